Background: an optimization exercise with open tools, aiming at small area, a short achievable clock period and few clock cycles per item. Do not read the settings as production practice.
Where RTL was checked, it was by simulation tests only, not by an equivalence proof against the original.
Runs are listed by start time; runs that overlapped did not see each other's results, and the first one shown may already differ from the original design.
Not every run is shown, and edits may drop behaviour that the tests do not exercise.
For runs 1 to 6, 11, 13 to 16, 21, 24, 25, 27, 29, 32, 41, 42 and 44 to 46, only the layout was checked, not whether the RTL still works.

==> design/flow/run.sh <==
#!/bin/bash
# synth_recipe.tcl (not shown) runs the flow's synth.tcl, then flattens the netlist and writes it again
# the make line also repeats each setting of config.mk as NAME=value (left out here)
make -C /OpenROAD-flow-scripts/flow DESIGN_CONFIG=/design/flow/config.mk WORK_HOME=/design/flow/orfs CLKGATE_MAP_FILE= SYNTH_SCRIPT=/design/flow/synth_recipe.tcl finish
==> design/flow/config.mk <==
export PLATFORM = sky130hd
export DESIGN_NAME = non_restoring_divider
export DESIGN_NICKNAME = non_restoring_divider
export VERILOG_FILES = /design/flow/design.v
export SDC_FILE = /design/flow/constraint.sdc
export NUM_CORES = 4
export LEC_CHECK = 0
export CAP_MARGIN = 20
export CORE_MARGIN = 2
export CORE_UTILIZATION = 40
export SLEW_MARGIN = 20
==> design/flow/constraint.sdc <==
create_clock -name core_clock -period 6.0 [get_ports {clk_i}]
set_input_delay 1.2000 -clock core_clock [delete_from_list [all_inputs] [get_ports {clk_i}]]
set_output_delay 1.2000 -clock core_clock [all_outputs]
set_load 0.01 [all_outputs]
==> design/flow/design.v <==
module non_restoring_divider #(
    parameter DATA_WIDTH = 32
) (
    input  logic                    clk_i,
    input  logic                    clk_en_i,
    input  logic                    rst_n_i,
    input  logic [DATA_WIDTH - 1:0] dividend_i,
    input  logic [DATA_WIDTH - 1:0] divisor_i,
    input  logic                    data_valid_i,
    output logic [DATA_WIDTH - 1:0] quotient_o,
    output logic [DATA_WIDTH - 1:0] remainder_o,
    output logic                    divide_by_zero_o,
    output logic                    data_valid_o,
    output logic                    idle_o
);
    localparam COUNTER_WIDTH = $clog2(DATA_WIDTH);
    typedef enum logic [1:0] {IDLE, DIVIDE, RESTORE} fsm_state_t;
    typedef struct packed {
        logic                    rem_sign;
        logic [DATA_WIDTH - 1:0] remainder;
        logic [DATA_WIDTH - 1:0] quotient;
    } result_t;
    fsm_state_t state_CRT, state_NXT;
        always_ff @(posedge clk_i) begin : state_register
            if (!rst_n_i) begin
                state_CRT <= IDLE;
            end else if (clk_en_i) begin
                state_CRT <= state_NXT;
            end
        end : state_register
    result_t partial_CRT, partial_NXT;
    logic [DATA_WIDTH - 1:0] divisor_CRT, divisor_NXT;
        always_ff @(posedge clk_i) begin : datapath_register
            if (clk_en_i) begin
                partial_CRT <= partial_NXT;
                divisor_CRT <= divisor_NXT;
            end
        end : datapath_register
    logic [COUNTER_WIDTH - 1:0] iter_count_CRT, iter_count_NXT;
        always_ff @(posedge clk_i) begin : counter 
            if (clk_en_i) begin
                iter_count_CRT <= iter_count_NXT;
            end
        end : counter 
    logic divide_by_zero_CRT, divide_by_zero_NXT;
        always_ff @(posedge clk_i) begin : status_register
            if (!rst_n_i) begin
                divide_by_zero_CRT <= 1'b0;
            end else if (clk_en_i) begin
                divide_by_zero_CRT <= divide_by_zero_NXT;
            end
        end : status_register
    result_t pair_shifted;
        always_comb begin : fsm_logic 
            divide_by_zero_NXT = divide_by_zero_CRT;
            iter_count_NXT = iter_count_CRT;
            partial_NXT = partial_CRT;
            divisor_NXT = divisor_CRT;
            state_NXT = state_CRT;
            pair_shifted = 'b0;
            remainder_o = partial_CRT.remainder;
            data_valid_o = 1'b0;
            idle_o = 1'b0;
            case (state_CRT) 
                IDLE: begin 
                    if (data_valid_i) begin
                        state_NXT = DIVIDE;
                    end
                    divide_by_zero_NXT = (divisor_i == '0);
                    partial_NXT.rem_sign = 1'b0;
                    partial_NXT.quotient = dividend_i;
                    partial_NXT.remainder = '0;
                    divisor_NXT = divisor_i;
                    iter_count_NXT = '0;
                    idle_o = 1'b1;
                end
                DIVIDE: begin
                    state_NXT = (iter_count_CRT == (DATA_WIDTH - 1)) ? RESTORE : state_CRT;
                    iter_count_NXT = iter_count_CRT + 1;
                    pair_shifted = partial_CRT << 1; 
                    if (partial_CRT.rem_sign) begin
                        {partial_NXT.rem_sign, partial_NXT.remainder} = {pair_shifted.rem_sign, pair_shifted.remainder} + divisor_CRT;
                    end else begin
                        {partial_NXT.rem_sign, partial_NXT.remainder} = {pair_shifted.rem_sign, pair_shifted.remainder} - divisor_CRT;
                    end
                    partial_NXT.quotient = {pair_shifted.quotient[DATA_WIDTH - 1:1], !partial_NXT.rem_sign};
                end
                RESTORE: begin
                    state_NXT = IDLE;
                    data_valid_o = 1'b1;
                    idle_o = 1'b0;
                    if (partial_CRT.rem_sign) begin
                        {partial_NXT.rem_sign, partial_NXT.remainder} = {partial_CRT.rem_sign, partial_CRT.remainder} + divisor_CRT;
                    end
                    remainder_o = partial_NXT.remainder;
                end
            endcase
        end : fsm_logic
    assign quotient_o = partial_CRT.quotient;
    assign divide_by_zero_o = divide_by_zero_CRT;
endmodule
==> flow_summary_export.csv, run 1 <==
group,metric,value,unit
synth,synthesis.area,9160,um^2
layout,fin_util,0.480,
setup_path,start_kind,"flop",
layout,nets,1233,
layout,final_cell_mix,"134 x clkdlybuf4s50_1, 116 x nand2_1, 102 x edfxtp_1",
layout,area_growth,18.2,%
floorplan,die_area,24100,um^2
clocking,clock_latency,0.37,ns
layout,diodes,0,
sta,setup_viol,0,
grt,use_met2,0.339,
detailed_routing,via_count,7884,
clocking,path_clk_slew,0.08,ns
setup_path,worstPathArrival,3.93,ns
detailed_routing,drt_iter0_markers,572,
sta,maxSlewHeadroom,0.377,
sta,finClkSkew,0.0163,ns
setup_path,worstSetupEndpointType,"output pin",
setup_path,worstReg2RegEnd,"partial_CRT[64]$_DFFE_PP_",
setup_path,reg2reg_setup_slack,1.32,ns
synth,ys_warn_count,1,
synth,synthCells,1008,
sta,holdWs,0.524,ns
clocking,clk_path_buf_depth,2,
sta,period_share,0.855,
sta,slew_viol_final,0,
setup_path,path_cells,"ha_1 -> fa_1 -> a211oi_1 -> o21bai_1 -> a21oi_1 -> a2111oi_2 -> and3_1 -> o211ai_1 -> nand2_1 -> xnor2_1 -> o21ai_1 -> clkdlybuf4s50_1",
synth,synth_area_per_cell,9.09,um^2
setup_path,cp_max_fo,4,
sta,rsz0062_at_grt,"false",
synth,synthFlopType,"edfxtp_1",
placement,portBuffers,134,
floorplan,boundaryPins,135,
worst_hold_path,hold_end,"divide_by_zero_CRT$_SDFFE_PN0P_",
synth,synth-seq-cells,105,
worst_hold_path,hold_path_depth,2,
floorplan,core_area,22600,um^2
grt,grt_start_max_net_pins,54,
clocking,htreeDepth,3,
floorplan,initial_core_util,0.406,
grt,grt_pass1_wl,41.7,mm
synth,synth-edff-count,102,
layout,drive_gt1_frac,0.0693,
grt,grtUsageMet3,0.0543,
detailed_routing,wirelength,26.7,mm
status,status,"timing/DRC/antenna clean",
synth,synth.distinct_cells,74,
placement,gp_congestion,0.923,
sta,worst_pin_slew,0.934,ns
setup_path,worstPathRequired,4.80,ns
floorplan,row_count,55,
detailed_routing,via_per_inst,5.71,
setup_path,path_class,"reg2out",
sta,max_freq,195,MHz
job,maxCapViolations,0,
synth,synth_nets,1150,
setup_path,r2r_start,"divisor_CRT[6]$_DFFE_PP_",
worst_hold_path,worstHoldStart,"divide_by_zero_CRT$_SDFFE_PN0P_",
synth,ys_seq_area_frac,0.341,
clocking,cts-root-buf,"clkbuf_16",
grt,grt-ovfl-total,0,
clocking,cts_num_sinks,105,
floorplan,die_w,155,um
detailed_routing,dr.pass1.iters,5,
placement,dp_hpwl,20.5,mm
clocking,ctsHoldBuffers,0,
setup_path,max_stage_delay,0.57,ns
grt,top_usage_layer,"met2",
layout,layoutNonFillerInstCount,1381,
detailed_routing,wire_per_inst,19.4,um
grt,grt_use_total,0.222,
detailed_routing,drc,0,
layout,fillers,2176,
worst_hold_path,hold_class,"reg2reg",
placement,dpl.cell_count,1365,
grt,antenna_found_initial,0,
clocking,cts_buffers,9,
clocking,cts_setup_buffers,0,
setup_path,rr_worst_depth,18,
clocking,cts_resized,0,
sta,fin_crit,5.13,ns
sta,finalSetupTns,0,ns
detailed_routing,ant_nets,0,
clocking,tritoncts,"done",
grt,grt_pass1_vias,7649,
grt,use_met1,0.321,
floorplan,die_y,155,um
sta,report.final.hold_viol_count,0,
setup_path,critPathSlowestCell,"clkdlybuf4s50_1",
synth,async_flop_share,0,
layout,mostFrequentLayoutCell,"clkdlybuf4s50_1",
flip-flops by register name, indices dropped and copies added, names as in the netlist:
signal              flops
state_CRT               2
divide_by_zero_CRT      1
iter_count_CRT          5
divisor_CRT            32
partial_CRT            65
logic make-up (layout without fill, tap and decap cells):
family          count (synthesis)  in the layout  synth area share
xor+xnor                       86             86            0.0822
compound gates                273            273             0.195
flops                         105            105             0.341
simple gates                  312            312             0.162
fa+ha+maj                      74             74             0.103
buf+inv                       108            196            0.0574
mux                            50             50            0.0595
worst max-delay path by stage:
stage / startpoint / endpoint / slack [ns] / cells past startpoint
2_1_floorplan: divisor_CRT[7]$_DFFE_PP_ / partial_CRT[64]$_DFFE_PP_ / 1.95 / 18
3_3_place_gp: divisor_CRT[0]$_DFFE_PP_ / remainder_o[18] / 1.31 / 12
3_5_place_dp: divisor_CRT[0]$_DFFE_PP_ / remainder_o[18] / 1.27 / 12
4_1_cts: divisor_CRT[0]$_DFFE_PP_ / remainder_o[18] / 0.88 / 12
5_1_grt: divisor_CRT[0]$_DFFE_PP_ / remainder_o[24] / 0.63 / 12
6_report: divisor_CRT[0]$_DFFE_PP_ / remainder_o[24] / 0.87 / 12
routing by layer:
layer	vias up	wire [um]
li1	3871	-
met1	3679	12800
met2	318	11300
met3	16	2390
met4	0	208
met5	-	0
stage by stage:
step | area, um^2 | setup slack [ns]
6_report | 10800 | 0.871
5_1_grt | 10800 | 0.634
3_5_place_dp | 10500 | 1.27
4_1_cts | 10800 | 0.876
3_3_place_gp | 10500 | 1.31
2_1_floorplan | 9160 | 1.95
critical path, delay by kind of cell, from the launching register on:
family	cells	cell delay, ns
AO/OA/AOI/OAI	6	1.31
adder cells (fa/ha/maj)	2	0.71
buffers and inverters	1	0.57
flip-flops	1	0.44
AND/OR/NAND/NOR	2	0.37
XOR/XNOR	1	0.15
cell usage after synthesis, drive strengths merged, types with 3 or more instances:
cell type	n	area, um^2
edfxtp	102	3060
nand3	15	75.1
and3	9	56.3
a2111oi	5	57.6
a22oi	5	37.5
clkbuf	35	131
ha	72	901
and4	3	26.3
nand4	12	75.1
xnor2	37	324
nand2	116	435
o21bai	7	52.6
xor2	49	429
a211oi	10	75.1
a21boi	3	22.5
nor3b	5	42.5
o211ai	13	103
nor2b	9	56.3
buf	35	251
or3	5	31.3
a2bb2oi	3	26.3
a211o	3	26.3
o21ai	60	300
nor2	79	299
a21o	23	173
nand4b	3	26.3
nor3	19	105
nand2b	8	50.1
nor4	15	109
and2	9	56.3
a221o	3	30.0
a221oi	4	41.3
a21oi	81	405
mux2i	14	140
inv	38	143
mux2	36	405
dfxtp	3	60.1
o21a	10	75.1
a31oi	12	75.1
o22ai	11	68.8
final cells by class:
| type | count | area (um^2) | area share |
|---|---|---|---|
| clock buffer | 9 | 225 | 0.0208 |
| clock inverter | 7 | 53.8 | 0.00497 |
| inverter | 38 | 143 | 0.0132 |
| multi-input combinational | 795 | 5520 | 0.510 |
| sequential | 105 | 3120 | 0.288 |
| tap | 285 | 357 | 0.0329 |
| timing repair buffer | 142 | 1400 | 0.129 |
Power of run 1 is not shown: the default activity estimate is doubtful for this run.
==> inputs of run 2 (changes only) <==
==> design/flow/design.v (replaced) <==
module non_restoring_divider #(
    parameter DATA_WIDTH = 32
) (
    input  logic                    clk_i,
    input  logic                    clk_en_i,
    input  logic                    rst_n_i,
    input  logic [DATA_WIDTH - 1:0] dividend_i,
    input  logic [DATA_WIDTH - 1:0] divisor_i,
    input  logic                    data_valid_i,
    output logic [DATA_WIDTH - 1:0] quotient_o,
    output logic [DATA_WIDTH - 1:0] remainder_o,
    output logic                    divide_by_zero_o,
    output logic                    data_valid_o,
    output logic                    idle_o
);
    logic [31:0] divisor_q, rem_q, quo_q;
    logic [4:0]  cnt_q;
    logic        busy_q, valid_q, dbz_q;
    logic [1:0] skip;
    always_comb begin
        if      (|divisor_i[31:24]) skip = 2'd3;
        else if (|divisor_i[23:16]) skip = 2'd2;
        else if (|divisor_i[15:8])  skip = 2'd1;
        else                        skip = 2'd0;
    end
    logic [63:0] init;
    assign init = {32'b0, dividend_i} << {skip, 3'b000};
    logic [32:0] trial;
    logic [32:0] diff;
    logic        borrow;
    assign trial = {rem_q, quo_q[31]};
    assign {borrow, diff} = {1'b0, trial} - {2'b00, divisor_q};
    logic start;
    assign start = !busy_q && data_valid_i;
    always_ff @(posedge clk_i) begin
        if (!rst_n_i) begin
            busy_q  <= 1'b0;
            valid_q <= 1'b0;
        end else if (clk_en_i) begin
            valid_q <= busy_q && (cnt_q == 5'd0);
            if (busy_q)
                busy_q <= (cnt_q != 5'd0);
            else
                busy_q <= data_valid_i;
        end
    end
    always_ff @(posedge clk_i) begin
        if (clk_en_i) begin
            if (start) begin
                divisor_q      <= divisor_i;
                {rem_q, quo_q} <= init;
                cnt_q          <= {~skip, 3'b111};
                dbz_q          <= (divisor_i == 32'b0);
            end else if (busy_q) begin
                rem_q <= borrow ? trial[31:0] : diff[31:0];
                quo_q <= {quo_q[30:0], !borrow};
                cnt_q <= cnt_q - 5'd1;
            end
        end
    end
    assign quotient_o       = quo_q;
    assign remainder_o      = rem_q;
    assign divide_by_zero_o = dbz_q;
    assign data_valid_o     = valid_q;
    assign idle_o           = !busy_q;
endmodule
==> flow_summary_export.csv, run 2 <==
group,metric,value,unit
status,status,"timing/DRC/antenna clean",
sta,setup_viol,0,
placement,dp_hpwl,14.7,mm
worst_hold_path,hold_end,"quo_q[5]$_DFFE_PP_",
detailed_routing,drc,0,
synth,synthesis.area,6510,um^2
grt,grt-ovfl-total,0,
sta,period_share,0.681,
sta,rsz0062_at_grt,"false",
sta,finClkSkew,0.00837,ns
grt,grtUsageMet3,0.0316,
synth,synth_nets,766,
sta,slew_viol_final,0,
layout,nets,895,
sta,maxSlewHeadroom,0.374,
setup_path,reg2reg_setup_slack,2.24,ns
worst_hold_path,worstHoldStart,"quo_q[4]$_DFFE_PP_",
layout,mostFrequentLayoutCell,"clkdlybuf4s50_1",
detailed_routing,wirelength,19.5,mm
layout,multi_input_area,3150,um^2
setup_path,path_class,"in2reg",
layout,drive_gt1_frac,0.0514,
grt,grt_use_total,0.223,
grt,grt_pass1_wl,30.2,mm
synth,synthTopCellsByArea,"edfxtp_1 47%, ha_1 6.5%, nand2_1 5.5%",
layout,area_growth,28.8,%
floorplan,initial_core_util,0.410,
setup_path,critPathBufInv,3,
clocking,cts_resized,0,
layout,seq_area,3100,um^2
clocking,cts-root-buf,"clkbuf_16",
setup_path,rr_worst_depth,11,
setup_path,r2r_start,"rem_q[21]$_DFFE_PP_",
setup_path,critPathSlowestCell,"nor4_1",
synth,synth_area_per_cell,9.82,um^2
detailed_routing,dr.pass1.iters,7,
sta,report.final.hold_viol_count,0,
clocking,clk_path_buf_depth,2,
synth,synth_top_area_frac,0.471,
floorplan,die_w,132,um
layout,fillers,1506,
clocking,cts_num_sinks,104,
synth,synthCells,663,
detailed_routing,wire_per_inst,19.2,um
clocking,clock_latency,0.36,ns
detailed_routing,ant_nets,0,
floorplan,boundaryPins,135,
floorplan,die_area,17300,um^2
setup_path,start_kind,"input pin",
placement,gp_congestion,0.906,
grt,use_met2,0.353,
layout,diodes,0,
floorplan,row_count,46,
clocking,ctsHoldBuffers,0,
grt,top_usage_layer,"met2",
detailed_routing,via_per_inst,5.58,
clocking,htreeDepth,3,
grt,grt_start_max_net_pins,45,
synth,synthTopCellsByCount,"102 x edfxtp_1, 96 x nand2_1, 70 x a21oi_1",
worst_hold_path,hold_class,"reg2reg",
worst_hold_path,hold_path_depth,1,
sta,finalSetupTns,0,ns
detailed_routing,via_count,5651,
setup_path,worstReg2RegEnd,"rem_q[8]$_DFFE_PP_",
clocking,path_clk_slew,0.08,ns
synth,yosysMostFrequentCell,"edfxtp_1",
setup_path,cp_top_family,"simple AND/OR/NAND/NOR gates",
clocking,cts_buffers,9,
synth,ys_warn_count,1,
synth,synth.distinct_cells,56,
grt,grt_pass1_vias,5422,
sta,fin_crit,4.08,ns
job,maxCapViolations,0,
clocking,cts_setup_buffers,0,
placement,portBuffers,134,
setup_path,cp_max_fo,25,
sta,worst_pin_slew,0.930,ns
setup_path,path_cells,"clkdlybuf4s50_1 -> nor4_1 -> nand2_1 -> buf_4 -> nor2_2 -> buf_4 -> mux2i_1 -> nand2_1 -> a31o_2",
synth,synth-edff-count,102,
layout,final_cell_mix,"134 x clkdlybuf4s50_1, 102 x edfxtp_1, 95 x nand2_1",
floorplan,die_y,132,um
setup_path,worstPathArrival,4.20,ns
setup_path,worstPathRequired,6.12,ns
sta,max_freq,245,MHz
detailed_routing,drt_iter0_markers,543,
clocking,tritoncts,"done",
layout,largestRegisters,"divisor_q (32), quo_q (32), rem_q (32)",
grt,use_met1,0.319,
synth,synthFlopType,"edfxtp_1",
synth,synth-seq-cells,104,
floorplan,core_area,15900,um^2
synth,ys_seq_area_frac,0.477,
setup_path,worstSetupEndpointType,"flop",
grt,antenna_found_initial,0,
synth,synth_top_cell_by_area,"edfxtp_1",
setup_path,max_stage_delay,0.82,ns
synth,async_flop_share,0,
[run 2: worst max-delay path by stage]
stage | from | endpoint | slack (ns) | depth (start not counted)
after floorplan | divisor_i[25] | quo_q[27]$_DFFE_PP_ | 2.77 | 7
final | divisor_i[29] | quo_q[24]$_DFFE_PP_ | 1.92 | 9
after CTS | divisor_i[29] | quo_q[24]$_DFFE_PP_ | 1.96 | 9
after detailed placement | divisor_i[29] | quo_q[24]$_DFFE_PP_ | 1.61 | 9
after global routing | divisor_i[28] | quo_q[7]$_DFFE_PP_ | 1.78 | 9
after global placement | divisor_i[28] | quo_q[7]$_DFFE_PP_ | 1.59 | 9
[run 2: through the flow]
stage	setup WS, ns	hold WS (ns)	cell area, um^2	util	cells
after floorplan	2.77	0.526	6510	-	663
after global placement	1.59	0.551	8090	0.509	997
after detailed placement	1.61	0.558	8090	0.509	997
after CTS	1.96	0.584	8380	0.527	1013
after global routing	1.78	0.608	8380	0.528	1013
final	1.92	0.584	8380	0.528	1013
[run 2: cell type report]
type / count / area share
multi-input cells: 492 / 0.376
clock buffers: 9 / 0.0269
inverters: 42 / 0.0188
clock inverters: 7 / 0.00761
flip-flops and latches: 104 / 0.370
repair buffers: 143 / 0.168
well taps: 216 / 0.0322
[run 2: worst register-to-register path, stage by stage (launching register included)]
cell and delay [ns]:
edfxtp_1 0.44, ha_1 0.42, a21o_1 0.21, a21o_1 0.17, a21oi_1 0.18, o21ai_1 0.10, or4_1 0.45, o21ai_4 0.60
buf_4 0.43, nor2_1 0.10, a21oi_1 0.20, o22ai_1 0.16
[run 2: metal layers]
metal  wire length, um  vias up
li1                  -     2706
met1              8870     2698
met2              9030      228
met3              1290       19
met4               284        0
met5                 0        -
[run 2: cells by family after synthesis]
group	count (synthesis)	synth area share
multiplexers	21	0.0323
flip-flops	104	0.477
XOR/XNOR	28	0.0377
AO/OA/AOI/OAI	212	0.209
adder cells (fa/ha/maj)	35	0.0684
buffers and inverters	67	0.0419
AND/OR/NAND/NOR	196	0.134
Power of run 2 is not shown: the default activity estimate is doubtful for this run.
==> inputs of run 3 (changes only) <==
--- a/design/flow/config.mk
+++ b/design/flow/config.mk
@@ -8,4 +8,5 @@
 export CAP_MARGIN = 20
 export CORE_MARGIN = 2
 export CORE_UTILIZATION = 40
+export SETUP_SLACK_MARGIN = 2.5
 export SLEW_MARGIN = 20
==> flow_summary_export.csv, run 3 <==
group,metric,value,unit
setup_path,worstPathRequired,6.11,ns
setup_path,start_kind,"input pin",
synth,synthesis.area,6510,um^2
layout,diodes,0,
grt,grt_use_total,0.226,
synth,synth-seq-cells,104,
floorplan,die_area,17300,um^2
sta,worst_slack,2.65,ns
synth,async_flop_share,0,
layout,multi_input_area,3260,um^2
sta,report.final.hold_viol_count,0,
setup_path,cp-startpoint,"divisor_i[30]",
synth,ys_seq_area_frac,0.477,
clocking,cts_num_sinks,104,
grt,grt_start_max_net_pins,45,
setup_path,rr_worst_depth,10,
layout,area_growth,31.5,%
layout,nets,904,
floorplan,die_w,132,um
synth,synth_top_cell_by_area,"edfxtp_1",
synth,yosys.area_share.adder,0.0684,
placement,portBuffers,134,
layout,fillers,1489,
sta,max_freq,298,MHz
sta,worst_pin_slew,0.709,ns
synth,synth-xor-area-share,0.0377,
grt,antenna_found_initial,0,
grt,grt_pass1_wl,30.6,mm
sta,rsz0062_at_grt,"false",
clocking,clk_path_buf_depth,2,
setup_path,reg2reg_setup_slack,2.67,ns
synth,synth.distinct_cells,56,
status,status,"timing/DRC/antenna clean",
sta,finalSetupTns,0,ns
layout,seq_area,3100,um^2
setup_path,worstSetupEndpointType,"flop",
placement,dpl_worst_slack,1.61,ns
clocking,htreeDepth,3,
detailed_routing,wirelength,19.7,mm
layout,largestRegisters,"divisor_q (32), quo_q (32), rem_q (32)",
floorplan,row_count,46,
detailed_routing,ant_nets,0,
detailed_routing,wire_per_inst,19.3,um
sta,period_share,0.559,
job,maxCapViolations,0,
synth,yosysMostFrequentCell,"edfxtp_1",
clocking,clock_latency,0.36,ns
setup_path,path_cells,"clkdlybuf4s50_1 -> nor4_4 -> nand2_1 -> buf_4 -> nor2_4 -> buf_6 -> mux2i_1 -> nand2_1 -> a31o_2",
placement,dp_hpwl,14.7,mm
synth,synth.mux.area_fraction,0.0323,
synth,synth_simple_gate_area_share,0.134,
clocking,cts-root-buf,"clkbuf_16",
placement,gp_congestion,0.906,
clocking,path_clk_slew,0.08,ns
layout,final_cell_mix,"134 x clkdlybuf4s50_1, 102 x edfxtp_1, 93 x nand2_1",
layout,layoutNonFillerInstCount,1022,
synth,synth_area_per_cell,9.82,um^2
floorplan,initial_core_util,0.410,
sta,slew_viol_final,0,
synth,synthTopCellsByArea,"edfxtp_1 47%, ha_1 6.5%, nand2_1 5.5%",
setup_path,r2r_start,"rem_q[3]$_DFFE_PP_",
floorplan,die_y,132,um
floorplan,core_area,15900,um^2
synth,ys_warn_count,1,
detailed_routing,dr.pass1.iters,6,
detailed_routing,via_count,5651,
synth,synthCells,663,
synth,synth_top_area_frac,0.471,
setup_path,crit_end,"quo_q[24]$_DFFE_PP_",
synth,synth_top_family_by_area,"compound AO/OA/AOI/OAI gates",
synth,synthFlopType,"edfxtp_1",
layout,drive_gt1_frac,0.0732,
detailed_routing,via_per_inst,5.53,
setup_path,critPathSlowestCell,"clkdlybuf4s50_1",
detailed_routing,drc,0,
setup_path,max_stage_delay,0.46,ns
floorplan,boundaryPins,135,
setup_path,worstReg2RegEnd,"rem_q[11]$_DFFE_PP_",
sta,setup_viol,0,
clocking,cts_buffers,9,
worst_hold_path,hold_class,"reg2reg",
setup_path,cp_max_fo,25,
clocking,ctsHoldBuffers,0,
setup_path,cpMostUsedCell,"nand2_1",
synth,synth_compound_area_frac,0.209,
clocking,tritoncts,"done",
grt,grt_pass1_vias,5455,
synth,synthTopCellsByCount,"102 x edfxtp_1, 96 x nand2_1, 70 x a21oi_1",
setup_path,path_class,"in2reg",
sta,finClkSkew,0.00814,ns
synth,synth_nets,766,
layout,mostFrequentLayoutCell,"clkdlybuf4s50_1",
synth,synth-edff-count,102,
grt,grt-ovfl-total,0,
sta,fin_crit,3.35,ns
sta,maxSlewHeadroom,0.526,
setup_path,worstPathArrival,3.47,ns
placement,dpl.cell_count,997,
detailed_routing,drt_iter0_markers,643,
[run 3: cell counts after synthesis]
No cell type changed its count.
[run 3: area by class of cell]
cell class,instances,share of cell area
Clock buffer,9,0.0263
Multi-Input combinational cell,493,0.381
Timing Repair Buffer,151,0.173
Inverter,42,0.0184
Sequential cell,104,0.363
Clock inverter,7,0.00746
Tap cell,216,0.0316
[run 3: how the worst min path moves through the flow]
stage | start | to | slack, ns | depth (start not counted)
6_report | quo_q[5]$_DFFE_PP_ | quo_q[6]$_DFFE_PP_ | 0.58 | 1
2_1_floorplan | busy_q$_SDFFE_PN0P_ | busy_q$_SDFFE_PN0P_ | 0.53 | 2
3_3_place_gp | quo_q[9]$_DFFE_PP_ | quo_q[10]$_DFFE_PP_ | 0.55 | 2
5_1_grt | quo_q[9]$_DFFE_PP_ | quo_q[10]$_DFFE_PP_ | 0.61 | 2
3_5_place_dp | quo_q[25]$_DFFE_PP_ | quo_q[26]$_DFFE_PP_ | 0.56 | 2
4_1_cts | quo_q[5]$_DFFE_PP_ | quo_q[6]$_DFFE_PP_ | 0.58 | 1
[run 3: kinds of logic after synthesis]
kind of cell	after synthesis
AO/OA/AOI/OAI	212
AND/OR/NAND/NOR	196
flip-flops	104
buffers and inverters	67
adder cells (fa/ha/maj)	35
XOR/XNOR	28
multiplexers	21
[run 3: repair_timing]
action | 4_1_cts | 5_1_grt
setup endpoints to repair | 48 | 18
hold endpoints to repair | 0 | 0
setup buffers | 1 | 7
pin swaps | 1 | 3
gates cloned | 1 | 0
resized for setup | 12 | 6
[run 3: metrics by stage]
step	util	hold WS (ns)	cell area [um^2]
2_1_floorplan	-	0.526	6510
3_3_place_gp	0.509	0.551	8090
3_5_place_dp	0.509	0.558	8090
4_1_cts	0.533	0.584	8470
5_1_grt	0.539	0.608	8560
6_report	0.539	0.582	8560
[run 3: metal layers]
| metal | routed length (um) | up-vias | global-route usage |
|---|---|---|---|
| met2 | 9110 | 225 | 0.358 |
| met1 | 8860 | 2679 | 0.323 |
| met4 | 340 | 0 | 0.0616 |
| met3 | 1390 | 26 | 0.0316 |
| met5 | 0 | - | 0 |
| li1 | - | 2721 | - |
[run 3: critical path: cells and delay by family]
kind / cells / cell delay, ns
AND/OR/NAND/NOR: 4 / 0.83
AO/OA/AOI/OAI: 1 / 0.24
multiplexers: 1 / 0.27
buffers and inverters: 3 / 0.91
Power of run 3 is not shown: the default activity estimate is doubtful for this run.
==> inputs of run 4 (changes only) <==
--- a/design/flow/config.mk
+++ b/design/flow/config.mk
@@ -5,6 +5,7 @@
 export SDC_FILE = /design/flow/constraint.sdc
 export NUM_CORES = 4
 export LEC_CHECK = 0
+export ABC_CLOCK_PERIOD_IN_PS = 3000
 export CAP_MARGIN = 20
 export CORE_MARGIN = 2
 export CORE_UTILIZATION = 40
==> flow_summary_export.csv, run 4 <==
group,metric,value,unit
status,status,"timing/DRC/antenna clean",
synth,synth_top_cell_by_area,"edfxtp_1",
synth,synthCells,663,
floorplan,die_w,132,um
clocking,path_clk_slew,0.08,ns
floorplan,row_count,46,
sta,finalSetupTns,0,ns
sta,period_share,0.559,
setup_path,start_kind,"input pin",
setup_path,path_class,"in2reg",
setup_path,critPathBufInv,3,
setup_path,worstPathRequired,6.11,ns
setup_path,rr_worst_depth,10,
clocking,cts-root-buf,"clkbuf_16",
layout,drive_gt1_frac,0.0732,
setup_path,r2r_start,"rem_q[3]$_DFFE_PP_",
synth,synth.distinct_cells,56,
setup_path,path_cells,"clkdlybuf4s50_1 -> nor4_4 -> nand2_1 -> buf_4 -> nor2_4 -> buf_6 -> mux2i_1 -> nand2_1 -> a31o_2",
layout,diodes,0,
clocking,clk_path_buf_depth,2,
worst_hold_path,hold_path_depth,1,
layout,mostFrequentLayoutCell,"clkdlybuf4s50_1",
setup_path,worstReg2RegEnd,"rem_q[11]$_DFFE_PP_",
synth,synthFlopType,"edfxtp_1",
sta,slew_viol_final,0,
synth,synth-edff-count,102,
detailed_routing,via_per_inst,5.53,
synth,synthTopCellsByCount,"102 x edfxtp_1, 96 x nand2_1, 70 x a21oi_1",
sta,maxSlewHeadroom,0.526,
sta,setup_viol,0,
sta,rsz0062_at_grt,"false",
layout,nets,904,
clocking,htreeDepth,3,
floorplan,die_area,17300,um^2
setup_path,max_stage_delay,0.46,ns
setup_path,cp_top_family,"buffers and inverters",
grt,grt-ovfl-total,0,
sta,fin_crit,3.35,ns
sta,report.final.hold_viol_count,0,
synth,yosysMostFrequentCell,"edfxtp_1",
detailed_routing,wire_per_inst,19.3,um
clocking,cts_buffers,9,
sta,holdWs,0.582,ns
setup_path,reg2reg_setup_slack,2.67,ns
sta,finClkSkew,0.00814,ns
synth,synth_nets,766,
layout,largestRegisters,"divisor_q (32), quo_q (32), rem_q (32)",
clocking,tritoncts,"done",
grt,antenna_found_initial,0,
placement,gp_congestion,0.906,
grt,grt_start_max_net_pins,45,
synth,synth_top_area_frac,0.471,
placement,portBuffers,134,
detailed_routing,ant_nets,0,
worst_hold_path,hold_end,"quo_q[6]$_DFFE_PP_",
job,maxCapViolations,0,
floorplan,die_y,132,um
synth,async_flop_share,0,
layout,fillers,1489,
worst_hold_path,hold_class,"reg2reg",
sta,max_freq,298,MHz
setup_path,cpMostUsedCell,"nand2_1",
detailed_routing,dr.pass1.iters,6,
sta,worst_pin_slew,0.709,ns
floorplan,initial_core_util,0.410,
floorplan,core_area,15900,um^2
grt,grt_use_total,0.226,
grt,grt_pass1_wl,30.6,mm
layout,area_growth,31.5,%
clocking,cts_num_sinks,104,
detailed_routing,drt_iter0_markers,643,
synth,ys_warn_count,1,
worst_hold_path,worstHoldStart,"quo_q[5]$_DFFE_PP_",
synth,synthTopCellsByArea,"edfxtp_1 47%, ha_1 6.5%, nand2_1 5.5%",
layout,final_cell_mix,"134 x clkdlybuf4s50_1, 102 x edfxtp_1, 93 x nand2_1",
floorplan,boundaryPins,135,
grt,grt_pass1_vias,5455,
synth,synth-seq-cells,104,
detailed_routing,wirelength,19.7,mm
synth,ys_seq_area_frac,0.477,
setup_path,cp_max_fo,25,
detailed_routing,drc,0,
detailed_routing,via_count,5651,
synth,synthesis.area,6510,um^2
synth,synth_area_per_cell,9.82,um^2
placement,dp_hpwl,14.7,mm
setup_path,worstSetupEndpointType,"flop",
setup_path,critPathSlowestCell,"clkdlybuf4s50_1",
setup_path,worstPathArrival,3.47,ns
clocking,clock_latency,0.36,ns
[run 4: cell counts after synthesis]
Identical to the previous run, type by type.
[run 4: layer usage]
layer / vias up / global-route usage / part of all wire
met3: 26 / 0.0316 / 0.070
li1: 2721 / - / -
met2: 225 / 0.358 / 0.46
met5: - / 0 / 0
met1: 2679 / 0.323 / 0.45
met4: 0 / 0.0616 / 0.017
[run 4: worst max path at each step]
stage / startpoint / to / slack, ns / cells past startpoint
6_report: divisor_i[30] / quo_q[24]$_DFFE_PP_ / 2.65 / 9
5_1_grt: rem_q[21]$_DFFE_PP_ / rem_q[11]$_DFFE_PP_ / 2.50 / 11
4_1_cts: divisor_i[29] / quo_q[24]$_DFFE_PP_ / 2.49 / 9
3_5_place_dp: divisor_i[29] / quo_q[24]$_DFFE_PP_ / 1.61 / 9
3_3_place_gp: divisor_i[28] / quo_q[7]$_DFFE_PP_ / 1.59 / 9
2_1_floorplan: divisor_i[25] / quo_q[27]$_DFFE_PP_ / 2.77 / 7
[run 4: repair_timing]
item / 4_1_cts / 5_1_grt
endpoints found under the setup margin: 48 / 18
pin swaps: 1 / 3
cloned: 1 / 0
buffers inserted: 1 / 7
gates resized for setup: 12 / 6
endpoints found under the hold margin: 0 / 0
hold buffers: 0 / 0
[run 4: final cells by class]
cell class / count / area [um^2] / share of cell area
multi-input combinational: 493 / 3260 / 0.381
sequential: 104 / 3100 / 0.363
timing repair buffer: 151 / 1480 / 0.173
tap: 216 / 270 / 0.0316
clock buffer: 9 / 225 / 0.0263
inverter: 42 / 158 / 0.0184
clock inverter: 7 / 63.8 / 0.00746
[run 4: logic make-up (layout without fill, tap and decap cells)]
family	after synthesis	count (layout)	synth area share
AO/OA/AOI/OAI	212	213	0.209
AND/OR/NAND/NOR	196	196	0.134
adder cells (fa/ha/maj)	35	35	0.0684
XOR/XNOR	28	28	0.0377
buffers and inverters	67	209	0.0419
multiplexers	21	21	0.0323
flip-flops	104	104	0.477
[run 4: per-stage QoR]
| step | utilization | setup slack (ns) | cells | area [um^2] |
|---|---|---|---|---|
| after detailed placement | 0.509 | 1.61 | 997 | 8090 |
| after CTS | 0.533 | 2.49 | 1015 | 8470 |
| final | 0.539 | 2.65 | 1022 | 8560 |
| after floorplan | - | 2.77 | 663 | 6510 |
| after global routing | 0.539 | 2.50 | 1022 | 8560 |
| after global placement | 0.509 | 1.59 | 997 | 8090 |
Power of run 4 is not shown: the default activity estimate is doubtful for this run.
==> inputs of run 5 (changes only) <==
--- a/design/flow/config.mk
+++ b/design/flow/config.mk
@@ -5,9 +5,8 @@
 export SDC_FILE = /design/flow/constraint.sdc
 export NUM_CORES = 4
 export LEC_CHECK = 0
-export ABC_CLOCK_PERIOD_IN_PS = 3000
 export CAP_MARGIN = 20
 export CORE_MARGIN = 2
 export CORE_UTILIZATION = 40
-export SETUP_SLACK_MARGIN = 2.5
+export SETUP_SLACK_MARGIN = 3.5
 export SLEW_MARGIN = 20
==> flow_summary_export.csv, run 5 <==
group,metric,value,unit
status,status,"timing/DRC/antenna clean",
synth,synthTopCellsByCount,"102 x edfxtp_1, 96 x nand2_1, 70 x a21oi_1",
sta,finalSetupTns,0,ns
synth,ys_warn_count,1,
synth,synth-seq-cells,104,
setup_path,path_class,"reg2reg",
setup_path,worstPathRequired,6.11,ns
detailed_routing,via_per_inst,5.77,
clocking,clk_path_buf_depth,2,
detailed_routing,wire_per_inst,21.8,um
clocking,cts_buffers,9,
sta,slew_viol_final,0,
sta,finClkSkew,0.00985,ns
placement,portBuffers,134,
grt,grt_use_total,0.270,
synth,synth_top_cell_by_area,"edfxtp_1",
setup_path,critPathSlowestCell,"edfxtp_1",
sta,fin_crit,3.02,ns
setup_path,r2r_start,"rem_q[4]$_DFFE_PP_",
detailed_routing,top_layer,"met4",
grt,antenna_found_initial,0,
floorplan,die_area,17300,um^2
synth,synthFlopType,"edfxtp_1",
clocking,clock_latency,0.37,ns
synth,synthesis.area,6510,um^2
layout,multi_input_area,3920,um^2
synth,synth_nets,766,
detailed_routing,via_count,6335,
job,maxCapViolations,0,
layout,mostFrequentLayoutCell,"edfxtp_1",
sta,setup_viol,0,
setup_path,cp_max_fo,3,
synth,ys_seq_area_frac,0.477,
clocking,cts-root-buf,"clkbuf_16",
floorplan,core_area,15900,um^2
floorplan,die_y,132,um
floorplan,die_w,132,um
floorplan,row_count,46,
setup_path,start_kind,"flop",
sta,max_freq,331,MHz
synth,synth-edff-count,102,
detailed_routing,m1WireLength,10.4,mm
setup_path,reg2reg_setup_slack,2.98,ns
worst_hold_path,hold_class,"reg2reg",
setup_path,max_stage_delay,0.46,ns
sta,rsz0062_at_grt,"true",
detailed_routing,wirelength,23.9,mm
setup_path,worstSetupEndpointType,"flop",
synth,synth_top_area_frac,0.471,
sta,report.final.hold_viol_count,0,
detailed_routing,dr.pass1.iters,6,
grt,grt_start_max_net_pins,48,
grt,grt_pass1_vias,6128,
setup_path,worstPathArrival,3.13,ns
sta,period_share,0.503,
layout,nets,979,
detailed_routing,ant_nets,0,
layout,diodes,0,
detailed_routing,drc,0,
worst_hold_path,hold_path_depth,2,
grt,grt-ovfl-total,0,
setup_path,rr_worst_depth,10,
layout,fin_util,0.623,
placement,gp_congestion,0.880,
layout,drive_gt1_frac,0.278,
detailed_routing,drt_iter0_markers,612,
clocking,ctsHoldBuffers,0,
layout,seq_area,3110,um^2
layout,final_cell_mix,"102 x edfxtp_1, 86 x nand2_1, 54 x buf_4",
clocking,cts_num_sinks,104,
placement,dp_hpwl,15.1,mm
sta,maxSlewHeadroom,0.593,
clocking,tritoncts,"done",
clocking,path_clk_slew,0.07,ns
synth,synthCells,663,
synth,synth_area_per_cell,9.82,um^2
floorplan,boundaryPins,135,
detailed_routing,met2_length,11.0,mm
worst_hold_path,hold_end,"quo_q[31]$_DFFE_PP_",
floorplan,initial_core_util,0.410,
setup_path,path_cells,"ha_4 -> and3_4 -> a21bo_4 -> a2111oi_4 -> nor2_1 -> a21oi_2 -> o21ai_1 -> xor2_1 -> o21ai_4 -> a22o_1",
synth,synthTopCellsByArea,"edfxtp_1 47%, ha_1 6.5%, nand2_1 5.5%",
setup_path,worstReg2RegEnd,"rem_q[23]$_DFFE_PP_",
layout,fillers,1390,
worst_hold_path,worstHoldStart,"quo_q[30]$_DFFE_PP_",
sta,worst_pin_slew,0.611,ns
synth,async_flop_share,0,
synth,yosysMostFrequentCell,"edfxtp_1",
grt,grt_pass1_wl,35.8,mm
detailed_routing,met3_length,2.09,mm
clocking,htreeDepth,3,
layout,largestRegisters,"divisor_q (32), quo_q (32), rem_q (32)",
layout,area_growth,52.0,%
synth,synth.distinct_cells,56,
## run 5: cell count changes in the layout (fill, tap and decap cells not counted), moves of 15 or more
cell	delta
a21oi_2	+16
clkdlybuf4s50_1	-88
buf_6	+22
a21oi_1	-18
dlymetal6s2s_1	+15
dlygate4sd2_1	+50
buf_4	+39
## run 5: per-layer routing
metal	vias to the layer above	track usage
met3	38	0.0598
li1	2881	-
met5	-	0
met1	3098	0.378
met4	0	0.0791
met2	318	0.419
## run 5: worst max-delay path: cells and delay by family, from the launching register on
| family | cells | cell delay (ns) |
|---|---|---|
| xor+xnor | 1 | 0.34 |
| compound gates | 6 | 1.32 |
| fa+ha+maj | 1 | 0.30 |
| simple gates | 2 | 0.34 |
| flops | 1 | 0.46 |
## run 5: worst max path at each step
| stage | end | slack, ns | startpoint |
|---|---|---|---|
| after detailed placement | quo_q[19]$_DFFE_PP_ | 1.75 | divisor_i[29] |
| after floorplan | rem_q[9]$_DFFE_PP_ | 3.14 | divisor_i[21] |
| after CTS | rem_q[20]$_DFFE_PP_ | 3.01 | rem_q[4]$_DFFE_PP_ |
| after global routing | rem_q[23]$_DFFE_PP_ | 2.92 | rem_q[4]$_DFFE_PP_ |
| after global placement | quo_q[16]$_DFFE_PP_ | 1.74 | divisor_i[29] |
| final | rem_q[23]$_DFFE_PP_ | 2.98 | rem_q[4]$_DFFE_PP_ |
## run 5: metrics by stage
stage	instances	hold WS, ns	setup WS (ns)	instance area [um^2]
after global placement	993	0.552	1.74	8270
after floorplan	663	0.538	3.14	6780
final	1097	0.569	2.98	9890
after CTS	1086	0.580	3.01	9530
after global routing	1097	0.622	2.92	9890
after detailed placement	993	0.556	1.75	8270
## run 5: cell families after synthesis
family / synth area share
buffers and inverters: 0.0419
flip-flops: 0.477
adder cells (fa/ha/maj): 0.0684
XOR/XNOR: 0.0377
AO/OA/AOI/OAI: 0.209
AND/OR/NAND/NOR: 0.134
multiplexers: 0.0323
## run 5: area by class of cell
type | instances | area share
clock buffers | 9 | 0.0228
clock inverters | 7 | 0.00582
inverters | 42 | 0.0159
multi-input cells | 500 | 0.396
flip-flops and latches | 104 | 0.314
well taps | 216 | 0.0273
repair buffers | 219 | 0.218
## run 5: timing repair
action	CTS	global route
setup buffers	67	10
pin swaps	40	33
resized for setup	239	66
cloned	10	1
hold endpoints to repair	0	0
setup endpoints to repair	221	116
Power of run 5 is not shown: the default activity estimate is doubtful for this run.
==> inputs of run 6 (changes only) <==
--- a/design/flow/design.v
+++ b/design/flow/design.v
@@ -14,7 +14,7 @@
     output logic                    idle_o
 );
     logic [31:0] divisor_q, rem_q, quo_q;
-    logic [4:0]  cnt_q;
+    logic [3:0]  cnt_q;
     logic        busy_q, valid_q, dbz_q;
     logic [1:0] skip;
     always_comb begin
@@ -25,11 +25,14 @@
     end
     logic [63:0] init;
     assign init = {32'b0, dividend_i} << {skip, 3'b000};
-    logic [32:0] trial;
-    logic [32:0] diff;
-    logic        borrow;
-    assign trial = {rem_q, quo_q[31]};
-    assign {borrow, diff} = {1'b0, trial} - {2'b00, divisor_q};
+    logic [32:0] trial1, diff1, trial2, diff2;
+    logic        borrow1, borrow2;
+    logic [31:0] rem1;
+    assign trial1 = {rem_q, quo_q[31]};
+    assign {borrow1, diff1} = {1'b0, trial1} - {2'b00, divisor_q};
+    assign rem1 = borrow1 ? trial1[31:0] : diff1[31:0];
+    assign trial2 = {rem1, quo_q[30]};
+    assign {borrow2, diff2} = {1'b0, trial2} - {2'b00, divisor_q};
     logic start;
     assign start = !busy_q && data_valid_i;
     always_ff @(posedge clk_i) begin
@@ -37,9 +40,9 @@
             busy_q  <= 1'b0;
             valid_q <= 1'b0;
         end else if (clk_en_i) begin
-            valid_q <= busy_q && (cnt_q == 5'd0);
+            valid_q <= busy_q && (cnt_q == 4'd0);
             if (busy_q)
-                busy_q <= (cnt_q != 5'd0);
+                busy_q <= (cnt_q != 4'd0);
             else
                 busy_q <= data_valid_i;
         end
@@ -49,12 +52,12 @@
             if (start) begin
                 divisor_q      <= divisor_i;
                 {rem_q, quo_q} <= init;
-                cnt_q          <= {~skip, 3'b111};
+                cnt_q          <= {~skip, 2'b11};
                 dbz_q          <= (divisor_i == 32'b0);
             end else if (busy_q) begin
-                rem_q <= borrow ? trial[31:0] : diff[31:0];
-                quo_q <= {quo_q[30:0], !borrow};
-                cnt_q <= cnt_q - 5'd1;
+                rem_q <= borrow2 ? trial2[31:0] : diff2[31:0];
+                quo_q <= {quo_q[29:0], !borrow1, !borrow2};
+                cnt_q <= cnt_q - 4'd1;
             end
         end
     end
--- a/design/flow/config.mk
+++ b/design/flow/config.mk
@@ -8,5 +8,5 @@
 export CAP_MARGIN = 20
 export CORE_MARGIN = 2
 export CORE_UTILIZATION = 40
-export SETUP_SLACK_MARGIN = 3.5
+export SETUP_SLACK_MARGIN = 2.5
 export SLEW_MARGIN = 20
==> flow_summary_export.csv, run 6 <==
group,metric,value,unit
worst_hold_path,hold_class,"reg2reg",
setup_path,cp_max_fo,6,
sta,fin_crit,5.06,ns
floorplan,boundaryPins,135,
synth,synth-seq-cells,103,
sta,worst_slack,0.940,ns
status,status,"timing/DRC/antenna clean",
synth,ys_warn_count,1,
layout,fillers,1649,
synth,synth_simple_gate_area_share,0.133,
clocking,tritoncts,"done",
grt,grt-ovfl-total,0,
synth,synth.mux.area_fraction,0.0742,
detailed_routing,wirelength,30.5,mm
synth,synth_top_area_frac,0.362,
synth,synth.distinct_cells,74,
clocking,cts_num_sinks,103,
setup_path,worstReg2RegEnd,"rem_q[0]$_DFFE_PP_",
setup_path,r2r_start,"rem_q[13]$_DFFE_PP_",
synth,synth-xor-area-share,0.0554,
layout,nets,1268,
synth,synth_compound_area_frac,0.227,
detailed_routing,drt_iter0_markers,602,
synth,yosysMostFrequentCell,"nand2_1",
detailed_routing,via_count,8181,
setup_path,reg2reg_setup_slack,0.94,ns
placement,dpl_worst_slack,0.571,ns
clocking,ctsHoldBuffers,0,
worst_hold_path,hold_path_depth,2,
setup_path,start_kind,"flop",
setup_path,critPathSlowestCell,"or4_4",
sta,finalSetupTns,0,ns
clocking,clk_path_buf_depth,2,
layout,diodes,0,
grt,grt_use_total,0.274,
detailed_routing,drc,0,
synth,ys_seq_area_frac,0.367,
setup_path,rr_worst_depth,24,
synth,synthFlopType,"edfxtp_1",
sta,report.final.hold_viol_count,0,
setup_path,max_stage_delay,0.52,ns
setup_path,path_class,"reg2reg",
placement,dp_hpwl,20.4,mm
floorplan,die_w,149,um
job,maxCapViolations,0,
clocking,cts_buffers,9,
grt,grt_pass1_wl,46.2,mm
synth,synth_top_family_by_area,"compound AO/OA/AOI/OAI gates",
synth,synthTopCellsByArea,"edfxtp_1 36%, ha_1 9.9%, mux2i_1 6.2%",
setup_path,critPathBufInv,5,
floorplan,core_area,20400,um^2
floorplan,die_area,22100,um^2
worst_hold_path,worstHoldStart,"valid_q$_SDFFE_PN0P_",
sta,slew_viol_final,0,
layout,fin_util,0.622,
layout,area_growth,51.2,%
sta,max_freq,198,MHz
setup_path,worstPathRequired,6.13,ns
placement,portBuffers,134,
detailed_routing,ant_nets,0,
synth,synth-edff-count,101,
placement,dpl.cell_count,1282,
synth,yosys.area_share.adder,0.103,
worst_hold_path,hold_end,"valid_q$_SDFFE_PN0P_",
sta,rsz0062_at_grt,"true",
clocking,path_clk_slew,0.08,ns
synth,synthTopCellsByCount,"106 x nand2_1, 101 x edfxtp_1, 66 x ha_1",
clocking,htreeDepth,3,
layout,final_cell_mix,"133 x clkdlybuf4s50_1, 104 x nand2_1, 101 x edfxtp_1",
synth,synth_top_cell_by_area,"edfxtp_1",
clocking,cts-root-buf,"clkbuf_16",
detailed_routing,via_per_inst,5.81,
grt,grt_pass1_vias,8322,
sta,maxSlewHeadroom,0.415,
floorplan,initial_core_util,0.411,
sta,period_share,0.843,
grt,grt_start_max_net_pins,60,
sta,worst_pin_slew,0.878,ns
synth,synth_area_per_cell,9.40,um^2
setup_path,path_cells,"ha_4 -> a21oi_2 -> buf_4 -> o21ba_4 -> o41a_1 -> o211ai_2 -> a31oi_4 -> buf_12 -> buf_6 -> a211oi_2 -> a21o_1 -> ha_4 -> or4_4 -> o21ai_4 -> a211oi_2 -> a21oi_2 -> o21a_2 -> o21ai_4 -> a21oi_2 -> o211ai_1 -> buf_4 -> clkbuf_16 -> mux2i_1 -> a221o_1",
grt,antenna_found_initial,0,
detailed_routing,wire_per_inst,21.7,um
floorplan,row_count,52,
placement,gp_congestion,0.953,
synth,synthCells,891,
layout,drive_gt1_frac,0.288,
layout,layoutNonFillerInstCount,1407,
synth,async_flop_share,0,
detailed_routing,dr.pass1.iters,5,
setup_path,cpMostUsedCell,"a21oi_2",
layout,mostFrequentLayoutCell,"clkdlybuf4s50_1",
setup_path,worstSetupEndpointType,"flop",
clocking,clock_latency,0.37,ns
floorplan,die_y,149,um
setup_path,cp.depth,24,
sta,finClkSkew,0.0169,ns
synth,synthesis.area,8380,um^2
sta,setup_viol,0,
layout,largestRegisters,"divisor_q (32), quo_q (32), rem_q (32)",
synth,synth_nets,1027,
setup_path,worstPathArrival,5.19,ns
setup_path,cp_top_family,"compound AO/OA/AOI/OAI gates",
run 6: cell types whose count changed after synthesis, moves of 9 or more:
cell | before | now
inv_1 | 42 | 52
mux2_2 | 0 | 9
mux2i_1 | 21 | 52
ha_1 | 34 | 66
xor2_1 | 11 | 23
nand2_1 | 96 | 106
xnor2_1 | 17 | 30
a22oi_1 | 12 | 0
a21oi_1 | 70 | 57
o21ai_0 | 25 | 58
run 6: area by class of cell:
type / count / area [um^2] / share of cell area
multi-input cells: 709 / 6180 / 0.488
flip-flops and latches: 103 / 3070 / 0.243
repair buffers: 257 / 2570 / 0.203
well taps: 270 / 338 / 0.0267
clock buffers: 9 / 225 / 0.0178
inverters: 52 / 195 / 0.0154
clock inverters: 7 / 87.6 / 0.00691
run 6: how the worst max path moves through the flow:
stage	start	end	slack (ns)
after detailed placement	rem_q[3]$_DFFE_PP_	rem_q[0]$_DFFE_PP_	0.57
after global routing	rem_q[13]$_DFFE_PP_	rem_q[7]$_DFFE_PP_	0.79
after global placement	quo_q[31]$_DFFE_PP_	rem_q[30]$_SDFFCE_PP0P_	0.68
after floorplan	rem_q[23]$_DFFE_PP_	rem_q[6]$_DFFE_PP_	1.41
after CTS	rem_q[13]$_DFFE_PP_	rem_q[0]$_DFFE_PP_	1.11
final	rem_q[13]$_DFFE_PP_	rem_q[0]$_DFFE_PP_	0.94
run 6: kinds of logic (layout without fill, tap and decap cells):
group / Yosys count / after routing
mux: 61 / 61
buf+inv: 80 / 325
xor+xnor: 53 / 53
flops: 103 / 103
fa+ha+maj: 68 / 68
compound gates: 288 / 289
simple gates: 238 / 238
run 6: through the flow:
step / hold WS [ns] / area, um^2
6_report: 0.500 / 12700
5_1_grt: 0.546 / 12700
4_1_cts: 0.503 / 12200
3_5_place_dp: 0.485 / 10200
3_3_place_gp: 0.480 / 10200
2_1_floorplan: 0.500 / 8580
run 6: per-layer routing:
metal / track usage / wire (um)
met5: 0 / 0
met4: 0.106 / 1070
met3: 0.0586 / 2140
met2: 0.445 / 14300
met1: 0.358 / 13100
run 6: what timing repair did:
action                                  4_1_cts  5_1_grt
pin swaps                                    49       32
endpoints found under the setup margin       64       57
gates cloned                                  8        2
resized for setup                           156       62
buffers inserted                             83       16
run 6: worst register-to-register path: stages (launching register included):
cell and delay (ns):
edfxtp_1 0.44, ha_4 0.31, a21oi_2 0.05, buf_4 0.14
o21ba_4 0.19, o41a_1 0.43, o211ai_2 0.12, a31oi_4 0.06
buf_12 0.18, buf_6 0.12, a211oi_2 0.15, a21o_1 0.17
ha_4 0.22, or4_4 0.53, o21ai_4 0.08, a211oi_2 0.07
a21oi_2 0.19, o21a_2 0.18, o21ai_4 0.07, a21oi_2 0.18
o211ai_1 0.17, buf_4 0.19, clkbuf_16 0.16, mux2i_1 0.13
a221o_1 0.29
Power of run 6 is not shown: the default activity estimate is doubtful for this run.
==> inputs of run 7 (changes only) <==
--- a/design/flow/design.v
+++ b/design/flow/design.v
@@ -14,7 +14,7 @@
     output logic                    idle_o
 );
     logic [31:0] divisor_q, rem_q, quo_q;
-    logic [3:0]  cnt_q;
+    logic [4:0]  cnt_q;
     logic        busy_q, valid_q, dbz_q;
     logic [1:0] skip;
     always_comb begin
@@ -25,14 +25,11 @@
     end
     logic [63:0] init;
     assign init = {32'b0, dividend_i} << {skip, 3'b000};
-    logic [32:0] trial1, diff1, trial2, diff2;
-    logic        borrow1, borrow2;
-    logic [31:0] rem1;
-    assign trial1 = {rem_q, quo_q[31]};
-    assign {borrow1, diff1} = {1'b0, trial1} - {2'b00, divisor_q};
-    assign rem1 = borrow1 ? trial1[31:0] : diff1[31:0];
-    assign trial2 = {rem1, quo_q[30]};
-    assign {borrow2, diff2} = {1'b0, trial2} - {2'b00, divisor_q};
+    logic [32:0] trial;
+    logic [32:0] diff;
+    logic        borrow;
+    assign trial = {rem_q, quo_q[31]};
+    assign {borrow, diff} = {1'b0, trial} - {2'b00, divisor_q};
     logic start;
     assign start = !busy_q && data_valid_i;
     always_ff @(posedge clk_i) begin
@@ -40,24 +37,24 @@
             busy_q  <= 1'b0;
             valid_q <= 1'b0;
         end else if (clk_en_i) begin
-            valid_q <= busy_q && (cnt_q == 4'd0);
+            valid_q <= busy_q && (cnt_q == 5'd0);
             if (busy_q)
-                busy_q <= (cnt_q != 4'd0);
+                busy_q <= (cnt_q != 5'd0);
             else
                 busy_q <= data_valid_i;
         end
     end
     always_ff @(posedge clk_i) begin
         if (clk_en_i) begin
-            if (start) begin
+            if (!busy_q) begin
                 divisor_q      <= divisor_i;
                 {rem_q, quo_q} <= init;
-                cnt_q          <= {~skip, 2'b11};
+                cnt_q          <= {~skip, 3'b111};
                 dbz_q          <= (divisor_i == 32'b0);
             end else if (busy_q) begin
-                rem_q <= borrow2 ? trial2[31:0] : diff2[31:0];
-                quo_q <= {quo_q[29:0], !borrow1, !borrow2};
-                cnt_q <= cnt_q - 4'd1;
+                rem_q <= borrow ? trial[31:0] : diff[31:0];
+                quo_q <= {quo_q[30:0], !borrow};
+                cnt_q <= cnt_q - 5'd1;
             end
         end
     end
--- a/design/flow/config.mk
+++ b/design/flow/config.mk
@@ -7,6 +7,6 @@
 export LEC_CHECK = 0
 export CAP_MARGIN = 20
 export CORE_MARGIN = 2
-export CORE_UTILIZATION = 40
+export CORE_UTILIZATION = 65
 export SETUP_SLACK_MARGIN = 2.5
 export SLEW_MARGIN = 20
==> flow_summary_export.csv, run 7 <==
group,metric,value,unit
setup_path,start_kind,"input pin",
synth,yosysMostFrequentCell,"edfxtp_1",
setup_path,path_class,"in2reg",
setup_path,worstReg2RegEnd,"rem_q[3]$_DFFE_PP_",
layout,final_cell_mix,"133 x clkdlybuf4s50_1, 102 x edfxtp_1, 87 x nand2_1",
layout,mostFrequentLayoutCell,"clkdlybuf4s50_1",
synth,synthTopCellsByArea,"edfxtp_1 48%, ha_1 6.6%, nand2_1 5.3%",
synth,synth_nets,742,
clocking,clock_latency,0.37,ns
floorplan,boundaryPins,135,
sta,rsz0062_at_grt,"true",
floorplan,initial_core_util,0.662,
detailed_routing,dr.pass1.iters,7,
floorplan,die_area,10700,um^2
floorplan,core_area,9680,um^2
grt,top_usage_layer,"met2",
synth,synth_top_area_frac,0.478,
sta,slew_viol_final,0,
sta,maxSlewHeadroom,0.391,
placement,portBuffers,134,
clocking,ctsHoldBuffers,0,
synth,synthesis.area,6410,um^2
grt,grt_pass1_vias,5448,
setup_path,rr_worst_depth,11,
layout,diodes,0,
worst_hold_path,hold_path_depth,2,
status,status,"timing/DRC/antenna clean",
setup_path,worstSetupEndpointType,"flop",
layout,layoutNonFillerInstCount,913,
grt,grtUsageMet3,0.0571,
layout,largestRegisters,"divisor_q (32), quo_q (32), rem_q (32)",
clocking,htreeDepth,3,
detailed_routing,drt_iter0_markers,542,
grt,antenna_found_initial,0,
grt,grt-ovfl-total,0,
synth,synthFlopType,"edfxtp_1",
detailed_routing,via_per_inst,6.46,
placement,dpl.cell_count,888,
clocking,tritoncts,"done",
grt,grt_start_max_net_pins,92,
worst_hold_path,hold_end,"quo_q[18]$_DFFE_PP_",
worst_hold_path,hold_class,"reg2reg",
sta,finalSetupTns,0,ns
synth,synthCells,639,
clocking,cts_num_sinks,104,
detailed_routing,wire_per_inst,20.9,um
floorplan,die_w,103,um
setup_path,reg2reg_setup_slack,2.63,ns
floorplan,die_y,103,um
detailed_routing,wirelength,19.1,mm
synth,synth.distinct_cells,58,
job,maxCapViolations,0,
layout,nets,878,
sta,report.final.hold_viol_count,0,
layout,drive_gt1_frac,0.0897,
grt,grt_use_total,0.343,
synth,ys_seq_area_frac,0.484,
clocking,path_clk_slew,0.10,ns
synth,synth_top_cell_by_area,"edfxtp_1",
setup_path,worstPathRequired,6.14,ns
placement,dp_hpwl,13.5,mm
clocking,clk_path_buf_depth,2,
detailed_routing,via_count,5902,
sta,setup_viol,0,
sta,max_freq,279,MHz
sta,worst_pin_slew,0.901,ns
grt,use_met2,0.592,
clocking,cts_buffers,9,
detailed_routing,drc,0,
synth,synth_area_per_cell,10.0,um^2
floorplan,row_count,36,
setup_path,cp_max_fo,12,
sta,fin_crit,3.58,ns
grt,grt_pass1_wl,27.6,mm
placement,gp_congestion,0.968,
synth,synth-edff-count,102,
layout,area_growth,29.0,%
synth,ys_warn_count,1,
sta,finClkSkew,0.0112,ns
synth,async_flop_share,0,
detailed_routing,ant_nets,0,
clocking,cts-root-buf,"clkbuf_8",
setup_path,worstPathArrival,3.72,ns
sta,period_share,0.597,
synth,synthTopCellsByCount,"102 x edfxtp_1, 90 x nand2_1, 60 x o21ai_0",
grt,use_met1,0.443,
worst_hold_path,worstHoldStart,"quo_q[17]$_DFFE_PP_",
setup_path,r2r_start,"rem_q[14]$_DFFE_PP_",
synth,synth-seq-cells,104,
[run 7: changes by cell type after synthesis, sizes merged, moves of 9 or more]
| cell | change |
|---|---|
| xnor2 | -15 |
| ha | -32 |
| a21oi | -15 |
| o21ai | -26 |
| mux2i | -33 |
| o21a | -10 |
| nand2 | -16 |
| xor2 | -10 |
| a21o | -12 |
| inv | -9 |
[run 7: cell type report]
| type | instances | area, um^2 |
|---|---|---|
| inverter | 43 | 161 |
| fill | 552 | 1410 |
| clock inverter | 6 | 83.8 |
| clock buffer | 10 | 128 |
| multi-input combinational | 467 | 3130 |
| tap | 133 | 166 |
| timing repair buffer | 150 | 1500 |
| sequential | 104 | 3100 |
[run 7: what timing repair did]
action / 4_1_cts / 5_1_grt
gates resized for setup: 13 / 12
gates cloned: 0 / 2
setup buffers: 1 / 6
endpoints found under the setup margin: 60 / 43
pin swaps: 2 / 6
endpoints found under the hold margin: 0 / 0
[run 7: worst max path at each step]
stage	start	endpoint	slack [ns]	depth (start not counted)
final	divisor_i[14]	quo_q[23]$_DFFE_PP_	2.42	9
after global routing	divisor_i[14]	quo_q[29]$_DFFE_PP_	2.39	10
after CTS	divisor_i[12]	rem_q[6]$_DFFE_PP_	2.50	9
after detailed placement	divisor_i[28]	quo_q[4]$_DFFE_PP_	1.65	8
after global placement	divisor_i[29]	quo_q[1]$_DFFE_PP_	1.80	8
after floorplan	divisor_i[13]	quo_q[16]$_DFFE_PP_	2.68	8
[run 7: worst max-delay path: stages]
cell and delay (ns):
clkdlybuf4s50_1 0.43, or4_4 0.57, nor2_4 0.18, nor2_2 0.08
nor2_4 0.23, clkbuf_16 0.23, mux2i_1 0.34, o21ai_0 0.15
mux2_2 0.28
[run 7: cells by family after synthesis]
family	count (synthesis)	share of synthesized area
AND/OR/NAND/NOR	192	0.135
flip-flops	104	0.484
adder cells (fa/ha/maj)	35	0.0695
AO/OA/AOI/OAI	182	0.180
XOR/XNOR	28	0.0382
multiplexers	30	0.0490
buffers and inverters	68	0.0451
[run 7: through the flow]
stage | hold slack, ns | util | area (um^2) | setup slack (ns)
2_1_floorplan | 0.556 | - | 6410 | 2.68
3_3_place_gp | 0.539 | 0.810 | 7850 | 1.80
3_5_place_dp | 0.558 | 0.810 | 7850 | 1.65
4_1_cts | 0.577 | 0.838 | 8120 | 2.50
5_1_grt | 0.602 | 0.854 | 8270 | 2.39
6_report | 0.577 | 0.854 | 8270 | 2.42
[run 7: per-layer routing]
layer / vias up / wire length, um
met4: 0 / 561
met2: 376 / 9440
li1: 2633 / -
met1: 2826 / 7130
met5: - / 0
met3: 67 / 1920
Testbench counts for the RTL of run 7, summed over its fixed seeds: cycles 167,768, divisions 8,000.
Power of run 7 is not shown: the default activity estimate is doubtful for this run.
==> inputs of run 8 (changes only) <==
--- a/design/flow/config.mk
+++ b/design/flow/config.mk
@@ -7,6 +7,6 @@
 export LEC_CHECK = 0
 export CAP_MARGIN = 20
 export CORE_MARGIN = 2
-export CORE_UTILIZATION = 65
+export CORE_UTILIZATION = 40
 export SETUP_SLACK_MARGIN = 2.5
 export SLEW_MARGIN = 20
==> flow_summary_export.csv, run 8 <==
group,metric,value,unit
layout,mostFrequentLayoutCell,"clkdlybuf4s50_1",
setup_path,max_stage_delay,0.57,ns
setup_path,path_cells,"clkdlybuf4s50_1 -> or4_4 -> nor2_4 -> nor2_4 -> nor2_4 -> bufbuf_16 -> mux2_2 -> o21ai_0 -> o21ai_0",
setup_path,cpMostUsedCell,"nor2_4",
synth,synthTopCellsByCount,"102 x edfxtp_1, 90 x nand2_1, 60 x o21ai_0",
clocking,clock_latency,0.36,ns
synth,ys_seq_area_frac,0.484,
detailed_routing,drc,0,
floorplan,die_area,17100,um^2
clocking,clk_path_buf_depth,2,
detailed_routing,via_per_inst,5.48,
sta,fin_crit,3.46,ns
sta,maxSlewHeadroom,0.421,
detailed_routing,via_count,5444,
synth,synth-edff-count,102,
detailed_routing,wirelength,18.9,mm
sta,setup_viol,0,
synth,synth-seq-cells,104,
clocking,path_clk_slew,0.08,ns
grt,antenna_found_initial,0,
job,maxCapViolations,0,
layout,nets,875,
clocking,cts_num_sinks,104,
setup_path,cp_max_fo,6,
floorplan,die_y,131,um
floorplan,core_area,15800,um^2
sta,worst_pin_slew,0.869,ns
grt,grt_use_total,0.222,
setup_path,worstPathRequired,6.08,ns
sta,max_freq,289,MHz
synth,synth_top_area_frac,0.478,
layout,final_cell_mix,"133 x clkdlybuf4s50_1, 102 x edfxtp_1, 87 x nand2_1",
detailed_routing,ant_nets,0,
synth,synthTopCellsByArea,"edfxtp_1 48%, ha_1 6.6%, nand2_1 5.3%",
sta,finClkSkew,0.00978,ns
status,status,"timing/DRC/antenna clean",
synth,async_flop_share,0,
placement,dp_hpwl,13.9,mm
clocking,cts_buffers,9,
setup_path,critPathSlowestCell,"or4_4",
floorplan,row_count,46,
layout,diodes,0,
detailed_routing,m1WireLength,8.62,mm
synth,yosysMostFrequentCell,"edfxtp_1",
synth,synth_top_cell_by_area,"edfxtp_1",
layout,final_area,8540,um^2
worst_hold_path,hold_class,"reg2reg",
setup_path,worstPathArrival,3.54,ns
sta,rsz0062_at_grt,"true",
grt,grt_pass1_wl,28.7,mm
synth,ys_warn_count,1,
placement,dpl_cell_area,7940,um^2
detailed_routing,top_layer,"met4",
clocking,tritoncts,"done",
sta,finalSetupTns,0,ns
setup_path,start_kind,"input pin",
layout,area_growth,33.2,%
synth,synthFlopType,"edfxtp_1",
layout,drive_gt1_frac,0.102,
synth,synthesis.area,6410,um^2
synth,synthCells,639,
detailed_routing,wire_per_inst,19.0,um
setup_path,path_class,"in2reg",
sta,worst_slack,2.54,ns
placement,portBuffers,134,
sta,slew_viol_final,0,
synth,synth.distinct_cells,58,
grt,grt_start_max_net_pins,92,
sta,report.final.hold_viol_count,0,
layout,fin_util,0.542,
detailed_routing,drt_iter0_markers,315,
floorplan,die_w,131,um
detailed_routing,met3_length,833,um
detailed_routing,dr.pass1.iters,4,
floorplan,initial_core_util,0.407,
synth,synth_nets,742,
grt,grt_pass1_vias,5313,
sta,period_share,0.577,
detailed_routing,met2_length,8.91,mm
setup_path,worstSetupEndpointType,"flop",
clocking,htreeDepth,3,
clocking,cts-root-buf,"clkbuf_16",
placement,gp_congestion,0.871,
floorplan,boundaryPins,135,
layout,largestRegisters,"divisor_q (32), quo_q (32), rem_q (32)",
placement,dpl_worst_slack,1.53,ns
grt,grt-ovfl-total,0,
synth,synth_area_per_cell,10.0,um^2
run 8: worst paths after layout:
kind / start / to / slack, ns / depth (start not counted)
min: quo_q[11]$_DFFE_PP_ / quo_q[12]$_DFFE_PP_ / 0.56 / 2
max: divisor_i[14] / quo_q[29]$_DFFE_PP_ / 2.54 / 9
max reg2reg: rem_q[9]$_DFFE_PP_ / rem_q[27]$_SDFFCE_PN0P_ / 2.73 / 11
min reg2reg: quo_q[11]$_DFFE_PP_ / quo_q[12]$_DFFE_PP_ / 0.56 / 2
run 8: what timing repair did:
| action | CTS | global route |
|---|---|---|
| endpoints found under the setup margin | 60 | 50 |
| setup buffers | 4 | 1 |
| gates resized for setup | 20 | 28 |
| pin swaps | 4 | 5 |
| cloned | 2 | 0 |
| hold buffers | 0 | 0 |
run 8: cells by family (layout without fill, tap and decap cells):
kind of cell    Yosys count  in the layout  share of synthesized area
mux                      30             30                     0.0490
compound gates          182            182                      0.180
buf+inv                  68            206                     0.0451
simple gates            192            192                      0.135
flops                   104            104                      0.484
fa+ha+maj                35             35                     0.0695
xor+xnor                 28             28                     0.0382
run 8: final cells by class:
class                      instances  area, um^2
fill                            1443        7230
timing repair buffer             147        1500
inverter                          43         161
multi-input combinational        467        3230
sequential                       104        3100
tap                              216         270
clock buffer                       9         225
clock inverter                     7        53.8
run 8: layer usage:
layer  vias up  global-route usage
met3        37              0.0314
met1      2622               0.305
met5         -                   0
met2       161               0.367
li1       2624                   -
met4         0              0.0695
run 8: per-stage QoR:
| step | instances | hold WS (ns) |
|---|---|---|
| after floorplan | 639 | 0.556 |
| after global placement | 970 | 0.535 |
| after detailed placement | 970 | 0.539 |
| after CTS | 992 | 0.558 |
| after global routing | 993 | 0.588 |
| final | 993 | 0.562 |
run 8: worst max-delay path, delay by kind of cell:
family	cells	cell delay (ns)
compound gates	2	0.28
mux	1	0.35
buf+inv	2	0.72
simple gates	4	0.98
Power of run 8 is not shown: the default activity estimate is doubtful for this run.
==> inputs of run 9 (changes only) <==
==> design/flow/flow/run.sh (new file) <==
#!/bin/bash
# Standard ORFS layout, but with small buffers on the ports instead of the
# default delay-cell buffers (repair may still upsize them).
set -euo pipefail
export BUFFER_PORTS_ARGS="-buffer_cell sky130_fd_sc_hd__buf_2"
bash standard.sh > standard.log 2>&1
==> design/flow/standard.sh (new file) <==
#!/bin/bash
# synth_recipe.tcl (not shown) runs the flow's synth.tcl, then flattens the netlist and writes it again
# the make line also repeats each setting of config.mk as NAME=value (left out here)
make -C /OpenROAD-flow-scripts/flow DESIGN_CONFIG=/design/flow/config.mk WORK_HOME=/design/flow/orfs CLKGATE_MAP_FILE= SYNTH_SCRIPT=/design/flow/synth_recipe.tcl "${@:-finish}"
removed: design/flow/run.sh
==> flow_summary_export.csv, run 9 <==
group,metric,value,unit
grt,antenna_found_initial,0,
synth,synth.distinct_cells,58,
floorplan,die_area,17100,um^2
layout,final_cell_mix,"134 x buf_2, 102 x edfxtp_1, 87 x nand2_1",
floorplan,die_w,131,um
sta,fin_crit,3.36,ns
synth,synthTopCellsByArea,"edfxtp_1 48%, ha_1 6.6%, nand2_1 5.3%",
setup_path,worstReg2RegEnd,"rem_q[16]$_DFFE_PP_",
layout,diodes,0,
setup_path,reg2reg_setup_slack,2.70,ns
sta,finClkSkew,0.0108,ns
grt,grt-ovfl-total,0,
placement,dpl_worst_slack,1.53,ns
worst_hold_path,hold_end,"quo_q[12]$_DFFE_PP_",
detailed_routing,drt_iter0_markers,338,
layout,largestRegisters,"divisor_q (32), quo_q (32), rem_q (32)",
synth,async_flop_share,0,
detailed_routing,met3_length,1.01,mm
floorplan,core_area,15800,um^2
synth,synthCells,639,
setup_path,worstSetupEndpointType,"flop",
layout,multi_input_area,3090,um^2
detailed_routing,wire_per_inst,18.4,um
floorplan,row_count,46,
sta,worst_pin_slew,0.748,ns
sta,report.final.hold_viol_count,0,
synth,ys_seq_area_frac,0.484,
synth,synthTopCellsByCount,"102 x edfxtp_1, 90 x nand2_1, 60 x o21ai_0",
synth,yosysMostFrequentCell,"edfxtp_1",
detailed_routing,via_per_inst,5.48,
clocking,cts-root-buf,"clkbuf_16",
sta,rsz0062_at_grt,"false",
placement,dp_hpwl,13.7,mm
detailed_routing,dr.pass1.iters,7,
synth,synth_area_per_cell,10.0,um^2
synth,synth_top_cell_by_area,"edfxtp_1",
layout,area_growth,19.8,%
detailed_routing,met2_length,8.81,mm
detailed_routing,wirelength,18.2,mm
synth,synth_top_area_frac,0.478,
sta,max_freq,298,MHz
job,maxCapViolations,0,
sta,finalSetupTns,0,ns
worst_hold_path,hold_class,"reg2reg",
floorplan,initial_core_util,0.407,
placement,portBuffers,134,
sta,holdWs,0.564,ns
synth,ys_warn_count,1,
setup_path,worstPathRequired,6.03,ns
grt,grt_pass1_wl,28.1,mm
grt,grt_use_total,0.217,
synth,synthesis.area,6410,um^2
layout,mostFrequentLayoutCell,"buf_2",
floorplan,die_y,131,um
clocking,cts_num_sinks,104,
synth,synthFlopType,"edfxtp_1",
layout,nets,876,
floorplan,boundaryPins,135,
worst_hold_path,worstHoldStart,"quo_q[11]$_DFFE_PP_",
clocking,clock_latency,0.36,ns
setup_path,path_class,"in2reg",
detailed_routing,drc,0,
grt,grt_pass1_vias,5216,
synth,synth-seq-cells,104,
sta,setup_viol,0,
layout,drive_gt1_frac,0.252,
setup_path,rr_worst_depth,9,
detailed_routing,via_count,5445,
sta,slew_viol_final,0,
setup_path,worstPathArrival,3.39,ns
synth,synth_nets,742,
sta,maxSlewHeadroom,0.497,
clocking,htreeDepth,3,
setup_path,cp_max_fo,6,
clocking,ctsHoldBuffers,0,
layout,seq_area,3100,um^2
clocking,cts_buffers,9,
clocking,tritoncts,"done",
placement,gp_congestion,0.914,
clocking,path_clk_slew,0.08,ns
clocking,clk_path_buf_depth,2,
status,status,"timing/DRC/antenna clean",
sta,period_share,0.560,
layout,fillers,1572,
synth,synth-edff-count,102,
detailed_routing,m1WireLength,8.18,mm
detailed_routing,ant_nets,0,
detailed_routing,top_layer,"met4",
sta,worst_slack,2.64,ns
setup_path,r2r_start,"rem_q[13]$_DFFE_PP_",
grt,grt_start_max_net_pins,93,
setup_path,start_kind,"input pin",
worst_hold_path,hold_path_depth,2,
-- run 9: cell counts after synthesis --
No cell type changed its count.
-- run 9: cells by family (layout without fill, tap and decap cells) --
kind of cell	Yosys count	count (layout)	share of synthesized area
buf+inv	68	206	0.0451
flops	104	104	0.484
xor+xnor	28	28	0.0382
mux	30	30	0.0490
compound gates	182	182	0.180
fa+ha+maj	35	35	0.0695
simple gates	192	192	0.135
-- run 9: how the worst max path moves through the flow --
stage	to	cells past startpoint	startpoint
finish	quo_q[31]$_DFFE_PP_	10	divisor_i[13]
global route	rem_q[3]$_DFFE_PP_	11	rem_q[14]$_DFFE_PP_
CTS	rem_q[6]$_DFFE_PP_	6	divisor_i[17]
detailed placement	quo_q[26]$_DFFE_PP_	8	divisor_i[29]
global placement	quo_q[24]$_DFFE_PP_	8	divisor_i[29]
floorplan	quo_q[16]$_DFFE_PP_	8	divisor_i[13]
-- run 9: repair_timing --
item | in CTS | in global routing
setup buffers | 3 | 3
gates cloned | 0 | 1
setup endpoints to repair | 60 | 40
resized for setup | 6 | 10
pin swaps | 1 | 2
-- run 9: routing by layer --
layer / GRT usage / vias up
met1: 0.285 / 2644
met4: 0.0626 / 0
met5: 0 / -
met3: 0.0383 / 16
li1: - / 2630
met2: 0.371 / 155
-- run 9: layout make-up --
cell class,instances,area share
tap,216,0.0352
clock inverter,5,0.00456
multi-input combinational,467,0.402
clock buffer,10,0.0298
inverter,43,0.0215
timing repair buffer,147,0.102
sequential,104,0.404
timing repair inverter,1,0.000651
-- run 9: worst max-delay path, cell delays in order --
cell,delay [ns]
buf_2,0.10
or4_1,0.56
nor2_2,0.29
nor2_1,0.17
nor2_4,0.23
buf_4,0.20
mux2i_1,0.31
nand2_1,0.09
nand2_1,0.06
o21ai_0,0.16
-- run 9: metrics by stage --
step / util / instance area (um^2) / instances
5_1_grt: 0.487 / 7680 / 993
3_3_place_gp: 0.462 / 7290 / 971
2_1_floorplan: - / 6410 / 639
3_5_place_dp: 0.462 / 7290 / 971
4_1_cts: 0.483 / 7610 / 989
6_report: 0.487 / 7680 / 993
Power of run 9 is not shown: the default activity estimate is doubtful for this run.
==> inputs of run 10 (changes only) <==
--- a/design/flow/config.mk
+++ b/design/flow/config.mk
@@ -8,5 +8,5 @@
 export CAP_MARGIN = 20
 export CORE_MARGIN = 2
 export CORE_UTILIZATION = 40
-export SETUP_SLACK_MARGIN = 2.5
+export SETUP_SLACK_MARGIN = 3.0
 export SLEW_MARGIN = 20
==> flow_summary_export.csv, run 10 <==
group,metric,value,unit
sta,report.final.hold_viol_count,0,
sta,finClkSkew,0.0106,ns
placement,dpl.cell_count,969,
sta,worst_pin_slew,0.997,ns
clocking,cts-root-buf,"clkbuf_16",
sta,maxSlewHeadroom,0.332,
sta,setup_viol,0,
placement,gp_congestion,0.895,
setup_path,reg2reg_setup_slack,3.04,ns
worst_hold_path,hold_class,"reg2reg",
grt,grt-ovfl-total,0,
floorplan,die_area,17100,um^2
floorplan,row_count,46,
setup_path,worstPathRequired,6.12,ns
synth,synth_area_per_cell,10.0,um^2
sta,fin_crit,3.06,ns
synth,synthCells,639,
floorplan,die_w,131,um
floorplan,die_y,131,um
layout,diodes,0,
detailed_routing,wirelength,20.1,mm
layout,area_growth,32.7,%
synth,ys_warn_count,1,
clocking,clk_path_buf_depth,2,
clocking,path_clk_slew,0.08,ns
synth,async_flop_share,0,
floorplan,core_area,15800,um^2
sta,worst_slack,2.94,ns
detailed_routing,ant_nets,0,
detailed_routing,dr.pass1.iters,5,
clocking,cts_num_sinks,104,
sta,slew_viol_final,0,
setup_path,cp_max_fo,7,
setup_path,crit_end,"rem_q[6]$_DFFE_PP_",
layout,drive_gt1_frac,0.341,
floorplan,initial_core_util,0.407,
synth,synthesis.area,6410,um^2
detailed_routing,via_count,5788,
setup_path,cp-startpoint,"divisor_i[10]",
synth,synth.distinct_cells,58,
setup_path,start_kind,"input pin",
synth,synth-seq-cells,104,
placement,dp_hpwl,13.9,mm
setup_path,rr_worst_depth,10,
detailed_routing,via_per_inst,5.66,
synth,synth_top_area_frac,0.478,
grt,grt_use_total,0.231,
layout,largestRegisters,"divisor_q (32), quo_q (32), rem_q (32)",
clocking,ctsHoldBuffers,0,
sta,finalSetupTns,0,ns
detailed_routing,wire_per_inst,19.7,um
setup_path,worstReg2RegEnd,"rem_q[27]$_SDFFCE_PN0P_",
grt,grt_pass1_vias,5599,
placement,dpl_worst_slack,1.80,ns
synth,synth-edff-count,102,
layout,layoutNonFillerInstCount,1022,
setup_path,worstPathArrival,3.18,ns
detailed_routing,drc,0,
clocking,tritoncts,"done",
worst_hold_path,worstHoldStart,"quo_q[20]$_DFFE_PP_",
grt,antenna_found_initial,0,
layout,fin_util,0.540,
sta,max_freq,327,MHz
synth,synthFlopType,"edfxtp_1",
status,status,"timing/DRC/antenna clean",
clocking,clock_latency,0.36,ns
layout,mostFrequentLayoutCell,"buf_2",
layout,nets,904,
grt,grt_start_max_net_pins,94,
clocking,cts_buffers,9,
synth,yosysMostFrequentCell,"edfxtp_1",
synth,ys_seq_area_frac,0.484,
layout,fillers,1459,
synth,synthTopCellsByCount,"102 x edfxtp_1, 90 x nand2_1, 60 x o21ai_0",
clocking,htreeDepth,3,
setup_path,worstSetupEndpointType,"flop",
layout,final_cell_mix,"131 x buf_2, 102 x edfxtp_1, 86 x nand2_1",
job,maxCapViolations,0,
grt,grt_pass1_wl,29.6,mm
floorplan,boundaryPins,135,
placement,portBuffers,134,
setup_path,path_class,"in2reg",
sta,period_share,0.510,
synth,synth_nets,742,
synth,synth_top_cell_by_area,"edfxtp_1",
setup_path,r2r_start,"rem_q[0]$_DFFE_PP_",
detailed_routing,drt_iter0_markers,442,
synth,synthTopCellsByArea,"edfxtp_1 48%, ha_1 6.6%, nand2_1 5.3%",
sta,rsz0062_at_grt,"true",
-- run 10: how the worst min path moves through the flow --
| stage | to | slack, ns | cells past startpoint |
|---|---|---|---|
| 5_1_grt | quo_q[12]$_DFFE_PP_ | 0.59 | 2 |
| 4_1_cts | quo_q[21]$_DFFE_PP_ | 0.56 | 2 |
| 6_report | quo_q[21]$_DFFE_PP_ | 0.55 | 2 |
| 3_5_place_dp | quo_q[21]$_DFFE_PP_ | 0.54 | 2 |
| 3_3_place_gp | quo_q[14]$_DFFE_PP_ | 0.54 | 2 |
| 2_1_floorplan | cnt_q[0]$_SDFFCE_PN1P_ | 0.56 | 1 |
-- run 10: kinds of logic (layout without fill, tap and decap cells) --
logic type | count (synthesis) | after routing | share of synthesized area
compound gates | 182 | 182 | 0.180
xor+xnor | 28 | 28 | 0.0382
fa+ha+maj | 35 | 35 | 0.0695
buf+inv | 68 | 234 | 0.0451
flops | 104 | 104 | 0.484
mux | 30 | 30 | 0.0490
simple gates | 192 | 193 | 0.135
-- run 10: layer usage --
metal	part of all wire	up-vias	track usage
met4	0.031	0	0.104
met3	0.064	40	0.0428
li1	-	2689	-
met5	0	-	0
met1	0.41	2844	0.297
met2	0.49	215	0.383
-- run 10: stage by stage --
step / instance area, um^2 / hold WS (ns)
3_3_place_gp: 7300 / 0.536
6_report: 8510 / 0.555
5_1_grt: 8510 / 0.588
2_1_floorplan: 6450 / 0.556
3_5_place_dp: 7300 / 0.539
4_1_cts: 7970 / 0.557
-- run 10: what timing repair did --
item | in CTS | in global routing
pin swaps | 11 | 32
setup endpoints to repair | 66 | 53
buffers inserted | 14 | 18
resized for setup | 37 | 80
gates cloned | 3 | 2
-- run 10: worst max-delay path, cell delays in order --
cell and delay (ns):
buf_6 0.09, or4_4 0.53, nor2_4 0.21, nor2_4 0.08
nor2_4 0.18, buf_12 0.17, mux2_4 0.32, nor2b_4 0.13
a221o_1 0.26
-- run 10: final cells by class --
cell class                 instances  area [um^2]  share of cell area
multi-input combinational        468         3580               0.421
tap                              216          270              0.0317
clock buffer                      10          229              0.0269
timing repair inverter             1         5.00            0.000588
timing repair buffer             174         1080               0.127
inverter                          43          165              0.0194
clock inverter                     6         73.8             0.00867
sequential                       104         3100               0.365
Power of run 10 is not shown: the default activity estimate is doubtful for this run.
==> inputs of run 11 (changes only) <==
--- a/design/flow/design.v
+++ b/design/flow/design.v
@@ -29,7 +29,28 @@
     logic [32:0] diff;
     logic        borrow;
     assign trial = {rem_q, quo_q[31]};
-    assign {borrow, diff} = {1'b0, trial} - {2'b00, divisor_q};
+    logic [33:0] g, p, gp, pp;
+    always_comb begin
+        g[0] = 1'b1;
+        p[0] = 1'b0;
+        for (int i = 0; i < 33; i++) begin
+            g[i+1] = trial[i] & ~((i < 32) ? divisor_q[i % 32] : 1'b0);
+            p[i+1] = ~(trial[i] ^ ((i < 32) ? divisor_q[i % 32] : 1'b0));
+        end
+        gp = g;
+        pp = p;
+        for (int l = 0; l < 6; l++) begin
+            for (int i = 0; i < 34; i++) begin
+                if ((i >> l) & 1) begin
+                    gp[i] = gp[i] | (pp[i] & gp[((i >> l) << l) - 1]);
+                    pp[i] = pp[i] & pp[((i >> l) << l) - 1];
+                end
+            end
+        end
+        for (int i = 0; i < 33; i++)
+            diff[i] = p[i+1] ^ gp[i];
+        borrow = ~gp[33];
+    end
     logic start;
     assign start = !busy_q && data_valid_i;
     always_ff @(posedge clk_i) begin
==> design/flow/flow/run.sh (replaced) <==
#!/bin/bash
# Standard ORFS layout, but with small buffers on the ports instead of the
# default delay-cell buffers (repair may still upsize them).
set -euo pipefail
export BUFFER_PORTS_ARGS="-buffer_cell sky130_fd_sc_hd__buf_1"
bash standard.sh > standard.log 2>&1
--- a/design/flow/config.mk
+++ b/design/flow/config.mk
@@ -8,5 +8,5 @@
 export CAP_MARGIN = 20
 export CORE_MARGIN = 2
 export CORE_UTILIZATION = 40
-export SETUP_SLACK_MARGIN = 3.0
+export SETUP_SLACK_MARGIN = 2.5
 export SLEW_MARGIN = 20
==> flow_summary_export.csv, run 11 <==
group,metric,value,unit
status,status,"timing/DRC/antenna clean",
sta,setup_viol,0,
setup_path,cp-startpoint,"rem_q[23]$_DFFE_PP_",
synth,synth_top_area_frac,0.478,
synth,synthCells,633,
detailed_routing,via_per_inst,5.49,
setup_path,worstPathArrival,3.48,ns
grt,use_met1,0.283,
clocking,clk_path_buf_depth,2,
setup_path,worstSetupEndpointType,"flop",
synth,synth_compound_area_frac,0.175,
synth,yosysMostFrequentCell,"edfxtp_1",
floorplan,initial_core_util,0.406,
detailed_routing,ant_nets,0,
synth,synth_simple_gate_area_share,0.139,
grt,antenna_found_initial,2,
grt,grtUsageMet3,0.0472,
sta,slew_viol_final,0,
layout,area_growth,17.9,%
sta,report.final.hold_viol_count,0,
detailed_routing,wirelength,18.1,mm
floorplan,die_area,17000,um^2
placement,portBuffers,134,
layout,nets,873,
floorplan,row_count,46,
synth,synthesis.area,6410,um^2
setup_path,cp_max_fo,6,
floorplan,boundaryPins,135,
layout,largestRegisters,"divisor_q (32), quo_q (32), rem_q (32)",
worst_hold_path,hold_class,"reg2reg",
job,maxCapViolations,0,
floorplan,die_y,131,um
grt,use_met2,0.343,
grt,grt_pass1_vias,5181,
synth,synth_top_family_by_area,"compound AO/OA/AOI/OAI gates",
sta,max_freq,294,MHz
sta,fin_crit,3.41,ns
clocking,tritoncts,"done",
sta,finalSetupTns,0,ns
synth,synth-edff-count,102,
layout,mostFrequentLayoutCell,"buf_1",
placement,gp_congestion,0.894,
detailed_routing,drc,0,
clocking,htreeDepth,3,
synth,synthFlopType,"edfxtp_1",
synth,synth_area_per_cell,10.1,um^2
layout,drive_gt1_frac,0.0751,
sta,maxSlewHeadroom,0.376,
clocking,ctsHoldBuffers,0,
setup_path,path_class,"reg2reg",
synth,synth.mux.area_fraction,0.0453,
setup_path,start_kind,"flop",
sta,finClkSkew,0.0134,ns
synth,synthTopCellsByArea,"edfxtp_1 48%, ha_1 6.6%, mux2i_1 4.5%",
detailed_routing,dr.pass1.iters,5,
synth,ys_seq_area_frac,0.484,
clocking,cts-root-buf,"clkbuf_16",
setup_path,worstPathRequired,6.08,ns
synth,async_flop_share,0,
grt,grt_start_max_net_pins,95,
clocking,path_clk_slew,0.07,ns
sta,holdWs,0.558,ns
floorplan,core_area,15800,um^2
detailed_routing,wire_per_inst,18.3,um
setup_path,r2r_start,"rem_q[23]$_DFFE_PP_",
synth,synth-seq-cells,104,
sta,period_share,0.568,
worst_hold_path,worstHoldStart,"quo_q[27]$_DFFE_PP_",
detailed_routing,via_count,5432,
layout,final_cell_mix,"133 x buf_1, 102 x edfxtp_1, 71 x nand2_1",
clocking,cts_buffers,9,
synth,synth_top_cell_by_area,"edfxtp_1",
grt,grt-ovfl-total,0,
synth,ys_warn_count,1,
synth,synth-xor-area-share,0.0287,
synth,yosys.area_share.adder,0.0789,
sta,rsz0062_at_grt,"false",
synth,synthTopCellsByCount,"102 x edfxtp_1, 73 x nand2_1, 52 x nor2_1",
clocking,clock_latency,0.36,ns
floorplan,die_w,131,um
clocking,cts_num_sinks,104,
synth,synth.distinct_cells,57,
sta,worst_pin_slew,0.936,ns
synth,synth_nets,739,
grt,grt_use_total,0.212,
placement,dp_hpwl,13.4,mm
detailed_routing,drt_iter0_markers,507,
grt,top_usage_layer,"met2",
grt,grt_pass1_wl,27.6,mm
run 11: changes by cell type after synthesis, sizes merged, moves of 6 or more:
cell / change
a221o: -7
inv: +6
a21o: -6
a221oi: +8
a22oi: +8
mux2: -11
nor3: +8
o22ai: -6
nor2: +12
nand2: -17
mux2i: +10
o21ai: -16
run 11: final cells by class:
class                      count  area (um^2)
clock buffer                  10          229
sequential                   104         3100
timing repair buffer         150          626
clock inverter                 6         67.6
fill                        1556         8220
antenna                        1         2.50
multi-input combinational    453         3070
inverter                      49          184
tap                          216          270
run 11: path summary, 6_finish.rpt:
check,to,slack [ns],depth (start not counted)
min reg2reg,quo_q[28]$_DFFE_PP_,0.56,2
max,rem_q[27]$_SDFFCE_PN0P_,2.60,11
max reg2reg,rem_q[27]$_SDFFCE_PN0P_,2.60,11
min,quo_q[28]$_DFFE_PP_,0.56,2
run 11: cell families after synthesis:
| kind of cell | after synthesis |
|---|---|
| buffers and inverters | 76 |
| AO/OA/AOI/OAI | 168 |
| flip-flops | 104 |
| multiplexers | 29 |
| XOR/XNOR | 21 |
| adder cells (fa/ha/maj) | 38 |
| AND/OR/NAND/NOR | 197 |
run 11: timing repair:
| action | 4_1_cts | 5_1_grt |
|---|---|---|
| gates resized for setup | 11 | 6 |
| cloned | 0 | 1 |
| endpoints found under the setup margin | 54 | 34 |
| setup buffers | 6 | 2 |
| pin swaps | 2 | 3 |
run 11: metal layers:
| layer | wire [um] | share of wire | vias up |
|---|---|---|---|
| li1 | - | - | 2608 |
| met1 | 7770 | 0.43 | 2609 |
| met2 | 8660 | 0.48 | 184 |
| met3 | 1230 | 0.068 | 31 |
| met4 | 478 | 0.026 | 0 |
| met5 | 0 | 0 | - |
run 11: critical path, cell delays in order, from the launching register on:
cell,delay (ns)
edfxtp_1,0.46
ha_1,0.39
a21oi_1,0.19
o21bai_1,0.11
a2111oi_1,0.58
o32a_1,0.25
o21ai_2,0.10
o41ai_4,0.22
buf_4,0.20
buf_4,0.14
nand2b_1,0.32
o21ai_0,0.17
run 11: metrics by stage:
| stage | instances | utilization | setup slack [ns] | area [um^2] |
|---|---|---|---|---|
| after floorplan | 633 | - | 2.79 | 6410 |
| after global placement | 963 | 0.451 | 1.52 | 7110 |
| after detailed placement | 963 | 0.451 | 1.35 | 7110 |
| after CTS | 985 | 0.476 | 2.54 | 7500 |
| after global routing | 988 | 0.479 | 2.50 | 7550 |
| final | 989 | 0.479 | 2.60 | 7550 |
Power of run 11 is not shown: the default activity estimate is doubtful for this run.
==> inputs of run 12 (changes only) <==
--- a/design/flow/design.v
+++ b/design/flow/design.v
@@ -29,28 +29,7 @@
     logic [32:0] diff;
     logic        borrow;
     assign trial = {rem_q, quo_q[31]};
-    logic [33:0] g, p, gp, pp;
-    always_comb begin
-        g[0] = 1'b1;
-        p[0] = 1'b0;
-        for (int i = 0; i < 33; i++) begin
-            g[i+1] = trial[i] & ~((i < 32) ? divisor_q[i % 32] : 1'b0);
-            p[i+1] = ~(trial[i] ^ ((i < 32) ? divisor_q[i % 32] : 1'b0));
-        end
-        gp = g;
-        pp = p;
-        for (int l = 0; l < 6; l++) begin
-            for (int i = 0; i < 34; i++) begin
-                if ((i >> l) & 1) begin
-                    gp[i] = gp[i] | (pp[i] & gp[((i >> l) << l) - 1]);
-                    pp[i] = pp[i] & pp[((i >> l) << l) - 1];
-                end
-            end
-        end
-        for (int i = 0; i < 33; i++)
-            diff[i] = p[i+1] ^ gp[i];
-        borrow = ~gp[33];
-    end
+    assign {borrow, diff} = {1'b0, trial} - {2'b00, divisor_q};
     logic start;
     assign start = !busy_q && data_valid_i;
     always_ff @(posedge clk_i) begin
--- a/design/flow/config.mk
+++ b/design/flow/config.mk
@@ -8,5 +8,5 @@
 export CAP_MARGIN = 20
 export CORE_MARGIN = 2
 export CORE_UTILIZATION = 40
-export SETUP_SLACK_MARGIN = 2.5
+export SETUP_SLACK_MARGIN = 2.0
 export SLEW_MARGIN = 20
==> flow_summary_export.csv, run 12 <==
group,metric,value,unit
sta,worst_slack,2.23,ns
detailed_routing,drt_iter0_markers,341,
floorplan,boundaryPins,135,
setup_path,critPathBufInv,2,
detailed_routing,via_count,5370,
sta,finalSetupTns,0,ns
setup_path,path_cells,"buf_1 -> nor4_1 -> nand2_1 -> nor2_4 -> buf_4 -> mux2_2 -> nor2b_1 -> a221o_1",
synth,synthCells,639,
layout,diodes,0,
layout,largestRegisters,"divisor_q (32), quo_q (32), rem_q (32)",
sta,period_share,0.629,
synth,ys_warn_count,1,
setup_path,worstSetupEndpointType,"flop",
sta,fin_crit,3.77,ns
synth,ys_seq_area_frac,0.484,
detailed_routing,ant_nets,0,
setup_path,rr_worst_depth,9,
synth,synthFlopType,"edfxtp_1",
detailed_routing,drc,0,
synth,synth-seq-cells,104,
placement,portBuffers,134,
status,status,"timing/DRC/antenna clean",
floorplan,row_count,46,
floorplan,die_area,17100,um^2
clocking,clock_latency,0.36,ns
floorplan,core_area,15800,um^2
setup_path,reg2reg_setup_slack,2.44,ns
setup_path,start_kind,"input pin",
setup_path,worstPathRequired,6.12,ns
floorplan,die_w,131,um
setup_path,critPathSlowestCell,"nor4_1",
layout,fillers,1601,
placement,gp_congestion,0.936,
synth,synth_top_cell_by_area,"edfxtp_1",
clocking,tritoncts,"done",
worst_hold_path,hold_class,"reg2reg",
grt,grt_pass1_vias,5283,
clocking,path_clk_slew,0.08,ns
grt,grt_use_total,0.216,
clocking,cts_num_sinks,104,
synth,synth_area_per_cell,10.0,um^2
sta,rsz0062_at_grt,"false",
grt,grt-ovfl-total,0,
clocking,clk_path_buf_depth,2,
setup_path,cp_top_family,"simple AND/OR/NAND/NOR gates",
layout,drive_gt1_frac,0.0636,
placement,dp_hpwl,13.8,mm
synth,synthTopCellsByArea,"edfxtp_1 48%, ha_1 6.6%, nand2_1 5.3%",
floorplan,die_y,131,um
setup_path,worstPathArrival,3.90,ns
sta,slew_viol_final,0,
clocking,cts_setup_buffers,0,
synth,synth.distinct_cells,58,
synth,synth-edff-count,102,
layout,mostFrequentLayoutCell,"buf_1",
job,maxCapViolations,0,
layout,fin_util,0.472,
sta,report.final.hold_viol_count,0,
layout,final_cell_mix,"133 x buf_1, 102 x edfxtp_1, 90 x nand2_1",
sta,maxSlewHeadroom,0.419,
layout,nets,868,
detailed_routing,via_per_inst,5.45,
placement,dpl_worst_slack,1.56,ns
synth,yosysMostFrequentCell,"edfxtp_1",
clocking,htreeDepth,3,
sta,max_freq,265,MHz
setup_path,cp_max_fo,13,
synth,synthesis.area,6410,um^2
detailed_routing,wire_per_inst,18.2,um
clocking,cts-root-buf,"clkbuf_16",
grt,grt_start_max_net_pins,93,
sta,finClkSkew,0.0126,ns
detailed_routing,wirelength,17.9,mm
grt,antenna_found_initial,0,
synth,synth_top_area_frac,0.478,
synth,async_flop_share,0,
worst_hold_path,hold_path_depth,2,
layout,area_growth,16.0,%
synth,synth_nets,742,
setup_path,path_class,"in2reg",
sta,worst_pin_slew,0.869,ns
grt,grt_pass1_wl,27.8,mm
synth,synthTopCellsByCount,"102 x edfxtp_1, 90 x nand2_1, 60 x o21ai_0",
setup_path,cp.depth,8,
sta,setup_viol,0,
clocking,cts_buffers,9,
setup_path,max_stage_delay,0.59,ns
detailed_routing,dr.pass1.iters,4,
floorplan,initial_core_util,0.407,
-- run 12: cells by family (layout without fill, tap and decap cells) --
logic type / count (synthesis) / in the layout / share of synthesized area
AND/OR/NAND/NOR: 192 / 192 / 0.135
AO/OA/AOI/OAI: 182 / 182 / 0.180
flip-flops: 104 / 104 / 0.484
buffers and inverters: 68 / 199 / 0.0451
adder cells (fa/ha/maj): 35 / 35 / 0.0695
multiplexers: 30 / 30 / 0.0490
XOR/XNOR: 28 / 28 / 0.0382
-- run 12: what timing repair did --
action / CTS / global route
endpoints found under the setup margin: 1 / 9
hold buffers: 0 / 0
pin swaps: 0 / 0
gates resized for setup: 1 / 3
-- run 12: final cells by class --
type / instances / area (um^2) / area share
clock inverters: 7 / 83.8 / 0.0113
clock buffers: 9 / 225 / 0.0303
repair buffers: 140 / 549 / 0.0739
multi-input cells: 467 / 3040 / 0.409
inverters: 43 / 161 / 0.0217
flip-flops and latches: 104 / 3100 / 0.417
well taps: 216 / 270 / 0.0363
-- run 12: worst paths after layout --
kind | startpoint | end
setup / recovery | divisor_i[29] | rem_q[6]$_DFFE_PP_
hold / removal | quo_q[11]$_DFFE_PP_ | quo_q[12]$_DFFE_PP_
setup reg to reg | rem_q[13]$_DFFE_PP_ | rem_q[15]$_DFFE_PP_
hold reg to reg | quo_q[11]$_DFFE_PP_ | quo_q[12]$_DFFE_PP_
-- run 12: routing by layer --
layer  share of wire  up-vias  global-route usage
met5               0        -                   0
met4           0.027        0              0.0876
met3           0.047       33              0.0326
met2            0.48      150               0.364
met1            0.44     2575               0.280
li1                -     2612                   -
-- run 12: worst min-delay path: stages, from the launching register on --
cell and delay [ns]:
edfxtp_1 0.36, nand2_1 0.06, nand2_1 0.05
-- run 12: through the flow --
| step | instance area (um^2) | std cells | hold WS [ns] |
|---|---|---|---|
| finish | 7440 | 986 | 0.561 |
| global route | 7440 | 986 | 0.593 |
| CTS | 7430 | 986 | 0.555 |
| detailed placement | 7110 | 970 | 0.535 |
| global placement | 7110 | 970 | 0.531 |
| floorplan | 6410 | 639 | 0.556 |
Testbench counts for the RTL of run 12, summed over its fixed seeds: cycles 167,768, divisions 8,000.
Power of run 12 is not shown: the default activity estimate is doubtful for this run.
==> inputs of run 13 (changes only) <==
--- a/design/flow/design.v
+++ b/design/flow/design.v
@@ -15,7 +15,7 @@
 );
     logic [31:0] divisor_q, rem_q, quo_q;
     logic [4:0]  cnt_q;
-    logic        busy_q, valid_q, dbz_q;
+    logic        busy_q, idle_q, valid_q, dbz_q;
     logic [1:0] skip;
     always_comb begin
         if      (|divisor_i[31:24]) skip = 2'd3;
@@ -30,18 +30,20 @@
     logic        borrow;
     assign trial = {rem_q, quo_q[31]};
     assign {borrow, diff} = {1'b0, trial} - {2'b00, divisor_q};
-    logic start;
-    assign start = !busy_q && data_valid_i;
     always_ff @(posedge clk_i) begin
         if (!rst_n_i) begin
             busy_q  <= 1'b0;
+            idle_q  <= 1'b1;
             valid_q <= 1'b0;
         end else if (clk_en_i) begin
             valid_q <= busy_q && (cnt_q == 5'd0);
-            if (busy_q)
+            if (busy_q) begin
                 busy_q <= (cnt_q != 5'd0);
-            else
+                idle_q <= (cnt_q == 5'd0);
+            end else begin
                 busy_q <= data_valid_i;
+                idle_q <= !data_valid_i;
+            end
         end
     end
     always_ff @(posedge clk_i) begin
@@ -62,5 +64,5 @@
     assign remainder_o      = rem_q;
     assign divide_by_zero_o = dbz_q;
     assign data_valid_o     = valid_q;
-    assign idle_o           = !busy_q;
+    assign idle_o           = idle_q;   
 endmodule
--- a/design/flow/config.mk
+++ b/design/flow/config.mk
@@ -8,5 +8,5 @@
 export CAP_MARGIN = 20
 export CORE_MARGIN = 2
 export CORE_UTILIZATION = 40
-export SETUP_SLACK_MARGIN = 2.0
+export SETUP_SLACK_MARGIN = 2.5
 export SLEW_MARGIN = 20
==> flow_summary_export.csv, run 13 <==
group,metric,value,unit
synth,synthFlopType,"edfxtp_1",
placement,dp_hpwl,13.9,mm
synth,ys_warn_count,1,
setup_path,path_class,"reg2reg",
grt,grt_start_max_net_pins,70,
detailed_routing,wirelength,18.8,mm
sta,worst_pin_slew,1.02,ns
job,maxCapViolations,0,
clocking,path_clk_slew,0.08,ns
setup_path,max_stage_delay,0.57,ns
synth,synth-edff-count,102,
floorplan,core_area,15900,um^2
detailed_routing,drt_iter0_markers,414,
synth,ys_seq_area_frac,0.480,
detailed_routing,dr.pass1.iters,4,
placement,gp_congestion,0.964,
clocking,cts_num_sinks,105,
sta,max_freq,295,MHz
grt,antenna_found_initial,0,
placement,dpl_worst_slack,1.70,ns
grt,grt_pass1_wl,29.6,mm
detailed_routing,top_layer,"met4",
grt,grt_use_total,0.218,
layout,fin_util,0.480,
setup_path,cp-startpoint,"rem_q[10]$_DFFE_PP_",
sta,worst_slack,2.61,ns
detailed_routing,via_count,5509,
clocking,clock_latency,0.37,ns
clocking,htreeDepth,3,
floorplan,row_count,46,
floorplan,boundaryPins,135,
layout,mostFrequentLayoutCell,"buf_1",
floorplan,die_w,132,um
grt,grt-ovfl-total,0,
setup_path,critPathSlowestCell,"or4_1",
placement,dpl.cell_count,963,
synth,async_flop_share,0,
synth,synth_top_area_frac,0.471,
sta,maxSlewHeadroom,0.321,
setup_path,r2r_start,"rem_q[10]$_DFFE_PP_",
layout,layoutNonFillerInstCount,987,
setup_path,worstPathRequired,6.08,ns
sta,finalSetupTns,0,ns
layout,area_growth,17.3,%
grt,grt_pass1_vias,5495,
detailed_routing,met2_length,8.93,mm
worst_hold_path,hold_class,"reg2reg",
status,status,"timing/DRC/antenna clean",
sta,rsz0062_at_grt,"true",
sta,report.final.hold_viol_count,0,
synth,synth.distinct_cells,66,
synth,synthesis.area,6510,um^2
synth,synth_nets,735,
detailed_routing,m1WireLength,8.26,mm
setup_path,path_cells,"ha_1 -> nand2_1 -> or4_1 -> a21oi_2 -> o21ai_4 -> o211ai_4 -> a31oi_4 -> buf_12 -> mux2i_1 -> o22ai_1",
layout,largestRegisters,"divisor_q (32), quo_q (32), rem_q (32)",
clocking,cts_buffers,9,
placement,portBuffers,134,
synth,synth_area_per_cell,10.3,um^2
floorplan,die_area,17300,um^2
detailed_routing,ant_nets,0,
synth,synthTopCellsByCount,"102 x edfxtp_1, 75 x nand2_1, 44 x o21ai_1",
sta,period_share,0.564,
setup_path,worstSetupEndpointType,"flop",
worst_hold_path,worstHoldStart,"quo_q[22]$_DFFE_PP_",
sta,setup_viol,0,
detailed_routing,met3_length,1.08,mm
synth,synth_top_cell_by_area,"edfxtp_1",
floorplan,initial_core_util,0.410,
clocking,cts-root-buf,"clkbuf_16",
layout,final_cell_mix,"133 x buf_1, 102 x edfxtp_1, 75 x nand2_1",
synth,synth-seq-cells,105,
detailed_routing,via_per_inst,5.58,
setup_path,start_kind,"flop",
sta,slew_viol_final,0,
synth,synthCells,632,
clocking,tritoncts,"done",
sta,finClkSkew,0.0164,ns
setup_path,cp_max_fo,14,
layout,diodes,0,
layout,drive_gt1_frac,0.0700,
detailed_routing,wire_per_inst,19.0,um
floorplan,die_y,132,um
layout,nets,869,
synth,synthTopCellsByArea,"edfxtp_1 47%, ha_1 6.5%, mux2i_1 5.7%",
clocking,clk_path_buf_depth,2,
synth,yosysMostFrequentCell,"edfxtp_1",
sta,fin_crit,3.39,ns
detailed_routing,drc,0,
setup_path,worstPathArrival,3.46,ns
run 13: worst paths after layout:
kind | to | slack [ns] | depth (start not counted)
hold reg to reg | quo_q[23]$_DFFE_PP_ | 0.58 | 2
setup / recovery | rem_q[13]$_DFFE_PP_ | 2.61 | 10
hold / removal | quo_q[23]$_DFFE_PP_ | 0.58 | 2
setup reg to reg | rem_q[13]$_DFFE_PP_ | 2.61 | 10
run 13: final cells by class:
cell class,instances,area [um^2]
multi-input combinational,464,3200
timing repair buffer,145,599
clock buffer,9,225
inverter,41,154
sequential,105,3120
fill,1524,8260
clock inverter,7,51.3
tap,216,270
run 13: logic make-up after synthesis:
logic type | Yosys count | synth area share
fa+ha+maj | 35 | 0.0685
buf+inv | 65 | 0.0410
compound gates | 164 | 0.162
mux | 48 | 0.0760
simple gates | 185 | 0.132
flops | 105 | 0.480
xor+xnor | 30 | 0.0404
run 13: what timing repair did:
action | CTS | global route
setup endpoints to repair | 63 | 29
hold buffers | 0 | 0
pin swaps | 2 | 0
buffers inserted | 6 | 0
gates resized for setup | 4 | 6
cloned | 2 | 0
run 13: worst max-delay path: cells and delay by family, from the launching register on:
family / cells / cell delay, ns
AO/OA/AOI/OAI: 5 / 0.99
adder cells (fa/ha/maj): 1 / 0.39
buffers and inverters: 1 / 0.18
flip-flops: 1 / 0.48
multiplexers: 1 / 0.30
AND/OR/NAND/NOR: 2 / 0.73
run 13: per-stage QoR:
stage          cell area (um^2)  hold slack [ns]
2_1_floorplan              6510            0.556
3_3_place_gp               7220            0.539
3_5_place_dp               7220            0.554
4_1_cts                    7600            0.573
5_1_grt                    7630            0.602
6_report                   7630            0.576
run 13: per-layer routing:
metal	vias to the layer above	track usage
li1	2626	-
met1	2638	0.284
met2	206	0.357
met3	39	0.0467
met4	0	0.0821
met5	-	0
Power of run 13 is not shown: the default activity estimate is doubtful for this run.
==> inputs of run 14 (changes only) <==
--- a/design/flow/config.mk
+++ b/design/flow/config.mk
@@ -8,5 +8,5 @@
 export CAP_MARGIN = 20
 export CORE_MARGIN = 2
 export CORE_UTILIZATION = 40
-export SETUP_SLACK_MARGIN = 2.5
+export SETUP_SLACK_MARGIN = 2.8
 export SLEW_MARGIN = 20
==> flow_summary_export.csv, run 14 <==
group,metric,value,unit
placement,dpl_worst_slack,1.70,ns
placement,portBuffers,134,
clocking,ctsHoldBuffers,0,
synth,async_flop_share,0,
layout,final_cell_mix,"133 x buf_1, 102 x edfxtp_1, 73 x nand2_1",
grt,grt_pass1_vias,5496,
grt,use_met2,0.364,
sta,max_freq,314,MHz
detailed_routing,dr.pass1.iters,5,
synth,yosysMostFrequentCell,"edfxtp_1",
detailed_routing,ant_nets,0,
synth,synth.distinct_cells,66,
layout,mostFrequentLayoutCell,"buf_1",
synth,synth_nets,735,
sta,period_share,0.530,
placement,dpl_cell_area,7220,um^2
clocking,path_clk_slew,0.08,ns
layout,drive_gt1_frac,0.117,
sta,fin_crit,3.18,ns
sta,report.final.hold_viol_count,0,
setup_path,start_kind,"input pin",
sta,worst_pin_slew,1.01,ns
grt,grtUsageMet3,0.0359,
setup_path,critPathBufInv,2,
clocking,cts_buffers,9,
layout,area_growth,23.6,%
floorplan,core_area,15900,um^2
layout,largestRegisters,"divisor_q (32), quo_q (32), rem_q (32)",
clocking,htreeDepth,3,
synth,synth_top_area_frac,0.471,
detailed_routing,wirelength,19.7,mm
synth,synth-seq-cells,105,
status,status,"timing/DRC/antenna clean",
sta,finalSetupTns,0,ns
grt,grt_use_total,0.221,
synth,synthTopCellsByCount,"102 x edfxtp_1, 75 x nand2_1, 44 x o21ai_1",
floorplan,boundaryPins,135,
placement,gp_congestion,0.918,
floorplan,die_y,132,um
synth,ys_seq_area_frac,0.480,
clocking,tritoncts,"done",
grt,top_usage_layer,"met2",
detailed_routing,drt_iter0_markers,494,
sta,finClkSkew,0.0128,ns
synth,synth_top_cell_by_area,"edfxtp_1",
setup_path,max_stage_delay,0.57,ns
detailed_routing,via_per_inst,5.63,
detailed_routing,wire_per_inst,19.6,um
setup_path,cp_top_family,"simple AND/OR/NAND/NOR gates",
job,maxCapViolations,0,
floorplan,die_area,17300,um^2
placement,dp_hpwl,14.1,mm
sta,rsz0062_at_grt,"true",
setup_path,critPathSlowestCell,"or4_1",
grt,grt_start_max_net_pins,70,
clocking,clk_path_buf_depth,2,
grt,use_met1,0.294,
layout,final_area,8040,um^2
setup_path,worstPathRequired,6.08,ns
setup_path,path_cells,"buf_1 -> or4_1 -> nor2_4 -> nor2_2 -> nor2_4 -> buf_4 -> mux2i_1 -> nor2_1 -> a31oi_1 -> o21ai_1",
worst_hold_path,hold_class,"reg2reg",
sta,slew_viol_final,0,
grt,antenna_found_initial,0,
setup_path,cpMostUsedCell,"nor2_4",
synth,synthTopCellsByArea,"edfxtp_1 47%, ha_1 6.5%, mux2i_1 5.7%",
clocking,cts-root-buf,"clkbuf_16",
synth,synth-edff-count,102,
clocking,clock_latency,0.36,ns
grt,grt-ovfl-total,0,
sta,setup_viol,0,
synth,ys_warn_count,1,
sta,maxSlewHeadroom,0.326,
worst_hold_path,hold_path_depth,2,
synth,synthesis.area,6510,um^2
layout,diodes,0,
setup_path,cp_max_fo,3,
synth,synthFlopType,"edfxtp_1",
detailed_routing,drc,0,
grt,grt_pass1_wl,30.0,mm
setup_path,path_class,"in2reg",
synth,synth_area_per_cell,10.3,um^2
setup_path,cp.depth,10,
setup_path,worstSetupEndpointType,"flop",
floorplan,initial_core_util,0.410,
sta,worst_slack,2.82,ns
synth,synthCells,632,
setup_path,rr_worst_depth,10,
layout,fillers,1497,
setup_path,worstPathArrival,3.26,ns
clocking,cts_num_sinks,105,
sta,holdWs,0.560,ns
floorplan,row_count,46,
layout,nets,887,
floorplan,die_w,132,um
detailed_routing,via_count,5654,
[run 14: timing repair]
action                                  CTS  global route
setup buffers                            10            13
pin swaps                                 3            12
resized for setup                        15            28
gates cloned                              2             1
endpoints found under the setup margin   64            47
[run 14: layout make-up]
cell class,count,area [um^2],area share
sequential,105,3120,0.389
clock buffer,10,229,0.0285
clock inverter,6,67.6,0.00840
timing repair buffer,163,785,0.0976
tap,216,270,0.0336
multi-input combinational,464,3410,0.424
inverter,41,154,0.0191
[run 14: worst paths after layout]
kind / startpoint / endpoint / slack, ns
worst min register to register: quo_q[9]$_DFFE_PP_ / quo_q[10]$_DFFE_PP_ / 0.56
worst max-delay path: divisor_i[9] / quo_q[20]$_DFFE_PP_ / 2.82
worst max register to register: rem_q[11]$_DFFE_PP_ / rem_q[1]$_DFFE_PP_ / 2.84
worst min-delay path: quo_q[9]$_DFFE_PP_ / quo_q[10]$_DFFE_PP_ / 0.56
[run 14: cells by family (layout without fill, tap and decap cells)]
kind of cell / Yosys count / in the layout / share of synthesized area
simple gates: 185 / 186 / 0.132
compound gates: 164 / 165 / 0.162
flops: 105 / 105 / 0.480
xor+xnor: 30 / 30 / 0.0404
fa+ha+maj: 35 / 35 / 0.0685
buf+inv: 65 / 220 / 0.0410
mux: 48 / 48 / 0.0760
[run 14: tightest hold or removal path, cell delays in order, from the launching register on]
cell      delay (ns)
edfxtp_1        0.36
nand2_1         0.06
nand2_1         0.05
[run 14: metrics by stage]
step,utilization,cells
2_1_floorplan,-,632
3_3_place_gp,0.455,963
3_5_place_dp,0.455,963
4_1_cts,0.486,991
5_1_grt,0.506,1005
6_report,0.506,1005
[run 14: per-layer routing]
| metal | routed length [um] | vias up | part of all wire |
|---|---|---|---|
| met5 | 0 | - | 0 |
| met4 | 397 | 0 | 0.020 |
| met3 | 1230 | 25 | 0.063 |
| met2 | 9650 | 228 | 0.49 |
| met1 | 8370 | 2737 | 0.43 |
| li1 | - | 2664 | - |
Power of run 14 is not shown: the default activity estimate is doubtful for this run.
==> inputs of run 15 (changes only) <==
--- a/design/flow/design.v
+++ b/design/flow/design.v
@@ -46,17 +46,23 @@
             end
         end
     end
+    logic [31:0] rem_keep, rem_sub, rem_nxt;
+    logic        qbit_keep, qbit_sub;
+    assign rem_keep  = busy_q ? trial[31:0] : init[63:32];
+    assign rem_sub   = busy_q ? diff[31:0]  : init[63:32];
+    assign rem_nxt   = borrow ? rem_keep : rem_sub;
+    assign qbit_keep = busy_q ? 1'b0 : init[0];
+    assign qbit_sub  = busy_q ? 1'b1 : init[0];
     always_ff @(posedge clk_i) begin
         if (clk_en_i) begin
+            rem_q <= rem_nxt;
+            quo_q <= busy_q ? {quo_q[30:0], borrow ? qbit_keep : qbit_sub} : init[31:0];
             if (!busy_q) begin
-                divisor_q      <= divisor_i;
-                {rem_q, quo_q} <= init;
-                cnt_q          <= {~skip, 3'b111};
-                dbz_q          <= (divisor_i == 32'b0);
-            end else if (busy_q) begin
-                rem_q <= borrow ? trial[31:0] : diff[31:0];
-                quo_q <= {quo_q[30:0], !borrow};
-                cnt_q <= cnt_q - 5'd1;
+                divisor_q <= divisor_i;
+                cnt_q     <= {~skip, 3'b111};
+                dbz_q     <= (divisor_i == 32'b0);
+            end else begin
+                cnt_q     <= cnt_q - 5'd1;
             end
         end
     end
--- a/design/flow/config.mk
+++ b/design/flow/config.mk
@@ -8,5 +8,5 @@
 export CAP_MARGIN = 20
 export CORE_MARGIN = 2
 export CORE_UTILIZATION = 40
-export SETUP_SLACK_MARGIN = 2.8
+export SETUP_SLACK_MARGIN = 2.5
 export SLEW_MARGIN = 20
==> flow_summary_export.csv, run 15 <==
group,metric,value,unit
status,status,"timing/DRC/antenna clean",
setup_path,worstSetupEndpointType,"flop",
synth,synth_top_area_frac,0.466,
setup_path,start_kind,"flop",
sta,period_share,0.572,
clocking,ctsHoldBuffers,0,
floorplan,initial_core_util,0.412,
synth,synthTopCellsByArea,"edfxtp_1 47%, ha_1 6.5%, mux2i_1 6.2%",
synth,synth_nets,749,
grt,grt_use_total,0.210,
setup_path,worstPathRequired,6.09,ns
sta,worst_slack,2.57,ns
synth,synthesis.area,6570,um^2
layout,drive_gt1_frac,0.0691,
grt,grt_pass1_wl,28.8,mm
placement,dpl.cell_count,975,
synth,yosysMostFrequentCell,"edfxtp_1",
detailed_routing,via_per_inst,5.68,
detailed_routing,met2_length,9.30,mm
synth,synth_area_per_cell,10.2,um^2
placement,gp_congestion,0.852,
detailed_routing,m1WireLength,8.28,mm
placement,dp_hpwl,13.8,mm
floorplan,row_count,46,
floorplan,die_w,132,um
layout,area_growth,17.3,%
synth,synthCells,646,
sta,setup_viol,0,
layout,nets,879,
detailed_routing,drc,0,
detailed_routing,dr.pass1.iters,5,
detailed_routing,wire_per_inst,19.1,um
clocking,cts_buffers,9,
synth,ys_warn_count,1,
grt,grt_start_max_net_pins,77,
setup_path,path_class,"reg2reg",
synth,synth.distinct_cells,55,
sta,rsz0062_at_grt,"true",
setup_path,worstPathArrival,3.52,ns
detailed_routing,met3_length,1.12,mm
clocking,path_clk_slew,0.07,ns
grt,grt_pass1_vias,5427,
detailed_routing,drt_iter0_markers,435,
floorplan,boundaryPins,135,
clocking,cts_num_sinks,105,
clocking,clk_path_buf_depth,2,
layout,diodes,0,
floorplan,core_area,15900,um^2
synth,synth-edff-count,102,
synth,ys_seq_area_frac,0.475,
layout,fillers,1557,
layout,mostFrequentLayoutCell,"buf_1",
floorplan,die_area,17500,um^2
detailed_routing,wirelength,19.0,mm
sta,worst_pin_slew,0.977,ns
setup_path,cp_max_fo,4,
synth,synth-seq-cells,105,
synth,synthFlopType,"edfxtp_1",
sta,holdWs,0.571,ns
detailed_routing,top_layer,"met4",
synth,async_flop_share,0,
sta,finClkSkew,0.00915,ns
grt,grt-ovfl-total,0,
floorplan,die_y,132,um
sta,finalSetupTns,0,ns
setup_path,reg2reg_setup_slack,2.57,ns
sta,max_freq,291,MHz
layout,largestRegisters,"divisor_q (32), quo_q (32), rem_q (32)",
sta,fin_crit,3.43,ns
worst_hold_path,hold_class,"reg2reg",
clocking,clock_latency,0.36,ns
detailed_routing,via_count,5663,
synth,synthTopCellsByCount,"102 x edfxtp_1, 77 x nand2_1, 57 x o21ai_0",
detailed_routing,ant_nets,0,
sta,report.final.hold_viol_count,0,
sta,maxSlewHeadroom,0.347,
placement,dpl_worst_slack,1.78,ns
synth,synth_top_cell_by_area,"edfxtp_1",
placement,portBuffers,134,
clocking,tritoncts,"done",
layout,layoutNonFillerInstCount,997,
clocking,htreeDepth,3,
grt,antenna_found_initial,0,
sta,slew_viol_final,0,
clocking,cts-root-buf,"clkbuf_16",
layout,final_cell_mix,"133 x buf_1, 102 x edfxtp_1, 74 x nand2_1",
job,maxCapViolations,0,
## run 15: worst max-delay path: stages (launching register included)
cell,delay [ns]
edfxtp_1,0.50
ha_1,0.33
nor2b_1,0.13
o21a_1,0.18
a311o_1,0.44
a211oi_4,0.34
nor3b_4,0.38
buf_4,0.17
o311ai_0,0.18
a21oi_1,0.23
xor2_1,0.17
o21ai_0,0.12
## run 15: timing repair
item | in CTS | in global routing
resized for setup | 9 | 12
pin swaps | 0 | 6
setup endpoints to repair | 45 | 36
gates cloned | 0 | 2
buffers inserted | 0 | 4
## run 15: per-layer routing
layer	vias to the layer above	track usage
met5	-	0
met4	0	0.0574
met3	23	0.0496
met2	217	0.349
met1	2755	0.274
li1	2668	-
## run 15: layout make-up
cell class / count / area, um^2 / area share
well taps: 216 / 270 / 0.0351
clock buffers: 9 / 225 / 0.0292
multi-input cells: 474 / 3280 / 0.426
inverters: 44 / 165 / 0.0214
repair buffers: 142 / 577 / 0.0748
flip-flops and latches: 105 / 3120 / 0.405
clock inverters: 7 / 61.3 / 0.00795
## run 15: per-stage QoR
| step | area, um^2 | utilization |
|---|---|---|
| 2_1_floorplan | 6570 | - |
| 3_3_place_gp | 7280 | 0.457 |
| 3_5_place_dp | 7280 | 0.457 |
| 4_1_cts | 7600 | 0.477 |
| 5_1_grt | 7710 | 0.483 |
| 6_report | 7710 | 0.483 |
## run 15: final timing paths
check                                    startpoint  depth (start not counted)             endpoint
worst max-delay path             rem_q[0]$_DFFE_PP_                         11  rem_q[31]$_DFFE_PP_
worst min-delay path            quo_q[17]$_DFFE_PP_                          2  quo_q[18]$_DFFE_PP_
worst max register to register   rem_q[0]$_DFFE_PP_                         11  rem_q[31]$_DFFE_PP_
worst min register to register  quo_q[17]$_DFFE_PP_                          2  quo_q[18]$_DFFE_PP_
## run 15: logic make-up after synthesis
kind of cell | count (synthesis) | share of synthesized area
buf+inv | 69 | 0.0427
fa+ha+maj | 35 | 0.0678
mux | 49 | 0.0762
compound gates | 179 | 0.173
simple gates | 178 | 0.124
flops | 105 | 0.475
xor+xnor | 31 | 0.0413
Power of run 15 is not shown: the default activity estimate is doubtful for this run.
==> inputs of run 16 (changes only) <==
--- a/design/flow/config.mk
+++ b/design/flow/config.mk
@@ -8,5 +8,5 @@
 export CAP_MARGIN = 20
 export CORE_MARGIN = 2
 export CORE_UTILIZATION = 40
-export SETUP_SLACK_MARGIN = 2.5
+export SETUP_SLACK_MARGIN = 2.8
 export SLEW_MARGIN = 20
==> flow_summary_export.csv, run 16 <==
group,metric,value,unit
setup_path,path_cells,"buf_1 -> or4_1 -> nor2_2 -> nand2_4 -> nand2_2 -> a21oi_1 -> a21oi_1 -> o311ai_1",
clocking,tritoncts,"done",
detailed_routing,drc,0,
layout,nets,897,
placement,gp_congestion,0.856,
sta,max_freq,315,MHz
detailed_routing,ant_nets,0,
sta,worst_pin_slew,0.967,ns
setup_path,max_stage_delay,0.60,ns
synth,ys_seq_area_frac,0.475,
sta,worst_slack,2.83,ns
detailed_routing,wire_per_inst,18.9,um
setup_path,cp_max_fo,19,
detailed_routing,via_count,5723,
placement,dpl_worst_slack,1.60,ns
layout,fillers,1518,
synth,synth_top_area_frac,0.466,
synth,synthesis.area,6570,um^2
sta,holdWs,0.568,ns
grt,antenna_found_initial,0,
synth,synth_nets,749,
placement,dp_hpwl,13.6,mm
sta,finalSetupTns,0,ns
layout,multi_input_area,3460,um^2
setup_path,worstPathRequired,6.09,ns
clocking,cts_buffers,9,
clocking,clk_path_buf_depth,2,
detailed_routing,via_per_inst,5.64,
layout,area_growth,22.2,%
floorplan,die_w,132,um
clocking,path_clk_slew,0.07,ns
sta,slew_viol_final,0,
synth,ys_warn_count,1,
layout,largestRegisters,"divisor_q (32), quo_q (32), rem_q (32)",
synth,synthTopCellsByCount,"102 x edfxtp_1, 77 x nand2_1, 57 x o21ai_0",
synth,synthFlopType,"edfxtp_1",
sta,period_share,0.529,
clocking,cts-root-buf,"clkbuf_16",
layout,final_cell_mix,"133 x buf_1, 102 x edfxtp_1, 74 x nand2_1",
clocking,ctsHoldBuffers,0,
worst_hold_path,hold_class,"reg2reg",
worst_hold_path,worstHoldStart,"quo_q[21]$_DFFE_PP_",
floorplan,die_y,132,um
clocking,cts_num_sinks,105,
grt,grt-ovfl-total,0,
clocking,htreeDepth,3,
setup_path,cpMostUsedCell,"a21oi_1",
layout,seq_area,3120,um^2
setup_path,start_kind,"input pin",
synth,synthTopCellsByArea,"edfxtp_1 47%, ha_1 6.5%, mux2i_1 6.2%",
floorplan,boundaryPins,135,
floorplan,core_area,15900,um^2
sta,report.final.hold_viol_count,0,
detailed_routing,wirelength,19.2,mm
setup_path,r2r_start,"rem_q[19]$_DFFE_PP_",
layout,drive_gt1_frac,0.118,
floorplan,die_area,17500,um^2
setup_path,cp-startpoint,"divisor_i[25]",
setup_path,path_class,"in2reg",
floorplan,initial_core_util,0.412,
synth,synth-edff-count,102,
synth,synth-seq-cells,105,
synth,async_flop_share,0,
sta,maxSlewHeadroom,0.356,
floorplan,row_count,46,
placement,portBuffers,134,
layout,final_area,8030,um^2
setup_path,critPathSlowestCell,"or4_1",
setup_path,worstSetupEndpointType,"flop",
layout,mostFrequentLayoutCell,"buf_1",
layout,diodes,0,
status,status,"timing/DRC/antenna clean",
synth,yosysMostFrequentCell,"edfxtp_1",
sta,setup_viol,0,
detailed_routing,dr.pass1.iters,4,
detailed_routing,drt_iter0_markers,418,
grt,grt_pass1_wl,29.3,mm
setup_path,worstPathArrival,3.26,ns
placement,dpl_cell_area,7280,um^2
grt,grt_use_total,0.214,
job,maxCapViolations,0,
synth,synthCells,646,
synth,synth_top_cell_by_area,"edfxtp_1",
sta,rsz0062_at_grt,"true",
synth,synth_area_per_cell,10.2,um^2
grt,grt_start_max_net_pins,77,
sta,finClkSkew,0.00937,ns
clocking,clock_latency,0.36,ns
setup_path,cp_top_family,"simple AND/OR/NAND/NOR gates",
setup_path,critPathBufInv,1,
grt,grt_pass1_vias,5452,
sta,fin_crit,3.17,ns
synth,synth.distinct_cells,55,
## run 16: cell types whose count changed in the layout (fill, tap and decap cells not counted), sizes merged
cell / before / now
inv: 43 / 45
clkinv: 6 / 3
buf: 142 / 160
clkinvlp: 1 / 2
## run 16: repair_timing
item,in CTS,in global routing
pin swaps,6,10
cloned,3,0
setup endpoints to repair,57,44
setup buffers,5,16
gates resized for setup,18,36
## run 16: metrics by stage
| step | std cells | utilization |
|---|---|---|
| global route | 1015 | 0.504 |
| floorplan | 646 | - |
| detailed placement | 975 | 0.457 |
| finish | 1015 | 0.504 |
| global placement | 975 | 0.457 |
| CTS | 999 | 0.484 |
## run 16: tightest hold or removal path: stages, from the launching register on
cell,delay (ns)
edfxtp_1,0.35
nand2_1,0.05
o21ai_0,0.06
## run 16: cell families (layout without fill, tap and decap cells)
| kind of cell | after synthesis | count (layout) | synth area share |
|---|---|---|---|
| AND/OR/NAND/NOR | 178 | 178 | 0.124 |
| AO/OA/AOI/OAI | 179 | 181 | 0.173 |
| buffers and inverters | 69 | 220 | 0.0427 |
| XOR/XNOR | 31 | 31 | 0.0413 |
| adder cells (fa/ha/maj) | 35 | 35 | 0.0678 |
| multiplexers | 49 | 49 | 0.0762 |
| flip-flops | 105 | 105 | 0.475 |
## run 16: layer usage
metal	vias up	routed length, um	GRT usage
met5	-	0	0
met4	0	396	0.0682
met3	30	1320	0.0481
met2	223	9370	0.354
met1	2762	8140	0.280
li1	2708	-	-
## run 16: area by class of cell
| cell class | count | area share |
|---|---|---|
| Multi-Input combinational cell | 474 | 0.431 |
| Sequential cell | 105 | 0.389 |
| Timing Repair Buffer | 160 | 0.0885 |
| Tap cell | 216 | 0.0337 |
| Clock buffer | 9 | 0.0280 |
| Inverter | 44 | 0.0210 |
| Clock inverter | 7 | 0.00857 |
## run 16: path summary, 6_finish.rpt
kind / to / slack, ns / cells after the start
setup reg to reg: rem_q[29]$_DFFE_PP_ / 2.84 / 9
hold / removal: quo_q[22]$_DFFE_PP_ / 0.57 / 2
setup / recovery: rem_q[0]$_DFFE_PP_ / 2.83 / 8
hold reg to reg: quo_q[22]$_DFFE_PP_ / 0.57 / 2
Power of run 16 is not shown: the default activity estimate is doubtful for this run.
==> inputs of run 17 (changes only) <==
==> design/flow/design.v (replaced) <==
module non_restoring_divider #(
    parameter DATA_WIDTH = 32
) (
    input  logic                    clk_i,
    input  logic                    clk_en_i,
    input  logic                    rst_n_i,
    input  logic [DATA_WIDTH - 1:0] dividend_i,
    input  logic [DATA_WIDTH - 1:0] divisor_i,
    input  logic                    data_valid_i,
    output logic [DATA_WIDTH - 1:0] quotient_o,
    output logic [DATA_WIDTH - 1:0] remainder_o,
    output logic                    divide_by_zero_o,
    output logic                    data_valid_o,
    output logic                    idle_o
);
    logic [31:0] divisor_q, rem_q, quo_q;
    logic [4:0]  cnt_q;
    logic        busy_q, valid_q, dbz_q;
    logic [1:0] skip;
    always_comb begin
        if      (|divisor_i[31:24]) skip = 2'd3;
        else if (|divisor_i[23:16]) skip = 2'd2;
        else if (|divisor_i[15:8])  skip = 2'd1;
        else                        skip = 2'd0;
    end
    logic [63:0] init;
    assign init = {32'b0, dividend_i} << {skip, 3'b000};
    logic [32:0] trial;
    logic [32:0] diff;
    logic        borrow;
    assign trial = {rem_q, quo_q[31]};
    assign {borrow, diff} = {1'b0, trial} - {2'b00, divisor_q};
    logic start;
    assign start = !busy_q && data_valid_i;
    always_ff @(posedge clk_i) begin
        if (!rst_n_i) begin
            busy_q  <= 1'b0;
            valid_q <= 1'b0;
        end else if (clk_en_i) begin
            valid_q <= busy_q && (cnt_q == 5'd0);
            if (busy_q)
                busy_q <= (cnt_q != 5'd0);
            else
                busy_q <= data_valid_i;
        end
    end
    always_ff @(posedge clk_i) begin
        if (clk_en_i) begin
            if (!busy_q) begin
                divisor_q      <= divisor_i;
                {rem_q, quo_q} <= init;
                cnt_q          <= {~skip, 3'b111};
                dbz_q          <= (divisor_i == 32'b0);
            end else if (busy_q) begin
                rem_q <= borrow ? trial[31:0] : diff[31:0];
                quo_q <= {quo_q[30:0], !borrow};
                cnt_q <= cnt_q - 5'd1;
            end
        end
    end
    assign quotient_o       = quo_q;
    assign remainder_o      = rem_q;
    assign divide_by_zero_o = dbz_q;
    assign data_valid_o     = valid_q;
    assign idle_o           = !busy_q;
endmodule
--- a/design/flow/config.mk
+++ b/design/flow/config.mk
@@ -8,5 +8,5 @@
 export CAP_MARGIN = 20
 export CORE_MARGIN = 2
 export CORE_UTILIZATION = 40
-export SETUP_SLACK_MARGIN = 2.8
+export SETUP_SLACK_MARGIN = 2.5
 export SLEW_MARGIN = 20
==> flow_summary_export.csv, run 17 <==
group,metric,value,unit
status,status,"timing/DRC/antenna clean",
sta,report.final.hold_viol_count,0,
worst_hold_path,hold_path_depth,2,
setup_path,critPathBufInv,2,
floorplan,core_area,15800,um^2
clocking,cts-root-buf,"clkbuf_16",
floorplan,initial_core_util,0.407,
synth,synth_top_area_frac,0.478,
synth,synth.distinct_cells,58,
setup_path,path_class,"in2reg",
sta,fin_crit,3.29,ns
floorplan,boundaryPins,135,
sta,finalSetupTns,0,ns
job,maxCapViolations,0,
sta,setup_viol,0,
clocking,tritoncts,"done",
setup_path,max_stage_delay,0.50,ns
synth,synthFlopType,"edfxtp_1",
synth,ys_warn_count,1,
setup_path,cp.depth,8,
layout,area_growth,16.9,%
setup_path,cp_max_fo,24,
detailed_routing,via_count,5370,
synth,synthCells,639,
clocking,path_clk_slew,0.08,ns
synth,synth_top_cell_by_area,"edfxtp_1",
clocking,cts_num_sinks,104,
setup_path,worstPathArrival,3.52,ns
layout,nets,870,
synth,synth-edff-count,102,
setup_path,cp_top_family,"simple AND/OR/NAND/NOR gates",
grt,antenna_found_initial,0,
worst_hold_path,hold_class,"reg2reg",
placement,dpl_cell_area,7110,um^2
sta,worst_pin_slew,0.808,ns
placement,dp_hpwl,13.8,mm
layout,mostFrequentLayoutCell,"buf_1",
setup_path,worstPathRequired,6.23,ns
clocking,clk_path_buf_depth,2,
sta,finClkSkew,0.0143,ns
layout,final_cell_mix,"133 x buf_1, 102 x edfxtp_1, 88 x nand2_1",
detailed_routing,dr.pass1.iters,4,
placement,portBuffers,134,
setup_path,start_kind,"input pin",
sta,holdWs,0.556,ns
sta,period_share,0.548,
synth,yosysMostFrequentCell,"edfxtp_1",
grt,grt_pass1_vias,5301,
layout,largestRegisters,"divisor_q (32), quo_q (32), rem_q (32)",
floorplan,die_w,131,um
layout,final_area,7500,um^2
detailed_routing,wirelength,18.1,mm
synth,ys_seq_area_frac,0.484,
synth,synth-seq-cells,104,
clocking,clock_latency,0.36,ns
grt,grt_use_total,0.216,
grt,grt-ovfl-total,0,
detailed_routing,drt_iter0_markers,348,
synth,synth_area_per_cell,10.0,um^2
synth,synth_nets,742,
sta,max_freq,304,MHz
grt,grt_start_max_net_pins,93,
synth,synthTopCellsByArea,"edfxtp_1 48%, ha_1 6.6%, nand2_1 5.3%",
detailed_routing,ant_nets,0,
setup_path,critPathSlowestCell,"nor4_1",
synth,synthTopCellsByCount,"102 x edfxtp_1, 90 x nand2_1, 60 x o21ai_0",
sta,maxSlewHeadroom,0.461,
floorplan,die_area,17100,um^2
clocking,cts_buffers,9,
synth,async_flop_share,0,
detailed_routing,drc,0,
layout,fin_util,0.475,
grt,grt_pass1_wl,27.8,mm
clocking,htreeDepth,3,
detailed_routing,wire_per_inst,18.3,um
layout,diodes,0,
placement,gp_congestion,0.936,
setup_path,rr_worst_depth,11,
synth,synthesis.area,6410,um^2
sta,rsz0062_at_grt,"true",
floorplan,row_count,46,
setup_path,worstSetupEndpointType,"flop",
setup_path,reg2reg_setup_slack,2.71,ns
detailed_routing,via_per_inst,5.44,
floorplan,die_y,131,um
layout,drive_gt1_frac,0.0751,
setup_path,path_cells,"buf_1 -> nor4_1 -> nand2_1 -> nor2_1 -> buf_4 -> nand2_1 -> nor2_1 -> a221o_1",
sta,slew_viol_final,0,
==> run 17: cell families (layout without fill, tap and decap cells) <==
logic type	after synthesis	in the layout	synth area share
compound gates	182	182	0.180
xor+xnor	28	28	0.0382
fa+ha+maj	35	35	0.0695
buf+inv	68	201	0.0451
flops	104	104	0.484
mux	30	30	0.0490
simple gates	192	192	0.135
==> run 17: area by class of cell <==
class / count / area (um^2)
sequential: 104 / 3100
timing repair inverter: 1 / 5.00
inverter: 43 / 165
fill: 1603 / 8270
clock inverter: 7 / 83.8
multi-input combinational: 467 / 3080
clock buffer: 9 / 225
timing repair buffer: 141 / 561
tap: 216 / 270
==> run 17: per-stage QoR <==
step | worst slack, ns | std cells
floorplan | 2.68 | 639
global placement | 1.63 | 970
detailed placement | 1.56 | 970
CTS | 2.51 | 987
global route | 2.46 | 988
finish | 2.71 | 988
==> run 17: worst min-delay path, delay by kind of cell (launching register included) <==
family,cells,cell delay [ns]
flops,1,0.35
simple gates,2,0.11
==> run 17: worst paths after layout <==
kind                  startpoint                  end
min reg2reg  quo_q[11]$_DFFE_PP_  quo_q[12]$_DFFE_PP_
max reg2reg  rem_q[13]$_DFFE_PP_   rem_q[6]$_DFFE_PP_
max                divisor_i[25]   rem_q[0]$_DFFE_PP_
min          quo_q[11]$_DFFE_PP_  quo_q[12]$_DFFE_PP_
==> run 17: timing repair <==
item,4_1_cts,5_1_grt
resized for setup,8,6
cloned,0,1
setup endpoints to repair,56,14
hold buffers,0,0
pin swaps,1,1
buffers inserted,1,0
==> run 17: routing by layer <==
metal,vias to the layer above,GRT usage,wire length [um]
li1,2619,-,-
met1,2561,0.279,7940
met2,159,0.363,8770
met3,31,0.0334,905
met4,0,0.0895,467
met5,-,0,0
Testbench counts for the RTL of run 17, summed over its fixed seeds: cycles 167,768, divisions 8,000.
Power of run 17 is not shown: the default activity estimate is doubtful for this run.
==> inputs of run 18 (changes only) <==
--- a/design/flow/config.mk
+++ b/design/flow/config.mk
@@ -7,6 +7,6 @@
 export LEC_CHECK = 0
 export CAP_MARGIN = 20
 export CORE_MARGIN = 2
-export CORE_UTILIZATION = 40
+export CORE_UTILIZATION = 60
 export SETUP_SLACK_MARGIN = 2.5
 export SLEW_MARGIN = 20
==> flow_summary_export.csv, run 18 <==
group,metric,value,unit
detailed_routing,via_per_inst,6.15,
layout,nets,875,
layout,diodes,0,
setup_path,start_kind,"input pin",
clocking,htreeDepth,3,
floorplan,core_area,10400,um^2
clocking,tritoncts,"done",
placement,dp_hpwl,13.1,mm
clocking,ctsHoldBuffers,0,
synth,async_flop_share,0,
floorplan,die_w,107,um
sta,max_freq,299,MHz
job,maxCapViolations,0,
clocking,path_clk_slew,0.10,ns
setup_path,worstSetupEndpointType,"flop",
sta,period_share,0.558,
detailed_routing,via_count,5612,
floorplan,boundaryPins,135,
setup_path,cp_top_family,"simple AND/OR/NAND/NOR gates",
detailed_routing,wirelength,17.7,mm
sta,finClkSkew,0.0112,ns
synth,synth.distinct_cells,58,
synth,synth-edff-count,102,
grt,grt_start_max_net_pins,71,
placement,portBuffers,134,
floorplan,die_area,11500,um^2
synth,ys_seq_area_frac,0.484,
setup_path,worstPathRequired,6.16,ns
sta,rsz0062_at_grt,"true",
grt,grt_pass1_vias,5300,
setup_path,cpMostUsedCell,"buf_4",
synth,synthCells,639,
detailed_routing,drc,0,
synth,ys_warn_count,1,
sta,slew_viol_final,0,
worst_hold_path,hold_class,"reg2reg",
synth,synth_top_area_frac,0.478,
layout,mostFrequentLayoutCell,"buf_1",
layout,drive_gt1_frac,0.0798,
detailed_routing,dr.pass1.iters,5,
layout,final_cell_mix,"133 x buf_1, 102 x edfxtp_1, 88 x nand2_1",
clocking,cts_buffers,9,
status,status,"timing/DRC/antenna clean",
grt,grt_pass1_wl,27.7,mm
synth,synth_top_cell_by_area,"edfxtp_1",
placement,gp_congestion,0.983,
setup_path,critPathBufInv,3,
floorplan,row_count,37,
detailed_routing,wire_per_inst,19.4,um
synth,yosysMostFrequentCell,"edfxtp_1",
setup_path,path_class,"in2reg",
grt,antenna_found_initial,0,
detailed_routing,ant_nets,0,
layout,area_growth,14.5,%
setup_path,cp_max_fo,7,
floorplan,die_y,107,um
sta,maxSlewHeadroom,0.393,
setup_path,max_stage_delay,0.67,ns
synth,synthTopCellsByArea,"edfxtp_1 48%, ha_1 6.6%, nand2_1 5.3%",
setup_path,reg2reg_setup_slack,2.66,ns
synth,synthFlopType,"edfxtp_1",
setup_path,worstPathArrival,3.50,ns
detailed_routing,drt_iter0_markers,456,
setup_path,path_cells,"buf_1 -> nor4_1 -> nand2_1 -> nor2_1 -> nor2_4 -> buf_4 -> buf_4 -> mux2i_1 -> o21ai_0 -> mux2_2",
sta,finalSetupTns,0,ns
clocking,cts-root-buf,"clkbuf_8",
grt,grt_use_total,0.316,
synth,synth_area_per_cell,10.0,um^2
sta,setup_viol,0,
layout,largestRegisters,"divisor_q (32), quo_q (32), rem_q (32)",
setup_path,critPathSlowestCell,"nor4_1",
sta,worst_pin_slew,0.910,ns
sta,fin_crit,3.35,ns
clocking,clock_latency,0.40,ns
grt,grt-ovfl-total,0,
sta,report.final.hold_viol_count,0,
synth,synthesis.area,6410,um^2
synth,synth_nets,742,
clocking,cts_num_sinks,104,
synth,synthTopCellsByCount,"102 x edfxtp_1, 90 x nand2_1, 60 x o21ai_0",
synth,synth-seq-cells,104,
clocking,clk_path_buf_depth,2,
floorplan,initial_core_util,0.618,
==> run 18: cell count changes in the layout (fill, tap and decap cells not counted), moves of 3 or more <==
cell       previous run  this run
clkbuf_8              0        10
clkbuf_16             9         0
buf_4                 6        12
clkbuf_1              0         3
inv_6                 3         0
==> run 18: worst paths after layout <==
check                 startpoint                 endpoint  depth (start not counted)
max                divisor_i[17]      quo_q[19]$_DFFE_PP_                         10
min          quo_q[11]$_DFFE_PP_      quo_q[12]$_DFFE_PP_                          2
max reg2reg  quo_q[31]$_DFFE_PP_  rem_q[30]$_SDFFCE_PN0P_                         12
min reg2reg  quo_q[11]$_DFFE_PP_      quo_q[12]$_DFFE_PP_                          2
==> run 18: area by class of cell <==
| cell class | count | area [um^2] |
|---|---|---|
| clock buffer | 13 | 149 |
| sequential | 104 | 3100 |
| clock inverter | 3 | 42.5 |
| multi-input combinational | 467 | 3110 |
| tap | 136 | 170 |
| inverter | 43 | 161 |
| fill | 833 | 3030 |
| timing repair buffer | 147 | 606 |
==> run 18: repair_timing <==
action	4_1_cts	5_1_grt
resized for setup	4	14
setup endpoints to repair	58	39
pin swaps	1	2
setup buffers	5	1
==> run 18: kinds of logic (layout without fill, tap and decap cells) <==
group | count (synthesis) | in the layout | share of synthesized area
multiplexers | 30 | 30 | 0.0490
XOR/XNOR | 28 | 28 | 0.0382
AND/OR/NAND/NOR | 192 | 192 | 0.135
flip-flops | 104 | 104 | 0.484
adder cells (fa/ha/maj) | 35 | 35 | 0.0695
AO/OA/AOI/OAI | 182 | 182 | 0.180
buffers and inverters | 68 | 206 | 0.0451
==> run 18: per-stage QoR <==
step | worst slack (ns) | utilization | std cells | hold slack [ns] | cell area, um^2
3_3_place_gp | 1.73 | 0.677 | 891 | 0.522 | 7020
2_1_floorplan | 2.68 | - | 639 | 0.556 | 6410
4_1_cts | 2.51 | 0.700 | 912 | 0.566 | 7260
3_5_place_dp | 1.64 | 0.677 | 891 | 0.543 | 7020
5_1_grt | 2.44 | 0.708 | 913 | 0.598 | 7340
6_report | 2.65 | 0.708 | 913 | 0.561 | 7340
==> run 18: per-layer routing <==
metal  GRT usage  share of wire  vias up  wire length [um]
li1            -              -     2620                 -
met1       0.433           0.42     2669              7440
met2       0.514           0.47      287              8370
met3      0.0623          0.080       36              1410
met4      0.0934          0.025        0               444
met5           0              0        -                 0
==> run 18: tightest hold or removal path: stages (launching register included) <==
cell and delay [ns]:
edfxtp_1 0.36, nand2_1 0.06, nand2_1 0.05
Power of run 18 is not shown: the default activity estimate is doubtful for this run.
==> inputs of run 19 (changes only) <==
--- a/design/flow/config.mk
+++ b/design/flow/config.mk
@@ -7,6 +7,7 @@
 export LEC_CHECK = 0
 export CAP_MARGIN = 20
 export CORE_MARGIN = 2
-export CORE_UTILIZATION = 60
+export CORE_UTILIZATION = 40
+export CTS_BUF_LIST = sky130_fd_sc_hd__clkbuf_8
 export SETUP_SLACK_MARGIN = 2.5
 export SLEW_MARGIN = 20
==> flow_summary_export.csv, run 19 <==
group,metric,value,unit
floorplan,die_area,17100,um^2
grt,grt_use_total,0.216,
grt,grt_pass1_wl,27.9,mm
grt,grt-ovfl-total,0,
setup_path,start_kind,"flop",
clocking,ctsHoldBuffers,0,
synth,synthesis.area,6410,um^2
setup_path,critPathBufInv,1,
setup_path,max_stage_delay,0.50,ns
synth,yosysMostFrequentCell,"edfxtp_1",
synth,synthFlopType,"edfxtp_1",
sta,slew_viol_final,0,
synth,synth_nets,742,
setup_path,worstSetupEndpointType,"flop",
detailed_routing,drc,0,
setup_path,cp_top_family,"compound AO/OA/AOI/OAI gates",
layout,nets,870,
detailed_routing,via_per_inst,5.40,
detailed_routing,ant_nets,0,
grt,grt_start_max_net_pins,94,
layout,area_growth,15.4,%
clocking,cts_buffers,9,
setup_path,cp_max_fo,36,
floorplan,core_area,15800,um^2
sta,finalSetupTns,0,ns
sta,rsz0062_at_grt,"false",
synth,synth_top_area_frac,0.478,
floorplan,die_w,131,um
floorplan,row_count,46,
sta,max_freq,302,MHz
sta,worst_pin_slew,0.827,ns
synth,synth_top_cell_by_area,"edfxtp_1",
job,maxCapViolations,0,
detailed_routing,wirelength,18.1,mm
synth,synth-edff-count,102,
placement,gp_congestion,0.936,
floorplan,boundaryPins,135,
clocking,htreeDepth,3,
placement,dp_hpwl,13.8,mm
grt,grt_pass1_vias,5315,
layout,final_cell_mix,"133 x buf_1, 102 x edfxtp_1, 88 x nand2_1",
synth,synthTopCellsByArea,"edfxtp_1 48%, ha_1 6.6%, nand2_1 5.3%",
placement,dpl_worst_slack,1.56,ns
sta,worst_slack,2.69,ns
sta,fin_crit,3.31,ns
layout,mostFrequentLayoutCell,"buf_1",
synth,synth.distinct_cells,58,
clocking,cts-root-buf,"clkbuf_8",
synth,ys_seq_area_frac,0.484,
clocking,path_clk_slew,0.12,ns
layout,drive_gt1_frac,0.0764,
setup_path,path_cells,"ha_1 -> nand4_1 -> nor3_2 -> o2111ai_1 -> a31oi_2 -> o211ai_2 -> and2_1 -> buf_4 -> nand2_1 -> o21ai_1 -> a221o_1",
sta,maxSlewHeadroom,0.448,
synth,synth-seq-cells,104,
setup_path,path_class,"reg2reg",
placement,dpl.cell_count,970,
layout,diodes,0,
floorplan,die_y,131,um
worst_hold_path,worstHoldStart,"quo_q[11]$_DFFE_PP_",
layout,fillers,1606,
clocking,clk_path_buf_depth,2,
setup_path,worstPathRequired,6.16,ns
synth,synth_area_per_cell,10.0,um^2
floorplan,initial_core_util,0.407,
grt,antenna_found_initial,0,
synth,synthTopCellsByCount,"102 x edfxtp_1, 90 x nand2_1, 60 x o21ai_0",
setup_path,r2r_start,"rem_q[13]$_DFFE_PP_",
detailed_routing,wire_per_inst,18.3,um
clocking,clock_latency,0.39,ns
setup_path,cp-startpoint,"rem_q[13]$_DFFE_PP_",
synth,async_flop_share,0,
placement,portBuffers,134,
detailed_routing,via_count,5339,
setup_path,worstPathArrival,3.47,ns
layout,layoutNonFillerInstCount,988,
detailed_routing,drt_iter0_markers,345,
sta,period_share,0.552,
status,status,"timing/DRC/antenna clean",
sta,report.final.hold_viol_count,0,
synth,synthCells,639,
clocking,cts_num_sinks,104,
layout,largestRegisters,"divisor_q (32), quo_q (32), rem_q (32)",
sta,setup_viol,0,
setup_path,critPathSlowestCell,"edfxtp_1",
sta,finClkSkew,0.0178,ns
synth,ys_warn_count,1,
clocking,tritoncts,"done",
worst_hold_path,hold_class,"reg2reg",
detailed_routing,dr.pass1.iters,4,
[run 19: cell types whose count changed in the layout (fill, tap and decap cells not counted), moves of 2 or more]
| cell | delta |
|---|---|
| clkbuf_1 | -3 |
| nor3_4 | -2 |
| ha_2 | -2 |
| buf_4 | -6 |
| inv_6 | +3 |
| nor3_2 | +2 |
| ha_1 | +2 |
| inv_8 | +2 |
[run 19: repair_timing]
item                       in CTS  in global routing
resized for setup               7                  8
pin swaps                       0                  2
buffers inserted                0                  1
cloned                          1                  0
setup endpoints to repair      50                 39
[run 19: cells by family after synthesis]
family	share of synthesized area
DFF	0.484
buffers and inverters	0.0451
muxes	0.0490
AOI/OAI and AO/OA	0.180
adders and majority gates	0.0695
and+or+nand+nor	0.135
xor gates and xnor gates	0.0382
[run 19: final cells by class]
| cell class | count | area (um^2) | area share |
|---|---|---|---|
| multi-input combinational | 467 | 3090 | 0.417 |
| tap | 216 | 270 | 0.0365 |
| sequential | 104 | 3100 | 0.420 |
| timing repair buffer | 141 | 561 | 0.0758 |
| inverter | 43 | 165 | 0.0223 |
| clock inverter | 7 | 83.8 | 0.0113 |
| timing repair inverter | 1 | 5.00 | 0.000676 |
| clock buffer | 9 | 124 | 0.0167 |
[run 19: per-layer routing]
layer / share of wire / track usage / wire (um)
met5: 0 / 0 / 0
met3: 0.046 / 0.0395 / 827
met4: 0.022 / 0.0726 / 393
met2: 0.48 / 0.363 / 8760
met1: 0.45 / 0.282 / 8130
[run 19: worst register-to-register path, cell delays in order, from the launching register on]
cell and delay [ns]:
edfxtp_1 0.50, ha_1 0.45, nand4_1 0.18, nor3_2 0.28
o2111ai_1 0.22, a31oi_2 0.37, o211ai_2 0.15, and2_1 0.17
buf_4 0.24, nand2_1 0.12, o21ai_1 0.09, a221o_1 0.31
[run 19: worst paths after layout]
check	end	slack, ns	cells past startpoint
max	rem_q[6]$_DFFE_PP_	2.69	11
min	quo_q[12]$_DFFE_PP_	0.57	2
max reg2reg	rem_q[6]$_DFFE_PP_	2.69	11
min reg2reg	quo_q[12]$_DFFE_PP_	0.57	2
[run 19: per-stage QoR]
stage               instance area (um^2)  hold WS (ns)   util
floorplan                           6410         0.556      -
global placement                    7110         0.531  0.451
detailed placement                  7110         0.535  0.451
CTS                                 7350         0.564  0.466
global route                        7400         0.602  0.469
finish                              7400         0.565  0.469
Power of run 19 is not shown: the default activity estimate is doubtful for this run.
==> inputs of run 20 (changes only) <==
--- a/design/flow/config.mk
+++ b/design/flow/config.mk
@@ -9,5 +9,6 @@
 export CORE_MARGIN = 2
 export CORE_UTILIZATION = 40
 export CTS_BUF_LIST = sky130_fd_sc_hd__clkbuf_8
+export CTS_CLUSTER_SIZE = 30
 export SETUP_SLACK_MARGIN = 2.5
 export SLEW_MARGIN = 20
==> flow_summary_export.csv, run 20 <==
group,metric,value,unit
detailed_routing,drc,0,
setup_path,worstPathArrival,3.47,ns
sta,finalSetupTns,0,ns
synth,async_flop_share,0,
sta,setup_viol,0,
clocking,clock_latency,0.39,ns
sta,report.final.hold_viol_count,0,
synth,synth-edff-count,102,
layout,largestRegisters,"divisor_q (32), quo_q (32), rem_q (32)",
layout,mostFrequentLayoutCell,"buf_1",
synth,ys_seq_area_frac,0.484,
synth,synthTopCellsByArea,"edfxtp_1 48%, ha_1 6.6%, nand2_1 5.3%",
synth,yosysMostFrequentCell,"edfxtp_1",
clocking,path_clk_slew,0.12,ns
detailed_routing,drt_iter0_markers,345,
clocking,clk_path_buf_depth,2,
synth,synthesis.area,6410,um^2
layout,area_growth,15.4,%
placement,dp_hpwl,13.8,mm
sta,period_share,0.552,
sta,worst_slack,2.69,ns
synth,synthFlopType,"edfxtp_1",
layout,final_area,7400,um^2
detailed_routing,ant_nets,0,
detailed_routing,dr.pass1.iters,4,
sta,fin_crit,3.31,ns
status,status,"timing/DRC/antenna clean",
floorplan,die_w,131,um
detailed_routing,via_count,5339,
synth,synthCells,639,
placement,gp_congestion,0.936,
synth,synth_area_per_cell,10.0,um^2
clocking,cts_buffers,9,
sta,slew_viol_final,0,
grt,grt_start_max_net_pins,94,
floorplan,initial_core_util,0.407,
synth,synthTopCellsByCount,"102 x edfxtp_1, 90 x nand2_1, 60 x o21ai_0",
synth,synth_top_area_frac,0.478,
job,maxCapViolations,0,
clocking,cts_num_sinks,104,
sta,max_freq,302,MHz
placement,dpl_cell_area,7110,um^2
placement,dpl_worst_slack,1.56,ns
grt,grt_use_total,0.216,
grt,grt-ovfl-total,0,
floorplan,boundaryPins,135,
setup_path,worstSetupEndpointType,"flop",
detailed_routing,via_per_inst,5.40,
synth,synth_nets,742,
floorplan,die_y,131,um
placement,portBuffers,134,
grt,grt_pass1_wl,27.9,mm
setup_path,worstPathRequired,6.16,ns
synth,ys_warn_count,1,
detailed_routing,wirelength,18.1,mm
sta,rsz0062_at_grt,"false",
clocking,cts-root-buf,"clkbuf_8",
detailed_routing,wire_per_inst,18.3,um
layout,final_cell_mix,"133 x buf_1, 102 x edfxtp_1, 88 x nand2_1",
layout,diodes,0,
grt,antenna_found_initial,0,
grt,grt_pass1_vias,5315,
floorplan,die_area,17100,um^2
setup_path,cp_max_fo,36,
floorplan,core_area,15800,um^2
synth,synth-seq-cells,104,
clocking,tritoncts,"done",
clocking,htreeDepth,3,
setup_path,path_class,"reg2reg",
sta,finClkSkew,0.0178,ns
synth,synth_top_cell_by_area,"edfxtp_1",
sta,worst_pin_slew,0.827,ns
synth,synth.distinct_cells,58,
worst_hold_path,hold_class,"reg2reg",
layout,nets,870,
clocking,ctsHoldBuffers,0,
setup_path,start_kind,"flop",
floorplan,row_count,46,
layout,drive_gt1_frac,0.0764,
sta,maxSlewHeadroom,0.448,
[run 20: logic make-up after synthesis]
kind of cell | count (synthesis) | share of synthesized area
flip-flops | 104 | 0.484
AND/OR/NAND/NOR | 192 | 0.135
buffers and inverters | 68 | 0.0451
AO/OA/AOI/OAI | 182 | 0.180
adder cells (fa/ha/maj) | 35 | 0.0695
XOR/XNOR | 28 | 0.0382
multiplexers | 30 | 0.0490
[run 20: path summary, 6_finish.rpt]
path,start,endpoint,slack (ns),cells after the start
worst max-delay path,rem_q[13]$_DFFE_PP_,rem_q[6]$_DFFE_PP_,2.69,11
worst min-delay path,quo_q[11]$_DFFE_PP_,quo_q[12]$_DFFE_PP_,0.57,2
worst max register to register,rem_q[13]$_DFFE_PP_,rem_q[6]$_DFFE_PP_,2.69,11
worst min register to register,quo_q[11]$_DFFE_PP_,quo_q[12]$_DFFE_PP_,0.57,2
[run 20: through the flow]
step / utilization / instances / hold WS [ns]
finish: 0.469 / 988 / 0.565
global route: 0.469 / 988 / 0.602
CTS: 0.466 / 987 / 0.564
detailed placement: 0.451 / 970 / 0.535
global placement: 0.451 / 970 / 0.531
floorplan: - / 639 / 0.556
[run 20: final cells by class]
| cell class | instances | area (um^2) |
|---|---|---|
| well taps | 216 | 270 |
| repair inverters | 1 | 5.00 |
| clock buffers | 9 | 124 |
| repair buffers | 141 | 561 |
| fillers | 1606 | 8370 |
| flip-flops and latches | 104 | 3100 |
| inverters | 43 | 165 |
| clock inverters | 7 | 83.8 |
| multi-input cells | 467 | 3090 |
[run 20: critical path: stages (launching register included)]
cell	delay (ns)
edfxtp_1	0.50
ha_1	0.45
nand4_1	0.18
nor3_2	0.28
o2111ai_1	0.22
a31oi_2	0.37
o211ai_2	0.15
and2_1	0.17
buf_4	0.24
nand2_1	0.11
o21ai_1	0.09
a221o_1	0.31
[run 20: what timing repair did]
action,in CTS,in global routing
buffers inserted,0,1
gates cloned,1,0
setup endpoints to repair,50,39
pin swaps,0,2
gates resized for setup,7,8
[run 20: metal layers]
layer | wire [um] | track usage
met4 | 393 | 0.0726
met2 | 8760 | 0.363
met1 | 8130 | 0.282
met3 | 827 | 0.0395
met5 | 0 | 0
Power of run 20 is not shown: the default activity estimate is doubtful for this run.
==> inputs of run 21 (changes only) <==
--- a/design/flow/design.v
+++ b/design/flow/design.v
@@ -15,7 +15,7 @@
 );
     logic [31:0] divisor_q, rem_q, quo_q;
     logic [4:0]  cnt_q;
-    logic        busy_q, valid_q, dbz_q;
+    logic        busy_q, idle_q, valid_q, dbz_q;
     logic [1:0] skip;
     always_comb begin
         if      (|divisor_i[31:24]) skip = 2'd3;
@@ -30,18 +30,20 @@
     logic        borrow;
     assign trial = {rem_q, quo_q[31]};
     assign {borrow, diff} = {1'b0, trial} - {2'b00, divisor_q};
-    logic start;
-    assign start = !busy_q && data_valid_i;
     always_ff @(posedge clk_i) begin
         if (!rst_n_i) begin
             busy_q  <= 1'b0;
+            idle_q  <= 1'b1;
             valid_q <= 1'b0;
         end else if (clk_en_i) begin
             valid_q <= busy_q && (cnt_q == 5'd0);
-            if (busy_q)
+            if (busy_q) begin
                 busy_q <= (cnt_q != 5'd0);
-            else
+                idle_q <= (cnt_q == 5'd0);
+            end else begin
                 busy_q <= data_valid_i;
+                idle_q <= !data_valid_i;
+            end
         end
     end
     always_ff @(posedge clk_i) begin
@@ -62,5 +64,5 @@
     assign remainder_o      = rem_q;
     assign divide_by_zero_o = dbz_q;
     assign data_valid_o     = valid_q;
-    assign idle_o           = !busy_q;
+    assign idle_o           = idle_q;   
 endmodule
--- a/design/flow/config.mk
+++ b/design/flow/config.mk
@@ -9,6 +9,5 @@
 export CORE_MARGIN = 2
 export CORE_UTILIZATION = 40
 export CTS_BUF_LIST = sky130_fd_sc_hd__clkbuf_8
-export CTS_CLUSTER_SIZE = 30
-export SETUP_SLACK_MARGIN = 2.5
+export SETUP_SLACK_MARGIN = 2.6
 export SLEW_MARGIN = 20
==> flow_summary_export.csv, run 21 <==
group,metric,value,unit
worst_hold_path,hold_class,"reg2reg",
sta,slew_viol_final,0,
detailed_routing,wirelength,18.7,mm
sta,report.final.hold_viol_count,0,
synth,synth_compound_area_frac,0.162,
sta,setup_viol,0,
setup_path,crit_end,"rem_q[13]$_DFFE_PP_",
clocking,path_clk_slew,0.11,ns
grt,grt_pass1_wl,29.5,mm
synth,synth-edff-count,102,
sta,maxSlewHeadroom,0.332,
synth,synth-seq-cells,105,
clocking,tritoncts,"done",
synth,synth-xor-area-share,0.0404,
grt,grt-ovfl-total,0,
floorplan,row_count,46,
setup_path,cp_max_fo,14,
layout,drive_gt1_frac,0.0724,
detailed_routing,ant_nets,0,
synth,synthCells,632,
setup_path,critPathSlowestCell,"or4_1",
placement,dp_hpwl,13.9,mm
grt,grt_pass1_vias,5506,
synth,synthTopCellsByArea,"edfxtp_1 47%, ha_1 6.5%, mux2i_1 5.7%",
synth,synthTopCellsByCount,"102 x edfxtp_1, 75 x nand2_1, 44 x o21ai_1",
synth,async_flop_share,0,
layout,mostFrequentLayoutCell,"buf_1",
clocking,cts_buffers,9,
synth,synthesis.area,6510,um^2
detailed_routing,via_per_inst,5.61,
setup_path,max_stage_delay,0.54,ns
setup_path,start_kind,"flop",
setup_path,worstSetupEndpointType,"flop",
layout,area_growth,15.9,%
synth,ys_warn_count,1,
grt,grt_start_max_net_pins,70,
synth,yosysMostFrequentCell,"edfxtp_1",
synth,synth_top_family_by_area,"compound AO/OA/AOI/OAI gates",
sta,fin_crit,3.30,ns
detailed_routing,drt_iter0_markers,377,
synth,synth_simple_gate_area_share,0.132,
layout,fillers,1540,
grt,antenna_found_initial,0,
setup_path,worstPathArrival,3.41,ns
sta,finalSetupTns,0,ns
layout,final_cell_mix,"133 x buf_1, 102 x edfxtp_1, 75 x nand2_1",
setup_path,path_class,"reg2reg",
floorplan,die_area,17300,um^2
synth,synth_top_cell_by_area,"edfxtp_1",
sta,finClkSkew,0.0208,ns
status,status,"timing/DRC/antenna clean",
grt,grt_use_total,0.218,
clocking,clock_latency,0.40,ns
synth,synthFlopType,"edfxtp_1",
placement,gp_congestion,0.964,
clocking,cts_num_sinks,105,
floorplan,die_w,132,um
layout,nets,871,
setup_path,worstPathRequired,6.11,ns
layout,multi_input_area,3200,um^2
synth,synth.mux.area_fraction,0.0760,
detailed_routing,via_count,5544,
synth,synth_top_area_frac,0.471,
detailed_routing,wire_per_inst,19.0,um
clocking,ctsHoldBuffers,0,
clocking,htreeDepth,3,
job,maxCapViolations,0,
sta,worst_pin_slew,1.00,ns
setup_path,worstReg2RegEnd,"rem_q[13]$_DFFE_PP_",
sta,period_share,0.550,
worst_hold_path,hold_path_depth,2,
layout,diodes,0,
floorplan,initial_core_util,0.410,
detailed_routing,drc,0,
placement,portBuffers,134,
synth,synth_area_per_cell,10.3,um^2
synth,synth_nets,735,
synth,ys_seq_area_frac,0.480,
synth,synth.distinct_cells,66,
floorplan,die_y,132,um
worst_hold_path,worstHoldStart,"quo_q[22]$_DFFE_PP_",
clocking,clk_path_buf_depth,2,
setup_path,rr_worst_depth,11,
layout,seq_area,3120,um^2
sta,max_freq,303,MHz
synth,yosys.area_share.adder,0.0685,
layout,largestRegisters,"divisor_q (32), quo_q (32), rem_q (32)",
detailed_routing,dr.pass1.iters,5,
setup_path,r2r_start,"rem_q[5]$_DFFE_PP_",
floorplan,core_area,15900,um^2
sta,rsz0062_at_grt,"true",
floorplan,boundaryPins,135,
setup_path,reg2reg_setup_slack,2.70,ns
clocking,cts-root-buf,"clkbuf_8",
setup_path,path_cells,"ha_1 -> a21o_1 -> a21oi_1 -> or4_1 -> a21oi_2 -> o21ai_4 -> o211ai_4 -> a31oi_4 -> buf_12 -> mux2i_1 -> o22ai_1",
setup_path,cp-startpoint,"rem_q[5]$_DFFE_PP_",
run 21: cell types whose count changed after synthesis, sizes merged, moves of 5 or more:
| cell | before | now |
|---|---|---|
| a32oi | 0 | 5 |
| o221ai | 0 | 5 |
| and3 | 6 | 1 |
| a21o | 9 | 3 |
| mux2i | 19 | 37 |
| a21oi | 45 | 38 |
| a221o | 8 | 3 |
| nand2 | 90 | 75 |
run 21: final cells by class:
cell class / count / area share
clock buffers: 9 / 0.0164
clock inverters: 7 / 0.00680
inverters: 41 / 0.0204
multi-input cells: 464 / 0.425
flip-flops and latches: 105 / 0.414
well taps: 216 / 0.0358
repair buffers: 147 / 0.0815
run 21: worst max-delay path: cells and delay by family (launching register included):
kind | cells | cell delay [ns]
and+or+nand+nor | 1 | 0.54
adders and majority gates | 1 | 0.39
AOI/OAI and AO/OA | 7 | 1.11
buffers and inverters | 1 | 0.18
DFF | 1 | 0.47
muxes | 1 | 0.29
run 21: layer usage:
metal	vias to the layer above	wire length, um	share of wire	global-route usage
li1	2631	-	-	-
met1	2621	7970	0.43	0.281
met2	253	8890	0.47	0.354
met3	39	1300	0.069	0.0498
met4	0	575	0.031	0.0870
met5	-	0	0	0
run 21: logic make-up (layout without fill, tap and decap cells):
family                   after synthesis  in the layout
AND/OR/NAND/NOR                      185            186
buffers and inverters                 65            204
XOR/XNOR                              30             30
adder cells (fa/ha/maj)               35             35
AO/OA/AOI/OAI                        164            165
flip-flops                           105            105
multiplexers                          48             48
run 21: worst min path at each step:
stage / endpoint / slack, ns
after floorplan: cnt_q[0]$_SDFFCE_PN1P_ / 0.56
after global placement: quo_q[23]$_DFFE_PP_ / 0.54
after detailed placement: quo_q[23]$_DFFE_PP_ / 0.55
after CTS: quo_q[23]$_DFFE_PP_ / 0.58
after global routing: quo_q[23]$_DFFE_PP_ / 0.61
final: quo_q[23]$_DFFE_PP_ / 0.58
run 21: repair_timing:
item / 4_1_cts / 5_1_grt
cloned: 2 / 0
endpoints found under the setup margin: 64 / 41
setup buffers: 6 / 2
gates resized for setup: 5 / 5
pin swaps: 2 / 2
run 21: stage by stage:
step           area (um^2)  setup slack, ns  hold WS, ns  std cells   util
4_1_cts               7500             2.64        0.581        987  0.472
2_1_floorplan         6510             2.66        0.556        632      -
3_3_place_gp          7220             1.78        0.539        963  0.455
5_1_grt               7540             2.52        0.611        989  0.475
6_report              7540             2.70        0.580        989  0.475
3_5_place_dp          7220             1.70        0.554        963  0.455
Power of run 21 is not shown: the default activity estimate is doubtful for this run.
==> inputs of run 22 (changes only) <==
--- a/design/flow/design.v
+++ b/design/flow/design.v
@@ -15,7 +15,7 @@
 );
     logic [31:0] divisor_q, rem_q, quo_q;
     logic [4:0]  cnt_q;
-    logic        busy_q, idle_q, valid_q, dbz_q;
+    logic        busy_q, valid_q, dbz_q;
     logic [1:0] skip;
     always_comb begin
         if      (|divisor_i[31:24]) skip = 2'd3;
@@ -30,20 +30,18 @@
     logic        borrow;
     assign trial = {rem_q, quo_q[31]};
     assign {borrow, diff} = {1'b0, trial} - {2'b00, divisor_q};
+    logic start;
+    assign start = !busy_q && data_valid_i;
     always_ff @(posedge clk_i) begin
         if (!rst_n_i) begin
             busy_q  <= 1'b0;
-            idle_q  <= 1'b1;
             valid_q <= 1'b0;
         end else if (clk_en_i) begin
             valid_q <= busy_q && (cnt_q == 5'd0);
-            if (busy_q) begin
+            if (busy_q)
                 busy_q <= (cnt_q != 5'd0);
-                idle_q <= (cnt_q == 5'd0);
-            end else begin
+            else
                 busy_q <= data_valid_i;
-                idle_q <= !data_valid_i;
-            end
         end
     end
     always_ff @(posedge clk_i) begin
@@ -64,5 +62,5 @@
     assign remainder_o      = rem_q;
     assign divide_by_zero_o = dbz_q;
     assign data_valid_o     = valid_q;
-    assign idle_o           = idle_q;   
+    assign idle_o           = !busy_q;
 endmodule
==> design/flow/flow/run.sh (replaced) <==
#!/bin/bash
# Standard ORFS layout (standard.sh), with small buffers on the
# ports instead of the default delay-cell buffers (repair may still upsize
# them). ORFS writes each step's log under orfs/logs; make's own output goes
# to standard.log here.
set -euo pipefail
export BUFFER_PORTS_ARGS="-buffer_cell sky130_fd_sc_hd__buf_1"
export RECOVER_POWER=100
bash standard.sh > standard.log 2>&1
--- a/design/flow/config.mk
+++ b/design/flow/config.mk
@@ -9,5 +9,5 @@
 export CORE_MARGIN = 2
 export CORE_UTILIZATION = 40
 export CTS_BUF_LIST = sky130_fd_sc_hd__clkbuf_8
-export SETUP_SLACK_MARGIN = 2.6
+export SETUP_SLACK_MARGIN = 2.9
 export SLEW_MARGIN = 20
==> flow_summary_export.csv, run 22 <==
group,metric,value,unit
status,status,"failed layout checks",
status,violations,"max-capacitance violations, max-slew violations",
sta,finalSetupTns,0,ns
sta,fin_crit,3.98,ns
layout,nets,894,
clocking,ctsHoldBuffers,0,
layout,mostFrequentLayoutCell,"buf_1",
floorplan,row_count,46,
worst_hold_path,hold_class,"reg2reg",
clocking,path_clk_slew,0.11,ns
detailed_routing,via_per_inst,5.56,
detailed_routing,drc,0,
synth,synth_top_cell_by_area,"edfxtp_1",
layout,area_growth,19.7,%
floorplan,initial_core_util,0.407,
synth,ys_seq_area_frac,0.484,
synth,synth_area_per_cell,10.0,um^2
synth,synth_top_area_frac,0.478,
grt,grt_pass1_wl,28.7,mm
clocking,cts-root-buf,"clkbuf_8",
grt,grt_use_total,0.223,
layout,final_cell_mix,"133 x buf_1, 102 x edfxtp_1, 89 x nand2_1",
synth,synthFlopType,"edfxtp_1",
synth,synthCells,639,
clocking,clk_path_buf_depth,2,
grt,grt_pass1_vias,5355,
synth,synth_nets,742,
synth,synthTopCellsByArea,"edfxtp_1 48%, ha_1 6.6%, nand2_1 5.3%",
clocking,cts_buffers,9,
detailed_routing,dr.pass1.iters,5,
synth,synthTopCellsByCount,"102 x edfxtp_1, 90 x nand2_1, 60 x o21ai_0",
detailed_routing,wire_per_inst,18.9,um
layout,drive_gt1_frac,0.0980,
setup_path,worstPathArrival,4.24,ns
setup_path,worstPathRequired,6.26,ns
sta,period_share,0.663,
synth,synth-edff-count,102,
clocking,cts_num_sinks,104,
job,maxCapViolations,1,
layout,fillers,1561,
placement,dp_hpwl,13.6,mm
layout,largestRegisters,"divisor_q (32), quo_q (32), rem_q (32)",
setup_path,path_class,"in2reg",
floorplan,boundaryPins,135,
grt,grt-ovfl-total,0,
synth,synthesis.area,6410,um^2
setup_path,cp_max_fo,24,
placement,gp_congestion,0.889,
floorplan,die_area,17100,um^2
grt,antenna_found_initial,0,
detailed_routing,ant_nets,0,
sta,report.final.hold_viol_count,0,
clocking,clock_latency,0.40,ns
floorplan,die_w,131,um
placement,portBuffers,134,
synth,synth-seq-cells,104,
detailed_routing,wirelength,19.1,mm
grt,grt_start_max_net_pins,94,
floorplan,die_y,131,um
layout,diodes,0,
sta,finClkSkew,0.0227,ns
synth,yosysMostFrequentCell,"edfxtp_1",
layout,fin_util,0.487,
detailed_routing,via_count,5624,
synth,ys_warn_count,1,
sta,worst_pin_slew,1.95,ns
clocking,tritoncts,"done",
sta,setup_viol,0,
setup_path,worstSetupEndpointType,"flop",
synth,synth.distinct_cells,58,
sta,rsz0062_at_grt,"true",
sta,slew_viol_final,32,
setup_path,start_kind,"input pin",
sta,max_freq,251,MHz
sta,maxSlewHeadroom,-0.299,
clocking,htreeDepth,3,
floorplan,core_area,15800,um^2
detailed_routing,drt_iter0_markers,438,
synth,async_flop_share,0,
[run 22: changes by cell type in the layout (fill, tap and decap cells not counted), sizes merged, moves of 6 or more]
cell,delta
nand2,+15
mux2i,-18
clkbuf,+14
a21o,+6
a21oi,+7
[run 22: per-layer routing]
| metal | part of all wire | GRT usage | vias to the layer above |
|---|---|---|---|
| li1 | - | - | 2660 |
| met1 | 0.44 | 0.304 | 2757 |
| met2 | 0.48 | 0.364 | 187 |
| met3 | 0.061 | 0.0411 | 20 |
| met4 | 0.015 | 0.0682 | 0 |
| met5 | 0 | 0 | - |
[run 22: area by class of cell]
cell class	count	area, um^2	share of cell area
inverters	43	163	0.0212
repair inverters	1	5.00	0.000652
clock buffers	9	124	0.0161
flip-flops and latches	104	3100	0.404
multi-input cells	469	3220	0.419
well taps	216	270	0.0352
clock inverters	7	78.8	0.0103
repair buffers	163	716	0.0932
[run 22: kinds of logic after synthesis]
family,Yosys count,share of synthesized area
AOI/OAI and AO/OA,182,0.180
xor gates and xnor gates,28,0.0382
adders and majority gates,35,0.0695
buffers and inverters,68,0.0451
DFF,104,0.484
muxes,30,0.0490
and+or+nand+nor,192,0.135
[run 22: path summary, 6_finish.rpt]
path                        from                  end  slack (ns)  cells past startpoint
max                divisor_i[25]   quo_q[4]$_DFFE_PP_        2.02                      8
min          quo_q[12]$_DFFE_PP_  quo_q[13]$_DFFE_PP_        0.58                      2
min reg2reg  quo_q[12]$_DFFE_PP_  quo_q[13]$_DFFE_PP_        0.58                      2
max reg2reg  rem_q[14]$_DFFE_PP_   rem_q[0]$_DFFE_PP_        2.16                     11
[run 22: per-stage QoR]
stage | instances | hold slack (ns) | instance area, um^2 | setup WS (ns)
2_1_floorplan | 639 | 0.556 | 6450 | 2.91
3_3_place_gp | 970 | 0.539 | 7140 | 1.85
3_5_place_dp | 970 | 0.549 | 7140 | 1.77
4_1_cts | 995 | 0.577 | 7540 | 2.90
5_1_grt | 1012 | 0.608 | 7680 | 1.74
6_report | 1012 | 0.576 | 7680 | 2.02
[run 22: what timing repair did]
item                                    4_1_cts  5_1_grt
pin swaps                                     6       24
buffers inserted                              7       15
gates resized for setup                      25       37
endpoints found under the setup margin       65       38
cloned                                        2        2
[run 22: worst max-delay path, stage by stage]
cell and delay, ns:
buf_1 0.09, nor4_1 0.76, nand2_4 0.22, nor2_1 0.15, clkbuf_1 0.67, nand2_1 0.21, nor3_1 0.70, a22o_1 0.24
Testbench counts for the RTL of run 22, summed over its fixed seeds: cycles 167,768, divisions 8,000.
Power of run 22 is not shown: the default activity estimate is doubtful for this run.
==> inputs of run 23 (changes only) <==
--- a/design/flow/flow/run.sh
+++ b/design/flow/flow/run.sh
@@ -5,5 +5,5 @@
 # to standard.log here.
 set -euo pipefail
 export BUFFER_PORTS_ARGS="-buffer_cell sky130_fd_sc_hd__buf_1"
-export RECOVER_POWER=100
+
 bash standard.sh > standard.log 2>&1
==> flow_summary_export.csv, run 23 <==
group,metric,value,unit
layout,largestRegisters,"divisor_q (32), quo_q (32), rem_q (32)",
detailed_routing,wirelength,19.1,mm
sta,fin_crit,3.04,ns
setup_path,path_class,"reg2reg",
grt,grt_use_total,0.223,
synth,synth_top_family_by_area,"compound AO/OA/AOI/OAI gates",
synth,synth_top_cell_by_area,"edfxtp_1",
clocking,tritoncts,"done",
detailed_routing,via_per_inst,5.56,
synth,ys_seq_area_frac,0.484,
floorplan,boundaryPins,135,
clocking,cts_num_sinks,104,
synth,yosysMostFrequentCell,"edfxtp_1",
worst_hold_path,hold_class,"reg2reg",
placement,dp_hpwl,13.6,mm
setup_path,path_cells,"ha_1 -> a21oi_1 -> nand2_1 -> o2111ai_4 -> a31oi_4 -> buf_6 -> o41ai_4 -> nor3_2 -> a211oi_2 -> mux2i_1 -> a311o_1",
grt,grt_pass1_vias,5355,
placement,dpl.cell_count,970,
sta,period_share,0.507,
sta,worst_pin_slew,0.702,ns
placement,gp_congestion,0.889,
job,maxCapViolations,0,
sta,setup_viol,0,
layout,nets,894,
detailed_routing,drc,0,
setup_path,cp_max_fo,5,
grt,grt-ovfl-total,0,
setup_path,max_stage_delay,0.46,ns
layout,final_cell_mix,"133 x buf_1, 102 x edfxtp_1, 87 x nand2_1",
floorplan,row_count,46,
detailed_routing,ant_nets,0,
sta,max_freq,329,MHz
layout,diodes,0,
sta,report.final.hold_viol_count,0,
synth,yosys.area_share.adder,0.0694,
floorplan,core_area,15800,um^2
floorplan,initial_core_util,0.407,
sta,slew_viol_final,0,
clocking,path_clk_slew,0.12,ns
detailed_routing,dr.pass1.iters,5,
synth,synthCells,639,
clocking,clock_latency,0.40,ns
sta,finalSetupTns,0,ns
synth,synth.mux.area_fraction,0.0490,
synth,synthesis.area,6410,um^2
grt,grt_start_max_net_pins,94,
grt,grt_pass1_wl,28.7,mm
floorplan,die_area,17100,um^2
floorplan,die_w,131,um
sta,finClkSkew,0.0213,ns
synth,async_flop_share,0,
clocking,cts_buffers,9,
detailed_routing,drt_iter0_markers,419,
setup_path,critPathSlowestCell,"edfxtp_1",
layout,area_growth,22.8,%
sta,holdWs,0.577,ns
floorplan,die_y,131,um
synth,synth.distinct_cells,58,
setup_path,worstPathArrival,3.21,ns
synth,synth_simple_gate_area_share,0.135,
synth,synthFlopType,"edfxtp_1",
synth,synth_area_per_cell,10.0,um^2
synth,synth-seq-cells,104,
layout,drive_gt1_frac,0.136,
setup_path,cp_top_family,"compound AO/OA/AOI/OAI gates",
layout,mostFrequentLayoutCell,"buf_1",
synth,synth_nets,742,
synth,ys_warn_count,1,
setup_path,critPathBufInv,1,
clocking,cts-root-buf,"clkbuf_8",
sta,maxSlewHeadroom,0.532,
detailed_routing,wire_per_inst,18.9,um
synth,synth_top_area_frac,0.478,
clocking,htreeDepth,3,
sta,rsz0062_at_grt,"true",
status,status,"timing/DRC/antenna clean",
synth,synth-edff-count,102,
synth,synthTopCellsByCount,"102 x edfxtp_1, 90 x nand2_1, 60 x o21ai_0",
setup_path,worstPathRequired,6.17,ns
setup_path,worstSetupEndpointType,"flop",
setup_path,start_kind,"flop",
placement,portBuffers,134,
synth,synth-xor-area-share,0.0382,
grt,antenna_found_initial,0,
detailed_routing,via_count,5624,
synth,synthTopCellsByArea,"edfxtp_1 48%, ha_1 6.6%, nand2_1 5.3%",
clocking,clk_path_buf_depth,2,
synth,synth_compound_area_frac,0.180,
layout,layoutNonFillerInstCount,1012,
[run 23: cell count changes in the layout (fill, tap and decap cells not counted), sizes merged]
cell    before  now
clkbuf      23   10
buf        149  162
[run 23: what timing repair did]
action,in CTS,in global routing
hold buffers,0,0
gates cloned,2,2
pin swaps,6,24
resized for setup,25,37
endpoints found under the hold margin,0,0
setup buffers,7,15
setup endpoints to repair,65,38
[run 23: worst reg2reg max path, cell delays in order, from the launching register on]
cell,delay (ns)
edfxtp_1,0.46
ha_1,0.40
a21oi_1,0.20
nand2_1,0.16
o2111ai_4,0.25
a31oi_4,0.16
buf_6,0.16
o41ai_4,0.36
nor3_2,0.07
a211oi_2,0.19
mux2i_1,0.10
a311o_1,0.31
[run 23: kinds of logic (layout without fill, tap and decap cells)]
kind of cell             count (synthesis)  count (layout)
adder cells (fa/ha/maj)                 35              35
AND/OR/NAND/NOR                        192             194
flip-flops                             104             104
multiplexers                            30              30
buffers and inverters                   68             223
AO/OA/AOI/OAI                          182             182
XOR/XNOR                                28              28
[run 23: area by class of cell]
cell class	instances	area, um^2
timing repair inverter	1	5.00
sequential	104	3100
timing repair buffer	163	776
tap	216	270
clock buffer	9	124
clock inverter	7	78.8
multi-input combinational	469	3360
fill	1526	7890
inverter	43	165
[run 23: final timing paths]
check	startpoint	endpoint	slack, ns	depth (start not counted)
hold / removal	quo_q[12]$_DFFE_PP_	quo_q[13]$_DFFE_PP_	0.58	2
setup reg to reg	rem_q[3]$_DFFE_PP_	rem_q[27]$_SDFFCE_PN0P_	2.96	11
hold reg to reg	quo_q[12]$_DFFE_PP_	quo_q[13]$_DFFE_PP_	0.58	2
setup / recovery	rem_q[3]$_DFFE_PP_	rem_q[27]$_SDFFCE_PN0P_	2.96	11
[run 23: per-stage QoR]
stage | area [um^2] | setup slack, ns | util
floorplan | 6450 | 2.91 | -
detailed placement | 7140 | 1.77 | 0.453
CTS | 7540 | 2.90 | 0.478
global placement | 7140 | 1.85 | 0.453
finish | 7880 | 2.96 | 0.500
global route | 7880 | 2.84 | 0.500
[run 23: routing by layer]
metal / up-vias / share of wire / track usage / routed length (um)
met1: 2753 / 0.44 / 0.304 / 8310
met4: 0 / 0.018 / 0.0682 / 346
met2: 190 / 0.48 / 0.364 / 9240
met5: - / 0 / 0 / 0
li1: 2655 / - / - / -
met3: 26 / 0.062 / 0.0411 / 1190
Power of run 23 is not shown: the default activity estimate is doubtful for this run.
==> inputs of run 24 (changes only) <==
--- a/design/flow/design.v
+++ b/design/flow/design.v
@@ -15,7 +15,7 @@
 );
     logic [31:0] divisor_q, rem_q, quo_q;
     logic [4:0]  cnt_q;
-    logic        busy_q, valid_q, dbz_q;
+    logic        busy_q, idle_q, valid_q, dbz_q;
     logic [1:0] skip;
     always_comb begin
         if      (|divisor_i[31:24]) skip = 2'd3;
@@ -30,18 +30,20 @@
     logic        borrow;
     assign trial = {rem_q, quo_q[31]};
     assign {borrow, diff} = {1'b0, trial} - {2'b00, divisor_q};
-    logic start;
-    assign start = !busy_q && data_valid_i;
     always_ff @(posedge clk_i) begin
         if (!rst_n_i) begin
             busy_q  <= 1'b0;
+            idle_q  <= 1'b1;
             valid_q <= 1'b0;
         end else if (clk_en_i) begin
             valid_q <= busy_q && (cnt_q == 5'd0);
-            if (busy_q)
+            if (busy_q) begin
                 busy_q <= (cnt_q != 5'd0);
-            else
+                idle_q <= (cnt_q == 5'd0);
+            end else begin
                 busy_q <= data_valid_i;
+                idle_q <= !data_valid_i;
+            end
         end
     end
     always_ff @(posedge clk_i) begin
@@ -62,5 +64,5 @@
     assign remainder_o      = rem_q;
     assign divide_by_zero_o = dbz_q;
     assign data_valid_o     = valid_q;
-    assign idle_o           = !busy_q;
+    assign idle_o           = idle_q;   
 endmodule
--- a/design/flow/config.mk
+++ b/design/flow/config.mk
@@ -9,5 +9,5 @@
 export CORE_MARGIN = 2
 export CORE_UTILIZATION = 40
 export CTS_BUF_LIST = sky130_fd_sc_hd__clkbuf_8
-export SETUP_SLACK_MARGIN = 2.9
+export SETUP_SLACK_MARGIN = 2.8
 export SLEW_MARGIN = 20
==> flow_summary_export.csv, run 24 <==
group,metric,value,unit
synth,synth-xor-area-share,0.0404,
synth,yosysMostFrequentCell,"edfxtp_1",
detailed_routing,drt_iter0_markers,451,
clocking,clock_latency,0.40,ns
sta,setup_viol,0,
synth,async_flop_share,0,
setup_path,cp_max_fo,7,
synth,synthTopCellsByCount,"102 x edfxtp_1, 75 x nand2_1, 44 x o21ai_1",
synth,synth_nets,735,
synth,synth_compound_area_frac,0.162,
worst_hold_path,hold_end,"quo_q[10]$_DFFE_PP_",
sta,period_share,0.527,
setup_path,rr_worst_depth,11,
floorplan,die_y,132,um
layout,diodes,0,
synth,synth_area_per_cell,10.3,um^2
setup_path,start_kind,"flop",
worst_hold_path,hold_class,"reg2reg",
setup_path,worstSetupEndpointType,"flop",
synth,synthesis.area,6510,um^2
synth,ys_seq_area_frac,0.480,
layout,seq_area,3120,um^2
synth,ys_warn_count,1,
worst_hold_path,hold_path_depth,2,
setup_path,r2r_start,"rem_q[11]$_DFFE_PP_",
layout,final_cell_mix,"133 x buf_1, 102 x edfxtp_1, 73 x nand2_1",
setup_path,worstReg2RegEnd,"rem_q[1]$_DFFE_PP_",
placement,dp_hpwl,14.1,mm
detailed_routing,via_per_inst,5.62,
layout,mostFrequentLayoutCell,"buf_1",
grt,grt_use_total,0.223,
synth,synth_top_area_frac,0.471,
clocking,htreeDepth,3,
grt,grt_pass1_wl,30.1,mm
sta,holdWs,0.563,ns
layout,multi_input_area,3420,um^2
synth,synthCells,632,
setup_path,worstPathArrival,3.32,ns
synth,synth_top_cell_by_area,"edfxtp_1",
grt,grt-ovfl-total,0,
synth,synth-seq-cells,105,
sta,max_freq,316,MHz
layout,nets,890,
sta,fin_crit,3.16,ns
synth,synth_top_family_by_area,"compound AO/OA/AOI/OAI gates",
detailed_routing,via_count,5668,
worst_hold_path,worstHoldStart,"quo_q[9]$_DFFE_PP_",
clocking,clk_path_buf_depth,2,
detailed_routing,ant_nets,0,
grt,antenna_found_initial,0,
job,maxCapViolations,0,
synth,yosys.area_share.adder,0.0685,
placement,portBuffers,134,
synth,synth.mux.area_fraction,0.0760,
floorplan,boundaryPins,135,
detailed_routing,dr.pass1.iters,7,
clocking,cts_buffers,9,
grt,grt_start_max_net_pins,70,
floorplan,die_area,17300,um^2
layout,area_growth,22.1,%
layout,drive_gt1_frac,0.120,
floorplan,initial_core_util,0.410,
clocking,cts_num_sinks,105,
floorplan,row_count,46,
sta,report.final.hold_viol_count,0,
setup_path,path_class,"reg2reg",
synth,synthFlopType,"edfxtp_1",
clocking,cts-root-buf,"clkbuf_8",
sta,finClkSkew,0.0141,ns
synth,synth_simple_gate_area_share,0.132,
status,status,"timing/DRC/antenna clean",
clocking,tritoncts,"done",
layout,largestRegisters,"divisor_q (32), quo_q (32), rem_q (32)",
grt,grt_pass1_vias,5546,
detailed_routing,drc,0,
sta,slew_viol_final,0,
floorplan,die_w,132,um
floorplan,core_area,15900,um^2
detailed_routing,wire_per_inst,19.7,um
synth,synth.distinct_cells,66,
sta,rsz0062_at_grt,"true",
detailed_routing,wirelength,19.8,mm
sta,finalSetupTns,0,ns
synth,synthTopCellsByArea,"edfxtp_1 47%, ha_1 6.5%, mux2i_1 5.7%",
sta,worst_pin_slew,1.03,ns
setup_path,worstPathRequired,6.16,ns
placement,gp_congestion,0.918,
layout,fillers,1509,
sta,maxSlewHeadroom,0.309,
setup_path,reg2reg_setup_slack,2.84,ns
synth,synth-edff-count,102,
clocking,path_clk_slew,0.11,ns
-- run 24: cell count changes after synthesis, moves of 6 or more --
cell	previous run	this run
o21ai_0	60	15
o21ai_1	4	44
mux2i_1	19	37
nand2_1	90	75
a21oi_1	45	37
a21o_1	9	3
mux2_1	0	6
mux2_2	11	5
-- run 24: cell type report --
| class | instances | area share |
|---|---|---|
| flip-flops and latches | 105 | 0.393 |
| well taps | 216 | 0.0340 |
| multi-input cells | 465 | 0.430 |
| clock buffers | 9 | 0.0156 |
| inverters | 41 | 0.0194 |
| clock inverters | 7 | 0.00897 |
| repair buffers | 165 | 0.0990 |
-- run 24: through the flow --
step | setup slack, ns | cells | instance area (um^2) | utilization
after floorplan | 2.81 | 632 | 6510 | -
after global placement | 1.76 | 963 | 7220 | 0.455
after detailed placement | 1.70 | 963 | 7220 | 0.455
after CTS | 2.81 | 992 | 7630 | 0.480
after global routing | 2.76 | 1008 | 7950 | 0.500
final | 2.84 | 1008 | 7950 | 0.500
-- run 24: metal layers --
metal  share of wire  track usage
met1            0.42        0.294
met3           0.071       0.0359
met2            0.49        0.367
met4           0.023       0.0882
met5               0            0
-- run 24: kinds of logic after synthesis --
kind of cell	count (synthesis)
multiplexers	48
adder cells (fa/ha/maj)	35
buffers and inverters	65
AND/OR/NAND/NOR	185
AO/OA/AOI/OAI	164
XOR/XNOR	30
flip-flops	105
-- run 24: worst max-delay path, cell delays in order, from the launching register on --
cell	delay [ns]
edfxtp_1	0.51
ha_4	0.37
nand2_1	0.07
or4_4	0.53
a21oi_4	0.18
o21ai_4	0.12
o211ai_4	0.30
a31oi_4	0.13
buf_12	0.17
buf_12	0.12
mux2i_1	0.12
a221o_1	0.30
-- run 24: timing repair --
action / 4_1_cts / 5_1_grt
setup endpoints to repair: 64 / 49
pin swaps: 4 / 9
resized for setup: 13 / 31
setup buffers: 10 / 16
hold buffers: 0 / 0
gates cloned: 3 / 0
-- run 24: worst max path at each step --
stage	start	to	slack (ns)	depth (start not counted)
4_1_cts	divisor_i[25]	quo_q[7]$_DFFE_PP_	2.81	8
2_1_floorplan	divisor_i[13]	quo_q[31]$_DFFE_PP_	2.81	8
6_report	rem_q[11]$_DFFE_PP_	rem_q[1]$_DFFE_PP_	2.84	11
5_1_grt	rem_q[11]$_DFFE_PP_	rem_q[1]$_DFFE_PP_	2.76	11
3_3_place_gp	divisor_i[25]	quo_q[22]$_DFFE_PP_	1.76	7
3_5_place_dp	divisor_i[25]	quo_q[22]$_DFFE_PP_	1.70	7
Power of run 24 is not shown: the default activity estimate is doubtful for this run.
==> inputs of run 25 (changes only) <==
--- a/design/flow/config.mk
+++ b/design/flow/config.mk
@@ -9,5 +9,5 @@
 export CORE_MARGIN = 2
 export CORE_UTILIZATION = 40
 export CTS_BUF_LIST = sky130_fd_sc_hd__clkbuf_8
-export SETUP_SLACK_MARGIN = 2.8
+export SETUP_SLACK_MARGIN = 3.0
 export SLEW_MARGIN = 20
==> flow_summary_export.csv, run 25 <==
group,metric,value,unit
status,status,"timing/DRC/antenna clean",
detailed_routing,met3_length,1.54,mm
setup_path,critPathBufInv,2,
clocking,path_clk_slew,0.11,ns
synth,synthCells,632,
layout,area_growth,28.5,%
job,maxCapViolations,0,
setup_path,start_kind,"flop",
grt,grt_pass1_wl,31.1,mm
layout,final_cell_mix,"133 x buf_1, 102 x edfxtp_1, 73 x nand2_1",
sta,finClkSkew,0.0172,ns
grt,grt_use_total,0.229,
synth,synth_simple_gate_area_share,0.132,
placement,portBuffers,134,
clocking,tritoncts,"done",
setup_path,path_cells,"ha_4 -> nand2_4 -> or4_4 -> a21oi_4 -> o21ai_4 -> o211ai_4 -> a31oi_4 -> buf_12 -> buf_12 -> mux2i_1 -> a221o_1",
setup_path,cpMostUsedCell,"buf_12",
floorplan,initial_core_util,0.410,
worst_hold_path,hold_class,"reg2reg",
sta,maxSlewHeadroom,0.316,
synth,synth_top_family_by_area,"compound AO/OA/AOI/OAI gates",
detailed_routing,via_per_inst,5.68,
sta,rsz0062_at_grt,"true",
grt,grt_start_max_net_pins,70,
detailed_routing,drt_iter0_markers,485,
sta,worst_pin_slew,1.02,ns
synth,ys_seq_area_frac,0.480,
sta,report.final.hold_viol_count,0,
clocking,cts_num_sinks,105,
sta,period_share,0.517,
grt,grt_pass1_vias,5705,
detailed_routing,top_layer,"met4",
synth,synth_top_area_frac,0.471,
setup_path,worstPathArrival,3.26,ns
clocking,clk_path_buf_depth,2,
synth,synth-seq-cells,105,
synth,synth_compound_area_frac,0.162,
placement,dp_hpwl,14.1,mm
grt,antenna_found_initial,0,
floorplan,die_y,132,um
synth,yosys.area_share.adder,0.0685,
setup_path,worstSetupEndpointType,"flop",
clocking,htreeDepth,3,
synth,synth_nets,735,
placement,dpl_worst_slack,1.74,ns
detailed_routing,drc,0,
setup_path,cp_top_family,"compound AO/OA/AOI/OAI gates",
sta,max_freq,323,MHz
detailed_routing,dr.pass1.iters,5,
placement,gp_congestion,0.964,
detailed_routing,ant_nets,0,
clocking,cts-root-buf,"clkbuf_8",
synth,synth_area_per_cell,10.3,um^2
setup_path,max_stage_delay,0.52,ns
synth,synthTopCellsByCount,"102 x edfxtp_1, 75 x nand2_1, 44 x o21ai_1",
sta,fin_crit,3.10,ns
synth,yosysMostFrequentCell,"edfxtp_1",
detailed_routing,wire_per_inst,19.8,um
synth,synth-edff-count,102,
sta,slew_viol_final,0,
floorplan,die_w,132,um
sta,finalSetupTns,0,ns
floorplan,row_count,46,
layout,largestRegisters,"divisor_q (32), quo_q (32), rem_q (32)",
layout,drive_gt1_frac,0.178,
sta,worst_slack,2.90,ns
layout,fin_util,0.526,
clocking,clock_latency,0.40,ns
detailed_routing,via_count,5892,
synth,async_flop_share,0,
clocking,ctsHoldBuffers,0,
sta,setup_viol,0,
synth,ys_warn_count,1,
floorplan,boundaryPins,135,
setup_path,path_class,"reg2reg",
synth,synthesis.area,6510,um^2
synth,synth.mux.area_fraction,0.0760,
detailed_routing,m1WireLength,8.56,mm
clocking,cts_buffers,9,
detailed_routing,wirelength,20.6,mm
synth,synth_top_cell_by_area,"edfxtp_1",
layout,mostFrequentLayoutCell,"buf_1",
synth,synth.distinct_cells,66,
synth,synthFlopType,"edfxtp_1",
floorplan,core_area,15900,um^2
setup_path,critPathSlowestCell,"or4_4",
synth,synth-xor-area-share,0.0404,
detailed_routing,met2_length,10.0,mm
floorplan,die_area,17300,um^2
layout,diodes,0,
synth,synthTopCellsByArea,"edfxtp_1 47%, ha_1 6.5%, mux2i_1 5.7%",
grt,grt-ovfl-total,0,
layout,nets,919,
setup_path,cp_max_fo,8,
setup_path,worstPathRequired,6.16,ns
==> run 25: path summary, 6_finish.rpt <==
| path | from | endpoint | slack (ns) | cells past startpoint |
|---|---|---|---|---|
| min | quo_q[10]$_DFFE_PP_ | quo_q[11]$_DFFE_PP_ | 0.58 | 2 |
| min reg2reg | quo_q[10]$_DFFE_PP_ | quo_q[11]$_DFFE_PP_ | 0.58 | 2 |
| max reg2reg | rem_q[10]$_DFFE_PP_ | rem_q[1]$_DFFE_PP_ | 2.90 | 11 |
| max | rem_q[10]$_DFFE_PP_ | rem_q[1]$_DFFE_PP_ | 2.90 | 11 |
==> run 25: cells by family after synthesis <==
family | count (synthesis)
buffers and inverters | 65
DFF | 105
muxes | 48
and+or+nand+nor | 185
AOI/OAI and AO/OA | 164
adders and majority gates | 35
xor gates and xnor gates | 30
==> run 25: repair_timing <==
action	in CTS	in global routing
pin swaps	13	32
buffers inserted	29	24
setup endpoints to repair	65	59
gates cloned	3	2
resized for setup	34	38
==> run 25: final cells by class <==
class                   instances  area, um^2
fillers                      1465        7520
multi-input cells             466        3590
flip-flops and latches        105        3120
repair buffers                193        1030
well taps                     216         270
inverters                      41         154
clock buffers                   9         124
clock inverters                 7        68.8
==> run 25: per-stage QoR <==
stage	instance area (um^2)	cells	hold slack [ns]
floorplan	6540	632	0.556
global placement	7240	963	0.545
detailed placement	7240	963	0.543
CTS	7950	1011	0.581
global route	8360	1037	0.618
finish	8360	1037	0.581
==> run 25: layer usage <==
metal / GRT usage / vias to the layer above
met2: 0.382 / 281
met4: 0.0767 / 0
met5: 0 / -
li1: - / 2737
met1: 0.296 / 2840
met3: 0.0475 / 34
==> run 25: worst register-to-register path, stage by stage (launching register included) <==
cell,delay [ns]
edfxtp_1,0.51
ha_4,0.34
nand2_4,0.05
or4_4,0.52
a21oi_4,0.19
o21ai_4,0.11
o211ai_4,0.28
a31oi_4,0.13
buf_12,0.17
buf_12,0.14
mux2i_1,0.12
a221o_1,0.30
Power of run 25 is not shown: the default activity estimate is doubtful for this run.
==> inputs of run 26 (changes only) <==
--- a/design/flow/design.v
+++ b/design/flow/design.v
@@ -15,7 +15,7 @@
 );
     logic [31:0] divisor_q, rem_q, quo_q;
     logic [4:0]  cnt_q;
-    logic        busy_q, idle_q, valid_q, dbz_q;
+    logic        busy_q, valid_q, dbz_q;
     logic [1:0] skip;
     always_comb begin
         if      (|divisor_i[31:24]) skip = 2'd3;
@@ -30,20 +30,18 @@
     logic        borrow;
     assign trial = {rem_q, quo_q[31]};
     assign {borrow, diff} = {1'b0, trial} - {2'b00, divisor_q};
+    logic start;
+    assign start = !busy_q && data_valid_i;
     always_ff @(posedge clk_i) begin
         if (!rst_n_i) begin
             busy_q  <= 1'b0;
-            idle_q  <= 1'b1;
             valid_q <= 1'b0;
         end else if (clk_en_i) begin
             valid_q <= busy_q && (cnt_q == 5'd0);
-            if (busy_q) begin
+            if (busy_q)
                 busy_q <= (cnt_q != 5'd0);
-                idle_q <= (cnt_q == 5'd0);
-            end else begin
+            else
                 busy_q <= data_valid_i;
-                idle_q <= !data_valid_i;
-            end
         end
     end
     always_ff @(posedge clk_i) begin
@@ -64,5 +62,5 @@
     assign remainder_o      = rem_q;
     assign divide_by_zero_o = dbz_q;
     assign data_valid_o     = valid_q;
-    assign idle_o           = idle_q;   
+    assign idle_o           = !busy_q;
 endmodule
==> design/flow/flow/run.sh (replaced) <==
#!/bin/bash
# Standard ORFS layout, but with small buffers on the ports instead of the
# default delay-cell buffers (repair may still upsize them).
set -euo pipefail
export BUFFER_PORTS_ARGS="-buffer_cell sky130_fd_sc_hd__buf_1"
bash standard.sh > standard.log 2>&1
--- a/design/flow/config.mk
+++ b/design/flow/config.mk
@@ -9,5 +9,5 @@
 export CORE_MARGIN = 2
 export CORE_UTILIZATION = 40
 export CTS_BUF_LIST = sky130_fd_sc_hd__clkbuf_8
-export SETUP_SLACK_MARGIN = 3.0
+export SETUP_SLACK_MARGIN = 2.7
 export SLEW_MARGIN = 20
==> flow_summary_export.csv, run 26 <==
group,metric,value,unit
detailed_routing,dr.pass1.iters,5,
layout,largestRegisters,"divisor_q (32), quo_q (32), rem_q (32)",
layout,drive_gt1_frac,0.0900,
synth,synthFlopType,"edfxtp_1",
sta,fin_crit,3.20,ns
floorplan,die_area,17100,um^2
detailed_routing,wirelength,18.0,mm
grt,grt_pass1_vias,5208,
layout,final_area,7490,um^2
sta,finClkSkew,0.0233,ns
setup_path,critPathSlowestCell,"or4_1",
setup_path,reg2reg_setup_slack,2.88,ns
detailed_routing,ant_nets,0,
layout,area_growth,16.7,%
floorplan,die_y,131,um
sta,max_freq,313,MHz
synth,synth_area_per_cell,10.0,um^2
setup_path,worstReg2RegEnd,"rem_q[27]$_SDFFCE_PN0P_",
grt,grt_pass1_wl,27.6,mm
sta,period_share,0.533,
layout,mostFrequentLayoutCell,"buf_1",
sta,finalSetupTns,0,ns
sta,worst_slack,2.80,ns
clocking,path_clk_slew,0.12,ns
clocking,cts-root-buf,"clkbuf_8",
placement,dpl_cell_area,7110,um^2
sta,slew_viol_final,0,
sta,maxSlewHeadroom,0.494,
floorplan,die_w,131,um
setup_path,max_stage_delay,0.61,ns
clocking,clk_path_buf_depth,2,
status,status,"timing/DRC/antenna clean",
sta,setup_viol,0,
sta,report.final.hold_viol_count,0,
detailed_routing,drt_iter0_markers,339,
floorplan,initial_core_util,0.407,
setup_path,cp_max_fo,25,
setup_path,path_cells,"buf_1 -> or4_1 -> nor2_4 -> nor2_1 -> nor2_2 -> buf_12 -> mux2_2 -> nor2b_1 -> a221o_1",
synth,synth_nets,742,
grt,antenna_found_initial,0,
floorplan,core_area,15800,um^2
sta,rsz0062_at_grt,"false",
synth,synth.distinct_cells,58,
setup_path,start_kind,"input pin",
clocking,htreeDepth,3,
placement,dpl_worst_slack,1.92,ns
detailed_routing,wire_per_inst,18.1,um
clocking,tritoncts,"done",
job,maxCapViolations,0,
clocking,ctsHoldBuffers,0,
clocking,clock_latency,0.40,ns
setup_path,worstPathArrival,3.35,ns
detailed_routing,via_count,5471,
synth,synthesis.area,6410,um^2
placement,gp_congestion,0.904,
grt,grt_start_max_net_pins,94,
synth,yosysMostFrequentCell,"edfxtp_1",
synth,synth_top_cell_by_area,"edfxtp_1",
setup_path,rr_worst_depth,11,
detailed_routing,drc,0,
layout,fillers,1578,
clocking,cts_num_sinks,104,
synth,async_flop_share,0,
worst_hold_path,worstHoldStart,"quo_q[28]$_DFFE_PP_",
sta,worst_pin_slew,0.759,ns
worst_hold_path,hold_end,"quo_q[29]$_DFFE_PP_",
synth,synth-edff-count,102,
clocking,cts_buffers,9,
setup_path,critPathBufInv,2,
synth,synthTopCellsByCount,"102 x edfxtp_1, 90 x nand2_1, 60 x o21ai_0",
detailed_routing,via_per_inst,5.50,
worst_hold_path,hold_path_depth,2,
floorplan,boundaryPins,135,
synth,synthTopCellsByArea,"edfxtp_1 48%, ha_1 6.6%, nand2_1 5.3%",
placement,portBuffers,134,
setup_path,cp_top_family,"simple AND/OR/NAND/NOR gates",
setup_path,path_class,"in2reg",
setup_path,r2r_start,"rem_q[7]$_DFFE_PP_",
synth,ys_warn_count,1,
synth,ys_seq_area_frac,0.484,
setup_path,worstPathRequired,6.15,ns
placement,dp_hpwl,13.4,mm
layout,nets,876,
layout,final_cell_mix,"133 x buf_1, 102 x edfxtp_1, 87 x nand2_1",
floorplan,row_count,46,
setup_path,worstSetupEndpointType,"flop",
synth,synthCells,639,
grt,grt-ovfl-total,0,
synth,synth_top_area_frac,0.478,
layout,diodes,0,
synth,synth-seq-cells,104,
grt,grt_use_total,0.213,
worst_hold_path,hold_class,"reg2reg",
[run 26: changes by cell type after synthesis, sizes merged, moves of 4 or more]
cell,before,now
a21o,3,9
a21oi,38,45
a221o,3,8
a32oi,5,0
and3,1,6
mux2i,37,19
nand2,75,90
o211ai,2,6
o21ai,60,64
o221ai,5,0
[run 26: tightest hold or removal path, stage by stage (launching register included)]
cell and delay [ns]:
edfxtp_1 0.36, nand2_1 0.05, o21ai_0 0.06
[run 26: cell families (layout without fill, tap and decap cells)]
family          count (synthesis)  count (layout)  synth area share
mux                            30              30            0.0490
xor+xnor                       28              28            0.0382
fa+ha+maj                      35              35            0.0695
simple gates                  192             192             0.135
buf+inv                        68             207            0.0451
compound gates                182             182             0.180
flops                         104             104             0.484
[run 26: layout make-up]
cell class | instances | area (um^2) | area share
multi-input cells | 467 | 3140 | 0.419
flip-flops and latches | 104 | 3100 | 0.415
repair buffers | 147 | 626 | 0.0836
well taps | 216 | 270 | 0.0361
inverters | 43 | 165 | 0.0221
clock buffers | 9 | 124 | 0.0165
clock inverters | 7 | 56.3 | 0.00752
repair inverters | 1 | 5.00 | 0.000669
[run 26: timing repair]
action / CTS / global route
gates resized for setup: 13 / 17
gates cloned: 1 / 0
pin swaps: 1 / 6
endpoints found under the setup margin: 63 / 39
hold endpoints to repair: 0 / 0
buffers inserted: 1 / 6
[run 26: routing by layer]
layer	GRT usage	share of wire
met4	0.0851	0.023
met2	0.350	0.47
met5	0	0
met1	0.283	0.45
met3	0.0362	0.053
[run 26: worst max path at each step]
stage | from | endpoint | slack, ns | cells after the start
6_report | divisor_i[13] | rem_q[6]$_DFFE_PP_ | 2.80 | 9
5_1_grt | rem_q[13]$_DFFE_PP_ | rem_q[27]$_SDFFCE_PN0P_ | 2.68 | 11
4_1_cts | divisor_i[13] | rem_q[6]$_DFFE_PP_ | 2.70 | 9
3_5_place_dp | divisor_i[29] | quo_q[7]$_DFFE_PP_ | 1.92 | 8
3_3_place_gp | divisor_i[29] | quo_q[4]$_DFFE_PP_ | 2.02 | 8
2_1_floorplan | divisor_i[13] | quo_q[16]$_DFFE_PP_ | 2.79 | 8
[run 26: through the flow]
stage               hold slack (ns)   util  cells
finish                        0.568  0.475    994
global route                  0.590  0.475    994
CTS                           0.572  0.466    988
detailed placement            0.543  0.451    970
global placement              0.536  0.451    970
floorplan                     0.556      -    639
Testbench counts for the RTL of run 26, summed over its fixed seeds: cycles 167,768, divisions 8,000.
Power of run 26 is not shown: the default activity estimate is doubtful for this run.
==> inputs of run 27 (changes only) <==
--- a/design/flow/design.v
+++ b/design/flow/design.v
@@ -15,33 +15,34 @@
 );
     logic [31:0] divisor_q, rem_q, quo_q;
     logic [4:0]  cnt_q;
-    logic        busy_q, valid_q, dbz_q;
-    logic [1:0] skip;
+    logic        busy_q, idle_q, valid_q, dbz_q;
+    logic [2:0] skip;
     always_comb begin
-        if      (|divisor_i[31:24]) skip = 2'd3;
-        else if (|divisor_i[23:16]) skip = 2'd2;
-        else if (|divisor_i[15:8])  skip = 2'd1;
-        else                        skip = 2'd0;
+        skip = 3'd0;
+        for (int k = 1; k < 8; k++)
+            if (|divisor_i[4*k +: 4]) skip = 3'(k);
     end
     logic [63:0] init;
-    assign init = {32'b0, dividend_i} << {skip, 3'b000};
+    assign init = {32'b0, dividend_i} << {skip, 2'b00};
     logic [32:0] trial;
     logic [32:0] diff;
     logic        borrow;
     assign trial = {rem_q, quo_q[31]};
     assign {borrow, diff} = {1'b0, trial} - {2'b00, divisor_q};
-    logic start;
-    assign start = !busy_q && data_valid_i;
     always_ff @(posedge clk_i) begin
         if (!rst_n_i) begin
             busy_q  <= 1'b0;
+            idle_q  <= 1'b1;
             valid_q <= 1'b0;
         end else if (clk_en_i) begin
             valid_q <= busy_q && (cnt_q == 5'd0);
-            if (busy_q)
+            if (busy_q) begin
                 busy_q <= (cnt_q != 5'd0);
-            else
+                idle_q <= (cnt_q == 5'd0);
+            end else begin
                 busy_q <= data_valid_i;
+                idle_q <= !data_valid_i;
+            end
         end
     end
     always_ff @(posedge clk_i) begin
@@ -49,7 +50,7 @@
             if (!busy_q) begin
                 divisor_q      <= divisor_i;
                 {rem_q, quo_q} <= init;
-                cnt_q          <= {~skip, 3'b111};
+                cnt_q          <= {~skip, 2'b11};
                 dbz_q          <= (divisor_i == 32'b0);
             end else if (busy_q) begin
                 rem_q <= borrow ? trial[31:0] : diff[31:0];
@@ -62,5 +63,5 @@
     assign remainder_o      = rem_q;
     assign divide_by_zero_o = dbz_q;
     assign data_valid_o     = valid_q;
-    assign idle_o           = !busy_q;
+    assign idle_o           = idle_q;   
 endmodule
==> design/flow/flow/run.sh (replaced) <==
#!/bin/bash
# Standard ORFS layout (standard.sh), with small buffers on the
# ports instead of the default delay-cell buffers (repair may still upsize
# them). ORFS writes each step's log under orfs/logs; make's own output goes
# to standard.log here.
set -euo pipefail
export BUFFER_PORTS_ARGS="-buffer_cell sky130_fd_sc_hd__buf_1"

bash standard.sh > standard.log 2>&1
==> flow_summary_export.csv, run 27 <==
group,metric,value,unit
clocking,tritoncts,"done",
clocking,cts_buffers,9,
layout,mostFrequentLayoutCell,"buf_1",
setup_path,reg2reg_setup_slack,2.80,ns
layout,area_growth,17.5,%
sta,rsz0062_at_grt,"false",
clocking,cts_num_sinks,105,
floorplan,core_area,17900,um^2
grt,grt-ovfl-total,0,
synth,synth_top_area_frac,0.420,
sta,maxSlewHeadroom,0.282,
clocking,path_clk_slew,0.12,ns
clocking,cts-root-buf,"clkbuf_8",
synth,synth_nets,831,
detailed_routing,dr.pass1.iters,5,
synth,synth-edff-count,102,
layout,fillers,1793,
setup_path,cp_max_fo,29,
sta,period_share,0.543,
detailed_routing,ant_nets,0,
grt,antenna_found_initial,0,
clocking,ctsHoldBuffers,0,
synth,synth.mux.area_fraction,0.103,
synth,ys_warn_count,1,
synth,synth_top_family_by_area,"compound AO/OA/AOI/OAI gates",
detailed_routing,drc,0,
placement,gp_congestion,0.920,
grt,grt_pass1_wl,34.3,mm
synth,synthTopCellsByArea,"edfxtp_1 42%, mux2i_1 10%, ha_1 5.8%",
floorplan,initial_core_util,0.407,
sta,report.final.hold_viol_count,0,
layout,multi_input_area,4060,um^2
job,maxCapViolations,0,
synth,synth-seq-cells,105,
clocking,clk_path_buf_depth,2,
setup_path,start_kind,"input pin",
floorplan,die_y,139,um
setup_path,path_class,"in2reg",
layout,seq_area,3120,um^2
sta,fin_crit,3.26,ns
layout,drive_gt1_frac,0.0998,
synth,synth_simple_gate_area_share,0.129,
grt,grt_use_total,0.227,
grt,grt_pass1_vias,6127,
synth,async_flop_share,0,
floorplan,boundaryPins,135,
detailed_routing,via_count,6490,
placement,portBuffers,134,
synth,synthTopCellsByCount,"102 x edfxtp_1, 74 x nand2_1, 73 x mux2i_1",
setup_path,worstPathRequired,6.28,ns
detailed_routing,wire_per_inst,20.2,um
synth,synth_top_cell_by_area,"edfxtp_1",
placement,dp_hpwl,16.5,mm
layout,diodes,0,
synth,synth.distinct_cells,69,
layout,final_cell_mix,"133 x buf_1, 102 x edfxtp_1, 72 x nand2_1",
clocking,htreeDepth,3,
synth,synthCells,728,
layout,largestRegisters,"divisor_q (32), quo_q (32), rem_q (32)",
synth,ys_seq_area_frac,0.429,
sta,worst_pin_slew,1.07,ns
detailed_routing,wirelength,22.2,mm
status,status,"timing/DRC/antenna clean",
clocking,clock_latency,0.41,ns
layout,nets,970,
detailed_routing,via_per_inst,5.89,
sta,finalSetupTns,0,ns
sta,slew_viol_final,0,
sta,finClkSkew,0.0218,ns
synth,synthesis.area,7290,um^2
sta,max_freq,307,MHz
synth,yosysMostFrequentCell,"edfxtp_1",
grt,grt_start_max_net_pins,53,
setup_path,worstPathArrival,3.54,ns
floorplan,row_count,49,
detailed_routing,drt_iter0_markers,580,
synth,synth-xor-area-share,0.0313,
floorplan,die_area,19300,um^2
floorplan,die_w,139,um
setup_path,worstSetupEndpointType,"flop",
worst_hold_path,hold_class,"reg2reg",
sta,setup_viol,0,
synth,synthFlopType,"edfxtp_1",
synth,synth_compound_area_frac,0.201,
synth,synth_area_per_cell,10.0,um^2
synth,yosys.area_share.adder,0.0611,
[run 27: metal layers]
metal  track usage  part of all wire
met1         0.310              0.44
met3        0.0508             0.067
met5             0                 0
met2         0.364              0.47
met4        0.0665             0.022
[run 27: per-stage QoR]
stage / setup slack, ns / instances / instance area [um^2] / hold slack (ns) / util
after global placement: 1.78 / 1063 / 7990 / 0.555 / 0.446
final: 2.74 / 1101 / 8560 / 0.577 / 0.478
after global routing: 2.68 / 1101 / 8560 / 0.595 / 0.478
after detailed placement: 1.79 / 1063 / 7990 / 0.543 / 0.446
after CTS: 2.70 / 1092 / 8400 / 0.576 / 0.469
after floorplan: 2.71 / 728 / 7310 / 0.555 / -
[run 27: logic make-up (layout without fill, tap and decap cells)]
group	after synthesis	count (layout)
buf+inv	79	221
simple gates	193	194
mux	75	75
compound gates	215	216
fa+ha+maj	35	35
xor+xnor	26	26
flops	105	105
[run 27: repair_timing]
| item | in CTS | in global routing |
|---|---|---|
| resized for setup | 26 | 17 |
| endpoints found under the hold margin | 0 | 0 |
| cloned | 2 | 0 |
| pin swaps | 5 | 2 |
| setup buffers | 11 | 9 |
| setup endpoints to repair | 65 | 45 |
[run 27: final timing paths]
path,to,from,cells past startpoint
worst max-delay path,quo_q[24]$_DFFE_PP_,divisor_i[9],10
worst min-delay path,quo_q[27]$_DFFE_PP_,quo_q[26]$_DFFE_PP_,1
worst max register to register,rem_q[20]$_DFFE_PP_,rem_q[9]$_DFFE_PP_,11
worst min register to register,quo_q[27]$_DFFE_PP_,quo_q[26]$_DFFE_PP_,1
[run 27: worst max-delay path: stages]
cell and delay, ns:
buf_1 0.09, or4_1 0.55, o21ai_2 0.22, a21oi_2 0.11, o21ai_2 0.19, buf_12 0.23
mux2i_1 0.47, nor2_1 0.08, a211oi_1 0.27, a21o_1 0.11
[run 27: cell type report]
type | instances | area share
inverter | 46 | 0.0202
sequential | 105 | 0.365
tap | 229 | 0.0335
multi-input combinational | 546 | 0.474
timing repair buffer | 159 | 0.0852
clock buffer | 9 | 0.0145
clock inverter | 7 | 0.00731
Power of run 27 is not shown: the default activity estimate is doubtful for this run.
==> inputs of run 28 (changes only) <==
--- a/design/flow/design.v
+++ b/design/flow/design.v
@@ -15,34 +15,33 @@
 );
     logic [31:0] divisor_q, rem_q, quo_q;
     logic [4:0]  cnt_q;
-    logic        busy_q, idle_q, valid_q, dbz_q;
-    logic [2:0] skip;
+    logic        busy_q, valid_q, dbz_q;
+    logic [1:0] skip;
     always_comb begin
-        skip = 3'd0;
-        for (int k = 1; k < 8; k++)
-            if (|divisor_i[4*k +: 4]) skip = 3'(k);
+        if      (|divisor_i[31:24]) skip = 2'd3;
+        else if (|divisor_i[23:16]) skip = 2'd2;
+        else if (|divisor_i[15:8])  skip = 2'd1;
+        else                        skip = 2'd0;
     end
     logic [63:0] init;
-    assign init = {32'b0, dividend_i} << {skip, 2'b00};
+    assign init = {32'b0, dividend_i} << {skip, 3'b000};
     logic [32:0] trial;
     logic [32:0] diff;
     logic        borrow;
     assign trial = {rem_q, quo_q[31]};
     assign {borrow, diff} = {1'b0, trial} - {2'b00, divisor_q};
+    logic start;
+    assign start = !busy_q && data_valid_i;
     always_ff @(posedge clk_i) begin
         if (!rst_n_i) begin
             busy_q  <= 1'b0;
-            idle_q  <= 1'b1;
             valid_q <= 1'b0;
         end else if (clk_en_i) begin
             valid_q <= busy_q && (cnt_q == 5'd0);
-            if (busy_q) begin
+            if (busy_q)
                 busy_q <= (cnt_q != 5'd0);
-                idle_q <= (cnt_q == 5'd0);
-            end else begin
+            else
                 busy_q <= data_valid_i;
-                idle_q <= !data_valid_i;
-            end
         end
     end
     always_ff @(posedge clk_i) begin
@@ -50,7 +49,7 @@
             if (!busy_q) begin
                 divisor_q      <= divisor_i;
                 {rem_q, quo_q} <= init;
-                cnt_q          <= {~skip, 2'b11};
+                cnt_q          <= {~skip, 3'b111};
                 dbz_q          <= (divisor_i == 32'b0);
             end else if (busy_q) begin
                 rem_q <= borrow ? trial[31:0] : diff[31:0];
@@ -63,5 +62,5 @@
     assign remainder_o      = rem_q;
     assign divide_by_zero_o = dbz_q;
     assign data_valid_o     = valid_q;
-    assign idle_o           = idle_q;   
+    assign idle_o           = !busy_q;
 endmodule
==> design/flow/flow/run.sh (replaced) <==
#!/bin/bash
# Standard ORFS layout (standard.sh) with two changes:
#  - small buffers on the ports instead of the default delay-cell buffers
#    (repair may still upsize them);
#  - synthesis maps the combinational logic with flow/abc.script in place of
#    ORFS's abc_speed.script (flip-flop mapping is unchanged, so the
#    registers keep the standard synthesis's names and cell types).
# ORFS writes each step's log under orfs/logs; make's output goes to
# standard.log here.
set -euo pipefail
rm -rf scripts_mod
cp -r "$FLOW_HOME/scripts" scripts_mod
cp flow/abc.script scripts_mod/abc_speed.script
export SCRIPTS_DIR="$PWD/scripts_mod"
export BUFFER_PORTS_ARGS="-buffer_cell sky130_fd_sc_hd__buf_1"
bash standard.sh > standard.log 2>&1
==> design/flow/flow/abc.script (new file) <==
&get -n
&st
&dch
&nf -R 1000
&put
==> flow_summary_export.csv, run 28 <==
group,metric,value,unit
layout,diodes,0,
detailed_routing,dr.pass1.iters,5,
clocking,path_clk_slew,0.11,ns
sta,report.final.hold_viol_count,0,
synth,synth_nets,732,
placement,dp_hpwl,14.7,mm
synth,synth_top_family_by_area,"compound AO/OA/AOI/OAI gates",
synth,synthCells,629,
setup_path,start_kind,"input pin",
detailed_routing,drc,0,
placement,dpl.cell_count,958,
detailed_routing,drt_iter0_markers,324,
synth,synth_simple_gate_area_share,0.117,
sta,max_freq,316,MHz
layout,layoutNonFillerInstCount,980,
worst_hold_path,hold_class,"reg2reg",
detailed_routing,ant_nets,0,
synth,synthesis.area,6230,um^2
grt,grt-ovfl-total,0,
sta,slew_viol_final,0,
floorplan,die_area,16600,um^2
grt,grt_start_max_net_pins,59,
synth,yosys.area_share.adder,0.0715,
clocking,clk_path_buf_depth,2,
clocking,cts_buffers,9,
sta,period_share,0.528,
floorplan,boundaryPins,135,
setup_path,worstSetupEndpointType,"flop",
detailed_routing,via_count,5659,
synth,synth.mux.area_fraction,0.0386,
sta,finalSetupTns,0,ns
clocking,clock_latency,0.39,ns
layout,drive_gt1_frac,0.0518,
synth,synthFlopType,"edfxtp_1",
status,status,"timing/DRC/antenna clean",
job,maxCapViolations,0,
synth,synth_compound_area_frac,0.205,
synth,synth_area_per_cell,9.90,um^2
setup_path,path_class,"in2reg",
sta,setup_viol,0,
floorplan,core_area,15200,um^2
floorplan,initial_core_util,0.410,
setup_path,worstPathRequired,6.15,ns
synth,synth_top_cell_by_area,"edfxtp_1",
detailed_routing,wirelength,19.5,mm
placement,portBuffers,134,
grt,antenna_found_initial,0,
synth,synth.distinct_cells,38,
sta,rsz0062_at_grt,"true",
detailed_routing,wire_per_inst,19.9,um
layout,area_growth,18.8,%
synth,synth_top_area_frac,0.492,
synth,synth-seq-cells,104,
synth,ys_seq_area_frac,0.498,
clocking,ctsHoldBuffers,0,
clocking,tritoncts,"done",
grt,grt_pass1_wl,30.0,mm
synth,synth-xor-area-share,0.0464,
sta,maxSlewHeadroom,0.468,
floorplan,die_y,129,um
synth,async_flop_share,0,
floorplan,row_count,45,
clocking,cts_num_sinks,104,
layout,largestRegisters,"divisor_q (32), quo_q (32), rem_q (32)",
layout,nets,890,
sta,worst_pin_slew,0.793,ns
clocking,htreeDepth,3,
synth,synthTopCellsByCount,"102 x edfxtp_1, 102 x o21ai_0, 81 x a21oi_1",
sta,finClkSkew,0.0143,ns
grt,grt_use_total,0.239,
setup_path,cp_max_fo,36,
placement,gp_congestion,0.901,
synth,synth-edff-count,102,
layout,final_cell_mix,"133 x buf_1, 102 x edfxtp_1, 89 x o21ai_0",
grt,grt_pass1_vias,5517,
synth,ys_warn_count,1,
sta,fin_crit,3.17,ns
synth,synthTopCellsByArea,"edfxtp_1 49%, o21ai_0 8.2%, ha_1 6.8%",
detailed_routing,via_per_inst,5.77,
clocking,cts-root-buf,"clkbuf_8",
layout,mostFrequentLayoutCell,"buf_1",
setup_path,worstPathArrival,3.32,ns
floorplan,die_w,129,um
-- run 28: kinds of logic (layout without fill, tap and decap cells) --
family                   Yosys count  after routing
AO/OA/AOI/OAI                    229            230
XOR/XNOR                          33             33
adder cells (fa/ha/maj)           35             35
buffers and inverters             38            200
flip-flops                       104            104
multiplexers                      24             24
AND/OR/NAND/NOR                  166            166
-- run 28: critical path: stages --
cell and delay [ns]:
buf_1 0.09, nor4_1 0.59, nand2_1 0.26, a21oi_4 0.20
buf_6 0.34, mux2i_1 0.35, nor2_1 0.07, a21oi_1 0.11
o21ai_1 0.07
-- run 28: what timing repair did --
action                                  in CTS  in global routing
setup buffers                                2                  3
pin swaps                                    1                  3
endpoints found under the setup margin      46                 32
resized for setup                            6                  6
gates cloned                                 1                  0
-- run 28: worst paths after layout --
path	start	endpoint	slack [ns]	cells past startpoint
setup reg to reg	quo_q[31]$_DFFE_PP_	rem_q[24]$_SDFFCE_PN0P_	2.84	11
hold reg to reg	quo_q[13]$_DFFE_PP_	quo_q[14]$_DFFE_PP_	0.57	2
setup / recovery	divisor_i[9]	quo_q[24]$_DFFE_PP_	2.83	9
hold / removal	quo_q[13]$_DFFE_PP_	quo_q[14]$_DFFE_PP_	0.57	2
-- run 28: per-layer routing --
metal | GRT usage | part of all wire
met1 | 0.307 | 0.41
met2 | 0.414 | 0.51
met3 | 0.0328 | 0.053
met4 | 0.0818 | 0.025
met5 | 0 | 0
-- run 28: final cells by class --
cell class	count	area, um^2
inverter	38	144
timing repair buffer	146	602
clock inverter	7	87.6
fill	1506	7800
sequential	104	3100
multi-input combinational	488	3100
clock buffer	9	124
tap	188	235
-- run 28: stage by stage --
stage / util / setup slack, ns / hold slack (ns) / cell area, um^2
after detailed placement: 0.467 / 2.14 / 0.550 / 7100
after global routing: 0.487 / 2.66 / 0.597 / 7400
after global placement: 0.467 / 2.24 / 0.537 / 7100
final: 0.487 / 2.83 / 0.574 / 7400
after CTS: 0.484 / 2.70 / 0.571 / 7360
after floorplan: - / 2.63 / 0.563 / 6300
Testbench counts for the RTL of run 28, summed over its fixed seeds: cycles 167,768, divisions 8,000.
Power of run 28 is not shown: the default activity estimate is doubtful for this run.
==> inputs of run 29 (changes only) <==
--- a/design/flow/design.v
+++ b/design/flow/design.v
@@ -14,7 +14,7 @@
     output logic                    idle_o
 );
     logic [31:0] divisor_q, rem_q, quo_q;
-    logic [4:0]  cnt_q;
+    logic [3:0]  cnt_q;
     logic        busy_q, valid_q, dbz_q;
     logic [1:0] skip;
     always_comb begin
@@ -25,11 +25,14 @@
     end
     logic [63:0] init;
     assign init = {32'b0, dividend_i} << {skip, 3'b000};
-    logic [32:0] trial;
-    logic [32:0] diff;
-    logic        borrow;
-    assign trial = {rem_q, quo_q[31]};
-    assign {borrow, diff} = {1'b0, trial} - {2'b00, divisor_q};
+    logic [32:0] trial1, diff1, trial2, diff2;
+    logic        borrow1, borrow2;
+    logic [31:0] rem1;
+    assign trial1 = {rem_q, quo_q[31]};
+    assign {borrow1, diff1} = {1'b0, trial1} - {2'b00, divisor_q};
+    assign rem1 = borrow1 ? trial1[31:0] : diff1[31:0];
+    assign trial2 = {rem1, quo_q[30]};
+    assign {borrow2, diff2} = {1'b0, trial2} - {2'b00, divisor_q};
     logic start;
     assign start = !busy_q && data_valid_i;
     always_ff @(posedge clk_i) begin
@@ -37,24 +40,24 @@
             busy_q  <= 1'b0;
             valid_q <= 1'b0;
         end else if (clk_en_i) begin
-            valid_q <= busy_q && (cnt_q == 5'd0);
+            valid_q <= busy_q && (cnt_q == 4'd0);
             if (busy_q)
-                busy_q <= (cnt_q != 5'd0);
+                busy_q <= (cnt_q != 4'd0);
             else
                 busy_q <= data_valid_i;
         end
     end
     always_ff @(posedge clk_i) begin
         if (clk_en_i) begin
-            if (!busy_q) begin
+            if (start) begin
                 divisor_q      <= divisor_i;
                 {rem_q, quo_q} <= init;
-                cnt_q          <= {~skip, 3'b111};
+                cnt_q          <= {~skip, 2'b11};
                 dbz_q          <= (divisor_i == 32'b0);
             end else if (busy_q) begin
-                rem_q <= borrow ? trial[31:0] : diff[31:0];
-                quo_q <= {quo_q[30:0], !borrow};
-                cnt_q <= cnt_q - 5'd1;
+                rem_q <= borrow2 ? trial2[31:0] : diff2[31:0];
+                quo_q <= {quo_q[29:0], !borrow1, !borrow2};
+                cnt_q <= cnt_q - 4'd1;
             end
         end
     end
==> design/flow/flow/run.sh (replaced) <==
#!/bin/bash
# Standard ORFS layout (standard.sh), with small buffers on the
# ports instead of the default delay-cell buffers (repair may still upsize
# them). ORFS writes each step's log under orfs/logs; make's own output goes
# to standard.log here.
set -euo pipefail
export BUFFER_PORTS_ARGS="-buffer_cell sky130_fd_sc_hd__buf_1"

bash standard.sh > standard.log 2>&1
--- a/design/flow/config.mk
+++ b/design/flow/config.mk
@@ -9,5 +9,5 @@
 export CORE_MARGIN = 2
 export CORE_UTILIZATION = 40
 export CTS_BUF_LIST = sky130_fd_sc_hd__clkbuf_8
-export SETUP_SLACK_MARGIN = 2.7
+export SETUP_SLACK_MARGIN = 1.0
 export SLEW_MARGIN = 20
removed: design/flow/flow/abc.script
==> flow_summary_export.csv, run 29 <==
group,metric,value,unit
detailed_routing,ant_nets,0,
clocking,cts_buffers,9,
synth,synthesis.area,8380,um^2
setup_path,cp_max_fo,8,
synth,yosysMostFrequentCell,"nand2_1",
sta,finalSetupTns,0,ns
floorplan,row_count,52,
layout,fin_util,0.533,
floorplan,die_area,22100,um^2
detailed_routing,met2_length,13.3,mm
worst_hold_path,hold_class,"reg2reg",
sta,worst_pin_slew,1.07,ns
clocking,cts-root-buf,"clkbuf_8",
floorplan,initial_core_util,0.411,
sta,fin_crit,5.12,ns
synth,synth_nets,1027,
sta,setup_viol,0,
grt,grt_use_total,0.241,
layout,mostFrequentLayoutCell,"buf_1",
detailed_routing,via_count,7913,
layout,largestRegisters,"divisor_q (32), quo_q (32), rem_q (32)",
placement,portBuffers,134,
detailed_routing,wire_per_inst,20.5,um
setup_path,path_class,"reg2reg",
grt,grt-ovfl-total,0,
sta,worst_slack,0.879,ns
synth,synthTopCellsByArea,"edfxtp_1 36%, ha_1 9.9%, mux2i_1 6.2%",
layout,final_cell_mix,"134 x buf_1, 105 x nand2_1, 101 x edfxtp_1",
clocking,tritoncts,"done",
clocking,htreeDepth,3,
placement,dpl_worst_slack,0.373,ns
setup_path,reg2reg_setup_slack,0.88,ns
detailed_routing,dr.pass1.iters,5,
floorplan,die_y,149,um
placement,dp_hpwl,19.7,mm
setup_path,worstSetupEndpointType,"flop",
detailed_routing,drt_iter0_markers,637,
sta,rsz0062_at_grt,"true",
synth,synthFlopType,"edfxtp_1",
clocking,cts_num_sinks,103,
sta,slew_viol_final,0,
job,maxCapViolations,0,
worst_hold_path,hold_path_depth,2,
status,status,"timing/DRC/antenna clean",
floorplan,boundaryPins,135,
layout,fillers,1862,
sta,finClkSkew,0.0138,ns
clocking,clock_latency,0.40,ns
detailed_routing,met3_length,1.80,mm
grt,grt_start_max_net_pins,60,
setup_path,start_kind,"flop",
layout,nets,1225,
grt,grt_pass1_wl,41.2,mm
layout,area_growth,29.5,%
grt,antenna_found_initial,0,
detailed_routing,via_per_inst,5.80,
sta,report.final.hold_viol_count,0,
detailed_routing,wirelength,28.0,mm
synth,synth-edff-count,101,
synth,ys_seq_area_frac,0.367,
synth,synth.distinct_cells,74,
detailed_routing,drc,0,
sta,maxSlewHeadroom,0.278,
clocking,ctsHoldBuffers,0,
synth,synthTopCellsByCount,"106 x nand2_1, 101 x edfxtp_1, 66 x ha_1",
synth,ys_warn_count,1,
synth,synthCells,891,
layout,diodes,0,
setup_path,rr_worst_depth,23,
grt,grt_pass1_vias,7631,
floorplan,core_area,20400,um^2
detailed_routing,top_layer,"met4",
setup_path,worstPathRequired,6.12,ns
placement,gp_congestion,0.963,
synth,synth_top_cell_by_area,"edfxtp_1",
synth,synth_top_area_frac,0.362,
clocking,clk_path_buf_depth,2,
layout,drive_gt1_frac,0.209,
sta,max_freq,195,MHz
synth,synth-seq-cells,103,
floorplan,die_w,149,um
synth,async_flop_share,0,
sta,period_share,0.854,
synth,synth_area_per_cell,9.40,um^2
clocking,path_clk_slew,0.12,ns
detailed_routing,m1WireLength,12.1,mm
setup_path,worstPathArrival,5.25,ns
[run 29: changes by cell type in the layout (fill, tap and decap cells not counted), sizes merged, moves of 9 or more]
cell	before	now
a211oi	3	14
ha	34	66
nand2	76	106
clkinv	38	2
inv	4	56
a21oi	81	60
mux2	0	9
mux2i	24	52
a21o	5	21
xnor2	15	30
o21ai	102	90
buf	146	211
o21a	1	14
[run 29: metal layers]
layer,up-vias,track usage
met2,294,0.401
li1,3744,-
met4,0,0.0724
met3,51,0.0414
met5,-,0
met1,3824,0.322
[run 29: area by class of cell]
type                            instances  area, um^2  share of cell area
Tap cell                              270         338              0.0311
Timing Repair Buffer                  215        1290               0.119
Clock buffer                            9         124              0.0114
Clock inverter                          7        95.1             0.00877
Multi-Input combinational cell        708        5740               0.529
Sequential cell                       103        3070               0.283
Inverter                               52         195              0.0180
[run 29: logic make-up after synthesis]
family,count (synthesis),share of synthesized area
AOI/OAI and AO/OA,288,0.227
xor gates and xnor gates,53,0.0554
adders and majority gates,68,0.103
buffers and inverters,80,0.0399
DFF,103,0.367
muxes,61,0.0742
and+or+nand+nor,238,0.133
[run 29: path summary, 6_finish.rpt]
path | startpoint | to
worst max register to register | rem_q[18]$_DFFE_PP_ | rem_q[3]$_DFFE_PP_
worst min register to register | valid_q$_SDFFE_PN0P_ | valid_q$_SDFFE_PN0P_
worst min-delay path | valid_q$_SDFFE_PN0P_ | valid_q$_SDFFE_PN0P_
worst max-delay path | rem_q[18]$_DFFE_PP_ | rem_q[3]$_DFFE_PP_
[run 29: timing repair]
item	CTS	global route
gates resized for setup	60	87
pin swaps	25	45
setup buffers	34	29
setup endpoints to repair	33	33
gates cloned	1	4
[run 29: worst max-delay path: stages (launching register included)]
cell and delay [ns]:
edfxtp_1 0.46, ha_4 0.32, and4_4 0.25, nand4bb_4 0.13, o41a_1 0.43, o211ai_2 0.11, a31oi_4 0.08, buf_12 0.16
clkbuf_16 0.15, nand2_1 0.08, o21ai_0 0.17, ha_1 0.37, o21a_1 0.17, o31ai_4 0.08, a211oi_2 0.27, a21oi_2 0.11
o21a_2 0.24, o21ai_4 0.21, a21oi_4 0.09, o211ai_1 0.22, buf_6 0.20, buf_12 0.16, mux2i_1 0.21, o221ai_1 0.16
[run 29: stage by stage]
step | instance area [um^2] | cells | hold slack (ns)
final | 10800 | 1364 | 0.500
after global routing | 10800 | 1364 | 0.541
after CTS | 10100 | 1331 | 0.498
after detailed placement | 9200 | 1280 | 0.478
after global placement | 9200 | 1280 | 0.472
after floorplan | 8380 | 891 | 0.500
Power of run 29 is not shown: the default activity estimate is doubtful for this run.
==> inputs of run 30 (changes only) <==
--- a/design/flow/design.v
+++ b/design/flow/design.v
@@ -14,7 +14,7 @@
     output logic                    idle_o
 );
     logic [31:0] divisor_q, rem_q, quo_q;
-    logic [3:0]  cnt_q;
+    logic [4:0]  cnt_q;
     logic        busy_q, valid_q, dbz_q;
     logic [1:0] skip;
     always_comb begin
@@ -25,14 +25,11 @@
     end
     logic [63:0] init;
     assign init = {32'b0, dividend_i} << {skip, 3'b000};
-    logic [32:0] trial1, diff1, trial2, diff2;
-    logic        borrow1, borrow2;
-    logic [31:0] rem1;
-    assign trial1 = {rem_q, quo_q[31]};
-    assign {borrow1, diff1} = {1'b0, trial1} - {2'b00, divisor_q};
-    assign rem1 = borrow1 ? trial1[31:0] : diff1[31:0];
-    assign trial2 = {rem1, quo_q[30]};
-    assign {borrow2, diff2} = {1'b0, trial2} - {2'b00, divisor_q};
+    logic [32:0] trial;
+    logic [32:0] diff;
+    logic        borrow;
+    assign trial = {rem_q, quo_q[31]};
+    assign {borrow, diff} = {1'b0, trial} - {2'b00, divisor_q};
     logic start;
     assign start = !busy_q && data_valid_i;
     always_ff @(posedge clk_i) begin
@@ -40,24 +37,24 @@
             busy_q  <= 1'b0;
             valid_q <= 1'b0;
         end else if (clk_en_i) begin
-            valid_q <= busy_q && (cnt_q == 4'd0);
+            valid_q <= busy_q && (cnt_q == 5'd0);
             if (busy_q)
-                busy_q <= (cnt_q != 4'd0);
+                busy_q <= (cnt_q != 5'd0);
             else
                 busy_q <= data_valid_i;
         end
     end
     always_ff @(posedge clk_i) begin
         if (clk_en_i) begin
-            if (start) begin
+            if (!busy_q) begin
                 divisor_q      <= divisor_i;
                 {rem_q, quo_q} <= init;
-                cnt_q          <= {~skip, 2'b11};
+                cnt_q          <= {~skip, 3'b111};
                 dbz_q          <= (divisor_i == 32'b0);
             end else if (busy_q) begin
-                rem_q <= borrow2 ? trial2[31:0] : diff2[31:0];
-                quo_q <= {quo_q[29:0], !borrow1, !borrow2};
-                cnt_q <= cnt_q - 4'd1;
+                rem_q <= borrow ? trial[31:0] : diff[31:0];
+                quo_q <= {quo_q[30:0], !borrow};
+                cnt_q <= cnt_q - 5'd1;
             end
         end
     end
--- a/design/flow/config.mk
+++ b/design/flow/config.mk
@@ -7,7 +7,7 @@
 export LEC_CHECK = 0
 export CAP_MARGIN = 20
 export CORE_MARGIN = 2
-export CORE_UTILIZATION = 40
+export CORE_UTILIZATION = 70
 export CTS_BUF_LIST = sky130_fd_sc_hd__clkbuf_8
-export SETUP_SLACK_MARGIN = 1.0
+export SETUP_SLACK_MARGIN = 2.7
 export SLEW_MARGIN = 20
==> flow_summary_export.csv, run 30 <==
group,metric,value,unit
status,status,"timing/DRC/antenna clean",
setup_path,worstPathArrival,3.44,ns
clocking,clk_path_buf_depth,2,
floorplan,row_count,34,
floorplan,boundaryPins,135,
worst_hold_path,worstHoldStart,"quo_q[11]$_DFFE_PP_",
synth,synthFlopType,"edfxtp_1",
detailed_routing,drt_iter0_markers,538,
clocking,cts_num_sinks,104,
grt,grt_start_max_net_pins,92,
detailed_routing,wire_per_inst,20.0,um
detailed_routing,via_per_inst,6.53,
placement,dp_hpwl,13.0,mm
synth,synthesis.area,6410,um^2
sta,report.final.hold_viol_count,0,
floorplan,die_area,9940,um^2
grt,grtUsageMet3,0.0422,
synth,synth_top_area_frac,0.478,
setup_path,rr_worst_depth,10,
detailed_routing,ant_nets,0,
synth,ys_seq_area_frac,0.484,
clocking,path_clk_slew,0.11,ns
layout,seq_area,3100,um^2
clocking,cts-root-buf,"clkbuf_8",
setup_path,worstReg2RegEnd,"rem_q[28]$_SDFFCE_PN0P_",
worst_hold_path,hold_end,"quo_q[12]$_DFFE_PP_",
grt,grt_use_total,0.354,
layout,largestRegisters,"divisor_q (32), quo_q (32), rem_q (32)",
floorplan,die_w,99.7,um
placement,portBuffers,134,
synth,synth-edff-count,102,
setup_path,worstPathRequired,6.19,ns
sta,maxSlewHeadroom,0.445,
detailed_routing,drc,0,
sta,finalSetupTns,0,ns
detailed_routing,dr.pass1.iters,5,
layout,area_growth,14.5,%
sta,fin_crit,3.25,ns
worst_hold_path,hold_class,"reg2reg",
setup_path,path_cells,"ha_1 -> nor2b_1 -> o2111ai_1 -> nand3b_1 -> a2111oi_4 -> o21ai_1 -> a31oi_2 -> o21ai_0 -> xnor2_1 -> a211oi_1",
layout,diodes,0,
layout,fillers,503,
synth,synthCells,639,
worst_hold_path,hold_path_depth,2,
setup_path,path_class,"reg2reg",
setup_path,worstSetupEndpointType,"flop",
synth,synthTopCellsByCount,"102 x edfxtp_1, 90 x nand2_1, 60 x o21ai_0",
sta,max_freq,307,MHz
layout,final_cell_mix,"133 x buf_1, 102 x edfxtp_1, 88 x nand2_1",
grt,use_met2,0.575,
clocking,htreeDepth,3,
synth,async_flop_share,0,
setup_path,cp_max_fo,4,
grt,grt-ovfl-total,0,
clocking,ctsHoldBuffers,0,
setup_path,reg2reg_setup_slack,2.75,ns
grt,grt_pass1_vias,5418,
layout,drive_gt1_frac,0.0840,
layout,multi_input_area,3150,um^2
setup_path,max_stage_delay,0.45,ns
synth,synth_nets,742,
floorplan,die_y,99.7,um
sta,worst_pin_slew,0.832,ns
clocking,cts_buffers,9,
grt,grt_pass1_wl,27.0,mm
placement,gp_congestion,0.953,
setup_path,r2r_start,"rem_q[1]$_DFFE_PP_",
layout,mostFrequentLayoutCell,"buf_1",
synth,yosysMostFrequentCell,"edfxtp_1",
synth,synth_area_per_cell,10.0,um^2
sta,period_share,0.542,
detailed_routing,via_count,5760,
sta,setup_viol,0,
sta,finClkSkew,0.0174,ns
synth,ys_warn_count,1,
synth,synth-seq-cells,104,
grt,use_met1,0.492,
synth,synth.distinct_cells,58,
clocking,tritoncts,"done",
synth,synth_top_cell_by_area,"edfxtp_1",
setup_path,critPathSlowestCell,"edfxtp_1",
grt,antenna_found_initial,0,
job,maxCapViolations,0,
layout,nets,872,
setup_path,start_kind,"flop",
sta,rsz0062_at_grt,"true",
floorplan,initial_core_util,0.728,
detailed_routing,wirelength,17.7,mm
grt,top_usage_layer,"met2",
sta,slew_viol_final,0,
synth,synthTopCellsByArea,"edfxtp_1 48%, ha_1 6.6%, nand2_1 5.3%",
clocking,clock_latency,0.38,ns
floorplan,core_area,8810,um^2
run 30: cell count changes after synthesis, sizes merged, moves of 10 or more:
cell and delta:
a21o -12, a21oi -15, ha -32, mux2i -33, nand2 -16, o21a -10
o21ai -26, xnor2 -15, xor2 -10
run 30: cell families after synthesis:
group	count (synthesis)	share of synthesized area
multiplexers	30	0.0490
buffers and inverters	68	0.0451
flip-flops	104	0.484
adder cells (fa/ha/maj)	35	0.0695
AO/OA/AOI/OAI	182	0.180
AND/OR/NAND/NOR	192	0.135
XOR/XNOR	28	0.0382
run 30: how the worst max path moves through the flow:
stage,to,startpoint
floorplan,quo_q[16]$_DFFE_PP_,divisor_i[13]
global placement,quo_q[22]$_DFFE_PP_,divisor_i[29]
detailed placement,quo_q[5]$_DFFE_PP_,divisor_i[29]
CTS,rem_q[28]$_SDFFCE_PN0P_,rem_q[1]$_DFFE_PP_
global route,rem_q[28]$_SDFFCE_PN0P_,quo_q[31]$_DFFE_PP_
finish,rem_q[28]$_SDFFCE_PN0P_,rem_q[1]$_DFFE_PP_
run 30: per-layer routing:
| metal | vias up | share of wire |
|---|---|---|
| met1 | 2724 | 0.40 |
| met4 | 0 | 0.031 |
| met5 | - | 0 |
| met3 | 45 | 0.096 |
| li1 | 2625 | - |
| met2 | 366 | 0.48 |
run 30: layout make-up:
| type | instances | share of cell area |
|---|---|---|
| timing repair buffer | 144 | 0.0804 |
| multi-input combinational | 467 | 0.429 |
| sequential | 104 | 0.423 |
| inverter | 43 | 0.0220 |
| clock buffer | 9 | 0.0169 |
| tap | 108 | 0.0184 |
| clock inverter | 7 | 0.0106 |
run 30: metrics by stage:
stage               utilization  instances  instance area, um^2  setup WS (ns)  hold WS [ns]
global route              0.834        882                 7340           2.64         0.588
detailed placement        0.793        863                 6980           2.00         0.525
finish                    0.834        882                 7340           2.75         0.548
CTS                       0.825        880                 7260           2.71         0.551
global placement          0.793        863                 6980           2.08         0.517
floorplan                     -        639                 6420           2.79         0.556
run 30: timing repair:
| item | 4_1_cts | 5_1_grt |
|---|---|---|
| gates resized for setup | 14 | 13 |
| endpoints found under the setup margin | 59 | 39 |
| buffers inserted | 1 | 2 |
| pin swaps | 1 | 3 |
run 30: worst max-delay path, delay by kind of cell, from the launching register on:
kind / cells / cell delay (ns)
xor+xnor: 1 / 0.17
flops: 1 / 0.45
fa+ha+maj: 1 / 0.38
compound gates: 6 / 1.61
simple gates: 2 / 0.45
Testbench counts for the RTL of run 30, summed over its fixed seeds: cycles 167,768, divisions 8,000.
Power of run 30 is not shown: the default activity estimate is doubtful for this run.
==> inputs of run 31 (changes only) <==
--- a/design/flow/config.mk
+++ b/design/flow/config.mk
@@ -7,7 +7,7 @@
 export LEC_CHECK = 0
 export CAP_MARGIN = 20
 export CORE_MARGIN = 2
-export CORE_UTILIZATION = 70
-export CTS_BUF_LIST = sky130_fd_sc_hd__clkbuf_8
+export CORE_UTILIZATION = 40
+export CTS_BUF_LIST = sky130_fd_sc_hd__clkbuf_8 sky130_fd_sc_hd__clkbuf_16
 export SETUP_SLACK_MARGIN = 2.7
 export SLEW_MARGIN = 20
==> flow_summary_export.csv, run 31 <==
group,metric,value,unit
setup_path,critPathBufInv,2,
detailed_routing,drc,0,
layout,fillers,1566,
detailed_routing,wirelength,18.1,mm
placement,gp_congestion,0.904,
layout,final_area,7590,um^2
sta,setup_viol,0,
setup_path,worstReg2RegEnd,"rem_q[27]$_SDFFCE_PN0P_",
synth,synth.distinct_cells,58,
floorplan,die_w,131,um
clocking,path_clk_slew,0.09,ns
layout,final_cell_mix,"133 x buf_1, 102 x edfxtp_1, 87 x nand2_1",
synth,synth-edff-count,102,
floorplan,initial_core_util,0.407,
grt,grt_use_total,0.213,
setup_path,start_kind,"input pin",
clocking,htreeDepth,3,
grt,grt-ovfl-total,0,
status,status,"timing/DRC/antenna clean",
floorplan,die_y,131,um
synth,synth_top_area_frac,0.478,
layout,mostFrequentLayoutCell,"buf_1",
setup_path,critPathSlowestCell,"or4_1",
detailed_routing,drt_iter0_markers,307,
clocking,cts_num_sinks,104,
clocking,cts_buffers,9,
clocking,clock_latency,0.37,ns
synth,synth_nets,742,
grt,antenna_found_initial,0,
sta,maxSlewHeadroom,0.496,
synth,ys_warn_count,1,
placement,portBuffers,134,
synth,synthTopCellsByCount,"102 x edfxtp_1, 90 x nand2_1, 60 x o21ai_0",
clocking,ctsHoldBuffers,0,
grt,grt_pass1_vias,5223,
placement,dpl_cell_area,7110,um^2
detailed_routing,wire_per_inst,18.3,um
floorplan,core_area,15800,um^2
setup_path,reg2reg_setup_slack,2.87,ns
synth,yosysMostFrequentCell,"edfxtp_1",
synth,synthesis.area,6410,um^2
clocking,cts-root-buf,"clkbuf_16",
job,maxCapViolations,0,
sta,fin_crit,3.20,ns
sta,rsz0062_at_grt,"false",
detailed_routing,dr.pass1.iters,5,
synth,synthCells,639,
setup_path,path_cells,"buf_1 -> or4_1 -> nor2_4 -> nor2_1 -> nor2_2 -> buf_12 -> mux2_2 -> nor2b_1 -> a221o_1",
worst_hold_path,hold_path_depth,2,
worst_hold_path,worstHoldStart,"quo_q[28]$_DFFE_PP_",
synth,async_flop_share,0,
setup_path,cp_max_fo,25,
grt,grt_start_max_net_pins,94,
placement,dp_hpwl,13.4,mm
clocking,clk_path_buf_depth,2,
clocking,tritoncts,"done",
setup_path,worstPathArrival,3.32,ns
synth,synthFlopType,"edfxtp_1",
worst_hold_path,hold_class,"reg2reg",
layout,largestRegisters,"divisor_q (32), quo_q (32), rem_q (32)",
sta,max_freq,312,MHz
setup_path,worstPathRequired,6.11,ns
setup_path,r2r_start,"rem_q[13]$_DFFE_PP_",
setup_path,max_stage_delay,0.57,ns
synth,synthTopCellsByArea,"edfxtp_1 48%, ha_1 6.6%, nand2_1 5.3%",
layout,area_growth,18.3,%
worst_hold_path,hold_end,"quo_q[29]$_DFFE_PP_",
layout,drive_gt1_frac,0.0901,
setup_path,cp_top_family,"simple AND/OR/NAND/NOR gates",
sta,slew_viol_final,0,
synth,synth-seq-cells,104,
floorplan,boundaryPins,135,
sta,period_share,0.534,
synth,synth_area_per_cell,10.0,um^2
layout,seq_area,3100,um^2
detailed_routing,via_count,5490,
setup_path,rr_worst_depth,11,
detailed_routing,via_per_inst,5.53,
sta,finalSetupTns,0,ns
grt,grt_pass1_wl,27.7,mm
floorplan,row_count,46,
layout,nets,875,
detailed_routing,ant_nets,0,
setup_path,worstSetupEndpointType,"flop",
layout,diodes,0,
synth,ys_seq_area_frac,0.484,
synth,synth_top_cell_by_area,"edfxtp_1",
layout,multi_input_area,3140,um^2
setup_path,path_class,"in2reg",
sta,worst_pin_slew,0.756,ns
sta,report.final.hold_viol_count,0,
floorplan,die_area,17100,um^2
sta,finClkSkew,0.0215,ns
[run 31: cell counts after synthesis]
Identical to the previous run, type by type.
[run 31: worst max-delay path by stage]
stage / from / to / slack [ns] / depth (start not counted)
3_5_place_dp: divisor_i[29] / quo_q[7]$_DFFE_PP_ / 1.92 / 8
4_1_cts: divisor_i[17] / rem_q[0]$_DFFE_PP_ / 2.71 / 6
5_1_grt: rem_q[13]$_DFFE_PP_ / rem_q[27]$_SDFFCE_PN0P_ / 2.68 / 11
2_1_floorplan: divisor_i[13] / quo_q[16]$_DFFE_PP_ / 2.79 / 8
6_report: divisor_i[9] / rem_q[6]$_DFFE_PP_ / 2.80 / 9
3_3_place_gp: divisor_i[29] / quo_q[4]$_DFFE_PP_ / 2.02 / 8
[run 31: area by class of cell]
type | count | area share
clock buffer | 9 | 0.0297
clock inverter | 7 | 0.00742
inverter | 43 | 0.0218
multi-input combinational | 467 | 0.414
sequential | 104 | 0.409
tap | 216 | 0.0356
timing repair buffer | 146 | 0.0815
timing repair inverter | 1 | 0.000660
[run 31: kinds of logic (layout without fill, tap and decap cells)]
family / count (synthesis) / count (layout) / share of synthesized area
mux: 30 / 30 / 0.0490
fa+ha+maj: 35 / 35 / 0.0695
compound gates: 182 / 182 / 0.180
buf+inv: 68 / 206 / 0.0451
xor+xnor: 28 / 28 / 0.0382
simple gates: 192 / 192 / 0.135
flops: 104 / 104 / 0.484
[run 31: metrics by stage]
step | cells | util | worst slack (ns) | hold slack, ns
3_3_place_gp | 970 | 0.451 | 2.02 | 0.536
2_1_floorplan | 639 | - | 2.79 | 0.556
4_1_cts | 988 | 0.474 | 2.71 | 0.564
5_1_grt | 993 | 0.481 | 2.68 | 0.581
6_report | 993 | 0.481 | 2.80 | 0.560
3_5_place_dp | 970 | 0.451 | 1.92 | 0.543
[run 31: what timing repair did]
action                                  in CTS  in global routing
resized for setup                           16                 15
endpoints found under the setup margin      63                 19
setup buffers                                1                  5
pin swaps                                    1                  7
gates cloned                                 1                  0
[run 31: worst register-to-register path, stage by stage, from the launching register on]
cell	delay, ns
edfxtp_1	0.45
ha_2	0.36
and3_1	0.18
o21a_1	0.19
a211oi_2	0.32
a31oi_4	0.15
buf_4	0.18
o41ai_4	0.28
nor3_1	0.10
a211oi_2	0.25
mux2i_1	0.10
a311o_1	0.32
[run 31: per-layer routing]
layer,GRT usage,vias up,wire [um]
li1,-,2630,-
met1,0.284,2643,8140
met5,0,-,0
met2,0.349,187,8540
met3,0.0366,30,1070
met4,0.0826,0,399
Power of run 31 is not shown: the default activity estimate is doubtful for this run.
==> inputs of run 32 (changes only) <==
--- a/design/flow/design.v
+++ b/design/flow/design.v
@@ -29,7 +29,34 @@
     logic [32:0] diff;
     logic        borrow;
     assign trial = {rem_q, quo_q[31]};
-    assign {borrow, diff} = {1'b0, trial} - {2'b00, divisor_q};
+    logic [33:0] g, p, gc, pc;
+    logic [32:0] dv;
+    assign dv = {1'b0, divisor_q};
+    always_comb begin
+        g[0] = 1'b1;
+        p[0] = 1'b0;
+        for (int i = 0; i < 33; i++) begin
+            g[i+1] = trial[i] & ~dv[i];
+            p[i+1] = ~(trial[i] ^ dv[i]);
+        end
+        gc = g;
+        pc = p;
+        for (int l = 0; l < 6; l++)
+            for (int i = 0; i < 34; i++)
+                if (((i + 1) % (2 << l)) == 0) begin
+                    gc[i] = gc[i] | (pc[i] & gc[i - (1 << l)]);
+                    pc[i] = pc[i] & pc[i - (1 << l)];
+                end
+        for (int l = 4; l >= 0; l--)
+            for (int i = 0; i < 34; i++)
+                if (((i + 1) % (2 << l)) == (1 << l) && i >= (2 << l)) begin
+                    gc[i] = gc[i] | (pc[i] & gc[i - (1 << l)]);
+                    pc[i] = pc[i] & pc[i - (1 << l)];
+                end
+        for (int i = 0; i < 33; i++)
+            diff[i] = p[i+1] ^ gc[i];
+        borrow = ~gc[33];
+    end
     logic start;
     assign start = !busy_q && data_valid_i;
     always_ff @(posedge clk_i) begin
--- a/design/flow/config.mk
+++ b/design/flow/config.mk
@@ -8,6 +8,6 @@
 export CAP_MARGIN = 20
 export CORE_MARGIN = 2
 export CORE_UTILIZATION = 40
-export CTS_BUF_LIST = sky130_fd_sc_hd__clkbuf_8 sky130_fd_sc_hd__clkbuf_16
+export CTS_BUF_LIST = sky130_fd_sc_hd__clkbuf_8
 export SETUP_SLACK_MARGIN = 2.7
 export SLEW_MARGIN = 20
==> flow_summary_export.csv, run 32 <==
group,metric,value,unit
status,status,"timing/DRC/antenna clean",
layout,drive_gt1_frac,0.100,
clocking,tritoncts,"done",
floorplan,boundaryPins,135,
synth,synth_nets,759,
clocking,path_clk_slew,0.11,ns
setup_path,critPathSlowestCell,"or4_1",
worst_hold_path,hold_class,"reg2reg",
detailed_routing,via_count,5649,
grt,grt_pass1_wl,29.6,mm
sta,slew_viol_final,0,
layout,diodes,0,
synth,synth.mux.area_fraction,0.0216,
floorplan,die_w,131,um
synth,synth-edff-count,102,
placement,portBuffers,134,
detailed_routing,dr.pass1.iters,6,
floorplan,die_area,17300,um^2
setup_path,worstSetupEndpointType,"flop",
synth,yosys.area_share.adder,0.112,
setup_path,start_kind,"input pin",
synth,synth_simple_gate_area_share,0.151,
setup_path,cp_max_fo,31,
setup_path,critPathBufInv,2,
synth,synth_top_family_by_area,"compound AO/OA/AOI/OAI gates",
clocking,cts_num_sinks,104,
sta,maxSlewHeadroom,0.364,
detailed_routing,wire_per_inst,19.3,um
floorplan,die_y,131,um
layout,largestRegisters,"divisor_q (32), quo_q (32), rem_q (32)",
sta,holdWs,0.568,ns
setup_path,path_class,"in2reg",
sta,finalSetupTns,0,ns
clocking,clock_latency,0.40,ns
layout,fillers,1538,
layout,area_growth,20.0,%
sta,worst_pin_slew,0.954,ns
synth,async_flop_share,0,
setup_path,cp_top_family,"simple AND/OR/NAND/NOR gates",
layout,final_cell_mix,"133 x buf_1, 106 x nand2_1, 102 x edfxtp_1",
floorplan,core_area,15900,um^2
clocking,clk_path_buf_depth,2,
grt,grt_pass1_vias,5429,
synth,yosysMostFrequentCell,"nand2_1",
sta,setup_viol,0,
placement,dpl_worst_slack,1.70,ns
job,maxCapViolations,0,
detailed_routing,drt_iter0_markers,477,
synth,ys_seq_area_frac,0.477,
sta,report.final.hold_viol_count,0,
layout,nets,901,
layout,mostFrequentLayoutCell,"buf_1",
grt,grt_use_total,0.220,
grt,grt-ovfl-total,0,
floorplan,row_count,46,
synth,synth_top_cell_by_area,"edfxtp_1",
synth,synth-seq-cells,104,
detailed_routing,ant_nets,0,
grt,antenna_found_initial,0,
synth,synth_top_area_frac,0.471,
synth,synthTopCellsByCount,"109 x nand2_1, 102 x edfxtp_1, 51 x o21ai_0",
sta,worst_slack,2.75,ns
detailed_routing,via_per_inst,5.62,
synth,synthCells,642,
clocking,htreeDepth,3,
sta,finClkSkew,0.0176,ns
sta,period_share,0.542,
synth,synthFlopType,"edfxtp_1",
placement,dp_hpwl,14.2,mm
synth,synthesis.area,6500,um^2
sta,rsz0062_at_grt,"true",
sta,max_freq,307,MHz
setup_path,worstPathArrival,3.39,ns
synth,synth_compound_area_frac,0.170,
synth,synth.distinct_cells,56,
layout,seq_area,3100,um^2
synth,synth_area_per_cell,10.1,um^2
floorplan,initial_core_util,0.409,
setup_path,path_cells,"buf_1 -> or4_1 -> nor2_4 -> o21a_1 -> buf_8 -> mux2i_1 -> nor2_1 -> a211oi_1 -> o311ai_0",
synth,synthTopCellsByArea,"edfxtp_1 47%, ha_1 6.5%, nand2_1 6.3%",
layout,multi_input_area,3300,um^2
detailed_routing,wirelength,19.4,mm
sta,fin_crit,3.25,ns
clocking,cts-root-buf,"clkbuf_8",
synth,ys_warn_count,1,
detailed_routing,drc,0,
clocking,cts_buffers,9,
setup_path,max_stage_delay,0.61,ns
setup_path,worstPathRequired,6.14,ns
placement,gp_congestion,0.940,
synth,synth-xor-area-share,0.0243,
grt,grt_start_max_net_pins,91,
-- run 32: tightest hold or removal path, cell delays in order, from the launching register on --
cell and delay, ns:
edfxtp_1 0.36, nand2_1 0.05, o21ai_0 0.05
-- run 32: cell families after synthesis --
family | after synthesis
AO/OA/AOI/OAI | 165
XOR/XNOR | 18
adder cells (fa/ha/maj) | 49
buffers and inverters | 72
flip-flops | 104
multiplexers | 14
AND/OR/NAND/NOR | 220
-- run 32: what timing repair did --
item | 4_1_cts | 5_1_grt
hold buffers | 0 | 0
gates resized for setup | 13 | 23
endpoints found under the setup margin | 47 | 42
pin swaps | 1 | 3
gates cloned | 0 | 1
setup buffers | 1 | 20
-- run 32: worst paths after layout --
path	start	to	slack (ns)	depth (start not counted)
setup / recovery	divisor_i[13]	rem_q[3]$_DFFE_PP_	2.75	9
hold / removal	quo_q[25]$_DFFE_PP_	quo_q[26]$_DFFE_PP_	0.57	2
setup reg to reg	rem_q[12]$_DFFE_PP_	rem_q[29]$_SDFFCE_PN0P_	2.77	11
hold reg to reg	quo_q[25]$_DFFE_PP_	quo_q[26]$_DFFE_PP_	0.57	2
-- run 32: layout make-up --
cell class	count	share of cell area
timing repair buffer	161	0.0916
multi-input combinational	467	0.424
clock inverter	7	0.0162
inverter	41	0.0197
sequential	104	0.398
clock buffer	9	0.0159
tap	216	0.0347
-- run 32: routing by layer --
metal	up-vias	wire length, um	global-route usage
met5	-	0	0
met4	0	432	0.0622
met3	26	1330	0.0498
met2	230	9510	0.369
met1	2747	8080	0.285
li1	2646	-	-
-- run 32: metrics by stage --
stage,util,area (um^2),cells
floorplan,-,6500,642
global placement,0.452,7180,967
detailed placement,0.452,7180,967
CTS,0.472,7490,984
global route,0.491,7800,1005
finish,0.491,7800,1005
Power of run 32 is not shown: the default activity estimate is doubtful for this run.
==> inputs of run 33 (changes only) <==
--- a/design/flow/design.v
+++ b/design/flow/design.v
@@ -29,34 +29,7 @@
     logic [32:0] diff;
     logic        borrow;
     assign trial = {rem_q, quo_q[31]};
-    logic [33:0] g, p, gc, pc;
-    logic [32:0] dv;
-    assign dv = {1'b0, divisor_q};
-    always_comb begin
-        g[0] = 1'b1;
-        p[0] = 1'b0;
-        for (int i = 0; i < 33; i++) begin
-            g[i+1] = trial[i] & ~dv[i];
-            p[i+1] = ~(trial[i] ^ dv[i]);
-        end
-        gc = g;
-        pc = p;
-        for (int l = 0; l < 6; l++)
-            for (int i = 0; i < 34; i++)
-                if (((i + 1) % (2 << l)) == 0) begin
-                    gc[i] = gc[i] | (pc[i] & gc[i - (1 << l)]);
-                    pc[i] = pc[i] & pc[i - (1 << l)];
-                end
-        for (int l = 4; l >= 0; l--)
-            for (int i = 0; i < 34; i++)
-                if (((i + 1) % (2 << l)) == (1 << l) && i >= (2 << l)) begin
-                    gc[i] = gc[i] | (pc[i] & gc[i - (1 << l)]);
-                    pc[i] = pc[i] & pc[i - (1 << l)];
-                end
-        for (int i = 0; i < 33; i++)
-            diff[i] = p[i+1] ^ gc[i];
-        borrow = ~gc[33];
-    end
+    assign {borrow, diff} = {1'b0, trial} - {2'b00, divisor_q};
     logic start;
     assign start = !busy_q && data_valid_i;
     always_ff @(posedge clk_i) begin
--- a/design/flow/config.mk
+++ b/design/flow/config.mk
@@ -9,5 +9,6 @@
 export CORE_MARGIN = 2
 export CORE_UTILIZATION = 40
 export CTS_BUF_LIST = sky130_fd_sc_hd__clkbuf_8
+export PLACE_DENSITY = 0.8
 export SETUP_SLACK_MARGIN = 2.7
 export SLEW_MARGIN = 20
==> flow_summary_export.csv, run 33 <==
group,metric,value,unit
status,status,"timing/DRC/antenna clean",
layout,final_cell_mix,"133 x buf_1, 102 x edfxtp_1, 87 x nand2_1",
placement,dp_hpwl,13.5,mm
layout,drive_gt1_frac,0.0899,
worst_hold_path,hold_path_depth,2,
setup_path,r2r_start,"rem_q[9]$_DFFE_PP_",
sta,rsz0062_at_grt,"true",
detailed_routing,dr.pass1.iters,5,
synth,synthTopCellsByArea,"edfxtp_1 48%, ha_1 6.6%, nand2_1 5.3%",
detailed_routing,ant_nets,0,
grt,grt-ovfl-total,0,
synth,synthTopCellsByCount,"102 x edfxtp_1, 90 x nand2_1, 60 x o21ai_0",
detailed_routing,drt_iter0_markers,558,
floorplan,die_area,17100,um^2
synth,synth_nets,742,
clocking,cts-root-buf,"clkbuf_8",
grt,grt_pass1_vias,5201,
setup_path,worstReg2RegEnd,"rem_q[27]$_SDFFCE_PN0P_",
detailed_routing,wire_per_inst,18.6,um
synth,synth_top_area_frac,0.478,
detailed_routing,via_count,5478,
grt,grt_use_total,0.217,
sta,slew_viol_final,0,
clocking,htreeDepth,3,
setup_path,path_cells,"buf_1 -> nor4_1 -> nand2_1 -> nor2_1 -> nor2_2 -> buf_8 -> mux2_2 -> a221oi_1 -> a21oi_1",
detailed_routing,drc,0,
setup_path,critPathSlowestCell,"nor4_1",
floorplan,initial_core_util,0.407,
floorplan,row_count,46,
layout,fillers,1514,
setup_path,reg2reg_setup_slack,2.84,ns
sta,maxSlewHeadroom,0.372,
detailed_routing,via_per_inst,5.50,
clocking,path_clk_slew,0.11,ns
setup_path,cp_max_fo,25,
grt,antenna_found_initial,1,
synth,ys_seq_area_frac,0.484,
setup_path,path_class,"in2reg",
sta,worst_pin_slew,0.943,ns
placement,portBuffers,134,
synth,synth.distinct_cells,58,
setup_path,cp-startpoint,"divisor_i[17]",
floorplan,boundaryPins,135,
clocking,tritoncts,"done",
sta,period_share,0.531,
setup_path,crit_end,"quo_q[22]$_DFFE_PP_",
setup_path,worstPathArrival,3.31,ns
synth,synth_area_per_cell,10.0,um^2
grt,grt_start_max_net_pins,92,
sta,fin_crit,3.18,ns
setup_path,rr_worst_depth,11,
layout,largestRegisters,"divisor_q (32), quo_q (32), rem_q (32)",
clocking,cts_buffers,9,
synth,async_flop_share,0,
floorplan,die_y,131,um
layout,area_growth,17.1,%
synth,synthFlopType,"edfxtp_1",
job,maxCapViolations,0,
sta,finalSetupTns,0,ns
grt,grt_pass1_wl,28.1,mm
clocking,ctsHoldBuffers,0,
floorplan,core_area,15800,um^2
detailed_routing,wirelength,18.5,mm
setup_path,worstSetupEndpointType,"flop",
sta,finClkSkew,0.0180,ns
synth,synth_top_cell_by_area,"edfxtp_1",
synth,yosysMostFrequentCell,"edfxtp_1",
sta,report.final.hold_viol_count,0,
synth,synthesis.area,6410,um^2
clocking,cts_num_sinks,104,
setup_path,worstPathRequired,6.13,ns
setup_path,start_kind,"input pin",
synth,ys_warn_count,1,
layout,nets,877,
sta,max_freq,314,MHz
placement,gp_congestion,0.931,
sta,setup_viol,0,
clocking,clk_path_buf_depth,2,
clocking,clock_latency,0.40,ns
setup_path,max_stage_delay,0.66,ns
synth,synthCells,639,
layout,mostFrequentLayoutCell,"buf_1",
worst_hold_path,hold_class,"reg2reg",
synth,synth-edff-count,102,
floorplan,die_w,131,um
synth,synth-seq-cells,104,
-- run 33: area by class of cell --
| cell class | instances | area (um^2) | share of cell area |
|---|---|---|---|
| clock buffer | 10 | 138 | 0.0183 |
| clock inverter | 6 | 67.6 | 0.00900 |
| inverter | 43 | 161 | 0.0215 |
| tap | 216 | 270 | 0.0360 |
| antenna | 1 | 2.50 | 0.000333 |
| timing repair buffer | 149 | 637 | 0.0848 |
| sequential | 104 | 3100 | 0.413 |
| multi-input combinational | 467 | 3130 | 0.417 |
-- run 33: worst max-delay path, delay by kind of cell --
kind	cells	cell delay, ns
multiplexers	1	0.30
buffers and inverters	2	0.28
AO/OA/AOI/OAI	2	0.37
AND/OR/NAND/NOR	4	1.16
-- run 33: per-stage QoR --
step	util	instance area (um^2)	hold WS (ns)	worst slack, ns	std cells
floorplan	-	6420	0.556	2.79	639
global placement	0.451	7120	0.535	2.05	971
detailed placement	0.451	7120	0.534	1.99	971
CTS	0.468	7370	0.579	2.70	988
global route	0.476	7510	0.609	2.63	996
finish	0.476	7510	0.578	2.82	996
-- run 33: worst min path at each step --
stage,from,slack (ns),to
after floorplan,cnt_q[0]$_SDFFCE_PN1P_,0.56,cnt_q[0]$_SDFFCE_PN1P_
after global placement,quo_q[17]$_DFFE_PP_,0.54,quo_q[18]$_DFFE_PP_
after detailed placement,quo_q[11]$_DFFE_PP_,0.53,quo_q[12]$_DFFE_PP_
after CTS,quo_q[29]$_DFFE_PP_,0.58,quo_q[30]$_DFFE_PP_
after global routing,quo_q[29]$_DFFE_PP_,0.61,quo_q[30]$_DFFE_PP_
final,quo_q[19]$_DFFE_PP_,0.58,quo_q[20]$_DFFE_PP_
-- run 33: metal layers --
metal | GRT usage | part of all wire | vias to the layer above | wire, um
met5 | 0 | 0 | - | 0
met4 | 0.0707 | 0.028 | 0 | 523
met3 | 0.0472 | 0.088 | 34 | 1630
met2 | 0.340 | 0.46 | 261 | 8590
met1 | 0.302 | 0.42 | 2565 | 7750
li1 | - | - | 2618 | -
-- run 33: kinds of logic after synthesis --
kind of cell	after synthesis	synth area share
fa+ha+maj	35	0.0695
mux	30	0.0490
compound gates	182	0.180
flops	104	0.484
buf+inv	68	0.0451
xor+xnor	28	0.0382
simple gates	192	0.135
-- run 33: timing repair --
item,CTS,global route
endpoints found under the setup margin,49,38
pin swaps,1,6
resized for setup,10,18
setup buffers,1,7
Testbench counts for the RTL of run 33, summed over its fixed seeds: cycles 167,768, divisions 8,000.
Power of run 33 is not shown: the default activity estimate is doubtful for this run.
==> inputs of run 34 (changes only) <==
--- a/design/flow/flow/run.sh
+++ b/design/flow/flow/run.sh
@@ -5,5 +5,5 @@
 # to standard.log here.
 set -euo pipefail
 export BUFFER_PORTS_ARGS="-buffer_cell sky130_fd_sc_hd__buf_1"
-
+export ADDER_MAP_FILE=
 bash standard.sh > standard.log 2>&1
--- a/design/flow/config.mk
+++ b/design/flow/config.mk
@@ -9,6 +9,5 @@
 export CORE_MARGIN = 2
 export CORE_UTILIZATION = 40
 export CTS_BUF_LIST = sky130_fd_sc_hd__clkbuf_8
-export PLACE_DENSITY = 0.8
 export SETUP_SLACK_MARGIN = 2.7
 export SLEW_MARGIN = 20
==> flow_summary_export.csv, run 34 <==
group,metric,value,unit
placement,dp_hpwl,14.2,mm
sta,period_share,0.592,
synth,async_flop_share,0,
sta,report.final.hold_viol_count,0,
clocking,htreeDepth,3,
synth,synthCells,651,
grt,grt_use_total,0.228,
setup_path,critPathBufInv,2,
detailed_routing,ant_nets,0,
synth,synth.distinct_cells,66,
clocking,cts-root-buf,"clkbuf_8",
synth,synthesis.area,6520,um^2
layout,final_cell_mix,"133 x buf_1, 102 x edfxtp_1, 81 x nand2_1",
layout,fin_util,0.528,
floorplan,row_count,46,
sta,finClkSkew,0.0122,ns
layout,final_area,8380,um^2
synth,ys_warn_count,1,
grt,grt_pass1_wl,30.9,mm
layout,area_growth,28.5,%
detailed_routing,via_count,6034,
synth,synth-seq-cells,104,
sta,fin_crit,3.55,ns
layout,drive_gt1_frac,0.179,
clocking,tritoncts,"done",
clocking,path_clk_slew,0.11,ns
synth,synth_top_cell_by_area,"edfxtp_1",
worst_hold_path,hold_class,"reg2reg",
floorplan,die_y,132,um
setup_path,cp_top_family,"compound AO/OA/AOI/OAI gates",
synth,synth-edff-count,102,
clocking,clk_path_buf_depth,2,
floorplan,boundaryPins,135,
sta,finalSetupTns,0,ns
sta,maxSlewHeadroom,0.525,
setup_path,start_kind,"flop",
detailed_routing,via_per_inst,5.76,
sta,slew_viol_final,0,
clocking,cts_buffers,9,
layout,nets,894,
grt,grt_pass1_vias,5691,
clocking,clock_latency,0.39,ns
synth,yosysMostFrequentCell,"edfxtp_1",
synth,ys_seq_area_frac,0.476,
synth,synthFlopType,"edfxtp_1",
setup_path,path_cells,"nor2b_4 -> maj3_2 -> maj3_2 -> maj3_2 -> o31ai_4 -> a211o_1 -> a21boi_2 -> o211ai_4 -> buf_6 -> buf_12 -> a21oi_4 -> xnor2_1 -> o221ai_1",
placement,dpl_cell_area,7260,um^2
setup_path,critPathSlowestCell,"edfxtp_1",
floorplan,core_area,15900,um^2
setup_path,worstSetupEndpointType,"flop",
synth,synth_area_per_cell,10.0,um^2
synth,synth_top_area_frac,0.470,
detailed_routing,wirelength,21.2,mm
setup_path,cpMostUsedCell,"maj3_2",
grt,grt_start_max_net_pins,66,
floorplan,die_area,17300,um^2
setup_path,max_stage_delay,0.49,ns
sta,worst_pin_slew,0.713,ns
job,maxCapViolations,0,
layout,largestRegisters,"divisor_q (32), quo_q (32), rem_q (32)",
sta,rsz0062_at_grt,"true",
grt,grt-ovfl-total,0,
setup_path,worstPathRequired,6.11,ns
status,status,"timing/DRC/antenna clean",
detailed_routing,drc,0,
sta,max_freq,281,MHz
floorplan,die_w,132,um
setup_path,path_class,"reg2reg",
placement,portBuffers,134,
setup_path,worstPathArrival,3.67,ns
grt,antenna_found_initial,0,
detailed_routing,drt_iter0_markers,521,
synth,synthTopCellsByArea,"edfxtp_1 47%, xnor2_1 6.0%, nand2_1 4.8%",
detailed_routing,wire_per_inst,20.3,um
setup_path,cp_max_fo,8,
synth,synth_nets,719,
clocking,cts_num_sinks,104,
detailed_routing,dr.pass1.iters,5,
synth,synthTopCellsByCount,"102 x edfxtp_1, 84 x nand2_1, 48 x o21ai_0",
layout,mostFrequentLayoutCell,"buf_1",
floorplan,initial_core_util,0.411,
placement,gp_congestion,0.841,
sta,setup_viol,0,
run 34: worst paths after layout:
| check | start | end | slack (ns) | cells past startpoint |
|---|---|---|---|---|
| hold / removal | quo_q[16]$_DFFE_PP_ | quo_q[17]$_DFFE_PP_ | 0.58 | 1 |
| hold reg to reg | quo_q[16]$_DFFE_PP_ | quo_q[17]$_DFFE_PP_ | 0.58 | 1 |
| setup reg to reg | rem_q[8]$_DFFE_PP_ | rem_q[2]$_DFFE_PP_ | 2.45 | 13 |
| setup / recovery | rem_q[8]$_DFFE_PP_ | rem_q[2]$_DFFE_PP_ | 2.45 | 13 |
run 34: metrics by stage:
stage	hold slack (ns)	instances	setup WS (ns)
floorplan	0.588	651	2.73
global placement	0.544	981	1.56
detailed placement	0.536	981	1.57
CTS	0.582	1027	2.43
global route	0.599	1047	2.33
finish	0.578	1048	2.45
run 34: kinds of logic (layout without fill, tap and decap cells):
group | after synthesis | in the layout | synth area share
adders and majority gates | 15 | 15 | 0.0238
muxes | 27 | 27 | 0.0416
xor gates and xnor gates | 56 | 56 | 0.0752
and+or+nand+nor | 217 | 217 | 0.169
DFF | 104 | 104 | 0.476
other | 0 | 1 | 0
buffers and inverters | 51 | 230 | 0.0311
AOI/OAI and AO/OA | 181 | 182 | 0.183
run 34: routing by layer:
metal,vias to the layer above,GRT usage,routed length [um]
met5,-,0,0
met4,0,0.0682,310
met3,27,0.0579,1590
met2,296,0.349,9910
met1,2931,0.319,9420
li1,2780,-,-
run 34: final cells by class:
cell class	count	area [um^2]
Antenna cell	1	2.50
Clock buffer	9	124
Clock inverter	7	56.3
Fill cell	1435	7500
Inverter	24	90.1
Multi-Input combinational cell	497	3710
Sequential cell	104	3100
Tap cell	216	270
Timing Repair Buffer	190	1020
run 34: what timing repair did:
item,in CTS,in global routing
hold buffers,0,0
cloned,1,2
endpoints found under the setup margin,58,52
resized for setup,35,67
buffers inserted,29,18
pin swaps,28,46
Power of run 34 is not shown: the default activity estimate is doubtful for this run.
==> inputs of run 35 (changes only) <==
--- a/design/flow/flow/run.sh
+++ b/design/flow/flow/run.sh
@@ -5,5 +5,5 @@
 # to standard.log here.
 set -euo pipefail
 export BUFFER_PORTS_ARGS="-buffer_cell sky130_fd_sc_hd__buf_1"
-export ADDER_MAP_FILE=
+
 bash standard.sh > standard.log 2>&1
--- a/design/flow/config.mk
+++ b/design/flow/config.mk
@@ -8,6 +8,6 @@
 export CAP_MARGIN = 20
 export CORE_MARGIN = 2
 export CORE_UTILIZATION = 40
-export CTS_BUF_LIST = sky130_fd_sc_hd__clkbuf_8
-export SETUP_SLACK_MARGIN = 2.7
+export CTS_BUF_LIST = sky130_fd_sc_hd__clkbuf_8 sky130_fd_sc_hd__clkbuf_16
+export SETUP_SLACK_MARGIN = 2.8
 export SLEW_MARGIN = 20
==> flow_summary_export.csv, run 35 <==
group,metric,value,unit
placement,gp_congestion,0.878,
detailed_routing,drt_iter0_markers,354,
detailed_routing,drc,0,
sta,fin_crit,3.13,ns
setup_path,rr_worst_depth,12,
clocking,tritoncts,"done",
clocking,cts_buffers,9,
synth,yosysMostFrequentCell,"edfxtp_1",
sta,maxSlewHeadroom,0.485,
synth,ys_seq_area_frac,0.484,
detailed_routing,via_per_inst,5.52,
grt,grt_pass1_vias,5368,
clocking,clock_latency,0.36,ns
synth,synth_area_per_cell,10.0,um^2
layout,final_cell_mix,"133 x buf_1, 102 x edfxtp_1, 87 x nand2_1",
sta,setup_viol,0,
sta,finClkSkew,0.0155,ns
synth,synthFlopType,"edfxtp_1",
setup_path,worstSetupEndpointType,"flop",
synth,synth-edff-count,102,
layout,nets,885,
synth,synth_top_cell_by_area,"edfxtp_1",
grt,antenna_found_initial,1,
grt,grt_pass1_wl,28.2,mm
floorplan,core_area,15800,um^2
job,maxCapViolations,0,
synth,ys_warn_count,1,
synth,synthCells,639,
grt,grt_use_total,0.217,
layout,diodes,0,
sta,max_freq,320,MHz
placement,dp_hpwl,13.8,mm
setup_path,start_kind,"input pin",
detailed_routing,dr.pass1.iters,4,
clocking,htreeDepth,3,
synth,synthTopCellsByCount,"102 x edfxtp_1, 90 x nand2_1, 60 x o21ai_0",
detailed_routing,wire_per_inst,18.1,um
synth,yosys.area_share.adder,0.0694,
synth,synth_top_family_by_area,"compound AO/OA/AOI/OAI gates",
detailed_routing,wirelength,18.2,mm
synth,synthTopCellsByArea,"edfxtp_1 48%, ha_1 6.6%, nand2_1 5.3%",
clocking,cts_num_sinks,104,
layout,area_growth,20.6,%
grt,grt_start_max_net_pins,94,
floorplan,row_count,46,
placement,dpl_worst_slack,1.70,ns
grt,grt-ovfl-total,0,
setup_path,worstReg2RegEnd,"rem_q[20]$_DFFE_PP_",
detailed_routing,via_count,5541,
setup_path,r2r_start,"quo_q[31]$_DFFE_PP_",
floorplan,die_y,131,um
status,status,"timing/DRC/antenna clean",
setup_path,cp_max_fo,5,
sta,period_share,0.521,
layout,mostFrequentLayoutCell,"buf_1",
setup_path,worstPathRequired,6.11,ns
synth,synth.distinct_cells,58,
detailed_routing,ant_nets,0,
sta,worst_slack,2.87,ns
sta,report.final.hold_viol_count,0,
clocking,cts-root-buf,"clkbuf_16",
synth,synth_compound_area_frac,0.180,
layout,fillers,1537,
layout,largestRegisters,"divisor_q (32), quo_q (32), rem_q (32)",
clocking,clk_path_buf_depth,2,
sta,slew_viol_final,0,
setup_path,worstPathArrival,3.24,ns
synth,synth-seq-cells,104,
setup_path,reg2reg_setup_slack,2.96,ns
floorplan,die_area,17100,um^2
layout,final_area,7740,um^2
synth,synthesis.area,6410,um^2
synth,synth-xor-area-share,0.0382,
sta,rsz0062_at_grt,"false",
clocking,path_clk_slew,0.08,ns
synth,synth_top_area_frac,0.478,
sta,worst_pin_slew,0.773,ns
layout,drive_gt1_frac,0.108,
floorplan,die_w,131,um
worst_hold_path,hold_path_depth,2,
placement,dpl_cell_area,7110,um^2
worst_hold_path,worstHoldStart,"quo_q[11]$_DFFE_PP_",
sta,finalSetupTns,0,ns
worst_hold_path,hold_end,"quo_q[12]$_DFFE_PP_",
sta,holdWs,0.565,ns
synth,synth_simple_gate_area_share,0.135,
worst_hold_path,hold_class,"reg2reg",
floorplan,boundaryPins,135,
setup_path,path_class,"in2reg",
synth,synth.mux.area_fraction,0.0490,
placement,portBuffers,134,
floorplan,initial_core_util,0.407,
synth,async_flop_share,0,
synth,synth_nets,742,
[run 35: cell types whose count changed in the layout (fill, tap and decap cells not counted), sizes merged, moves of 10 or more]
| cell | change |
|---|---|
| inv | +18 |
| nor2b | -21 |
| xnor2 | -30 |
| ha | +34 |
| nor2 | +21 |
| mux2 | +10 |
| o21ai | +13 |
| maj3 | -15 |
| nand2b | -16 |
| buf | -32 |
[run 35: metal layers]
layer	vias up	share of wire	GRT usage	routed length, um
met1	2700	0.44	0.282	7970
met5	-	0.00044	0	8
li1	2647	-	-	-
met4	2	0.022	0.0776	400
met3	29	0.056	0.0403	1010
met2	163	0.48	0.364	8810
[run 35: what timing repair did]
item                                    in CTS  in global routing
hold buffers                                 0                  0
endpoints found under the setup margin      64                 54
gates cloned                                 1                  0
pin swaps                                    6                  5
gates resized for setup                     21                 21
setup buffers                                7                  9
[run 35: metrics by stage]
step / utilization / cells
2_1_floorplan: - / 639
4_1_cts: 0.480 / 994
3_3_place_gp: 0.451 / 970
3_5_place_dp: 0.451 / 970
6_report: 0.491 / 1003
5_1_grt: 0.491 / 1003
[run 35: critical path: stages]
cell     delay [ns]
buf_1          0.08
or4_1          0.57
nor2_4         0.21
nor2_2         0.10
nor2_4         0.18
buf_4          0.18
mux2i_1        0.27
o21ai_0        0.13
mux2_2         0.31
[run 35: final cells by class]
class,count,area (um^2),area share
Timing Repair inverter,1,5.00,0.000647
Timing Repair Buffer,156,693,0.0896
Sequential cell,104,3100,0.401
Multi-Input combinational cell,467,3220,0.416
Clock inverter,6,45.0,0.00582
Clock buffer,10,239,0.0309
Inverter,43,165,0.0213
Tap cell,216,270,0.0349
[run 35: how the worst max path moves through the flow]
stage                   startpoint                       to  slack, ns  depth (start not counted)
6_report              divisor_i[9]      quo_q[23]$_DFFE_PP_       2.87                          9
3_5_place_dp         divisor_i[29]      quo_q[26]$_DFFE_PP_       1.70                          8
5_1_grt               divisor_i[9]      quo_q[23]$_DFFE_PP_       2.78                          9
3_3_place_gp         divisor_i[29]      quo_q[19]$_DFFE_PP_       1.78                          8
2_1_floorplan        divisor_i[13]       rem_q[6]$_DFFE_PP_       2.81                          7
4_1_cts        quo_q[31]$_DFFE_PP_  rem_q[30]$_SDFFCE_PN0P_       2.80                         12
[run 35: logic make-up (layout without fill, tap and decap cells)]
| group | count (synthesis) | after routing |
|---|---|---|
| AND/OR/NAND/NOR | 192 | 192 |
| AO/OA/AOI/OAI | 182 | 182 |
| flip-flops | 104 | 104 |
| buffers and inverters | 68 | 216 |
| adder cells (fa/ha/maj) | 35 | 35 |
| multiplexers | 30 | 30 |
| XOR/XNOR | 28 | 28 |
Power of run 35 is not shown: the default activity estimate is doubtful for this run.
==> inputs of run 36 (changes only) <==
==> design/flow/config.mk (replaced) <==
export PLATFORM = sky130hd
export DESIGN_NAME = non_restoring_divider
export DESIGN_NICKNAME = non_restoring_divider
export VERILOG_FILES = /design/flow/design.v
export SDC_FILE = /design/flow/constraint.sdc
export NUM_CORES = 4
export LEC_CHECK = 0
export CAP_MARGIN = 5
export CORE_MARGIN = 2
export CORE_UTILIZATION = 40
export CTS_BUF_LIST = sky130_fd_sc_hd__clkbuf_8
export SETUP_SLACK_MARGIN = 2.7
export SLEW_MARGIN = 5
==> flow_summary_export.csv, run 36 <==
group,metric,value,unit
clocking,tritoncts,"done",
worst_hold_path,worstHoldStart,"quo_q[28]$_DFFE_PP_",
grt,grt_pass1_wl,27.6,mm
placement,portBuffers,134,
clocking,cts_num_sinks,104,
placement,dpl.cell_count,970,
clocking,clock_latency,0.40,ns
clocking,cts_buffers,9,
detailed_routing,wire_per_inst,18.1,um
layout,final_area,7490,um^2
floorplan,core_area,15800,um^2
layout,drive_gt1_frac,0.0900,
sta,report.final.hold_viol_count,0,
detailed_routing,via_count,5471,
clocking,cts-root-buf,"clkbuf_8",
detailed_routing,via_per_inst,5.50,
synth,ys_seq_area_frac,0.484,
synth,synth_area_per_cell,10.0,um^2
layout,layoutNonFillerInstCount,994,
synth,synthTopCellsByCount,"102 x edfxtp_1, 90 x nand2_1, 60 x o21ai_0",
synth,synthFlopType,"edfxtp_1",
synth,synth-edff-count,102,
synth,async_flop_share,0,
setup_path,cp-startpoint,"divisor_i[13]",
worst_hold_path,hold_path_depth,2,
sta,finClkSkew,0.0233,ns
sta,fin_crit,3.20,ns
floorplan,initial_core_util,0.407,
synth,synthesis.area,6410,um^2
sta,maxSlewHeadroom,0.494,
setup_path,start_kind,"input pin",
synth,synthTopCellsByArea,"edfxtp_1 48%, ha_1 6.6%, nand2_1 5.3%",
sta,worst_slack,2.80,ns
placement,gp_congestion,0.904,
setup_path,worstSetupEndpointType,"flop",
grt,use_met1,0.283,
job,maxCapViolations,0,
detailed_routing,dr.pass1.iters,5,
floorplan,die_w,131,um
setup_path,worstPathArrival,3.35,ns
layout,final_cell_mix,"133 x buf_1, 102 x edfxtp_1, 87 x nand2_1",
sta,finalSetupTns,0,ns
synth,synth.distinct_cells,58,
synth,synthCells,639,
grt,grt_pass1_vias,5208,
setup_path,r2r_start,"rem_q[7]$_DFFE_PP_",
setup_path,path_class,"in2reg",
sta,rsz0062_at_grt,"false",
detailed_routing,drc,0,
synth,synth_top_cell_by_area,"edfxtp_1",
grt,grt-ovfl-total,0,
setup_path,rr_worst_depth,11,
layout,largestRegisters,"divisor_q (32), quo_q (32), rem_q (32)",
grt,grtUsageMet3,0.0362,
placement,dp_hpwl,13.4,mm
clocking,htreeDepth,3,
floorplan,die_area,17100,um^2
clocking,clk_path_buf_depth,2,
floorplan,boundaryPins,135,
synth,synth_top_area_frac,0.478,
setup_path,path_cells,"buf_1 -> or4_1 -> nor2_4 -> nor2_1 -> nor2_2 -> buf_12 -> mux2_2 -> nor2b_1 -> a221o_1",
grt,grt_use_total,0.213,
synth,synth-seq-cells,104,
sta,setup_viol,0,
sta,max_freq,313,MHz
sta,period_share,0.533,
floorplan,die_y,131,um
setup_path,cp_max_fo,25,
layout,diodes,0,
grt,top_usage_layer,"met2",
detailed_routing,ant_nets,0,
clocking,ctsHoldBuffers,0,
synth,ys_warn_count,1,
sta,slew_viol_final,0,
grt,grt_start_max_net_pins,94,
placement,dpl_cell_area,7110,um^2
layout,mostFrequentLayoutCell,"buf_1",
worst_hold_path,hold_class,"reg2reg",
floorplan,row_count,46,
setup_path,worstPathRequired,6.15,ns
sta,worst_pin_slew,0.759,ns
detailed_routing,wirelength,18.0,mm
synth,yosysMostFrequentCell,"edfxtp_1",
setup_path,max_stage_delay,0.61,ns
layout,nets,876,
grt,use_met2,0.350,
setup_path,critPathSlowestCell,"or4_1",
grt,antenna_found_initial,0,
status,status,"timing/DRC/antenna clean",
placement,dpl_worst_slack,1.92,ns
detailed_routing,drt_iter0_markers,339,
clocking,path_clk_slew,0.12,ns
synth,synth_nets,742,
layout,area_growth,16.7,%
[run 36: kinds of logic after synthesis]
logic type,synth area share
AO/OA/AOI/OAI,0.180
XOR/XNOR,0.0382
adder cells (fa/ha/maj),0.0695
buffers and inverters,0.0451
flip-flops,0.484
multiplexers,0.0490
AND/OR/NAND/NOR,0.135
[run 36: critical path: cells and delay by family]
family                 cells  cell delay, ns
AND/OR/NAND/NOR            5            1.21
multiplexers               1            0.37
buffers and inverters      2            0.29
AO/OA/AOI/OAI              1            0.26
[run 36: path summary, 6_finish.rpt]
kind	slack (ns)	end
worst max-delay path	2.80	rem_q[6]$_DFFE_PP_
worst min-delay path	0.57	quo_q[29]$_DFFE_PP_
worst max register to register	2.88	rem_q[27]$_SDFFCE_PN0P_
worst min register to register	0.57	quo_q[29]$_DFFE_PP_
[run 36: through the flow]
stage               utilization  hold WS, ns
floorplan                     -        0.556
finish                    0.475        0.568
global route              0.475        0.590
CTS                       0.466        0.572
detailed placement        0.451        0.543
global placement          0.451        0.536
[run 36: area by class of cell]
| class | count | area, um^2 |
|---|---|---|
| flip-flops and latches | 104 | 3100 |
| multi-input cells | 467 | 3140 |
| well taps | 216 | 270 |
| inverters | 43 | 165 |
| fillers | 1578 | 8280 |
| repair inverters | 1 | 5.00 |
| repair buffers | 147 | 626 |
| clock buffers | 9 | 124 |
| clock inverters | 7 | 56.3 |
[run 36: routing by layer]
metal	part of all wire	wire (um)
met1	0.45	8120
met2	0.47	8530
met3	0.053	964
met4	0.023	409
met5	0	0
[run 36: repair_timing]
item                                    4_1_cts  5_1_grt
cloned                                        1        0
setup buffers                                 1        6
resized for setup                            13       17
endpoints found under the setup margin       63       39
hold endpoints to repair                      0        0
pin swaps                                     1        6
Power of run 36 is not shown: the default activity estimate is doubtful for this run.
==> inputs of run 37 (changes only) <==
==> design/flow/flow/run.sh (replaced) <==
#!/bin/bash
# Standard ORFS layout (standard.sh) with two changes:
#  - small buffers on the ports instead of the default delay-cell buffers
#    (repair may still upsize them);
#  - synthesis maps the combinational logic with flow/abc.script in place of
#    ORFS's abc_speed.script (flip-flop mapping is unchanged, so the
#    registers keep the standard synthesis's names and cell types).
# ORFS writes each step's log under orfs/logs; make's output goes to
# standard.log here.
set -euo pipefail
rm -rf scripts_mod
cp -r "$FLOW_HOME/scripts" scripts_mod
cp flow/abc.script scripts_mod/abc_speed.script
export SCRIPTS_DIR="$PWD/scripts_mod"
export BUFFER_PORTS_ARGS="-buffer_cell sky130_fd_sc_hd__buf_1"
bash standard.sh > standard.log 2>&1
==> design/flow/flow/abc.script (new file) <==
&get -n
&st
&dch
&nf -p
&st
&syn2
&if -g -K 6
&synch2
&nf -p
&st
&syn2
&if -g -K 6
&synch2
&nf -p
&st
&syn2
&if -g -K 6
&synch2
&nf -p
&st
&syn2
&if -g -K 6
&synch2
&nf -p
&st
&syn2
&if -g -K 6
&synch2
&nf -p
&put
buffer -c
topo
stime -c
upsize -c
dnsize -c
--- a/design/flow/config.mk
+++ b/design/flow/config.mk
@@ -5,9 +5,9 @@
 export SDC_FILE = /design/flow/constraint.sdc
 export NUM_CORES = 4
 export LEC_CHECK = 0
-export CAP_MARGIN = 5
+export CAP_MARGIN = 20
 export CORE_MARGIN = 2
 export CORE_UTILIZATION = 40
 export CTS_BUF_LIST = sky130_fd_sc_hd__clkbuf_8
 export SETUP_SLACK_MARGIN = 2.7
-export SLEW_MARGIN = 5
+export SLEW_MARGIN = 20
==> flow_summary_export.csv, run 37 <==
group,metric,value,unit
status,status,"timing/DRC/antenna clean",
job,maxCapViolations,0,
grt,use_met1,0.316,
synth,synth_nets,730,
grt,use_met2,0.351,
setup_path,worstPathRequired,6.15,ns
sta,finClkSkew,0.0187,ns
synth,synthFlopType,"edfxtp_1",
grt,grt-ovfl-total,0,
detailed_routing,wire_per_inst,19.1,um
layout,final_area,7490,um^2
clocking,htreeDepth,3,
detailed_routing,via_per_inst,5.57,
sta,slew_viol_final,0,
clocking,ctsHoldBuffers,0,
setup_path,crit_end,"rem_q[27]$_SDFFCE_PN0P_",
synth,ys_seq_area_frac,0.484,
placement,dp_hpwl,14.1,mm
grt,top_usage_layer,"met2",
layout,nets,864,
sta,finalSetupTns,0,ns
synth,synth_area_per_cell,10.2,um^2
synth,synthTopCellsByArea,"edfxtp_1 48%, ha_1 6.6%, nand2_1 4.9%",
layout,fillers,1594,
synth,async_flop_share,0,
grt,grt_use_total,0.221,
floorplan,die_w,131,um
sta,worst_pin_slew,0.982,ns
synth,yosysMostFrequentCell,"edfxtp_1",
layout,diodes,0,
setup_path,cp-startpoint,"rem_q[25]$_SDFFCE_PN0P_",
grt,grtUsageMet3,0.0326,
floorplan,initial_core_util,0.407,
clocking,clock_latency,0.40,ns
detailed_routing,ant_nets,0,
sta,report.final.hold_viol_count,0,
floorplan,row_count,46,
synth,synth.distinct_cells,61,
sta,worst_slack,2.83,ns
setup_path,worstSetupEndpointType,"flop",
clocking,cts-root-buf,"clkbuf_8",
synth,synthCells,627,
detailed_routing,drt_iter0_markers,419,
synth,synthesis.area,6420,um^2
sta,max_freq,316,MHz
sta,fin_crit,3.17,ns
detailed_routing,dr.pass1.iters,5,
layout,drive_gt1_frac,0.0928,
layout,seq_area,3100,um^2
clocking,cts_buffers,9,
grt,antenna_found_initial,0,
placement,portBuffers,134,
placement,dpl_cell_area,7130,um^2
setup_path,rr_worst_depth,10,
setup_path,path_class,"reg2reg",
clocking,path_clk_slew,0.11,ns
floorplan,boundaryPins,135,
setup_path,cp_max_fo,37,
sta,rsz0062_at_grt,"true",
layout,multi_input_area,3160,um^2
sta,setup_viol,0,
floorplan,die_area,17100,um^2
setup_path,reg2reg_setup_slack,2.83,ns
clocking,tritoncts,"done",
detailed_routing,drc,0,
sta,period_share,0.528,
setup_path,r2r_start,"rem_q[25]$_SDFFCE_PN0P_",
floorplan,core_area,15800,um^2
setup_path,worstPathArrival,3.32,ns
worst_hold_path,hold_class,"reg2reg",
grt,grt_pass1_vias,5254,
clocking,cts_num_sinks,104,
detailed_routing,via_count,5464,
synth,synth_top_cell_by_area,"edfxtp_1",
setup_path,worstReg2RegEnd,"rem_q[27]$_SDFFCE_PN0P_",
synth,ys_warn_count,1,
detailed_routing,wirelength,18.7,mm
floorplan,die_y,131,um
layout,area_growth,16.7,%
layout,mostFrequentLayoutCell,"buf_1",
synth,synth-seq-cells,104,
grt,grt_start_max_net_pins,88,
synth,synth-edff-count,102,
clocking,clk_path_buf_depth,2,
sta,maxSlewHeadroom,0.345,
layout,final_cell_mix,"133 x buf_1, 102 x edfxtp_1, 80 x nand2_1",
synth,synth_top_area_frac,0.477,
synth,synthTopCellsByCount,"102 x edfxtp_1, 83 x nand2_1, 53 x o21ai_0",
placement,dpl_worst_slack,1.62,ns
layout,largestRegisters,"divisor_q (32), quo_q (32), rem_q (32)",
placement,gp_congestion,0.915,
setup_path,start_kind,"flop",
grt,grt_pass1_wl,28.5,mm
## run 37: changes by cell type after synthesis, sizes merged, moves of 4 or more
cell     before  now
nor2         40   32
nand2        90   83
o2bb2ai       0    4
o22ai         7    3
## run 37: worst min path at each step
stage,endpoint,slack [ns],start,cells after the start
after floorplan,cnt_q[0]$_SDFFCE_PN1P_,0.56,cnt_q[0]$_SDFFCE_PN1P_,1
after global routing,quo_q[3]$_DFFE_PP_,0.63,quo_q[2]$_DFFE_PP_,1
after CTS,quo_q[29]$_DFFE_PP_,0.59,quo_q[28]$_DFFE_PP_,2
after detailed placement,quo_q[12]$_DFFE_PP_,0.56,quo_q[11]$_DFFE_PP_,2
after global placement,quo_q[24]$_DFFE_PP_,0.56,quo_q[23]$_DFFE_PP_,2
final,quo_q[29]$_DFFE_PP_,0.58,quo_q[28]$_DFFE_PP_,2
## run 37: area by class of cell
class                           instances  area share
Clock buffer                            9      0.0165
Clock inverter                          6     0.00668
Inverter                               42      0.0210
Multi-Input combinational cell        456       0.422
Sequential cell                       104       0.414
Tap cell                              216      0.0361
Timing Repair Buffer                  148      0.0830
## run 37: through the flow
stage                     utilization  instances  hold slack (ns)
final                           0.475        981            0.580
after global routing            0.475        981            0.626
after CTS                       0.469        979            0.589
after detailed placement        0.452        959            0.559
after global placement          0.452        959            0.556
after floorplan                     -        627            0.556
## run 37: per-layer routing
layer | vias to the layer above | share of wire
met4 | 0 | 0.015
met2 | 207 | 0.46
met5 | - | 0
met3 | 19 | 0.071
met1 | 2649 | 0.46
li1 | 2589 | -
## run 37: kinds of logic (layout without fill, tap and decap cells)
group / after synthesis / after routing / share of synthesized area
AO/OA/AOI/OAI: 181 / 181 / 0.183
AND/OR/NAND/NOR: 178 / 178 / 0.128
XOR/XNOR: 28 / 28 / 0.0382
buffers and inverters: 67 / 205 / 0.0427
multiplexers: 34 / 34 / 0.0554
adder cells (fa/ha/maj): 35 / 35 / 0.0694
flip-flops: 104 / 104 / 0.484
## run 37: critical path, cell delays in order, from the launching register on
cell and delay (ns):
edfxtp_1 0.46, ha_1 0.43, a21oi_1 0.18, o21ai_1 0.12, or4b_1 0.60, o211ai_4 0.23
and2_1 0.20, buf_12 0.20, or3_1 0.14, mux2i_1 0.06, a311o_1 0.32
## run 37: timing repair
item                       4_1_cts  5_1_grt
resized for setup               10       17
pin swaps                        0        4
hold endpoints to repair         0        0
setup endpoints to repair       54       29
setup buffers                    5        2
Power of run 37 is not shown: the default activity estimate is doubtful for this run.
==> inputs of run 38 (changes only) <==
==> design/flow/flow/abc.script (replaced) <==
&get -n
&st
&dch -f
&nf -p
&put
buffer -c
topo
stime -c
upsize -c
dnsize -c
==> flow_summary_export.csv, run 38 <==
group,metric,value,unit
status,status,"timing/DRC/antenna clean",
synth,synthFlopType,"edfxtp_1",
detailed_routing,wire_per_inst,20.4,um
sta,setup_viol,0,
sta,holdWs,0.569,ns
setup_path,worstReg2RegEnd,"rem_q[0]$_DFFE_PP_",
setup_path,worstSetupEndpointType,"flop",
sta,slew_viol_final,0,
synth,synth_top_cell_by_area,"edfxtp_1",
layout,area_growth,15.1,%
synth,synthTopCellsByArea,"edfxtp_1 47%, o21ai_0 7.1%, ha_1 6.5%",
worst_hold_path,hold_path_depth,2,
detailed_routing,ant_nets,0,
synth,ys_seq_area_frac,0.475,
setup_path,cp_top_family,"simple AND/OR/NAND/NOR gates",
clocking,cts_num_sinks,104,
setup_path,path_cells,"ha_1 -> and4_1 -> nand2_1 -> or4_1 -> o211a_2 -> o31ai_4 -> buf_6 -> mux2i_1 -> a211o_1",
floorplan,row_count,46,
detailed_routing,dr.pass1.iters,5,
setup_path,r2r_start,"rem_q[12]$_DFFE_PP_",
clocking,ctsHoldBuffers,0,
floorplan,boundaryPins,135,
detailed_routing,drt_iter0_markers,573,
synth,synth.distinct_cells,44,
floorplan,die_y,132,um
grt,grt_pass1_wl,32.0,mm
setup_path,critPathSlowestCell,"edfxtp_1",
layout,drive_gt1_frac,0.0477,
setup_path,worstPathArrival,3.40,ns
synth,synthCells,686,
setup_path,reg2reg_setup_slack,2.75,ns
synth,synth_area_per_cell,9.51,um^2
setup_path,start_kind,"flop",
synth,synth_top_area_frac,0.469,
worst_hold_path,worstHoldStart,"quo_q[14]$_DFFE_PP_",
job,maxCapViolations,0,
floorplan,die_area,17400,um^2
sta,maxSlewHeadroom,0.409,
sta,worst_pin_slew,0.887,ns
layout,fin_util,0.471,
worst_hold_path,hold_class,"reg2reg",
synth,ys_warn_count,1,
sta,period_share,0.542,
placement,dpl_cell_area,7240,um^2
clocking,cts_buffers,9,
layout,final_area,7510,um^2
sta,finClkSkew,0.0144,ns
placement,gp_congestion,0.916,
clocking,tritoncts,"done",
clocking,htreeDepth,3,
floorplan,die_w,132,um
grt,grt_pass1_vias,5857,
synth,async_flop_share,0,
grt,antenna_found_initial,0,
worst_hold_path,hold_end,"quo_q[15]$_DFFE_PP_",
grt,grt-ovfl-total,0,
sta,report.final.hold_viol_count,0,
layout,mostFrequentLayoutCell,"buf_1",
detailed_routing,drc,0,
clocking,clk_path_buf_depth,2,
floorplan,core_area,15900,um^2
layout,largestRegisters,"divisor_q (32), quo_q (32), rem_q (32)",
setup_path,max_stage_delay,0.53,ns
layout,final_cell_mix,"133 x buf_1, 105 x nand2_1, 102 x edfxtp_1",
setup_path,path_class,"reg2reg",
sta,finalSetupTns,0,ns
layout,nets,916,
grt,grt_use_total,0.237,
layout,diodes,0,
synth,synth_nets,789,
sta,rsz0062_at_grt,"true",
clocking,path_clk_slew,0.11,ns
grt,grt_start_max_net_pins,80,
synth,yosysMostFrequentCell,"nand2_1",
synth,synthTopCellsByCount,"106 x nand2_1, 102 x edfxtp_1, 93 x o21ai_0",
detailed_routing,via_per_inst,5.77,
sta,fin_crit,3.25,ns
setup_path,critPathBufInv,1,
detailed_routing,wirelength,21.1,mm
clocking,clock_latency,0.39,ns
setup_path,cp_max_fo,23,
placement,portBuffers,134,
setup_path,worstPathRequired,6.15,ns
synth,synth-seq-cells,104,
floorplan,initial_core_util,0.409,
sta,max_freq,307,MHz
placement,dp_hpwl,16.1,mm
synth,synthesis.area,6530,um^2
clocking,cts-root-buf,"clkbuf_8",
synth,synth-edff-count,102,
detailed_routing,via_count,5968,
setup_path,rr_worst_depth,9,
[run 38: cell type report]
| class | instances | area, um^2 |
|---|---|---|
| Fill cell | 1562 | 8430 |
| Multi-Input combinational cell | 517 | 3230 |
| Sequential cell | 104 | 3100 |
| Timing Repair Buffer | 142 | 581 |
| Tap cell | 216 | 270 |
| Inverter | 39 | 148 |
| Clock buffer | 9 | 124 |
| Clock inverter | 7 | 55.1 |
[run 38: per-layer routing]
layer	vias to the layer above	track usage	wire length [um]
li1	2809	-	-
met1	2861	0.340	9780
met2	265	0.368	9560
met3	33	0.0258	1280
met4	0	0.0918	495
met5	-	0	0
[run 38: worst max path at each step]
| stage | startpoint | endpoint | slack, ns | depth (start not counted) |
|---|---|---|---|---|
| floorplan | clk_en_i | dbz_q$_DFFE_PP_ | 2.88 | 1 |
| global placement | divisor_i[21] | rem_q[0]$_DFFE_PP_ | 2.10 | 7 |
| detailed placement | divisor_i[17] | quo_q[17]$_DFFE_PP_ | 1.96 | 5 |
| CTS | rem_q[8]$_DFFE_PP_ | rem_q[23]$_DFFE_PP_ | 2.71 | 8 |
| global route | divisor_i[17] | quo_q[5]$_DFFE_PP_ | 2.67 | 5 |
| finish | rem_q[12]$_DFFE_PP_ | rem_q[0]$_DFFE_PP_ | 2.75 | 9 |
[run 38: worst reg2reg max path: stages (launching register included)]
cell and delay (ns):
edfxtp_1 0.53, ha_1 0.47, and4_1 0.27, nand2_1 0.08
or4_1 0.51, o211a_2 0.21, o31ai_4 0.28, buf_6 0.24
mux2i_1 0.13, a211o_1 0.29
[run 38: through the flow]
stage                     std cells  setup slack, ns
after CTS                      1031             2.71
after detailed placement       1013             1.96
after global placement         1013             2.10
final                          1034             2.75
after floorplan                 686             2.88
after global routing           1034             2.67
[run 38: cells by family after synthesis]
family | share of synthesized area
compound gates | 0.202
simple gates | 0.133
flops | 0.475
buf+inv | 0.0393
fa+ha+maj | 0.0683
xor+xnor | 0.0443
mux | 0.0383
[run 38: timing repair]
item | 4_1_cts | 5_1_grt
endpoints found under the setup margin | 56 | 32
pin swaps | 2 | 0
gates resized for setup | 4 | 10
cloned | 1 | 0
setup buffers | 1 | 3
Power of run 38 is not shown: the default activity estimate is doubtful for this run.
==> inputs of run 39 (changes only) <==
==> design/flow/flow/run.sh (replaced) <==
#!/bin/bash
# Standard ORFS layout (standard.sh), with small buffers on the
# ports instead of the default delay-cell buffers (repair may still upsize
# them). ORFS writes each step's log under orfs/logs; make's own output goes
# to standard.log here.
set -euo pipefail
export BUFFER_PORTS_ARGS="-buffer_cell sky130_fd_sc_hd__buf_1"

bash standard.sh > standard.log 2>&1
--- a/design/flow/config.mk
+++ b/design/flow/config.mk
@@ -8,6 +8,7 @@
 export CAP_MARGIN = 20
 export CORE_MARGIN = 2
 export CORE_UTILIZATION = 40
-export CTS_BUF_LIST = sky130_fd_sc_hd__clkbuf_8
+export CTS_BUF_LIST = sky130_fd_sc_hd__clkbuf_8 sky130_fd_sc_hd__clkbuf_16
+export PLACE_DENSITY = 0.8
 export SETUP_SLACK_MARGIN = 2.7
 export SLEW_MARGIN = 20
removed: design/flow/flow/abc.script
==> flow_summary_export.csv, run 39 <==
group,metric,value,unit
status,status,"timing/DRC/antenna clean",
setup_path,path_class,"reg2reg",
clocking,path_clk_slew,0.07,ns
layout,nets,875,
detailed_routing,drt_iter0_markers,558,
clocking,ctsHoldBuffers,0,
clocking,cts_num_sinks,104,
sta,fin_crit,3.20,ns
layout,largestRegisters,"divisor_q (32), quo_q (32), rem_q (32)",
setup_path,cp_max_fo,5,
sta,max_freq,313,MHz
synth,synth-seq-cells,104,
setup_path,worstSetupEndpointType,"flop",
synth,yosysMostFrequentCell,"edfxtp_1",
floorplan,core_area,15800,um^2
floorplan,die_y,131,um
setup_path,worstPathRequired,6.11,ns
detailed_routing,wire_per_inst,18.6,um
grt,grt_use_total,0.218,
detailed_routing,via_per_inst,5.52,
grt,grt_start_max_net_pins,92,
floorplan,die_area,17100,um^2
floorplan,initial_core_util,0.407,
floorplan,boundaryPins,135,
clocking,htreeDepth,3,
grt,grt-ovfl-total,0,
synth,synthTopCellsByCount,"102 x edfxtp_1, 90 x nand2_1, 60 x o21ai_0",
layout,area_growth,18.5,%
sta,setup_viol,0,
synth,async_flop_share,0,
clocking,cts_buffers,9,
sta,slew_viol_final,0,
clocking,clock_latency,0.36,ns
sta,finalSetupTns,0,ns
grt,grt_pass1_vias,5247,
synth,ys_warn_count,1,
detailed_routing,wirelength,18.5,mm
grt,grt_pass1_wl,28.2,mm
detailed_routing,via_count,5489,
clocking,tritoncts,"done",
synth,synth_top_cell_by_area,"edfxtp_1",
sta,rsz0062_at_grt,"true",
sta,report.final.hold_viol_count,0,
placement,dpl.cell_count,971,
synth,synthCells,639,
setup_path,start_kind,"flop",
job,maxCapViolations,0,
synth,ys_seq_area_frac,0.484,
placement,dp_hpwl,13.5,mm
detailed_routing,ant_nets,0,
sta,maxSlewHeadroom,0.369,
placement,gp_congestion,0.931,
clocking,clk_path_buf_depth,2,
synth,synth-edff-count,102,
detailed_routing,dr.pass1.iters,6,
worst_hold_path,hold_class,"reg2reg",
sta,finClkSkew,0.0140,ns
floorplan,die_w,131,um
layout,drive_gt1_frac,0.0862,
sta,holdWs,0.568,ns
floorplan,row_count,46,
clocking,cts-root-buf,"clkbuf_16",
grt,antenna_found_initial,1,
layout,layoutNonFillerInstCount,994,
synth,synthTopCellsByArea,"edfxtp_1 48%, ha_1 6.6%, nand2_1 5.3%",
synth,synthFlopType,"edfxtp_1",
sta,worst_pin_slew,0.946,ns
synth,synth_top_area_frac,0.478,
sta,period_share,0.533,
synth,synth_nets,742,
synth,synth.distinct_cells,58,
layout,mostFrequentLayoutCell,"buf_1",
setup_path,worstPathArrival,3.31,ns
synth,synthesis.area,6410,um^2
layout,final_cell_mix,"133 x buf_1, 102 x edfxtp_1, 87 x nand2_1",
placement,portBuffers,134,
synth,synth_area_per_cell,10.0,um^2
detailed_routing,drc,0,
-- run 39: changes by cell type in the layout (fill, tap and decap cells not counted), moves of 8 or more --
cell,change
nand3_1,+16
xor2_1,-10
o221ai_1,-16
mux2_2,+11
o21ai_0,-34
clkbuf_8,-8
a21oi_1,-16
nor2_1,-16
a221o_1,+8
clkbuf_16,+9
nand2_1,-18
-- run 39: path summary, 6_finish.rpt --
check                                          from  slack, ns  cells past startpoint                       to
worst max-delay path             rem_q[9]$_DFFE_PP_       2.80                     11  rem_q[27]$_SDFFCE_PN0P_
worst min-delay path            quo_q[29]$_DFFE_PP_       0.57                      2      quo_q[30]$_DFFE_PP_
worst max register to register   rem_q[9]$_DFFE_PP_       2.80                     11  rem_q[27]$_SDFFCE_PN0P_
worst min register to register  quo_q[29]$_DFFE_PP_       0.57                      2      quo_q[30]$_DFFE_PP_
-- run 39: routing by layer --
| metal | vias up | part of all wire | wire [um] | global-route usage |
|---|---|---|---|---|
| met1 | 2597 | 0.42 | 7800 | 0.297 |
| met2 | 241 | 0.47 | 8770 | 0.347 |
| met4 | 0 | 0.024 | 439 | 0.0682 |
| met5 | - | 0 | 0 | 0 |
| li1 | 2619 | - | - | - |
| met3 | 32 | 0.081 | 1500 | 0.0509 |
-- run 39: final cells by class --
| cell class | count | area, um^2 |
|---|---|---|
| inverter | 43 | 161 |
| tap | 216 | 270 |
| sequential | 104 | 3100 |
| clock inverter | 6 | 67.6 |
| antenna | 1 | 2.50 |
| fill | 1496 | 8170 |
| multi-input combinational | 467 | 3130 |
| timing repair buffer | 147 | 627 |
| clock buffer | 10 | 239 |
-- run 39: kinds of logic (layout without fill, tap and decap cells) --
kind of cell	after synthesis	after routing	synth area share
buf+inv	68	206	0.0451
xor+xnor	28	28	0.0382
simple gates	192	192	0.135
other cells	0	1	0
flops	104	104	0.484
compound gates	182	182	0.180
fa+ha+maj	35	35	0.0695
mux	30	30	0.0490
-- run 39: critical path, cell delays in order (launching register included) --
cell and delay (ns):
edfxtp_1 0.47, ha_1 0.40, a21oi_1 0.21, o21ai_0 0.17, a211oi_2 0.28, a31oi_2 0.18
buf_4 0.19, o41ai_4 0.27, nor3_1 0.10, a211oi_2 0.26, mux2i_1 0.10, a311o_1 0.31
-- run 39: repair_timing --
action | 4_1_cts | 5_1_grt
setup buffers | 1 | 5
gates resized for setup | 10 | 18
pin swaps | 1 | 6
endpoints found under the setup margin | 55 | 50
-- run 39: metrics by stage --
| stage | cell area (um^2) | util | setup WS [ns] |
|---|---|---|---|
| detailed placement | 7120 | 0.451 | 1.99 |
| global route | 7600 | 0.482 | 2.64 |
| finish | 7600 | 0.482 | 2.80 |
| floorplan | 6420 | - | 2.79 |
| global placement | 7120 | 0.451 | 2.05 |
| CTS | 7470 | 0.474 | 2.70 |
Power of run 39 is not shown: the default activity estimate is doubtful for this run.
==> inputs of run 40 (changes only) <==
--- a/design/flow/config.mk
+++ b/design/flow/config.mk
@@ -8,7 +8,6 @@
 export CAP_MARGIN = 20
 export CORE_MARGIN = 2
 export CORE_UTILIZATION = 40
-export CTS_BUF_LIST = sky130_fd_sc_hd__clkbuf_8 sky130_fd_sc_hd__clkbuf_16
-export PLACE_DENSITY = 0.8
-export SETUP_SLACK_MARGIN = 2.7
+export CTS_BUF_LIST = sky130_fd_sc_hd__clkbuf_8
+export SETUP_SLACK_MARGIN = 2.6
 export SLEW_MARGIN = 20
==> flow_summary_export.csv, run 40 <==
group,metric,value,unit
setup_path,path_class,"in2reg",
synth,ys_seq_area_frac,0.484,
sta,max_freq,302,MHz
layout,mostFrequentLayoutCell,"buf_1",
synth,synthTopCellsByArea,"edfxtp_1 48%, ha_1 6.6%, nand2_1 5.3%",
floorplan,initial_core_util,0.407,
sta,report.final.hold_viol_count,0,
detailed_routing,drt_iter0_markers,352,
synth,synth-seq-cells,104,
setup_path,max_stage_delay,0.57,ns
setup_path,r2r_start,"rem_q[13]$_DFFE_PP_",
setup_path,cp_max_fo,13,
detailed_routing,via_count,5377,
placement,portBuffers,134,
synth,ys_warn_count,1,
layout,layoutNonFillerInstCount,991,
synth,synth_top_area_frac,0.478,
grt,grtUsageMet3,0.0391,
sta,finalSetupTns,0,ns
floorplan,core_area,15800,um^2
sta,rsz0062_at_grt,"false",
grt,grt_pass1_vias,5320,
clocking,ctsHoldBuffers,0,
sta,worst_pin_slew,0.817,ns
layout,fillers,1606,
setup_path,critPathBufInv,2,
detailed_routing,ant_nets,0,
grt,antenna_found_initial,0,
detailed_routing,wire_per_inst,18.3,um
detailed_routing,via_per_inst,5.43,
setup_path,cp_top_family,"simple AND/OR/NAND/NOR gates",
placement,dpl.cell_count,970,
layout,seq_area,3100,um^2
worst_hold_path,hold_class,"reg2reg",
synth,synthTopCellsByCount,"102 x edfxtp_1, 90 x nand2_1, 60 x o21ai_0",
synth,synth_top_cell_by_area,"edfxtp_1",
sta,maxSlewHeadroom,0.455,
layout,largestRegisters,"divisor_q (32), quo_q (32), rem_q (32)",
setup_path,cp-startpoint,"divisor_i[13]",
synth,yosysMostFrequentCell,"edfxtp_1",
detailed_routing,drc,0,
layout,nets,873,
job,maxCapViolations,0,
layout,multi_input_area,3110,um^2
clocking,clk_path_buf_depth,2,
grt,top_usage_layer,"met2",
clocking,path_clk_slew,0.12,ns
grt,grt_start_max_net_pins,94,
worst_hold_path,worstHoldStart,"quo_q[11]$_DFFE_PP_",
sta,fin_crit,3.31,ns
grt,grt_use_total,0.216,
placement,dp_hpwl,13.8,mm
setup_path,critPathSlowestCell,"or4_1",
setup_path,start_kind,"input pin",
clocking,cts_num_sinks,104,
synth,async_flop_share,0,
sta,finClkSkew,0.0205,ns
floorplan,boundaryPins,135,
setup_path,path_cells,"buf_1 -> or4_1 -> nor2_2 -> nor2_1 -> nor2_4 -> buf_4 -> mux2_2 -> nor2b_1 -> a221o_1",
grt,grt-ovfl-total,0,
layout,diodes,0,
grt,use_met1,0.281,
sta,setup_viol,0,
floorplan,die_y,131,um
synth,synth.distinct_cells,58,
setup_path,worstPathArrival,3.47,ns
synth,synthFlopType,"edfxtp_1",
clocking,clock_latency,0.40,ns
grt,grt_pass1_wl,27.9,mm
detailed_routing,wirelength,18.2,mm
layout,final_cell_mix,"133 x buf_1, 102 x edfxtp_1, 88 x nand2_1",
synth,synthesis.area,6410,um^2
synth,synth_area_per_cell,10.0,um^2
grt,use_met2,0.366,
clocking,cts-root-buf,"clkbuf_8",
layout,area_growth,16.1,%
layout,fin_util,0.472,
status,status,"timing/DRC/antenna clean",
synth,synthCells,639,
clocking,tritoncts,"done",
synth,synth_nets,742,
floorplan,die_w,131,um
sta,slew_viol_final,0,
sta,period_share,0.551,
clocking,htreeDepth,3,
layout,drive_gt1_frac,0.0839,
setup_path,worstSetupEndpointType,"flop",
detailed_routing,dr.pass1.iters,5,
placement,gp_congestion,0.936,
floorplan,die_area,17100,um^2
setup_path,worstPathRequired,6.16,ns
synth,synth-edff-count,102,
clocking,cts_buffers,9,
floorplan,row_count,46,
-- run 40: worst reg2reg max path: stages, from the launching register on --
cell,delay [ns]
edfxtp_1,0.50
ha_2,0.44
nand4_1,0.16
nor3_2,0.28
o2111ai_1,0.21
a31oi_2,0.33
o211ai_2,0.14
and2_1,0.17
buf_4,0.23
nand2_1,0.13
o21ai_1,0.10
a221o_1,0.31
-- run 40: worst paths after layout --
kind | end | slack, ns | cells after the start
worst min-delay path | quo_q[12]$_DFFE_PP_ | 0.57 | 2
worst min register to register | quo_q[12]$_DFFE_PP_ | 0.57 | 2
worst max register to register | rem_q[6]$_DFFE_PP_ | 2.77 | 11
worst max-delay path | rem_q[6]$_DFFE_PP_ | 2.69 | 9
-- run 40: metrics by stage --
step	hold WS [ns]	setup WS, ns	cell area (um^2)
5_1_grt	0.602	2.60	7450
2_1_floorplan	0.556	2.68	6410
3_5_place_dp	0.535	1.56	7110
4_1_cts	0.564	2.66	7380
6_report	0.566	2.69	7450
3_3_place_gp	0.531	1.63	7110
-- run 40: cell type report --
cell class | count | area share
clock inverters | 7 | 0.0113
multi-input cells | 467 | 0.418
clock buffers | 9 | 0.0166
inverters | 43 | 0.0222
flip-flops and latches | 104 | 0.417
well taps | 216 | 0.0363
repair buffers | 144 | 0.0783
repair inverters | 1 | 0.000672
-- run 40: what timing repair did --
| action | in CTS | in global routing |
|---|---|---|
| setup buffers | 1 | 3 |
| setup endpoints to repair | 62 | 26 |
| pin swaps | 1 | 3 |
| gates resized for setup | 11 | 9 |
| cloned | 1 | 0 |
-- run 40: logic make-up after synthesis --
family                   synth area share
multiplexers                       0.0490
flip-flops                          0.484
AND/OR/NAND/NOR                     0.135
adder cells (fa/ha/maj)            0.0695
XOR/XNOR                           0.0382
buffers and inverters              0.0451
AO/OA/AOI/OAI                       0.180
-- run 40: metal layers --
| metal | wire length (um) | part of all wire |
|---|---|---|
| met1 | 8050 | 0.44 |
| met4 | 361 | 0.020 |
| met2 | 8850 | 0.49 |
| met5 | 0 | 0 |
| met3 | 906 | 0.050 |
Power of run 40 is not shown: the default activity estimate is doubtful for this run.
==> inputs of run 41 (changes only) <==
--- a/design/flow/design.v
+++ b/design/flow/design.v
@@ -16,15 +16,12 @@
     logic [31:0] divisor_q, rem_q, quo_q;
     logic [4:0]  cnt_q;
     logic        busy_q, valid_q, dbz_q;
-    logic [1:0] skip;
-    always_comb begin
-        if      (|divisor_i[31:24]) skip = 2'd3;
-        else if (|divisor_i[23:16]) skip = 2'd2;
-        else if (|divisor_i[15:8])  skip = 2'd1;
-        else                        skip = 2'd0;
-    end
-    logic [63:0] init;
-    assign init = {32'b0, dividend_i} << {skip, 3'b000};
+    logic        shift16, shift8;
+    logic [63:0] half, init;
+    assign shift16 = |divisor_i[31:16];
+    assign shift8  = shift16 ? |divisor_i[31:24] : |divisor_i[15:8];
+    assign half    = shift16 ? {16'b0, dividend_i, 16'b0} : {32'b0, dividend_i};
+    assign init    = shift8 ? {half[55:0], 8'b0} : half;
     logic [32:0] trial;
     logic [32:0] diff;
     logic        borrow;
@@ -49,7 +46,7 @@
             if (!busy_q) begin
                 divisor_q      <= divisor_i;
                 {rem_q, quo_q} <= init;
-                cnt_q          <= {~skip, 3'b111};
+                cnt_q          <= {~shift16, ~shift8, 3'b111};
                 dbz_q          <= (divisor_i == 32'b0);
             end else if (busy_q) begin
                 rem_q <= borrow ? trial[31:0] : diff[31:0];
--- a/design/flow/config.mk
+++ b/design/flow/config.mk
@@ -9,5 +9,5 @@
 export CORE_MARGIN = 2
 export CORE_UTILIZATION = 40
 export CTS_BUF_LIST = sky130_fd_sc_hd__clkbuf_8
-export SETUP_SLACK_MARGIN = 2.6
+export SETUP_SLACK_MARGIN = 2.9
 export SLEW_MARGIN = 20
==> flow_summary_export.csv, run 41 <==
group,metric,value,unit
status,status,"timing/DRC/antenna clean",
synth,ys_seq_area_frac,0.463,
synth,synthFlopType,"edfxtp_1",
sta,finClkSkew,0.0198,ns
floorplan,boundaryPins,135,
sta,worst_pin_slew,1.05,ns
layout,area_growth,17.5,%
sta,setup_viol,0,
clocking,tritoncts,"done",
layout,fin_util,0.479,
floorplan,row_count,47,
placement,dp_hpwl,14.2,mm
layout,drive_gt1_frac,0.0952,
setup_path,path_class,"reg2reg",
synth,synthesis.area,6710,um^2
clocking,clock_latency,0.40,ns
floorplan,core_area,16500,um^2
detailed_routing,via_count,5783,
clocking,cts_buffers,9,
clocking,clk_path_buf_depth,2,
floorplan,die_y,133,um
grt,grt_start_max_net_pins,83,
clocking,path_clk_slew,0.12,ns
sta,rsz0062_at_grt,"true",
sta,maxSlewHeadroom,0.298,
synth,synth-edff-count,102,
detailed_routing,via_per_inst,5.57,
synth,synth_nets,790,
synth,synth_area_per_cell,9.76,um^2
placement,portBuffers,134,
setup_path,worstPathArrival,3.22,ns
grt,grt_use_total,0.220,
floorplan,die_area,17800,um^2
synth,yosysMostFrequentCell,"nand2_1",
layout,final_cell_mix,"133 x buf_1, 115 x nand2_1, 102 x edfxtp_1",
sta,report.final.hold_viol_count,0,
clocking,cts_num_sinks,104,
clocking,cts-root-buf,"clkbuf_8",
layout,nets,917,
synth,synth-seq-cells,104,
synth,synth_top_cell_by_area,"edfxtp_1",
setup_path,cp_max_fo,3,
placement,gp_congestion,0.858,
setup_path,worstSetupEndpointType,"flop",
synth,synth_top_area_frac,0.457,
synth,synthCells,687,
detailed_routing,drc,0,
setup_path,worstPathRequired,6.14,ns
grt,grt-ovfl-total,0,
grt,grtUsageMet3,0.0590,
grt,top_usage_layer,"met2",
worst_hold_path,hold_class,"reg2reg",
sta,fin_crit,3.08,ns
layout,diodes,0,
synth,synth.distinct_cells,59,
synth,ys_warn_count,1,
detailed_routing,drt_iter0_markers,539,
grt,grt_pass1_wl,30.5,mm
clocking,htreeDepth,3,
grt,antenna_found_initial,0,
grt,use_met1,0.300,
detailed_routing,wire_per_inst,18.5,um
floorplan,die_w,133,um
grt,grt_pass1_vias,5536,
sta,max_freq,325,MHz
synth,async_flop_share,0,
grt,use_met2,0.352,
layout,largestRegisters,"divisor_q (32), quo_q (32), rem_q (32)",
sta,slew_viol_final,0,
synth,synthTopCellsByArea,"edfxtp_1 46%, nand2_1 6.6%, ha_1 6.3%",
sta,finalSetupTns,0,ns
sta,period_share,0.513,
job,maxCapViolations,0,
layout,mostFrequentLayoutCell,"buf_1",
detailed_routing,ant_nets,0,
detailed_routing,dr.pass1.iters,5,
setup_path,start_kind,"flop",
detailed_routing,wirelength,19.2,mm
floorplan,initial_core_util,0.407,
clocking,ctsHoldBuffers,0,
synth,synthTopCellsByCount,"118 x nand2_1, 102 x edfxtp_1, 59 x o21ai_0",
==> run 41: changes by cell type after synthesis, sizes merged, moves of 6 or more <==
| cell | before | now |
|---|---|---|
| a21oi | 45 | 51 |
| a221oi | 1 | 7 |
| a22o | 7 | 0 |
| buf | 10 | 17 |
| clkbuf | 15 | 21 |
| nand2 | 90 | 118 |
| nand3 | 17 | 10 |
| nand4 | 4 | 10 |
| nor2 | 40 | 30 |
| nor3 | 6 | 13 |
| o22ai | 7 | 1 |
==> run 41: per-stage QoR <==
stage	instances	hold slack, ns	setup slack, ns	instance area [um^2]
global route	1039	0.602	2.76	7880
CTS	1031	0.572	2.89	7770
floorplan	687	0.555	2.92	6710
detailed placement	1009	0.551	1.80	7360
global placement	1009	0.540	1.82	7360
finish	1039	0.573	2.92	7880
==> run 41: kinds of logic after synthesis <==
logic type / count (synthesis) / share of synthesized area
AO/OA/AOI/OAI: 199 / 0.198
XOR/XNOR: 30 / 0.0392
adder cells (fa/ha/maj): 35 / 0.0664
buffers and inverters: 79 / 0.0496
flip-flops: 104 / 0.463
multiplexers: 29 / 0.0448
AND/OR/NAND/NOR: 211 / 0.140
==> run 41: worst paths after layout <==
| kind | start | to | slack, ns | depth (start not counted) |
|---|---|---|---|---|
| hold reg to reg | quo_q[6]$_DFFE_PP_ | quo_q[7]$_DFFE_PP_ | 0.57 | 2 |
| setup / recovery | quo_q[31]$_DFFE_PP_ | rem_q[28]$_SDFFCE_PN0P_ | 2.92 | 12 |
| setup reg to reg | quo_q[31]$_DFFE_PP_ | rem_q[28]$_SDFFCE_PN0P_ | 2.92 | 12 |
| hold / removal | quo_q[6]$_DFFE_PP_ | quo_q[7]$_DFFE_PP_ | 0.57 | 2 |
==> run 41: critical path, stage by stage, from the launching register on <==
cell and delay (ns):
edfxtp_1 0.43, inv_1 0.06, ha_2 0.19, fa_2 0.40, nand2b_4 0.17, a21oi_4 0.18, o211ai_1 0.19, a2111oi_4 0.41
o2111a_2 0.28, o21ai_2 0.07, mux2i_1 0.13, a2111oi_2 0.22, a21oi_1 0.10
==> run 41: repair_timing <==
| action | in CTS | in global routing |
|---|---|---|
| setup endpoints to repair | 49 | 28 |
| setup buffers | 6 | 8 |
| gates resized for setup | 23 | 9 |
| pin swaps | 13 | 9 |
==> run 41: layer usage <==
metal	up-vias	part of all wire
li1	2783	-
met1	2763	0.44
met2	221	0.47
met3	16	0.078
met4	0	0.014
met5	-	0
==> run 41: area by class of cell <==
cell class                      instances  area [um^2]
Inverter                               41          154
Sequential cell                       104         3110
Timing Repair Buffer                  154          679
Clock inverter                          7          114
Tap cell                              220          275
Multi-Input combinational cell        504         3430
Fill cell                            1665         8590
Clock buffer                            9          124
Power of run 41 is not shown: the default activity estimate is doubtful for this run.
==> inputs of run 42 (changes only) <==
--- a/design/flow/config.mk
+++ b/design/flow/config.mk
@@ -9,5 +9,5 @@
 export CORE_MARGIN = 2
 export CORE_UTILIZATION = 40
 export CTS_BUF_LIST = sky130_fd_sc_hd__clkbuf_8
-export SETUP_SLACK_MARGIN = 2.9
+export SETUP_SLACK_MARGIN = 2.7
 export SLEW_MARGIN = 20
==> flow_summary_export.csv, run 42 <==
group,metric,value,unit
setup_path,path_cells,"inv_1 -> ha_2 -> fa_2 -> nand2b_4 -> a21oi_4 -> o211ai_1 -> a2111oi_4 -> o2111a_2 -> o21ai_2 -> mux2i_1 -> a2111oi_2 -> a21oi_1",
floorplan,row_count,47,
floorplan,boundaryPins,135,
synth,synth-seq-cells,104,
setup_path,cp_max_fo,3,
sta,finClkSkew,0.0161,ns
clocking,cts_buffers,9,
clocking,clk_path_buf_depth,2,
floorplan,die_w,133,um
synth,synth_top_cell_by_area,"edfxtp_1",
detailed_routing,wire_per_inst,18.9,um
synth,synthFlopType,"edfxtp_1",
grt,antenna_found_initial,0,
setup_path,worstPathArrival,3.38,ns
grt,grt-ovfl-total,0,
floorplan,die_area,17800,um^2
sta,slew_viol_final,0,
clocking,ctsHoldBuffers,0,
synth,async_flop_share,0,
synth,ys_seq_area_frac,0.463,
layout,nets,909,
placement,dp_hpwl,14.4,mm
clocking,cts_num_sinks,104,
worst_hold_path,hold_end,"quo_q[14]$_DFFE_PP_",
clocking,path_clk_slew,0.11,ns
detailed_routing,ant_nets,0,
sta,worst_slack,2.77,ns
setup_path,reg2reg_setup_slack,2.77,ns
worst_hold_path,hold_class,"reg2reg",
sta,max_freq,309,MHz
sta,fin_crit,3.23,ns
worst_hold_path,hold_path_depth,2,
sta,maxSlewHeadroom,0.315,
layout,final_cell_mix,"133 x buf_1, 116 x nand2_1, 102 x edfxtp_1",
sta,setup_viol,0,
synth,synthTopCellsByCount,"118 x nand2_1, 102 x edfxtp_1, 59 x o21ai_0",
detailed_routing,dr.pass1.iters,4,
status,status,"timing/DRC/antenna clean",
grt,grt_pass1_vias,5563,
grt,grt_pass1_wl,30.1,mm
layout,area_growth,15.4,%
synth,synth_nets,790,
placement,dpl_worst_slack,1.86,ns
grt,grt_start_max_net_pins,83,
sta,report.final.hold_viol_count,0,
floorplan,core_area,16500,um^2
setup_path,critPathBufInv,1,
detailed_routing,drc,0,
sta,worst_pin_slew,1.03,ns
setup_path,cp_top_family,"compound AO/OA/AOI/OAI gates",
setup_path,rr_worst_depth,12,
setup_path,critPathSlowestCell,"a2111oi_4",
setup_path,cp.depth,12,
layout,largestRegisters,"divisor_q (32), quo_q (32), rem_q (32)",
synth,synthCells,687,
detailed_routing,via_per_inst,5.53,
detailed_routing,wirelength,19.5,mm
floorplan,initial_core_util,0.407,
setup_path,start_kind,"flop",
sta,rsz0062_at_grt,"true",
worst_hold_path,worstHoldStart,"quo_q[13]$_DFFE_PP_",
synth,synth.distinct_cells,59,
setup_path,worstSetupEndpointType,"flop",
synth,synthTopCellsByArea,"edfxtp_1 46%, nand2_1 6.6%, ha_1 6.3%",
detailed_routing,via_count,5703,
setup_path,worstPathRequired,6.14,ns
job,maxCapViolations,0,
layout,drive_gt1_frac,0.0826,
clocking,clock_latency,0.40,ns
synth,ys_warn_count,1,
placement,gp_congestion,0.890,
layout,diodes,0,
synth,synth_top_area_frac,0.457,
setup_path,path_class,"reg2reg",
floorplan,die_y,133,um
clocking,htreeDepth,3,
clocking,cts-root-buf,"clkbuf_8",
layout,mostFrequentLayoutCell,"buf_1",
synth,synth_area_per_cell,9.76,um^2
clocking,tritoncts,"done",
setup_path,max_stage_delay,0.45,ns
synth,synth-edff-count,102,
detailed_routing,drt_iter0_markers,603,
synth,yosysMostFrequentCell,"nand2_1",
sta,period_share,0.539,
placement,portBuffers,134,
synth,synthesis.area,6710,um^2
setup_path,r2r_start,"quo_q[31]$_DFFE_PP_",
grt,grt_use_total,0.219,
sta,finalSetupTns,0,ns
setup_path,worstReg2RegEnd,"rem_q[28]$_SDFFCE_PN0P_",
==> run 42: final cells by class <==
cell class,count,area [um^2]
fillers,1637,8720
multi-input cells,504,3390
flip-flops and latches,104,3110
repair buffers,146,594
well taps,220,275
inverters,41,154
clock buffers,9,124
clock inverters,7,95.1
==> run 42: repair_timing <==
item                                    in CTS  in global routing
endpoints found under the setup margin      34                 22
resized for setup                           10                 13
pin swaps                                    6                  9
buffers inserted                             2                  3
hold endpoints to repair                     0                  0
==> run 42: metal layers <==
| layer | up-vias | wire length (um) | global-route usage |
|---|---|---|---|
| li1 | 2760 | - | - |
| met1 | 2681 | 8730 | 0.301 |
| met2 | 229 | 8950 | 0.345 |
| met3 | 33 | 1450 | 0.0514 |
| met4 | 0 | 368 | 0.0662 |
| met5 | - | 0 | 0 |
==> run 42: how the worst max path moves through the flow <==
stage,to,slack (ns),from
floorplan,dbz_q$_DFFE_PP_,2.88,clk_en_i
global placement,rem_q[2]$_DFFE_PP_,1.86,divisor_i[29]
detailed placement,rem_q[2]$_DFFE_PP_,1.86,divisor_i[29]
CTS,rem_q[30]$_SDFFCE_PN0P_,2.73,quo_q[31]$_DFFE_PP_
global route,rem_q[28]$_SDFFCE_PN0P_,2.64,quo_q[31]$_DFFE_PP_
finish,rem_q[28]$_SDFFCE_PN0P_,2.77,quo_q[31]$_DFFE_PP_
==> run 42: cells by family after synthesis <==
family / Yosys count / synth area share
xor+xnor: 30 / 0.0392
fa+ha+maj: 35 / 0.0664
simple gates: 211 / 0.140
buf+inv: 79 / 0.0496
compound gates: 199 / 0.198
flops: 104 / 0.463
mux: 29 / 0.0448
==> run 42: tightest hold or removal path: stages, from the launching register on <==
cell and delay (ns):
edfxtp_1 0.36, nand2_1 0.05, o21ai_0 0.06
==> run 42: metrics by stage <==
step	area [um^2]	std cells	hold slack, ns	util
2_1_floorplan	6710	687	0.555	-
4_1_cts	7650	1028	0.569	0.465
3_5_place_dp	7370	1010	0.543	0.448
5_1_grt	7740	1031	0.601	0.470
3_3_place_gp	7370	1010	0.537	0.448
6_report	7740	1031	0.564	0.470
Power of run 42 is not shown: the default activity estimate is doubtful for this run.
==> inputs of run 43 (changes only) <==
--- a/design/flow/design.v
+++ b/design/flow/design.v
@@ -16,12 +16,15 @@
     logic [31:0] divisor_q, rem_q, quo_q;
     logic [4:0]  cnt_q;
     logic        busy_q, valid_q, dbz_q;
-    logic        shift16, shift8;
-    logic [63:0] half, init;
-    assign shift16 = |divisor_i[31:16];
-    assign shift8  = shift16 ? |divisor_i[31:24] : |divisor_i[15:8];
-    assign half    = shift16 ? {16'b0, dividend_i, 16'b0} : {32'b0, dividend_i};
-    assign init    = shift8 ? {half[55:0], 8'b0} : half;
+    logic [1:0] skip;
+    always_comb begin
+        if      (|divisor_i[31:24]) skip = 2'd3;
+        else if (|divisor_i[23:16]) skip = 2'd2;
+        else if (|divisor_i[15:8])  skip = 2'd1;
+        else                        skip = 2'd0;
+    end
+    logic [63:0] init;
+    assign init = {32'b0, dividend_i} << {skip, 3'b000};
     logic [32:0] trial;
     logic [32:0] diff;
     logic        borrow;
@@ -46,7 +49,7 @@
             if (!busy_q) begin
                 divisor_q      <= divisor_i;
                 {rem_q, quo_q} <= init;
-                cnt_q          <= {~shift16, ~shift8, 3'b111};
+                cnt_q          <= {~skip, 3'b111};
                 dbz_q          <= (divisor_i == 32'b0);
             end else if (busy_q) begin
                 rem_q <= borrow ? trial[31:0] : diff[31:0];
--- a/design/flow/config.mk
+++ b/design/flow/config.mk
@@ -9,5 +9,5 @@
 export CORE_MARGIN = 2
 export CORE_UTILIZATION = 40
 export CTS_BUF_LIST = sky130_fd_sc_hd__clkbuf_8
-export SETUP_SLACK_MARGIN = 2.7
+export SETUP_SLACK_MARGIN = 2.8
 export SLEW_MARGIN = 20
==> flow_summary_export.csv, run 43 <==
group,metric,value,unit
synth,synthTopCellsByCount,"102 x edfxtp_1, 90 x nand2_1, 60 x o21ai_0",
layout,fillers,1548,
placement,dp_hpwl,13.8,mm
synth,synthFlopType,"edfxtp_1",
sta,fin_crit,3.14,ns
synth,synth-edff-count,102,
detailed_routing,met2_length,8.90,mm
job,maxCapViolations,0,
detailed_routing,drc,0,
detailed_routing,met3_length,1.06,mm
grt,grt-ovfl-total,0,
sta,maxSlewHeadroom,0.479,
clocking,tritoncts,"done",
sta,slew_viol_final,0,
setup_path,start_kind,"flop",
setup_path,worstPathArrival,3.29,ns
status,status,"timing/DRC/antenna clean",
worst_hold_path,hold_class,"reg2reg",
setup_path,critPathBufInv,1,
grt,grt_start_max_net_pins,94,
clocking,cts-root-buf,"clkbuf_8",
detailed_routing,dr.pass1.iters,5,
sta,finClkSkew,0.0251,ns
floorplan,die_area,17100,um^2
detailed_routing,m1WireLength,8.03,mm
detailed_routing,wire_per_inst,18.4,um
synth,synthCells,639,
floorplan,die_y,131,um
detailed_routing,drt_iter0_markers,385,
sta,finalSetupTns,0,ns
synth,synth-seq-cells,104,
setup_path,max_stage_delay,0.56,ns
floorplan,core_area,15800,um^2
sta,worst_pin_slew,0.781,ns
clocking,clock_latency,0.40,ns
layout,layoutNonFillerInstCount,1002,
placement,portBuffers,134,
detailed_routing,via_count,5545,
layout,drive_gt1_frac,0.111,
synth,synth_area_per_cell,10.0,um^2
placement,dpl_worst_slack,1.70,ns
synth,synth.distinct_cells,58,
clocking,cts_num_sinks,104,
placement,gp_congestion,0.878,
setup_path,worstSetupEndpointType,"flop",
synth,synth_top_area_frac,0.478,
synth,synth_top_cell_by_area,"edfxtp_1",
sta,setup_viol,0,
synth,ys_warn_count,1,
detailed_routing,ant_nets,0,
sta,period_share,0.523,
floorplan,die_w,131,um
clocking,clk_path_buf_depth,2,
synth,ys_seq_area_frac,0.484,
layout,area_growth,19.0,%
layout,final_cell_mix,"133 x buf_1, 102 x edfxtp_1, 87 x nand2_1",
floorplan,boundaryPins,135,
grt,antenna_found_initial,1,
grt,grt_pass1_wl,28.2,mm
setup_path,critPathSlowestCell,"a2111oi_4",
setup_path,cp_top_family,"compound AO/OA/AOI/OAI gates",
setup_path,path_class,"reg2reg",
layout,mostFrequentLayoutCell,"buf_1",
floorplan,initial_core_util,0.407,
setup_path,path_cells,"inv_2 -> ha_4 -> fa_2 -> nor2b_2 -> o2111ai_1 -> nand3b_1 -> a2111oi_4 -> o21ai_2 -> a31o_2 -> a211o_1 -> nand2_1 -> o21ai_1",
detailed_routing,via_per_inst,5.53,
clocking,path_clk_slew,0.11,ns
sta,report.final.hold_viol_count,0,
clocking,cts_buffers,9,
placement,dpl.cell_count,970,
synth,synth_nets,742,
detailed_routing,wirelength,18.4,mm
synth,async_flop_share,0,
layout,largestRegisters,"divisor_q (32), quo_q (32), rem_q (32)",
grt,grt_use_total,0.218,
sta,rsz0062_at_grt,"true",
sta,max_freq,319,MHz
synth,synthTopCellsByArea,"edfxtp_1 48%, ha_1 6.6%, nand2_1 5.3%",
detailed_routing,top_layer,"met5",
setup_path,worstPathRequired,6.15,ns
grt,grt_pass1_vias,5397,
clocking,htreeDepth,3,
sta,worst_slack,2.86,ns
layout,nets,884,
synth,yosysMostFrequentCell,"edfxtp_1",
layout,diodes,0,
floorplan,row_count,46,
setup_path,cp_max_fo,5,
synth,synthesis.area,6410,um^2
-- run 43: worst min-delay path, cell delays in order (launching register included) --
cell      delay [ns]
edfxtp_1        0.37
nand2_1         0.06
nand2_1         0.05
-- run 43: what timing repair did --
action | CTS | global route
gates resized for setup | 20 | 27
setup endpoints to repair | 64 | 60
gates cloned | 1 | 0
pin swaps | 4 | 16
setup buffers | 6 | 9
hold buffers | 0 | 0
-- run 43: cell families after synthesis --
| kind of cell | synth area share |
|---|---|
| muxes | 0.0490 |
| and+or+nand+nor | 0.135 |
| DFF | 0.484 |
| adders and majority gates | 0.0695 |
| AOI/OAI and AO/OA | 0.180 |
| xor gates and xnor gates | 0.0382 |
| buffers and inverters | 0.0451 |
-- run 43: final timing paths --
check                           start                       to  slack, ns  depth (start not counted)
setup / recovery  quo_q[31]$_DFFE_PP_  rem_q[24]$_SDFFCE_PN0P_       2.86                         12
hold / removal    quo_q[11]$_DFFE_PP_      quo_q[12]$_DFFE_PP_       0.58                          2
setup reg to reg  quo_q[31]$_DFFE_PP_  rem_q[24]$_SDFFCE_PN0P_       2.86                         12
hold reg to reg   quo_q[11]$_DFFE_PP_      quo_q[12]$_DFFE_PP_       0.58                          2
-- run 43: area by class of cell --
cell class	count	area (um^2)	share of cell area
clock buffer	10	138	0.0180
multi-input combinational	467	3230	0.422
inverter	43	165	0.0216
timing repair inverter	1	5.00	0.000656
sequential	104	3100	0.407
clock inverter	6	45.0	0.00590
timing repair buffer	155	682	0.0893
tap	216	270	0.0354
-- run 43: routing by layer --
| metal | global-route usage | up-vias |
|---|---|---|
| li1 | - | 2637 |
| met1 | 0.286 | 2711 |
| met2 | 0.358 | 167 |
| met3 | 0.0411 | 28 |
| met4 | 0.0832 | 2 |
| met5 | 0 | - |
-- run 43: through the flow --
stage	utilization	instance area (um^2)	hold slack (ns)
finish	0.484	7630	0.577
CTS	0.472	7440	0.574
detailed placement	0.451	7110	0.546
global placement	0.451	7110	0.542
global route	0.484	7630	0.596
floorplan	-	6420	0.556
Testbench counts for the RTL of run 43, summed over its fixed seeds: cycles 167,768, divisions 8,000.
Power of run 43 is not shown: the default activity estimate is doubtful for this run.
==> inputs of run 44 (changes only) <==
--- a/design/flow/design.v
+++ b/design/flow/design.v
@@ -26,12 +26,29 @@
     logic [63:0] init;
     assign init = {32'b0, dividend_i} << {skip, 3'b000};
     logic [32:0] trial;
-    logic [32:0] diff;
+    logic [33:0] g, p, gc, pc;
+    logic [31:0] rem_step;
     logic        borrow;
     assign trial = {rem_q, quo_q[31]};
-    assign {borrow, diff} = {1'b0, trial} - {2'b00, divisor_q};
-    logic start;
-    assign start = !busy_q && data_valid_i;
+    always_comb begin
+        g[0] = 1'b1;
+        p[0] = 1'b0;
+        for (int i = 0; i < 33; i++) begin
+            g[i+1] = trial[i] & ~((i < 32) ? divisor_q[i % 32] : 1'b0);
+            p[i+1] = ~(trial[i] ^ ((i < 32) ? divisor_q[i % 32] : 1'b0));
+        end
+        gc = g;
+        pc = p;
+        for (int l = 0; l < 6; l++)
+            for (int i = 0; i < 34; i++)
+                if ((i >> l) & 1) begin
+                    gc[i] = gc[i] | (pc[i] & gc[((i >> l) << l) - 1]);
+                    pc[i] = pc[i] & pc[((i >> l) << l) - 1];
+                end
+        borrow = ~gc[33];
+        for (int i = 0; i < 32; i++)
+            rem_step[i] = borrow ? trial[i] : (gc[i] ? ~p[i+1] : p[i+1]);
+    end
     always_ff @(posedge clk_i) begin
         if (!rst_n_i) begin
             busy_q  <= 1'b0;
@@ -52,7 +69,7 @@
                 cnt_q          <= {~skip, 3'b111};
                 dbz_q          <= (divisor_i == 32'b0);
             end else if (busy_q) begin
-                rem_q <= borrow ? trial[31:0] : diff[31:0];
+                rem_q <= rem_step;
                 quo_q <= {quo_q[30:0], !borrow};
                 cnt_q <= cnt_q - 5'd1;
             end
--- a/design/flow/config.mk
+++ b/design/flow/config.mk
@@ -9,5 +9,5 @@
 export CORE_MARGIN = 2
 export CORE_UTILIZATION = 40
 export CTS_BUF_LIST = sky130_fd_sc_hd__clkbuf_8
-export SETUP_SLACK_MARGIN = 2.8
+export SETUP_SLACK_MARGIN = 2.7
 export SLEW_MARGIN = 20
==> flow_summary_export.csv, run 44 <==
group,metric,value,unit
synth,async_flop_share,0,
sta,max_freq,314,MHz
synth,synthTopCellsByArea,"edfxtp_1 48%, ha_1 6.6%, mux2i_1 4.5%",
synth,synth-seq-cells,104,
detailed_routing,via_per_inst,5.46,
sta,setup_viol,0,
detailed_routing,wire_per_inst,18.4,um
grt,grt_pass1_wl,27.0,mm
sta,rsz0062_at_grt,"false",
layout,diodes,0,
floorplan,row_count,46,
synth,synth_nets,739,
placement,dpl.cell_count,963,
layout,drive_gt1_frac,0.0964,
job,maxCapViolations,0,
worst_hold_path,hold_path_depth,2,
clocking,clk_path_buf_depth,2,
grt,grt_pass1_vias,5144,
detailed_routing,drt_iter0_markers,425,
setup_path,path_cells,"buf_1 -> nor4_2 -> nand2_1 -> buf_4 -> nor2_2 -> nand2_1 -> nor2_4 -> a22o_1",
setup_path,critPathBufInv,2,
clocking,path_clk_slew,0.10,ns
setup_path,reg2reg_setup_slack,2.82,ns
sta,report.final.hold_viol_count,0,
worst_hold_path,hold_end,"quo_q[29]$_DFFE_PP_",
synth,synthFlopType,"edfxtp_1",
floorplan,die_y,131,um
sta,holdWs,0.563,ns
setup_path,worstSetupEndpointType,"flop",
worst_hold_path,worstHoldStart,"quo_q[28]$_DFFE_PP_",
detailed_routing,via_count,5426,
sta,maxSlewHeadroom,0.525,
detailed_routing,drc,0,
setup_path,worstReg2RegEnd,"rem_q[23]$_DFFE_PP_",
synth,synth_top_cell_by_area,"edfxtp_1",
synth,ys_seq_area_frac,0.484,
floorplan,die_w,131,um
clocking,htreeDepth,3,
synth,synth-edff-count,102,
setup_path,worstPathArrival,3.46,ns
detailed_routing,wirelength,18.2,mm
clocking,cts_buffers,9,
placement,dp_hpwl,13.4,mm
synth,synthTopCellsByCount,"102 x edfxtp_1, 73 x nand2_1, 52 x nor2_1",
grt,grt_start_max_net_pins,57,
sta,period_share,0.531,
placement,portBuffers,134,
detailed_routing,ant_nets,0,
synth,synthesis.area,6410,um^2
sta,slew_viol_final,0,
sta,worst_pin_slew,0.713,ns
setup_path,cp_max_fo,33,
setup_path,start_kind,"input pin",
synth,ys_warn_count,1,
setup_path,rr_worst_depth,11,
floorplan,core_area,15800,um^2
setup_path,cpMostUsedCell,"nand2_1",
grt,grt_use_total,0.209,
clocking,tritoncts,"done",
synth,yosysMostFrequentCell,"edfxtp_1",
setup_path,critPathSlowestCell,"nor4_2",
clocking,ctsHoldBuffers,0,
layout,final_cell_mix,"133 x buf_1, 102 x edfxtp_1, 72 x nand2_1",
synth,synth_top_area_frac,0.478,
placement,gp_congestion,0.866,
grt,antenna_found_initial,0,
sta,finClkSkew,0.0155,ns
status,status,"timing/DRC/antenna clean",
clocking,cts_num_sinks,104,
setup_path,r2r_start,"rem_q[9]$_DFFE_PP_",
worst_hold_path,hold_class,"reg2reg",
sta,worst_slack,2.81,ns
synth,synth.distinct_cells,57,
floorplan,die_area,17000,um^2
layout,layoutNonFillerInstCount,994,
clocking,clock_latency,0.40,ns
detailed_routing,dr.pass1.iters,6,
grt,grt-ovfl-total,0,
sta,finalSetupTns,0,ns
clocking,cts-root-buf,"clkbuf_8",
layout,largestRegisters,"divisor_q (32), quo_q (32), rem_q (32)",
synth,synth_area_per_cell,10.1,um^2
layout,area_growth,18.8,%
sta,fin_crit,3.19,ns
synth,synthCells,633,
placement,dpl_worst_slack,1.78,ns
setup_path,cp_top_family,"simple AND/OR/NAND/NOR gates",
setup_path,path_class,"in2reg",
floorplan,boundaryPins,135,
setup_path,worstPathRequired,6.27,ns
floorplan,initial_core_util,0.406,
setup_path,max_stage_delay,0.47,ns
layout,mostFrequentLayoutCell,"buf_1",
layout,nets,879,
## run 44: cell types whose count changed after synthesis, moves of 7 or more
| cell | delta |
|---|---|
| o21ai_0 | -18 |
| nand2_1 | -17 |
| nor2_1 | +12 |
| mux2_2 | -11 |
| mux2i_1 | +10 |
| nor3_1 | +9 |
| a22oi_1 | +8 |
| a221o_1 | -7 |
| a221oi_1 | +7 |
## run 44: layout make-up
class	count	area, um^2
clock buffers	9	124
clock inverters	7	72.6
fillers	1522	8160
inverters	49	184
multi-input cells	453	3160
flip-flops and latches	104	3100
well taps	216	270
repair buffers	156	694
## run 44: cell families after synthesis
| logic type | after synthesis | synth area share |
|---|---|---|
| AOI/OAI and AO/OA | 168 | 0.175 |
| xor gates and xnor gates | 21 | 0.0287 |
| adders and majority gates | 38 | 0.0789 |
| buffers and inverters | 76 | 0.0486 |
| DFF | 104 | 0.484 |
| muxes | 29 | 0.0453 |
| and+or+nand+nor | 197 | 0.139 |
## run 44: stage by stage
step / cell area (um^2) / util
floorplan: 6410 / -
global placement: 7110 / 0.451
detailed placement: 7110 / 0.451
CTS: 7410 / 0.470
global route: 7610 / 0.483
finish: 7610 / 0.483
## run 44: worst max-delay path by stage
stage | from | end | cells past startpoint
floorplan | divisor_i[21] | rem_q[13]$_DFFE_PP_ | 9
global placement | divisor_i[21] | quo_q[1]$_DFFE_PP_ | 7
detailed placement | divisor_i[21] | quo_q[1]$_DFFE_PP_ | 7
CTS | rem_q[3]$_DFFE_PP_ | rem_q[22]$_DFFE_PP_ | 10
global route | rem_q[7]$_DFFE_PP_ | rem_q[23]$_DFFE_PP_ | 11
finish | divisor_i[25] | quo_q[1]$_DFFE_PP_ | 8
## run 44: worst reg2reg max path, stage by stage, from the launching register on
cell	delay [ns]
edfxtp_1	0.49
ha_4	0.30
a21oi_2	0.19
nor2_1	0.06
o31a_1	0.39
o31ai_4	0.33
o21ai_4	0.12
o41ai_4	0.39
buf_4	0.21
buf_6	0.18
mux2i_1	0.23
o21ai_1	0.07
## run 44: routing by layer
metal	vias up	wire length, um	GRT usage
li1	2618	-	-
met1	2608	7850	0.268
met2	181	8960	0.349
met3	19	1170	0.0578
met4	0	273	0.0569
met5	-	0	0
## run 44: what timing repair did
item	in CTS	in global routing
pin swaps	1	8
gates resized for setup	16	18
buffers inserted	4	9
endpoints found under the setup margin	56	39
gates cloned	0	2
Power of run 44 is not shown: the default activity estimate is doubtful for this run.
==> inputs of run 45 (changes only) <==
==> design/flow/design.v (replaced) <==
module non_restoring_divider #(
    parameter DATA_WIDTH = 32
) (
    input  logic                    clk_i,
    input  logic                    clk_en_i,
    input  logic                    rst_n_i,
    input  logic [DATA_WIDTH - 1:0] dividend_i,
    input  logic [DATA_WIDTH - 1:0] divisor_i,
    input  logic                    data_valid_i,
    output logic [DATA_WIDTH - 1:0] quotient_o,
    output logic [DATA_WIDTH - 1:0] remainder_o,
    output logic                    divide_by_zero_o,
    output logic                    data_valid_o,
    output logic                    idle_o
);
    logic [31:0] divisor_q, rem_q, quo_q;
    logic [4:0]  cnt_q;
    logic        nxt_q;
    logic        busy_q, align_q, idle_q, valid_q, dbz_q;
    logic [7:0] nz, sel, keep;    
    logic [2:0] lead;
    always_comb begin
        for (int j = 0; j < 8; j++)
            nz[j] = |divisor_q[4*j +: 4];
        for (int j = 0; j < 8; j++)
            sel[j] = (j == 0 || nz[j]) && !(|(nz >> (j + 1)));
        lead = {|sel[7:4], |{sel[7:6], sel[3:2]}, |{sel[7], sel[5], sel[3], sel[1]}};
        for (int j = 0; j < 8; j++)
            keep[j] = !(|(sel >> (8 - j)));    
    end
    logic [31:0] rem_align, keep_mask;
    logic        nxt_bit;
    always_comb begin
        rem_align = '0;
        nxt_bit   = 1'b0;
        for (int j = 0; j < 8; j++) begin
            rem_align = rem_align | ({32{sel[j]}} & 32'({32'b0, quo_q} >> (32 - 4 * j)));
            nxt_bit   = nxt_bit   | (sel[j] & quo_q[31 - 4 * j]);
        end
        for (int j = 0; j < 8; j++)
            keep_mask[4*j +: 4] = {4{keep[j]}};
    end
    logic [32:0] trial;
    logic [32:0] diff;
    logic        borrow;
    assign trial = {rem_q, nxt_q};
    assign {borrow, diff} = {1'b0, trial} - {2'b00, divisor_q};
    logic step;
    assign step = busy_q && !align_q;
    always_ff @(posedge clk_i) begin
        if (!rst_n_i) begin
            busy_q  <= 1'b0;
            align_q <= 1'b0;
            idle_q  <= 1'b1;
            valid_q <= 1'b0;
        end else if (clk_en_i) begin
            valid_q <= step && (cnt_q == 5'd0);
            align_q <= !busy_q && data_valid_i;
            if (!busy_q) begin
                busy_q <= data_valid_i;
                idle_q <= !data_valid_i;
            end else if (step) begin
                busy_q <= (cnt_q != 5'd0);
                idle_q <= (cnt_q == 5'd0);
            end
        end
    end
    always_ff @(posedge clk_i) begin
        if (clk_en_i) begin
            rem_q <= step ? (borrow ? trial[31:0] : diff[31:0]) : rem_align;
            quo_q <= busy_q ? ({quo_q[30:0], !borrow} & keep_mask) : dividend_i;
            nxt_q <= nxt_bit;
            if (!busy_q) begin
                divisor_q <= divisor_i;
                dbz_q     <= (divisor_i == 32'b0);
            end else begin
                cnt_q     <= align_q ? {~lead, 2'b11} : cnt_q - 5'd1;
            end
        end
    end
    assign quotient_o       = quo_q;
    assign remainder_o      = rem_q;
    assign divide_by_zero_o = dbz_q;
    assign data_valid_o     = valid_q;
    assign idle_o           = idle_q;   
endmodule
--- a/design/flow/config.mk
+++ b/design/flow/config.mk
@@ -9,5 +9,5 @@
 export CORE_MARGIN = 2
 export CORE_UTILIZATION = 40
 export CTS_BUF_LIST = sky130_fd_sc_hd__clkbuf_8
-export SETUP_SLACK_MARGIN = 2.7
+export SETUP_SLACK_MARGIN = 2.9
 export SLEW_MARGIN = 20
==> flow_summary_export.csv, run 45 <==
group,metric,value,unit
setup_path,path_cells,"ha_2 -> nand2_1 -> nor3_2 -> o211ai_1 -> a21o_1 -> o41a_1 -> buf_4 -> buf_4 -> a21boi_4 -> buf_4 -> nand2b_1 -> a21oi_1",
synth,synth_top_area_frac,0.434,
layout,area_growth,19.2,%
detailed_routing,drc,0,
setup_path,worstPathRequired,6.15,ns
setup_path,start_kind,"flop",
sta,report.final.hold_viol_count,0,
grt,grt_start_max_net_pins,60,
setup_path,cpMostUsedCell,"buf_4",
layout,fillers,1695,
detailed_routing,via_per_inst,5.79,
sta,worst_pin_slew,1.10,ns
setup_path,path_class,"reg2reg",
sta,slew_viol_final,0,
status,status,"timing/DRC/antenna clean",
clocking,cts_buffers,9,
floorplan,boundaryPins,135,
layout,final_cell_mix,"133 x buf_1, 103 x edfxtp_1, 73 x inv_1",
sta,holdWs,0.603,ns
setup_path,r2r_start,"rem_q[11]$_DFFE_PP_",
worst_hold_path,hold_path_depth,1,
detailed_routing,via_count,6413,
clocking,path_clk_slew,0.11,ns
clocking,clock_latency,0.41,ns
grt,grt-ovfl-total,0,
detailed_routing,dr.pass1.iters,5,
synth,synth-edff-count,103,
clocking,ctsHoldBuffers,0,
setup_path,reg2reg_setup_slack,2.93,ns
clocking,htreeDepth,3,
sta,finalSetupTns,0,ns
setup_path,cp-startpoint,"rem_q[11]$_DFFE_PP_",
detailed_routing,wirelength,22.1,mm
synth,async_flop_share,0,
layout,drive_gt1_frac,0.103,
clocking,tritoncts,"done",
floorplan,die_w,137,um
placement,gp_congestion,0.899,
job,maxCapViolations,0,
floorplan,row_count,48,
detailed_routing,ant_nets,0,
placement,dp_hpwl,15.7,mm
synth,synth_nets,844,
setup_path,cp_top_family,"compound AO/OA/AOI/OAI gates",
sta,max_freq,326,MHz
synth,ys_warn_count,1,
synth,yosysMostFrequentCell,"edfxtp_1",
synth,synth_area_per_cell,9.61,um^2
layout,nets,981,
synth,synth-seq-cells,107,
grt,grt_pass1_vias,5979,
grt,antenna_found_initial,0,
floorplan,die_y,137,um
setup_path,worstSetupEndpointType,"flop",
sta,period_share,0.512,
synth,synthFlopType,"edfxtp_1",
synth,synthesis.area,7120,um^2
worst_hold_path,hold_class,"reg2reg",
placement,portBuffers,134,
clocking,cts_num_sinks,107,
worst_hold_path,worstHoldStart,"quo_q[2]$_DFFE_PP_",
synth,synthCells,741,
clocking,clk_path_buf_depth,2,
synth,synth_top_cell_by_area,"edfxtp_1",
setup_path,critPathSlowestCell,"edfxtp_1",
sta,finClkSkew,0.0151,ns
synth,ys_seq_area_frac,0.446,
sta,maxSlewHeadroom,0.258,
sta,setup_viol,0,
setup_path,cp_max_fo,7,
detailed_routing,wire_per_inst,19.9,um
grt,grt_use_total,0.235,
floorplan,initial_core_util,0.410,
synth,synthTopCellsByArea,"edfxtp_1 43%, ha_1 6.0%, a21oi_1 4.1%",
layout,largestRegisters,"divisor_q (32), quo_q (32), rem_q (32)",
floorplan,die_area,18900,um^2
setup_path,worstPathArrival,3.22,ns
sta,rsz0062_at_grt,"true",
layout,mostFrequentLayoutCell,"buf_1",
clocking,cts-root-buf,"clkbuf_8",
sta,fin_crit,3.07,ns
synth,synthTopCellsByCount,"103 x edfxtp_1, 72 x inv_1, 69 x nand2_1",
setup_path,critPathBufInv,3,
worst_hold_path,hold_end,"quo_q[3]$_DFFE_PP_",
floorplan,core_area,17400,um^2
layout,diodes,0,
setup_path,rr_worst_depth,12,
setup_path,max_stage_delay,0.45,ns
grt,grt_pass1_wl,33.5,mm
synth,synth.distinct_cells,66,
detailed_routing,drt_iter0_markers,584,
setup_path,worstReg2RegEnd,"rem_q[31]$_SDFFCE_PN0P_",
[run 45: worst reg2reg max path: stages (launching register included)]
cell      delay, ns
edfxtp_1       0.45
ha_2           0.41
nand2_1        0.11
nor3_2         0.19
o211ai_1       0.16
a21o_1         0.25
o41a_1         0.40
buf_4          0.16
buf_4          0.13
a21boi_4       0.19
buf_4          0.19
nand2b_1       0.11
a21oi_1        0.06
[run 45: cells by family after synthesis]
family | share of synthesized area
AO/OA/AOI/OAI | 0.225
multiplexers | 0.0358
buffers and inverters | 0.0627
flip-flops | 0.446
XOR/XNOR | 0.0320
adder cells (fa/ha/maj) | 0.0626
AND/OR/NAND/NOR | 0.136
[run 45: how the worst max path moves through the flow]
stage	endpoint	slack [ns]	cells after the start
floorplan	rem_q[2]$_DFFE_PP_	3.08	11
global placement	rem_q[13]$_DFFE_PP_	2.04	10
detailed placement	rem_q[2]$_DFFE_PP_	1.99	10
CTS	rem_q[1]$_DFFE_PP_	2.90	6
global route	rem_q[20]$_DFFE_PP_	2.81	11
finish	rem_q[31]$_SDFFCE_PN0P_	2.93	12
[run 45: timing repair]
item                                    CTS  global route
gates cloned                              1             0
pin swaps                                 3            13
buffers inserted                          4            19
hold endpoints to repair                  0             0
endpoints found under the setup margin   39            35
gates resized for setup                  22            21
[run 45: layer usage]
layer | global-route usage | vias to the layer above | wire length (um)
met3 | 0.0537 | 39 | 1320
met5 | 0 | - | 0
li1 | - | 3074 | -
met4 | 0.0756 | 0 | 572
met1 | 0.309 | 3084 | 9510
met2 | 0.386 | 216 | 10700
[run 45: final cells by class]
cell class | count | area, um^2 | area share
timing repair buffer | 165 | 790 | 0.0930
clock buffer | 9 | 124 | 0.0146
multi-input combinational | 523 | 3760 | 0.443
sequential | 107 | 3170 | 0.374
inverter | 72 | 270 | 0.0318
clock inverter | 7 | 85.1 | 0.0100
tap | 225 | 282 | 0.0332
[run 45: stage by stage]
stage	area [um^2]	instances	utilization	setup slack, ns
finish	8490	1108	0.489	2.93
global route	8490	1108	0.489	2.81
CTS	8180	1088	0.471	2.90
detailed placement	7810	1067	0.450	1.99
global placement	7810	1067	0.450	2.04
floorplan	7120	741	-	3.08
Power of run 45 is not shown: the default activity estimate is doubtful for this run.
==> inputs of run 46 (changes only) <==
--- a/design/flow/config.mk
+++ b/design/flow/config.mk
@@ -9,5 +9,5 @@
 export CORE_MARGIN = 2
 export CORE_UTILIZATION = 40
 export CTS_BUF_LIST = sky130_fd_sc_hd__clkbuf_8
-export SETUP_SLACK_MARGIN = 2.9
+export SETUP_SLACK_MARGIN = 3.1
 export SLEW_MARGIN = 20
==> flow_summary_export.csv, run 46 <==
group,metric,value,unit
setup_path,reg2reg_setup_slack,2.97,ns
layout,drive_gt1_frac,0.156,
synth,synthTopCellsByCount,"103 x edfxtp_1, 72 x inv_1, 69 x nand2_1",
setup_path,start_kind,"flop",
floorplan,die_area,18900,um^2
detailed_routing,wire_per_inst,19.9,um
synth,synth_top_cell_by_area,"edfxtp_1",
setup_path,cp_max_fo,7,
grt,grt-ovfl-total,0,
clocking,cts_num_sinks,107,
layout,diodes,0,
clocking,ctsHoldBuffers,0,
layout,mostFrequentLayoutCell,"buf_1",
synth,yosysMostFrequentCell,"edfxtp_1",
clocking,cts-root-buf,"clkbuf_8",
sta,setup_viol,0,
synth,synth.mux.area_fraction,0.0358,
synth,synthCells,741,
layout,nets,1014,
placement,dpl_worst_slack,2.03,ns
floorplan,row_count,48,
grt,use_met1,0.317,
synth,synth_simple_gate_area_share,0.136,
sta,report.final.hold_viol_count,0,
sta,period_share,0.504,
setup_path,crit_end,"rem_q[13]$_DFFE_PP_",
clocking,path_clk_slew,0.12,ns
grt,antenna_found_initial,0,
synth,synthFlopType,"edfxtp_1",
layout,final_cell_mix,"133 x buf_1, 103 x edfxtp_1, 71 x inv_1",
sta,maxSlewHeadroom,0.235,
setup_path,worstPathArrival,3.16,ns
sta,finClkSkew,0.0189,ns
clocking,tritoncts,"done",
sta,worst_slack,2.97,ns
setup_path,rr_worst_depth,11,
synth,synth_area_per_cell,9.61,um^2
clocking,htreeDepth,3,
synth,synthTopCellsByArea,"edfxtp_1 43%, ha_1 6.0%, a21oi_1 4.1%",
status,status,"timing/DRC/antenna clean",
grt,grt_pass1_vias,6121,
synth,synth_nets,844,
synth,synth_top_family_by_area,"compound AO/OA/AOI/OAI gates",
detailed_routing,drc,0,
synth,ys_seq_area_frac,0.446,
layout,area_growth,25.3,%
placement,gp_congestion,0.881,
detailed_routing,ant_nets,0,
sta,finalSetupTns,0,ns
sta,max_freq,330,MHz
grt,grt_start_max_net_pins,71,
setup_path,r2r_start,"rem_q[7]$_DFFE_PP_",
synth,synth_compound_area_frac,0.225,
sta,rsz0062_at_grt,"true",
sta,worst_pin_slew,1.14,ns
synth,async_flop_share,0,
detailed_routing,dr.pass1.iters,9,
layout,largestRegisters,"divisor_q (32), quo_q (32), rem_q (32)",
floorplan,die_y,137,um
detailed_routing,via_per_inst,5.84,
synth,ys_warn_count,1,
floorplan,die_w,137,um
synth,yosys.area_share.adder,0.0626,
worst_hold_path,hold_class,"reg2reg",
layout,fillers,1625,
setup_path,worstSetupEndpointType,"flop",
detailed_routing,drt_iter0_markers,533,
grt,grt_use_total,0.235,
detailed_routing,wirelength,22.7,mm
sta,fin_crit,3.03,ns
placement,portBuffers,134,
clocking,clk_path_buf_depth,2,
clocking,clock_latency,0.40,ns
job,maxCapViolations,0,
sta,slew_viol_final,0,
grt,grtUsageMet3,0.0401,
setup_path,path_class,"reg2reg",
floorplan,core_area,17400,um^2
synth,synth.distinct_cells,66,
floorplan,boundaryPins,135,
synth,synth-xor-area-share,0.0320,
synth,synthesis.area,7120,um^2
grt,grt_pass1_wl,33.7,mm
grt,use_met2,0.384,
synth,synth-seq-cells,107,
setup_path,worstReg2RegEnd,"rem_q[13]$_DFFE_PP_",
placement,dp_hpwl,15.5,mm
setup_path,worstPathRequired,6.14,ns
synth,synth-edff-count,103,
setup_path,cp-startpoint,"rem_q[7]$_DFFE_PP_",
grt,top_usage_layer,"met2",
synth,synth_top_area_frac,0.434,
layout,fin_util,0.514,
clocking,cts_buffers,9,
detailed_routing,via_count,6661,
floorplan,initial_core_util,0.410,
run 46: cell counts after synthesis:
Identical to the previous run, type by type.
run 46: repair_timing:
item,CTS,global route
gates resized for setup,54,24
setup buffers,36,17
pin swaps,17,29
setup endpoints to repair,39,38
gates cloned,1,2
run 46: area by class of cell:
type,instances,area [um^2],share of cell area
Inverter,72,270,0.0303
Sequential cell,107,3170,0.356
Clock inverter,7,53.8,0.00603
Clock buffer,9,124,0.0139
Tap cell,225,282,0.0316
Timing Repair Buffer,197,1080,0.121
Multi-Input combinational cell,524,3940,0.441
run 46: metrics by stage:
step	instances	hold slack (ns)	instance area [um^2]
floorplan	741	0.486	7160
global placement	1068	0.557	7860
detailed placement	1068	0.568	7860
CTS	1121	0.601	8640
global route	1141	0.628	8920
finish	1141	0.599	8920
run 46: logic make-up (layout without fill, tap and decap cells):
group / count (synthesis) / in the layout
AO/OA/AOI/OAI: 238 / 239
XOR/XNOR: 26 / 26
adder cells (fa/ha/maj): 35 / 35
buffers and inverters: 112 / 285
flip-flops: 107 / 107
multiplexers: 25 / 25
AND/OR/NAND/NOR: 198 / 199
run 46: worst min path at each step:
stage	startpoint	endpoint	slack, ns	cells after the start
detailed placement	quo_q[2]$_DFFE_PP_	quo_q[3]$_DFFE_PP_	0.57	1
global placement	quo_q[2]$_DFFE_PP_	quo_q[3]$_DFFE_PP_	0.56	1
global route	quo_q[2]$_DFFE_PP_	quo_q[3]$_DFFE_PP_	0.63	1
floorplan	align_q$_SDFFE_PN0P_	align_q$_SDFFE_PN0P_	0.49	2
finish	quo_q[2]$_DFFE_PP_	quo_q[3]$_DFFE_PP_	0.60	1
CTS	quo_q[2]$_DFFE_PP_	quo_q[3]$_DFFE_PP_	0.60	1
run 46: per-layer routing:
| metal | vias to the layer above | wire (um) |
|---|---|---|
| met5 | - | 0 |
| met4 | 0 | 617 |
| met3 | 46 | 1560 |
| met2 | 306 | 10800 |
| met1 | 3177 | 9660 |
| li1 | 3132 | - |
run 46: critical path, cell delays in order, from the launching register on:
cell	delay [ns]
edfxtp_1	0.45
ha_4	0.32
a211oi_2	0.08
o211ai_1	0.33
a211oi_2	0.13
a21o_1	0.24
o41a_1	0.44
a21boi_4	0.20
buf_12	0.16
buf_12	0.14
mux2i_1	0.21
a21oi_1	0.08
Power of run 46 is not shown: the default activity estimate is doubtful for this run.
==> inputs of run 47 (changes only) <==
==> design/flow/design.v (replaced) <==
module non_restoring_divider #(
    parameter DATA_WIDTH = 32
) (
    input  logic                    clk_i,
    input  logic                    clk_en_i,
    input  logic                    rst_n_i,
    input  logic [DATA_WIDTH - 1:0] dividend_i,
    input  logic [DATA_WIDTH - 1:0] divisor_i,
    input  logic                    data_valid_i,
    output logic [DATA_WIDTH - 1:0] quotient_o,
    output logic [DATA_WIDTH - 1:0] remainder_o,
    output logic                    divide_by_zero_o,
    output logic                    data_valid_o,
    output logic                    idle_o
);
    logic [31:0] divisor_q, rem_q, quo_q;
    logic [4:0]  cnt_q;
    logic        busy_q, valid_q, dbz_q;
    logic [1:0] skip;
    always_comb begin
        if      (|divisor_i[31:24]) skip = 2'd3;
        else if (|divisor_i[23:16]) skip = 2'd2;
        else if (|divisor_i[15:8])  skip = 2'd1;
        else                        skip = 2'd0;
    end
    logic [63:0] init;
    assign init = {32'b0, dividend_i} << {skip, 3'b000};
    logic [32:0] trial;
    logic [32:0] diff;
    logic        borrow;
    assign trial = {rem_q, quo_q[31]};
    assign {borrow, diff} = {1'b0, trial} - {2'b00, divisor_q};
    logic start;
    assign start = !busy_q && data_valid_i;
    always_ff @(posedge clk_i) begin
        if (!rst_n_i) begin
            busy_q  <= 1'b0;
            valid_q <= 1'b0;
        end else if (clk_en_i) begin
            valid_q <= busy_q && (cnt_q == 5'd0);
            if (busy_q)
                busy_q <= (cnt_q != 5'd0);
            else
                busy_q <= data_valid_i;
        end
    end
    always_ff @(posedge clk_i) begin
        if (clk_en_i) begin
            if (!busy_q) begin
                divisor_q      <= divisor_i;
                {rem_q, quo_q} <= init;
                cnt_q          <= {~skip, 3'b111};
                dbz_q          <= (divisor_i == 32'b0);
            end else if (busy_q) begin
                rem_q <= borrow ? trial[31:0] : diff[31:0];
                quo_q <= {quo_q[30:0], !borrow};
                cnt_q <= cnt_q - 5'd1;
            end
        end
    end
    assign quotient_o       = quo_q;
    assign remainder_o      = rem_q;
    assign divide_by_zero_o = dbz_q;
    assign data_valid_o     = valid_q;
    assign idle_o           = !busy_q;
endmodule
--- a/design/flow/config.mk
+++ b/design/flow/config.mk
@@ -9,5 +9,6 @@
 export CORE_MARGIN = 2
 export CORE_UTILIZATION = 40
 export CTS_BUF_LIST = sky130_fd_sc_hd__clkbuf_8
-export SETUP_SLACK_MARGIN = 3.1
+export GPL_ROUTABILITY_DRIVEN = 0
+export SETUP_SLACK_MARGIN = 2.7
 export SLEW_MARGIN = 20
==> flow_summary_export.csv, run 47 <==
group,metric,value,unit
layout,fillers,1578,
synth,synth_compound_area_frac,0.180,
placement,dp_hpwl,13.4,mm
sta,setup_viol,0,
layout,area_growth,16.7,%
worst_hold_path,worstHoldStart,"quo_q[28]$_DFFE_PP_",
synth,synthCells,639,
setup_path,worstReg2RegEnd,"rem_q[27]$_SDFFCE_PN0P_",
worst_hold_path,hold_end,"quo_q[29]$_DFFE_PP_",
layout,mostFrequentLayoutCell,"buf_1",
sta,maxSlewHeadroom,0.494,
grt,use_met1,0.283,
synth,synth_area_per_cell,10.0,um^2
sta,finClkSkew,0.0233,ns
floorplan,die_w,131,um
layout,final_cell_mix,"133 x buf_1, 102 x edfxtp_1, 87 x nand2_1",
status,status,"timing/DRC/antenna clean",
synth,synth_top_family_by_area,"compound AO/OA/AOI/OAI gates",
detailed_routing,wirelength,18.0,mm
setup_path,r2r_start,"rem_q[7]$_DFFE_PP_",
sta,max_freq,313,MHz
detailed_routing,via_count,5471,
detailed_routing,ant_nets,0,
setup_path,worstPathRequired,6.15,ns
clocking,cts_buffers,9,
sta,worst_pin_slew,0.759,ns
setup_path,start_kind,"input pin",
layout,nets,876,
sta,period_share,0.533,
job,maxCapViolations,0,
layout,seq_area,3100,um^2
grt,grt-ovfl-total,0,
floorplan,initial_core_util,0.407,
worst_hold_path,hold_class,"reg2reg",
setup_path,reg2reg_setup_slack,2.88,ns
clocking,clock_latency,0.40,ns
synth,synth_simple_gate_area_share,0.135,
detailed_routing,dr.pass1.iters,5,
synth,synth_nets,742,
detailed_routing,wire_per_inst,18.1,um
clocking,path_clk_slew,0.12,ns
synth,synth_top_cell_by_area,"edfxtp_1",
synth,synthTopCellsByCount,"102 x edfxtp_1, 90 x nand2_1, 60 x o21ai_0",
detailed_routing,drc,0,
placement,portBuffers,134,
grt,grt_use_total,0.213,
layout,largestRegisters,"divisor_q (32), quo_q (32), rem_q (32)",
grt,use_met2,0.350,
grt,antenna_found_initial,0,
floorplan,core_area,15800,um^2
synth,ys_seq_area_frac,0.484,
synth,yosysMostFrequentCell,"edfxtp_1",
synth,async_flop_share,0,
grt,grtUsageMet3,0.0362,
layout,multi_input_area,3140,um^2
detailed_routing,via_per_inst,5.50,
synth,synthTopCellsByArea,"edfxtp_1 48%, ha_1 6.6%, nand2_1 5.3%",
sta,report.final.hold_viol_count,0,
synth,synth_top_area_frac,0.478,
sta,fin_crit,3.20,ns
clocking,cts-root-buf,"clkbuf_8",
grt,grt_pass1_vias,5208,
synth,synth-xor-area-share,0.0382,
setup_path,path_cells,"buf_1 -> or4_1 -> nor2_4 -> nor2_1 -> nor2_2 -> buf_12 -> mux2_2 -> nor2b_1 -> a221o_1",
floorplan,die_y,131,um
sta,slew_viol_final,0,
worst_hold_path,hold_path_depth,2,
layout,drive_gt1_frac,0.0900,
synth,yosys.area_share.adder,0.0694,
clocking,tritoncts,"done",
grt,grt_pass1_wl,27.6,mm
setup_path,worstSetupEndpointType,"flop",
setup_path,worstPathArrival,3.35,ns
floorplan,row_count,46,
floorplan,die_area,17100,um^2
setup_path,max_stage_delay,0.61,ns
synth,synthesis.area,6410,um^2
sta,rsz0062_at_grt,"false",
floorplan,boundaryPins,135,
synth,synth.distinct_cells,58,
grt,grt_start_max_net_pins,94,
clocking,ctsHoldBuffers,0,
setup_path,rr_worst_depth,11,
synth,synthFlopType,"edfxtp_1",
grt,top_usage_layer,"met2",
sta,finalSetupTns,0,ns
synth,synth-edff-count,102,
clocking,clk_path_buf_depth,2,
clocking,cts_num_sinks,104,
layout,diodes,0,
setup_path,cp_max_fo,25,
detailed_routing,drt_iter0_markers,339,
setup_path,path_class,"in2reg",
synth,ys_warn_count,1,
setup_path,critPathSlowestCell,"or4_1",
synth,synth-seq-cells,104,
clocking,htreeDepth,3,
synth,synth.mux.area_fraction,0.0490,
==> run 47: cell types whose count changed in the layout (fill, tap and decap cells not counted), sizes merged, moves of 9 or more <==
cell	previous run	this run
a21oi	59	45
a221oi	14	1
o22ai	16	7
inv	75	46
buf	196	147
o21ai	47	64
nor4	16	6
nand2	69	90
a22oi	14	0
nor3	15	6
==> run 47: worst max-delay path: cells and delay by family <==
kind / cells / cell delay (ns)
mux: 1 / 0.37
compound gates: 1 / 0.26
simple gates: 5 / 1.21
buf+inv: 2 / 0.29
==> run 47: cell type report <==
type                    count  share of cell area
inverters                  43              0.0221
well taps                 216              0.0361
multi-input cells         467               0.419
clock buffers               9              0.0165
repair buffers            147              0.0836
repair inverters            1            0.000669
clock inverters             7             0.00752
flip-flops and latches    104               0.415
==> run 47: per-stage QoR <==
stage | setup slack [ns] | util | instances | hold slack [ns] | cell area, um^2
3_3_place_gp | 2.02 | 0.451 | 970 | 0.536 | 7110
4_1_cts | 2.70 | 0.466 | 988 | 0.572 | 7350
6_report | 2.80 | 0.475 | 994 | 0.568 | 7490
5_1_grt | 2.68 | 0.475 | 994 | 0.590 | 7490
3_5_place_dp | 1.92 | 0.451 | 970 | 0.543 | 7110
2_1_floorplan | 2.79 | - | 639 | 0.556 | 6420
==> run 47: cells by family (layout without fill, tap and decap cells) <==
logic type,after synthesis,after routing
multiplexers,30,30
buffers and inverters,68,207
AO/OA/AOI/OAI,182,182
flip-flops,104,104
XOR/XNOR,28,28
adder cells (fa/ha/maj),35,35
AND/OR/NAND/NOR,192,192
==> run 47: what timing repair did <==
item | in CTS | in global routing
endpoints found under the setup margin | 63 | 39
cloned | 1 | 0
setup buffers | 1 | 6
gates resized for setup | 13 | 17
pin swaps | 1 | 6
==> run 47: worst max path at each step <==
stage / start / end / slack [ns] / depth (start not counted)
5_1_grt: rem_q[13]$_DFFE_PP_ / rem_q[27]$_SDFFCE_PN0P_ / 2.68 / 11
3_5_place_dp: divisor_i[29] / quo_q[7]$_DFFE_PP_ / 1.92 / 8
4_1_cts: divisor_i[13] / rem_q[6]$_DFFE_PP_ / 2.70 / 9
3_3_place_gp: divisor_i[29] / quo_q[4]$_DFFE_PP_ / 2.02 / 8
2_1_floorplan: divisor_i[13] / quo_q[16]$_DFFE_PP_ / 2.79 / 8
6_report: divisor_i[13] / rem_q[6]$_DFFE_PP_ / 2.80 / 9
==> run 47: routing by layer <==
metal | part of all wire | up-vias
met1 | 0.45 | 2637
met3 | 0.053 | 28
met4 | 0.023 | 0
met2 | 0.47 | 174
li1 | - | 2632
met5 | 0 | -
Testbench counts for the RTL of run 47, summed over its fixed seeds: cycles 167,768, divisions 8,000.
Power of run 47 is not shown: the default activity estimate is doubtful for this run.

==> re-timing with driven ports <==
In the flow no input, the clock included, has a driving cell. The finished layouts below were timed again as built, in two steps. Step 1 assumes that a clkbuf_16 drives the clock port and a buf_2 every other input. Step 2, shift: input delay + t, output delay - t, t = (earliest + latest rising clock arrival at the registers) / 2. This alone moves slack from input paths to output paths. Three values: no drivers, after step 1, after step 2; two values: the first two.
run	t (ns)	slack for setup (ns)	worst hold slack (ns)	worst setup path after step 2	worst data-port slew with drivers (ns)
run 1	0.407	0.871 / 0.824 / 1.231	0.524 / 0.524 / 0.524	register to output	0.05
run 2	0.401	1.917 / 1.934 / 1.533	0.584 / 0.584 / 0.584	input to register	0.04
run 3	0.399	2.649 / 2.666 / 2.267	0.582 / 0.582 / 0.582	input to register	0.04
run 4	0.399	2.649 / 2.666 / 2.267	0.582 / 0.582 / 0.582	input to register	0.04
run 5	0.404	2.980 / 2.980 / 2.850	0.569 / 0.569 / 0.569	input to register	0.06
run 6	0.414	0.940 / 0.940 / 0.940	0.500 / 0.500 / 0.500	register to register	0.05
run 7	0.404	2.417 / 2.415 / 2.011	0.577 / 0.577 / 0.577	input to register	0.07
run 8	0.393	2.541 / 2.560 / 2.168	0.562 / 0.562 / 0.562	input to register	0.06
run 9	0.397	2.641 / 2.660 / 2.263	0.564 / 0.564 / 0.564	input to register	0.06
run 10	0.401	2.938 / 2.949 / 2.549	0.555 / 0.555 / 0.555	input to register	0.05
run 11	0.389	2.595 / 2.595 / 2.258	0.558 / 0.558 / 0.558	input to register	0.07
run 12	0.399	2.226 / 2.245 / 1.845	0.561 / 0.561 / 0.561	input to register	0.05
run 13	0.405	2.614 / 2.614 / 2.310	0.576 / 0.576 / 0.576	input to register	0.05
run 14	0.396	2.817 / 2.837 / 2.442	0.560 / 0.560 / 0.560	input to register	0.05
run 15	0.395	2.569 / 2.569 / 2.265	0.571 / 0.571 / 0.571	input to register	0.06
run 16	0.401	2.827 / 2.842 / 2.447	0.568 / 0.568 / 0.568	input to register	0.05
run 17	0.400	2.709 / 2.710 / 2.321	0.556 / 0.556 / 0.556	input to register	0.06
run 18	0.425	2.651 / 2.664 / 2.240	0.561 / 0.561 / 0.561	input to register	0.04
run 19	0.424	2.690 / 2.690 / 2.279	0.565 / 0.565 / 0.565	input to register	0.05
run 20	0.424	2.690 / 2.690 / 2.279	0.565 / 0.565 / 0.565	input to register	0.05
run 21	0.427	2.699 / 2.699 / 2.323	0.580 / 0.580 / 0.580	input to register	0.05
run 22	0.425	2.020 / 2.032 / 1.607	0.576 / 0.576 / 0.576	input to register	0.05
run 23	0.424	2.960 / 2.960 / 2.571	0.577 / 0.577 / 0.577	input to register	0.05
run 24	0.430	2.838 / 2.838 / 2.471	0.563 / 0.563 / 0.563	input to register	0.05
run 25	0.426	2.901 / 2.901 / 2.607	0.581 / 0.581 / 0.581	input to register	0.06
run 26	0.430	2.800 / 2.770 / 2.389	0.568 / 0.568 / 0.568	input to register	0.06
run 27	0.440	2.742 / 2.766 / 2.326	0.577 / 0.577 / 0.577	input to register	0.05
run 28	0.419	2.832 / 2.840 / 2.430	0.574 / 0.574 / 0.574	input to register	0.03
run 29	0.437	0.879 / 0.879 / 0.879	0.500 / 0.500 / 0.500	register to register	0.04
run 30	0.399	2.748 / 2.748 / 2.390	0.548 / 0.548 / 0.548	input to register	0.04
run 31	0.402	2.798 / 2.815 / 2.416	0.560 / 0.560 / 0.560	input to register	0.06
run 32	0.428	2.747 / 2.761 / 2.333	0.568 / 0.568 / 0.568	input to register	0.06
run 33	0.423	2.817 / 2.834 / 2.410	0.578 / 0.578 / 0.578	input to register	0.09
run 34	0.421	2.446 / 2.446 / 2.310	0.578 / 0.578 / 0.578	input to register	0.07
run 35	0.393	2.873 / 2.887 / 2.494	0.565 / 0.565 / 0.565	input to register	0.05
run 36	0.430	2.800 / 2.770 / 2.389	0.568 / 0.568 / 0.568	input to register	0.06
run 37	0.428	2.831 / 2.831 / 2.464	0.580 / 0.580 / 0.580	input to register	0.04
run 38	0.421	2.747 / 2.747 / 2.374	0.569 / 0.569 / 0.569	input to register	0.05
run 39	0.398	2.802 / 2.802 / 2.429	0.568 / 0.568 / 0.568	input to register	0.09
run 40	0.422	2.691 / 2.708 / 2.285	0.566 / 0.566 / 0.566	input to register	0.06
run 41	0.432	2.920 / 2.920 / 2.670	0.573 / 0.573 / 0.573	input to register	0.06
run 42	0.431	2.766 / 2.766 / 2.518	0.564 / 0.564 / 0.564	input to register	0.06
run 43	0.422	2.861 / 2.861 / 2.491	0.577 / 0.577 / 0.577	input to register	0.05
run 44	0.430	2.813 / 2.823 / 2.394	0.563 / 0.563 / 0.563	input to register	0.07
run 45	0.436	2.931 / 2.931 / 2.931	0.603 / 0.603 / 0.603	register to register	0.04
run 46	0.432	2.974 / 2.974 / 2.974	0.599 / 0.599 / 0.599	register to register	0.04
run 47	0.430	2.800 / 2.770 / 2.389	0.568 / 0.568 / 0.568	input to register	0.06
For run 44, which loses most, drivers alone change the setup slack by +0.010 ns; drivers and shift together by -0.419 ns.
